What follows belongs to an exercise in optimizing a design on an open flow for small area, a short achievable clock period and few clock cycles per item; a production flow would make more cautious choices. At most, simulation tests tie the RTL to the original design; equivalence was not proved. Runs are listed by start time; runs that overlapped did not see each other's results, and the first one shown may already differ from the original design. The series may have gaps, and a smaller design here may also do less where the tests do not look. Function not checked in runs 2 to 7, 19, 21 to 25, 31, 35 and 46: the RTL went through the layout flow alone. Power is estimated from default activity; no workload was simulated.

$ cat design/flow/run.sh
#!/bin/bash
# synth_recipe.tcl (not shown) runs the flow's synth.tcl, then flattens the netlist and writes it again
# the make line also repeats each setting of config.mk as NAME=value (left out here)
make -C /OpenROAD-flow-scripts/flow DESIGN_CONFIG=/design/flow/config.mk WORK_HOME=/design/flow/orfs CLKGATE_MAP_FILE= SYNTH_SCRIPT=/design/flow/synth_recipe.tcl finish
$ cat design/flow/design.v
`timescale 1ns / 1ps
module cordic(
    input clk,
    input rst,                 
    input start,               
    input signed [7:0] xin,  
    input signed [7:0] yin,  
    input signed [7:0] angle,  
    output reg signed [7:0] sine,  
    output reg done            
);
    parameter IDLE = 0;
    parameter STAGE_0 = 1;
    parameter STAGE_1 = 2;
    parameter STAGE_2 = 3;
    parameter STAGE_3 = 4;
    parameter STAGE_4 = 5;
    parameter STAGE_5 = 6;
    parameter STAGE_6 = 7;
    parameter STAGE_7 = 8;
    reg [3:0] state;   
    reg signed [7:0] x_stage[0:7];
    reg signed [7:0] y_stage[0:7];
    reg signed [7:0] z_stage[0:7];
    wire [7:0] atan_table [0:7];
    assign atan_table[0] = 8'b00110010;  
    assign atan_table[1] = 8'b00011101;  
    assign atan_table[2] = 8'b00001111; 
    assign atan_table[3] = 8'b00001000; 
    assign atan_table[4] = 8'b00000100; 
    assign atan_table[5] = 8'b00000010; 
    assign atan_table[6] = 8'b00000001; 
    assign atan_table[7] = 8'b00000000;
    always @(posedge clk) begin
    state <= 4'b0000;
    done <= 1'b0;
    if (rst) begin
        state <= IDLE;
    end else begin
        case (state)
            IDLE: begin
                x_stage[0] <= xin;
                y_stage[0] <= yin;
                z_stage[0] <= angle;
                state <= start ? STAGE_0 : IDLE;
            end
            STAGE_0: begin
                x_stage[1] <= (z_stage[0][7] ? x_stage[0] + (y_stage[0] >>> 0) : x_stage[0] - (y_stage[0] >>> 0));
                y_stage[1] <= (z_stage[0][7] ? y_stage[0] - (x_stage[0] >>> 0) : y_stage[0] + (x_stage[0] >>> 0));
                z_stage[1] <= (z_stage[0][7] ? z_stage[0] + atan_table[0] : z_stage[0] - atan_table[0]);
                state <= STAGE_1;
            end
            STAGE_1: begin
                x_stage[2] <= (z_stage[1][7] ? x_stage[1] + (y_stage[1] >>> 1) : x_stage[1] - (y_stage[1] >>> 1));
                y_stage[2] <= (z_stage[1][7] ? y_stage[1] - (x_stage[1] >>> 1) : y_stage[1] + (x_stage[1] >>> 1));
                z_stage[2] <= (z_stage[1][7] ? z_stage[1] + atan_table[1] : z_stage[1] - atan_table[1]);
                state <= STAGE_2;
            end
            STAGE_2: begin
                x_stage[3] <= (z_stage[2][7] ? x_stage[2] + (y_stage[2] >>> 2) : x_stage[2] - (y_stage[2] >>> 2));
                y_stage[3] <= (z_stage[2][7] ? y_stage[2] - (x_stage[2] >>> 2) : y_stage[2] + (x_stage[2] >>> 2));
                z_stage[3] <= (z_stage[2][7] ? z_stage[2] + atan_table[2] : z_stage[2] - atan_table[2]);
                state <= STAGE_3;
            end
             STAGE_3: begin
                x_stage[4] <= z_stage[3][7] ? x_stage[3] + (y_stage[3] >>> 3) : x_stage[3] - (y_stage[3] >>> 3);
                y_stage[4] <= z_stage[3][7] ? y_stage[3] - (x_stage[3] >>> 3) : y_stage[3] + (x_stage[3] >>> 3);
                z_stage[4] <= z_stage[3][7] ? z_stage[3] + atan_table[3] : z_stage[3] - atan_table[3];
                state <= STAGE_4;
            end
            STAGE_4: begin
                x_stage[5] <= z_stage[4][7] ? x_stage[4] + (y_stage[4] >>> 4) : x_stage[4] - (y_stage[4] >>> 4);
                y_stage[5] <= z_stage[4][7] ? y_stage[4] - (x_stage[4] >>> 4) : y_stage[4] + (x_stage[4] >>> 4);
                z_stage[5] <= z_stage[4][7] ? z_stage[4] + atan_table[4] : z_stage[4] - atan_table[4];
                state <= STAGE_5;
            end
            STAGE_5: begin
                x_stage[6] <= z_stage[5][7] ? x_stage[5] + (y_stage[5] >>> 5) : x_stage[5] - (y_stage[5] >>> 5);
                y_stage[6] <= z_stage[5][7] ? y_stage[5] - (x_stage[5] >>> 5) : y_stage[5] + (x_stage[5] >>> 5);
                z_stage[6] <= z_stage[5][7] ? z_stage[5] + atan_table[5] : z_stage[5] - atan_table[5];
                state <= STAGE_6;
            end
            STAGE_6: begin
                x_stage[7] <= z_stage[6][7] ? x_stage[6] + (y_stage[6] >>> 6) : x_stage[6] - (y_stage[6] >>> 6);
                y_stage[7] <= z_stage[6][7] ? y_stage[6] - (x_stage[6] >>> 6) : y_stage[6] + (x_stage[6] >>> 6);
                z_stage[7] <= z_stage[6][7] ? z_stage[6] + atan_table[6] : z_stage[6] - atan_table[6];
                state <= STAGE_7;
            end
            STAGE_7: begin
               sine <= (z_stage[7][7] ? y_stage[7] - (x_stage[7] >>> 7) : y_stage[7] + (x_stage[7] >>> 7));
                done <= 1'b1;
                state <= IDLE;   
            end
        endcase
    end
    end
endmodule
$ cat design/flow/config.mk
export PLATFORM = sky130hd
export DESIGN_NAME = cordic
export DESIGN_NICKNAME = cordic
export VERILOG_FILES = /design/flow/design.v
export SDC_FILE = /design/flow/constraint.sdc
export NUM_CORES = 4
export LEC_CHECK = 0
export CAP_MARGIN = 20
export CORE_MARGIN = 2
export CORE_UTILIZATION = 40
export SLEW_MARGIN = 20
$ cat design/flow/constraint.sdc
create_clock -name core_clock -period 4.0 [get_ports {clk}]
set_input_delay 0.8000 -clock core_clock [delete_from_list [all_inputs] [get_ports {clk}]]
set_output_delay 0.8000 -clock core_clock [all_outputs]
set_load 0.01 [all_outputs]
==> results of run 1 <==
==> cell usage in the layout (no fill, tap or decap), drive strengths merged, types with 4 or more instances in the layout <==
cell           instances
edfxtp               185
ha                   164
inv                  121
xnor2                104
nor2                  98
a21oi                 88
o21ai                 43
nor3                  38
xor2                  36
clkdlybuf4s50         35
nor2b                 29
a21o                  22
o21bai                22
fa                    21
mux2i                 18
nand2                 18
clkbuf                17
o21a                  12
o41ai                 12
mux2                  10
nand2b                 9
buf                    7
clkinv                 6
dfxtp                  5
or3                    4
o41a                   4
a31oi                  4
==> where the power goes <==
| group | switching [mW] | internal [mW] | total [mW] |
|---|---|---|---|
| registers | 0.0601 | 2.29 | 2.35 |
| clock network | 0.825 | 0.840 | 1.67 |
| logic | 0.373 | 0.340 | 0.713 |
| total | 1.26 | 3.47 | 4.72 |
==> cells in the mapped netlist, types with 3 or more instances <==
library cell  number
a31oi_1            4
nor2b_1           28
fa_1              21
nor2_1            97
dfxtp_1            5
nand2b_1           9
clkbuf_1          10
inv_1            113
o21a_1            12
o41ai_1           11
o41a_1             4
nor3_1            38
nand3_1            3
xor2_1            36
xnor2_1          104
edfxtp_1         185
ha_1             164
o21ai_0           40
a211oi_1           3
o21bai_1          21
mux2i_1           18
buf_4              3
a21oi_1           88
mux2_2            10
nand2_1           18
buf_2              4
a21o_1            22
or3_1              4
==> layer usage <==
metal	vias to the layer above	part of all wire
met1	3664	0.43
met3	26	0.018
met5	-	0
met4	0	0.018
li1	4030	-
met2	73	0.53
==> cell families (layout without fill, tap and decap cells) <==
group	after synthesis	after routing	share of synthesized area
AOI/OAI and AO/OA	227	227	0.1154
and+or+nand+nor	207	207	0.07651
DFF	190	190	0.4485
adders and majority gates	185	185	0.1961
xor gates and xnor gates	141	141	0.09904
buffers and inverters	132	188	0.04118
muxes	28	28	0.02322
==> worst max-delay path, stage by stage (launching register included) <==
cell      delay, ps
edfxtp_1        820
mux2_2          440
ha_1            270
a21oi_1         120
nor2b_1          80
o21a_1          190
o21a_1          180
o41a_1          320
xnor2_1         130
==> state kept, by name, indices dropped and copies added, names as in the netlist <==
| name | cells |
|---|---|
| done | 1 |
| sine | 8 |
| state | 4 |
| x_stage | 57 |
| y_stage | 63 |
| z_stage | 57 |
==> through the flow <==
stage | worst slack (ps) | power, mW | instance area (µm²) | hold slack [ps]
2_1_floorplan | 719.3 | 2.945 | 12610 | 400.3
3_3_place_gp | 1230 | 3.095 | 13450 | 403.4
3_5_place_dp | 1218 | 3.113 | 13450 | 404.5
4_1_cts | 1194 | 4.801 | 14040 | 423.5
5_1_grt | 1024 | 4.961 | 14040 | 433.0
6_report | 1198 | 4.724 | 14040 | 421.7
==> layout make-up <==
cell class,instances,area (µm²)
fill,2863,17270
multi-input combinational,788,6456
sequential,190,5655
tap,402,503.0
inverter,114,427.9
clock buffer,17,425.4
timing repair buffer,42,402.9
clock inverter,15,166.4
==> path summary, 6_finish.rpt <==
kind                  from       endpoint  cells past startpoint
max          z_stage[2][7]  x_stage[3][7]                      8
max reg2reg  z_stage[2][7]  x_stage[3][7]                      8
min          z_stage[3][2]  z_stage[4][2]                      0
min reg2reg  z_stage[3][2]  z_stage[4][2]                      0
==> results.sh, run 1 <==
export IMPL_status="no timing/DRC/antenna violations"
export IMPL_synth_area_leaders="edfxtp_1 (44%), ha_1 (16%), xnor2_1 (7.2%), a21oi_1 (3.5%), inv_1 (3.4%)"
export IMPL_cts_sinks=190
export IMPL_rows=65
export IMPL_grt_pass1_vias=7855
export IMPL_dr_pass1_iters=5
export IMPL_start_kind="flip-flop"
export IMPL_hp_class="flip-flop to flip-flop"
export IMPL_synth_main_ff_cell="edfxtp_1"
export IMPL_grt_remaining_overflow=0
export IMPL_finalHoldViolations=0
export IMPL_vdd_drop_max_mv=0.3276
export IMPL_yosysWarnings=4
export IMPL_slew_violations=0
export IMPL_period_share=0.7004
export IMPL_cts_htree_levels=4
export IMPL_async_reset_ff_frac=0
export IMPL_final_nets=1365
export IMPL_yosysUniqueCellTypes=56
export IMPL_setup_viol=0
export IMPL_syn_inst=1110
export IMPL_drt_iter0_markers=285
export IMPL_cts_hold_buf=0
export IMPL_rsz0062_at_grt="false"
export IMPL_netlist_area_mm2=0.01261
export IMPL_power_density_mw_per_mm2=336.5
export IMPL_die_w_um=181.5
export IMPL_wirelength_um=21260
export IMPL_tightest_slew_ps=887.4
export IMPL_layout_min_cycle_time_ps=2802
export IMPL_criticalPathCategory="flip-flop to flip-flop"
export IMPL_fin_setup_tns_ps=0
export IMPL_cap_viol_max_count=0
export IMPL_synth_top_area_share=0.4406
export IMPL_final_cells=1568
export IMPL_clk_path_buf_depth=2
export IMPL_layout_drive_gt1_share=0.05660
export IMPL_antenna_found_initial=0
export IMPL_worst_ep_arrival_time_ps=2990
export IMPL_fp_coreArea_mm2=0.03131
export IMPL_ys_ff_latch=190
export IMPL_worstPathMaxFanout=20
export IMPL_reg2reg_setup_slack_ps=1200
export IMPL_hpwl_um=16950
export IMPL_port_buffers=35
export IMPL_syn_to_final_growth_pct=11.33
export IMPL_syn_area_per_cell_um2=11.36
export IMPL_endpoint_kind="flip-flop"
export IMPL_cts_resized_gates=0
export IMPL_die_y_um=181.5
export IMPL_clk_pin_slew_ps=70
export IMPL_postCtsSetupRepairBufs=0
export IMPL_routedWlPerCell_um=13.56
export IMPL_fmax_ghz=0.3569
export IMPL_grt_util_met2=0.2581
export IMPL_avgViaCountPerCell=4.970
export IMPL_io_pins=36
export IMPL_cts_tree="done"
export IMPL_slew_limit_headroom=0.4084
export IMPL_dp_cells=1536
export IMPL_p_leak_nw=5.586
export IMPL_grt_max_degree=29
export IMPL_track_usage=0.1337
export IMPL_required_ps=4190
export IMPL_grtUsageMet3=0.02306
export IMPL_synth_edf_count=185
export IMPL_cts_made_buffers=17
export IMPL_root_buffer="clkbuf_16"
export IMPL_final_util=0.4483
export IMPL_gp_congestion=0.8062
export IMPL_drc=0
export IMPL_insertion_delay_ps=430
export IMPL_grt_pass1_wl_um=35830
export IMPL_busiest_layer="met2"
export IMPL_antenna_cells=0
export IMPL_dieArea_mm2=0.03296
export IMPL_vias=7793
export IMPL_yosys_area_top_type="edfxtp_1"
export IMPL_met1_usage=0.1472
export IMPL_finClkSkew_ps=10.57
export IMPL_ant_nets=0
export IMPL_synth_net_count=1322
export IMPL_start_util=0.4027
export IMPL_ys_seq_area_frac=0.4485
Testbench counts, summed over its fixed seeds: cycles 36,000, items 4,000.
==> run 2, diff against run 1 <==
==> design/flow/design.v (replaced) <==
`timescale 1ns / 1ps
module cordic(
    input clk,
    input rst,                 
    input start,               
    input signed [7:0] xin,
    input signed [7:0] yin,
    input signed [7:0] angle,
    output reg signed [7:0] sine,
    output reg done
);
    parameter CUT = 4;   
    function [23:0] rot;
        input [7:0] xi, yi, zi;
        input integer i;
        reg signed [7:0] x, y, z, xs, ys;
        reg [7:0] at;
        begin
            x = xi; y = yi; z = zi;
            case (i)
                0: at = 8'd50;
                1: at = 8'd29;
                2: at = 8'd15;
                3: at = 8'd8;
                4: at = 8'd4;
                5: at = 8'd2;
                default: at = 8'd1;
            endcase
            xs = x >>> i;
            ys = y >>> i;
            if (z[7]) rot = {x + ys, y - xs, z + at};
            else      rot = {x - ys, y + xs, z - at};
        end
    endfunction
    reg [23:0] s [0:7];
    integer k;
    always @(*) begin
        s[0] = {xin, yin, angle};
        for (k = 0; k < CUT; k = k + 1) s[k+1] = rot(s[k][23:16], s[k][15:8], s[k][7:0], k);
    end
    reg [23:0] mid;
    reg [23:0] t [0:7];
    reg signed [7:0] xf, yf;
    always @(posedge clk) begin
        mid <= s[CUT];
        done <= start & ~rst;
    end
    always @(*) begin
        t[CUT] = mid;
        for (k = CUT; k < 7; k = k + 1) t[k+1] = rot(t[k][23:16], t[k][15:8], t[k][7:0], k);
        xf = t[7][23:16];
        yf = t[7][15:8];
        sine = t[7][7] ? yf - (xf >>> 7) : yf + (xf >>> 7);
    end
endmodule
==> run 2 against run 1 <==
Synthesized area down 38%. Sequential share of layout area down 36 points. Routed wire length up 8.6%. Global-route usage up 8.2 points. Die area down 38%. Fmax down 68%. The layout now fails its checks (setup timing). Critical path depth up 37. Synthesized cell count down 12%. Worst setup slack worse by 5800 ps. Design area down 4.7%. Via count up 7.0%.
==> results.sh, run 2 <==
export IMPL_seqCellArea_um2=508.0
export IMPL_rsz0062_at_grt="true"
export IMPL_vias=8339
export IMPL_largest_reg_flops=24
export IMPL_synth_area_leaders="ha_1 (27%), xnor2_1 (9.7%), dfxtp_1 (6.5%), inv_1 (6.4%), a21oi_1 (6.2%)"
export IMPL_setup_ws_ps=-4635
export IMPL_dpl_cell_area_mm2=0.01149
export IMPL_layout_drive_gt1_share=0.5119
export IMPL_regMostFlops="mid"
export IMPL_rows=50
export IMPL_syn_area_per_cell_um2=7.908
export IMPL_dieArea_mm2=0.02052
export IMPL_syn_inst=981
export IMPL_drt_iter0_markers=269
export IMPL_avgViaCountPerCell=4.952
export IMPL_final_fill_count=1406
export IMPL_slew_limit_headroom=0.7028
export IMPL_final_common_cell="buf_4"
export IMPL_drc=0
export IMPL_setup_viol=29
export IMPL_fin_setup_tns_ps=-69200
export IMPL_start_kind="flip-flop"
export IMPL_yosysWarnings=3
export IMPL_slew_violations=0
export IMPL_track_usage=0.2153
export IMPL_antenna_found_initial=0
export IMPL_grt_remaining_overflow=0
export IMPL_grt_max_degree=18
export IMPL_start_util=0.4106
export IMPL_dr_pass1_iters=5
export IMPL_async_reset_ff_frac=0
export IMPL_synth_edf_count=0
export IMPL_cts_htree_levels=1
export IMPL_post_place_ws_ps=-5020
export IMPL_cts_hold_buf=0
export IMPL_final_nets=1638
export IMPL_checkFailReasons="setup timing"
export IMPL_tightest_slew_ps=441.7
export IMPL_clk_path_buf_depth=2
export IMPL_reg_largest_list="mid x24, done x1"
export IMPL_grt_pass1_vias=8287
export IMPL_routedWlPerCell_um=13.71
export IMPL_endpoint_kind="output pin"
export IMPL_cts_made_buffers=3
export IMPL_hpwl_um=17510
export IMPL_multi_input_area_mm2=0.008268
export IMPL_synthTopCellsByCount="ha_1 (166), inv_1 (132), a21oi_1 (96)"
export IMPL_min_delay_start="rst"
export IMPL_cpMostUsedCell="xnor2_1"
export IMPL_status="failed layout checks"
export IMPL_port_buffers=35
export IMPL_wirelength_um=23090
export IMPL_cpMaxStageDelayCell="a2111o_1"
export IMPL_grt_pass1_wl_um=36620
export IMPL_period_share=2.159
export IMPL_cts_tree="done"
export IMPL_required_ps=3200
export IMPL_whs_ps=1068
export IMPL_finalHoldViolations=0
export IMPL_hp_class="input pin to flip-flop"
export IMPL_yosys_area_top_type="ha_1"
export IMPL_antenna_cells=0
export IMPL_clk_pin_slew_ps=60
export IMPL_ys_ff_latch=25
export IMPL_crit_start="mid[13]"
export IMPL_finish_instance_area_mm2=0.01338
export IMPL_synth_net_count=1194
export IMPL_die_w_um=143.3
export IMPL_synth_top_area_share=0.2677
export IMPL_gp_congestion=0.8704
export IMPL_die_y_um=143.3
export IMPL_cp_slowest_stage_delay_ps=390
export IMPL_layout_min_cycle_time_ps=8635
export IMPL_final_cell_mix="buf_4 (377), ha_1 (118), inv_1 (99), xnor2_1 (63), a21oi_1 (52)"
export IMPL_worst_ep_arrival_time_ps=7840
export IMPL_netlist_area_mm2=0.007757
export IMPL_cap_viol_max_count=0
export IMPL_yosysUniqueCellTypes=73
export IMPL_fp_coreArea_mm2=0.01889
export IMPL_worstPathMaxFanout=5
export IMPL_ys_seq_area_frac=0.06452
export IMPL_syn_to_final_growth_pct=72.52
export IMPL_fmax_ghz=0.1158
export IMPL_io_pins=36
export IMPL_ant_nets=0
export IMPL_root_buffer="clkbuf_16"
export IMPL_cts_sinks=25
export IMPL_synth_main_ff_cell="dfxtp_1"
export IMPL_synth_most_common_cell="ha_1"
export IMPL_criticalPathCategory="flip-flop to output pin"
[run 2: cell types whose count changed in the layout (fill, tap and decap cells not counted), sizes merged, moves of 12 or more]
cell and delta:
dfxtp +20, buf +418, o21ai +17, inv +14, nor2 -32, edfxtp -185
nand2b +13, a21o +12, nor3 -27, clkdlybuf4s50 -24, xnor2 -13, nand2 +15
[run 2: timing repair]
item                                    4_1_cts  5_1_grt
buffers inserted                             75       35
pin swaps                                   136      157
gates resized for setup                     199      166
cloned                                        1        0
endpoints found under the setup margin       31       30
[run 2: cell type report]
cell class | count | share of cell area
Multi-Input combinational cell | 807 | 0.6178
Timing Repair Buffer | 450 | 0.2712
Inverter | 138 | 0.04254
Sequential cell | 25 | 0.03796
Tap cell | 260 | 0.02431
Clock buffer | 3 | 0.005610
Clock inverter | 1 | 0.0005610
[run 2: worst paths after layout]
kind / to / slack [ps] / depth (start not counted)
setup / recovery: sine[7] / -4640 / 45
hold / removal: done / 1070 / 2
[run 2: routing by layer]
layer / part of all wire / GRT usage
met1: 0.42 / 0.2586
met2: 0.55 / 0.4286
met4: 0.015 / 0.03251
met3: 0.020 / 0.007713
met5: 0 / 0
[run 2: worst max-delay path: cells and delay by family, from the launching register on]
family | cells | cell delay [ps]
simple gates | 5 | 640
buf+inv | 6 | 470
compound gates | 17 | 2570
mux | 2 | 480
fa+ha+maj | 7 | 1640
flops | 1 | 360
xor+xnor | 8 | 1410
[run 2: logic make-up after synthesis]
| logic type | after synthesis | share of synthesized area |
|---|---|---|
| buffers and inverters | 149 | 0.07564 |
| xor gates and xnor gates | 132 | 0.1600 |
| AOI/OAI and AO/OA | 282 | 0.2358 |
| adders and majority gates | 186 | 0.3194 |
| and+or+nand+nor | 192 | 0.1244 |
| muxes | 15 | 0.02032 |
| DFF | 25 | 0.06452 |
[run 2: stage by stage]
step | instances | utilization
after floorplan | 981 | -
after global placement | 1608 | 0.6084
after detailed placement | 1608 | 0.6084
after CTS | 1677 | 0.6725
after global routing | 1684 | 0.7083
final | 1684 | 0.7083
Power of run 2 is left out: the tool's default activity adds up to more than one toggle a clock period on the data nets, which glitch-free logic cannot reach.
==> run 3, diff against run 2 <==
==> design/flow/design.v (replaced) <==
`timescale 1ns / 1ps
module cordic(
    input clk,
    input rst,                 
    input start,               
    input signed [7:0] xin,
    input signed [7:0] yin,
    input signed [7:0] angle,
    output reg signed [7:0] sine,
    output reg done
);
    reg signed [7:0] x, y, z;
    reg [2:0] cnt;
    reg busy;
    reg [7:0] at;
    always @(*) begin
        case (cnt)
            3'd0: at = 8'd50;
            3'd1: at = 8'd29;
            3'd2: at = 8'd15;
            3'd3: at = 8'd8;
            3'd4: at = 8'd4;
            3'd5: at = 8'd2;
            default: at = 8'd1;
        endcase
    end
    wire signed [7:0] xs = x >>> cnt;
    wire signed [7:0] ys = y >>> cnt;
    wire neg = z[7];
    always @(posedge clk) begin
        done <= 1'b0;
        if (rst) begin
            busy <= 1'b0;
        end else if (start) begin
            x <= xin;
            y <= yin;
            z <= angle;
            cnt <= 3'd0;
            busy <= 1'b1;
        end else if (busy) begin
            x <= neg ? x + ys : x - ys;
            y <= neg ? y - xs : y + xs;
            z <= neg ? z + at : z - at;
            cnt <= cnt + 3'd1;
            if (cnt == 3'd6) begin
                busy <= 1'b0;
                done <= 1'b1;
            end
        end
    end
    always @(*) sine = z[7] ? y - (x >>> 7) : y + (x >>> 7);
endmodule
==> run 3 against run 2 <==
Now clean on timing, DRC and antenna. Synthesized cell count down 60%. Sequential share of layout area up 17 points. Fmax rose by 130%. Die area shrank 55%. First-iteration DRC count decreased by 55%. Routed wire length decreased by 66%. Non-clock buffer count is 394 lower. Via count is 65% lower. Critical path depth fell by 35. Critical endpoint unchanged.
==> results.sh, run 3 <==
export IMPL_status="no timing/DRC/antenna violations"
export IMPL_p_leak_nw=1.640
export IMPL_drc=0
export IMPL_synth_area_leaders="edfxtp_1 (24%), ha_1 (14%), o21ai_0 (5.6%), xnor2_1 (5.1%), a21oi_1 (4.3%)"
export IMPL_endpoint_kind="output pin"
export IMPL_setup_viol=0
export IMPL_finClkSkew_ps=7.541
export IMPL_syn_to_final_growth_pct=18.83
export IMPL_cts_tree="done"
export IMPL_ant_nets=0
export IMPL_insertion_delay_ps=280
export IMPL_reg_largest_list="x x8, y x8, z x8"
export IMPL_final_fill_count=810
export IMPL_finalHoldViolations=0
export IMPL_ys_ff_latch=29
export IMPL_whs_ps=478.3
export IMPL_final_common_cell="ha_1"
export IMPL_synth_top_area_share=0.2374
export IMPL_seqCellArea_um2=850.8
export IMPL_cpMostUsedCell="o21ai_0"
export IMPL_hpwl_um=5834
export IMPL_cts_made_buffers=5
export IMPL_synth_edf_count=27
export IMPL_synthTopCellsByCount="o21ai_0 (38), ha_1 (37), nand2_1 (31)"
export IMPL_synth_main_ff_cell="edfxtp_1"
export IMPL_dr_pass1_iters=4
export IMPL_yosysWarnings=1
export IMPL_antenna_found_initial=0
export IMPL_period_share=0.9345
export IMPL_root_buffer="clkbuf_8"
export IMPL_crit_buf_inv=1
export IMPL_worstPathMaxFanout=8
export IMPL_start_util=0.4135
export IMPL_final_cell_mix="ha_1 (37), o21ai_0 (36), clkdlybuf4s50_1 (35), nand2_1 (31)"
export IMPL_power_density_mw_per_mm2=448.6
export IMPL_grt_pass1_vias=2782
export IMPL_final_nets=496
export IMPL_dieArea_mm2=0.009291
export IMPL_grt_remaining_overflow=0
export IMPL_fp_coreArea_mm2=0.008258
export IMPL_synth_net_count=456
export IMPL_syn_inst=388
export IMPL_drt_iter0_markers=121
export IMPL_yosys_area_top_type="edfxtp_1"
export IMPL_synth_most_common_cell="o21ai_0"
export IMPL_final_util=0.4914
export IMPL_io_pins=36
export IMPL_criticalPathCategory="flip-flop to output pin"
export IMPL_yosysUniqueCellTypes=53
export IMPL_layout_min_cycle_time_ps=3738
export IMPL_async_reset_ff_frac=0
export IMPL_cpMaxStageDelayCell="clkdlybuf4s50_1"
export IMPL_layout_drive_gt1_share=0.1166
export IMPL_clk_pin_slew_ps=60
export IMPL_rows=33
export IMPL_slew_limit_headroom=0.6829
export IMPL_syn_area_per_cell_um2=8.800
export IMPL_antenna_cells=0
export IMPL_grt_pass1_wl_um=13040
export IMPL_vdd_drop_max_mv=0.1735
export IMPL_vias=2905
export IMPL_avgViaCountPerCell=5.440
export IMPL_wirelength_um=7866
export IMPL_tightest_slew_ps=475.6
export IMPL_track_usage=0.1794
export IMPL_cts_sinks=29
export IMPL_netlist_area_mm2=0.003415
export IMPL_worstPathCellList="nand2_1 > ha_1 > nor2b_1 > o21ai_0 > nand2b_1 > a21o_1 > a21oi_1 > o21ai_0 > xnor2_1 > clkdlybuf4s50_1"
export IMPL_gp_congestion=0.8386
export IMPL_grt_max_degree=47
export IMPL_routedWlPerCell_um=14.73
export IMPL_multi_input_area_mm2=0.002396
export IMPL_slew_violations=0
export IMPL_required_ps=3200
export IMPL_path_delay_family="compound AO/OA/AOI/OAI gates"
export IMPL_fmax_ghz=0.2675
export IMPL_port_buffers=35
export IMPL_p_total_mw=1.820
export IMPL_die_w_um=96.39
export IMPL_worst_ep_arrival_time_ps=2940
export IMPL_cts_htree_levels=2
export IMPL_start_kind="flip-flop"
export IMPL_hp_class="flip-flop to flip-flop"
export IMPL_clk_path_buf_depth=2
export IMPL_die_y_um=96.39
export IMPL_cp_slowest_stage_delay_ps=550
export IMPL_ys_seq_area_frac=0.2492
export IMPL_cap_viol_max_count=0
-- run 3: cell count changes after synthesis, moves of 16 or more --
cell and delta:
a21o_1 -26, a21oi_1 -67, dfxtp_1 -23, edfxtp_1 +27, fa_1 -16, ha_1 -129, inv_1 -111, nand2b_1 -16
nor2_1 -37, o21ai_0 -16, o21bai_1 -20, xnor2_1 -66, xor2_1 -24
-- run 3: worst paths after layout --
check               from  endpoint  slack [ps]  cells after the start
hold / removal      busy      done         480                      1
hold reg to reg     busy      done         480                      1
setup / recovery    x[7]   sine[7]         260                     10
setup reg to reg  cnt[1]      x[7]         290                     15
-- run 3: metal layers --
metal	wire [µm]	GRT usage	vias up	share of wire
li1	-	-	1473	-
met1	3674	0.2352	1373	0.47
met2	3832	0.3108	47	0.49
met3	202	0.01939	12	0.026
met4	157	0.05516	0	0.020
met5	0	0	-	0
-- run 3: repair_timing --
item,CTS,global route
setup buffers,1,3
endpoints found under the setup margin,1,5
hold buffers,0,0
gates cloned,0,0
endpoints found under the hold margin,0,0
resized for setup,0,4
-- run 3: kinds of logic after synthesis --
logic type	share of synthesized area
xor+xnor	0.09381
simple gates	0.1466
flops	0.2492
buf+inv	0.05240
mux	0.09894
compound gates	0.2001
fa+ha+maj	0.1590
-- run 3: report_power, final --
| part | switching [mW] | total, mW | internal (mW) |
|---|---|---|---|
| clock network | 0.111 | 0.235 | 0.123 |
| logic | 0.544 | 1.13 | 0.582 |
| registers | 0.0551 | 0.459 | 0.404 |
| total | 0.711 | 1.82 | 1.11 |
-- run 3: layout make-up --
type                    instances  share of cell area
repair buffers                 56              0.1283
flip-flops and latches         29              0.2097
multi-input cells             315              0.5905
well taps                     105             0.03238
inverters                      21             0.01943
clock buffers                   8             0.01973
-- run 3: worst reg2reg max path: stages, from the launching register on --
cell and delay (ps):
edfxtp_1 440, buf_4 170, mux4_2 480, o21ai_0 260
ha_1 290, nor2_1 110, a21oi_2 60, ha_1 290
a21o_1 150, a21oi_1 200, nor2b_1 70, o21a_1 200
o41ai_1 260, buf_4 170, xnor3_1 280, o21ai_1 130
-- run 3: per-stage QoR --
stage               worst slack [ps]  setup TNS, ps  cells  cell area, µm²
floorplan                      46.52              0    388            3415
global placement               123.3              0    522            3939
detailed placement             64.11              0    522            3939
CTS                            46.82              0    531            4026
global route                  -34.87         -34.87    534            4058
finish                         262.0              0    534            4058
==> run 4, diff against run 3 <==
==> design/flow/design.v (replaced) <==
`timescale 1ns / 1ps
module cordic(
    input clk,
    input rst,                 
    input start,               
    input signed [7:0] xin,
    input signed [7:0] yin,
    input signed [7:0] angle,
    output reg signed [7:0] sine,
    output reg done
);
    reg signed [7:0] x, y, z;
    reg [1:0] p;
    reg busy;
    reg [7:0] at0, at1;
    always @(*) begin
        case (p)
            2'd0: begin at0 = 8'd50; at1 = 8'd29; end
            2'd1: begin at0 = 8'd15; at1 = 8'd8;  end
            2'd2: begin at0 = 8'd4;  at1 = 8'd2;  end
            default: begin at0 = 8'd1; at1 = 8'd0; end
        endcase
    end
    wire [2:0] sh0 = {p, 1'b0};
    wire [2:0] sh1 = {p, 1'b1};
    wire n0 = z[7];
    wire signed [7:0] x1 = n0 ? x + (y >>> sh0) : x - (y >>> sh0);
    wire signed [7:0] y1 = n0 ? y - (x >>> sh0) : y + (x >>> sh0);
    wire signed [7:0] z1 = n0 ? z + at0 : z - at0;
    wire n1 = z1[7];
    wire signed [7:0] x2 = n1 ? x1 + (y1 >>> sh1) : x1 - (y1 >>> sh1);
    wire signed [7:0] y2 = n1 ? y1 - (x1 >>> sh1) : y1 + (x1 >>> sh1);
    wire signed [7:0] z2 = n1 ? z1 + at1 : z1 - at1;
    always @(posedge clk) begin
        done <= 1'b0;
        if (rst) begin
            busy <= 1'b0;
        end else if (start) begin
            x <= xin;
            y <= yin;
            z <= angle;
            p <= 2'd0;
            busy <= 1'b1;
        end else if (busy) begin
            x <= x2;
            y <= y2;
            z <= z2;
            p <= p + 2'd1;
            if (p == 2'd3) begin
                busy <= 1'b0;
                done <= 1'b1;
            end
        end
    end
    always @(*) sine = y;
endmodule
==> run 4 against run 3 <==
Now fails the layout checks on setup timing. Via count increased by 73%. Sequential share of layout area decreased by 9.8 points. Worst setup slack got worse by 2000 ps. Register-to-register slack got worse by 2000 ps. Non-clock buffer count increased by 200. Flip-flop and latch count decreased by 1.
==> results.sh, run 4 <==
export IMPL_fp_coreArea_mm2=0.01084
export IMPL_finish_instance_area_mm2=0.007348
export IMPL_start_kind="flip-flop"
export IMPL_cts_htree_levels=1
export IMPL_layout_min_cycle_time_ps=5710
export IMPL_final_cell_mix="buf_4 (202), nand2_1 (54), ha_1 (43), nor2_1 (37), clkdlybuf4s50_1 (34)"
export IMPL_criticalPathCategory="flip-flop to flip-flop"
export IMPL_finalHoldViolations=0
export IMPL_syn_area_per_cell_um2=8.062
export IMPL_dpl_cell_area_mm2=0.006334
export IMPL_grt_pass1_vias=5046
export IMPL_grt_remaining_overflow=0
export IMPL_antenna_cells=0
export IMPL_top_layer_used="met4"
export IMPL_layout_drive_gt1_share=0.4369
export IMPL_cts_hold_buf=0
export IMPL_grt_max_degree=51
export IMPL_insertion_delay_ps=300
export IMPL_hpwl_um=11590
export IMPL_fin_setup_tns_ps=-20610
export IMPL_status="failed layout checks"
export IMPL_start_util=0.4112
export IMPL_synthTopCellsByCount="nand2_1 (58), ha_1 (50), nor2_1 (45)"
export IMPL_reg2reg_depth=24
export IMPL_setup_viol=23
export IMPL_period_share=1.427
export IMPL_wl_met2_um=8320
export IMPL_synth_area_leaders="edfxtp_1 (18%), ha_1 (14%), xnor2_1 (8.1%), nand2_1 (4.9%), o21ai_0 (4.8%)"
export IMPL_final_fill_count=844
export IMPL_worstPathMaxFanout=4
export IMPL_root_buffer="clkbuf_8"
export IMPL_cts_sinks=28
export IMPL_hp_class="flip-flop to flip-flop"
export IMPL_grt_pass1_wl_um=24360
export IMPL_clk_pin_slew_ps=120
export IMPL_cts_made_buffers=3
export IMPL_rows=38
export IMPL_wl_met3_um=487
export IMPL_cpMaxStageDelayCell="mux4_2"
export IMPL_synth_main_ff_cell="edfxtp_1"
export IMPL_gp_congestion=0.9713
export IMPL_final_cells=932
export IMPL_setup_ws_ps=-1710
export IMPL_syn_inst=553
export IMPL_wirelength_um=15840
export IMPL_ys_seq_area_frac=0.1841
export IMPL_clk_path_buf_depth=2
export IMPL_ys_ff_latch=28
export IMPL_ant_nets=0
export IMPL_routedWlPerCell_um=17.00
export IMPL_rsz0062_at_grt="true"
export IMPL_antenna_found_initial=0
export IMPL_final_nets=876
export IMPL_async_reset_ff_frac=0
export IMPL_tightest_slew_ps=527.3
export IMPL_drt_met1_wl_um=6581
export IMPL_cp_slowest_stage_delay_ps=540
export IMPL_slew_limit_headroom=0.6429
export IMPL_slew_violations=0
export IMPL_finClkSkew_ps=17.87
export IMPL_die_w_um=109.6
export IMPL_port_buffers=35
export IMPL_avgViaCountPerCell=5.407
export IMPL_yosysUniqueCellTypes=68
export IMPL_checkFailReasons="setup timing"
export IMPL_required_ps=4040
export IMPL_netlist_area_mm2=0.004458
export IMPL_whs_path_depth=1
export IMPL_synth_net_count=636
export IMPL_cts_tree="done"
export IMPL_vias=5039
export IMPL_yosysWarnings=1
export IMPL_dieArea_mm2=0.01201
export IMPL_reg_largest_list="x x8, y x8, z x8"
export IMPL_endpoint_kind="flip-flop"
export IMPL_track_usage=0.2605
export IMPL_fmax_ghz=0.1751
export IMPL_dp_cells=884
export IMPL_synth_most_common_cell="nand2_1"
export IMPL_dr_pass1_iters=4
export IMPL_yosys_area_top_type="edfxtp_1"
export IMPL_synth_top_area_share=0.1751
export IMPL_worst_ep_arrival_time_ps=5750
export IMPL_final_common_cell="buf_4"
export IMPL_cap_viol_max_count=0
export IMPL_synth_edf_count=26
export IMPL_io_pins=36
export IMPL_die_y_um=109.6
export IMPL_worstPathCellList="buf_6 > mux4_2 > inv_2 > ha_4 > mux2_4 > inv_2 > ha_4 > nor2b_4 > o31a_1 > or4_4 > a31oi_4 > xnor3_2 > o22ai_4 > and2_4 > or3_1 > o211ai_1 > ha_1 > and3_4 > o2111ai_4 > a31oi_4 > nor2_2 > maj3_2 > xnor2_2 > o21ai_1"
export IMPL_drt_iter0_markers=311
export IMPL_drc=0
export IMPL_syn_to_final_growth_pct=64.83
-- run 4: changes by cell type after synthesis, sizes merged, moves of 6 or more --
cell    delta
and3       +6
a21oi     +11
nor2      +16
o211ai     +6
ha        +13
xnor2     +21
nand2     +27
o21ai     +10
inv       +16
-- run 4: path summary, 6_finish.rpt --
check | to | start | slack (ps)
hold reg to reg | done | busy | 510
setup reg to reg | x[7] | p[0] | -1710
setup / recovery | x[7] | p[0] | -1710
hold / removal | done | busy | 510
-- run 4: layout make-up --
type	count	area (µm²)	share of cell area
Sequential cell	28	820.8	0.1117
Inverter	37	141.4	0.01924
Clock buffer	3	41.29	0.005619
Multi-Input combinational cell	467	4034	0.5490
Clock inverter	1	30.03	0.004086
Timing Repair Buffer	256	2106	0.2866
Tap cell	140	175.2	0.02384
-- run 4: per-stage QoR --
stage | util | worst slack (ps) | hold WS (ps)
final | 0.6779 | -1710 | 511.2
after global routing | 0.6779 | -1859 | 542.3
after detailed placement | 0.5843 | -1814 | 496.5
after floorplan | - | -1806 | 471.2
after global placement | 0.5843 | -1789 | 488.0
after CTS | 0.6285 | -1735 | 514.7
-- run 4: routing by layer --
layer / GRT usage / vias up
li1: - / 2471
met1: 0.3164 / 2440
met2: 0.4749 / 99
met3: 0.02134 / 29
met4: 0.09946 / 0
met5: 0 / -
-- run 4: cell families (layout without fill, tap and decap cells) --
family,Yosys count,in the layout,synth area share
AO/OA/AOI/OAI,161,161,0.2330
XOR/XNOR,58,58,0.1204
adder cells (fa/ha/maj),57,57,0.1698
buffers and inverters,58,297,0.05024
flip-flops,28,28,0.1841
multiplexers,18,18,0.05192
AND/OR/NAND/NOR,173,173,0.1906
-- run 4: worst max-delay path: cells and delay by family (launching register included) --
family,cells,cell delay (ps)
AND/OR/NAND/NOR,6,1120
buffers and inverters,3,300
XOR/XNOR,2,490
AO/OA/AOI/OAI,7,1140
adder cells (fa/ha/maj),4,1080
multiplexers,2,840
flip-flops,1,490
-- run 4: what timing repair did --
action	in CTS	in global routing
endpoints found under the setup margin	23	23
setup buffers	27	20
cloned	0	1
gates resized for setup	53	84
pin swaps	25	40
endpoints found under the hold margin	0	0
Power of run 4 is left out: the tool's default activity adds up to more than one toggle a clock period on the data nets, which glitch-free logic cannot reach.
==> run 5, diff against run 4 <==
==> design/flow/design.v (replaced) <==
`timescale 1ns / 1ps
module cordic(
    input clk,
    input rst,                 
    input start,               
    input signed [7:0] xin,
    input signed [7:0] yin,
    input signed [7:0] angle,
    output reg signed [7:0] sine,
    output reg done
);
    reg signed [7:0] x, y, z;
    reg [2:0] cnt;             
    reg [7:0] at;
    always @(*) begin
        case (cnt)
            3'd0: at = 8'd50;
            3'd1: at = 8'd29;
            3'd2: at = 8'd15;
            3'd3: at = 8'd8;
            3'd4: at = 8'd4;
            3'd5: at = 8'd2;
            default: at = 8'd1;
        endcase
    end
    wire signed [7:0] xa = start ? xin : x;
    wire signed [7:0] ya = start ? yin : y;
    wire signed [7:0] za = start ? angle : z;
    wire signed [7:0] xs = start ? xin : (x >>> cnt);
    wire signed [7:0] ys = start ? yin : (y >>> cnt);
    wire neg = za[7];
    always @(posedge clk) begin
        x <= neg ? xa + ys : xa - ys;
        y <= neg ? ya - xs : ya + xs;
        z <= neg ? za + at : za - at;
        done <= 1'b0;
        if (rst) begin
            cnt <= 3'd0;
        end else if (start) begin
            cnt <= 3'd1;
        end else if (cnt != 3'd0) begin
            cnt <= (cnt == 3'd6) ? 3'd0 : cnt + 3'd1;
            done <= (cnt == 3'd6);
        end
    end
    always @(*) sine = z[7] ? y - (x >>> 7) : y + (x >>> 7);
endmodule
--- a/design/flow/config.mk
+++ b/design/flow/config.mk
@@ -9,3 +9,4 @@
 export CORE_MARGIN = 2
 export CORE_UTILIZATION = 40
+export SETUP_SLACK_MARGIN = 1.0
 export SLEW_MARGIN = 20
==> run 5 against run 4 <==
The run now finishes clean. Die area is 28% lower. Sequential share of layout area is 2.1 points higher. Utilization is 11 points lower. Clock-buffer cell count stayed put. Global-route usage is 5.5 points lower. Register-to-register slack better by 2500 ps.
==> results.sh, run 5 <==
export IMPL_fin_setup_tns_ps=0
export IMPL_finClkSkew_ps=2.791
export IMPL_grt_max_degree=24
export IMPL_rows=32
export IMPL_clk_pin_slew_ps=120
export IMPL_drc=0
export IMPL_grt_remaining_overflow=0
export IMPL_antenna_cells=0
export IMPL_whs_ps=593.0
export IMPL_synth_most_common_cell="ha_1"
export IMPL_track_usage=0.2052
export IMPL_syn_area_per_cell_um2=8.418
export IMPL_multi_input_area_mm2=0.002596
export IMPL_drt_iter0_markers=187
export IMPL_final_common_cell="buf_4"
export IMPL_final_nets=526
export IMPL_reg2reg_from="cnt[0]"
export IMPL_worst_ep_arrival_time_ps=3420
export IMPL_layout_drive_gt1_share=0.3139
export IMPL_worstPathMaxFanout=7
export IMPL_crit_start="cnt[0]"
export IMPL_p_int_mw=1.988
export IMPL_syn_to_final_growth_pct=37.42
export IMPL_yosys_area_top_type="dfxtp_1"
export IMPL_yosysWarnings=1
export IMPL_clockPowerShare=0.070
export IMPL_yosysUniqueCellTypes=64
export IMPL_cts_htree_levels=1
export IMPL_netlist_area_mm2=0.003157
export IMPL_ys_ff_latch=28
export IMPL_fmax_ghz=0.3133
export IMPL_rsz0062_at_grt="true"
export IMPL_setup_viol=0
export IMPL_finalHoldViolations=0
export IMPL_hp_class="flip-flop to flip-flop"
export IMPL_status="no timing/DRC/antenna violations"
export IMPL_ys_seq_area_frac=0.1776
export IMPL_cpMaxStageDelayCell="mux4_2"
export IMPL_die_y_um=92.84
export IMPL_worstPathCellList="mux2_4 > mux4_2 > mux2i_4 > ha_4 > nand2_1 > o21ai_2 > ha_1 > a21o_1 > a21oi_2 > nor2b_1 > nor2_1 > nor2_2 > o41ai_2 > xnor2_1"
export IMPL_synth_main_ff_cell="dfxtp_1"
export IMPL_async_reset_ff_frac=0
export IMPL_grt_pass1_vias=2931
export IMPL_synthTopCellsByCount="ha_1 (32), xnor2_1 (31), a21oi_1 (29)"
export IMPL_endpoint_kind="flip-flop"
export IMPL_crit_end="x[7]"
export IMPL_ant_nets=0
export IMPL_combPwrFrac=0.760
export IMPL_root_buffer="clkbuf_8"
export IMPL_cp_slowest_stage_delay_ps=520
export IMPL_cts_made_buffers=3
export IMPL_reg2reg_setup_slack_ps=810
export IMPL_dr_pass1_iters=5
export IMPL_insertion_delay_ps=290
export IMPL_antenna_found_initial=0
export IMPL_syn_inst=375
export IMPL_hpwl_um=6244
export IMPL_grt_pass1_wl_um=14080
export IMPL_cap_viol_max_count=0
export IMPL_final_cells=564
export IMPL_dp_cells=510
export IMPL_power_density_mw_per_mm2=801.6
export IMPL_synth_net_count=438
export IMPL_period_share=0.7979
export IMPL_vias=3065
export IMPL_die_w_um=92.84
export IMPL_slew_violations=0
export IMPL_start_util=0.4106
export IMPL_layout_min_cycle_time_ps=3192
export IMPL_fp_coreArea_mm2=0.007687
export IMPL_port_buffers=35
export IMPL_routedWlPerCell_um=16.05
export IMPL_synth_top_area_share=0.1776
export IMPL_power_share_sequential=0.170
export IMPL_final_cell_mix="buf_4 (58), xnor2_1 (30), clkdlybuf4s50_1 (30), ha_1 (29), inv_1 (26)"
export IMPL_p_sw_frac=0.4283
export IMPL_vdd_drop_max_mv=0.5056
export IMPL_start_kind="flip-flop"
export IMPL_avgViaCountPerCell=5.434
export IMPL_criticalPathCategory="flip-flop to flip-flop"
export IMPL_required_ps=4230
export IMPL_final_fill_count=694
export IMPL_synth_area_leaders="dfxtp_1 (18%), ha_1 (13%), xnor2_1 (8.6%), mux2i_1 (5.4%), mux2_2 (5.4%)"
export IMPL_p_leak_nw=1.878
export IMPL_synth_edf_count=0
export IMPL_slew_limit_headroom=0.6670
export IMPL_reg_largest_list="x x8, y x8, z x8"
export IMPL_p_switching_mw=1.489
export IMPL_seqCellArea_um2=576.8
export IMPL_reg2reg_depth=14
export IMPL_cts_hold_buf=0
export IMPL_cts_tree="done"
export IMPL_wirelength_um=9050
export IMPL_r2r_end="x[7]"
export IMPL_clk_path_buf_depth=2
export IMPL_tightest_slew_ps=494.3
export IMPL_gp_congestion=0.8693
export IMPL_dieArea_mm2=0.008618
export IMPL_cts_sinks=28
export IMPL_io_pins=36
run 5: changes by cell type after synthesis, sizes merged, moves of 13 or more:
cell	delta
mux2i	+13
ha	-18
nor2	-17
o21ai	-21
edfxtp	-26
nand2	-34
dfxtp	+26
run 5: worst min path at each step:
stage	from	to	slack (ps)	cells after the start
after global placement	z[0]	z[0]	550	2
after global routing	z[0]	z[0]	630	2
after detailed placement	z[0]	z[0]	570	2
final	z[0]	z[0]	590	2
after floorplan	z[0]	z[0]	540	2
after CTS	z[0]	z[0]	600	2
run 5: power groups by stage:
| stage | logic (mW) | registers (mW) | clock network, mW |
|---|---|---|---|
| after floorplan | 1.64 | 0.505 | 0 |
| final | 2.64 | 0.591 | 0.244 |
| after CTS | 2.35 | 0.577 | 0.245 |
| after global routing | 2.94 | 0.606 | 0.253 |
| after detailed placement | 2.24 | 0.573 | 0 |
| after global placement | 2.21 | 0.574 | 0 |
run 5: logic make-up (layout without fill, tap and decap cells):
logic type,Yosys count,in the layout,synth area share
compound gates,101,101,0.2089
buf+inv,44,131,0.06738
fa+ha+maj,36,36,0.1522
xor+xnor,41,41,0.1161
simple gates,87,87,0.1395
flops,28,28,0.1776
mux,38,38,0.1383
run 5: cell type report:
type                            instances  area share
Clock buffer                            3    0.009518
Clock inverter                          1    0.006922
Inverter                               29     0.02682
Multi-Input combinational cell        303      0.5985
Sequential cell                        28      0.1330
Tap cell                              102     0.02942
Timing Repair Buffer                   98      0.1958
run 5: per-layer routing:
| metal | routed length, µm | GRT usage |
|---|---|---|
| met3 | 534 | 0.03173 |
| met4 | 245 | 0.06985 |
| met2 | 4290 | 0.3351 |
| met1 | 3979 | 0.2750 |
| met5 | 0 | 0 |
run 5: timing repair:
action | 4_1_cts | 5_1_grt
buffers inserted | 27 | 23
pin swaps | 11 | 24
setup endpoints to repair | 22 | 14
gates resized for setup | 35 | 34
run 5: critical path, delay by kind of cell (launching register included):
family | cells | cell delay (ps)
xor+xnor | 1 | 150
flops | 1 | 420
simple gates | 4 | 370
compound gates | 4 | 620
mux | 3 | 1070
fa+ha+maj | 2 | 510
run 5: per-stage QoR:
step | setup WS [ps] | cell area [µm²] | total power [mW] | utilization
after global placement | 427.8 | 3659 | 2.788 | 0.4759
after global routing | 594.1 | 4338 | 3.797 | 0.5643
final | 808.3 | 4338 | 3.477 | 0.5643
after detailed placement | 412.2 | 3659 | 2.817 | 0.4759
after CTS | 827.1 | 4031 | 3.174 | 0.5244
after floorplan | 995.9 | 3217 | 2.147 | -
==> run 6, diff against run 5 <==
--- a/design/flow/config.mk
+++ b/design/flow/config.mk
@@ -9,4 +9,3 @@
 export CORE_MARGIN = 2
 export CORE_UTILIZATION = 40
-export SETUP_SLACK_MARGIN = 1.0
 export SLEW_MARGIN = 20
==> run 6 against run 5 <==
Still clean on timing, DRC and antenna. Synthesized area unchanged. Clock power shrank 2%. Global-route usage down 1.8 points. Fmax fell by 14%. Worst setup slack got worse by 510 ps. Flip-flop and latch count did not move. Register-to-register slack worse by 510 ps. Sequential share of layout area grew 1.7 points. Power shrank 13%. Routed wire length decreased by 15%.
==> results.sh, run 6 <==
export IMPL_status="no timing/DRC/antenna violations"
export IMPL_crit_buf_inv=5
export IMPL_synth_edf_count=0
export IMPL_tightest_slew_ps=510.3
export IMPL_drc=0
export IMPL_r2r_end="y[7]"
export IMPL_syn_inst=375
export IMPL_criticalPathCategory="flip-flop to flip-flop"
export IMPL_yosys_area_top_type="dfxtp_1"
export IMPL_vdd_drop_max_mv=0.4728
export IMPL_dieArea_mm2=0.008618
export IMPL_io_pins=36
export IMPL_die_w_um=92.84
export IMPL_final_common_cell="clkdlybuf4s50_1"
export IMPL_cpMostUsedCell="inv_1"
export IMPL_drt_iter0_markers=166
export IMPL_start_util=0.4106
export IMPL_seqCellArea_um2=560.5
export IMPL_routedWlPerCell_um=14.98
export IMPL_worstPathCellList="buf_4 > inv_1 > a2111oi_0 > buf_4 > o41ai_4 > inv_1 > ha_1 > o21a_1 > inv_1 > ha_1 > nor2b_1 > o21ai_0 > nand2b_1 > a21o_1 > a21oi_1 > o21ai_0 > xnor2_1"
export IMPL_finClkSkew_ps=3.527
export IMPL_fp_coreArea_mm2=0.007687
export IMPL_synthTopCellsByCount="ha_1 (32), xnor2_1 (31), a21oi_1 (29)"
export IMPL_finalHoldViolations=0
export IMPL_yosys_area_share_xor_xnor=0.1161
export IMPL_synth_area_leaders="dfxtp_1 (18%), ha_1 (13%), xnor2_1 (8.6%), mux2i_1 (5.4%), mux2_2 (5.4%)"
export IMPL_path_delay_family="compound AO/OA/AOI/OAI gates"
export IMPL_synth_top_area_share=0.1776
export IMPL_port_buffers=35
export IMPL_layout_min_cycle_time_ps=3703
export IMPL_yosysUniqueCellTypes=64
export IMPL_synth_compound_area_share=0.2089
export IMPL_fmax_ghz=0.2700
export IMPL_yosys_area_share_simple=0.1395
export IMPL_slew_limit_headroom=0.6569
export IMPL_cap_viol_max_count=0
export IMPL_gp_congestion=0.8576
export IMPL_p_leak_nw=1.600
export IMPL_yosysWarnings=1
export IMPL_multi_input_area_mm2=0.002397
export IMPL_fin_setup_tns_ps=0
export IMPL_die_y_um=92.84
export IMPL_grt_pass1_wl_um=12790
export IMPL_synth_most_common_cell="ha_1"
export IMPL_grt_pass1_vias=2549
export IMPL_synth_main_ff_cell="dfxtp_1"
export IMPL_reg_largest_list="x x8, y x8, z x8"
export IMPL_synth_top_family_by_area="compound AO/OA/AOI/OAI gates"
export IMPL_p_total_mw=3.039
export IMPL_rows=32
export IMPL_async_reset_ff_frac=0
export IMPL_avgViaCountPerCell=5.302
export IMPL_worst_path_stages=17
export IMPL_ys_ff_latch=28
export IMPL_postCtsSetupRepairBufs=0
export IMPL_root_buffer="clkbuf_8"
export IMPL_syn_to_final_growth_pct=18.35
export IMPL_synth_fa_ha_area_frac=0.1522
export IMPL_period_share=0.9258
export IMPL_reg2reg_from="cnt[0]"
export IMPL_whs_path_depth=2
export IMPL_grt_max_degree=43
export IMPL_vias=2736
export IMPL_antenna_found_initial=0
export IMPL_clk_pin_slew_ps=110
export IMPL_yosys_mux_area_fraction=0.1383
export IMPL_slew_violations=0
export IMPL_worst_ep_arrival_time_ps=3890
export IMPL_power_density_mw_per_mm2=813.4
export IMPL_reg2reg_setup_slack_ps=300
export IMPL_cpMaxStageDelayCell="dfxtp_1"
export IMPL_cts_htree_levels=1
export IMPL_cts_made_buffers=3
export IMPL_setup_viol=0
export IMPL_final_cell_mix="clkdlybuf4s50_1 (34), ha_1 (32), xnor2_1 (31), a21oi_1 (29)"
export IMPL_required_ps=4190
export IMPL_ys_seq_area_frac=0.1776
export IMPL_layout_drive_gt1_share=0.1304
export IMPL_grt_remaining_overflow=0
export IMPL_synth_net_count=438
export IMPL_cts_sinks=28
export IMPL_syn_area_per_cell_um2=8.418
export IMPL_start_kind="flip-flop"
export IMPL_worstPathMaxFanout=25
export IMPL_reg2reg_depth=17
export IMPL_track_usage=0.1871
export IMPL_cts_tree="done"
export IMPL_hpwl_um=6213
export IMPL_netlist_area_mm2=0.003157
export IMPL_final_nets=478
export IMPL_cts_hold_buf=0
export IMPL_min_delay_start="z[0]"
export IMPL_antenna_cells=0
export IMPL_cp_slowest_stage_delay_ps=480
export IMPL_insertion_delay_ps=290
export IMPL_hp_class="flip-flop to flip-flop"
export IMPL_final_fill_count=758
export IMPL_clk_path_buf_depth=2
export IMPL_dr_pass1_iters=4
export IMPL_wirelength_um=7731
export IMPL_endpoint_kind="flip-flop"
export IMPL_ant_nets=0
export IMPL_rsz0062_at_grt="false"
export IMPL_hold_path_end="z[0]"
-- run 6: changes by cell type in the layout (fill, tap and decap cells not counted), moves of 4 or more --
cell | before | now
a21oi_1 | 19 | 29
o21ai_0 | 20 | 26
dfxtp_1 | 23 | 28
buf_6 | 4 | 0
nor2_1 | 19 | 25
o21ai_1 | 7 | 2
fa_2 | 4 | 0
dfxtp_4 | 4 | 0
buf_4 | 58 | 14
nor2_2 | 7 | 2
fa_1 | 0 | 4
clkdlybuf4s50_1 | 30 | 34
a21oi_2 | 9 | 0
-- run 6: cells by family after synthesis --
| logic type | Yosys count |
|---|---|
| xor+xnor | 41 |
| buf+inv | 44 |
| simple gates | 87 |
| mux | 38 |
| compound gates | 101 |
| fa+ha+maj | 36 |
| flops | 28 |
-- run 6: how the worst max path moves through the flow --
stage | slack, ps | end | from
6_report | 300 | y[7] | cnt[0]
5_1_grt | 30 | y[7] | cnt[0]
4_1_cts | 190 | sine[7] | x[7]
3_5_place_dp | 340 | y[7] | cnt[0]
3_3_place_gp | 360 | y[7] | cnt[0]
2_1_floorplan | 600 | y[7] | start
-- run 6: metrics by stage --
step	cells	setup WS (ps)	instance area, µm²	util	hold slack, ps
6_report	516	296.8	3736	0.4860	582.1
5_1_grt	516	30.54	3736	0.4860	626.0
4_1_cts	516	190.0	3722	0.4842	588.9
3_5_place_dp	512	337.5	3651	0.4749	559.6
3_3_place_gp	512	361.6	3651	0.4749	549.1
2_1_floorplan	375	599.3	3157	-	541.5
-- run 6: cell type report --
type / count / share of cell area
timing repair buffer: 50 / 0.1259
clock buffer: 3 / 0.01105
sequential: 28 / 0.1500
inverter: 29 / 0.02914
tap: 102 / 0.03416
multi-input combinational: 303 / 0.6417
clock inverter: 1 / 0.008038
-- run 6: power by group --
group          total [mW]  switching [mW]  internal, mW
clock network       0.238           0.104         0.134
registers           0.556           0.128         0.428
logic                2.24            1.06          1.18
-- run 6: repair_timing --
action	4_1_cts	5_1_grt
endpoints found under the setup margin	0	2
hold endpoints to repair	0	0
resized for setup	0	2
-- run 6: metal layers --
layer / track usage / routed length [µm] / vias up
li1: - / - / 1397
met1: 0.2661 / 3660 / 1282
met2: 0.2965 / 3584 / 46
met3: 0.01953 / 340 / 11
met4: 0.05882 / 146 / 0
met5: 0 / 0 / -
-- run 6: worst reg2reg max path: stages (launching register included) --
cell and delay, ps:
dfxtp_1 480, buf_4 350, inv_1 220, a2111oi_0 410, buf_4 210, o41ai_4 100, inv_1 80, ha_1 220
o21a_1 210, inv_1 60, ha_1 210, nor2b_1 120, o21ai_0 150, nand2b_1 110, a21o_1 180, a21oi_1 210
o21ai_0 150, xnor2_1 140
==> run 7, diff against run 6 <==
==> design/flow/design.v (replaced) <==
`timescale 1ns / 1ps
module cordic(
    input clk,
    input rst,                 
    input start,               
    input signed [7:0] xin,
    input signed [7:0] yin,
    input signed [7:0] angle,
    output reg signed [7:0] sine,
    output reg done
);
    reg signed [7:0] x, y, z;
    reg [6:0] ph;
    wire idle = ph[0];
    reg [7:0] xs, ys, at;
    integer j, k;
    always @(*) begin
        for (j = 0; j < 8; j = j + 1) begin
            xs[j] = idle & xin[j];
            ys[j] = idle & yin[j];
            for (k = 1; k < 7; k = k + 1) begin
                xs[j] = xs[j] | (ph[k] & x[(j + k > 7) ? 7 : j + k]);
                ys[j] = ys[j] | (ph[k] & y[(j + k > 7) ? 7 : j + k]);
            end
        end
        at = ({8{idle}} & 8'd50) | ({8{ph[1]}} & 8'd29) | ({8{ph[2]}} & 8'd15)
           | ({8{ph[3]}} & 8'd8) | ({8{ph[4]}} & 8'd4) | ({8{ph[5]}} & 8'd2)
           | ({8{ph[6]}} & 8'd1);
    end
    wire signed [7:0] xa = idle ? xin : x;
    wire signed [7:0] ya = idle ? yin : y;
    wire signed [7:0] za = idle ? angle : z;
    wire neg = za[7];
    always @(posedge clk) begin
        x <= neg ? xa + ys : xa - ys;
        y <= neg ? ya - xs : ya + xs;
        z <= neg ? za + at : za - at;
        done <= ph[6] & ~rst;
        if (rst)
            ph <= 7'b0000001;
        else if (idle)
            ph <= start ? 7'b0000010 : 7'b0000001;
        else
            ph <= {ph[5:0], ph[6]};
    end
    always @(*) sine = z[7] ? y - (x >>> 7) : y + (x >>> 7);
endmodule
==> run 7 against run 6 <==
Still clean. Synthesized area down 5.7%. Clock power up 37%. Worst setup slack better by 84 ps. Clock skew up 6.5 ps. Sequential share of layout area up 3.3 points. Sequential power up 8.1%. Critical path type is now flip-flop to output pin. Largest power group unchanged. Highest routed layer unchanged.
==> results.sh, run 7 <==
export IMPL_whs_path_depth=1
export IMPL_busiest_layer="met2"
export IMPL_fin_setup_tns_ps=0
export IMPL_vdd_drop_max_mv=0.2433
export IMPL_async_reset_ff_frac=0
export IMPL_setup_ws_ps=381.0
export IMPL_power_density_mw_per_mm2=736.9
export IMPL_tightest_slew_ps=758.8
export IMPL_vias=2592
export IMPL_hpwl_um=5193
export IMPL_port_buffers=35
export IMPL_ys_ff_latch=32
export IMPL_reg_largest_list="x x8, y x8, z x8"
export IMPL_finClkSkew_ps=10.05
export IMPL_grt_max_degree=23
export IMPL_synth_most_common_cell="dfxtp_1"
export IMPL_slew_violations=0
export IMPL_yosys_area_top_type="dfxtp_1"
export IMPL_antenna_cells=0
export IMPL_die_w_um=90.25
export IMPL_cts_htree_levels=2
export IMPL_drt_iter0_markers=215
export IMPL_slew_limit_headroom=0.4940
export IMPL_whs_ps=498.2
export IMPL_syn_to_final_growth_pct=17.58
export IMPL_postCtsSetupRepairBufs=0
export IMPL_ant_nets=0
export IMPL_final_fill_count=734
export IMPL_synthTopCellsByCount="dfxtp_1 (32), ha_1 (30), xnor2_1 (29)"
export IMPL_fmax_ghz=0.2763
export IMPL_worstPathMaxFanout=8
export IMPL_synth_main_ff_cell="dfxtp_1"
export IMPL_syn_area_per_cell_um2=8.453
export IMPL_die_y_um=90.25
export IMPL_yosysWarnings=1
export IMPL_synth_area_leaders="dfxtp_1 (22%), ha_1 (13%), xnor2_1 (8.5%), mux2_2 (5.3%), nor2_1 (3.5%)"
export IMPL_grt_util_met2=0.3089
export IMPL_start_kind="flip-flop"
export IMPL_clk_pin_slew_ps=80
export IMPL_criticalPathCategory="flip-flop to output pin"
export IMPL_grt_pass1_vias=2553
export IMPL_synth_top_area_share=0.2153
export IMPL_cts_sinks=32
export IMPL_gp_congestion=0.8355
export IMPL_required_ps=3200
export IMPL_cts_hold_buf=0
export IMPL_antenna_found_initial=0
export IMPL_grt_pass1_wl_um=12030
export IMPL_reg2reg_setup_slack_ps=790
export IMPL_layout_drive_gt1_share=0.09711
export IMPL_fp_coreArea_mm2=0.007214
export IMPL_dr_pass1_iters=8
export IMPL_wirelength_um=6850
export IMPL_dieArea_mm2=0.008144
export IMPL_period_share=0.9047
export IMPL_ys_seq_area_frac=0.2153
export IMPL_grt_remaining_overflow=0
export IMPL_cts_resized_gates=0
export IMPL_final_common_cell="clkdlybuf4s50_1"
export IMPL_start_util=0.4124
export IMPL_layout_min_cycle_time_ps=3619
export IMPL_cts_tree="done"
export IMPL_setup_viol=0
export IMPL_routedWlPerCell_um=14.27
export IMPL_rsz0062_at_grt="false"
export IMPL_clk_path_buf_depth=2
export IMPL_drc=0
export IMPL_synth_net_count=413
export IMPL_met1_usage=0.2273
export IMPL_worst_ep_arrival_time_ps=2820
export IMPL_endpoint_kind="output pin"
export IMPL_syn_inst=352
export IMPL_reg2reg_depth=12
export IMPL_finalHoldViolations=0
export IMPL_final_cell_mix="clkdlybuf4s50_1 (35), dfxtp_1 (31), ha_1 (30), xnor2_1 (29), nor2_1 (28)"
export IMPL_p_leak_nw=1.476
export IMPL_insertion_delay_ps=300
export IMPL_rows=31
export IMPL_final_nets=441
export IMPL_netlist_area_mm2=0.002975
export IMPL_yosysUniqueCellTypes=52
export IMPL_cap_viol_max_count=0
export IMPL_hp_class="flip-flop to flip-flop"
export IMPL_status="no timing/DRC/antenna violations"
export IMPL_synth_edf_count=0
export IMPL_cts_made_buffers=5
export IMPL_io_pins=36
export IMPL_grtUsageMet3=0.04610
export IMPL_post_place_ws_ps=293.0
export IMPL_avgViaCountPerCell=5.400
export IMPL_track_usage=0.1805
export IMPL_root_buffer="clkbuf_8"
[run 7: cell count changes in the layout (fill, tap and decap cells not counted), sizes merged, moves of 8 or more]
cell and change:
a222oi +9, a22oi +8, mux2i -15, a21oi -12
o21ai -10, buf -10
[run 7: final timing paths]
kind                            start      end
worst max-delay path             z[7]  sine[5]
worst min-delay path            ph[6]     done
worst max register to register  ph[4]     x[7]
worst min register to register  ph[6]     done
[run 7: cell families after synthesis]
logic type,count (synthesis),share of synthesized area
AO/OA/AOI/OAI,88,0.2111
XOR/XNOR,40,0.1177
adder cells (fa/ha/maj),34,0.1531
buffers and inverters,43,0.06686
flip-flops,32,0.2153
multiplexers,17,0.06308
AND/OR/NAND/NOR,98,0.1728
[run 7: metal layers]
metal,vias to the layer above,wire (µm)
met5,-,0
met4,0,67
met3,7,457
met2,91,3302
met1,1177,3023
li1,1317,-
[run 7: cell type report]
class | count | area [µm²] | share of cell area
clock inverter | 3 | 46.29 | 0.01323
timing repair buffer | 41 | 395.4 | 0.1130
multi-input combinational | 277 | 2136 | 0.6105
tap | 99 | 123.9 | 0.03541
sequential | 32 | 641.9 | 0.1835
inverter | 23 | 86.33 | 0.02468
clock buffer | 5 | 68.82 | 0.01967
[run 7: worst max-delay path, cell delays in order (launching register included)]
cell	delay, ps
dfxtp_1	390
nand2_1	240
ha_1	350
nor2b_1	120
o21ai_0	190
a21boi_0	150
o21ai_0	240
nor2b_1	190
xnor2_1	120
clkdlybuf4s50_1	540
[run 7: report_power, final]
group          internal [mW]  switching [mW]
Combinational          0.899           0.750
Clock                  0.188           0.140
Sequential             0.453           0.149
[run 7: per-stage QoR]
stage	utilization	power, mW	cells	instance area (µm²)
3_5_place_dp	0.4690	2.269	472	3383
6_report	0.4849	2.578	480	3498
2_1_floorplan	-	1.716	352	2975
4_1_cts	0.4849	2.612	480	3498
5_1_grt	0.4849	2.837	480	3498
3_3_place_gp	0.4690	2.249	472	3383
==> run 8, diff against run 7 <==
--- a/design/flow/design.v
+++ b/design/flow/design.v
@@ -32,8 +32,17 @@
     wire signed [7:0] za = idle ? angle : z;
     wire neg = za[7];
+    function [7:0] addsub;
+        input [7:0] a, b;
+        input n;
+        reg [8:0] t;
+        begin
+            t = {a, 1'b1} + {b ^ {8{n}}, n};
+            addsub = t[8:1];
+        end
+    endfunction
     always @(posedge clk) begin
-        x <= neg ? xa + ys : xa - ys;
-        y <= neg ? ya - xs : ya + xs;
-        z <= neg ? za + at : za - at;
+        x <= addsub(xa, ys, ~neg);
+        y <= addsub(ya, xs, neg);
+        z <= addsub(za, at, ~neg);
         done <= ph[6] & ~rst;
         if (rst)
==> run 8 against run 7 <==
Largest power group unchanged. Clock-buffer cell count unchanged. Clock skew about the same. Via count fell by 4.4%. Power rose by 5.2%. Combinational power grew 12%. Register-to-register slack improved by 350 ps. Clock power is 19% lower. Non-clock buffer count decreased by 2. First-iteration DRC count fell by 23%. Global-route usage is 0.87 points higher. Synthesized cell count fell by 2.8%. Utilization rose by 0.59 points.
==> results.sh, run 8 <==
export IMPL_drc=0
export IMPL_fmax_ghz=0.2765
export IMPL_reg2reg_depth=9
export IMPL_synth_most_common_cell="xnor2_1"
export IMPL_cpMaxStageDelayCell="clkdlybuf4s50_1"
export IMPL_clk_pin_slew_ps=80
export IMPL_vdd_drop_max_mv=0.3081
export IMPL_p_total_mw=2.713
export IMPL_synth_area_leaders="dfxtp_1 (23%), xnor2_1 (14%), ha_1 (12%), mux2_2 (6.3%), o21ai_0 (4.6%)"
export IMPL_die_y_um=88.25
export IMPL_gp_congestion=0.8124
export IMPL_reg2reg_setup_slack_ps=1140
export IMPL_track_usage=0.1892
export IMPL_yosys_area_share_xor_xnor=0.1604
export IMPL_status="no timing/DRC/antenna violations"
export IMPL_crit_buf_inv=1
export IMPL_synth_top_area_share=0.2257
export IMPL_grt_util_met2=0.2953
export IMPL_rows=30
export IMPL_clk_path_buf_depth=2
export IMPL_cts_made_buffers=5
export IMPL_layout_min_cycle_time_ps=3617
export IMPL_async_reset_ff_frac=0
export IMPL_insertion_delay_ps=300
export IMPL_fp_coreArea_mm2=0.006832
export IMPL_yosys_mux_area_fraction=0.06875
export IMPL_path_delay_family="compound AO/OA/AOI/OAI gates"
export IMPL_antenna_cells=0
export IMPL_dr_pass1_iters=6
export IMPL_cts_htree_levels=2
export IMPL_worstPathMaxFanout=8
export IMPL_setup_viol=0
export IMPL_grt_remaining_overflow=0
export IMPL_setup_ws_ps=383.0
export IMPL_postCtsSetupRepairBufs=0
export IMPL_synth_fa_ha_area_frac=0.1305
export IMPL_io_pins=36
export IMPL_synth_main_ff_cell="dfxtp_1"
export IMPL_worst_ep_arrival_time_ps=2820
export IMPL_slew_limit_headroom=0.4518
export IMPL_final_cells=467
export IMPL_port_buffers=35
export IMPL_cp_slowest_stage_delay_ps=540
export IMPL_die_w_um=88.25
export IMPL_routedWlPerCell_um=14.80
export IMPL_final_util=0.4908
export IMPL_endpoint_kind="output pin"
export IMPL_start_util=0.4156
export IMPL_tightest_slew_ps=821.2
export IMPL_p_leak_nw=1.398
export IMPL_cts_resized_gates=0
export IMPL_hp_class="flip-flop to flip-flop"
export IMPL_r2r_end="x[7]"
export IMPL_period_share=0.9043
export IMPL_ys_ff_latch=32
export IMPL_post_place_ws_ps=520.1
export IMPL_synth_edf_count=0
export IMPL_power_density_mw_per_mm2=808.9
export IMPL_final_common_cell="xnor2_1"
export IMPL_root_buffer="clkbuf_8"
export IMPL_avgViaCountPerCell=5.308
export IMPL_finClkSkew_ps=10.22
export IMPL_start_kind="flip-flop"
export IMPL_hold_path_end="z[7]"
export IMPL_layout_drive_gt1_share=0.09973
export IMPL_fin_setup_tns_ps=0
export IMPL_rsz0062_at_grt="false"
export IMPL_finish_instance_area_mm2=0.003353
export IMPL_cts_hold_buf=0
export IMPL_met1_usage=0.2708
export IMPL_drt_iter0_markers=166
export IMPL_grt_pass1_wl_um=11620
export IMPL_grt_pass1_vias=2375
export IMPL_cap_viol_max_count=0
export IMPL_required_ps=3200
export IMPL_antenna_found_initial=0
export IMPL_ant_nets=0
export IMPL_final_nets=426
export IMPL_dpl_cell_area_mm2=0.003261
export IMPL_cts_tree="done"
export IMPL_syn_to_final_growth_pct=18.11
export IMPL_wirelength_um=6910
export IMPL_netlist_area_mm2=0.002839
export IMPL_ys_seq_area_frac=0.2257
export IMPL_synth_compound_area_share=0.2177
export IMPL_syn_area_per_cell_um2=8.301
export IMPL_grtUsageMet3=0.03358
export IMPL_grt_max_degree=47
export IMPL_whs_path_depth=3
export IMPL_reg2reg_from="ph[3]"
export IMPL_syn_inst=342
export IMPL_reg_largest_list="x x8, y x8, z x8"
export IMPL_yosysWarnings=1
export IMPL_worstPathCellList="nand2_1 > ha_1 > nor2b_1 > o21ai_0 > a21boi_0 > o21ai_0 > nor2b_1 > xnor2_1 > clkdlybuf4s50_1"
export IMPL_finalHoldViolations=0
export IMPL_cts_sinks=32
export IMPL_yosysUniqueCellTypes=48
export IMPL_final_cell_mix="xnor2_1 (44), clkdlybuf4s50_1 (35), dfxtp_1 (32), nand2_1 (31), ha_1 (28)"
export IMPL_synth_net_count=398
export IMPL_dp_cells=459
export IMPL_whs_ps=661.4
export IMPL_yosys_area_share_simple=0.1428
export IMPL_min_delay_start="z[6]"
export IMPL_synthTopCellsByCount="xnor2_1 (44), dfxtp_1 (32), nand2_1 (31)"
export IMPL_busiest_layer="met2"
export IMPL_yosys_area_top_type="dfxtp_1"
export IMPL_vias=2479
export IMPL_hpwl_um=5096
export IMPL_slew_violations=0
export IMPL_dieArea_mm2=0.007787
export IMPL_criticalPathCategory="flip-flop to output pin"
export IMPL_synth_top_family_by_area="compound AO/OA/AOI/OAI gates"
==> run 8: area by class of cell <==
| type | count | area, µm² |
|---|---|---|
| well taps | 96 | 120.1 |
| clock inverters | 3 | 23.77 |
| repair buffers | 39 | 380.4 |
| flip-flops and latches | 32 | 640.6 |
| multi-input cells | 272 | 2044 |
| inverters | 20 | 75.07 |
| clock buffers | 5 | 68.82 |
| fillers | 678 | 3478 |
==> run 8: layer usage <==
layer  vias to the layer above  share of wire
met2                        67           0.43
li1                       1273              -
met3                         7          0.051
met5                         -              0
met4                         0         0.0088
met1                      1132           0.51
==> run 8: report_power, final <==
part           total, mW  switching, mW  internal [mW]  leakage [nW]
clock network      0.266          0.143          0.123        0.0404
logic               1.84          0.866          0.972          1.09
registers          0.609          0.148          0.462         0.267
==> run 8: worst max path at each step <==
stage,startpoint,endpoint,slack (ps),depth (start not counted)
floorplan,x[7],sine[7],1180,9
global placement,angle[7],y[7],570,11
detailed placement,angle[7],y[7],520,11
CTS,z[7],sine[5],350,9
global route,x[7],sine[7],130,9
finish,z[7],sine[5],380,9
==> run 8: logic make-up after synthesis <==
logic type | Yosys count
AOI/OAI and AO/OA | 91
xor gates and xnor gates | 52
adders and majority gates | 29
buffers and inverters | 38
DFF | 32
muxes | 17
and+or+nand+nor | 83
==> run 8: worst min-delay path, stage by stage (launching register included) <==
cell	delay, ps
dfxtp_1	310
mux2_2	140
ha_1	130
a21oi_1	40
Testbench counts for the RTL of run 8, summed over its fixed seeds: cycles 28,000, items 4,000.
==> run 9, diff against run 8 <==
--- a/design/flow/config.mk
+++ b/design/flow/config.mk
@@ -9,3 +9,4 @@
 export CORE_MARGIN = 2
 export CORE_UTILIZATION = 40
+export SETUP_SLACK_MARGIN = 0.8
 export SLEW_MARGIN = 20
==> run 9 against run 8 <==
Highest routed layer unchanged. Die area unchanged. First-iteration DRC count up 23%. Synthesized cell count is the same. Sequential power increased by 0.8%. Critical path depth unchanged.
==> results.sh, run 9 <==
export IMPL_antenna_found_initial=0
export IMPL_routedWlPerCell_um=14.89
export IMPL_dpl_cell_area_mm2=0.003261
export IMPL_cts_htree_levels=2
export IMPL_slew_violations=0
export IMPL_grt_max_degree=47
export IMPL_grt_pass1_vias=2371
export IMPL_grt_remaining_overflow=0
export IMPL_rsz0062_at_grt="true"
export IMPL_syn_area_per_cell_um2=8.301
export IMPL_synthTopCellsByCount="xnor2_1 (44), dfxtp_1 (32), nand2_1 (31)"
export IMPL_layout_min_cycle_time_ps=3283
export IMPL_final_cells=467
export IMPL_avgViaCountPerCell=5.355
export IMPL_port_buffers=35
export IMPL_p_leak_nw=1.416
export IMPL_seqCellArea_um2=641.9
export IMPL_hp_class="flip-flop to flip-flop"
export IMPL_rows=30
export IMPL_worstPathMaxFanout=8
export IMPL_ys_ff_latch=32
export IMPL_period_share=0.8208
export IMPL_grt_pass1_wl_um=11610
export IMPL_status="no timing/DRC/antenna violations"
export IMPL_slew_limit_headroom=0.4491
export IMPL_ant_nets=0
export IMPL_cts_made_buffers=5
export IMPL_final_fill_count=680
export IMPL_ys_seq_area_frac=0.2257
export IMPL_root_buffer="clkbuf_8"
export IMPL_final_cell_mix="xnor2_1 (44), clkdlybuf4s50_1 (32), dfxtp_1 (31), nand2_1 (30), ha_1 (27)"
export IMPL_hpwl_um=5096
export IMPL_tightest_slew_ps=825.3
export IMPL_start_util=0.4156
export IMPL_cts_resized_gates=9
export IMPL_finish_instance_area_mm2=0.003374
export IMPL_start_kind="flip-flop"
export IMPL_dp_cells=459
export IMPL_required_ps=3200
export IMPL_track_usage=0.1890
export IMPL_setup_viol=0
export IMPL_async_reset_ff_frac=0
export IMPL_clk_pin_slew_ps=80
export IMPL_synth_area_leaders="dfxtp_1 (23%), xnor2_1 (14%), ha_1 (12%), mux2_2 (6.3%), o21ai_0 (4.6%)"
export IMPL_layout_drive_gt1_share=0.1159
export IMPL_dr_pass1_iters=5
export IMPL_antenna_cells=0
export IMPL_worst_ep_arrival_time_ps=2480
export IMPL_fin_setup_tns_ps=0
export IMPL_synth_main_ff_cell="dfxtp_1"
export IMPL_gp_congestion=0.8124
export IMPL_syn_to_final_growth_pct=18.86
export IMPL_dieArea_mm2=0.007787
export IMPL_synth_net_count=398
export IMPL_syn_inst=342
export IMPL_yosysWarnings=1
export IMPL_criticalPathCategory="flip-flop to output pin"
export IMPL_clk_path_buf_depth=2
export IMPL_insertion_delay_ps=300
export IMPL_synth_edf_count=0
export IMPL_wirelength_um=6955
export IMPL_endpoint_kind="output pin"
export IMPL_final_nets=426
export IMPL_vdd_drop_max_mv=0.3080
export IMPL_synth_top_area_share=0.2257
export IMPL_die_y_um=88.25
export IMPL_yosysUniqueCellTypes=48
export IMPL_netlist_area_mm2=0.002839
export IMPL_yosys_area_top_type="dfxtp_1"
export IMPL_finClkSkew_ps=9.608
export IMPL_reg_largest_list="x x8, y x8, z x8"
export IMPL_cts_tree="done"
export IMPL_final_common_cell="xnor2_1"
export IMPL_finalHoldViolations=0
export IMPL_fp_coreArea_mm2=0.006832
export IMPL_io_pins=36
export IMPL_die_w_um=88.25
export IMPL_drc=0
export IMPL_multi_input_area_mm2=0.002062
export IMPL_cts_sinks=32
export IMPL_drt_iter0_markers=205
export IMPL_fmax_ghz=0.3046
export IMPL_postCtsSetupRepairBufs=0
export IMPL_vias=2501
export IMPL_power_density_mw_per_mm2=800.3
export IMPL_cap_viol_max_count=0
export IMPL_cts_hold_buf=0
export IMPL_synth_most_common_cell="xnor2_1"
[run 9: cell count changes in the layout (fill, tap and decap cells not counted), sizes merged]
cell / before / now
clkdlybuf4s50: 35 / 32
dlygate4sd2: 0 / 1
dlymetal6s2s: 0 / 1
clkbuf: 5 / 6
[run 9: path summary, 6_finish.rpt]
check | from | slack, ps | end | depth (start not counted)
max | z[7] | 720 | sine[5] | 9
min | z[6] | 660 | z[7] | 3
max reg2reg | ph[3] | 1150 | x[7] | 9
min reg2reg | z[6] | 660 | z[7] | 3
[run 9: metal layers]
| metal | vias to the layer above | track usage | wire (µm) |
|---|---|---|---|
| met2 | 69 | 0.2946 | 2990 |
| met4 | 0 | 0.04821 | 63 |
| met1 | 1151 | 0.2708 | 3486 |
| met3 | 6 | 0.03358 | 414 |
| met5 | - | 0 | 0 |
| li1 | 1275 | - | - |
[run 9: cell families (layout without fill, tap and decap cells)]
kind of cell | Yosys count | in the layout | share of synthesized area
xor+xnor | 52 | 52 | 0.1604
compound gates | 91 | 91 | 0.2177
simple gates | 83 | 83 | 0.1428
flops | 32 | 32 | 0.2256
mux | 17 | 17 | 0.06875
buf+inv | 38 | 67 | 0.05421
fa+ha+maj | 29 | 29 | 0.1305
[run 9: critical path: stages (launching register included)]
cell and delay [ps]:
dfxtp_1 380, nand2_4 110, ha_1 280, nor2b_1 130, o21ai_1 160, a21boi_1 110
o21ai_1 180, nor2b_2 180, xnor2_1 110, clkdlybuf4s50_1 540
[run 9: per-stage QoR]
step                total power [mW]    util  setup WS, ps  hold WS, ps
finish                         2.701  0.4940         716.8        661.1
global route                   2.964  0.4940         547.3        690.0
CTS                            2.712  0.4923         676.4        662.5
detailed placement             2.448  0.4773         520.1        652.6
global placement               2.424  0.4773         570.4        644.8
floorplan                      1.853       -          1177        593.6
[run 9: final cells by class]
class,count,share of cell area
Inverter,20,0.02299
Multi-Input combinational cell,272,0.6110
Timing Repair Buffer,39,0.1127
Tap cell,96,0.03560
Clock inverter,3,0.007045
Clock buffer,5,0.02039
Sequential cell,32,0.1902
[run 9: where the power goes]
group          total, mW  switching (mW)  internal, mW
Sequential         0.614           0.151         0.463
Combinational       1.82           0.876         0.944
Clock              0.267           0.144         0.123
Total               2.70            1.17          1.53
==> run 10, diff against run 9 <==
--- a/design/flow/config.mk
+++ b/design/flow/config.mk
@@ -9,4 +9,4 @@
 export CORE_MARGIN = 2
 export CORE_UTILIZATION = 40
-export SETUP_SLACK_MARGIN = 0.8
+export SETUP_SLACK_MARGIN = 0.4
 export SLEW_MARGIN = 20
==> run 10 against run 9 <==
Fmax decreased by 3.7%. Sequential power shrank 1%. Power is 0.69% higher. Non-clock buffer count stayed put. Still clean. Hold slack worse by 1.6 ps. Die area did not move. Highest routed layer unchanged. Clock skew barely moved. Cell count unchanged. Clock power hardly changed.
==> results.sh, run 10 <==
export IMPL_synth_top_area_share=0.2257
export IMPL_cts_made_buffers=5
export IMPL_grt_pass1_wl_um=11600
export IMPL_worstPathCellList="buf_4 > ha_1 > fa_1 > nor2b_1 > o21ai_0 > nand2b_1 > a21o_1 > a21oi_1 > xnor2_1 > clkdlybuf4s50_1"
export IMPL_synth_most_common_cell="xnor2_1"
export IMPL_die_w_um=88.25
export IMPL_hpwl_um=5096
export IMPL_reg2reg_from="ph[3]"
export IMPL_netlist_area_mm2=0.002839
export IMPL_cts_hold_buf=0
export IMPL_io_pins=36
export IMPL_worst_ep_arrival_time_ps=2610
export IMPL_final_nets=426
export IMPL_start_util=0.4156
export IMPL_insertion_delay_ps=300
export IMPL_ant_nets=0
export IMPL_antenna_found_initial=0
export IMPL_rows=30
export IMPL_fp_coreArea_mm2=0.006832
export IMPL_grt_pass1_vias=2368
export IMPL_crit_end="sine[6]"
export IMPL_syn_area_per_cell_um2=8.301
export IMPL_postCtsSetupRepairBufs=0
export IMPL_ys_ff_latch=32
export IMPL_cpMaxStageDelayCell="clkdlybuf4s50_1"
export IMPL_wirelength_um=6900
export IMPL_tightest_slew_ps=803.9
export IMPL_finish_instance_area_mm2=0.003356
export IMPL_finClkSkew_ps=9.461
export IMPL_worstPathMaxFanout=8
export IMPL_reg_largest_list="x x8, y x8, z x8"
export IMPL_root_buffer="clkbuf_8"
export IMPL_die_y_um=88.25
export IMPL_period_share=0.8526
export IMPL_slew_violations=0
export IMPL_drc=0
export IMPL_dieArea_mm2=0.007787
export IMPL_multi_input_area_mm2=0.002047
export IMPL_cap_viol_max_count=0
export IMPL_gp_congestion=0.8124
export IMPL_cp_slowest_stage_delay_ps=540
export IMPL_synth_main_ff_cell="dfxtp_1"
export IMPL_layout_min_cycle_time_ps=3411
export IMPL_syn_inst=342
export IMPL_yosysWarnings=1
export IMPL_final_cell_mix="xnor2_1 (44), clkdlybuf4s50_1 (35), dfxtp_1 (32), nand2_1 (30), ha_1 (28)"
export IMPL_rsz0062_at_grt="false"
export IMPL_status="no timing/DRC/antenna violations"
export IMPL_grt_max_degree=47
export IMPL_seqCellArea_um2=640.6
export IMPL_port_buffers=35
export IMPL_avgViaCountPerCell=5.325
export IMPL_synth_edf_count=0
export IMPL_async_reset_ff_frac=0
export IMPL_hp_class="flip-flop to flip-flop"
export IMPL_cts_tree="done"
export IMPL_grt_remaining_overflow=0
export IMPL_required_ps=3200
export IMPL_endpoint_kind="output pin"
export IMPL_dr_pass1_iters=7
export IMPL_reg2reg_depth=9
export IMPL_start_kind="flip-flop"
export IMPL_final_fill_count=681
export IMPL_finalHoldViolations=0
export IMPL_crit_start="x[7]"
export IMPL_clk_pin_slew_ps=80
export IMPL_synth_area_leaders="dfxtp_1 (23%), xnor2_1 (14%), ha_1 (12%), mux2_2 (6.3%), o21ai_0 (4.6%)"
export IMPL_slew_limit_headroom=0.4633
export IMPL_reg2reg_setup_slack_ps=1150
export IMPL_yosys_area_top_type="dfxtp_1"
export IMPL_syn_to_final_growth_pct=18.20
export IMPL_antenna_cells=0
export IMPL_fin_setup_tns_ps=0
export IMPL_final_common_cell="xnor2_1"
export IMPL_ys_seq_area_frac=0.2257
export IMPL_routedWlPerCell_um=14.78
export IMPL_cts_htree_levels=2
export IMPL_setup_viol=0
export IMPL_yosysUniqueCellTypes=48
export IMPL_p_leak_nw=1.398
export IMPL_vias=2487
export IMPL_track_usage=0.1890
export IMPL_cts_sinks=32
export IMPL_dpl_cell_area_mm2=0.003261
export IMPL_vdd_drop_max_mv=0.3072
export IMPL_drt_iter0_markers=179
export IMPL_layout_drive_gt1_share=0.1024
export IMPL_synth_net_count=398
export IMPL_criticalPathCategory="flip-flop to output pin"
export IMPL_r2r_end="x[7]"
export IMPL_clk_path_buf_depth=2
export IMPL_power_density_mw_per_mm2=810.3
export IMPL_fmax_ghz=0.2932
export IMPL_synthTopCellsByCount="xnor2_1 (44), dfxtp_1 (32), nand2_1 (31)"
==> run 10: how the worst min path moves through the flow <==
| stage | startpoint | slack [ps] | endpoint | depth (start not counted) |
|---|---|---|---|---|
| 5_1_grt | ph[5] | 690 | ph[6] | 1 |
| 3_5_place_dp | z[6] | 650 | z[7] | 3 |
| 3_3_place_gp | z[6] | 640 | z[7] | 3 |
| 6_report | z[6] | 660 | z[7] | 3 |
| 2_1_floorplan | ph[3] | 590 | ph[4] | 2 |
| 4_1_cts | z[6] | 660 | z[7] | 3 |
==> run 10: cell families after synthesis <==
family / Yosys count / synth area share
AO/OA/AOI/OAI: 91 / 0.2177
XOR/XNOR: 52 / 0.1604
adder cells (fa/ha/maj): 29 / 0.1305
buffers and inverters: 38 / 0.05421
flip-flops: 32 / 0.2256
multiplexers: 17 / 0.06875
AND/OR/NAND/NOR: 83 / 0.1428
==> run 10: where the power goes <==
part	internal (mW)	switching [mW]	leakage, nW	total, mW
Combinational	0.976	0.870	1.09	1.85
Clock	0.123	0.142	0.0404	0.265
Sequential	0.462	0.146	0.267	0.608
Total	1.56	1.16	1.40	2.72
==> run 10: worst max-delay path: cells and delay by family, from the launching register on <==
kind	cells	cell delay (ps)
AOI/OAI and AO/OA	3	280
buffers and inverters	2	720
xor gates and xnor gates	1	130
and+or+nand+nor	2	230
DFF	1	330
adders and majority gates	2	620
==> run 10: metal layers <==
metal,wire [µm],vias to the layer above,part of all wire,track usage
met2,2916,75,0.42,0.2946
li1,-,1275,-,-
met1,3462,1129,0.50,0.2708
met4,79,0,0.011,0.04821
met3,442,8,0.064,0.03358
met5,0,-,0,0
==> run 10: cell type report <==
type | count | share of cell area
clock buffers | 5 | 0.02051
repair buffers | 39 | 0.1133
clock inverters | 3 | 0.007084
flip-flops and latches | 32 | 0.1909
multi-input cells | 272 | 0.6100
inverters | 20 | 0.02237
well taps | 96 | 0.03579
==> run 10: repair_timing <==
item | in CTS | in global routing
hold endpoints to repair | 0 | 0
gates resized for setup | 1 | 2
endpoints found under the setup margin | 2 | 2
==> run 10: through the flow <==
stage          hold slack (ps)  cells  total power, mW    util  setup slack [ps]
6_report                 659.5    467            2.719  0.4912             589.4
5_1_grt                  690.0    467            2.987  0.4912             403.8
4_1_cts                  662.5    467            2.727  0.4912             468.9
3_5_place_dp             652.6    459            2.448  0.4773             520.1
3_3_place_gp             644.8    459            2.424  0.4773             570.4
2_1_floorplan            593.6    342            1.853       -              1177
==> run 11, diff against run 10 <==
--- a/design/flow/config.mk
+++ b/design/flow/config.mk
@@ -9,4 +9,4 @@
 export CORE_MARGIN = 2
 export CORE_UTILIZATION = 40
-export SETUP_SLACK_MARGIN = 0.4
+export SETUP_SLACK_MARGIN = 1.2
 export SLEW_MARGIN = 20
==> run 11 against run 10 <==
Still clean. First-iteration DRC count increased by 46%. Via count is 8.9% higher. Clock skew is 4.5 ps lower. Non-clock buffer count increased by 30. Cell count increased by 6.4%. Combinational power rose by 17%. Clock power rose by 19%. Utilization increased by 6.2 points. Die area unchanged. Power is 14% higher. Worst setup slack better by 590 ps. Critical path type unchanged. Largest cell class unchanged. Highest routed layer unchanged.
==> results.sh, run 11 <==
export IMPL_status="no timing/DRC/antenna violations"
export IMPL_reg2reg_depth=9
export IMPL_dieArea_mm2=0.007787
export IMPL_cts_htree_levels=2
export IMPL_grt_pass1_wl_um=12100
export IMPL_wirelength_um=7959
export IMPL_reg_largest_list="x x8, y x8, z x8"
export IMPL_period_share=0.7052
export IMPL_power_density_mw_per_mm2=819.8
export IMPL_synthTopCellsByCount="xnor2_1 (44), dfxtp_1 (32), nand2_1 (31)"
export IMPL_worstPathMaxFanout=4
export IMPL_ys_seq_area_frac=0.2257
export IMPL_track_usage=0.2003
export IMPL_yosys_area_top_type="dfxtp_1"
export IMPL_root_buffer="clkbuf_8"
export IMPL_antenna_found_initial=0
export IMPL_cts_hold_buf=0
export IMPL_syn_to_final_growth_pct=33.05
export IMPL_fmax_ghz=0.3545
export IMPL_async_reset_ff_frac=0
export IMPL_required_ps=3200
export IMPL_worst_ep_arrival_time_ps=2020
export IMPL_grt_remaining_overflow=0
export IMPL_drc=0
export IMPL_reg2reg_setup_slack_ps=1340
export IMPL_synth_most_common_cell="xnor2_1"
export IMPL_vias=2708
export IMPL_fp_coreArea_mm2=0.006832
export IMPL_slew_violations=0
export IMPL_vdd_drop_max_mv=0.2564
export IMPL_hpwl_um=5186
export IMPL_die_y_um=88.25
export IMPL_yosysWarnings=1
export IMPL_dr_pass1_iters=8
export IMPL_rows=30
export IMPL_grt_max_degree=47
export IMPL_synth_edf_count=0
export IMPL_port_buffers=35
export IMPL_io_pins=36
export IMPL_synth_main_ff_cell="dfxtp_1"
export IMPL_rsz0062_at_grt="true"
export IMPL_yosysUniqueCellTypes=48
export IMPL_cts_sinks=32
export IMPL_syn_inst=342
export IMPL_cts_made_buffers=5
export IMPL_finish_instance_area_mm2=0.003777
export IMPL_hp_class="flip-flop to flip-flop"
export IMPL_whs_path_depth=1
export IMPL_drt_iter0_markers=261
export IMPL_ys_ff_latch=32
export IMPL_criticalPathCategory="flip-flop to output pin"
export IMPL_syn_area_per_cell_um2=8.301
export IMPL_die_w_um=88.25
export IMPL_final_cells=497
export IMPL_finalHoldViolations=0
export IMPL_tightest_slew_ps=479.4
export IMPL_synth_net_count=398
export IMPL_layout_drive_gt1_share=0.2569
export IMPL_dpl_cell_area_mm2=0.003256
export IMPL_layout_min_cycle_time_ps=2821
export IMPL_cts_tree="done"
export IMPL_start_kind="flip-flop"
export IMPL_synth_area_leaders="dfxtp_1 (23%), xnor2_1 (14%), ha_1 (12%), mux2_2 (6.3%), o21ai_0 (4.6%)"
export IMPL_clk_path_buf_depth=2
export IMPL_start_util=0.4156
export IMPL_final_nets=456
export IMPL_grt_pass1_vias=2478
export IMPL_synth_top_area_share=0.2257
export IMPL_endpoint_kind="output pin"
export IMPL_finClkSkew_ps=4.924
export IMPL_avgViaCountPerCell=5.449
export IMPL_ant_nets=0
export IMPL_netlist_area_mm2=0.002839
export IMPL_final_common_cell="xnor2_1"
export IMPL_p_leak_nw=1.628
export IMPL_setup_viol=0
export IMPL_slew_limit_headroom=0.6804
export IMPL_clk_pin_slew_ps=70
export IMPL_dp_cells=458
export IMPL_insertion_delay_ps=290
export IMPL_cap_viol_max_count=0
export IMPL_gp_congestion=0.8339
export IMPL_final_cell_mix="xnor2_1 (42), buf_4 (32), nand2_1 (30), clkdlybuf4s50_1 (27), dfxtp_1 (24)"
export IMPL_whs_ps=510.2
export IMPL_fin_setup_tns_ps=0
export IMPL_antenna_cells=0
export IMPL_routedWlPerCell_um=16.01
run 11: changes by cell type in the layout (fill, tap and decap cells not counted), sizes merged:
cell,before,now
dlygate4sd2,0,2
bufinv,0,1
buf,4,38
dlymetal6s2s,0,2
clkinvlp,2,0
clkbuf,5,6
clkdlybuf4s50,35,27
run 11: path summary, 6_finish.rpt:
path | start | to
worst min-delay path | ph[4] | ph[5]
worst max-delay path | x[7] | sine[6]
worst max register to register | ph[5] | x[7]
worst min register to register | ph[4] | ph[5]
run 11: worst max-delay path: stages (launching register included):
cell      delay [ps]
dfxtp_2          360
nand2_4           80
buf_6            130
ha_4             240
nor2b_4          120
o21ai_2          100
nand2b_1          90
a21o_1           190
a21oi_2          140
xnor2_1          130
buf_2            150
run 11: cell families after synthesis:
group,Yosys count,synth area share
mux,17,0.06875
buf+inv,38,0.05421
compound gates,91,0.2177
xor+xnor,52,0.1604
fa+ha+maj,29,0.1305
flops,32,0.2256
simple gates,83,0.1428
run 11: through the flow:
| stage | setup slack (ps) | utilization | total power, mW |
|---|---|---|---|
| 6_report | 1179 | 0.5529 | 3.097 |
| 5_1_grt | 1062 | 0.5529 | 3.353 |
| 4_1_cts | 1119 | 0.5216 | 2.900 |
| 3_5_place_dp | 309.2 | 0.4766 | 2.458 |
| 3_3_place_gp | 391.2 | 0.4766 | 2.425 |
| 2_1_floorplan | 1234 | - | 1.856 |
run 11: repair_timing:
item,in CTS,in global routing
pin swaps,15,22
setup endpoints to repair,23,11
hold endpoints to repair,0,0
setup buffers,17,14
gates resized for setup,43,31
run 11: metal layers:
metal  vias to the layer above  share of wire  global-route usage
li1                       1329              -                   -
met2                        85           0.48              0.3281
met4                         0          0.014             0.06474
met5                         -              0                   0
met1                      1285           0.46              0.2677
met3                         9          0.048             0.03638
run 11: where the power goes:
part	internal, mW	switching [mW]	total (mW)
clock network	0.185	0.130	0.315
registers	0.462	0.163	0.625
logic	1.13	1.03	2.16
total	1.78	1.32	3.10
run 11: area by class of cell:
type,count,area (µm²)
Fill cell,648,3054
Multi-Input combinational cell,272,2213
Sequential cell,32,658.1
Timing Repair Buffer,69,595.6
Tap cell,96,120.1
Inverter,20,82.58
Clock buffer,6,72.57
Clock inverter,2,35.03
==> run 12, diff against run 11 <==
--- a/design/flow/config.mk
+++ b/design/flow/config.mk
@@ -8,5 +8,5 @@
 export CAP_MARGIN = 20
 export CORE_MARGIN = 2
-export CORE_UTILIZATION = 40
-export SETUP_SLACK_MARGIN = 1.2
+export CORE_UTILIZATION = 70
+export SETUP_SLACK_MARGIN = 0.8
 export SLEW_MARGIN = 20
==> run 12 against run 11 <==
Power shrank 12%. Critical endpoint is now y[7]. Synthesized cell count is the same. First-iteration DRC count shrank 15%. Flip-flop and latch count is the same. Fmax shrank 8.2%. Global-route usage grew 14 points. Combinational power shrank 15%. Routed wire length shrank 11%. Still clean.
==> results.sh, run 12 <==
export IMPL_final_nets=426
export IMPL_yosys_area_top_type="dfxtp_1"
export IMPL_synth_edf_count=0
export IMPL_synthTopCellsByCount="xnor2_1 (44), dfxtp_1 (32), nand2_1 (31)"
export IMPL_insertion_delay_ps=290
export IMPL_synth_main_ff_cell="dfxtp_1"
export IMPL_netlist_area_mm2=0.002839
export IMPL_grt_pass1_wl_um=11520
export IMPL_antenna_cells=0
export IMPL_final_cell_mix="xnor2_1 (44), clkdlybuf4s50_1 (31), nand2_1 (30), dfxtp_1 (30), ha_1 (28)"
export IMPL_ant_nets=0
export IMPL_synth_top_family_by_area="compound AO/OA/AOI/OAI gates"
export IMPL_setup_viol=0
export IMPL_yosys_mux_area_fraction=0.06875
export IMPL_vias=2610
export IMPL_power_density_mw_per_mm2=824.3
export IMPL_endpoint_kind="flip-flop"
export IMPL_cpMaxStageDelayCell="clkdlybuf4s50_1"
export IMPL_layout_drive_gt1_share=0.1186
export IMPL_vdd_drop_max_mv=0.6155
export IMPL_clk_path_buf_depth=2
export IMPL_async_reset_ff_frac=0
export IMPL_setup_ws_ps=928.3
export IMPL_worstPathCellList="clkdlybuf4s50_1 > mux2_2 > inv_6 > xnor2_1 > ha_1 > a21o_1 > a21oi_1 > nor2b_1 > a311oi_2 > o21ai_1 > xnor2_1"
export IMPL_power_share_sequential=0.233
export IMPL_yosys_area_share_simple=0.1428
export IMPL_slew_violations=0
export IMPL_reg_largest_list="x x8, y x8, z x8"
export IMPL_layout_min_cycle_time_ps=3072
export IMPL_seqCellArea_um2=648.1
export IMPL_path_delay_family="compound AO/OA/AOI/OAI gates"
export IMPL_worst_ep_arrival_time_ps=3250
export IMPL_track_usage=0.3372
export IMPL_start_kind="input pin"
export IMPL_p_sw_frac=0.4398
export IMPL_p_leak_nw=1.428
export IMPL_clockPowerShare=0.096
export IMPL_period_share=0.7679
export IMPL_whs_path_depth=1
export IMPL_worstPathMaxFanout=17
export IMPL_slew_limit_headroom=0.4450
export IMPL_reg2reg_setup_slack_ps=1080
export IMPL_gp_congestion=0.8940
export IMPL_dp_cells=411
export IMPL_routedWlPerCell_um=16.90
export IMPL_synth_area_leaders="dfxtp_1 (23%), xnor2_1 (14%), ha_1 (12%), mux2_2 (6.3%), o21ai_0 (4.6%)"
export IMPL_fmax_ghz=0.3256
export IMPL_synth_fa_ha_area_frac=0.1305
export IMPL_tightest_slew_ps=831.3
export IMPL_ys_seq_area_frac=0.2257
export IMPL_combPwrFrac=0.671
export IMPL_synth_net_count=398
export IMPL_post_place_ws_ps=452.2
export IMPL_synth_compound_area_share=0.2177
export IMPL_final_cells=421
export IMPL_syn_area_per_cell_um2=8.301
export IMPL_cts_htree_levels=2
export IMPL_reg2reg_from="ph[3]"
export IMPL_synth_top_area_share=0.2257
export IMPL_wirelength_um=7117
export IMPL_syn_to_final_growth_pct=17.06
export IMPL_cts_sinks=32
export IMPL_min_delay_start="ph[5]"
export IMPL_multi_input_area_mm2=0.002064
export IMPL_avgViaCountPerCell=6.200
export IMPL_final_fill_count=259
export IMPL_reg2reg_depth=9
export IMPL_drt_iter0_markers=223
export IMPL_io_pins=36
export IMPL_cpMostUsedCell="xnor2_1"
export IMPL_p_int_mw=1.535
export IMPL_synth_most_common_cell="xnor2_1"
export IMPL_finalHoldViolations=0
export IMPL_hpwl_um=5199
export IMPL_dr_pass1_iters=6
export IMPL_grt_pass1_vias=2671
export IMPL_criticalPathCategory="input pin to flip-flop"
export IMPL_cts_tree="done"
export IMPL_start_util=0.7201
export IMPL_drc=0
export IMPL_finClkSkew_ps=7.116
export IMPL_required_ps=4170
export IMPL_rsz0062_at_grt="true"
export IMPL_cap_viol_max_count=0
export IMPL_final_common_cell="xnor2_1"
export IMPL_root_buffer="clkbuf_8"
export IMPL_ys_ff_latch=32
export IMPL_clk_pin_slew_ps=70
export IMPL_grt_remaining_overflow=0
export IMPL_p_switching_mw=1.205
export IMPL_antenna_found_initial=0
export IMPL_port_buffers=35
export IMPL_syn_inst=342
export IMPL_cts_made_buffers=5
export IMPL_r2r_end="x[7]"
export IMPL_status="no timing/DRC/antenna violations"
export IMPL_yosysUniqueCellTypes=48
export IMPL_die_w_um=67.69
export IMPL_die_y_um=67.69
export IMPL_yosys_area_share_xor_xnor=0.1604
export IMPL_fin_setup_tns_ps=0
export IMPL_hold_path_end="ph[6]"
export IMPL_grt_max_degree=47
export IMPL_fp_coreArea_mm2=0.003943
export IMPL_crit_buf_inv=2
export IMPL_cp_slowest_stage_delay_ps=490
export IMPL_rows=23
export IMPL_dieArea_mm2=0.004581
export IMPL_hp_class="flip-flop to flip-flop"
export IMPL_yosysWarnings=1
-- run 12: cell counts after synthesis --
Identical to the previous run, type by type.
-- run 12: area by class of cell --
| class | count | area share |
|---|---|---|
| well taps | 50 | 0.01883 |
| clock buffers | 6 | 0.02485 |
| clock inverters | 2 | 0.003012 |
| repair buffers | 39 | 0.1130 |
| inverters | 20 | 0.02410 |
| multi-input cells | 272 | 0.6212 |
| flip-flops and latches | 32 | 0.1950 |
-- run 12: worst max-delay path by stage --
stage                     slack [ps]     start  depth (start not counted)      end
after detailed placement         450      x[7]                          9  sine[5]
after CTS                        710      z[7]                          9  sine[5]
after global routing             790  angle[7]                         10     x[6]
final                            930  angle[7]                         11     y[7]
after global placement           590  angle[7]                         11     y[7]
after floorplan                 1180      x[7]                          9  sine[7]
-- run 12: repair_timing --
action	CTS	global route
gates resized for setup	13	7
buffers inserted	2	0
hold buffers	0	0
endpoints found under the setup margin	6	6
hold endpoints to repair	0	0
-- run 12: kinds of logic after synthesis --
group,Yosys count
mux,17
simple gates,83
buf+inv,38
xor+xnor,52
compound gates,91
fa+ha+maj,29
flops,32
-- run 12: power by group through the flow --
stage | sequential (mW) | clock, mW | combinational [mW]
after floorplan | 0.540 | 0 | 1.31
after global placement | 0.624 | 0 | 1.76
after detailed placement | 0.630 | 0 | 1.83
after CTS | 0.622 | 0.264 | 1.83
after global routing | 0.647 | 0.278 | 2.05
final | 0.638 | 0.264 | 1.84
-- run 12: metrics by stage --
step / utilization / total power, mW / hold WS (ps) / instance area, µm²
2_1_floorplan: - / 1.853 / 593.6 / 2839
3_3_place_gp: 0.8086 / 2.388 / 621.9 / 3188
3_5_place_dp: 0.8086 / 2.456 / 626.0 / 3188
4_1_cts: 0.8394 / 2.714 / 641.2 / 3309
5_1_grt: 0.8429 / 2.971 / 689.1 / 3323
6_report: 0.8429 / 2.739 / 662.6 / 3323
-- run 12: metal layers --
metal	vias up	wire, µm	global-route usage
li1	1271	-	-
met1	1212	2887	0.3915
met2	104	3590	0.5858
met3	23	450	0.07000
met4	0	188	0.1607
met5	-	0	0
==> run 13, diff against run 12 <==
==> design/flow/flow/run.sh (new file) <==
#!/bin/bash
# The standard layout, with the port buffers made from buf_2 cells instead of the
# slow delay buffers buffer_ports picks by default.
set -euo pipefail
export BUFFER_PORTS_ARGS="-buffer_cell sky130_fd_sc_hd__buf_2"
bash standard.sh > standard.log 2>&1
==> design/flow/standard.sh (new file) <==
#!/bin/bash
# synth_recipe.tcl (not shown) runs the flow's synth.tcl, then flattens the netlist and writes it again
# the make line also repeats each setting of config.mk as NAME=value (left out here)
make -C /OpenROAD-flow-scripts/flow DESIGN_CONFIG=/design/flow/config.mk WORK_HOME=/design/flow/orfs CLKGATE_MAP_FILE= SYNTH_SCRIPT=/design/flow/synth_recipe.tcl "${@:-finish}"
--- a/design/flow/config.mk
+++ b/design/flow/config.mk
@@ -8,5 +8,5 @@
 export CAP_MARGIN = 20
 export CORE_MARGIN = 2
-export CORE_UTILIZATION = 70
+export CORE_UTILIZATION = 40
 export SETUP_SLACK_MARGIN = 0.8
 export SLEW_MARGIN = 20
removed: design/flow/run.sh
==> run 13 against run 12 <==
Via count decreased by 7.3%. Die area increased by 70%. Still clean on timing, DRC and antenna. Worst setup slack improved by 39 ps. Routed wire length decreased by 11%. Utilization decreased by 38 points. Global-route usage decreased by 16 points. Clock-buffer cell count decreased by 1. Highest routed layer unchanged. Design area decreased by 4.6%.
==> results.sh, run 13 <==
export IMPL_status="no timing/DRC/antenna violations"
export IMPL_finalHoldViolations=0
export IMPL_grt_pass1_vias=2195
export IMPL_criticalPathCategory="flip-flop to output pin"
export IMPL_layout_min_cycle_time_ps=3033
export IMPL_cts_htree_levels=2
export IMPL_reg2reg_setup_slack_ps=1180
export IMPL_postCtsSetupRepairBufs=0
export IMPL_rsz0062_at_grt="false"
export IMPL_antenna_found_initial=0
export IMPL_finClkSkew_ps=7.991
export IMPL_final_nets=424
export IMPL_worstPathMaxFanout=9
export IMPL_track_usage=0.1776
export IMPL_netlist_area_mm2=0.002839
export IMPL_hp_class="flip-flop to flip-flop"
export IMPL_p_leak_nw=1.391
export IMPL_tightest_slew_ps=764.9
export IMPL_synth_net_count=398
export IMPL_async_reset_ff_frac=0
export IMPL_avgViaCountPerCell=5.202
export IMPL_slew_violations=0
export IMPL_synth_most_common_cell="xnor2_1"
export IMPL_rows=30
export IMPL_clk_path_buf_depth=2
export IMPL_cap_viol_max_count=0
export IMPL_drt_iter0_markers=155
export IMPL_cts_tree="done"
export IMPL_die_y_um=88.25
export IMPL_ant_nets=0
export IMPL_reg_largest_list="x x8, y x8, z x8"
export IMPL_yosysWarnings=1
export IMPL_syn_inst=342
export IMPL_ys_ff_latch=32
export IMPL_die_w_um=88.25
export IMPL_port_buffers=35
export IMPL_grt_pass1_wl_um=10840
export IMPL_syn_to_final_growth_pct=11.64
export IMPL_antenna_cells=0
export IMPL_whs_path_depth=3
export IMPL_hpwl_um=4857
export IMPL_start_util=0.4156
export IMPL_root_buffer="clkbuf_8"
export IMPL_io_pins=36
export IMPL_synth_area_leaders="dfxtp_1 (23%), xnor2_1 (14%), ha_1 (12%), mux2_2 (6.3%), o21ai_0 (4.6%)"
export IMPL_grt_max_degree=47
export IMPL_min_delay_start="z[6]"
export IMPL_cts_sinks=32
export IMPL_wirelength_um=6343
export IMPL_grt_remaining_overflow=0
export IMPL_final_fill_count=712
export IMPL_cts_made_buffers=5
export IMPL_synthTopCellsByCount="xnor2_1 (44), dfxtp_1 (32), nand2_1 (31)"
export IMPL_p_total_mw=2.502
export IMPL_r2r_end="x[7]"
export IMPL_dr_pass1_iters=5
export IMPL_yosysUniqueCellTypes=48
export IMPL_start_kind="flip-flop"
export IMPL_period_share=0.7582
export IMPL_fp_coreArea_mm2=0.006832
export IMPL_cts_hold_buf=0
export IMPL_syn_area_per_cell_um2=8.301
export IMPL_synth_main_ff_cell="dfxtp_1"
export IMPL_slew_limit_headroom=0.4893
export IMPL_endpoint_kind="output pin"
export IMPL_yosys_area_top_type="dfxtp_1"
export IMPL_layout_drive_gt1_share=0.1951
export IMPL_cts_resized_gates=3
export IMPL_final_cell_mix="xnor2_1 (44), buf_2 (35), dfxtp_1 (31), nand2_1 (30), ha_1 (28)"
export IMPL_dieArea_mm2=0.007787
export IMPL_gp_congestion=0.8334
export IMPL_synth_edf_count=0
export IMPL_hold_path_end="z[7]"
export IMPL_clk_pin_slew_ps=80
export IMPL_reg2reg_from="ph[3]"
export IMPL_insertion_delay_ps=290
export IMPL_setup_viol=0
export IMPL_routedWlPerCell_um=13.64
export IMPL_fmax_ghz=0.3297
export IMPL_ys_seq_area_frac=0.2257
export IMPL_vias=2419
export IMPL_reg2reg_depth=9
export IMPL_required_ps=3200
export IMPL_drc=0
export IMPL_power_density_mw_per_mm2=789.4
export IMPL_final_common_cell="xnor2_1"
export IMPL_worst_ep_arrival_time_ps=2230
export IMPL_vdd_drop_max_mv=0.2856
export IMPL_fin_setup_tns_ps=0
export IMPL_synth_top_area_share=0.2257
==> run 13: report_power, final <==
group | internal (mW) | switching [mW]
combinational | 0.798 | 0.829
sequential | 0.466 | 0.154
clock | 0.123 | 0.133
==> run 13: area by class of cell <==
type,instances,area (µm²),share of cell area
Clock buffer,5,68.82,0.02171
Clock inverter,3,23.77,0.007501
Inverter,20,75.07,0.02369
Multi-Input combinational cell,272,2047,0.6459
Sequential cell,32,644.4,0.2033
Tap cell,96,120.1,0.03790
Timing Repair Buffer,37,190.2,0.06001
==> run 13: critical path, cell delays in order (launching register included) <==
cell      delay, ps
dfxtp_4         440
nand2_2         160
ha_1            340
nor2b_1         140
o21ai_0         150
nand2b_1        100
a21o_1          180
a21oi_1         160
xnor2_1         130
buf_2           140
==> run 13: cell families after synthesis <==
group | after synthesis | share of synthesized area
buffers and inverters | 38 | 0.05421
AO/OA/AOI/OAI | 91 | 0.2177
AND/OR/NAND/NOR | 83 | 0.1428
XOR/XNOR | 52 | 0.1604
multiplexers | 17 | 0.06875
adder cells (fa/ha/maj) | 29 | 0.1305
flip-flops | 32 | 0.2256
==> run 13: metal layers <==
metal / wire length (µm) / vias to the layer above / track usage
li1: - / 1270 / -
met5: 0 / - / 0
met1: 3272 / 1076 / 0.2714
met3: 394 / 6 / 0.02985
met2: 2605 / 67 / 0.2563
met4: 70 / 0 / 0.04821
==> run 13: how the worst max path moves through the flow <==
| stage | start | end | slack [ps] | depth (start not counted) |
|---|---|---|---|---|
| floorplan | x[7] | sine[7] | 1180 | 9 |
| global placement | angle[7] | y[7] | 750 | 11 |
| detailed placement | angle[7] | y[7] | 720 | 11 |
| CTS | x[7] | sine[5] | 850 | 9 |
| global route | z[7] | sine[6] | 810 | 10 |
| finish | x[7] | sine[6] | 970 | 9 |
==> run 13: metrics by stage <==
stage | cells | hold slack (ps) | cell area (µm²) | util | setup slack (ps)
CTS | 465 | 650.4 | 3169 | 0.4639 | 848.0
finish | 465 | 653.5 | 3169 | 0.4639 | 967.2
floorplan | 342 | 593.6 | 2839 | - | 1177
detailed placement | 457 | 638.1 | 3070 | 0.4495 | 719.9
global route | 465 | 696.5 | 3169 | 0.4639 | 814.9
global placement | 457 | 645.5 | 3070 | 0.4495 | 748.2
==> run 14, diff against run 13 <==
--- a/design/flow/config.mk
+++ b/design/flow/config.mk
@@ -8,5 +8,5 @@
 export CAP_MARGIN = 20
 export CORE_MARGIN = 2
-export CORE_UTILIZATION = 40
-export SETUP_SLACK_MARGIN = 0.8
+export CORE_UTILIZATION = 70
+export SETUP_SLACK_MARGIN = 1.2
 export SLEW_MARGIN = 20
==> run 14 against run 13 <==
Global-route usage is 16 points higher. Cell count decreased by 6.7%. First-iteration DRC count rose by 29%.
==> results.sh, run 14 <==
export IMPL_track_usage=0.3352
export IMPL_tightest_slew_ps=458.4
export IMPL_p_int_mw=1.599
export IMPL_syn_to_final_growth_pct=18.86
export IMPL_syn_inst=342
export IMPL_cpMaxStageDelayCell="dfxtp_4"
export IMPL_worstPathMaxFanout=3
export IMPL_dr_pass1_iters=9
export IMPL_worst_ep_arrival_time_ps=2130
export IMPL_synth_edf_count=0
export IMPL_status="no timing/DRC/antenna violations"
export IMPL_synthTopCellsByCount="xnor2_1 (44), dfxtp_1 (32), nand2_1 (31)"
export IMPL_avgViaCountPerCell=6.300
export IMPL_p_sw_frac=0.4556
export IMPL_ant_nets=0
export IMPL_required_ps=3200
export IMPL_cts_made_buffers=5
export IMPL_antenna_found_initial=0
export IMPL_dieArea_mm2=0.004581
export IMPL_insertion_delay_ps=290
export IMPL_vdd_drop_max_mv=0.5759
export IMPL_reg_largest_list="x x8, y x8, z x8"
export IMPL_reg2reg_setup_slack_ps=1270
export IMPL_slew_limit_headroom=0.6944
export IMPL_worstPathCellList="ha_4 > fa_2 > nor2b_1 > o21ai_1 > nand2b_1 > a21o_1 > a21oi_2 > xnor2_1 > buf_2"
export IMPL_yosys_mux_area_fraction=0.06875
export IMPL_netlist_area_mm2=0.002839
export IMPL_port_buffers=35
export IMPL_grt_pass1_vias=2400
export IMPL_die_w_um=67.69
export IMPL_cts_tree="done"
export IMPL_io_pins=36
export IMPL_grt_remaining_overflow=0
export IMPL_power_share_sequential=0.220
export IMPL_root_buffer="clkbuf_8"
export IMPL_p_switching_mw=1.338
export IMPL_worst_path_stages=9
export IMPL_finClkSkew_ps=2.465
export IMPL_grt_max_degree=47
export IMPL_fin_setup_tns_ps=0
export IMPL_rsz0062_at_grt="true"
export IMPL_vias=2734
export IMPL_fp_coreArea_mm2=0.003943
export IMPL_synth_area_leaders="dfxtp_1 (23%), xnor2_1 (14%), ha_1 (12%), mux2_2 (6.3%), o21ai_0 (4.6%)"
export IMPL_yosysUniqueCellTypes=48
export IMPL_clk_pin_slew_ps=70
export IMPL_whs_ps=549.0
export IMPL_wirelength_um=7646
export IMPL_cts_htree_levels=2
export IMPL_r2r_end="y[7]"
export IMPL_fmax_ghz=0.3410
export IMPL_period_share=0.7331
export IMPL_syn_area_per_cell_um2=8.301
export IMPL_yosys_area_share_xor_xnor=0.1604
export IMPL_reg2reg_from="ph[5]"
export IMPL_synth_most_common_cell="xnor2_1"
export IMPL_finalHoldViolations=0
export IMPL_rows=23
export IMPL_p_leak_nw=1.499
export IMPL_layout_drive_gt1_share=0.2917
export IMPL_cts_sinks=32
export IMPL_synth_main_ff_cell="dfxtp_1"
export IMPL_ys_ff_latch=32
export IMPL_layout_min_cycle_time_ps=2932
export IMPL_die_y_um=67.69
export IMPL_criticalPathCategory="flip-flop to output pin"
export IMPL_setup_viol=0
export IMPL_yosys_area_share_simple=0.1428
export IMPL_start_kind="flip-flop"
export IMPL_crit_start="x[7]"
export IMPL_grt_pass1_wl_um=11390
export IMPL_power_density_mw_per_mm2=870.5
export IMPL_synth_fa_ha_area_frac=0.1305
export IMPL_path_delay_family="adder cells"
export IMPL_combPwrFrac=0.689
export IMPL_routedWlPerCell_um=17.62
export IMPL_synth_compound_area_share=0.2177
export IMPL_endpoint_kind="output pin"
export IMPL_final_common_cell="xnor2_1"
export IMPL_cap_viol_max_count=0
export IMPL_hpwl_um=4840
export IMPL_drc=0
export IMPL_synth_top_area_share=0.2257
export IMPL_slew_violations=0
export IMPL_cp_slowest_stage_delay_ps=390
export IMPL_final_nets=439
export IMPL_crit_buf_inv=1
export IMPL_reg2reg_depth=10
export IMPL_gp_congestion=0.9745
export IMPL_synth_net_count=398
export IMPL_antenna_cells=0
export IMPL_yosysWarnings=1
export IMPL_hp_class="flip-flop to flip-flop"
export IMPL_clockPowerShare=0.091
export IMPL_async_reset_ff_frac=0
export IMPL_drt_iter0_markers=200
export IMPL_final_cell_mix="xnor2_1 (44), buf_2 (35), nand2_1 (30)"
export IMPL_synth_top_family_by_area="compound AO/OA/AOI/OAI gates"
export IMPL_clk_path_buf_depth=2
export IMPL_start_util=0.7201
export IMPL_crit_end="sine[6]"
export IMPL_ys_seq_area_frac=0.2257
export IMPL_yosys_area_top_type="dfxtp_1"
run 14: layout make-up:
type                            count  area (µm²)
Multi-Input combinational cell    272        2161
Sequential cell                    32       665.6
Fill cell                         240       568.0
Timing Repair Buffer               52       310.3
Clock buffer                        6       82.58
Inverter                           20       82.58
Tap cell                           50       62.56
Clock inverter                      2       10.01
run 14: worst min path at each step:
stage / from / end / slack, ps / cells past startpoint
6_report: ph[5] / ph[6] / 550 / 1
3_5_place_dp: z[6] / z[7] / 670 / 3
5_1_grt: ph[5] / ph[6] / 550 / 1
3_3_place_gp: z[6] / z[7] / 650 / 3
4_1_cts: ph[4] / ph[5] / 600 / 1
2_1_floorplan: ph[3] / ph[4] / 590 / 2
run 14: stage by stage:
stage	cells	instance area [µm²]	power [mW]	setup WS (ps)	util
finish	434	3374	2.938	1068	0.8559
detailed placement	410	3008	2.248	723.1	0.7629
global route	434	3374	3.145	1011	0.8559
floorplan	342	2841	1.856	1234	-
global placement	410	3008	2.219	754.4	0.7629
CTS	424	3237	2.691	1181	0.8210
run 14: cells by family (layout without fill, tap and decap cells):
family                     after synthesis  count (layout)
and+or+nand+nor                         83              83
AOI/OAI and AO/OA                       91              91
adders and majority gates               29              29
buffers and inverters                   38              80
DFF                                     32              32
xor gates and xnor gates                52              52
muxes                                   17              17
run 14: power by group through the flow:
stage / clock network [mW] / logic [mW] / registers [mW]
floorplan: 0 / 1.32 / 0.540
global placement: 0 / 1.60 / 0.624
detailed placement: 0 / 1.62 / 0.626
CTS: 0.269 / 1.79 / 0.630
global route: 0.279 / 2.21 / 0.657
finish: 0.267 / 2.02 / 0.647
run 14: what timing repair did:
item,4_1_cts,5_1_grt
setup endpoints to repair,10,9
hold buffers,0,0
gates resized for setup,22,23
setup buffers,6,10
pin swaps,5,10
run 14: routing by layer:
metal | wire length (µm) | up-vias | GRT usage
met5 | 0 | - | 0
met4 | 204 | 0 | 0.1352
met3 | 627 | 25 | 0.07167
met2 | 3680 | 168 | 0.5772
met1 | 3133 | 1244 | 0.4025
li1 | - | 1297 | -
==> run 15, diff against run 14 <==
--- a/design/flow/config.mk
+++ b/design/flow/config.mk
@@ -6,7 +6,8 @@
 export NUM_CORES = 4
 export LEC_CHECK = 0
+export ABC_CLOCK_PERIOD_IN_PS = 2000
 export CAP_MARGIN = 20
 export CORE_MARGIN = 2
 export CORE_UTILIZATION = 70
-export SETUP_SLACK_MARGIN = 1.2
+export SETUP_SLACK_MARGIN = 0.8
 export SLEW_MARGIN = 20
==> run 15 against run 14 <==
Clock power decreased by 2%. Largest cell class unchanged. Clock skew is 2.2 ps higher. Design area decreased by 8.0%. Die area unchanged. Critical endpoint unchanged. Synthesized area unchanged. Critical path depth is the same. Routed wire length shrank 13%. Still clean. Worst setup slack lost 130 ps. Cell count shrank 3.7%. Clock-buffer cell count grew 2. Synthesized cell count unchanged.
==> results.sh, run 15 <==
export IMPL_status="no timing/DRC/antenna violations"
export IMPL_synth_area_leaders="dfxtp_1 (23%), xnor2_1 (14%), ha_1 (12%), mux2_2 (6.3%), o21ai_0 (4.6%)"
export IMPL_slew_violations=0
export IMPL_die_w_um=67.69
export IMPL_crit_buf_inv=1
export IMPL_synth_most_common_cell="xnor2_1"
export IMPL_hpwl_um=4954
export IMPL_netlist_area_mm2=0.002839
export IMPL_final_util=0.7877
export IMPL_finalHoldViolations=0
export IMPL_grt_remaining_overflow=0
export IMPL_reg2reg_from="ph[3]"
export IMPL_cts_sinks=32
export IMPL_rows=23
export IMPL_drt_iter0_markers=189
export IMPL_die_y_um=67.69
export IMPL_layout_drive_gt1_share=0.1929
export IMPL_crit_end="sine[6]"
export IMPL_syn_to_final_growth_pct=9.387
export IMPL_cap_viol_max_count=0
export IMPL_power_density_mw_per_mm2=823.7
export IMPL_vias=2570
export IMPL_grt_pass1_wl_um=10590
export IMPL_reg2reg_setup_slack_ps=1130
export IMPL_cp_slowest_stage_delay_ps=410
export IMPL_tightest_slew_ps=782.5
export IMPL_period_share=0.7659
export IMPL_final_cell_mix="xnor2_1 (44), buf_2 (35), nand2_1 (30), dfxtp_1 (30), ha_1 (28)"
export IMPL_drc=0
export IMPL_crit_start="z[7]"
export IMPL_yosys_area_top_type="dfxtp_1"
export IMPL_fp_coreArea_mm2=0.003943
export IMPL_start_kind="flip-flop"
export IMPL_r2r_end="x[7]"
export IMPL_worst_path_stages=9
export IMPL_cpMaxStageDelayCell="dfxtp_2"
export IMPL_antenna_found_initial=0
export IMPL_clk_path_buf_depth=2
export IMPL_fmax_ghz=0.3264
export IMPL_hp_class="flip-flop to flip-flop"
export IMPL_synth_net_count=398
export IMPL_endpoint_kind="output pin"
export IMPL_gp_congestion=0.9167
export IMPL_layout_min_cycle_time_ps=3064
export IMPL_ys_seq_area_frac=0.2257
export IMPL_p_leak_nw=1.394
export IMPL_yosysWarnings=1
export IMPL_routedWlPerCell_um=15.94
export IMPL_worstPathCellList="nand2_2 > ha_1 > nor2b_1 > o21ai_0 > nand2b_1 > a21o_1 > a21oi_1 > xnor2_1 > buf_2"
export IMPL_rsz0062_at_grt="false"
export IMPL_async_reset_ff_frac=0
export IMPL_synth_main_ff_cell="dfxtp_1"
export IMPL_final_cells=418
export IMPL_grt_max_degree=47
export IMPL_port_buffers=35
export IMPL_reg_largest_list="x x8, y x8, z x8"
export IMPL_criticalPathCategory="flip-flop to output pin"
export IMPL_yosysUniqueCellTypes=48
export IMPL_required_ps=3200
export IMPL_dp_cells=410
export IMPL_ys_ff_latch=32
export IMPL_wirelength_um=6662
export IMPL_start_util=0.7201
export IMPL_synth_edf_count=0
export IMPL_finClkSkew_ps=4.622
export IMPL_clk_pin_slew_ps=70
export IMPL_dr_pass1_iters=5
export IMPL_cts_tree="done"
export IMPL_reg2reg_depth=9
export IMPL_avgViaCountPerCell=6.148
export IMPL_synth_top_area_share=0.2257
export IMPL_whs_ps=645.7
export IMPL_track_usage=0.3113
export IMPL_final_nets=423
export IMPL_cts_htree_levels=2
export IMPL_cts_made_buffers=5
export IMPL_vdd_drop_max_mv=0.5508
export IMPL_worst_ep_arrival_time_ps=2260
export IMPL_root_buffer="clkbuf_8"
export IMPL_syn_inst=342
export IMPL_slew_limit_headroom=0.4776
export IMPL_setup_viol=0
export IMPL_syn_area_per_cell_um2=8.301
export IMPL_path_delay_family="compound AO/OA/AOI/OAI gates"
export IMPL_postCtsSetupRepairBufs=0
export IMPL_final_common_cell="xnor2_1"
export IMPL_io_pins=36
export IMPL_fin_setup_tns_ps=0
export IMPL_grt_pass1_vias=2335
export IMPL_dieArea_mm2=0.004581
export IMPL_ant_nets=0
export IMPL_worstPathMaxFanout=8
export IMPL_antenna_cells=0
export IMPL_insertion_delay_ps=290
export IMPL_synthTopCellsByCount="xnor2_1 (44), dfxtp_1 (32), nand2_1 (31)"
## run 15: cell counts after synthesis
No cell type changed its count.
## run 15: report_power, final
part	switching, mW	internal, mW	leakage [nW]
Sequential	0.168	0.467	0.268
Combinational	0.859	0.803	1.08
Clock	0.121	0.140	0.0455
Total	1.15	1.41	1.39
## run 15: what timing repair did
action | in CTS | in global routing
endpoints found under the setup margin | 3 | 3
resized for setup | 4 | 4
hold buffers | 0 | 0
endpoints found under the hold margin | 0 | 0
pin swaps | 0 | 1
## run 15: metrics by stage
stage,worst slack [ps],area (µm²),power [mW]
finish,936.2,3105,2.558
floorplan,1177,2839,1.853
global placement,779.2,3005,2.221
global route,822.4,3105,2.787
CTS,874.8,3100,2.546
detailed placement,716.8,3005,2.268
## run 15: worst min path at each step
| stage | from | end | cells past startpoint |
|---|---|---|---|
| 3_5_place_dp | z[6] | z[7] | 3 |
| 2_1_floorplan | ph[3] | ph[4] | 2 |
| 4_1_cts | ph[5] | ph[6] | 1 |
| 6_report | z[6] | z[7] | 3 |
| 5_1_grt | ph[5] | ph[6] | 1 |
| 3_3_place_gp | ph[5] | ph[6] | 1 |
## run 15: cell type report
type	instances	area, µm²
Fill cell	289	837.1
Timing Repair Buffer	36	182.7
Clock buffer	8	90.09
Sequential cell	32	645.6
Tap cell	50	62.56
Multi-Input combinational cell	272	2049
Inverter	20	75.07
## run 15: kinds of logic after synthesis
group | count (synthesis) | synth area share
AO/OA/AOI/OAI | 91 | 0.2177
AND/OR/NAND/NOR | 83 | 0.1428
XOR/XNOR | 52 | 0.1604
buffers and inverters | 38 | 0.05421
flip-flops | 32 | 0.2256
adder cells (fa/ha/maj) | 29 | 0.1305
multiplexers | 17 | 0.06875
## run 15: worst register-to-register path, delay by kind of cell (launching register included)
kind | cells | cell delay (ps)
xor+xnor | 2 | 330
fa+ha+maj | 1 | 290
flops | 1 | 460
simple gates | 3 | 1050
compound gates | 3 | 640
## run 15: layer usage
layer  vias to the layer above  GRT usage  routed length [µm]
met3                        18    0.06000                 399
met4                         0     0.1327                 138
met1                      1178     0.3707                2812
li1                       1270          -                   -
met2                       104     0.5404                3312
met5                         -          0                   0
==> run 16, diff against run 15 <==
--- a/design/flow/flow/run.sh
+++ b/design/flow/flow/run.sh
@@ -4,3 +4,4 @@
 set -euo pipefail
 export BUFFER_PORTS_ARGS="-buffer_cell sky130_fd_sc_hd__buf_2"
+export ADDER_MAP_FILE=
 bash standard.sh > standard.log 2>&1
--- a/design/flow/config.mk
+++ b/design/flow/config.mk
@@ -6,5 +6,4 @@
 export NUM_CORES = 4
 export LEC_CHECK = 0
-export ABC_CLOCK_PERIOD_IN_PS = 2000
 export CAP_MARGIN = 20
 export CORE_MARGIN = 2
==> run 16 against run 15 <==
Design area shrank 1.6%. Sequential share of layout area grew 0.21 points. Worst setup slack gained 4.6 ps. Critical path depth is the same. Clock power grew 32%. Clock skew grew 4.3 ps. Fmax grew 0.15%. First-iteration DRC count grew 14%. Via count grew 2.2%. Synthesized cell count grew 1.2%. Synthesized area shrank 1.9%. Register-to-register slack lost 190 ps. Largest power group unchanged.
==> results.sh, run 16 <==
export IMPL_status="no timing/DRC/antenna violations"
export IMPL_grt_remaining_overflow=0
export IMPL_rsz0062_at_grt="true"
export IMPL_die_w_um=67.07
export IMPL_ys_seq_area_frac=0.2301
export IMPL_slew_violations=0
export IMPL_routedWlPerCell_um=16.33
export IMPL_whs_ps=547.6
export IMPL_tightest_slew_ps=667.2
export IMPL_antenna_cells=0
export IMPL_r2r_end="y[7]"
export IMPL_period_share=0.7648
export IMPL_rows=22
export IMPL_final_fill_count=263
export IMPL_drc=0
export IMPL_hp_class="flip-flop to flip-flop"
export IMPL_cap_viol_max_count=0
export IMPL_synth_area_leaders="dfxtp_1 (23%), xnor2_1 (17%), xor2_1 (4.7%), mux2i_1 (4.7%), nand2_1 (4.6%)"
export IMPL_yosysWarnings=1
export IMPL_cts_sinks=32
export IMPL_reg2reg_setup_slack_ps=940
export IMPL_whs_path_depth=2
export IMPL_drt_iter0_markers=216
export IMPL_async_reset_ff_frac=0
export IMPL_clockPowerShare=0.164
export IMPL_synth_edf_count=0
export IMPL_final_util=0.8165
export IMPL_ant_nets=0
export IMPL_finClkSkew_ps=8.944
export IMPL_io_pins=36
export IMPL_worst_ep_arrival_time_ps=3230
export IMPL_power_density_mw_per_mm2=689.4
export IMPL_cts_resized_gates=0
export IMPL_postCtsSetupRepairBufs=0
export IMPL_insertion_delay_ps=290
export IMPL_reg_largest_list="x x8, y x8, z x8"
export IMPL_ys_ff_latch=32
export IMPL_final_common_cell="xnor2_1"
export IMPL_setup_viol=0
export IMPL_vdd_drop_max_mv=0.3879
export IMPL_grt_max_degree=35
export IMPL_fmax_ghz=0.3269
export IMPL_dr_pass1_iters=6
export IMPL_p_sw_frac=0.4336
export IMPL_worstPathMaxFanout=23
export IMPL_criticalPathCategory="flip-flop to flip-flop"
export IMPL_dieArea_mm2=0.004498
export IMPL_port_buffers=35
export IMPL_reg2reg_depth=9
export IMPL_finalHoldViolations=0
export IMPL_synthTopCellsByCount="xnor2_1 (55), nand2_1 (34), dfxtp_1 (32)"
export IMPL_synth_most_common_cell="xnor2_1"
export IMPL_start_util=0.7436
export IMPL_layout_min_cycle_time_ps=3059
export IMPL_synth_top_area_share=0.2301
export IMPL_syn_area_per_cell_um2=8.046
export IMPL_final_cells=415
export IMPL_gp_congestion=0.8780
export IMPL_cts_tree="done"
export IMPL_synth_main_ff_cell="dfxtp_1"
export IMPL_combPwrFrac=0.514
export IMPL_p_switching_mw=0.9136
export IMPL_root_buffer="clkbuf_8"
export IMPL_clk_path_buf_depth=2
export IMPL_p_int_mw=1.194
export IMPL_wirelength_um=6779
export IMPL_cts_htree_levels=2
export IMPL_netlist_area_mm2=0.002784
export IMPL_cts_hold_buf=0
export IMPL_track_usage=0.3247
export IMPL_slew_limit_headroom=0.5546
export IMPL_final_nets=393
export IMPL_syn_to_final_growth_pct=9.798
export IMPL_layout_drive_gt1_share=0.1880
export IMPL_start_kind="flip-flop"
export IMPL_fp_coreArea_mm2=0.003744
export IMPL_fin_setup_tns_ps=0
export IMPL_reg2reg_from="ph[0]"
export IMPL_grt_pass1_vias=2475
export IMPL_clk_pin_slew_ps=70
export IMPL_die_y_um=67.07
export IMPL_endpoint_kind="flip-flop"
export IMPL_grt_pass1_wl_um=11230
export IMPL_hpwl_um=4818
export IMPL_dp_cells=407
export IMPL_hold_path_end="ph[1]"
export IMPL_yosys_area_top_type="dfxtp_1"
export IMPL_final_cell_mix="xnor2_1 (55), buf_2 (35), nand2_1 (34), dfxtp_1 (31), nor2_1 (18)"
export IMPL_vias=2627
export IMPL_cts_made_buffers=5
export IMPL_power_share_sequential=0.323
export IMPL_yosysUniqueCellTypes=50
export IMPL_antenna_found_initial=0
export IMPL_p_leak_nw=1.266
export IMPL_min_delay_start="ph[0]"
export IMPL_required_ps=4170
export IMPL_avgViaCountPerCell=6.330
export IMPL_synth_net_count=373
export IMPL_p_total_mw=2.107
export IMPL_syn_inst=346
## run 16: cell count changes in the layout (fill, tap and decap cells not counted), moves of 8 or more
cell	delta
ha_1	-28
mux2i_1	+13
inv_1	-11
xnor2_1	+11
mux2_2	-9
nand3_1	+8
## run 16: worst max path at each step
| stage | start | end | slack, ps | cells after the start |
|---|---|---|---|---|
| 6_report | ph[0] | y[7] | 940 | 9 |
| 3_5_place_dp | angle[7] | y[7] | 680 | 11 |
| 5_1_grt | z[7] | sine[7] | 760 | 9 |
| 2_1_floorplan | angle[7] | y[7] | 1040 | 9 |
| 4_1_cts | angle[7] | y[7] | 960 | 11 |
| 3_3_place_gp | angle[7] | y[7] | 780 | 11 |
## run 16: critical path, cell delays in order, from the launching register on
cell and delay (ps):
dfxtp_2 420, buf_4 300, mux2_4 450, xnor2_1 200
maj3_2 360, a21oi_2 260, o211ai_2 150, maj3_2 350
maj3_2 330, xnor2_1 120
## run 16: kinds of logic after synthesis
group                    count (synthesis)  synth area share
buffers and inverters                   33           0.05618
flip-flops                              32            0.2301
AO/OA/AOI/OAI                           82            0.2045
multiplexers                            24           0.09348
AND/OR/NAND/NOR                         97            0.1640
adder cells (fa/ha/maj)                  8           0.03146
XOR/XNOR                                70            0.2202
## run 16: through the flow
step	setup WS, ps	instance area [µm²]
after floorplan	1041	2784
after global placement	780.7	2917
after detailed placement	678.5	2917
after CTS	962.3	3043
after global routing	757.2	3057
final	940.8	3057
## run 16: layout make-up
class / count / area [µm²] / area share
Timing Repair Buffer: 38 / 197.7 / 0.06467
Inverter: 8 / 30.03 / 0.009824
Clock buffer: 7 / 96.34 / 0.03152
Multi-Input combinational cell: 281 / 2001 / 0.6545
Sequential cell: 32 / 641.9 / 0.2100
Clock inverter: 1 / 30.03 / 0.009824
Tap cell: 48 / 60.06 / 0.01965
## run 16: per-layer routing
metal,GRT usage,up-vias,routed length (µm)
li1,-,1284,-
met1,0.4066,1195,2922
met2,0.5557,125,3162
met3,0.06588,23,548
met4,0.09694,0,145
met5,0,-,0
## run 16: power by group through the flow
| stage | Clock, mW | Sequential [mW] | Combinational [mW] |
|---|---|---|---|
| 6_report | 0.345 | 0.680 | 1.08 |
| 5_1_grt | 0.362 | 0.689 | 1.19 |
| 4_1_cts | 0.348 | 0.658 | 1.08 |
| 3_5_place_dp | 0 | 0.665 | 1.06 |
| 3_3_place_gp | 0 | 0.665 | 1.02 |
| 2_1_floorplan | 0 | 0.526 | 0.946 |
==> run 17, diff against run 16 <==
--- a/design/flow/flow/run.sh
+++ b/design/flow/flow/run.sh
@@ -4,4 +4,4 @@
 set -euo pipefail
 export BUFFER_PORTS_ARGS="-buffer_cell sky130_fd_sc_hd__buf_2"
-export ADDER_MAP_FILE=
+
 bash standard.sh > standard.log 2>&1
--- a/design/flow/config.mk
+++ b/design/flow/config.mk
@@ -9,4 +9,7 @@
 export CORE_MARGIN = 2
 export CORE_UTILIZATION = 70
+export CTS_BUF_LIST = sky130_fd_sc_hd__clkbuf_16
+export CTS_CLUSTER_DIAMETER = 200
+export CTS_CLUSTER_SIZE = 50
 export SETUP_SLACK_MARGIN = 0.8
 export SLEW_MARGIN = 20
==> run 17 against run 16 <==
Power up 26%. Combinational power up 55%. Synthesized cell count down 1.2%. Global-route usage down 1.7 points. Non-clock buffer count down 2. Largest power group unchanged. Via count down 3.0%. Synthesized area up 2.0%. Die area up 1.9%. Routed wire length down 1.9%. Design area up 3.3%.
==> results.sh, run 17 <==
export IMPL_status="no timing/DRC/antenna violations"
export IMPL_power_density_mw_per_mm2=843.5
export IMPL_grt_remaining_overflow=0
export IMPL_busiest_layer="met2"
export IMPL_ys_seq_area_frac=0.2257
export IMPL_cp_slowest_stage_delay_ps=420
export IMPL_tightest_slew_ps=772.1
export IMPL_track_usage=0.3082
export IMPL_path_delay_family="compound AO/OA/AOI/OAI gates"
export IMPL_avgViaCountPerCell=6.093
export IMPL_cts_sinks=32
export IMPL_final_common_cell="xnor2_1"
export IMPL_synth_edf_count=0
export IMPL_async_reset_ff_frac=0
export IMPL_endpoint_kind="flip-flop"
export IMPL_cpMaxStageDelayCell="mux2_2"
export IMPL_yosysWarnings=1
export IMPL_criticalPathCategory="input pin to flip-flop"
export IMPL_cap_viol_max_count=0
export IMPL_period_share=0.7539
export IMPL_grt_util_met2=0.5319
export IMPL_wirelength_um=6650
export IMPL_clk_path_buf_depth=2
export IMPL_synth_top_area_share=0.2257
export IMPL_worstPathMaxFanout=17
export IMPL_syn_inst=342
export IMPL_finClkSkew_ps=3.733
export IMPL_insertion_delay_ps=280
export IMPL_rsz0062_at_grt="false"
export IMPL_grtUsageMet3=0.07667
export IMPL_ys_ff_latch=32
export IMPL_clk_pin_slew_ps=50
export IMPL_routedWlPerCell_um=15.91
export IMPL_drc=0
export IMPL_netlist_area_mm2=0.002839
export IMPL_die_w_um=67.69
export IMPL_grt_pass1_vias=2316
export IMPL_met1_usage=0.3616
export IMPL_gp_congestion=0.9167
export IMPL_yosys_area_top_type="dfxtp_1"
export IMPL_synth_area_leaders="dfxtp_1 (23%), xnor2_1 (14%), ha_1 (12%), mux2_2 (6.3%), o21ai_0 (4.6%)"
export IMPL_syn_to_final_growth_pct=11.19
export IMPL_required_ps=4160
export IMPL_start_kind="input pin"
export IMPL_layout_drive_gt1_share=0.1902
export IMPL_port_buffers=35
export IMPL_antenna_cells=0
export IMPL_slew_limit_headroom=0.4845
export IMPL_drt_iter0_markers=215
export IMPL_root_buffer="clkbuf_16"
export IMPL_final_nets=423
export IMPL_synth_net_count=398
export IMPL_start_util=0.7201
export IMPL_vdd_drop_max_mv=0.5696
export IMPL_antenna_found_initial=0
export IMPL_cts_made_buffers=5
export IMPL_dieArea_mm2=0.004581
export IMPL_die_y_um=67.69
export IMPL_reg_largest_list="x x8, y x8, z x8"
export IMPL_cpMostUsedCell="xnor2_1"
export IMPL_yosysUniqueCellTypes=48
export IMPL_synthTopCellsByCount="xnor2_1 (44), dfxtp_1 (32), nand2_1 (31)"
export IMPL_worstPathCellList="buf_2 > mux2_2 > inv_2 > xnor2_1 > ha_1 > a21o_1 > a21oi_1 > nor2b_1 > a311oi_2 > o21ai_1 > xnor2_1"
export IMPL_p_leak_nw=1.425
export IMPL_rows=23
export IMPL_io_pins=36
export IMPL_hpwl_um=4954
export IMPL_grt_pass1_wl_um=10450
export IMPL_finalHoldViolations=0
export IMPL_hp_class="flip-flop to flip-flop"
export IMPL_synth_most_common_cell="xnor2_1"
export IMPL_grt_max_degree=47
export IMPL_synth_main_ff_cell="dfxtp_1"
export IMPL_dr_pass1_iters=6
export IMPL_ant_nets=0
export IMPL_layout_min_cycle_time_ps=3016
export IMPL_fmax_ghz=0.3316
export IMPL_whs_ps=646.0
export IMPL_cts_tree="done"
export IMPL_setup_viol=0
export IMPL_slew_violations=0
export IMPL_vias=2547
export IMPL_syn_area_per_cell_um2=8.301
export IMPL_crit_buf_inv=2
export IMPL_fp_coreArea_mm2=0.003943
export IMPL_fin_setup_tns_ps=0
export IMPL_cts_htree_levels=2
export IMPL_worst_ep_arrival_time_ps=3180
export IMPL_final_cell_mix="xnor2_1 (44), buf_2 (35), nand2_1 (30), dfxtp_1 (30), ha_1 (28)"
## run 17: worst paths after layout
path	startpoint	end	slack [ps]	cells past startpoint
max	angle[7]	y[7]	980	11
max reg2reg	ph[3]	x[7]	1130	9
min	z[6]	z[7]	650	3
min reg2reg	z[6]	z[7]	650	3
## run 17: where the power goes
group | internal (mW) | switching (mW)
logic | 0.803 | 0.862
registers | 0.468 | 0.171
clock network | 0.223 | 0.135
## run 17: per-layer routing
layer	vias up	part of all wire	routed length [µm]
met2	79	0.49	3253
met3	11	0.051	339
met4	0	0.015	101
met5	-	0	0
li1	1271	-	-
met1	1186	0.44	2955
## run 17: logic make-up (layout without fill, tap and decap cells)
kind of cell	count (synthesis)	count (layout)	share of synthesized area
flip-flops	32	32	0.2256
AND/OR/NAND/NOR	83	83	0.1428
multiplexers	17	17	0.06875
AO/OA/AOI/OAI	91	91	0.2177
buffers and inverters	38	64	0.05421
adder cells (fa/ha/maj)	29	29	0.1305
XOR/XNOR	52	52	0.1604
## run 17: worst reg2reg max path, stage by stage, from the launching register on
cell,delay (ps)
dfxtp_1,450
or4_4,650
or2_2,320
a222oi_1,380
xnor2_1,170
ha_1,290
o21a_1,200
nor2_1,80
a31oi_1,60
xor2_1,160
## run 17: metrics by stage
stage	cell area (µm²)	setup slack, ps	cells	total power [mW]	util
CTS	3146	808.5	418	2.644	0.7978
global placement	3005	779.2	410	2.221	0.7623
global route	3157	804.9	418	2.889	0.8007
detailed placement	3005	716.8	410	2.268	0.7623
finish	3157	984.4	418	2.663	0.8007
floorplan	2839	1177	342	1.853	-
## run 17: final cells by class
| class | instances | area (µm²) |
|---|---|---|
| clock buffers | 5 | 125.1 |
| clock inverters | 3 | 11.26 |
| fillers | 286 | 785.8 |
| inverters | 20 | 75.07 |
| multi-input cells | 272 | 2054 |
| flip-flops and latches | 32 | 645.6 |
| well taps | 50 | 62.56 |
| repair buffers | 36 | 182.7 |
## run 17: repair_timing
action                     4_1_cts  5_1_grt
resized for setup                3        5
hold buffers                     0        0
setup endpoints to repair        3        3
pin swaps                        0        1
setup buffers                    0        0
==> run 18, diff against run 17 <==
--- a/design/flow/flow/run.sh
+++ b/design/flow/flow/run.sh
@@ -4,4 +4,3 @@
 set -euo pipefail
 export BUFFER_PORTS_ARGS="-buffer_cell sky130_fd_sc_hd__buf_2"
-
 bash standard.sh > standard.log 2>&1
--- a/design/flow/config.mk
+++ b/design/flow/config.mk
@@ -9,7 +9,4 @@
 export CORE_MARGIN = 2
 export CORE_UTILIZATION = 70
-export CTS_BUF_LIST = sky130_fd_sc_hd__clkbuf_16
-export CTS_CLUSTER_DIAMETER = 200
-export CTS_CLUSTER_SIZE = 50
 export SETUP_SLACK_MARGIN = 0.8
 export SLEW_MARGIN = 20
==> run 18 against run 17 <==
Critical path depth fell by 2. Sequential power fell by 0.6%. Still clean on timing, DRC and antenna. Sequential share of layout area rose by 0.34 points. Hold slack barely moved. First-iteration DRC count fell by 12%. Synthesized cell count did not move. Largest power group unchanged. Flip-flop and latch count did not move. Synthesized area did not move. Critical path type is now flip-flop to output pin.
==> results.sh, run 18 <==
export IMPL_status="no timing/DRC/antenna violations"
export IMPL_rsz0062_at_grt="false"
export IMPL_reg_largest_list="x x8, y x8, z x8"
export IMPL_final_fill_count=289
export IMPL_synth_main_ff_cell="dfxtp_1"
export IMPL_ys_ff_latch=32
export IMPL_cap_viol_max_count=0
export IMPL_fin_setup_tns_ps=0
export IMPL_required_ps=3200
export IMPL_io_pins=36
export IMPL_syn_area_per_cell_um2=8.301
export IMPL_synth_top_area_share=0.2257
export IMPL_cts_tree="done"
export IMPL_slew_limit_headroom=0.4776
export IMPL_hp_class="flip-flop to flip-flop"
export IMPL_antenna_found_initial=0
export IMPL_yosysUniqueCellTypes=48
export IMPL_finClkSkew_ps=4.622
export IMPL_die_y_um=67.69
export IMPL_finish_instance_area_mm2=0.003105
export IMPL_wirelength_um=6662
export IMPL_p_leak_nw=1.394
export IMPL_layout_drive_gt1_share=0.1929
export IMPL_worst_ep_arrival_time_ps=2260
export IMPL_layout_min_cycle_time_ps=3064
export IMPL_syn_to_final_growth_pct=9.387
export IMPL_rows=23
export IMPL_routedWlPerCell_um=15.94
export IMPL_criticalPathCategory="flip-flop to output pin"
export IMPL_dp_cells=410
export IMPL_ys_seq_area_frac=0.2257
export IMPL_hpwl_um=4954
export IMPL_power_density_mw_per_mm2=823.7
export IMPL_postCtsSetupRepairBufs=0
export IMPL_grt_max_degree=47
export IMPL_start_kind="flip-flop"
export IMPL_dpl_cell_area_mm2=0.003005
export IMPL_fp_coreArea_mm2=0.003943
export IMPL_cts_htree_levels=2
export IMPL_yosys_area_top_type="dfxtp_1"
export IMPL_clk_pin_slew_ps=70
export IMPL_worstPathMaxFanout=8
export IMPL_yosysWarnings=1
export IMPL_fmax_ghz=0.3264
export IMPL_avgViaCountPerCell=6.148
export IMPL_antenna_cells=0
export IMPL_final_common_cell="xnor2_1"
export IMPL_synth_edf_count=0
export IMPL_drc=0
export IMPL_netlist_area_mm2=0.002839
export IMPL_endpoint_kind="output pin"
export IMPL_root_buffer="clkbuf_8"
export IMPL_cts_sinks=32
export IMPL_gp_congestion=0.9167
export IMPL_synthTopCellsByCount="xnor2_1 (44), dfxtp_1 (32), nand2_1 (31)"
export IMPL_seqCellArea_um2=645.6
export IMPL_syn_inst=342
export IMPL_synth_area_leaders="dfxtp_1 (23%), xnor2_1 (14%), ha_1 (12%), mux2_2 (6.3%), o21ai_0 (4.6%)"
export IMPL_start_util=0.7201
export IMPL_drt_iter0_markers=189
export IMPL_dr_pass1_iters=5
export IMPL_port_buffers=35
export IMPL_cts_hold_buf=0
export IMPL_grt_remaining_overflow=0
export IMPL_synth_net_count=398
export IMPL_final_cells=418
export IMPL_multi_input_area_mm2=0.002049
export IMPL_grt_pass1_vias=2335
export IMPL_finalHoldViolations=0
export IMPL_synth_most_common_cell="xnor2_1"
export IMPL_insertion_delay_ps=290
export IMPL_final_nets=423
export IMPL_track_usage=0.3113
export IMPL_period_share=0.7659
export IMPL_final_cell_mix="xnor2_1 (44), buf_2 (35), nand2_1 (30), dfxtp_1 (30), ha_1 (28)"
export IMPL_slew_violations=0
export IMPL_whs_ps=645.7
export IMPL_vias=2570
export IMPL_ant_nets=0
export IMPL_dieArea_mm2=0.004581
export IMPL_async_reset_ff_frac=0
export IMPL_cts_made_buffers=5
export IMPL_die_w_um=67.69
export IMPL_setup_viol=0
export IMPL_clk_path_buf_depth=2
export IMPL_grt_pass1_wl_um=10590
export IMPL_vdd_drop_max_mv=0.5508
export IMPL_tightest_slew_ps=782.5
[run 18: cell counts after synthesis]
Identical to the previous run, type by type.
[run 18: worst paths after layout]
check                            from       to  slack [ps]  cells past startpoint
worst min register to register   z[6]     z[7]         650                      3
worst max-delay path             z[7]  sine[6]         940                      9
worst max register to register  ph[3]     x[7]        1130                      9
worst min-delay path             z[6]     z[7]         650                      3
[run 18: cell type report]
cell class / count / area share
inverters: 20 / 0.02417
repair buffers: 36 / 0.05882
multi-input cells: 272 / 0.6600
well taps: 50 / 0.02015
clock buffers: 8 / 0.02901
flip-flops and latches: 32 / 0.2079
[run 18: what timing repair did]
action	4_1_cts	5_1_grt
endpoints found under the hold margin	0	0
pin swaps	0	1
gates resized for setup	4	4
setup endpoints to repair	3	3
[run 18: kinds of logic after synthesis]
logic type      Yosys count  synth area share
compound gates           91            0.2177
xor+xnor                 52            0.1604
fa+ha+maj                29            0.1305
mux                      17           0.06875
simple gates             83            0.1428
flops                    32            0.2256
buf+inv                  38           0.05421
[run 18: metrics by stage]
stage / util / power, mW / worst slack (ps)
floorplan: - / 1.853 / 1177
global placement: 0.7623 / 2.221 / 779.2
detailed placement: 0.7623 / 2.268 / 716.8
CTS: 0.7864 / 2.546 / 874.8
global route: 0.7877 / 2.787 / 822.4
finish: 0.7877 / 2.558 / 936.2
[run 18: worst max-delay path, cell delays in order, from the launching register on]
cell	delay (ps)
dfxtp_2	410
nand2_2	160
ha_1	350
nor2b_1	140
o21ai_0	160
nand2b_1	110
a21o_1	190
a21oi_1	170
xnor2_1	130
buf_2	140
[run 18: report_power, final]
group	internal [mW]	total, mW	switching [mW]
registers	0.467	0.635	0.168
logic	0.803	1.66	0.859
clock network	0.140	0.261	0.121
total	1.41	2.56	1.15
[run 18: per-layer routing]
layer,global-route usage,share of wire,up-vias,wire [µm]
met5,0,0,-,0
met4,0.1327,0.021,0,138
met3,0.06000,0.060,18,399
met2,0.5404,0.50,104,3312
met1,0.3707,0.42,1178,2812
li1,-,-,1270,-
==> run 19, diff against run 18 <==
==> design/flow/design.v (replaced) <==
`timescale 1ns / 1ps
module cordic(
    input clk,
    input rst,                 
    input start,               
    input signed [7:0] xin,
    input signed [7:0] yin,
    input signed [7:0] angle,
    output reg signed [7:0] sine,
    output reg done
);
    reg signed [7:0] x, y, z;
    reg [6:0] ph;
    wire idle = ph[0];
    wire ni = angle[7];        
    wire nr = z[7];            
    wire [7:0] xi = xin ^ {8{ni}};        
    wire [7:0] yi = yin ^ {8{~ni}};       
    wire [7:0] xr = x ^ {8{nr}};
    wire [7:0] yr = y ^ {8{~nr}};
    reg [7:0] bx, by, bz;
    integer j, k;
    always @(*) begin
        for (j = 0; j < 8; j = j + 1) begin
            by[j] = idle & xi[j];
            bx[j] = idle & yi[j];
            for (k = 1; k < 7; k = k + 1) begin
                by[j] = by[j] | (ph[k] & xr[(j + k > 7) ? 7 : j + k]);
                bx[j] = bx[j] | (ph[k] & yr[(j + k > 7) ? 7 : j + k]);
            end
        end
        bz = ({8{idle}} & (ni ? 8'd50 : ~8'd50)) | ({8{ph[1]}} & (nr ? 8'd29 : ~8'd29))
           | ({8{ph[2]}} & (nr ? 8'd15 : ~8'd15)) | ({8{ph[3]}} & (nr ? 8'd8 : ~8'd8))
           | ({8{ph[4]}} & (nr ? 8'd4 : ~8'd4)) | ({8{ph[5]}} & (nr ? 8'd2 : ~8'd2))
           | ({8{ph[6]}} & (nr ? 8'd1 : ~8'd1));
    end
    wire n = idle ? ni : nr;
    wire [7:0] xa = idle ? xin : x;
    wire [7:0] ya = idle ? yin : y;
    wire [7:0] za = idle ? angle : z;
    function [7:0] add_c;
        input [7:0] a, b;
        input c;
        reg [8:0] t;
        begin
            t = {a, 1'b1} + {b, c};
            add_c = t[8:1];
        end
    endfunction
    always @(posedge clk) begin
        x <= add_c(xa, bx, ~n);
        y <= add_c(ya, by, n);
        z <= add_c(za, bz, ~n);
        done <= ph[6] & ~rst;
        if (rst)
            ph <= 7'b0000001;
        else if (idle)
            ph <= start ? 7'b0000010 : 7'b0000001;
        else
            ph <= {ph[5:0], ph[6]};
    end
    always @(*) sine = z[7] ? y - (x >>> 7) : y + (x >>> 7);
endmodule
==> run 19 against run 18 <==
Synthesized area up 16%. Clock skew up 1.3 ps. Clock power up 18%. Non-clock buffer count up 2. Critical endpoint unchanged. Sequential share of layout area down 2.8 points. Fmax down 2.7%. Sequential power up 9.6%. Cell count up 16%. Combinational power up about 20%. Design area up 15%. Routed wire length up 29%.
==> results.sh, run 19 <==
export IMPL_syn_inst=413
export IMPL_ant_nets=0
export IMPL_finalHoldViolations=0
export IMPL_dr_pass1_iters=9
export IMPL_reg2reg_setup_slack_ps=970
export IMPL_min_delay_start="z[0]"
export IMPL_hold_path_end="z[0]"
export IMPL_routedWlPerCell_um=17.86
export IMPL_synth_top_area_share=0.1944
export IMPL_p_leak_nw=1.575
export IMPL_drt_iter0_markers=507
export IMPL_vdd_drop_max_mv=0.5160
export IMPL_reg2reg_depth=10
export IMPL_dieArea_mm2=0.005273
export IMPL_clk_path_buf_depth=2
export IMPL_fp_coreArea_mm2=0.004444
export IMPL_hp_class="flip-flop to flip-flop"
export IMPL_grt_remaining_overflow=0
export IMPL_fin_setup_tns_ps=0
export IMPL_power_density_mw_per_mm2=838.9
export IMPL_synth_most_common_cell="dfxtp_1"
export IMPL_grt_pass1_vias=3065
export IMPL_postCtsSetupRepairBufs=0
export IMPL_rows=24
export IMPL_setup_viol=0
export IMPL_post_place_ws_ps=843.8
export IMPL_final_nets=490
export IMPL_io_pins=36
export IMPL_reg_largest_list="x x8, y x8, z x8"
export IMPL_slew_violations=0
export IMPL_fmax_ghz=0.3176
export IMPL_die_y_um=72.62
export IMPL_start_util=0.7416
export IMPL_r2r_end="x[7]"
export IMPL_netlist_area_mm2=0.003296
export IMPL_synth_main_ff_cell="dfxtp_1"
export IMPL_track_usage=0.3420
export IMPL_cts_tree="done"
export IMPL_tightest_slew_ps=796.2
export IMPL_syn_to_final_growth_pct=8.694
export IMPL_dpl_cell_area_mm2=0.003447
export IMPL_path_delay_family="simple AND/OR/NAND/NOR gates"
export IMPL_ys_ff_latch=32
export IMPL_synth_net_count=473
export IMPL_whs_path_depth=2
export IMPL_crit_buf_inv=2
export IMPL_grt_pass1_wl_um=14150
export IMPL_vias=3278
export IMPL_hpwl_um=6410
export IMPL_synth_area_leaders="dfxtp_1 (19%), ha_1 (11%), xnor2_1 (6.4%), xor2_1 (5.6%), mux2_2 (5.5%)"
export IMPL_criticalPathCategory="flip-flop to output pin"
export IMPL_worstPathMaxFanout=6
export IMPL_endpoint_kind="output pin"
export IMPL_layout_drive_gt1_share=0.1763
export IMPL_cpMaxStageDelayCell="or4_1"
export IMPL_ys_seq_area_frac=0.1944
export IMPL_reg2reg_from="ph[3]"
export IMPL_final_cell_mix="buf_2 (35), nand2_1 (30), ha_1 (28), dfxtp_1 (28)"
export IMPL_finClkSkew_ps=5.959
export IMPL_avgViaCountPerCell=6.787
export IMPL_finish_instance_area_mm2=0.003582
export IMPL_setup_ws_ps=851.0
export IMPL_yosys_area_top_type="dfxtp_1"
export IMPL_start_kind="flip-flop"
export IMPL_drc=0
export IMPL_layout_min_cycle_time_ps=3149
export IMPL_wirelength_um=8625
export IMPL_antenna_found_initial=0
export IMPL_cts_htree_levels=2
export IMPL_rsz0062_at_grt="true"
export IMPL_root_buffer="clkbuf_8"
export IMPL_clk_pin_slew_ps=70
export IMPL_die_w_um=72.62
export IMPL_port_buffers=35
export IMPL_cp_slowest_stage_delay_ps=430
export IMPL_worst_ep_arrival_time_ps=2350
export IMPL_grt_max_degree=39
export IMPL_cts_made_buffers=5
export IMPL_worst_path_stages=9
export IMPL_synthTopCellsByCount="dfxtp_1 (32), nand2_1 (30), ha_1 (29)"
export IMPL_antenna_cells=0
export IMPL_yosysWarnings=1
export IMPL_synth_edf_count=0
export IMPL_worstPathCellList="ha_4 > inv_1 > ha_1 > nor2b_1 > o21ai_2 > a21boi_1 > or4_1 > nand3_1 > buf_2"
export IMPL_status="no timing/DRC/antenna violations"
export IMPL_final_common_cell="buf_2"
export IMPL_final_cells=483
export IMPL_insertion_delay_ps=290
export IMPL_cts_sinks=32
export IMPL_gp_congestion=1.000
export IMPL_dp_cells=475
export IMPL_period_share=0.7873
export IMPL_yosysUniqueCellTypes=54
export IMPL_syn_area_per_cell_um2=7.980
export IMPL_required_ps=3200
export IMPL_cap_viol_max_count=0
export IMPL_async_reset_ff_frac=0
export IMPL_slew_limit_headroom=0.4540
[run 19: per-stage QoR]
stage          power (mW)    util  hold slack [ps]
2_1_floorplan       2.093       -            599.9
3_3_place_gp        2.522  0.7756            635.7
3_5_place_dp        2.582  0.7756            650.4
4_1_cts             2.931  0.8032            671.8
5_1_grt             3.255  0.8060            710.2
6_report            3.005  0.8060            665.7
[run 19: worst register-to-register path: stages, from the launching register on]
cell,delay [ps]
dfxtp_1,500
inv_1,320
o22ai_1,140
o41ai_1,490
nand2_1,190
fa_1,430
a21o_1,200
a211oi_1,250
nor2_1,100
o22ai_1,200
xor2_1,150
[run 19: metal layers]
metal / vias to the layer above / track usage / wire [µm]
li1: 1563 / - / -
met1: 1459 / 0.4743 / 3508
met2: 214 / 0.5162 / 3736
met3: 42 / 0.07597 / 1003
met4: 0 / 0.1358 / 376
met5: - / 0 / 0
[run 19: where the power goes]
group          switching, mW  total [mW]  internal [mW]
Combinational           1.07        2.00          0.927
Clock                  0.125       0.309          0.185
Sequential             0.227       0.696          0.469
Total                   1.42        3.01           1.58
[run 19: what timing repair did]
action	in CTS	in global routing
setup endpoints to repair	2	5
hold buffers	0	0
gates resized for setup	5	5
[run 19: worst max path at each step]
stage	slack, ps	startpoint	to
floorplan	1010	angle[7]	z[7]
detailed placement	840	angle[7]	z[7]
global placement	900	angle[7]	x[6]
CTS	820	x[7]	sine[6]
global route	760	x[7]	sine[6]
finish	850	x[7]	sine[6]
[run 19: area by class of cell]
type / count / area, µm²
Sequential cell: 32 / 645.6
Clock buffer: 6 / 72.57
Inverter: 23 / 86.33
Tap cell: 52 / 65.06
Clock inverter: 2 / 35.03
Multi-Input combinational cell: 330 / 2480
Timing Repair Buffer: 38 / 197.7
Fill cell: 305 / 862.1
[run 19: cell families (layout without fill, tap and decap cells)]
family,Yosys count,after routing,synth area share
flops,32,32,0.1944
compound gates,133,133,0.2775
mux,19,19,0.06378
simple gates,100,100,0.1500
fa+ha+maj,33,33,0.1344
buf+inv,51,69,0.06036
xor+xnor,45,45,0.1196
==> run 20, diff against run 19 <==
==> design/flow/design.v (replaced) <==
`timescale 1ns / 1ps
module cordic(
    input clk,
    input rst,                 
    input start,               
    input signed [7:0] xin,
    input signed [7:0] yin,
    input signed [7:0] angle,
    output reg signed [7:0] sine,
    output reg done
);
    reg signed [7:0] x, y, z;
    reg [6:0] ph;
    wire idle = ph[0];
    reg [7:0] xs, ys, at;
    integer j, k;
    always @(*) begin
        for (j = 0; j < 8; j = j + 1) begin
            xs[j] = idle & xin[j];
            ys[j] = idle & yin[j];
            for (k = 1; k < 7; k = k + 1) begin
                xs[j] = xs[j] | (ph[k] & x[(j + k > 7) ? 7 : j + k]);
                ys[j] = ys[j] | (ph[k] & y[(j + k > 7) ? 7 : j + k]);
            end
        end
        at = ({8{idle}} & 8'd50) | ({8{ph[1]}} & 8'd29) | ({8{ph[2]}} & 8'd15)
           | ({8{ph[3]}} & 8'd8) | ({8{ph[4]}} & 8'd4) | ({8{ph[5]}} & 8'd2)
           | ({8{ph[6]}} & 8'd1);
    end
    wire signed [7:0] xa = idle ? xin : x;
    wire signed [7:0] ya = idle ? yin : y;
    wire signed [7:0] za = idle ? angle : z;
    wire neg = za[7];
    function [7:0] addsub;
        input [7:0] a, b;
        input n;
        reg [8:0] t;
        begin
            t = {a, 1'b1} + {b ^ {8{n}}, n};
            addsub = t[8:1];
        end
    endfunction
    always @(posedge clk) begin
        x <= addsub(xa, ys, ~neg);
        y <= addsub(ya, xs, neg);
        z <= addsub(za, at, ~neg);
        done <= ph[6] & ~rst;
        if (rst)
            ph <= 7'b0000001;
        else if (idle)
            ph <= start ? 7'b0000010 : 7'b0000001;
        else
            ph <= {ph[5:0], ph[6]};
    end
    always @(*) sine = z[7] ? y - (x >>> 7) : y + (x >>> 7);
endmodule
--- a/design/flow/flow/run.sh
+++ b/design/flow/flow/run.sh
@@ -4,3 +4,4 @@
 set -euo pipefail
 export BUFFER_PORTS_ARGS="-buffer_cell sky130_fd_sc_hd__buf_2"
+
 bash standard.sh > standard.log 2>&1
--- a/design/flow/config.mk
+++ b/design/flow/config.mk
@@ -6,4 +6,5 @@
 export NUM_CORES = 4
 export LEC_CHECK = 0
+export ABC_AREA = 1
 export CAP_MARGIN = 20
 export CORE_MARGIN = 2
==> run 20 against run 19 <==
Largest cell class unchanged. Power is 11% lower. Highest routed layer unchanged. Critical path depth is 1 lower. Synthesized area is 9.8% lower. Synthesized cell count is 6.1% higher.
==> results.sh, run 20 <==
export IMPL_status="no timing/DRC/antenna violations"
export IMPL_fp_coreArea_mm2=0.004029
export IMPL_fin_setup_tns_ps=0
export IMPL_clk_pin_slew_ps=70
export IMPL_worst_ep_arrival_time_ps=2260
export IMPL_finClkSkew_ps=4.440
export IMPL_worstPathCellList="nand2_2 > ha_1 > nand2_1 > o21ai_0 > a21oi_1 > o21ai_0 > xor2_1 > buf_2"
export IMPL_antenna_found_initial=0
export IMPL_synth_most_common_cell="nand2_1"
export IMPL_cts_htree_levels=2
export IMPL_synth_top_area_share=0.2156
export IMPL_ys_seq_area_frac=0.2156
export IMPL_start_kind="flip-flop"
export IMPL_layout_drive_gt1_share=0.1371
export IMPL_dr_pass1_iters=5
export IMPL_p_switching_mw=1.283
export IMPL_synth_area_leaders="dfxtp_1 (22%), nand2_1 (18%), ha_1 (12%), xor2_1 (9.4%), inv_1 (5.9%)"
export IMPL_antenna_cells=0
export IMPL_synthTopCellsByCount="nand2_1 (146), inv_1 (47), dfxtp_1 (32), xor2_1 (32), ha_1 (28)"
export IMPL_power_share_sequential=0.223
export IMPL_syn_to_final_growth_pct=10.19
export IMPL_setup_viol=0
export IMPL_yosys_area_top_type="dfxtp_1"
export IMPL_avgViaCountPerCell=5.733
export IMPL_io_pins=36
export IMPL_syn_area_per_cell_um2=6.784
export IMPL_cpMostUsedCell="o21ai_0"
export IMPL_insertion_delay_ps=290
export IMPL_async_reset_ff_frac=0
export IMPL_cpMaxStageDelayCell="dfxtp_2"
export IMPL_cts_sinks=32
export IMPL_yosys_area_share_xor_xnor=0.1293
export IMPL_yosys_mux_area_fraction=0
export IMPL_cts_made_buffers=5
export IMPL_p_leak_nw=1.810
export IMPL_gp_congestion=0.9203
export IMPL_cap_viol_max_count=0
export IMPL_hpwl_um=5745
export IMPL_power_density_mw_per_mm2=814.0
export IMPL_grt_max_degree=26
export IMPL_worstPathMaxFanout=9
export IMPL_rsz0062_at_grt="true"
export IMPL_wirelength_um=7316
export IMPL_finalHoldViolations=0
export IMPL_clockPowerShare=0.117
export IMPL_dpl_cell_area_mm2=0.003163
export IMPL_grt_pass1_vias=2857
export IMPL_p_total_mw=2.665
export IMPL_reg_largest_list="x x8, y x8, z x8"
export IMPL_ys_ff_latch=32
export IMPL_cts_hold_buf=0
export IMPL_track_usage=0.3206
export IMPL_synth_net_count=494
export IMPL_slew_limit_headroom=0.6459
export IMPL_clk_path_buf_depth=2
export IMPL_period_share=0.7642
export IMPL_layout_min_cycle_time_ps=3057
export IMPL_path_delay_family="compound AO/OA/AOI/OAI gates"
export IMPL_synth_compound_area_share=0.1764
export IMPL_criticalPathCategory="flip-flop to output pin"
export IMPL_yosys_area_share_simple=0.2678
export IMPL_crit_buf_inv=1
export IMPL_rows=23
export IMPL_port_buffers=35
export IMPL_ant_nets=0
export IMPL_synth_top_family_by_area="simple AND/OR/NAND/NOR gates"
export IMPL_endpoint_kind="output pin"
export IMPL_slew_violations=0
export IMPL_root_buffer="clkbuf_8"
export IMPL_yosysWarnings=1
export IMPL_drt_iter0_markers=192
export IMPL_vdd_drop_max_mv=0.4326
export IMPL_synth_edf_count=0
export IMPL_drc=0
export IMPL_final_common_cell="nand2_1"
export IMPL_p_int_mw=1.382
export IMPL_cts_resized_gates=1
export IMPL_final_nets=529
export IMPL_vias=3004
export IMPL_final_cell_mix="nand2_1 (145), inv_1 (47), buf_2 (35), xor2_1 (32), dfxtp_1 (31)"
export IMPL_yosysUniqueCellTypes=37
export IMPL_combPwrFrac=0.660
export IMPL_grt_remaining_overflow=0
export IMPL_required_ps=3200
export IMPL_grt_pass1_wl_um=12700
export IMPL_postCtsSetupRepairBufs=0
export IMPL_routedWlPerCell_um=13.96
export IMPL_tightest_slew_ps=531.1
export IMPL_synth_fa_ha_area_frac=0.1246
export IMPL_start_util=0.7376
export IMPL_hp_class="flip-flop to flip-flop"
export IMPL_whs_ps=615.1
export IMPL_cp_slowest_stage_delay_ps=430
export IMPL_synth_main_ff_cell="dfxtp_1"
export IMPL_fmax_ghz=0.3271
export IMPL_finish_instance_area_mm2=0.003274
export IMPL_die_w_um=69.16
export IMPL_dieArea_mm2=0.004782
export IMPL_cts_tree="done"
export IMPL_die_y_um=69.16
export IMPL_p_sw_frac=0.4815
export IMPL_netlist_area_mm2=0.002972
export IMPL_syn_inst=438
## run 20: stage by stage
step,std cells,setup WS [ps],util
floorplan,438,1356,-
global placement,516,1071,0.7851
detailed placement,516,1011,0.7851
CTS,524,833.2,0.8124
global route,524,765.2,0.8127
finish,524,943.2,0.8127
## run 20: power groups by stage
stage                     Sequential [mW]  Combinational (mW)  Clock, mW
after floorplan                     0.542                1.34          0
after global placement              0.589                1.67          0
after detailed placement            0.590                1.74          0
after CTS                           0.586                1.75      0.311
after global routing                0.604                1.99      0.326
final                               0.595                1.76      0.312
## run 20: worst register-to-register path, stage by stage (launching register included)
cell	delay, ps
dfxtp_1	320
buf_4	210
o21ai_2	460
buf_4	350
xor2_1	210
ha_1	310
a21oi_1	210
nor2_1	60
a211oi_1	180
nand2_1	110
xor2_1	150
## run 20: final timing paths
kind	start	to	slack, ps	cells after the start
worst min register to register	ph[6]	done	620	2
worst max-delay path	x[7]	sine[5]	940	8
worst max register to register	ph[0]	z[5]	1340	10
worst min-delay path	ph[6]	done	620	2
## run 20: routing by layer
| layer | share of wire | track usage | vias up |
|---|---|---|---|
| met2 | 0.47 | 0.5427 | 129 |
| met1 | 0.43 | 0.4134 | 1349 |
| met4 | 0.023 | 0.1133 | 0 |
| met5 | 0 | 0 | - |
| li1 | - | - | 1506 |
| met3 | 0.071 | 0.04825 | 20 |
## run 20: cell type report
class	instances	area (µm²)
clock inverters	2	35.03
multi-input cells	347	2081
flip-flops and latches	32	641.9
repair buffers	38	197.7
fillers	303	754.5
well taps	50	62.56
clock buffers	6	72.57
inverters	49	183.9
## run 20: cells by family after synthesis
family | count (synthesis)
buffers and inverters | 59
AO/OA/AOI/OAI | 84
XOR/XNOR | 43
flip-flops | 32
AND/OR/NAND/NOR | 191
adder cells (fa/ha/maj) | 29
Testbench counts for the RTL of run 20, summed over its fixed seeds: cycles 28,000, items 4,000.
==> run 21, diff against run 20 <==
--- a/design/flow/design.v
+++ b/design/flow/design.v
@@ -11,5 +11,5 @@
 );
     reg signed [7:0] x, y, z;
-    reg [6:0] ph;
+    reg [5:0] ph;
     wire idle = ph[0];
     reg [7:0] xs, ys, at;
@@ -19,5 +19,5 @@
             xs[j] = idle & xin[j];
             ys[j] = idle & yin[j];
-            for (k = 1; k < 7; k = k + 1) begin
+            for (k = 1; k < 6; k = k + 1) begin
                 xs[j] = xs[j] | (ph[k] & x[(j + k > 7) ? 7 : j + k]);
                 ys[j] = ys[j] | (ph[k] & y[(j + k > 7) ? 7 : j + k]);
@@ -25,6 +25,5 @@
         end
         at = ({8{idle}} & 8'd50) | ({8{ph[1]}} & 8'd29) | ({8{ph[2]}} & 8'd15)
-           | ({8{ph[3]}} & 8'd8) | ({8{ph[4]}} & 8'd4) | ({8{ph[5]}} & 8'd2)
-           | ({8{ph[6]}} & 8'd1);
+           | ({8{ph[3]}} & 8'd8) | ({8{ph[4]}} & 8'd4) | ({8{ph[5]}} & 8'd2);
     end
     wire signed [7:0] xa = idle ? xin : x;
@@ -45,12 +44,19 @@
         y <= addsub(ya, xs, neg);
         z <= addsub(za, at, ~neg);
-        done <= ph[6] & ~rst;
+        done <= ph[5] & ~rst;
         if (rst)
-            ph <= 7'b0000001;
+            ph <= 6'b000001;
         else if (idle)
-            ph <= start ? 7'b0000010 : 7'b0000001;
+            ph <= start ? 6'b000010 : 6'b000001;
         else
-            ph <= {ph[5:0], ph[6]};
+            ph <= {ph[4:0], ph[5]};
     end
-    always @(*) sine = z[7] ? y - (x >>> 7) : y + (x >>> 7);
+    wire nr = z[7];
+    wire signed [2:0] xh = {x[7], x[7:6]};              
+    wire signed [2:0] yh = {y[7], y[7:6]};              
+    wire signed [7:0] x7 = nr ? x + yh : x - yh;
+    wire n7 = nr ? (z != 8'hff) : (z == 8'h00);          
+    wire signed [2:0] c7 = x7[7] ? (n7 ? 3'sd1 : -3'sd1) : 3'sd0;    
+    wire signed [2:0] d = (nr ? -xh : xh) + c7;
+    always @(*) sine = y + {{5{d[2]}}, d};
 endmodule
--- a/design/flow/flow/run.sh
+++ b/design/flow/flow/run.sh
@@ -4,4 +4,4 @@
 set -euo pipefail
 export BUFFER_PORTS_ARGS="-buffer_cell sky130_fd_sc_hd__buf_2"
-
+export ADDER_MAP_FILE=
 bash standard.sh > standard.log 2>&1
--- a/design/flow/config.mk
+++ b/design/flow/config.mk
@@ -6,5 +6,4 @@
 export NUM_CORES = 4
 export LEC_CHECK = 0
-export ABC_AREA = 1
 export CAP_MARGIN = 20
 export CORE_MARGIN = 2
==> run 21 against run 20 <==
Non-clock buffer count is 28 higher. First-iteration DRC count rose by 100%. Power is 33% higher. Synthesized cell count decreased by 9.6%. Via count is 14% higher. Sequential power increased by 22%. Critical path depth is 3 higher. Critical endpoint unchanged. Clock-buffer cell count decreased by 1. Register-to-register slack got worse by 330 ps. Combinational power rose by 44%. Cell count decreased by 6.3%.
==> results.sh, run 21 <==
export IMPL_status="no timing/DRC/antenna violations"
export IMPL_grt_pass1_wl_um=14970
export IMPL_required_ps=3200
export IMPL_finClkSkew_ps=7.083
export IMPL_start_util=0.7302
export IMPL_crit_end="sine[5]"
export IMPL_power_density_mw_per_mm2=940.7
export IMPL_cts_tree="done"
export IMPL_fmax_ghz=0.2597
export IMPL_synth_most_common_cell="xnor2_1"
export IMPL_finalHoldViolations=0
export IMPL_io_pins=36
export IMPL_syn_to_final_growth_pct=18.22
export IMPL_criticalPathCategory="flip-flop to output pin"
export IMPL_synth_edf_count=0
export IMPL_yosys_area_share_simple=0.2035
export IMPL_synth_main_ff_cell="dfxtp_1"
export IMPL_yosys_mux_area_fraction=0.07517
export IMPL_ant_nets=0
export IMPL_wirelength_um=9755
export IMPL_dpl_cell_area_mm2=0.003302
export IMPL_setup_viol=0
export IMPL_insertion_delay_ps=300
export IMPL_synth_area_leaders="dfxtp_1 (20%), xnor2_1 (13%), mux2i_1 (5.7%), xor2_1 (5.2%), a22oi_1 (5.0%)"
export IMPL_track_usage=0.3692
export IMPL_hp_class="input pin to flip-flop"
export IMPL_synth_compound_area_share=0.2192
export IMPL_start_kind="flip-flop"
export IMPL_grt_pass1_vias=3207
export IMPL_p_leak_nw=1.562
export IMPL_grt_remaining_overflow=0
export IMPL_tightest_slew_ps=602.9
export IMPL_yosys_area_share_xor_xnor=0.2035
export IMPL_met1_usage=0.4614
export IMPL_netlist_area_mm2=0.003179
export IMPL_synth_top_area_share=0.1952
export IMPL_syn_area_per_cell_um2=8.029
export IMPL_ys_seq_area_frac=0.1952
export IMPL_die_y_um=71.40
export IMPL_reg_largest_list="x x8, y x8, z x8"
export IMPL_vias=3411
export IMPL_final_cell_mix="xnor2_1 (46), nand2_1 (36), buf_2 (34), buf_4 (26), dfxtp_1 (22)"
export IMPL_avgViaCountPerCell=6.947
export IMPL_yosysUniqueCellTypes=70
export IMPL_hpwl_um=5589
export IMPL_yosys_area_top_type="dfxtp_1"
export IMPL_clk_path_buf_depth=2
export IMPL_cts_made_buffers=5
export IMPL_cts_htree_levels=2
export IMPL_async_reset_ff_frac=0
export IMPL_root_buffer="clkbuf_8"
export IMPL_post_place_ws_ps=215.0
export IMPL_reg2reg_depth=8
export IMPL_cts_hold_buf=0
export IMPL_clk_pin_slew_ps=80
export IMPL_rows=24
export IMPL_grt_max_degree=36
export IMPL_final_nets=465
export IMPL_slew_limit_headroom=0.5975
export IMPL_setup_ws_ps=148.8
export IMPL_period_share=0.9628
export IMPL_syn_inst=396
export IMPL_yosysWarnings=1
export IMPL_fp_coreArea_mm2=0.004354
export IMPL_dr_pass1_iters=7
export IMPL_drc=0
export IMPL_synthTopCellsByCount="xnor2_1 (49), nand2_1 (39), dfxtp_1 (31)"
export IMPL_fin_setup_tns_ps=0
export IMPL_reg2reg_setup_slack_ps=1010
export IMPL_p_total_mw=3.536
export IMPL_antenna_found_initial=0
export IMPL_finish_instance_area_mm2=0.003759
export IMPL_gp_congestion=0.8866
export IMPL_synth_net_count=423
export IMPL_rsz0062_at_grt="true"
export IMPL_grtUsageMet3=0.06188
export IMPL_synth_fa_ha_area_frac=0.02952
export IMPL_worstPathMaxFanout=6
export IMPL_ys_ff_latch=31
export IMPL_slew_violations=0
export IMPL_port_buffers=35
export IMPL_layout_drive_gt1_share=0.2916
export IMPL_r2r_end="z[7]"
export IMPL_crit_start="y[6]"
export IMPL_cp_slowest_stage_delay_ps=560
export IMPL_drt_iter0_markers=388
export IMPL_final_util=0.8632
export IMPL_cts_sinks=31
export IMPL_cap_viol_max_count=0
export IMPL_synth_top_family_by_area="compound AO/OA/AOI/OAI gates"
export IMPL_die_w_um=71.40
export IMPL_grt_util_met2=0.5905
export IMPL_dieArea_mm2=0.005097
export IMPL_vdd_drop_max_mv=0.5792
export IMPL_endpoint_kind="output pin"
export IMPL_reg2reg_from="z[7]"
export IMPL_routedWlPerCell_um=19.87
export IMPL_busiest_layer="met2"
export IMPL_worstPathCellList="nor3b_4 > a21oi_4 > xnor2_4 > xor2_4 > buf_6 > o211ai_1 > nand3_2 > or4_4 > o22ai_2 > xor2_1 > buf_2"
export IMPL_layout_min_cycle_time_ps=3851
export IMPL_worst_ep_arrival_time_ps=3050
export IMPL_antenna_cells=0
export IMPL_final_common_cell="xnor2_1"
export IMPL_cpMaxStageDelayCell="or4_4"
-- run 21: cell types whose count changed after synthesis, moves of 18 or more --
| cell | previous run | this run |
|---|---|---|
| a22oi_1 | 0 | 21 |
| ha_1 | 28 | 0 |
| inv_1 | 47 | 8 |
| mux2i_1 | 0 | 18 |
| nand2_1 | 146 | 39 |
| xnor2_1 | 10 | 49 |
-- run 21: report_power, final --
part | internal (mW) | total [mW] | switching, mW
clock | 0.125 | 0.273 | 0.148
combinational | 1.24 | 2.54 | 1.30
sequential | 0.462 | 0.727 | 0.265
-- run 21: worst min path at each step --
stage,to,cells after the start,from
4_1_cts,ph[5],1,ph[4]
6_report,ph[1],2,rst
3_3_place_gp,z[0],2,z[0]
5_1_grt,ph[1],2,rst
3_5_place_dp,ph[5],1,ph[4]
2_1_floorplan,z[0],2,z[0]
-- run 21: per-layer routing --
layer	part of all wire	wire length [µm]
met5	0	0
met4	0.049	479
met3	0.087	845
met2	0.48	4694
met1	0.38	3736
-- run 21: critical path, delay by kind of cell (launching register included) --
family / cells / cell delay, ps
XOR/XNOR: 3 / 560
flip-flops: 1 / 400
AO/OA/AOI/OAI: 3 / 490
AND/OR/NAND/NOR: 3 / 1010
buffers and inverters: 2 / 290
-- run 21: cell type report --
cell class | instances | area (µm²)
multi-input combinational | 326 | 2491
sequential | 31 | 646.9
fill | 250 | 595.6
timing repair buffer | 66 | 432.9
clock buffer | 5 | 68.82
tap | 52 | 65.06
inverter | 8 | 30.03
clock inverter | 3 | 23.77
-- run 21: cell families after synthesis --
logic type	count (synthesis)
multiplexers	23
buffers and inverters	39
XOR/XNOR	70
flip-flops	31
AO/OA/AOI/OAI	99
AND/OR/NAND/NOR	125
adder cells (fa/ha/maj)	9
-- run 21: through the flow --
stage / instances / hold WS [ps]
floorplan: 396 / 603.6
global placement: 462 / 669.7
detailed placement: 462 / 667.3
CTS: 487 / 679.3
global route: 491 / 714.8
finish: 491 / 707.0
-- run 21: timing repair --
item,in CTS,in global routing
cloned,0,0
pin swaps,17,6
endpoints found under the setup margin,7,11
resized for setup,36,18
buffers inserted,17,4
==> run 22, diff against run 21 <==
--- a/design/flow/design.v
+++ b/design/flow/design.v
@@ -53,10 +53,20 @@
     end
     wire nr = z[7];
-    wire signed [2:0] xh = {x[7], x[7:6]};              
-    wire signed [2:0] yh = {y[7], y[7:6]};              
-    wire signed [7:0] x7 = nr ? x + yh : x - yh;
-    wire n7 = nr ? (z != 8'hff) : (z == 8'h00);          
-    wire signed [2:0] c7 = x7[7] ? (n7 ? 3'sd1 : -3'sd1) : 3'sd0;    
-    wire signed [2:0] d = (nr ? -xh : xh) + c7;
-    always @(*) sine = y + {{5{d[2]}}, d};
+    wire e_p1 = nr ? (y[7:6] == 2'b01) : (y[7:6] == 2'b11);    
+    wire e_p2 = ~nr & (y[7:6] == 2'b10);                          
+    wire e_m1 = nr ? (y[7:6] == 2'b11) : (y[7:6] == 2'b01);    
+    wire e_m2 = nr & (y[7:6] == 2'b10);                         
+    wire ones = &x[6:1];
+    wire zeros = ~|x[6:1];
+    wire flip = (e_p1 & ones & x[0]) | (e_p2 & ones) | (e_m1 & zeros & ~x[0]) | (e_m2 & zeros);
+    wire x7n = x[7] ^ flip;                                       
+    wire n7 = nr ? (z != 8'hff) : (z == 8'h00);                   
+    wire signed [2:0] xh = {x[7], x[7:6]};                        
+    wire signed [2:0] a = nr ? -xh : xh;
+    wire signed [1:0] c7 = x7n ? (n7 ? 2'sd1 : -2'sd1) : 2'sd0;
+    wire signed [3:0] t = $signed({2'b00, y[1:0]}) + a + c7;
+    wire [5:0] hi = y[7:2];
+    wire [5:0] hi_p = hi + 6'd1;
+    wire [5:0] hi_m = hi - 6'd1;
+    always @(*) sine = {t[3] ? hi_m : (t[2] ? hi_p : hi), t[1:0]};
 endmodule
--- a/design/flow/flow/run.sh
+++ b/design/flow/flow/run.sh
@@ -4,4 +4,4 @@
 set -euo pipefail
 export BUFFER_PORTS_ARGS="-buffer_cell sky130_fd_sc_hd__buf_2"
-export ADDER_MAP_FILE=
+
 bash standard.sh > standard.log 2>&1
==> run 22 against run 21 <==
Now fails the layout checks on setup timing. Flip-flop and latch count did not move. Cell count decreased by 3.7%. Utilization increased by 4.2 points. Routed wire length down 0.17%. Hold slack got worse by 3.9 ps. Die area fell by 4.3%. Synthesized area decreased by 4.5%. Fmax shrank 18%. Largest cell class unchanged.
==> results.sh, run 22 <==
export IMPL_status="failed layout checks"
export IMPL_checkFailReasons="setup timing"
export IMPL_ys_seq_area_frac=0.2045
export IMPL_antenna_found_initial=0
export IMPL_setup_ws_ps=-692.5
export IMPL_vias=3228
export IMPL_syn_area_per_cell_um2=8.160
export IMPL_dr_pass1_iters=7
export IMPL_start_kind="flip-flop"
export IMPL_synth_top_area_share=0.2045
export IMPL_grt_pass1_vias=3160
export IMPL_seqCellArea_um2=630.6
export IMPL_cts_htree_levels=2
export IMPL_clk_path_buf_depth=2
export IMPL_netlist_area_mm2=0.003035
export IMPL_r2r_end="y[6]"
export IMPL_yosysUniqueCellTypes=57
export IMPL_cts_hold_buf=0
export IMPL_final_cell_mix="xnor2_1 (41), nand2_1 (35), buf_2 (34), ha_1 (25), dfxtp_1 (25)"
export IMPL_final_cells=473
export IMPL_whs_ps=703.1
export IMPL_root_buffer="clkbuf_8"
export IMPL_slew_limit_headroom=0.5991
export IMPL_setup_viol=6
export IMPL_crit_buf_inv=4
export IMPL_fmax_ghz=0.2131
export IMPL_insertion_delay_ps=300
export IMPL_reg2reg_depth=10
export IMPL_final_nets=478
export IMPL_synth_edf_count=0
export IMPL_hold_path_end="done"
export IMPL_dieArea_mm2=0.004879
export IMPL_multi_input_area_mm2=0.002400
export IMPL_cts_tree="done"
export IMPL_hp_class="input pin to flip-flop"
export IMPL_layout_min_cycle_time_ps=4692
export IMPL_cap_viol_max_count=0
export IMPL_syn_inst=372
export IMPL_start_util=0.7428
export IMPL_reg2reg_setup_slack_ps=800
export IMPL_finalHoldViolations=0
export IMPL_rsz0062_at_grt="true"
export IMPL_fin_setup_tns_ps=-3417
export IMPL_grt_pass1_wl_um=14970
export IMPL_worst_ep_arrival_time_ps=3890
export IMPL_synth_area_leaders="dfxtp_1 (20%), xnor2_1 (12%), ha_1 (11%), mux2_2 (5.2%), nand2_1 (4.8%)"
export IMPL_worstPathCellList="nor4_4 > a31oi_1 > o31ai_1 > xnor2_1 > nand2_1 > fa_1 > inv_2 > ha_4 > inv_2 > fa_2 > buf_6 > xnor2_4 > nor4_4 > nor2_1 > xnor2_1 > buf_2"
export IMPL_synth_most_common_cell="xnor2_1"
export IMPL_crit_start="x[1]"
export IMPL_yosys_area_top_type="dfxtp_1"
export IMPL_gp_congestion=0.8984
export IMPL_fp_coreArea_mm2=0.004086
export IMPL_worstPathMaxFanout=3
export IMPL_drc=0
export IMPL_hpwl_um=5944
export IMPL_rows=23
export IMPL_required_ps=3200
export IMPL_synth_main_ff_cell="dfxtp_1"
export IMPL_criticalPathCategory="flip-flop to output pin"
export IMPL_cts_made_buffers=5
export IMPL_final_common_cell="xnor2_1"
export IMPL_clk_pin_slew_ps=70
export IMPL_yosysWarnings=1
export IMPL_port_buffers=35
export IMPL_syn_to_final_growth_pct=21.93
export IMPL_tightest_slew_ps=601.4
export IMPL_reg_largest_list="x x8, y x8, z x8"
export IMPL_synth_net_count=428
export IMPL_antenna_cells=0
export IMPL_path_delay_family="adder cells"
export IMPL_synthTopCellsByCount="xnor2_1 (43), nand2_1 (39), dfxtp_1 (31)"
export IMPL_final_fill_count=188
export IMPL_grt_max_degree=47
export IMPL_endpoint_kind="output pin"
export IMPL_drt_iter0_markers=412
export IMPL_wirelength_um=9738
export IMPL_io_pins=36
export IMPL_reg2reg_from="z[7]"
export IMPL_whs_path_depth=2
export IMPL_dp_cells=459
export IMPL_finClkSkew_ps=8.100
export IMPL_routedWlPerCell_um=20.59
export IMPL_ant_nets=0
export IMPL_period_share=1.173
export IMPL_die_y_um=69.85
export IMPL_layout_drive_gt1_share=0.2931
export IMPL_avgViaCountPerCell=6.825
export IMPL_async_reset_ff_frac=0
export IMPL_cp_slowest_stage_delay_ps=460
export IMPL_cts_sinks=31
export IMPL_track_usage=0.3903
export IMPL_grt_remaining_overflow=0
export IMPL_final_util=0.9057
export IMPL_slew_violations=0
export IMPL_min_delay_start="rst"
export IMPL_die_w_um=69.85
export IMPL_ys_ff_latch=31
export IMPL_cpMaxStageDelayCell="fa_1"
## run 22: final cells by class
type,count,share of cell area
clock buffers,8,0.02705
inverters,19,0.01927
multi-input cells,300,0.6484
flip-flops and latches,31,0.1704
well taps,50,0.01690
repair buffers,65,0.1180
## run 22: worst max-delay path by stage
stage          endpoint  slack, ps  depth (start not counted)
2_1_floorplan   sine[7]       -150                         16
3_3_place_gp    sine[7]       -180                         17
3_5_place_dp    sine[7]       -330                         17
4_1_cts         sine[5]       -440                         16
5_1_grt         sine[5]       -870                         16
6_report        sine[5]       -690                         16
## run 22: what timing repair did
item                                    CTS  global route
endpoints found under the setup margin    7             8
pin swaps                                18             2
resized for setup                        30             3
setup buffers                             6             0
## run 22: kinds of logic (layout without fill, tap and decap cells)
kind of cell / Yosys count / count (layout) / synth area share
AO/OA/AOI/OAI: 96 / 96 / 0.2271
multiplexers: 19 / 19 / 0.06884
buffers and inverters: 41 / 92 / 0.05770
adder cells (fa/ha/maj): 29 / 29 / 0.1245
XOR/XNOR: 53 / 53 / 0.1529
flip-flops: 31 / 31 / 0.2045
AND/OR/NAND/NOR: 103 / 103 / 0.1645
## run 22: per-layer routing
layer / wire (µm) / vias up / part of all wire / global-route usage
li1: - / 1436 / - / -
met3: 1041 / 79 / 0.11 / 0.08947
met2: 4401 / 263 / 0.45 / 0.6381
met1: 3744 / 1450 / 0.38 / 0.4768
met5: 0 / - / 0 / 0
met4: 551 / 0 / 0.057 / 0.2030
## run 22: stage by stage
stage | setup WS [ps] | area (µm²)
after floorplan | -154.1 | 3100
after global routing | -874.9 | 3701
after CTS | -436.4 | 3684
final | -692.5 | 3701
after global placement | -184.8 | 3400
after detailed placement | -334.5 | 3400
Power of run 22 is not shown: the default activity estimate is doubtful for this run.
==> run 23, diff against run 22 <==
--- a/design/flow/flow/run.sh
+++ b/design/flow/flow/run.sh
@@ -4,4 +4,4 @@
 set -euo pipefail
 export BUFFER_PORTS_ARGS="-buffer_cell sky130_fd_sc_hd__buf_2"
-
+export ADDER_MAP_FILE=
 bash standard.sh > standard.log 2>&1
==> run 23 against run 22 <==
Flip-flop and latch count unchanged. The layout still fails its checks (setup timing). Sequential share of layout area increased by 2.0 points. Clock skew increased by 0.53 ps. Global-route usage decreased by 6.2 points. Routed wire length decreased by 20%. Largest cell class unchanged. Via count decreased by 15%. Non-clock buffer count decreased by 9. Critical path depth decreased by 6.
==> results.sh, run 23 <==
export IMPL_status="failed layout checks"
export IMPL_checkFailReasons="setup timing"
export IMPL_cpMaxStageDelayCell="or4_4"
export IMPL_synth_main_ff_cell="dfxtp_1"
export IMPL_netlist_area_mm2=0.002939
export IMPL_track_usage=0.3282
export IMPL_syn_area_per_cell_um2=8.619
export IMPL_slew_violations=0
export IMPL_worstPathCellList="or4_4 > or4_4 > nand2_2 > mux2_4 > o32a_1 > o221a_4 > or3b_4 > a21oi_4 > xnor2_2 > buf_2"
export IMPL_ys_seq_area_frac=0.2112
export IMPL_port_buffers=35
export IMPL_finClkSkew_ps=8.631
export IMPL_grt_max_degree=26
export IMPL_final_common_cell="xnor2_1"
export IMPL_final_nets=404
export IMPL_start_kind="flip-flop"
export IMPL_cp_slowest_stage_delay_ps=540
export IMPL_multi_input_area_mm2=0.002173
export IMPL_synth_area_leaders="dfxtp_1 (21%), xnor2_1 (16%), a22oi_1 (5.4%), xor2_1 (5.4%), mux2i_1 (4.8%)"
export IMPL_fmax_ghz=0.2380
export IMPL_io_pins=36
export IMPL_hp_class="flip-flop to flip-flop"
export IMPL_setup_ws_ps=-202.1
export IMPL_drt_met1_wl_um=3188
export IMPL_final_cell_mix="xnor2_1 (51), buf_2 (35), nand2_1 (25), dfxtp_1 (22), a22oi_1 (21)"
export IMPL_grt_pass1_vias=2406
export IMPL_clk_pin_slew_ps=80
export IMPL_synth_edf_count=0
export IMPL_syn_inst=341
export IMPL_cap_viol_max_count=0
export IMPL_cts_sinks=31
export IMPL_wirelength_um=7748
export IMPL_rows=23
export IMPL_yosys_area_top_type="dfxtp_1"
export IMPL_endpoint_kind="output pin"
export IMPL_seqCellArea_um2=634.4
export IMPL_finalHoldViolations=0
export IMPL_hpwl_um=5513
export IMPL_yosysUniqueCellTypes=63
export IMPL_synth_net_count=368
export IMPL_vias=2749
export IMPL_wl_met2_um=3767
export IMPL_layout_drive_gt1_share=0.3122
export IMPL_cpMostUsedCell="or4_4"
export IMPL_ant_nets=0
export IMPL_final_util=0.8264
export IMPL_cts_tree="done"
export IMPL_routedWlPerCell_um=18.10
export IMPL_drt_iter0_markers=282
export IMPL_gp_congestion=0.9290
export IMPL_rsz0062_at_grt="true"
export IMPL_grt_pass1_wl_um=11320
export IMPL_insertion_delay_ps=290
export IMPL_cts_htree_levels=2
export IMPL_layout_min_cycle_time_ps=4202
export IMPL_dr_pass1_iters=6
export IMPL_die_w_um=68.80
export IMPL_die_y_um=68.80
export IMPL_fp_coreArea_mm2=0.004029
export IMPL_drc=0
export IMPL_grt_remaining_overflow=0
export IMPL_synth_most_common_cell="xnor2_1"
export IMPL_finish_instance_area_mm2=0.003329
export IMPL_worst_ep_arrival_time_ps=3400
export IMPL_avgViaCountPerCell=6.423
export IMPL_synthTopCellsByCount="xnor2_1 (55), dfxtp_1 (31), nand2_1 (25)"
export IMPL_final_fill_count=288
export IMPL_wl_met3_um=596
export IMPL_yosysWarnings=1
export IMPL_clk_path_buf_depth=2
export IMPL_setup_viol=5
export IMPL_syn_to_final_growth_pct=13.28
export IMPL_antenna_cells=0
export IMPL_criticalPathCategory="flip-flop to output pin"
export IMPL_cts_hold_buf=0
export IMPL_worstPathMaxFanout=3
export IMPL_async_reset_ff_frac=0
export IMPL_reg_largest_list="x x8, y x8, z x8"
export IMPL_fin_setup_tns_ps=-691.1
export IMPL_dpl_cell_area_mm2=0.003124
export IMPL_ys_ff_latch=31
export IMPL_synth_top_area_share=0.2112
export IMPL_cts_made_buffers=5
export IMPL_dieArea_mm2=0.004733
export IMPL_slew_limit_headroom=0.6620
export IMPL_post_place_ws_ps=74.23
export IMPL_top_layer_used="met4"
export IMPL_tightest_slew_ps=503.6
export IMPL_antenna_found_initial=0
export IMPL_root_buffer="clkbuf_8"
export IMPL_period_share=1.051
export IMPL_start_util=0.7295
export IMPL_required_ps=3200
## run 23: cell types whose count changed after synthesis, sizes merged, moves of 6 or more
cell	previous run	this run
ha	27	0
nand2	39	26
nor2	23	10
maj3	0	12
xnor2	43	55
inv	19	8
a22oi	11	21
mux2i	4	14
xor2	10	18
a21oi	17	10
mux2	15	8
clkbuf	12	18
nor3	6	12
o21ai	27	21
## run 23: routing by layer
layer	GRT usage	vias to the layer above
li1	-	1299
met1	0.4206	1289
met2	0.5397	143
met3	0.06006	18
met4	0.1397	0
met5	0	-
## run 23: repair_timing
action | 4_1_cts | 5_1_grt
gates resized for setup | 6 | 22
setup buffers | 2 | 1
setup endpoints to repair | 12 | 13
gates cloned | 0 | 0
pin swaps | 7 | 2
## run 23: final cells by class
| class | count | share of cell area |
|---|---|---|
| clock inverter | 2 | 0.003758 |
| multi-input combinational | 275 | 0.6528 |
| sequential | 31 | 0.1905 |
| timing repair buffer | 56 | 0.1011 |
| clock buffer | 6 | 0.02180 |
| inverter | 8 | 0.01127 |
| tap | 50 | 0.01879 |
## run 23: per-stage QoR
stage	cells	hold WS (ps)
floorplan	341	562.5
global placement	417	594.4
detailed placement	417	620.9
CTS	427	635.7
global route	428	596.1
finish	428	591.1
## run 23: critical path, delay by kind of cell, from the launching register on
kind | cells | cell delay (ps)
flops | 1 | 320
simple gates | 4 | 1550
compound gates | 3 | 690
mux | 1 | 300
xor+xnor | 1 | 120
buf+inv | 1 | 140
## run 23: kinds of logic (layout without fill, tap and decap cells)
kind of cell	Yosys count	after routing	synth area share
flops	31	31	0.2112
compound gates	80	80	0.1954
fa+ha+maj	12	12	0.04385
buf+inv	35	72	0.09025
xor+xnor	74	74	0.2252
mux	22	22	0.07833
simple gates	87	87	0.1558
## run 23: path summary, 6_finish.rpt
check | start | end | slack (ps) | depth (start not counted)
setup / recovery | x[6] | sine[7] | -200 | 10
hold / removal | ph[4] | ph[5] | 590 | 1
setup reg to reg | ph[2] | x[7] | 840 | 10
hold reg to reg | ph[4] | ph[5] | 590 | 1
Power of run 23 is not shown: the default activity estimate is doubtful for this run.
==> run 24, diff against run 23 <==
--- a/design/flow/design.v
+++ b/design/flow/design.v
@@ -52,4 +52,14 @@
             ph <= {ph[4:0], ph[5]};
     end
+    wire [7:0] sine_w;
+    cordic_final fin (.x(x), .y(y), .z(z), .sine(sine_w));
+    always @(*) sine = sine_w;
+endmodule
+module cordic_final(
+    input [7:0] x,
+    input [7:0] y,
+    input [7:0] z,
+    output [7:0] sine
+);
     wire nr = z[7];
     wire e_p1 = nr ? (y[7:6] == 2'b01) : (y[7:6] == 2'b11);    
@@ -69,4 +79,4 @@
     wire [5:0] hi_p = hi + 6'd1;
     wire [5:0] hi_m = hi - 6'd1;
-    always @(*) sine = {t[3] ? hi_m : (t[2] ? hi_p : hi), t[1:0]};
+    assign sine = {t[3] ? hi_m : (t[2] ? hi_p : hi), t[1:0]};
 endmodule
--- a/design/flow/flow/run.sh
+++ b/design/flow/flow/run.sh
@@ -4,4 +4,4 @@
 set -euo pipefail
 export BUFFER_PORTS_ARGS="-buffer_cell sky130_fd_sc_hd__buf_2"
-export ADDER_MAP_FILE=
+
 bash standard.sh > standard.log 2>&1
--- a/design/flow/config.mk
+++ b/design/flow/config.mk
@@ -11,2 +11,3 @@
 export SETUP_SLACK_MARGIN = 0.8
 export SLEW_MARGIN = 20
+export SYNTH_HIERARCHICAL = 1
==> run 24 against run 23 <==
The layout still fails its checks (setup timing). Design area grew 8.3%. Hold slack gained 110 ps. Cell count grew 8.4%. Synthesized cell count grew 7.6%. Via count grew 11%. Fmax shrank 6.3%. Worst setup slack lost 280 ps. Global-route usage grew 2.6 points. First-iteration DRC count grew 15%. Sequential share of layout area shrank 1.4 points. Register-to-register slack gained 190 ps. Utilization grew 5.6 points.
==> results.sh, run 24 <==
export IMPL_status="failed layout checks"
export IMPL_checkFailReasons="setup timing"
export IMPL_clk_path_buf_depth=2
export IMPL_reg_largest_list="x x8, y x8, z x8"
export IMPL_antenna_found_initial=0
export IMPL_cpMaxStageDelayCell="or4_4"
export IMPL_final_cell_mix="xnor2_1 (41), buf_2 (35), nand2_1 (32), ha_1 (27)"
export IMPL_multi_input_area_mm2=0.002399
export IMPL_root_buffer="clkbuf_8"
export IMPL_cts_sinks=31
export IMPL_syn_inst=367
export IMPL_netlist_area_mm2=0.003047
export IMPL_clk_pin_slew_ps=70
export IMPL_yosysUniqueCellTypes=57
export IMPL_wirelength_um=9149
export IMPL_syn_area_per_cell_um2=8.302
export IMPL_ys_ff_latch=31
export IMPL_finalHoldViolations=0
export IMPL_tightest_slew_ps=698.6
export IMPL_fp_coreArea_mm2=0.004086
export IMPL_drc=0
export IMPL_cts_tree="done"
export IMPL_synth_area_leaders="dfxtp_1 (20%), xnor2_1 (13%), ha_1 (11%), mux2_2 (4.8%), nand2_1 (4.3%)"
export IMPL_slew_violations=0
export IMPL_hp_class="flip-flop to flip-flop"
export IMPL_dr_pass1_iters=5
export IMPL_insertion_delay_ps=290
export IMPL_port_buffers=35
export IMPL_cts_htree_levels=2
export IMPL_avgViaCountPerCell=6.565
export IMPL_routedWlPerCell_um=19.72
export IMPL_final_nets=469
export IMPL_rsz0062_at_grt="true"
export IMPL_final_fill_count=212
export IMPL_layout_drive_gt1_share=0.2995
export IMPL_synth_main_ff_cell="dfxtp_1"
export IMPL_dieArea_mm2=0.004896
export IMPL_cp_slowest_stage_delay_ps=540
export IMPL_seqCellArea_um2=635.6
export IMPL_setup_ws_ps=-484.6
export IMPL_worstPathCellList="or4_4 > nor4_4 > o22ai_2 > nand2_2 > fa_1 > inv_1 > ha_1 > inv_1 > fa_2 > xor2_4 > nor2_2 > and4_4 > a22oi_2 > xnor2_2 > buf_2"
export IMPL_required_ps=3200
export IMPL_die_w_um=69.97
export IMPL_syn_to_final_growth_pct=18.36
export IMPL_cpMostUsedCell="inv_1"
export IMPL_yosysWarnings=7
export IMPL_synth_net_count=423
export IMPL_criticalPathCategory="flip-flop to output pin"
export IMPL_synth_edf_count=0
export IMPL_endpoint_kind="output pin"
export IMPL_layout_min_cycle_time_ps=4485
export IMPL_fin_setup_tns_ps=-1952
export IMPL_period_share=1.121
export IMPL_synthTopCellsByCount="xnor2_1 (45), nand2_1 (35), dfxtp_1 (31)"
export IMPL_cap_viol_max_count=0
export IMPL_setup_viol=6
export IMPL_synth_top_area_share=0.2037
export IMPL_finClkSkew_ps=5.035
export IMPL_ant_nets=0
export IMPL_io_pins=36
export IMPL_ys_seq_area_frac=0.2037
export IMPL_die_y_um=69.97
export IMPL_final_common_cell="xnor2_1"
export IMPL_vias=3046
export IMPL_worst_ep_arrival_time_ps=3680
export IMPL_synth_most_common_cell="xnor2_1"
export IMPL_grt_pass1_wl_um=14030
export IMPL_cts_made_buffers=5
export IMPL_worstPathMaxFanout=3
export IMPL_slew_limit_headroom=0.5336
export IMPL_start_util=0.7456
export IMPL_track_usage=0.3538
export IMPL_antenna_cells=0
export IMPL_rows=23
export IMPL_gp_congestion=0.9444
export IMPL_cts_hold_buf=0
export IMPL_yosys_area_top_type="dfxtp_1"
export IMPL_async_reset_ff_frac=0
export IMPL_fmax_ghz=0.2230
export IMPL_hpwl_um=5779
export IMPL_grt_remaining_overflow=0
export IMPL_start_kind="flip-flop"
export IMPL_drt_iter0_markers=324
export IMPL_grt_max_degree=35
export IMPL_grt_pass1_vias=3009
[run 24: worst paths after layout]
path	endpoint	start	depth (start not counted)	slack, ps
worst max-delay path	sine[7]	z[2]	15	-480
worst min-delay path	done	ph[5]	1	700
worst max register to register	x[7]	ph[0]	13	1030
worst min register to register	done	ph[5]	1	700
[run 24: critical path, delay by kind of cell (launching register included)]
| kind | cells | cell delay [ps] |
|---|---|---|
| adders and majority gates | 3 | 1020 |
| buffers and inverters | 3 | 320 |
| DFF | 1 | 320 |
| and+or+nand+nor | 5 | 1200 |
| AOI/OAI and AO/OA | 2 | 200 |
| xor gates and xnor gates | 2 | 360 |
[run 24: cells by family (layout without fill, tap and decap cells)]
logic type | after synthesis | after routing | synth area share
AND/OR/NAND/NOR | 101 | 101 | 0.1606
buffers and inverters | 38 | 85 | 0.05832
adder cells (fa/ha/maj) | 29 | 29 | 0.1240
XOR/XNOR | 55 | 55 | 0.1581
multiplexers | 20 | 20 | 0.07762
flip-flops | 31 | 31 | 0.2037
AO/OA/AOI/OAI | 93 | 93 | 0.2177
[run 24: modules after synthesis, one instance, submodules excluded]
module	copies in the design	cells	flip-flops and latches	area, µm²
cordic_final	1	62	0	464.2
cordic	1	305	31	2582
[run 24: area by class of cell]
type,instances,area share
Timing Repair Buffer,57,0.09542
Clock inverter,2,0.003470
Tap cell,50,0.01735
Clock buffer,6,0.02012
Sequential cell,31,0.1763
Multi-Input combinational cell,298,0.6652
Inverter,20,0.02221
[run 24: repair_timing]
item                       4_1_cts  5_1_grt
setup buffers                    5        1
gates resized for setup         19        7
gates cloned                     0        0
setup endpoints to repair        7        7
pin swaps                        3        5
[run 24: metrics by stage]
| step | hold slack [ps] | setup slack, ps | cell area, µm² | instances | utilization |
|---|---|---|---|---|---|
| 2_1_floorplan | 627.7 | 153.7 | 3104 | 367 | - |
| 3_3_place_gp | 658.2 | 14.77 | 3364 | 450 | 0.8233 |
| 3_5_place_dp | 662.5 | -112.8 | 3364 | 450 | 0.8233 |
| 4_1_cts | 671.0 | -313.3 | 3552 | 463 | 0.8693 |
| 5_1_grt | 702.9 | -590.0 | 3606 | 464 | 0.8824 |
| 6_report | 697.3 | -484.6 | 3606 | 464 | 0.8824 |
[run 24: routing by layer]
| layer | track usage | vias up | part of all wire |
|---|---|---|---|
| met2 | 0.6011 | 189 | 0.48 |
| li1 | - | 1413 | - |
| met1 | 0.4307 | 1412 | 0.39 |
| met3 | 0.06349 | 32 | 0.093 |
| met4 | 0.1688 | 0 | 0.040 |
| met5 | 0 | - | 0 |
Power of run 24 is not shown: the default activity estimate is doubtful for this run.
==> run 25, diff against run 24 <==
--- a/design/flow/flow/run.sh
+++ b/design/flow/flow/run.sh
@@ -4,4 +4,4 @@
 set -euo pipefail
 export BUFFER_PORTS_ARGS="-buffer_cell sky130_fd_sc_hd__buf_2"
-
+export ADDER_MAP_FILE=
 bash standard.sh > standard.log 2>&1
==> run 25 against run 24 <==
Now clean on timing, DRC and antenna. Global-route usage grew 4.6 points. Die area increased by 14%. Via count is 35% higher. Sequential share of layout area decreased by 2.2 points. Critical path type unchanged. Hold slack got worse by 52 ps. Fmax up 19%. Synthesized cell count increased by 21%. Register-to-register slack got worse by 280 ps. Design area rose by 17%. Routed wire length is 32% higher.
==> results.sh, run 25 <==
export IMPL_vias=4124
export IMPL_io_pins=36
export IMPL_start_kind="flip-flop"
export IMPL_yosysWarnings=7
export IMPL_synthTopCellsByCount="xnor2_1 (58), nand2_1 (34), nor2_1 (34)"
export IMPL_synth_top_area_share=0.1775
export IMPL_finalHoldViolations=0
export IMPL_yosysUniqueCellTypes=74
export IMPL_final_common_cell="xnor2_1"
export IMPL_dr_pass1_iters=9
export IMPL_dieArea_mm2=0.005576
export IMPL_ys_ff_latch=31
export IMPL_final_nets=528
export IMPL_crit_start="x[5]"
export IMPL_track_usage=0.4003
export IMPL_async_reset_ff_frac=0
export IMPL_ant_nets=0
export IMPL_wirelength_um=12120
export IMPL_worstPathMaxFanout=8
export IMPL_netlist_area_mm2=0.003496
export IMPL_routedWlPerCell_um=21.30
export IMPL_gp_congestion=0.9367
export IMPL_synth_area_leaders="dfxtp_1 (18%), xnor2_1 (15%), mux2i_1 (4.9%), a22oi_1 (4.5%), xor2_1 (3.8%)"
export IMPL_setup_ws_ps=223.0
export IMPL_synth_edf_count=0
export IMPL_yosys_area_top_type="dfxtp_1"
export IMPL_reg_largest_list="x x8, y x8, z x8"
export IMPL_cap_viol_max_count=0
export IMPL_port_buffers=35
export IMPL_hpwl_um=7191
export IMPL_cts_hold_buf=0
export IMPL_cts_made_buffers=5
export IMPL_required_ps=3200
export IMPL_insertion_delay_ps=290
export IMPL_antenna_found_initial=0
export IMPL_vdd_drop_max_mv=0.4483
export IMPL_fin_setup_tns_ps=0
export IMPL_cts_htree_levels=2
export IMPL_syn_to_final_growth_pct=20.54
export IMPL_cts_sinks=31
export IMPL_reg2reg_from="x[4]"
export IMPL_worst_ep_arrival_time_ps=2980
export IMPL_power_density_mw_per_mm2=800.5
export IMPL_r2r_end="y[7]"
export IMPL_endpoint_kind="output pin"
export IMPL_worstPathCellList="nand4_1 > buf_4 > a2111oi_4 > buf_4 > o21ai_2 > o2111a_2 > a2111oi_4 > a32oi_4 > a31oi_1 > xnor2_1 > buf_2"
export IMPL_ys_seq_area_frac=0.1775
export IMPL_drc=0
export IMPL_rsz0062_at_grt="true"
export IMPL_final_cell_mix="xnor2_1 (56), buf_4 (41), buf_2 (35), nand2_1 (33), nor2_1 (32)"
export IMPL_setup_viol=0
export IMPL_synth_most_common_cell="xnor2_1"
export IMPL_slew_violations=0
export IMPL_status="no timing/DRC/antenna violations"
export IMPL_grt_pass1_vias=3654
export IMPL_syn_inst=444
export IMPL_fmax_ghz=0.2648
export IMPL_clk_pin_slew_ps=80
export IMPL_drt_iter0_markers=824
export IMPL_clk_path_buf_depth=2
export IMPL_cpMaxStageDelayCell="dfxtp_2"
export IMPL_period_share=0.9442
export IMPL_layout_min_cycle_time_ps=3777
export IMPL_whs_path_depth=2
export IMPL_hp_class="flip-flop to flip-flop"
export IMPL_synth_net_count=471
export IMPL_reg2reg_setup_slack_ps=750
export IMPL_cts_tree="done"
export IMPL_hold_path_end="z[6]"
export IMPL_min_delay_start="z[6]"
export IMPL_tightest_slew_ps=663.2
export IMPL_grt_remaining_overflow=0
export IMPL_avgViaCountPerCell=7.248
export IMPL_criticalPathCategory="flip-flop to output pin"
export IMPL_die_y_um=74.67
export IMPL_finClkSkew_ps=9.315
export IMPL_cp_slowest_stage_delay_ps=460
export IMPL_start_util=0.7353
export IMPL_reg2reg_depth=10
export IMPL_fp_coreArea_mm2=0.004755
export IMPL_slew_limit_headroom=0.5579
export IMPL_grt_max_degree=27
export IMPL_post_place_ws_ps=315.3
export IMPL_rows=25
export IMPL_layout_drive_gt1_share=0.2988
export IMPL_grt_pass1_wl_um=17270
export IMPL_antenna_cells=0
export IMPL_p_leak_nw=1.709
export IMPL_synth_main_ff_cell="dfxtp_1"
export IMPL_syn_area_per_cell_um2=7.874
export IMPL_die_w_um=74.67
export IMPL_root_buffer="clkbuf_8"
run 25: changes by cell type in the layout (fill, tap and decap cells not counted), sizes merged, moves of 11 or more:
cell   change
buf       +19
ha        -27
mux2      -11
mux2i     +14
nor2      +15
xnor2     +13
run 25: metal layers:
metal  vias to the layer above  global-route usage  routed length (µm)
met1                      1873              0.4835                4191
li1                       1746                   -                   -
met2                       373              0.6676                5542
met5                         -                   0                   0
met3                       132             0.08701                1420
met4                         0              0.2103                 967
run 25: how the worst max path moves through the flow:
stage                     endpoint
after global placement     sine[5]
after detailed placement   sine[5]
final                      sine[6]
after global routing       sine[5]
after floorplan               y[7]
after CTS                  sine[5]
run 25: where the power goes:
group / internal (mW) / total (mW) / switching [mW]
Clock: 0.202 / 0.333 / 0.131
Sequential: 0.458 / 0.712 / 0.254
Combinational: 1.05 / 2.33 / 1.27
run 25: cell type report:
| type | count | area (µm²) |
|---|---|---|
| inverters | 10 | 37.54 |
| flip-flops and latches | 31 | 648.1 |
| clock buffers | 6 | 82.58 |
| well taps | 67 | 83.83 |
| clock inverters | 2 | 35.03 |
| fillers | 234 | 540.5 |
| repair buffers | 77 | 488.0 |
| multi-input cells | 376 | 2839 |
run 25: kinds of logic (layout without fill, tap and decap cells):
| family | Yosys count | count (layout) | synth area share |
|---|---|---|---|
| buf+inv | 37 | 95 | 0.05046 |
| mux | 23 | 23 | 0.06800 |
| fa+ha+maj | 9 | 9 | 0.02756 |
| flops | 31 | 31 | 0.1775 |
| xor+xnor | 73 | 73 | 0.1829 |
| simple gates | 148 | 148 | 0.2169 |
| compound gates | 123 | 123 | 0.2767 |
run 25: what timing repair did:
item,in CTS,in global routing
pin swaps,20,18
cloned,0,0
endpoints found under the setup margin,10,12
resized for setup,29,13
buffers inserted,14,16
run 25: worst max-delay path: cells and delay by family (launching register included):
family / cells / cell delay, ps
AO/OA/AOI/OAI: 6 / 1330
XOR/XNOR: 1 / 130
buffers and inverters: 3 / 570
flip-flops: 1 / 460
AND/OR/NAND/NOR: 1 / 200
run 25: per-module statistics from Yosys, one instance, submodules excluded:
module,flip-flops and latches,cells
cordic,31,317
cordic_final,0,127
run 25: stage by stage:
step | power, mW | util | area [µm²] | hold slack [ps] | cells
final | 3.373 | 0.8863 | 4214 | 644.8 | 569
after global routing | 3.527 | 0.8863 | 4214 | 704.2 | 569
after CTS | 3.100 | 0.8492 | 4038 | 624.8 | 553
after detailed placement | 2.574 | 0.7832 | 3724 | 615.7 | 531
after global placement | 2.512 | 0.7832 | 3724 | 600.7 | 531
after floorplan | 2.117 | - | 3517 | 548.8 | 444
==> run 26, diff against run 25 <==
==> design/flow/design.v (replaced) <==
`timescale 1ns / 1ps
module cordic(
    input clk,
    input rst,                 
    input start,               
    input signed [7:0] xin,
    input signed [7:0] yin,
    input signed [7:0] angle,
    output reg signed [7:0] sine,
    output reg done
);
    reg signed [7:0] x, y, z;
    reg [6:0] ph;
    wire idle = ph[0];
    reg [7:0] xs, ys, at;
    integer j, k;
    always @(*) begin
        for (j = 0; j < 8; j = j + 1) begin
            xs[j] = idle & xin[j];
            ys[j] = idle & yin[j];
            for (k = 1; k < 7; k = k + 1) begin
                xs[j] = xs[j] | (ph[k] & x[(j + k > 7) ? 7 : j + k]);
                ys[j] = ys[j] | (ph[k] & y[(j + k > 7) ? 7 : j + k]);
            end
        end
        at = ({8{idle}} & 8'd50) | ({8{ph[1]}} & 8'd29) | ({8{ph[2]}} & 8'd15)
           | ({8{ph[3]}} & 8'd8) | ({8{ph[4]}} & 8'd4) | ({8{ph[5]}} & 8'd2)
           | ({8{ph[6]}} & 8'd1);
    end
    wire signed [7:0] xa = idle ? xin : x;
    wire signed [7:0] ya = idle ? yin : y;
    wire signed [7:0] za = idle ? angle : z;
    wire neg = za[7];
    function [7:0] addsub;
        input [7:0] a, b;
        input n;
        reg [7:0] bb, g, p, gg, pp, gn, pn;
        integer i, s;
        begin
            bb = b ^ {8{n}};
            g = a & bb;
            p = a ^ bb;
            gg = g;
            pp = p;
            gg[0] = g[0] | (p[0] & n);
            for (s = 1; s < 8; s = s * 2) begin
                gn = gg;
                pn = pp;
                for (i = s; i < 8; i = i + 1) begin
                    gn[i] = gg[i] | (pp[i] & gg[i - s]);
                    pn[i] = pp[i] & pp[i - s];
                end
                gg = gn;
                pp = pn;
            end
            addsub = p ^ {gg[6:0], n};
        end
    endfunction
    always @(posedge clk) begin
        x <= addsub(xa, ys, ~neg);
        y <= addsub(ya, xs, neg);
        z <= addsub(za, at, ~neg);
        done <= ph[6] & ~rst;
        if (rst)
            ph <= 7'b0000001;
        else if (idle)
            ph <= start ? 7'b0000010 : 7'b0000001;
        else
            ph <= {ph[5:0], ph[6]};
    end
    always @(*) sine = z[7] ? y - (x >>> 7) : y + (x >>> 7);
endmodule
--- a/design/flow/config.mk
+++ b/design/flow/config.mk
@@ -11,3 +11,2 @@
 export SETUP_SLACK_MARGIN = 0.8
 export SLEW_MARGIN = 20
-export SYNTH_HIERARCHICAL = 1
==> run 26 against run 25 <==
First-iteration DRC count decreased by 61%. Synthesized cell count shrank 18%. Sequential share of layout area increased by 5.0 points. Hold slack lost 72 ps. Die area fell by 16%. Synthesized area down 17%. Critical path type is now input pin to flip-flop. Largest power group unchanged. Highest routed layer unchanged.
==> results.sh, run 26 <==
export IMPL_antenna_found_initial=0
export IMPL_synth_most_common_cell="xnor2_1"
export IMPL_dieArea_mm2=0.004674
export IMPL_die_y_um=68.37
export IMPL_cts_sinks=32
export IMPL_p_leak_nw=1.282
export IMPL_seqCellArea_um2=644.4
export IMPL_status="no timing/DRC/antenna violations"
export IMPL_cts_made_buffers=5
export IMPL_clk_path_buf_depth=2
export IMPL_ys_ff_latch=32
export IMPL_die_w_um=68.37
export IMPL_grt_pass1_vias=2516
export IMPL_final_nets=411
export IMPL_cts_hold_buf=0
export IMPL_required_ps=4220
export IMPL_dr_pass1_iters=8
export IMPL_grt_max_degree=26
export IMPL_synth_main_ff_cell="dfxtp_1"
export IMPL_ys_seq_area_frac=0.2209
export IMPL_fin_setup_tns_ps=0
export IMPL_port_buffers=35
export IMPL_worstPathCellList="buf_2 > mux2i_2 > or4_1 > a21oi_2 > maj3_1 > o211ai_1 > a21o_1 > a41oi_1 > a31oi_1 > xnor2_1"
export IMPL_start_util=0.7251
export IMPL_layout_min_cycle_time_ps=3023
export IMPL_period_share=0.7558
export IMPL_start_kind="input pin"
export IMPL_cp_slowest_stage_delay_ps=570
export IMPL_final_cells=435
export IMPL_endpoint_kind="flip-flop"
export IMPL_grt_pass1_wl_um=11990
export IMPL_reg2reg_from="ph[0]"
export IMPL_io_pins=36
export IMPL_yosysUniqueCellTypes=54
export IMPL_drt_iter0_markers=319
export IMPL_synth_edf_count=0
export IMPL_drc=0
export IMPL_final_common_cell="xnor2_1"
export IMPL_cpMaxStageDelayCell="mux2i_2"
export IMPL_routedWlPerCell_um=16.96
export IMPL_slew_limit_headroom=0.5204
export IMPL_multi_input_area_mm2=0.002113
export IMPL_criticalPathCategory="input pin to flip-flop"
export IMPL_hpwl_um=5287
export IMPL_reg_largest_list="x x8, y x8, z x8"
export IMPL_worst_ep_arrival_time_ps=3240
export IMPL_synth_net_count=391
export IMPL_gp_congestion=0.9088
export IMPL_yosysWarnings=1
export IMPL_cts_htree_levels=2
export IMPL_synth_top_area_share=0.2209
export IMPL_wirelength_um=7379
export IMPL_netlist_area_mm2=0.002900
export IMPL_layout_drive_gt1_share=0.1922
export IMPL_final_cell_mix="xnor2_1 (54), nand2_1 (36), buf_2 (35), dfxtp_1 (31), nor2_1 (26)"
export IMPL_hp_class="flip-flop to flip-flop"
export IMPL_worstPathMaxFanout=10
export IMPL_path_delay_family="compound AO/OA/AOI/OAI gates"
export IMPL_track_usage=0.3437
export IMPL_setup_viol=0
export IMPL_finalHoldViolations=0
export IMPL_cts_tree="done"
export IMPL_dp_cells=425
export IMPL_grt_remaining_overflow=0
export IMPL_antenna_cells=0
export IMPL_vdd_drop_max_mv=0.4023
export IMPL_syn_area_per_cell_um2=7.968
export IMPL_finClkSkew_ps=7.328
export IMPL_synth_area_leaders="dfxtp_1 (22%), xnor2_1 (16%), mux2i_1 (6.2%), nand2_1 (4.7%), a22oi_1 (3.6%)"
export IMPL_fp_coreArea_mm2=0.004000
export IMPL_min_delay_start="x[0]"
export IMPL_syn_to_final_growth_pct=9.102
export IMPL_cap_viol_max_count=0
export IMPL_slew_violations=0
export IMPL_fmax_ghz=0.3308
export IMPL_clk_pin_slew_ps=70
export IMPL_vias=2803
export IMPL_async_reset_ff_frac=0
export IMPL_tightest_slew_ps=718.4
export IMPL_rows=23
export IMPL_power_density_mw_per_mm2=653.6
export IMPL_syn_inst=364
export IMPL_crit_buf_inv=1
export IMPL_insertion_delay_ps=290
export IMPL_crit_start="angle[7]"
export IMPL_ant_nets=0
export IMPL_final_fill_count=302
export IMPL_root_buffer="clkbuf_8"
export IMPL_rsz0062_at_grt="false"
export IMPL_avgViaCountPerCell=6.444
export IMPL_synthTopCellsByCount="xnor2_1 (54), nand2_1 (36), dfxtp_1 (32)"
export IMPL_yosys_area_top_type="dfxtp_1"
==> run 26: logic make-up after synthesis <==
family	Yosys count	share of synthesized area
AOI/OAI and AO/OA	84	0.2101
xor gates and xnor gates	66	0.1993
adders and majority gates	9	0.03279
buffers and inverters	34	0.05263
DFF	32	0.2209
muxes	28	0.1018
and+or+nand+nor	111	0.1825
==> run 26: path summary, 6_finish.rpt <==
path	to	slack (ps)	cells past startpoint
worst min-delay path	x[0]	570	2
worst max register to register	y[7]	980	10
worst max-delay path	y[7]	980	10
worst min register to register	x[0]	570	2
==> run 26: cell type report <==
type                       count  share of cell area
tap                           50             0.01977
multi-input combinational    298              0.6679
inverter                       5            0.005931
clock inverter                 1            0.002372
sequential                    32              0.2036
timing repair buffer          42             0.07315
clock buffer                   7             0.02728
==> run 26: worst reg2reg max path: cells and delay by family, from the launching register on <==
| kind | cells | cell delay [ps] |
|---|---|---|
| flip-flops | 1 | 430 |
| buffers and inverters | 1 | 220 |
| adder cells (fa/ha/maj) | 1 | 450 |
| AO/OA/AOI/OAI | 6 | 1560 |
| XOR/XNOR | 2 | 290 |
==> run 26: report_power, final <==
part | internal, mW | switching [mW] | total (mW)
registers | 0.449 | 0.231 | 0.680
logic | 0.546 | 0.574 | 1.12
clock network | 0.140 | 0.128 | 0.268
==> run 26: metrics by stage <==
stage                     worst slack [ps]  total power [mW]  utilization  hold slack (ps)  cell area [µm²]
after floorplan                      943.9             1.505            -            507.6             2900
after global placement               843.1             1.735       0.7607            528.1             3043
after detailed placement             760.1             1.769       0.7607            546.9             3043
after CTS                            879.1             2.044       0.7842            576.7             3137
after global routing                 836.1             2.227       0.7911            614.1             3164
final                                976.8             2.068       0.7911            572.7             3164
==> run 26: metal layers <==
metal | global-route usage | part of all wire | vias to the layer above
met1 | 0.4516 | 0.43 | 1280
met2 | 0.5607 | 0.46 | 155
li1 | - | - | 1344
met3 | 0.05757 | 0.081 | 24
met4 | 0.1325 | 0.025 | 0
met5 | 0 | 0 | -
==> run 26: timing repair <==
action | in CTS | in global routing
buffers inserted | 0 | 2
setup endpoints to repair | 0 | 5
gates resized for setup | 0 | 3
Testbench counts for the RTL of run 26, summed over its fixed seeds: cycles 28,000, items 4,000.
==> run 27, diff against run 26 <==
--- a/design/flow/flow/run.sh
+++ b/design/flow/flow/run.sh
@@ -4,4 +4,4 @@
 set -euo pipefail
 export BUFFER_PORTS_ARGS="-buffer_cell sky130_fd_sc_hd__buf_2"
-export ADDER_MAP_FILE=
+
 bash standard.sh > standard.log 2>&1
==> run 27 against run 26 <==
Register-to-register slack improved by 260 ps. Sequential share of layout area is 0.94 points higher. Via count fell by 12%. Critical path depth down 1. Fmax increased by 0.48%. Design area is 4.0% lower. Combinational power grew about 30%. Synthesized area down 4.7%. Largest power group unchanged.
==> results.sh, run 27 <==
export IMPL_synth_edf_count=0
export IMPL_criticalPathCategory="flip-flop to output pin"
export IMPL_required_ps=3200
export IMPL_async_reset_ff_frac=0
export IMPL_wirelength_um=6259
export IMPL_dp_cells=389
export IMPL_clk_pin_slew_ps=70
export IMPL_syn_area_per_cell_um2=8.580
export IMPL_yosys_area_share_xor_xnor=0.1427
export IMPL_drt_iter0_markers=422
export IMPL_reg2reg_from="z[7]"
export IMPL_gp_congestion=0.8895
export IMPL_layout_min_cycle_time_ps=3009
export IMPL_rows=22
export IMPL_min_delay_start="x[0]"
export IMPL_whs_path_depth=2
export IMPL_slew_limit_headroom=0.5390
export IMPL_grt_max_degree=50
export IMPL_insertion_delay_ps=290
export IMPL_yosysUniqueCellTypes=46
export IMPL_synth_most_common_cell="xnor2_1"
export IMPL_synthTopCellsByCount="xnor2_1 (34), nand2_1 (33), dfxtp_1 (32)"
export IMPL_rsz0062_at_grt="false"
export IMPL_final_cells=397
export IMPL_yosys_mux_area_fraction=0.06793
export IMPL_synth_fa_ha_area_frac=0.1603
export IMPL_fin_setup_tns_ps=0
export IMPL_postCtsSetupRepairBufs=0
export IMPL_final_common_cell="buf_2"
export IMPL_slew_violations=0
export IMPL_yosys_area_share_simple=0.1472
export IMPL_finClkSkew_ps=4.883
export IMPL_ant_nets=0
export IMPL_syn_to_final_growth_pct=9.918
export IMPL_die_w_um=66.82
export IMPL_period_share=0.7522
export IMPL_p_leak_nw=1.397
export IMPL_grt_pass1_vias=2255
export IMPL_r2r_end="z[6]"
export IMPL_tightest_slew_ps=690.6
export IMPL_routedWlPerCell_um=15.77
export IMPL_hold_path_end="x[0]"
export IMPL_dieArea_mm2=0.004465
export IMPL_avgViaCountPerCell=6.181
export IMPL_netlist_area_mm2=0.002763
export IMPL_grt_pass1_wl_um=10500
export IMPL_endpoint_kind="output pin"
export IMPL_port_buffers=35
export IMPL_track_usage=0.3106
export IMPL_final_fill_count=271
export IMPL_die_y_um=66.82
export IMPL_synth_top_area_share=0.2319
export IMPL_io_pins=36
export IMPL_vdd_drop_max_mv=0.4971
export IMPL_final_cell_mix="buf_2 (35), xnor2_1 (34), nand2_1 (32), ha_1 (29), dfxtp_1 (29)"
export IMPL_drc=0
export IMPL_status="no timing/DRC/antenna violations"
export IMPL_yosys_area_top_type="dfxtp_1"
export IMPL_worst_ep_arrival_time_ps=2210
export IMPL_cts_sinks=32
export IMPL_multi_input_area_mm2=0.001964
export IMPL_post_place_ws_ps=699.2
export IMPL_clk_path_buf_depth=2
export IMPL_yosysWarnings=1
export IMPL_whs_ps=589.1
export IMPL_setup_viol=0
export IMPL_final_nets=408
export IMPL_synth_net_count=382
export IMPL_cap_viol_max_count=0
export IMPL_layout_drive_gt1_share=0.2034
export IMPL_syn_inst=322
export IMPL_grt_remaining_overflow=0
export IMPL_hpwl_um=4617
export IMPL_power_density_mw_per_mm2=790.5
export IMPL_synth_main_ff_cell="dfxtp_1"
export IMPL_reg2reg_depth=9
export IMPL_start_kind="flip-flop"
export IMPL_synth_top_family_by_area="compound AO/OA/AOI/OAI gates"
export IMPL_antenna_cells=0
export IMPL_worstPathMaxFanout=9
export IMPL_reg2reg_setup_slack_ps=1240
export IMPL_antenna_found_initial=0
export IMPL_fp_coreArea_mm2=0.003716
export IMPL_reg_largest_list="x x8, y x8, z x8"
export IMPL_finalHoldViolations=0
export IMPL_dr_pass1_iters=7
export IMPL_root_buffer="clkbuf_8"
export IMPL_synth_compound_area_share=0.1902
export IMPL_hp_class="flip-flop to flip-flop"
export IMPL_ys_seq_area_frac=0.2319
export IMPL_fmax_ghz=0.3324
export IMPL_seqCellArea_um2=646.9
export IMPL_cts_htree_levels=2
export IMPL_cts_made_buffers=5
export IMPL_ys_ff_latch=32
export IMPL_vias=2454
export IMPL_cts_tree="done"
export IMPL_start_util=0.7434
export IMPL_setup_ws_ps=991.3
export IMPL_synth_area_leaders="dfxtp_1 (23%), ha_1 (13%), xnor2_1 (11%), nand2_1 (4.5%), mux2_2 (4.5%)"
[run 27: cell types whose count changed after synthesis, sizes merged, moves of 9 or more]
cell / previous run / this run
ha: 0 / 29
xnor2: 54 / 34
nor2: 26 / 12
inv: 5 / 18
mux2i: 19 / 6
clkbuf: 17 / 8
maj3: 9 / 0
[run 27: through the flow]
step / total power [mW] / utilization / instance area [µm²]
finish: 2.400 / 0.8172 / 3037
global route: 2.605 / 0.8172 / 3037
CTS: 2.387 / 0.8148 / 3028
detailed placement: 2.058 / 0.7828 / 2909
floorplan: 1.688 / - / 2763
global placement: 2.015 / 0.7828 / 2909
[run 27: what timing repair did]
action | in CTS | in global routing
setup endpoints to repair | 3 | 3
hold buffers | 0 | 0
endpoints found under the hold margin | 0 | 0
gates resized for setup | 4 | 3
[run 27: area by class of cell]
class	count	area share
tap	48	0.01978
timing repair buffer	36	0.06016
inverter	18	0.02349
clock buffer	5	0.02266
multi-input combinational	255	0.6469
sequential	32	0.2130
clock inverter	3	0.01401
[run 27: power breakdown]
part           internal (mW)  total, mW  switching [mW]
Clock                  0.184      0.314           0.130
Sequential             0.460      0.630           0.170
Combinational          0.704       1.46           0.753
[run 27: how the worst max path moves through the flow]
stage / cells after the start / start / end
floorplan: 11 / angle[7] / y[6]
global placement: 10 / angle[7] / z[6]
detailed placement: 10 / angle[7] / z[6]
CTS: 9 / z[7] / sine[5]
global route: 9 / z[7] / sine[5]
finish: 9 / z[7] / sine[5]
[run 27: logic make-up after synthesis]
logic type,Yosys count
and+or+nand+nor,83
adders and majority gates,33
AOI/OAI and AO/OA,77
xor gates and xnor gates,45
DFF,32
muxes,17
buffers and inverters,35
[run 27: metal layers]
layer  vias up  part of all wire  track usage
li1       1188                 -            -
met1      1120              0.44       0.4165
met2       128              0.46       0.5038
met3        18             0.074      0.04899
met4         0             0.030       0.1097
met5         -                 0            0
[run 27: worst max-delay path, stage by stage, from the launching register on]
cell and delay [ps]:
dfxtp_2 430, nand2_4 120, ha_1 280, nor2b_1 130
o21ai_1 170, a21boi_0 130, o21ai_0 200, nor2b_1 180
xnor2_1 120, buf_2 140
==> run 28, diff against run 27 <==
--- a/design/flow/config.mk
+++ b/design/flow/config.mk
@@ -9,4 +9,4 @@
 export CORE_MARGIN = 2
 export CORE_UTILIZATION = 70
-export SETUP_SLACK_MARGIN = 0.8
+export SETUP_SLACK_MARGIN = 1.0
 export SLEW_MARGIN = 20
==> run 28 against run 27 <==
Still clean. Clock-buffer cell count unchanged. Power up 3.5%. Global-route usage grew 0.14 points. Synthesized area did not move. Combinational power is 5% higher. Register-to-register slack is essentially flat. Synthesized cell count is the same. Clock power about the same. Cell count increased by 2.0%. Flip-flop and latch count did not move. Via count grew 2.4%. Largest cell class unchanged.
==> results.sh, run 28 <==
export IMPL_p_switching_mw=1.091
export IMPL_slew_violations=0
export IMPL_clk_path_buf_depth=2
export IMPL_worst_path_stages=9
export IMPL_grt_max_degree=50
export IMPL_antenna_found_initial=0
export IMPL_required_ps=3200
export IMPL_final_common_cell="buf_2"
export IMPL_root_buffer="clkbuf_8"
export IMPL_setup_viol=0
export IMPL_cts_made_buffers=5
export IMPL_reg2reg_setup_slack_ps=1240
export IMPL_syn_inst=322
export IMPL_whs_ps=579.7
export IMPL_clockPowerShare=0.127
export IMPL_synth_top_area_share=0.2319
export IMPL_status="no timing/DRC/antenna violations"
export IMPL_synthTopCellsByCount="xnor2_1 (34), nand2_1 (33), dfxtp_1 (32)"
export IMPL_start_kind="flip-flop"
export IMPL_p_leak_nw=1.431
export IMPL_die_w_um=66.82
export IMPL_wirelength_um=6588
export IMPL_criticalPathCategory="flip-flop to output pin"
export IMPL_hp_class="flip-flop to flip-flop"
export IMPL_yosys_area_top_type="dfxtp_1"
export IMPL_dieArea_mm2=0.004465
export IMPL_cts_tree="done"
export IMPL_dr_pass1_iters=6
export IMPL_combPwrFrac=0.619
export IMPL_finalHoldViolations=0
export IMPL_cts_htree_levels=2
export IMPL_layout_drive_gt1_share=0.2269
export IMPL_setup_ws_ps=1084
export IMPL_cp_slowest_stage_delay_ps=410
export IMPL_avgViaCountPerCell=6.205
export IMPL_crit_end="sine[5]"
export IMPL_rsz0062_at_grt="true"
export IMPL_ys_seq_area_frac=0.2319
export IMPL_insertion_delay_ps=290
export IMPL_period_share=0.7289
export IMPL_fp_coreArea_mm2=0.003716
export IMPL_worstPathCellList="nand2_4 > ha_1 > nor2b_1 > o21ai_1 > a21boi_1 > o21ai_1 > nor2b_1 > xnor2_1 > buf_2"
export IMPL_finish_instance_area_mm2=0.003112
export IMPL_path_delay_family="compound AO/OA/AOI/OAI gates"
export IMPL_tightest_slew_ps=683.2
export IMPL_yosysUniqueCellTypes=46
export IMPL_power_density_mw_per_mm2=798.6
export IMPL_hpwl_um=4617
export IMPL_gp_congestion=0.8895
export IMPL_die_y_um=66.82
export IMPL_fmax_ghz=0.3430
export IMPL_yosysWarnings=1
export IMPL_synth_net_count=382
export IMPL_vdd_drop_max_mv=0.5074
export IMPL_layout_min_cycle_time_ps=2916
export IMPL_final_cell_mix="buf_2 (35), xnor2_1 (34), nand2_1 (32), dfxtp_1 (29), ha_1 (28)"
export IMPL_cpMaxStageDelayCell="dfxtp_4"
export IMPL_endpoint_kind="output pin"
export IMPL_rows=22
export IMPL_drc=0
export IMPL_crit_buf_inv=1
export IMPL_power_share_sequential=0.255
export IMPL_ys_ff_latch=32
export IMPL_cts_hold_buf=0
export IMPL_routedWlPerCell_um=16.27
export IMPL_synth_most_common_cell="xnor2_1"
export IMPL_port_buffers=35
export IMPL_antenna_cells=0
export IMPL_worstPathMaxFanout=9
export IMPL_slew_limit_headroom=0.5439
export IMPL_synth_area_leaders="dfxtp_1 (23%), ha_1 (13%), xnor2_1 (11%), nand2_1 (4.5%), mux2_2 (4.5%)"
export IMPL_clk_pin_slew_ps=70
export IMPL_reg2reg_depth=9
export IMPL_vias=2513
export IMPL_crit_start="x[7]"
export IMPL_grt_remaining_overflow=0
export IMPL_synth_main_ff_cell="dfxtp_1"
export IMPL_syn_to_final_growth_pct=12.64
export IMPL_cap_viol_max_count=0
export IMPL_grt_pass1_vias=2271
export IMPL_async_reset_ff_frac=0
export IMPL_grt_pass1_wl_um=10570
export IMPL_track_usage=0.3120
export IMPL_p_int_mw=1.394
export IMPL_ant_nets=0
export IMPL_synth_edf_count=0
export IMPL_io_pins=36
export IMPL_fin_setup_tns_ps=0
export IMPL_dpl_cell_area_mm2=0.002909
export IMPL_start_util=0.7434
export IMPL_drt_iter0_markers=500
export IMPL_final_nets=416
export IMPL_netlist_area_mm2=0.002763
export IMPL_reg_largest_list="x x8, y x8, z x8"
export IMPL_p_sw_frac=0.4389
export IMPL_syn_area_per_cell_um2=8.580
export IMPL_r2r_end="x[6]"
export IMPL_post_place_ws_ps=699.2
export IMPL_reg2reg_from="ph[0]"
export IMPL_finClkSkew_ps=4.543
export IMPL_cts_sinks=32
export IMPL_worst_ep_arrival_time_ps=2120
run 28: cells by family after synthesis:
family,Yosys count,synth area share
compound gates,77,0.1902
xor+xnor,45,0.1427
fa+ha+maj,33,0.1603
buf+inv,35,0.05978
flops,32,0.2319
mux,17,0.06793
simple gates,83,0.1472
run 28: layer usage:
metal | GRT usage | vias up | share of wire
met5 | 0 | - | 0
met4 | 0.1097 | 0 | 0.028
met3 | 0.04899 | 18 | 0.068
met2 | 0.5138 | 121 | 0.46
met1 | 0.4123 | 1168 | 0.44
li1 | - | 1206 | -
run 28: worst min path at each step:
stage	startpoint	depth (start not counted)	to	slack, ps
after floorplan	x[0]	2	x[0]	510
after global placement	x[0]	2	x[0]	550
after detailed placement	x[0]	2	x[0]	560
after CTS	x[0]	2	x[0]	580
after global routing	x[0]	2	x[0]	620
final	x[0]	2	x[0]	580
run 28: worst min-delay path, delay by kind of cell, from the launching register on:
kind	cells	cell delay, ps
muxes	1	100
DFF	1	310
xor gates and xnor gates	1	140
run 28: area by class of cell:
cell class	count	area (µm²)
clock buffer	5	68.82
clock inverter	3	42.54
fill	256	604.3
inverter	18	71.32
multi-input combinational	255	1979
sequential	32	649.4
tap	48	60.06
timing repair buffer	43	235.2
timing repair inverter	1	5.005
run 28: timing repair:
action,in CTS,in global routing
buffers inserted,0,7
setup endpoints to repair,6,7
cloned,0,1
gates resized for setup,8,4
run 28: per-stage QoR:
step / std cells / util / power [mW]
2_1_floorplan: 322 / - / 1.688
3_3_place_gp: 389 / 0.7828 / 2.015
3_5_place_dp: 389 / 0.7828 / 2.058
4_1_cts: 397 / 0.8178 / 2.399
5_1_grt: 405 / 0.8374 / 2.680
6_report: 405 / 0.8374 / 2.485
run 28: power by group through the flow:
| stage | Clock (mW) | Sequential (mW) | Combinational, mW |
|---|---|---|---|
| after floorplan | 0 | 0.539 | 1.15 |
| after global placement | 0 | 0.610 | 1.40 |
| after detailed placement | 0 | 0.614 | 1.44 |
| after CTS | 0.316 | 0.621 | 1.46 |
| after global routing | 0.329 | 0.640 | 1.71 |
| final | 0.315 | 0.633 | 1.54 |
==> run 29, diff against run 28 <==
--- a/design/flow/config.mk
+++ b/design/flow/config.mk
@@ -9,4 +9,5 @@
 export CORE_MARGIN = 2
 export CORE_UTILIZATION = 70
-export SETUP_SLACK_MARGIN = 1.0
+export PLACE_DENSITY = 0.85
+export SETUP_SLACK_MARGIN = 0.8
 export SLEW_MARGIN = 20
==> run 29 against run 28 <==
Sequential share of layout area grew 0.49 points. Register-to-register slack got worse by 140 ps. Design area shrank 2.5%. Routed wire length shrank 6.3%. Fmax shrank 4.3%. Sequential power hardly changed. Power fell by 3.6%. Clock power hardly changed. Clock-buffer cell count did not move. Via count down 3.5%. Critical endpoint is now y[6]. Worst setup slack got worse by 130 ps. Cell count fell by 2.0%.
==> results.sh, run 29 <==
export IMPL_status="no timing/DRC/antenna violations"
export IMPL_finalHoldViolations=0
export IMPL_yosysUniqueCellTypes=46
export IMPL_antenna_found_initial=0
export IMPL_drc=0
export IMPL_final_common_cell="buf_2"
export IMPL_ys_ff_latch=32
export IMPL_hp_class="flip-flop to flip-flop"
export IMPL_final_cells=397
export IMPL_dpl_cell_area_mm2=0.002908
export IMPL_synth_net_count=382
export IMPL_die_w_um=66.82
export IMPL_synth_edf_count=0
export IMPL_reg2reg_setup_slack_ps=1100
export IMPL_rows=22
export IMPL_final_cell_mix="buf_2 (35), xnor2_1 (34), nand2_1 (32), dfxtp_1 (30), ha_1 (29)"
export IMPL_criticalPathCategory="input pin to flip-flop"
export IMPL_die_y_um=66.82
export IMPL_fin_setup_tns_ps=0
export IMPL_postCtsSetupRepairBufs=0
export IMPL_hpwl_um=4537
export IMPL_worstPathCellList="buf_2 > mux2_2 > inv_1 > xnor2_1 > fa_1 > a21o_1 > a21oi_1 > o21bai_1 > a21oi_1 > xnor2_1"
export IMPL_insertion_delay_ps=290
export IMPL_avgViaCountPerCell=6.111
export IMPL_period_share=0.7616
export IMPL_io_pins=36
export IMPL_synthTopCellsByCount="xnor2_1 (34), nand2_1 (33), dfxtp_1 (32)"
export IMPL_fmax_ghz=0.3282
export IMPL_cts_sinks=32
export IMPL_ant_nets=0
export IMPL_cts_hold_buf=0
export IMPL_layout_min_cycle_time_ps=3047
export IMPL_yosys_area_top_type="dfxtp_1"
export IMPL_synth_most_common_cell="xnor2_1"
export IMPL_grt_pass1_wl_um=10360
export IMPL_cts_tree="done"
export IMPL_async_reset_ff_frac=0
export IMPL_synth_top_area_share=0.2319
export IMPL_fp_coreArea_mm2=0.003716
export IMPL_final_nets=408
export IMPL_gp_congestion=0.8724
export IMPL_drt_iter0_markers=453
export IMPL_reg_largest_list="x x8, y x8, z x8"
export IMPL_grt_pass1_vias=2281
export IMPL_routedWlPerCell_um=15.54
export IMPL_port_buffers=35
export IMPL_wirelength_um=6170
export IMPL_start_kind="input pin"
export IMPL_yosysWarnings=1
export IMPL_cts_htree_levels=2
export IMPL_worstPathMaxFanout=11
export IMPL_syn_to_final_growth_pct=9.828
export IMPL_whs_path_depth=2
export IMPL_track_usage=0.3081
export IMPL_power_density_mw_per_mm2=789.9
export IMPL_clk_pin_slew_ps=70
export IMPL_syn_inst=322
export IMPL_ys_seq_area_frac=0.2319
export IMPL_worst_ep_arrival_time_ps=3270
export IMPL_dr_pass1_iters=7
export IMPL_layout_drive_gt1_share=0.1977
export IMPL_grt_remaining_overflow=0
export IMPL_cap_viol_max_count=0
export IMPL_reg2reg_depth=9
export IMPL_antenna_cells=0
export IMPL_dp_cells=389
export IMPL_reg2reg_from="ph[0]"
export IMPL_min_delay_start="x[0]"
export IMPL_setup_viol=0
export IMPL_root_buffer="clkbuf_8"
export IMPL_netlist_area_mm2=0.002763
export IMPL_syn_area_per_cell_um2=8.580
export IMPL_vias=2426
export IMPL_cts_made_buffers=5
export IMPL_rsz0062_at_grt="false"
export IMPL_cp_slowest_stage_delay_ps=460
export IMPL_dieArea_mm2=0.004465
export IMPL_clk_path_buf_depth=2
export IMPL_endpoint_kind="flip-flop"
export IMPL_finClkSkew_ps=4.185
export IMPL_hold_path_end="x[0]"
export IMPL_setup_ws_ps=953.5
export IMPL_tightest_slew_ps=710.0
export IMPL_finish_instance_area_mm2=0.003034
export IMPL_post_place_ws_ps=680.7
export IMPL_required_ps=4220
export IMPL_vdd_drop_max_mv=0.4352
export IMPL_final_util=0.8165
export IMPL_start_util=0.7434
export IMPL_synth_area_leaders="dfxtp_1 (23%), ha_1 (13%), xnor2_1 (11%), nand2_1 (4.5%), mux2_2 (4.5%)"
export IMPL_p_leak_nw=1.403
export IMPL_slew_violations=0
export IMPL_r2r_end="y[6]"
export IMPL_cts_resized_gates=3
export IMPL_grt_max_degree=50
export IMPL_synth_main_ff_cell="dfxtp_1"
export IMPL_slew_limit_headroom=0.5260
export IMPL_cpMaxStageDelayCell="fa_1"
==> run 29: how the worst max path moves through the flow <==
stage	cells past startpoint	slack (ps)	endpoint	from
floorplan	11	1100	y[6]	angle[7]
global placement	10	790	z[6]	angle[7]
detailed placement	10	680	y[6]	angle[7]
CTS	9	820	sine[5]	x[7]
global route	9	810	sine[5]	x[7]
finish	10	950	y[6]	angle[7]
==> run 29: where the power goes <==
part / switching, mW / internal, mW
clock network: 0.131 / 0.184
registers: 0.169 / 0.461
logic: 0.749 / 0.703
total: 1.05 / 1.35
==> run 29: final cells by class <==
| type | instances | area [µm²] |
|---|---|---|
| Fill cell | 251 | 681.9 |
| Multi-Input combinational cell | 255 | 1964 |
| Tap cell | 48 | 60.06 |
| Timing Repair Buffer | 36 | 182.7 |
| Sequential cell | 32 | 648.1 |
| Clock buffer | 5 | 68.82 |
| Inverter | 18 | 67.56 |
| Clock inverter | 3 | 42.54 |
==> run 29: metal layers <==
metal,track usage,wire length (µm),share of wire
met1,0.3977,2598,0.42
met2,0.5025,2928,0.47
met3,0.07264,541,0.088
met4,0.1046,102,0.017
met5,0,0,0
==> run 29: per-stage QoR <==
stage	hold slack, ps	total power, mW
finish	596.9	2.397
floorplan	512.3	1.688
CTS	594.1	2.389
global route	624.0	2.630
detailed placement	558.2	2.059
global placement	549.0	2.012
==> run 29: worst max-delay path: cells and delay by family <==
family / cells / cell delay [ps]
AOI/OAI and AO/OA: 4 / 690
buffers and inverters: 2 / 580
adders and majority gates: 1 / 460
muxes: 1 / 370
xor gates and xnor gates: 2 / 370
==> run 29: kinds of logic (layout without fill, tap and decap cells) <==
group,count (synthesis),count (layout),share of synthesized area
compound gates,77,77,0.1902
xor+xnor,45,45,0.1427
fa+ha+maj,33,33,0.1603
buf+inv,35,62,0.05978
flops,32,32,0.2319
mux,17,17,0.06793
simple gates,83,83,0.1472
==> run 30, diff against run 29 <==
--- a/design/flow/config.mk
+++ b/design/flow/config.mk
@@ -9,5 +9,4 @@
 export CORE_MARGIN = 2
 export CORE_UTILIZATION = 70
-export PLACE_DENSITY = 0.85
-export SETUP_SLACK_MARGIN = 0.8
+export SETUP_SLACK_MARGIN = 1.2
 export SLEW_MARGIN = 20
==> run 30 against run 29 <==
First-iteration DRC count grew 25%. Design area is 12% higher. Sequential power up 8.2%. Register-to-register slack about the same. Die area unchanged. Fmax up 3.4%. Clock power is 3% higher. Flip-flop and latch count did not move. Cell count is 6.5% higher. Still clean. Routed wire length increased by 54%. Largest power group unchanged. Clock skew rose by 2.8 ps. Sequential share of layout area shrank 2.0 points.
==> results.sh, run 30 <==
export IMPL_grt_util_met2=0.6263
export IMPL_final_nets=434
export IMPL_fp_coreArea_mm2=0.003716
export IMPL_p_switching_mw=1.423
export IMPL_vdd_drop_max_mv=0.5443
export IMPL_grt_pass1_wl_um=12560
export IMPL_syn_inst=322
export IMPL_start_kind="flip-flop"
export IMPL_period_share=0.7368
export IMPL_power_share_sequential=0.220
export IMPL_rows=22
export IMPL_cts_sinks=32
export IMPL_clockPowerShare=0.104
export IMPL_busiest_layer="met2"
export IMPL_layout_drive_gt1_share=0.3253
export IMPL_finClkSkew_ps=6.963
export IMPL_cp_slowest_stage_delay_ps=370
export IMPL_syn_area_per_cell_um2=8.580
export IMPL_ant_nets=0
export IMPL_start_util=0.7434
export IMPL_reg_largest_list="x x8, y x8, z x8"
export IMPL_drc=0
export IMPL_syn_to_final_growth_pct=23.28
export IMPL_tightest_slew_ps=567.7
export IMPL_synth_net_count=382
export IMPL_status="no timing/DRC/antenna violations"
export IMPL_grt_max_degree=31
export IMPL_die_w_um=66.82
export IMPL_grt_pass1_vias=2708
export IMPL_combPwrFrac=0.676
export IMPL_grtUsageMet3=0.06757
export IMPL_p_sw_frac=0.4579
export IMPL_grt_remaining_overflow=0
export IMPL_netlist_area_mm2=0.002763
export IMPL_synth_area_leaders="dfxtp_1 (23%), ha_1 (13%), xnor2_1 (11%), nand2_1 (4.5%), mux2_2 (4.5%)"
export IMPL_p_leak_nw=1.551
export IMPL_whs_ps=599.7
export IMPL_antenna_found_initial=0
export IMPL_rsz0062_at_grt="true"
export IMPL_clk_path_buf_depth=2
export IMPL_cap_viol_max_count=0
export IMPL_endpoint_kind="output pin"
export IMPL_synthTopCellsByCount="xnor2_1 (34), nand2_1 (33), dfxtp_1 (32)"
export IMPL_setup_ws_ps=1053
export IMPL_die_y_um=66.82
export IMPL_p_total_mw=3.108
export IMPL_finish_instance_area_mm2=0.003406
export IMPL_synth_main_ff_cell="dfxtp_1"
export IMPL_yosys_area_top_type="dfxtp_1"
export IMPL_criticalPathCategory="flip-flop to output pin"
export IMPL_hpwl_um=4761
export IMPL_dpl_cell_area_mm2=0.002912
export IMPL_wirelength_um=9532
export IMPL_dr_pass1_iters=11
export IMPL_required_ps=3200
export IMPL_root_buffer="clkbuf_8"
export IMPL_ys_seq_area_frac=0.2319
export IMPL_cts_hold_buf=0
export IMPL_power_density_mw_per_mm2=912.6
export IMPL_slew_violations=0
export IMPL_io_pins=36
export IMPL_finalHoldViolations=0
export IMPL_final_cell_mix="buf_2 (35), xnor2_1 (34), nand2_1 (31), ha_1 (25)"
export IMPL_worst_ep_arrival_time_ps=2150
export IMPL_dieArea_mm2=0.004465
export IMPL_antenna_cells=0
export IMPL_post_place_ws_ps=683.8
export IMPL_final_common_cell="buf_2"
export IMPL_worstPathCellList="inv_1 > ha_4 > fa_2 > nor2b_1 > o21ai_1 > nand2b_1 > a21o_1 > a21oi_2 > xnor2_1 > buf_2"
export IMPL_clk_pin_slew_ps=80
export IMPL_synth_edf_count=0
export IMPL_async_reset_ff_frac=0
export IMPL_yosysUniqueCellTypes=46
export IMPL_worstPathMaxFanout=2
export IMPL_final_fill_count=152
export IMPL_hp_class="flip-flop to flip-flop"
export IMPL_cts_htree_levels=2
export IMPL_synth_top_area_share=0.2319
export IMPL_ys_ff_latch=32
export IMPL_slew_limit_headroom=0.6187
export IMPL_p_int_mw=1.685
export IMPL_port_buffers=35
export IMPL_routedWlPerCell_um=22.53
export IMPL_cts_made_buffers=5
export IMPL_layout_min_cycle_time_ps=2947
export IMPL_drt_iter0_markers=568
export IMPL_avgViaCountPerCell=6.865
export IMPL_yosysWarnings=1
export IMPL_cts_tree="done"
export IMPL_fmax_ghz=0.3393
export IMPL_setup_viol=0
export IMPL_fin_setup_tns_ps=0
export IMPL_vias=2904
export IMPL_track_usage=0.3757
export IMPL_met1_usage=0.4443
export IMPL_crit_buf_inv=2
export IMPL_path_delay_family="adder cells"
export IMPL_cpMaxStageDelayCell="fa_2"
export IMPL_insertion_delay_ps=290
export IMPL_gp_congestion=0.8832
export IMPL_synth_most_common_cell="xnor2_1"
## run 30: cell counts after synthesis
No cell type changed its count.
## run 30: per-stage QoR
stage,util,cells
after floorplan,-,322
after global placement,0.7835,389
after detailed placement,0.7835,389
after global routing,0.9165,423
after CTS,0.8677,415
final,0.9165,423
## run 30: power groups by stage
stage	clock, mW	sequential [mW]	combinational (mW)
6_report	0.323	0.683	2.10
5_1_grt	0.330	0.680	2.28
4_1_cts	0.316	0.628	1.71
3_5_place_dp	0	0.622	1.46
3_3_place_gp	0	0.619	1.40
2_1_floorplan	0	0.539	1.15
## run 30: per-layer routing
layer	routed length (µm)	vias up
li1	-	1241
met1	3419	1316
met2	4253	255
met3	1120	92
met4	739	0
met5	0	-
## run 30: cells by family after synthesis
logic type,Yosys count,synth area share
AO/OA/AOI/OAI,77,0.1902
XOR/XNOR,45,0.1427
adder cells (fa/ha/maj),33,0.1603
buffers and inverters,35,0.05978
flip-flops,32,0.2319
multiplexers,17,0.06793
AND/OR/NAND/NOR,83,0.1472
## run 30: repair_timing
action | in CTS | in global routing
pin swaps | 6 | 10
buffers inserted | 17 | 8
endpoints found under the hold margin | 0 | 0
gates resized for setup | 17 | 32
cloned | 1 | 0
setup endpoints to repair | 14 | 13
## run 30: final timing paths
kind	from	end	slack, ps	depth (start not counted)
max	y[0]	sine[6]	1050	10
min	ph[4]	ph[5]	600	1
min reg2reg	ph[4]	ph[5]	600	1
max reg2reg	ph[5]	y[6]	1100	9
## run 30: cell type report
| cell class | instances | area, µm² | share of cell area |
|---|---|---|---|
| sequential | 32 | 660.6 | 0.1940 |
| clock inverter | 3 | 42.54 | 0.01249 |
| timing repair buffer | 61 | 389.1 | 0.1143 |
| tap | 48 | 60.06 | 0.01763 |
| clock buffer | 5 | 68.82 | 0.02021 |
| inverter | 18 | 71.32 | 0.02094 |
| multi-input combinational | 256 | 2113 | 0.6205 |
==> run 31, diff against run 30 <==
--- a/design/flow/design.v
+++ b/design/flow/design.v
@@ -13,13 +13,16 @@
     reg [6:0] ph;
     wire idle = ph[0];
-    reg [7:0] xs, ys, at;
+    wire ni = angle[7];
+    wire nr = z[7];
+    wire [7:0] xsr, ysr;
+    reg [7:0] xsh, ysh, at;
     integer j, k;
     always @(*) begin
         for (j = 0; j < 8; j = j + 1) begin
-            xs[j] = idle & xin[j];
-            ys[j] = idle & yin[j];
+            xsh[j] = 1'b0;
+            ysh[j] = 1'b0;
             for (k = 1; k < 7; k = k + 1) begin
-                xs[j] = xs[j] | (ph[k] & x[(j + k > 7) ? 7 : j + k]);
-                ys[j] = ys[j] | (ph[k] & y[(j + k > 7) ? 7 : j + k]);
+                xsh[j] = xsh[j] | (ph[k] & x[(j + k > 7) ? 7 : j + k]);
+                ysh[j] = ysh[j] | (ph[k] & y[(j + k > 7) ? 7 : j + k]);
             end
         end
@@ -28,8 +31,10 @@
            | ({8{ph[6]}} & 8'd1);
     end
+    wire [7:0] bx = idle ? (yin ^ {8{~ni}}) : (ysh ^ {8{~nr}});
+    wire [7:0] by = idle ? (xin ^ {8{ni}}) : (xsh ^ {8{nr}});
+    wire n = idle ? ni : nr;
     wire signed [7:0] xa = idle ? xin : x;
     wire signed [7:0] ya = idle ? yin : y;
     wire signed [7:0] za = idle ? angle : z;
-    wire neg = za[7];
     function [7:0] addsub;
         input [7:0] a, b;
@@ -57,8 +62,32 @@
         end
     endfunction
+    function [7:0] addc;
+        input [7:0] a, b;
+        input c;
+        reg [7:0] g, p, gg, pp, gn, pn;
+        integer i, s;
+        begin
+            g = a & b;
+            p = a ^ b;
+            gg = g;
+            pp = p;
+            gg[0] = g[0] | (p[0] & c);
+            for (s = 1; s < 8; s = s * 2) begin
+                gn = gg;
+                pn = pp;
+                for (i = s; i < 8; i = i + 1) begin
+                    gn[i] = gg[i] | (pp[i] & gg[i - s]);
+                    pn[i] = pp[i] & pp[i - s];
+                end
+                gg = gn;
+                pp = pn;
+            end
+            addc = p ^ {gg[6:0], c};
+        end
+    endfunction
     always @(posedge clk) begin
-        x <= addsub(xa, ys, ~neg);
-        y <= addsub(ya, xs, neg);
-        z <= addsub(za, at, ~neg);
+        x <= addc(xa, bx, ~n);
+        y <= addc(ya, by, n);
+        z <= addsub(za, at, ~n);
         done <= ph[6] & ~rst;
         if (rst)
--- a/design/flow/config.mk
+++ b/design/flow/config.mk
@@ -9,4 +9,4 @@
 export CORE_MARGIN = 2
 export CORE_UTILIZATION = 70
-export SETUP_SLACK_MARGIN = 1.2
+export SETUP_SLACK_MARGIN = 1.0
 export SLEW_MARGIN = 20
==> run 31 against run 30 <==
Largest power group unchanged. Critical path depth is 2 lower. Non-clock buffer count decreased by 23. Still clean on timing, DRC and antenna. First-iteration DRC count is 71% lower. Register-to-register slack improved by 130 ps.
==> results.sh, run 31 <==
export IMPL_hpwl_um=4517
export IMPL_combPwrFrac=0.642
export IMPL_grt_pass1_vias=2196
export IMPL_root_buffer="clkbuf_8"
export IMPL_clockPowerShare=0.105
export IMPL_synth_area_leaders="dfxtp_1 (22%), ha_1 (11%), xnor2_1 (10%), mux2_2 (6.5%), xor2_1 (5.9%)"
export IMPL_routedWlPerCell_um=14.94
export IMPL_syn_to_final_growth_pct=10.22
export IMPL_required_ps=3200
export IMPL_worst_ep_arrival_time_ps=2070
export IMPL_cts_hold_buf=0
export IMPL_dieArea_mm2=0.004750
export IMPL_start_kind="flip-flop"
export IMPL_rsz0062_at_grt="false"
export IMPL_die_w_um=68.92
export IMPL_fp_coreArea_mm2=0.004029
export IMPL_die_y_um=68.92
export IMPL_avgViaCountPerCell=5.905
export IMPL_syn_inst=337
export IMPL_yosysWarnings=1
export IMPL_cts_htree_levels=2
export IMPL_fmax_ghz=0.3480
export IMPL_track_usage=0.2756
export IMPL_synth_net_count=397
export IMPL_port_buffers=35
export IMPL_status="no timing/DRC/antenna violations"
export IMPL_start_util=0.7323
export IMPL_syn_area_per_cell_um2=8.755
export IMPL_synth_top_area_share=0.2171
export IMPL_p_total_mw=2.475
export IMPL_yosys_area_top_type="dfxtp_1"
export IMPL_cap_viol_max_count=0
export IMPL_drc=0
export IMPL_finClkSkew_ps=6.110
export IMPL_drt_iter0_markers=165
export IMPL_yosysUniqueCellTypes=47
export IMPL_hp_class="flip-flop to flip-flop"
export IMPL_reg_largest_list="x x8, y x8, z x8"
export IMPL_tightest_slew_ps=466.2
export IMPL_slew_limit_headroom=0.6888
export IMPL_p_int_mw=1.392
export IMPL_final_util=0.8071
export IMPL_rows=23
export IMPL_grt_pass1_wl_um=9735
export IMPL_power_density_mw_per_mm2=761.2
export IMPL_ys_seq_area_frac=0.2171
export IMPL_antenna_cells=0
export IMPL_clk_path_buf_depth=2
export IMPL_insertion_delay_ps=280
export IMPL_io_pins=36
export IMPL_grt_max_degree=39
export IMPL_vias=2433
export IMPL_criticalPathCategory="flip-flop to output pin"
export IMPL_vdd_drop_max_mv=0.3957
export IMPL_synth_main_ff_cell="dfxtp_1"
export IMPL_ant_nets=0
export IMPL_dr_pass1_iters=6
export IMPL_gp_congestion=0.8887
export IMPL_cts_tree="done"
export IMPL_finalHoldViolations=0
export IMPL_final_common_cell="xnor2_1"
export IMPL_synth_edf_count=0
export IMPL_wirelength_um=6155
export IMPL_netlist_area_mm2=0.002950
export IMPL_p_switching_mw=1.084
export IMPL_p_sw_frac=0.4378
export IMPL_final_nets=421
export IMPL_grt_remaining_overflow=0
export IMPL_synth_most_common_cell="xnor2_1"
export IMPL_period_share=0.7184
export IMPL_p_leak_nw=1.467
export IMPL_fin_setup_tns_ps=0
export IMPL_synthTopCellsByCount="xnor2_1 (35), dfxtp_1 (32), ha_1 (27)"
export IMPL_layout_min_cycle_time_ps=2873
export IMPL_power_share_sequential=0.253
export IMPL_ys_ff_latch=32
export IMPL_final_cell_mix="xnor2_1 (35), buf_2 (34), dfxtp_1 (26), ha_1 (25), nor2_1 (22)"
export IMPL_slew_violations=0
export IMPL_cts_sinks=32
export IMPL_antenna_found_initial=0
export IMPL_clk_pin_slew_ps=70
export IMPL_async_reset_ff_frac=0
export IMPL_cts_made_buffers=5
export IMPL_layout_drive_gt1_share=0.2210
export IMPL_setup_viol=0
export IMPL_worstPathMaxFanout=7
export IMPL_endpoint_kind="output pin"
[run 31: cell types whose count changed in the layout (fill, tap and decap cells not counted), sizes merged, moves of 3 or more]
cell and change:
nand2 -14, a222oi -6, mux2i -3, a22oi +10
xor2 +9, a21oi -4, a21boi +4, o21ai +3
buf -24, nor2 +10, inv -4, mux2 +8
or2 -3, nand4 -4
[run 31: worst paths after layout]
path,to,depth (start not counted),slack [ps],start
setup / recovery,sine[6],8,1130,x[7]
setup reg to reg,y[6],11,1230,ph[3]
hold reg to reg,z[0],2,560,z[0]
hold / removal,z[0],2,560,z[0]
[run 31: per-layer routing]
layer	wire length, µm	GRT usage	part of all wire	vias to the layer above
met4	91	0.1029	0.015	0
li1	-	-	-	1232
met3	354	0.04708	0.058	10
met5	0	0	0	-
met2	3051	0.4928	0.50	87
met1	2657	0.3280	0.43	1104
[run 31: worst max-delay path, cell delays in order, from the launching register on]
cell and delay (ps):
dfxtp_4 410, ha_2 210, fa_1 220, nor2b_1 60, o21ai_1 150, a21boi_1 110
or4_1 410, nand3_1 90, buf_2 120
[run 31: area by class of cell]
| type | count | area (µm²) |
|---|---|---|
| clock buffers | 6 | 82.58 |
| clock inverters | 2 | 10.01 |
| well taps | 50 | 62.56 |
| flip-flops and latches | 32 | 653.1 |
| fillers | 280 | 777.0 |
| inverters | 13 | 48.80 |
| repair buffers | 38 | 203.9 |
| multi-input cells | 271 | 2191 |
[run 31: through the flow]
step	worst slack (ps)	hold slack [ps]	instance area, µm²	std cells
4_1_cts	1023	572.9	3214	411
5_1_grt	1012	589.0	3252	412
6_report	1127	564.8	3252	412
3_5_place_dp	809.8	556.8	3108	403
3_3_place_gp	873.6	552.8	3108	403
2_1_floorplan	1102	538.5	2950	337
[run 31: what timing repair did]
action,CTS,global route
buffers inserted,0,1
pin swaps,0,1
cloned,0,0
endpoints found under the setup margin,4,4
resized for setup,5,9
[run 31: cell families after synthesis]
group                      share of synthesized area
AOI/OAI and AO/OA                             0.1925
and+or+nand+nor                               0.1192
buffers and inverters                        0.04919
DFF                                           0.2171
muxes                                        0.08821
adders and majority gates                     0.1552
xor gates and xnor gates                      0.1785
[run 31: power by group through the flow]
stage / Clock (mW) / Combinational (mW) / Sequential, mW
3_5_place_dp: 0 / 1.55 / 0.615
4_1_cts: 0.262 / 1.56 / 0.618
3_3_place_gp: 0 / 1.51 / 0.612
5_1_grt: 0.277 / 1.80 / 0.644
6_report: 0.259 / 1.59 / 0.626
2_1_floorplan: 0 / 1.25 / 0.534
==> run 32, diff against run 31 <==
==> design/flow/design.v (replaced) <==
`timescale 1ns / 1ps
module cordic(
    input clk,
    input rst,                 
    input start,               
    input signed [7:0] xin,
    input signed [7:0] yin,
    input signed [7:0] angle,
    output reg signed [7:0] sine,
    output reg done
);
    reg signed [7:0] x, y, z;
    reg [6:0] ph;
    wire idle = ph[0];
    reg [7:0] xs, ys, at;
    integer j, k;
    always @(*) begin
        for (j = 0; j < 8; j = j + 1) begin
            xs[j] = idle & xin[j];
            ys[j] = idle & yin[j];
            for (k = 1; k < 7; k = k + 1) begin
                xs[j] = xs[j] | (ph[k] & x[(j + k > 7) ? 7 : j + k]);
                ys[j] = ys[j] | (ph[k] & y[(j + k > 7) ? 7 : j + k]);
            end
        end
        at = ({8{idle}} & 8'd50) | ({8{ph[1]}} & 8'd29) | ({8{ph[2]}} & 8'd15)
           | ({8{ph[3]}} & 8'd8) | ({8{ph[4]}} & 8'd4) | ({8{ph[5]}} & 8'd2)
           | ({8{ph[6]}} & 8'd1);
    end
    wire signed [7:0] xa = idle ? xin : x;
    wire signed [7:0] ya = idle ? yin : y;
    wire signed [7:0] za = idle ? angle : z;
    wire neg = za[7];
    function [7:0] addsub;
        input [7:0] a, b;
        input n;
        reg [7:0] bb, g, p, gg, pp, gn, pn;
        integer i, s;
        begin
            bb = b ^ {8{n}};
            g = a & bb;
            p = a ^ bb;
            gg = g;
            pp = p;
            gg[0] = g[0] | (p[0] & n);
            for (s = 1; s < 8; s = s * 2) begin
                gn = gg;
                pn = pp;
                for (i = s; i < 8; i = i + 1) begin
                    gn[i] = gg[i] | (pp[i] & gg[i - s]);
                    pn[i] = pp[i] & pp[i - s];
                end
                gg = gn;
                pp = pn;
            end
            addsub = p ^ {gg[6:0], n};
        end
    endfunction
    always @(posedge clk) begin
        x <= addsub(xa, ys, ~neg);
        y <= addsub(ya, xs, neg);
        z <= addsub(za, at, ~neg);
        done <= ph[6] & ~rst;
        if (rst)
            ph <= 7'b0000001;
        else if (idle)
            ph <= start ? 7'b0000010 : 7'b0000001;
        else
            ph <= {ph[5:0], ph[6]};
    end
    always @(*) sine = z[7] ? y - (x >>> 7) : y + (x >>> 7);
endmodule
--- a/design/flow/config.mk
+++ b/design/flow/config.mk
@@ -6,7 +6,7 @@
 export NUM_CORES = 4
 export LEC_CHECK = 0
-export CAP_MARGIN = 20
+export CAP_MARGIN = 5
 export CORE_MARGIN = 2
 export CORE_UTILIZATION = 70
 export SETUP_SLACK_MARGIN = 1.0
-export SLEW_MARGIN = 20
+export SLEW_MARGIN = 5
==> run 32 against run 31 <==
Via count is 3.3% higher. Global-route usage up 3.6 points. Still clean on timing, DRC and antenna. Die area is 6.0% lower. Routed wire length increased by 7.0%. Largest power group unchanged. Highest routed layer unchanged.
==> results.sh, run 32 <==
export IMPL_status="no timing/DRC/antenna violations"
export IMPL_p_sw_frac=0.4389
export IMPL_yosysUniqueCellTypes=46
export IMPL_antenna_cells=0
export IMPL_synth_most_common_cell="xnor2_1"
export IMPL_finalHoldViolations=0
export IMPL_io_pins=36
export IMPL_final_cells=405
export IMPL_tightest_slew_ps=683.2
export IMPL_yosys_area_share_simple=0.1472
export IMPL_start_kind="flip-flop"
export IMPL_syn_inst=322
export IMPL_synth_top_family_by_area="compound AO/OA/AOI/OAI gates"
export IMPL_cts_tree="done"
export IMPL_hp_class="flip-flop to flip-flop"
export IMPL_routedWlPerCell_um=16.27
export IMPL_r2r_end="x[6]"
export IMPL_period_share=0.7289
export IMPL_slew_violations=0
export IMPL_ant_nets=0
export IMPL_wirelength_um=6588
export IMPL_syn_to_final_growth_pct=12.64
export IMPL_avgViaCountPerCell=6.205
export IMPL_endpoint_kind="output pin"
export IMPL_layout_drive_gt1_share=0.2269
export IMPL_grt_pass1_vias=2271
export IMPL_dr_pass1_iters=6
export IMPL_cts_htree_levels=2
export IMPL_ys_ff_latch=32
export IMPL_synth_main_ff_cell="dfxtp_1"
export IMPL_clk_path_buf_depth=2
export IMPL_synth_top_area_share=0.2319
export IMPL_reg2reg_setup_slack_ps=1240
export IMPL_path_delay_family="compound AO/OA/AOI/OAI gates"
export IMPL_hold_path_end="x[0]"
export IMPL_synth_net_count=382
export IMPL_async_reset_ff_frac=0
export IMPL_setup_viol=0
export IMPL_start_util=0.7434
export IMPL_synth_area_leaders="dfxtp_1 (23%), ha_1 (13%), xnor2_1 (11%), nand2_1 (4.5%), mux2_2 (4.5%)"
export IMPL_yosys_mux_area_fraction=0.06793
export IMPL_antenna_found_initial=0
export IMPL_worst_path_stages=9
export IMPL_required_ps=3200
export IMPL_combPwrFrac=0.619
export IMPL_power_share_sequential=0.255
export IMPL_hpwl_um=4617
export IMPL_cap_viol_max_count=0
export IMPL_clockPowerShare=0.127
export IMPL_reg2reg_from="ph[0]"
export IMPL_synth_compound_area_share=0.1902
export IMPL_whs_path_depth=2
export IMPL_crit_buf_inv=1
export IMPL_die_y_um=66.82
export IMPL_clk_pin_slew_ps=70
export IMPL_cpMaxStageDelayCell="dfxtp_4"
export IMPL_drt_iter0_markers=500
export IMPL_grt_remaining_overflow=0
export IMPL_cp_slowest_stage_delay_ps=410
export IMPL_reg2reg_depth=9
export IMPL_power_density_mw_per_mm2=798.6
export IMPL_slew_limit_headroom=0.5439
export IMPL_reg_largest_list="x x8, y x8, z x8"
export IMPL_ys_seq_area_frac=0.2319
export IMPL_final_common_cell="buf_2"
export IMPL_layout_min_cycle_time_ps=2916
export IMPL_yosys_area_top_type="dfxtp_1"
export IMPL_synth_edf_count=0
export IMPL_final_cell_mix="buf_2 (35), xnor2_1 (34), nand2_1 (32), dfxtp_1 (29), ha_1 (28)"
export IMPL_fin_setup_tns_ps=0
export IMPL_drc=0
export IMPL_yosysWarnings=1
export IMPL_syn_area_per_cell_um2=8.580
export IMPL_gp_congestion=0.8895
export IMPL_p_leak_nw=1.431
export IMPL_root_buffer="clkbuf_8"
export IMPL_grt_pass1_wl_um=10570
export IMPL_port_buffers=35
export IMPL_dieArea_mm2=0.004465
export IMPL_track_usage=0.3120
export IMPL_vias=2513
export IMPL_synthTopCellsByCount="xnor2_1 (34), nand2_1 (33), dfxtp_1 (32)"
export IMPL_vdd_drop_max_mv=0.5074
export IMPL_cts_sinks=32
export IMPL_cts_made_buffers=5
export IMPL_whs_ps=579.7
export IMPL_worstPathCellList="nand2_4 > ha_1 > nor2b_1 > o21ai_1 > a21boi_1 > o21ai_1 > nor2b_1 > xnor2_1 > buf_2"
export IMPL_netlist_area_mm2=0.002763
export IMPL_min_delay_start="x[0]"
export IMPL_grt_max_degree=50
export IMPL_p_switching_mw=1.091
export IMPL_p_int_mw=1.394
export IMPL_worstPathMaxFanout=9
export IMPL_dp_cells=389
export IMPL_insertion_delay_ps=290
export IMPL_final_nets=416
export IMPL_fmax_ghz=0.3430
export IMPL_rows=22
export IMPL_worst_ep_arrival_time_ps=2120
export IMPL_criticalPathCategory="flip-flop to output pin"
export IMPL_die_w_um=66.82
export IMPL_synth_fa_ha_area_frac=0.1603
export IMPL_finClkSkew_ps=4.543
export IMPL_fp_coreArea_mm2=0.003716
export IMPL_yosys_area_share_xor_xnor=0.1427
export IMPL_rsz0062_at_grt="true"
[run 32: cell types whose count changed in the layout (fill, tap and decap cells not counted), moves of 4 or more]
cell,previous run,this run
a21boi_1,5,1
a21oi_1,14,19
a222oi_1,4,10
a22oi_1,18,8
buf_4,2,8
inv_1,12,17
mux2_2,17,11
nand2_1,20,32
nand4_1,0,4
nor2_1,22,12
o21ai_0,5,16
o21ai_1,17,4
xor2_1,20,11
[run 32: cells by family (layout without fill, tap and decap cells)]
group,count (synthesis),in the layout
xor+xnor,45,45
compound gates,77,77
mux,17,17
buf+inv,35,70
simple gates,83,83
fa+ha+maj,33,33
flops,32,32
[run 32: what timing repair did]
item | 4_1_cts | 5_1_grt
setup endpoints to repair | 6 | 7
pin swaps | 0 | 0
gates resized for setup | 8 | 4
hold buffers | 0 | 0
gates cloned | 0 | 1
setup buffers | 0 | 7
[run 32: worst register-to-register path, delay by kind of cell (launching register included)]
kind / cells / cell delay, ps
buffers and inverters: 1 / 460
DFF: 1 / 370
xor gates and xnor gates: 1 / 140
adders and majority gates: 1 / 440
AOI/OAI and AO/OA: 4 / 730
muxes: 2 / 570
[run 32: worst max path at each step]
stage / to / startpoint
3_5_place_dp: z[6] / angle[7]
6_report: sine[5] / x[7]
2_1_floorplan: y[6] / angle[7]
5_1_grt: sine[5] / x[7]
4_1_cts: sine[5] / x[7]
3_3_place_gp: z[6] / angle[7]
[run 32: routing by layer]
layer / wire, µm / vias up / global-route usage / part of all wire
met1: 2904 / 1168 / 0.4123 / 0.44
met5: 0 / - / 0 / 0
met2: 3047 / 121 / 0.5138 / 0.46
met3: 449 / 18 / 0.04899 / 0.068
met4: 187 / 0 / 0.1097 / 0.028
li1: - / 1206 / - / -
[run 32: layout make-up]
cell class,instances,area (µm²)
clock buffer,5,68.82
tap,48,60.06
timing repair inverter,1,5.005
inverter,18,71.32
clock inverter,3,42.54
multi-input combinational,255,1979
sequential,32,649.4
fill,256,604.3
timing repair buffer,43,235.2
[run 32: per-stage QoR]
step,utilization,cell area (µm²),power (mW),setup WS [ps]
3_3_place_gp,0.7828,2909,2.015,763.9
3_5_place_dp,0.7828,2909,2.058,699.2
6_report,0.8374,3112,2.485,1084
4_1_cts,0.8178,3039,2.399,985.1
2_1_floorplan,-,2763,1.688,1097
5_1_grt,0.8374,3112,2.680,967.5
[run 32: power by group through the flow]
stage	registers (mW)	logic, mW	clock network, mW
floorplan	0.539	1.15	0
global placement	0.610	1.40	0
detailed placement	0.614	1.44	0
CTS	0.621	1.46	0.316
global route	0.640	1.71	0.329
finish	0.633	1.54	0.315
Testbench counts for the RTL of run 32, summed over its fixed seeds: cycles 28,000, items 4,000.
==> run 33, diff against run 32 <==
--- a/design/flow/config.mk
+++ b/design/flow/config.mk
@@ -6,7 +6,8 @@
 export NUM_CORES = 4
 export LEC_CHECK = 0
-export CAP_MARGIN = 5
+export CAP_MARGIN = 20
 export CORE_MARGIN = 2
 export CORE_UTILIZATION = 70
 export SETUP_SLACK_MARGIN = 1.0
-export SLEW_MARGIN = 5
+export SLEW_MARGIN = 20
+export TNS_END_PERCENT = 5
==> run 33 against run 32 <==
Still clean. Synthesized area stayed put. Critical path depth did not move. Utilization shrank 0.40 points. First-iteration DRC count grew 3.2%. Sequential share of layout area up 0.10 points. Worst setup slack got worse by 24 ps. Synthesized cell count unchanged. Hold slack worse by 4.5 ps. Clock-buffer cell count unchanged.
==> results.sh, run 33 <==
export IMPL_status="no timing/DRC/antenna violations"
export IMPL_synth_top_area_share=0.2319
export IMPL_reg2reg_depth=9
export IMPL_port_buffers=35
export IMPL_synth_most_common_cell="xnor2_1"
export IMPL_finalHoldViolations=0
export IMPL_yosysWarnings=1
export IMPL_p_leak_nw=1.432
export IMPL_insertion_delay_ps=290
export IMPL_final_common_cell="buf_2"
export IMPL_yosys_area_top_type="dfxtp_1"
export IMPL_synth_edf_count=0
export IMPL_wirelength_um=6504
export IMPL_hp_class="flip-flop to flip-flop"
export IMPL_whs_path_depth=2
export IMPL_io_pins=36
export IMPL_grt_pass1_wl_um=10570
export IMPL_grt_max_degree=50
export IMPL_criticalPathCategory="flip-flop to output pin"
export IMPL_tightest_slew_ps=680.4
export IMPL_die_y_um=66.82
export IMPL_period_share=0.7350
export IMPL_clk_pin_slew_ps=70
export IMPL_reg_largest_list="x x8, y x8, z x8"
export IMPL_async_reset_ff_frac=0
export IMPL_power_density_mw_per_mm2=794.0
export IMPL_drc=0
export IMPL_layout_drive_gt1_share=0.2213
export IMPL_cts_sinks=32
export IMPL_synth_net_count=382
export IMPL_dr_pass1_iters=5
export IMPL_vias=2501
export IMPL_whs_ps=575.2
export IMPL_rows=22
export IMPL_slew_violations=0
export IMPL_avgViaCountPerCell=6.175
export IMPL_yosys_area_share_simple=0.1472
export IMPL_yosys_area_share_xor_xnor=0.1427
export IMPL_synth_main_ff_cell="dfxtp_1"
export IMPL_antenna_cells=0
export IMPL_syn_area_per_cell_um2=8.580
export IMPL_clk_path_buf_depth=2
export IMPL_drt_iter0_markers=516
export IMPL_synth_area_leaders="dfxtp_1 (23%), ha_1 (13%), xnor2_1 (11%), nand2_1 (4.5%), mux2_2 (4.5%)"
export IMPL_endpoint_kind="output pin"
export IMPL_netlist_area_mm2=0.002763
export IMPL_cts_htree_levels=2
export IMPL_syn_to_final_growth_pct=12.09
export IMPL_setup_viol=0
export IMPL_p_total_mw=2.459
export IMPL_root_buffer="clkbuf_8"
export IMPL_yosys_mux_area_fraction=0.06793
export IMPL_cap_viol_max_count=0
export IMPL_antenna_found_initial=0
export IMPL_ant_nets=0
export IMPL_dieArea_mm2=0.004465
export IMPL_ys_seq_area_frac=0.2319
export IMPL_start_kind="flip-flop"
export IMPL_fin_setup_tns_ps=0
export IMPL_synth_fa_ha_area_frac=0.1603
export IMPL_die_w_um=66.82
export IMPL_cts_made_buffers=5
export IMPL_worstPathMaxFanout=9
export IMPL_rsz0062_at_grt="true"
export IMPL_start_util=0.7434
export IMPL_synth_top_family_by_area="compound AO/OA/AOI/OAI gates"
export IMPL_hpwl_um=4617
export IMPL_track_usage=0.3120
export IMPL_final_nets=416
export IMPL_fmax_ghz=0.3401
export IMPL_final_cell_mix="buf_2 (35), xnor2_1 (34), nand2_1 (32), ha_1 (29), dfxtp_1 (29)"
export IMPL_grt_pass1_vias=2271
export IMPL_cts_tree="done"
export IMPL_vdd_drop_max_mv=0.5050
export IMPL_fp_coreArea_mm2=0.003716
export IMPL_routedWlPerCell_um=16.06
export IMPL_worst_ep_arrival_time_ps=2140
export IMPL_grt_remaining_overflow=0
export IMPL_synthTopCellsByCount="xnor2_1 (34), nand2_1 (33), dfxtp_1 (32)"
export IMPL_gp_congestion=0.8895
export IMPL_syn_inst=322
export IMPL_synth_compound_area_share=0.1902
export IMPL_yosysUniqueCellTypes=46
export IMPL_cts_hold_buf=0
export IMPL_setup_ws_ps=1060
export IMPL_slew_limit_headroom=0.5458
export IMPL_layout_min_cycle_time_ps=2940
export IMPL_post_place_ws_ps=699.2
export IMPL_final_util=0.8333
export IMPL_required_ps=3200
export IMPL_finClkSkew_ps=4.443
export IMPL_ys_ff_latch=32
## run 33: changes by cell type in the layout (fill, tap and decap cells not counted)
cell | before | now
ha_4 | 1 | 0
fa_2 | 1 | 0
ha_1 | 28 | 29
fa_1 | 3 | 4
## run 33: where the power goes
part           switching [mW]  total [mW]  internal, mW
clock                   0.130       0.314         0.184
combinational           0.779        1.51         0.735
sequential              0.169       0.631         0.462
## run 33: final cells by class
cell class	instances	area [µm²]
repair inverters	1	5.005
inverters	18	71.32
flip-flops and latches	32	649.4
well taps	48	60.06
repair buffers	43	235.2
fillers	260	619.3
clock inverters	3	42.54
clock buffers	5	68.82
multi-input cells	255	1964
## run 33: final timing paths
path | slack [ps] | endpoint | startpoint
worst max-delay path | 1060 | sine[6] | x[7]
worst min-delay path | 580 | x[0] | x[0]
worst max register to register | 1240 | x[6] | ph[0]
worst min register to register | 580 | x[0] | x[0]
## run 33: what timing repair did
| action | in CTS | in global routing |
|---|---|---|
| cloned | 0 | 1 |
| buffers inserted | 0 | 7 |
| gates resized for setup | 8 | 2 |
| endpoints found under the setup margin | 6 | 7 |
| endpoints found under the hold margin | 0 | 0 |
## run 33: cells by family after synthesis
kind of cell,Yosys count
AOI/OAI and AO/OA,77
xor gates and xnor gates,45
adders and majority gates,33
buffers and inverters,35
DFF,32
muxes,17
and+or+nand+nor,83
## run 33: metal layers
metal,track usage,share of wire
met5,0,0
met1,0.4123,0.42
met4,0.1097,0.031
met3,0.04899,0.091
met2,0.5138,0.46
## run 33: metrics by stage
| stage | std cells | area (µm²) |
|---|---|---|
| final | 405 | 3097 |
| after global routing | 405 | 3097 |
| after CTS | 397 | 3039 |
| after detailed placement | 389 | 2909 |
| after global placement | 389 | 2909 |
| after floorplan | 322 | 2763 |
## run 33: worst max-delay path, cell delays in order (launching register included)
cell and delay, ps:
dfxtp_4 410, nand2_4 110, ha_1 330, nor2b_1 140, o21ai_0 140, nand2b_1 100, a21o_1 180, a21oi_1 170
xnor2_1 130, buf_2 140
==> run 34, diff against run 33 <==
--- a/design/flow/design.v
+++ b/design/flow/design.v
@@ -47,7 +47,9 @@
                 gn = gg;
                 pn = pp;
-                for (i = s; i < 8; i = i + 1) begin
-                    gn[i] = gg[i] | (pp[i] & gg[i - s]);
-                    pn[i] = pp[i] & pp[i - s];
+                for (i = 0; i < 8; i = i + 1) begin
+                    if ((i & s) != 0) begin
+                        gn[i] = gg[i] | (pp[i] & gg[(i & ~(s - 1)) - 1]);
+                        pn[i] = pp[i] & pp[(i & ~(s - 1)) - 1];
+                    end
                 end
                 gg = gn;
--- a/design/flow/config.mk
+++ b/design/flow/config.mk
@@ -9,5 +9,4 @@
 export CORE_MARGIN = 2
 export CORE_UTILIZATION = 70
-export SETUP_SLACK_MARGIN = 1.0
+export SETUP_SLACK_MARGIN = 0.8
 export SLEW_MARGIN = 20
-export TNS_END_PERCENT = 5
==> run 34 against run 33 <==
Still clean. Worst setup slack worse by 110 ps. Sequential share of layout area is 0.95 points higher. Utilization is 2.1 points lower. Cell count is 7.2% lower. Clock-buffer cell count stayed put. Hold slack worse by 5.8 ps. Synthesized cell count is 7.8% lower. Clock power is 2% higher. Design area is 4.7% lower. Clock skew hardly changed. Global-route usage is 1.2 points lower. Synthesized area is 4.8% lower. Critical path type unchanged. Highest routed layer unchanged.
==> results.sh, run 34 <==
export IMPL_synth_top_area_share=0.2437
export IMPL_dieArea_mm2=0.004261
export IMPL_post_place_ws_ps=982.3
export IMPL_worst_path_stages=7
export IMPL_synth_most_common_cell="dfxtp_1"
export IMPL_worst_ep_arrival_time_ps=2250
export IMPL_synth_edf_count=0
export IMPL_root_buffer="clkbuf_8"
export IMPL_die_y_um=65.28
export IMPL_syn_inst=297
export IMPL_cp_slowest_stage_delay_ps=410
export IMPL_rows=22
export IMPL_synth_area_leaders="dfxtp_1 (24%), ha_1 (10%), fa_1 (7.6%), xnor2_1 (7.3%), xor2_1 (5.3%)"
export IMPL_yosysUniqueCellTypes=40
export IMPL_final_cells=376
export IMPL_track_usage=0.3005
export IMPL_cap_viol_max_count=0
export IMPL_syn_area_per_cell_um2=8.851
export IMPL_r2r_end="x[5]"
export IMPL_dp_cells=368
export IMPL_finClkSkew_ps=4.097
export IMPL_async_reset_ff_frac=0
export IMPL_vias=2288
export IMPL_io_pins=36
export IMPL_min_delay_start="x[0]"
export IMPL_grt_remaining_overflow=0
export IMPL_clk_pin_slew_ps=70
export IMPL_period_share=0.7613
export IMPL_synth_net_count=356
export IMPL_grt_pass1_wl_um=9942
export IMPL_dr_pass1_iters=6
export IMPL_p_leak_nw=1.379
export IMPL_dpl_cell_area_mm2=0.002829
export IMPL_yosys_area_top_type="dfxtp_1"
export IMPL_grt_max_degree=20
export IMPL_criticalPathCategory="flip-flop to output pin"
export IMPL_syn_to_final_growth_pct=12.28
export IMPL_hpwl_um=4312
export IMPL_vdd_drop_max_mv=0.4677
export IMPL_ys_ff_latch=32
export IMPL_cts_htree_levels=2
export IMPL_finish_instance_area_mm2=0.002952
export IMPL_insertion_delay_ps=290
export IMPL_fin_setup_tns_ps=0
export IMPL_layout_min_cycle_time_ps=3045
export IMPL_grt_pass1_vias=2226
export IMPL_yosysWarnings=1
export IMPL_start_util=0.7235
export IMPL_cts_resized_gates=2
export IMPL_crit_buf_inv=1
export IMPL_reg2reg_from="ph[0]"
export IMPL_required_ps=3200
export IMPL_finalHoldViolations=0
export IMPL_tightest_slew_ps=592.7
export IMPL_crit_start="z[7]"
export IMPL_status="no timing/DRC/antenna violations"
export IMPL_cpMaxStageDelayCell="dfxtp_2"
export IMPL_synth_main_ff_cell="dfxtp_1"
export IMPL_fmax_ghz=0.3284
export IMPL_final_cell_mix="buf_2 (35), dfxtp_1 (29), inv_1 (25), nand2_1 (24)"
export IMPL_layout_drive_gt1_share=0.1707
export IMPL_setup_ws_ps=954.8
export IMPL_hp_class="flip-flop to flip-flop"
export IMPL_reg2reg_depth=9
export IMPL_slew_violations=0
export IMPL_avgViaCountPerCell=6.085
export IMPL_final_util=0.8123
export IMPL_wirelength_um=5801
export IMPL_synthTopCellsByCount="dfxtp_1 (32), inv_1 (25), nand2_1 (25)"
export IMPL_final_nets=386
export IMPL_netlist_area_mm2=0.002629
export IMPL_p_total_mw=2.356
export IMPL_reg_largest_list="x x8, y x8, z x8"
export IMPL_rsz0062_at_grt="false"
export IMPL_power_density_mw_per_mm2=798.1
export IMPL_port_buffers=35
export IMPL_path_delay_family="compound AO/OA/AOI/OAI gates"
export IMPL_antenna_found_initial=0
export IMPL_postCtsSetupRepairBufs=0
export IMPL_cts_tree="done"
export IMPL_cts_hold_buf=0
export IMPL_drc=0
export IMPL_cts_made_buffers=5
export IMPL_cts_sinks=32
export IMPL_worstPathCellList="nand2_2 > ha_1 > a21o_1 > a41o_1 > o41a_1 > xnor2_1 > buf_2"
export IMPL_die_w_um=65.28
export IMPL_reg2reg_setup_slack_ps=1210
export IMPL_fp_coreArea_mm2=0.003633
export IMPL_drt_iter0_markers=186
export IMPL_routedWlPerCell_um=15.43
export IMPL_crit_end="sine[7]"
export IMPL_endpoint_kind="output pin"
export IMPL_antenna_cells=0
export IMPL_clk_path_buf_depth=2
export IMPL_whs_ps=569.4
export IMPL_worstPathMaxFanout=8
export IMPL_ys_seq_area_frac=0.2437
export IMPL_slew_limit_headroom=0.6043
export IMPL_ant_nets=0
export IMPL_setup_viol=0
export IMPL_final_common_cell="buf_2"
export IMPL_gp_congestion=0.8682
export IMPL_start_kind="flip-flop"
-- run 34: changes by cell type after synthesis, moves of 8 or more --
cell	delta
mux2_2	-11
mux2_1	+11
o21ai_0	-12
o21ai_1	+8
xnor2_1	-12
nand2_1	-8
a21oi_1	-15
-- run 34: layout make-up --
type	count	area, µm²
Multi-Input combinational cell	225	1838
Fill cell	262	681.9
Sequential cell	32	646.9
Timing Repair Buffer	38	197.7
Inverter	25	93.84
Clock buffer	5	68.82
Tap cell	48	60.06
Clock inverter	3	46.29
-- run 34: kinds of logic after synthesis --
| family | synth area share |
|---|---|
| and+or+nand+nor | 0.1366 |
| AOI/OAI and AO/OA | 0.1675 |
| buffers and inverters | 0.05807 |
| xor gates and xnor gates | 0.1266 |
| adders and majority gates | 0.1809 |
| DFF | 0.2437 |
| muxes | 0.08663 |
-- run 34: report_power, final --
| group | internal [mW] | switching, mW | total [mW] |
|---|---|---|---|
| combinational | 0.666 | 0.743 | 1.41 |
| sequential | 0.458 | 0.170 | 0.628 |
| clock | 0.187 | 0.132 | 0.319 |
| total | 1.31 | 1.04 | 2.36 |
-- run 34: layer usage --
metal,routed length (µm),vias to the layer above,track usage,share of wire
li1,-,1107,-,-
met4,116,0,0.1042,0.020
met2,2775,114,0.5000,0.48
met1,2475,1050,0.3791,0.43
met3,432,17,0.07534,0.074
met5,0,-,0,0
-- run 34: worst min-delay path, cell delays in order (launching register included) --
cell     delay (ps)
dfxtp_1         310
mux2_1          150
xor2_1           70
-- run 34: how the worst min path moves through the flow --
stage,end,slack (ps),depth (start not counted)
2_1_floorplan,x[0],530,2
3_3_place_gp,x[0],540,2
3_5_place_dp,x[0],570,2
4_1_cts,x[0],580,2
5_1_grt,x[0],610,2
6_report,x[0],570,2
Testbench counts for the RTL of run 34, summed over its fixed seeds: cycles 28,000, items 4,000.
==> run 35, diff against run 34 <==
--- a/design/flow/design.v
+++ b/design/flow/design.v
@@ -35,6 +35,5 @@
         input [7:0] a, b;
         input n;
-        reg [7:0] bb, g, p, gg, pp, gn, pn;
-        integer i, s;
+        reg [7:0] bb, g, p, gg, pp;
         begin
             bb = b ^ {8{n}};
@@ -44,16 +43,14 @@
             pp = p;
             gg[0] = g[0] | (p[0] & n);
-            for (s = 1; s < 8; s = s * 2) begin
-                gn = gg;
-                pn = pp;
-                for (i = 0; i < 8; i = i + 1) begin
-                    if ((i & s) != 0) begin
-                        gn[i] = gg[i] | (pp[i] & gg[(i & ~(s - 1)) - 1]);
-                        pn[i] = pp[i] & pp[(i & ~(s - 1)) - 1];
-                    end
-                end
-                gg = gn;
-                pp = pn;
-            end
+            {gg[1], pp[1]} = {gg[1] | (pp[1] & gg[0]), pp[1] & pp[0]};
+            {gg[3], pp[3]} = {gg[3] | (pp[3] & gg[2]), pp[3] & pp[2]};
+            {gg[5], pp[5]} = {gg[5] | (pp[5] & gg[4]), pp[5] & pp[4]};
+            {gg[7], pp[7]} = {gg[7] | (pp[7] & gg[6]), pp[7] & pp[6]};
+            {gg[3], pp[3]} = {gg[3] | (pp[3] & gg[1]), pp[3] & pp[1]};
+            {gg[7], pp[7]} = {gg[7] | (pp[7] & gg[5]), pp[7] & pp[5]};
+            {gg[5], pp[5]} = {gg[5] | (pp[5] & gg[3]), pp[5] & pp[3]};
+            {gg[2], pp[2]} = {gg[2] | (pp[2] & gg[1]), pp[2] & pp[1]};
+            {gg[4], pp[4]} = {gg[4] | (pp[4] & gg[3]), pp[4] & pp[3]};
+            {gg[6], pp[6]} = {gg[6] | (pp[6] & gg[5]), pp[6] & pp[5]};
             addsub = p ^ {gg[6:0], n};
         end
--- a/design/flow/config.mk
+++ b/design/flow/config.mk
@@ -9,4 +9,4 @@
 export CORE_MARGIN = 2
 export CORE_UTILIZATION = 70
-export SETUP_SLACK_MARGIN = 0.8
+export SETUP_SLACK_MARGIN = 1.0
 export SLEW_MARGIN = 20
==> run 35 against run 34 <==
Utilization rose by 6.8 points. Register-to-register slack got worse by 160 ps. Flip-flop and latch count did not move. Power rose by 11%. Worst setup slack improved by 51 ps. Clock power barely moved. Combinational power rose by 17%. Design area rose by 7.6%. Synthesized cell count fell by 4.4%.
==> results.sh, run 35 <==
export IMPL_status="no timing/DRC/antenna violations"
export IMPL_io_pins=36
export IMPL_ant_nets=0
export IMPL_track_usage=0.3056
export IMPL_slew_limit_headroom=0.6735
export IMPL_avgViaCountPerCell=6.252
export IMPL_fin_setup_tns_ps=0
export IMPL_cts_sinks=32
export IMPL_grt_pass1_wl_um=9894
export IMPL_criticalPathCategory="input pin to flip-flop"
export IMPL_setup_viol=0
export IMPL_synth_fa_ha_area_frac=0.1925
export IMPL_worstPathMaxFanout=2
export IMPL_synth_most_common_cell="dfxtp_1"
export IMPL_clk_pin_slew_ps=80
export IMPL_ys_ff_latch=32
export IMPL_wirelength_um=6717
export IMPL_synth_top_family_by_area="adder cells"
export IMPL_yosys_area_share_xor_xnor=0.1287
export IMPL_cts_made_buffers=5
export IMPL_antenna_found_initial=0
export IMPL_period_share=0.7485
export IMPL_multi_input_area_mm2=0.001904
export IMPL_tightest_slew_ps=489.0
export IMPL_rsz0062_at_grt="true"
export IMPL_vdd_drop_max_mv=0.4274
export IMPL_whs_ps=593.8
export IMPL_synthTopCellsByCount="dfxtp_1 (32), inv_1 (28), xnor2_1 (27)"
export IMPL_vias=2357
export IMPL_cts_tree="done"
export IMPL_async_reset_ff_frac=0
export IMPL_synth_area_leaders="dfxtp_1 (25%), fa_1 (10%), ha_1 (9.2%), xnor2_1 (9.1%), mux2i_1 (5.0%)"
export IMPL_power_density_mw_per_mm2=821.7
export IMPL_worst_ep_arrival_time_ps=3170
export IMPL_yosys_area_top_type="dfxtp_1"
export IMPL_hp_class="flip-flop to flip-flop"
export IMPL_required_ps=4180
export IMPL_antenna_cells=0
export IMPL_endpoint_kind="flip-flop"
export IMPL_grt_pass1_vias=2200
export IMPL_gp_congestion=0.8219
export IMPL_final_nets=387
export IMPL_dieArea_mm2=0.004197
export IMPL_slew_violations=0
export IMPL_grt_max_degree=24
export IMPL_finClkSkew_ps=8.160
export IMPL_hpwl_um=4119
export IMPL_dr_pass1_iters=8
export IMPL_clk_path_buf_depth=2
export IMPL_fp_coreArea_mm2=0.003606
export IMPL_port_buffers=35
export IMPL_drt_iter0_markers=390
export IMPL_layout_min_cycle_time_ps=2994
export IMPL_synth_top_area_share=0.2477
export IMPL_syn_to_final_growth_pct=22.79
export IMPL_drc=0
export IMPL_yosysUniqueCellTypes=38
export IMPL_cap_viol_max_count=0
export IMPL_reg2reg_from="ph[5]"
export IMPL_final_fill_count=196
export IMPL_start_kind="input pin"
export IMPL_cts_htree_levels=2
export IMPL_syn_area_per_cell_um2=9.106
export IMPL_rows=22
export IMPL_reg_largest_list="x x8, y x8, z x8"
export IMPL_routedWlPerCell_um=17.82
export IMPL_start_util=0.7172
export IMPL_insertion_delay_ps=290
export IMPL_crit_start="xin[1]"
export IMPL_yosys_area_share_simple=0.1103
export IMPL_die_w_um=64.79
export IMPL_finalHoldViolations=0
export IMPL_layout_drive_gt1_share=0.3222
export IMPL_root_buffer="clkbuf_8"
export IMPL_synth_net_count=343
export IMPL_min_delay_start="z[0]"
export IMPL_syn_inst=284
export IMPL_ys_seq_area_frac=0.2477
export IMPL_yosysWarnings=1
export IMPL_synth_compound_area_share=0.1684
export IMPL_seqCellArea_um2=655.6
export IMPL_synth_edf_count=0
export IMPL_netlist_area_mm2=0.002586
export IMPL_synth_main_ff_cell="dfxtp_1"
export IMPL_final_common_cell="buf_2"
export IMPL_die_y_um=64.79
export IMPL_p_leak_nw=1.503
export IMPL_grt_remaining_overflow=0
export IMPL_yosys_mux_area_fraction=0.08079
export IMPL_fmax_ghz=0.3340
export IMPL_final_cell_mix="buf_2 (34), inv_1 (26), dfxtp_1 (26), xnor2_1 (22), nand2_1 (20)"
[run 35: worst max-delay path, stage by stage]
cell      delay [ps]
buf_2            120
a222oi_1         270
nand3_1          210
xnor2_2          200
fa_2             360
inv_2             70
a21o_1           110
a21o_1           140
a21o_1           140
a21oi_1           90
fa_2             380
xnor2_2          140
xnor2_1          130
[run 35: layout make-up]
cell class | count | area share
flip-flops and latches | 32 | 0.2065
clock buffers | 5 | 0.02167
multi-input cells | 206 | 0.5997
well taps | 48 | 0.01891
clock inverters | 3 | 0.01340
inverters | 29 | 0.03428
repair buffers | 54 | 0.1056
[run 35: repair_timing]
item / in CTS / in global routing
gates resized for setup: 9 / 33
hold buffers: 0 / 0
setup endpoints to repair: 9 / 7
buffers inserted: 1 / 15
pin swaps: 1 / 28
[run 35: where the power goes]
part	internal, mW	leakage [nW]	switching, mW
logic	0.835	1.18	0.812
registers	0.457	0.270	0.188
clock network	0.184	0.0541	0.134
total	1.48	1.50	1.13
[run 35: kinds of logic after synthesis]
kind of cell | count (synthesis)
flip-flops | 32
multiplexers | 20
adder cells (fa/ha/maj) | 32
AO/OA/AOI/OAI | 59
AND/OR/NAND/NOR | 57
XOR/XNOR | 38
buffers and inverters | 46
[run 35: worst paths after layout]
kind | end | slack (ps) | cells past startpoint
setup / recovery | y[7] | 1010 | 13
hold / removal | z[0] | 590 | 2
setup reg to reg | y[6] | 1050 | 12
hold reg to reg | z[0] | 590 | 2
[run 35: metrics by stage]
stage | power [mW] | utilization | area, µm² | worst slack [ps] | instances
final | 2.609 | 0.8806 | 3176 | 1006 | 377
after detailed placement | 1.926 | 0.7679 | 2769 | 715.4 | 353
after global placement | 1.877 | 0.7679 | 2769 | 818.9 | 353
after global routing | 2.808 | 0.8806 | 3176 | 924.0 | 377
after CTS | 2.281 | 0.8081 | 2914 | 993.9 | 362
after floorplan | 1.567 | - | 2589 | 1063 | 284
[run 35: layer usage]
layer	GRT usage	part of all wire	vias to the layer above	wire, µm
met5	0	0	-	0
met4	0.1197	0.033	0	225
met3	0.07118	0.084	28	565
met2	0.5284	0.50	162	3387
met1	0.3654	0.38	1097	2538
li1	-	-	1070	-
==> run 36, diff against run 35 <==
--- a/design/flow/design.v
+++ b/design/flow/design.v
@@ -35,5 +35,6 @@
         input [7:0] a, b;
         input n;
-        reg [7:0] bb, g, p, gg, pp;
+        reg [7:0] bb, g, p, gg, pp, gn, pn;
+        integer i, s;
         begin
             bb = b ^ {8{n}};
@@ -43,14 +44,16 @@
             pp = p;
             gg[0] = g[0] | (p[0] & n);
-            {gg[1], pp[1]} = {gg[1] | (pp[1] & gg[0]), pp[1] & pp[0]};
-            {gg[3], pp[3]} = {gg[3] | (pp[3] & gg[2]), pp[3] & pp[2]};
-            {gg[5], pp[5]} = {gg[5] | (pp[5] & gg[4]), pp[5] & pp[4]};
-            {gg[7], pp[7]} = {gg[7] | (pp[7] & gg[6]), pp[7] & pp[6]};
-            {gg[3], pp[3]} = {gg[3] | (pp[3] & gg[1]), pp[3] & pp[1]};
-            {gg[7], pp[7]} = {gg[7] | (pp[7] & gg[5]), pp[7] & pp[5]};
-            {gg[5], pp[5]} = {gg[5] | (pp[5] & gg[3]), pp[5] & pp[3]};
-            {gg[2], pp[2]} = {gg[2] | (pp[2] & gg[1]), pp[2] & pp[1]};
-            {gg[4], pp[4]} = {gg[4] | (pp[4] & gg[3]), pp[4] & pp[3]};
-            {gg[6], pp[6]} = {gg[6] | (pp[6] & gg[5]), pp[6] & pp[5]};
+            for (s = 1; s < 8; s = s * 2) begin
+                gn = gg;
+                pn = pp;
+                for (i = 0; i < 8; i = i + 1) begin
+                    if ((i & s) != 0) begin
+                        gn[i] = gg[i] | (pp[i] & gg[(i & ~(s - 1)) - 1]);
+                        pn[i] = pp[i] & pp[(i & ~(s - 1)) - 1];
+                    end
+                end
+                gg = gn;
+                pp = pn;
+            end
             addsub = p ^ {gg[6:0], n};
         end
==> run 36 against run 35 <==
Die area grew 1.5%. Still clean on timing, DRC and antenna. Clock power shrank 2%. Routed wire length shrank 12%. Sequential share of layout area grew 0.99 points. Critical path type is now flip-flop to output pin. Utilization shrank 5.5 points. Design area shrank 5.5%. Combinational power shrank 12%. Hold slack lost 5.0 ps. Largest power group unchanged. Synthesized area grew 1.6%. Via count shrank 5.1%.
==> results.sh, run 36 <==
export IMPL_fin_setup_tns_ps=0
export IMPL_final_cells=380
export IMPL_port_buffers=35
export IMPL_dieArea_mm2=0.004261
export IMPL_synth_net_count=356
export IMPL_ant_nets=0
export IMPL_cts_htree_levels=2
export IMPL_track_usage=0.3013
export IMPL_whs_ps=588.8
export IMPL_grt_remaining_overflow=0
export IMPL_r2r_end="x[7]"
export IMPL_multi_input_area_mm2=0.001858
export IMPL_start_kind="flip-flop"
export IMPL_finalHoldViolations=0
export IMPL_reg2reg_from="ph[6]"
export IMPL_ys_seq_area_frac=0.2437
export IMPL_synth_top_area_share=0.2437
export IMPL_insertion_delay_ps=290
export IMPL_rows=22
export IMPL_worstPathMaxFanout=8
export IMPL_yosys_area_top_type="dfxtp_1"
export IMPL_hpwl_um=4246
export IMPL_vias=2237
export IMPL_reg2reg_setup_slack_ps=1250
export IMPL_hold_path_end="z[0]"
export IMPL_syn_area_per_cell_um2=8.851
export IMPL_root_buffer="clkbuf_8"
export IMPL_final_common_cell="buf_2"
export IMPL_grt_pass1_wl_um=9818
export IMPL_drt_iter0_markers=146
export IMPL_reg_largest_list="x x8, y x8, z x8"
export IMPL_final_cell_mix="buf_2 (36), dfxtp_1 (29), inv_1 (25), nand2_1 (24)"
export IMPL_crit_start="z[7]"
export IMPL_finClkSkew_ps=2.226
export IMPL_reg2reg_depth=9
export IMPL_required_ps=3200
export IMPL_routedWlPerCell_um=15.59
export IMPL_start_util=0.7235
export IMPL_min_delay_start="z[0]"
export IMPL_synth_most_common_cell="dfxtp_1"
export IMPL_synth_main_ff_cell="dfxtp_1"
export IMPL_synth_area_leaders="dfxtp_1 (24%), ha_1 (10%), fa_1 (7.6%), xnor2_1 (7.3%), xor2_1 (5.3%)"
export IMPL_cap_viol_max_count=0
export IMPL_power_density_mw_per_mm2=796.3
export IMPL_netlist_area_mm2=0.002629
export IMPL_grt_pass1_vias=2125
export IMPL_synth_edf_count=0
export IMPL_seqCellArea_um2=649.4
export IMPL_fp_coreArea_mm2=0.003633
export IMPL_period_share=0.7261
export IMPL_status="no timing/DRC/antenna violations"
export IMPL_yosysUniqueCellTypes=40
export IMPL_final_nets=390
export IMPL_cts_sinks=32
export IMPL_cts_tree="done"
export IMPL_vdd_drop_max_mv=0.3499
export IMPL_setup_viol=0
export IMPL_antenna_cells=0
export IMPL_clk_path_buf_depth=2
export IMPL_p_leak_nw=1.403
export IMPL_wirelength_um=5925
export IMPL_syn_inst=297
export IMPL_fmax_ghz=0.3443
export IMPL_layout_drive_gt1_share=0.1867
export IMPL_ys_ff_latch=32
export IMPL_rsz0062_at_grt="true"
export IMPL_grt_max_degree=49
export IMPL_dp_cells=367
export IMPL_cts_hold_buf=0
export IMPL_io_pins=36
export IMPL_tightest_slew_ps=676.9
export IMPL_slew_limit_headroom=0.5391
export IMPL_endpoint_kind="output pin"
export IMPL_worst_ep_arrival_time_ps=2100
export IMPL_avgViaCountPerCell=5.887
export IMPL_cts_made_buffers=5
export IMPL_final_fill_count=269
export IMPL_die_w_um=65.28
export IMPL_drc=0
export IMPL_hp_class="flip-flop to flip-flop"
export IMPL_dr_pass1_iters=7
export IMPL_syn_to_final_growth_pct=14.18
export IMPL_antenna_found_initial=0
export IMPL_clk_pin_slew_ps=70
export IMPL_layout_min_cycle_time_ps=2904
export IMPL_gp_congestion=0.9334
export IMPL_slew_violations=0
export IMPL_synthTopCellsByCount="dfxtp_1 (32), inv_1 (25), nand2_1 (25)"
export IMPL_async_reset_ff_frac=0
export IMPL_die_y_um=65.28
export IMPL_whs_path_depth=3
export IMPL_criticalPathCategory="flip-flop to output pin"
export IMPL_yosysWarnings=1
## run 36: cell types whose count changed after synthesis, sizes merged, moves of 4 or more
cell,change
inv,-4
xnor2,-5
clkbuf,+4
mux2,+4
a21o,-5
a21oi,-4
nor2,+9
xor2,+5
nand2,+4
buf,-6
## run 36: final cells by class
class	count	share of cell area
multi-input combinational	225	0.6190
clock buffer	5	0.02293
inverter	25	0.03126
clock inverter	3	0.01417
sequential	32	0.2163
timing repair buffer	42	0.07628
tap	48	0.02001
## run 36: timing repair
item | CTS | global route
setup endpoints to repair | 4 | 5
hold endpoints to repair | 0 | 0
buffers inserted | 0 | 5
gates resized for setup | 6 | 3
pin swaps | 0 | 2
## run 36: kinds of logic after synthesis
family / after synthesis / synth area share
multiplexers: 21 / 0.08663
AND/OR/NAND/NOR: 74 / 0.1366
flip-flops: 32 / 0.2437
buffers and inverters: 40 / 0.05807
AO/OA/AOI/OAI: 60 / 0.1675
adder cells (fa/ha/maj): 32 / 0.1809
XOR/XNOR: 38 / 0.1266
## run 36: through the flow
step / setup slack (ps) / power, mW / util / area (µm²)
global route: 986.3 / 2.619 / 0.8261 / 3002
floorplan: 1079 / 1.638 / - / 2638
detailed placement: 932.9 / 2.006 / 0.7789 / 2830
finish: 1096 / 2.390 / 0.8261 / 3002
global placement: 979.6 / 1.972 / 0.7789 / 2830
CTS: 1007 / 2.344 / 0.8137 / 2957
## run 36: how the worst max path moves through the flow
stage	cells past startpoint	to
floorplan	7	sine[7]
global placement	7	sine[7]
detailed placement	9	x[5]
CTS	7	sine[7]
global route	7	sine[7]
finish	7	sine[7]
## run 36: worst max-delay path, cell delays in order, from the launching register on
cell	delay (ps)
dfxtp_4	380
nand2_4	90
ha_1	280
a21o_1	190
a41o_1	250
o41a_1	320
xnor2_1	140
buf_2	150
## run 36: report_power, final
part | switching (mW) | internal (mW) | total [mW]
sequential | 0.155 | 0.460 | 0.615
clock | 0.128 | 0.184 | 0.312
combinational | 0.763 | 0.699 | 1.46
total | 1.05 | 1.34 | 2.39
## run 36: metal layers
layer  wire (µm)  track usage  vias to the layer above  part of all wire
met5           0            0                        -                 0
met4          89       0.1224                        0             0.015
met3         443      0.05822                        8             0.075
met2        2819       0.4809                      104              0.48
met1        2573       0.4007                     1006              0.43
li1            -            -                     1119                 -
Testbench counts for the RTL of run 36, summed over its fixed seeds: cycles 28,000, items 4,000.
==> run 37, diff against run 36 <==
--- a/design/flow/config.mk
+++ b/design/flow/config.mk
@@ -9,4 +9,4 @@
 export CORE_MARGIN = 2
 export CORE_UTILIZATION = 70
-export SETUP_SLACK_MARGIN = 1.0
+export SETUP_SLACK_MARGIN = 1.1
 export SLEW_MARGIN = 20
==> run 37 against run 36 <==
Still clean. Worst setup slack better by 24 ps. First-iteration DRC count up 60%. Via count up 4.2%. Cell count up 0.79%. Register-to-register slack worse by 80 ps. Die area unchanged. Fmax up 0.83%. Power up 4.6%. Largest cell class unchanged.
==> results.sh, run 37 <==
export IMPL_status="no timing/DRC/antenna violations"
export IMPL_final_common_cell="buf_2"
export IMPL_finClkSkew_ps=5.320
export IMPL_dieArea_mm2=0.004261
export IMPL_async_reset_ff_frac=0
export IMPL_yosysWarnings=1
export IMPL_ys_ff_latch=32
export IMPL_synth_most_common_cell="dfxtp_1"
export IMPL_fin_setup_tns_ps=0
export IMPL_gp_congestion=0.9295
export IMPL_die_w_um=65.28
export IMPL_fp_coreArea_mm2=0.003633
export IMPL_antenna_found_initial=0
export IMPL_cp_slowest_stage_delay_ps=370
export IMPL_start_util=0.7235
export IMPL_insertion_delay_ps=290
export IMPL_dr_pass1_iters=5
export IMPL_grt_pass1_vias=2205
export IMPL_cts_hold_buf=0
export IMPL_slew_violations=0
export IMPL_whs_path_depth=2
export IMPL_port_buffers=35
export IMPL_start_kind="flip-flop"
export IMPL_clk_path_buf_depth=2
export IMPL_rsz0062_at_grt="true"
export IMPL_worstPathMaxFanout=2
export IMPL_worst_ep_arrival_time_ps=2080
export IMPL_ant_nets=0
export IMPL_layout_min_cycle_time_ps=2880
export IMPL_syn_to_final_growth_pct=17.23
export IMPL_synth_top_area_share=0.2437
export IMPL_drt_iter0_markers=233
export IMPL_syn_inst=297
export IMPL_setup_viol=0
export IMPL_vdd_drop_max_mv=0.3634
export IMPL_netlist_area_mm2=0.002629
export IMPL_die_y_um=65.28
export IMPL_layout_drive_gt1_share=0.2239
export IMPL_endpoint_kind="output pin"
export IMPL_syn_area_per_cell_um2=8.851
export IMPL_hp_class="flip-flop to flip-flop"
export IMPL_grt_pass1_wl_um=10180
export IMPL_ys_seq_area_frac=0.2437
export IMPL_io_pins=36
export IMPL_synth_edf_count=0
export IMPL_criticalPathCategory="flip-flop to output pin"
export IMPL_power_density_mw_per_mm2=811.1
export IMPL_cts_tree="done"
export IMPL_drc=0
export IMPL_final_cell_mix="buf_2 (35), inv_1 (25), nand2_1 (24), dfxtp_1 (23), xnor2_1 (22)"
export IMPL_antenna_cells=0
export IMPL_required_ps=3200
export IMPL_track_usage=0.3097
export IMPL_routedWlPerCell_um=16.86
export IMPL_reg2reg_depth=9
export IMPL_cpMaxStageDelayCell="fa_2"
export IMPL_final_util=0.8481
export IMPL_reg2reg_setup_slack_ps=1170
export IMPL_p_leak_nw=1.410
export IMPL_cap_viol_max_count=0
export IMPL_hold_path_end="x[0]"
export IMPL_synthTopCellsByCount="dfxtp_1 (32), inv_1 (25), nand2_1 (25)"
export IMPL_avgViaCountPerCell=6.084
export IMPL_grt_remaining_overflow=0
export IMPL_path_delay_family="adder cells"
export IMPL_cts_htree_levels=2
export IMPL_p_total_mw=2.500
export IMPL_yosysUniqueCellTypes=40
export IMPL_wirelength_um=6456
export IMPL_slew_limit_headroom=0.5915
export IMPL_reg2reg_from="ph[6]"
export IMPL_synth_main_ff_cell="dfxtp_1"
export IMPL_yosys_area_top_type="dfxtp_1"
export IMPL_finalHoldViolations=0
export IMPL_grt_max_degree=29
export IMPL_vias=2330
export IMPL_root_buffer="clkbuf_8"
export IMPL_r2r_end="y[7]"
export IMPL_final_nets=393
export IMPL_tightest_slew_ps=611.9
export IMPL_min_delay_start="x[0]"
export IMPL_synth_area_leaders="dfxtp_1 (24%), ha_1 (10%), fa_1 (7.6%), xnor2_1 (7.3%), xor2_1 (5.3%)"
export IMPL_hpwl_um=4381
export IMPL_worstPathCellList="inv_1 > ha_2 > fa_2 > nor2b_1 > o21ai_1 > a21boi_2 > mux2i_1 > nand2_1 > buf_2"
export IMPL_clk_pin_slew_ps=70
export IMPL_synth_net_count=356
export IMPL_cts_sinks=32
export IMPL_cts_made_buffers=5
export IMPL_period_share=0.7201
export IMPL_fmax_ghz=0.3472
export IMPL_reg_largest_list="x x8, y x8, z x8"
export IMPL_crit_buf_inv=2
export IMPL_rows=22
==> run 37: worst max-delay path by stage <==
stage | from | endpoint | depth (start not counted)
finish | y[0] | sine[6] | 9
global route | y[0] | sine[6] | 9
CTS | x[7] | sine[7] | 7
detailed placement | angle[7] | x[5] | 9
global placement | angle[7] | x[5] | 9
floorplan | z[7] | sine[7] | 7
==> run 37: cell families after synthesis <==
family,Yosys count,share of synthesized area
buf+inv,40,0.05807
compound gates,60,0.1675
xor+xnor,38,0.1266
flops,32,0.2437
mux,21,0.08663
fa+ha+maj,32,0.1809
simple gates,74,0.1366
==> run 37: per-stage QoR <==
step,cells,hold slack [ps],setup slack (ps),area [µm²]
after global placement,367,548.6,1048,2833
after floorplan,297,528.8,1157,2641
final,383,560.0,1120,3082
after global routing,383,598.3,1037,3082
after CTS,378,564.1,1085,2963
after detailed placement,367,550.3,994.3,2833
==> run 37: layout make-up <==
| cell class | instances | area [µm²] |
|---|---|---|
| Inverter | 25 | 93.84 |
| Clock inverter | 3 | 23.77 |
| Clock buffer | 5 | 68.82 |
| Tap cell | 48 | 60.06 |
| Timing Repair Buffer | 45 | 266.5 |
| Fill cell | 228 | 551.8 |
| Multi-Input combinational cell | 225 | 1907 |
| Sequential cell | 32 | 661.9 |
==> run 37: report_power, final <==
part | total, mW | internal (mW) | switching, mW | leakage (nW)
clock network | 0.256 | 0.123 | 0.133 | 0.0404
registers | 0.640 | 0.462 | 0.177 | 0.270
logic | 1.60 | 0.781 | 0.823 | 1.10
total | 2.50 | 1.37 | 1.13 | 1.41
==> run 37: per-layer routing <==
metal | up-vias | part of all wire | global-route usage
li1 | 1120 | - | -
met1 | 1079 | 0.42 | 0.3963
met2 | 116 | 0.48 | 0.5140
met3 | 15 | 0.078 | 0.06164
met4 | 0 | 0.018 | 0.1198
met5 | - | 0 | 0
==> run 37: what timing repair did <==
item,4_1_cts,5_1_grt
pin swaps,1,7
gates resized for setup,6,15
buffers inserted,3,5
endpoints found under the setup margin,4,14
==> run 37: worst register-to-register path, cell delays in order (launching register included) <==
cell,delay (ps)
dfxtp_4,400
or4_4,560
or2_0,280
a222oi_1,440
xor2_1,130
ha_1,350
o21ai_0,90
a31oi_1,220
nor2_1,100
xnor2_1,140
==> run 38, diff against run 37 <==
--- a/design/flow/design.v
+++ b/design/flow/design.v
@@ -71,4 +71,11 @@
             ph <= {ph[5:0], ph[6]};
     end
-    always @(*) sine = z[7] ? y - (x >>> 7) : y + (x >>> 7);
+    wire [7:0] t = y ~^ {8{z[7]}};
+    reg [7:0] run;             
+    integer m;
+    always @(*) begin
+        run[0] = 1'b1;
+        for (m = 1; m < 8; m = m + 1) run[m] = run[m - 1] & t[m - 1];
+        sine = y ^ ({8{x[7]}} & run);
+    end
 endmodule
--- a/design/flow/config.mk
+++ b/design/flow/config.mk
@@ -9,4 +9,4 @@
 export CORE_MARGIN = 2
 export CORE_UTILIZATION = 70
-export SETUP_SLACK_MARGIN = 1.1
+export SETUP_SLACK_MARGIN = 1.0
 export SLEW_MARGIN = 20
==> run 38 against run 37 <==
Routed wire length is 12% lower. Utilization is 3.0 points lower. Clock skew is 5.8 ps higher.
==> results.sh, run 38 <==
export IMPL_status="no timing/DRC/antenna violations"
export IMPL_reg2reg_setup_slack_ps=1200
export IMPL_dieArea_mm2=0.004084
export IMPL_start_util=0.7412
export IMPL_vdd_drop_max_mv=0.3924
export IMPL_gp_congestion=0.8605
export IMPL_routedWlPerCell_um=15.58
export IMPL_syn_inst=293
export IMPL_dp_cells=355
export IMPL_final_cells=364
export IMPL_yosysUniqueCellTypes=41
export IMPL_criticalPathCategory="flip-flop to output pin"
export IMPL_p_sw_frac=0.4359
export IMPL_root_buffer="clkbuf_4"
export IMPL_synth_top_area_share=0.2550
export IMPL_reg2reg_from="ph[1]"
export IMPL_combPwrFrac=0.484
export IMPL_cts_tree="done"
export IMPL_final_util=0.8184
export IMPL_r2r_end="z[5]"
export IMPL_ys_ff_latch=32
export IMPL_ant_nets=0
export IMPL_final_cell_mix="buf_2 (35), nand2_1 (30), dfxtp_1 (30), xnor2_1 (25), o21ai_0 (22)"
export IMPL_die_y_um=63.91
export IMPL_fp_coreArea_mm2=0.003390
export IMPL_cts_sinks=32
export IMPL_synth_net_count=344
export IMPL_p_int_mw=1.011
export IMPL_hp_class="flip-flop to flip-flop"
export IMPL_yosys_area_top_type="dfxtp_1"
export IMPL_rsz0062_at_grt="false"
export IMPL_synth_most_common_cell="dfxtp_1"
export IMPL_syn_to_final_growth_pct=10.41
export IMPL_clk_path_buf_depth=2
export IMPL_final_common_cell="buf_2"
export IMPL_final_nets=368
export IMPL_setup_viol=0
export IMPL_endpoint_kind="output pin"
export IMPL_cap_viol_max_count=0
export IMPL_antenna_cells=0
export IMPL_fmax_ghz=0.3514
export IMPL_period_share=0.7115
export IMPL_rows=21
export IMPL_fin_setup_tns_ps=0
export IMPL_finalHoldViolations=0
export IMPL_synth_main_ff_cell="dfxtp_1"
export IMPL_cts_htree_levels=2
export IMPL_start_kind="flip-flop"
export IMPL_tightest_slew_ps=592.2
export IMPL_layout_min_cycle_time_ps=2846
export IMPL_wirelength_um=5672
export IMPL_synth_edf_count=0
export IMPL_reg_largest_list="x x8, y x8, z x8"
export IMPL_clockPowerShare=0.145
export IMPL_p_leak_nw=1.278
export IMPL_drt_iter0_markers=201
export IMPL_grt_pass1_wl_um=9446
export IMPL_layout_drive_gt1_share=0.1887
export IMPL_finClkSkew_ps=11.09
export IMPL_dr_pass1_iters=9
export IMPL_grt_remaining_overflow=0
export IMPL_cts_made_buffers=5
export IMPL_hpwl_um=4075
export IMPL_synthTopCellsByCount="dfxtp_1 (32), nand2_1 (30), xnor2_1 (25)"
export IMPL_slew_violations=0
export IMPL_grt_max_degree=27
export IMPL_p_total_mw=1.792
export IMPL_p_switching_mw=0.7811
export IMPL_die_w_um=63.91
export IMPL_required_ps=3200
export IMPL_antenna_found_initial=0
export IMPL_clk_pin_slew_ps=120
export IMPL_drc=0
export IMPL_grt_pass1_vias=2194
export IMPL_avgViaCountPerCell=6.124
export IMPL_crit_end="sine[7]"
export IMPL_power_share_sequential=0.370
export IMPL_power_density_mw_per_mm2=646.0
export IMPL_slew_limit_headroom=0.6046
export IMPL_finish_instance_area_mm2=0.002774
export IMPL_final_fill_count=229
export IMPL_port_buffers=35
export IMPL_dpl_cell_area_mm2=0.002680
export IMPL_netlist_area_mm2=0.002512
export IMPL_reg2reg_depth=9
export IMPL_vias=2229
export IMPL_async_reset_ff_frac=0
export IMPL_crit_start="z[7]"
export IMPL_io_pins=36
export IMPL_synth_area_leaders="dfxtp_1 (25%), xnor2_1 (8.7%), ha_1 (7.5%), fa_1 (7.2%), xor2_1 (6.3%)"
export IMPL_insertion_delay_ps=350
export IMPL_worstPathMaxFanout=15
export IMPL_yosysWarnings=1
export IMPL_syn_area_per_cell_um2=8.575
export IMPL_worst_ep_arrival_time_ps=2050
export IMPL_track_usage=0.2957
export IMPL_ys_seq_area_frac=0.2550
==> run 38: worst min-delay path by stage <==
stage / slack (ps) / startpoint / cells past startpoint / to
6_report: 590 / x[0] / 2 / x[0]
4_1_cts: 600 / x[0] / 2 / x[0]
3_5_place_dp: 580 / x[0] / 2 / x[0]
2_1_floorplan: 530 / z[0] / 3 / z[0]
5_1_grt: 620 / rst / 2 / done
3_3_place_gp: 550 / x[0] / 2 / x[0]
==> run 38: kinds of logic (layout without fill, tap and decap cells) <==
kind of cell	Yosys count	after routing	share of synthesized area
AOI/OAI and AO/OA	58	58	0.1554
xor gates and xnor gates	43	43	0.1499
adders and majority gates	24	24	0.1464
buffers and inverters	40	65	0.06424
DFF	32	32	0.2550
muxes	18	18	0.07769
and+or+nand+nor	78	78	0.1514
==> run 38: power groups by stage <==
stage	Clock (mW)	Combinational [mW]	Sequential (mW)
global route	0.275	0.990	0.680
floorplan	0	0.763	0.522
CTS	0.263	0.871	0.653
detailed placement	0	0.857	0.660
finish	0.261	0.868	0.663
global placement	0	0.825	0.654
==> run 38: critical path, cell delays in order (launching register included) <==
cell and delay (ps):
dfxtp_4 430, or4_1 550, nor2_1 120, o21a_1 190
o21ai_0 130, xnor2_1 140, buf_2 140
==> run 38: what timing repair did <==
item,CTS,global route
resized for setup,0,3
hold buffers,0,0
setup buffers,0,1
setup endpoints to repair,0,13
==> run 38: per-layer routing <==
layer / wire length, µm / GRT usage / part of all wire / vias to the layer above
met5: 0 / 0 / 0 / -
met4: 59 / 0.1196 / 0.010 / 0
met3: 394 / 0.05458 / 0.069 / 8
met2: 2857 / 0.5208 / 0.50 / 103
met1: 2361 / 0.3515 / 0.42 / 1057
li1: - / - / - / 1061
==> run 38: cell type report <==
cell class / count / area (µm²) / area share
clock buffers: 5 / 37.54 / 0.01353
clock inverters: 3 / 42.54 / 0.01534
inverters: 19 / 71.32 / 0.02571
multi-input cells: 221 / 1719 / 0.6198
flip-flops and latches: 32 / 648.1 / 0.2336
well taps: 46 / 57.56 / 0.02075
repair buffers: 38 / 197.7 / 0.07127
==> run 38: through the flow <==
step / setup WS, ps / hold WS, ps
6_report: 1154 / 591.6
5_1_grt: 1002 / 619.1
4_1_cts: 1011 / 596.0
3_5_place_dp: 922.0 / 576.5
3_3_place_gp: 973.6 / 551.7
2_1_floorplan: 1105 / 526.9
Testbench counts for the RTL of run 38, summed over its fixed seeds: cycles 28,000, items 4,000.
==> run 39, diff against run 38 <==
--- a/design/flow/config.mk
+++ b/design/flow/config.mk
@@ -9,4 +9,5 @@
 export CORE_MARGIN = 2
 export CORE_UTILIZATION = 70
+export CTS_BUF_LIST = sky130_fd_sc_hd__clkbuf_4
 export SETUP_SLACK_MARGIN = 1.0
 export SLEW_MARGIN = 20
==> run 39 against run 38 <==
Flip-flop and latch count unchanged. Register-to-register slack about the same. First-iteration DRC count unchanged. Via count unchanged. Largest power group unchanged. Largest cell class unchanged. Critical path type unchanged. Worst setup slack unchanged. Hold slack unchanged.
==> results.sh, run 39 <==
export IMPL_status="no timing/DRC/antenna violations"
export IMPL_rsz0062_at_grt="false"
export IMPL_hp_class="flip-flop to flip-flop"
export IMPL_wirelength_um=5672
export IMPL_period_share=0.7115
export IMPL_cts_htree_levels=2
export IMPL_final_common_cell="buf_2"
export IMPL_cts_hold_buf=0
export IMPL_rows=21
export IMPL_async_reset_ff_frac=0
export IMPL_die_y_um=63.91
export IMPL_worstPathCellList="or4_1 > nor2_1 > o21a_1 > o21ai_0 > xnor2_1 > buf_2"
export IMPL_criticalPathCategory="flip-flop to output pin"
export IMPL_reg_largest_list="x x8, y x8, z x8"
export IMPL_synth_most_common_cell="dfxtp_1"
export IMPL_fmax_ghz=0.3514
export IMPL_slew_limit_headroom=0.6046
export IMPL_routedWlPerCell_um=15.58
export IMPL_hpwl_um=4075
export IMPL_multi_input_area_mm2=0.001719
export IMPL_crit_buf_inv=1
export IMPL_synth_main_ff_cell="dfxtp_1"
export IMPL_grtUsageMet3=0.05458
export IMPL_combPwrFrac=0.484
export IMPL_io_pins=36
export IMPL_start_util=0.7412
export IMPL_p_int_mw=1.011
export IMPL_grt_remaining_overflow=0
export IMPL_yosys_area_top_type="dfxtp_1"
export IMPL_grt_util_met2=0.5208
export IMPL_ys_ff_latch=32
export IMPL_cp_slowest_stage_delay_ps=550
export IMPL_synth_top_area_share=0.2550
export IMPL_vias=2229
export IMPL_endpoint_kind="output pin"
export IMPL_avgViaCountPerCell=6.124
export IMPL_final_cell_mix="buf_2 (35), nand2_1 (30), dfxtp_1 (30), xnor2_1 (25), o21ai_0 (22)"
export IMPL_drt_iter0_markers=201
export IMPL_gp_congestion=0.8605
export IMPL_clk_path_buf_depth=2
export IMPL_fp_coreArea_mm2=0.003390
export IMPL_p_switching_mw=0.7811
export IMPL_busiest_layer="met2"
export IMPL_seqCellArea_um2=648.1
export IMPL_vdd_drop_max_mv=0.3924
export IMPL_synth_edf_count=0
export IMPL_power_density_mw_per_mm2=646.0
export IMPL_final_util=0.8184
export IMPL_layout_min_cycle_time_ps=2846
export IMPL_yosysWarnings=1
export IMPL_reg2reg_setup_slack_ps=1200
export IMPL_clk_pin_slew_ps=120
export IMPL_path_delay_family="simple AND/OR/NAND/NOR gates"
export IMPL_ys_seq_area_frac=0.2550
export IMPL_antenna_found_initial=0
export IMPL_worstPathMaxFanout=15
export IMPL_syn_area_per_cell_um2=8.575
export IMPL_worst_ep_arrival_time_ps=2050
export IMPL_p_sw_frac=0.4359
export IMPL_cts_sinks=32
export IMPL_cts_made_buffers=5
export IMPL_cap_viol_max_count=0
export IMPL_start_kind="flip-flop"
export IMPL_dieArea_mm2=0.004084
export IMPL_met1_usage=0.3515
export IMPL_finalHoldViolations=0
export IMPL_port_buffers=35
export IMPL_synth_area_leaders="dfxtp_1 (25%), xnor2_1 (8.7%), ha_1 (7.5%), fa_1 (7.2%), xor2_1 (6.3%)"
export IMPL_track_usage=0.2957
export IMPL_p_leak_nw=1.278
export IMPL_slew_violations=0
export IMPL_power_share_sequential=0.370
export IMPL_cts_tree="done"
export IMPL_dr_pass1_iters=9
export IMPL_fin_setup_tns_ps=0
export IMPL_cpMaxStageDelayCell="or4_1"
export IMPL_final_nets=368
export IMPL_grt_max_degree=27
export IMPL_setup_viol=0
export IMPL_final_fill_count=229
export IMPL_ant_nets=0
export IMPL_drc=0
export IMPL_root_buffer="clkbuf_4"
export IMPL_post_place_ws_ps=922.0
export IMPL_tightest_slew_ps=592.2
export IMPL_insertion_delay_ps=350
export IMPL_synthTopCellsByCount="dfxtp_1 (32), nand2_1 (30), xnor2_1 (25)"
export IMPL_die_w_um=63.91
export IMPL_grt_pass1_vias=2194
export IMPL_grt_pass1_wl_um=9446
export IMPL_netlist_area_mm2=0.002512
export IMPL_finClkSkew_ps=11.09
export IMPL_layout_drive_gt1_share=0.1887
export IMPL_syn_inst=293
export IMPL_antenna_cells=0
export IMPL_yosysUniqueCellTypes=41
export IMPL_synth_net_count=344
export IMPL_required_ps=3200
export IMPL_setup_ws_ps=1154
export IMPL_clockPowerShare=0.145
export IMPL_syn_to_final_growth_pct=10.41
-- run 39: power by group through the flow --
stage | combinational, mW | sequential, mW | clock (mW)
after floorplan | 0.763 | 0.522 | 0
after global placement | 0.825 | 0.654 | 0
after detailed placement | 0.857 | 0.660 | 0
after CTS | 0.871 | 0.653 | 0.263
after global routing | 0.990 | 0.680 | 0.275
final | 0.868 | 0.663 | 0.261
-- run 39: worst paths after layout --
path	from	to	depth (start not counted)
worst min register to register	x[0]	x[0]	2
worst max-delay path	z[7]	sine[7]	6
worst min-delay path	x[0]	x[0]	2
worst max register to register	ph[1]	z[5]	9
-- run 39: repair_timing --
action	CTS	global route
buffers inserted	0	1
endpoints found under the setup margin	0	13
gates resized for setup	0	3
-- run 39: layer usage --
| metal | vias up | part of all wire |
|---|---|---|
| met5 | - | 0 |
| met1 | 1057 | 0.42 |
| met3 | 8 | 0.069 |
| li1 | 1061 | - |
| met2 | 103 | 0.50 |
| met4 | 0 | 0.010 |
-- run 39: cell families (layout without fill, tap and decap cells) --
logic type,after synthesis,count (layout),share of synthesized area
AND/OR/NAND/NOR,78,78,0.1514
buffers and inverters,40,65,0.06424
AO/OA/AOI/OAI,58,58,0.1554
multiplexers,18,18,0.07769
adder cells (fa/ha/maj),24,24,0.1464
flip-flops,32,32,0.2550
XOR/XNOR,43,43,0.1499
-- run 39: final cells by class --
| cell class | instances | area share |
|---|---|---|
| clock buffer | 5 | 0.01353 |
| clock inverter | 3 | 0.01534 |
| inverter | 19 | 0.02571 |
| multi-input combinational | 221 | 0.6198 |
| sequential | 32 | 0.2336 |
| tap | 46 | 0.02075 |
| timing repair buffer | 38 | 0.07127 |
-- run 39: worst reg2reg max path: cells and delay by family (launching register included) --
kind            cells  cell delay (ps)
xor+xnor            1              130
compound gates      4              620
fa+ha+maj           2              930
buf+inv             1               70
simple gates        1              450
flops               1              510
-- run 39: metrics by stage --
step | hold slack [ps] | instance area, µm² | total power, mW | std cells
2_1_floorplan | 526.9 | 2521 | 1.284 | 293
3_3_place_gp | 551.7 | 2680 | 1.480 | 355
3_5_place_dp | 576.5 | 2680 | 1.518 | 355
4_1_cts | 596.0 | 2760 | 1.788 | 363
5_1_grt | 619.1 | 2774 | 1.944 | 364
6_report | 591.6 | 2774 | 1.792 | 364
==> run 40, diff against run 39 <==
--- a/design/flow/flow/run.sh
+++ b/design/flow/flow/run.sh
@@ -4,4 +4,4 @@
 set -euo pipefail
 export BUFFER_PORTS_ARGS="-buffer_cell sky130_fd_sc_hd__buf_2"
-
+export ADDER_MAP_FILE=
 bash standard.sh > standard.log 2>&1
--- a/design/flow/config.mk
+++ b/design/flow/config.mk
@@ -9,5 +9,4 @@
 export CORE_MARGIN = 2
 export CORE_UTILIZATION = 70
-export CTS_BUF_LIST = sky130_fd_sc_hd__clkbuf_4
 export SETUP_SLACK_MARGIN = 1.0
 export SLEW_MARGIN = 20
==> run 40 against run 39 <==
Still clean on timing, DRC and antenna. Routed wire length up 26%. Synthesized area increased by 15%. Design area up 14%. Via count up 21%. Clock skew fell by 6.3 ps. Critical path depth up 1. Non-clock buffer count rose by 2. Synthesized cell count up 19%. Cell count rose by 16%. Critical path type unchanged.
==> results.sh, run 40 <==
export IMPL_synth_main_ff_cell="dfxtp_1"
export IMPL_reg_largest_list="x x8, y x8, z x8"
export IMPL_netlist_area_mm2=0.002884
export IMPL_cap_viol_max_count=0
export IMPL_wirelength_um=7175
export IMPL_track_usage=0.3289
export IMPL_vdd_drop_max_mv=0.4135
export IMPL_grt_max_degree=25
export IMPL_worstPathMaxFanout=18
export IMPL_cts_hold_buf=0
export IMPL_grtUsageMet3=0.07730
export IMPL_synth_net_count=377
export IMPL_busiest_layer="met2"
export IMPL_cts_made_buffers=5
export IMPL_routedWlPerCell_um=17.04
export IMPL_endpoint_kind="output pin"
export IMPL_gp_congestion=0.8218
export IMPL_syn_area_per_cell_um2=8.240
export IMPL_yosysWarnings=1
export IMPL_dpl_cell_area_mm2=0.003018
export IMPL_rows=23
export IMPL_ys_seq_area_frac=0.2221
export IMPL_tightest_slew_ps=825.1
export IMPL_io_pins=36
export IMPL_hold_path_end="z[0]"
export IMPL_async_reset_ff_frac=0
export IMPL_hpwl_um=4974
export IMPL_die_w_um=68.19
export IMPL_r2r_end="y[7]"
export IMPL_synth_most_common_cell="xnor2_1"
export IMPL_reg2reg_from="ph[2]"
export IMPL_final_cell_mix="xnor2_1 (56), buf_2 (35), dfxtp_1 (29), nand2_1 (24), mux2i_1 (21)"
export IMPL_crit_start="z[7]"
export IMPL_status="no timing/DRC/antenna violations"
export IMPL_synth_top_area_share=0.2221
export IMPL_synth_edf_count=0
export IMPL_final_fill_count=299
export IMPL_dr_pass1_iters=6
export IMPL_min_delay_start="z[0]"
export IMPL_port_buffers=35
export IMPL_layout_min_cycle_time_ps=2941
export IMPL_cts_htree_levels=2
export IMPL_grt_pass1_vias=2419
export IMPL_hp_class="flip-flop to flip-flop"
export IMPL_fmax_ghz=0.3400
export IMPL_fin_setup_tns_ps=0
export IMPL_finalHoldViolations=0
export IMPL_final_nets=397
export IMPL_multi_input_area_mm2=0.002115
export IMPL_finClkSkew_ps=4.764
export IMPL_whs_path_depth=2
export IMPL_ant_nets=0
export IMPL_dieArea_mm2=0.004649
export IMPL_setup_viol=0
export IMPL_power_density_mw_per_mm2=646.8
export IMPL_yosysUniqueCellTypes=52
export IMPL_grt_util_met2=0.5413
export IMPL_finish_instance_area_mm2=0.003172
export IMPL_drc=0
export IMPL_synthTopCellsByCount="xnor2_1 (57), dfxtp_1 (32), nand2_1 (24)"
export IMPL_yosys_area_top_type="dfxtp_1"
export IMPL_start_kind="flip-flop"
export IMPL_drt_iter0_markers=252
export IMPL_die_y_um=68.19
export IMPL_reg2reg_setup_slack_ps=1120
export IMPL_synth_area_leaders="dfxtp_1 (22%), xnor2_1 (17%), mux2i_1 (7.3%), a22oi_1 (4.4%), xor2_1 (3.9%)"
export IMPL_criticalPathCategory="flip-flop to output pin"
export IMPL_insertion_delay_ps=300
export IMPL_antenna_cells=0
export IMPL_cts_sinks=32
export IMPL_grt_pass1_wl_um=11330
export IMPL_vias=2697
export IMPL_fp_coreArea_mm2=0.003971
export IMPL_worst_ep_arrival_time_ps=2140
export IMPL_reg2reg_depth=8
export IMPL_met1_usage=0.4168
export IMPL_syn_inst=350
export IMPL_avgViaCountPerCell=6.406
export IMPL_root_buffer="clkbuf_8"
export IMPL_final_common_cell="xnor2_1"
export IMPL_clk_path_buf_depth=2
export IMPL_slew_violations=0
export IMPL_period_share=0.7352
export IMPL_slew_limit_headroom=0.4499
export IMPL_syn_to_final_growth_pct=9.978
export IMPL_ys_ff_latch=32
export IMPL_antenna_found_initial=0
export IMPL_cts_tree="done"
export IMPL_clk_pin_slew_ps=70
export IMPL_grt_remaining_overflow=0
export IMPL_p_leak_nw=1.318
export IMPL_start_util=0.7262
export IMPL_rsz0062_at_grt="true"
export IMPL_layout_drive_gt1_share=0.1698
export IMPL_required_ps=3200
export IMPL_seqCellArea_um2=646.9
==> run 40: report_power, final <==
| group | switching, mW | internal [mW] |
|---|---|---|
| clock network | 0.137 | 0.184 |
| logic | 0.515 | 0.536 |
| registers | 0.229 | 0.450 |
==> run 40: routing by layer <==
layer | up-vias | part of all wire
met5 | - | 0
met4 | 0 | 0.013
met3 | 11 | 0.077
met2 | 108 | 0.48
met1 | 1262 | 0.43
li1 | 1316 | -
==> run 40: worst max-delay path: stages, from the launching register on <==
cell	delay, ps
dfxtp_2	340
buf_12	150
or4_4	530
mux2i_1	170
and2_4	190
o21ai_0	100
xnor2_1	190
buf_2	160
==> run 40: area by class of cell <==
class,count,share of cell area
multi-input combinational,288,0.6667
sequential,32,0.2039
timing repair buffer,40,0.07101
clock buffer,5,0.02170
tap,50,0.01972
clock inverter,3,0.01341
inverter,3,0.003550
==> run 40: repair_timing <==
item / in CTS / in global routing
buffers inserted: 0 / 1
resized for setup: 2 / 8
setup endpoints to repair: 3 / 10
endpoints found under the hold margin: 0 / 0
pin swaps: 1 / 2
==> run 40: kinds of logic after synthesis <==
kind of cell / Yosys count / synth area share
AOI/OAI and AO/OA: 85 / 0.2035
DFF: 32 / 0.2221
xor gates and xnor gates: 70 / 0.2126
adders and majority gates: 11 / 0.03861
muxes: 27 / 0.09718
buffers and inverters: 30 / 0.05076
and+or+nand+nor: 95 / 0.1753
==> run 40: metrics by stage <==
stage	worst slack, ps	instances	hold slack [ps]	utilization	total power, mW
floorplan	1097	350	515.8	-	1.448
global placement	842.9	412	552.6	0.7599	1.657
detailed placement	742.6	412	577.3	0.7599	1.687
CTS	1016	420	594.4	0.7895	2.015
global route	994.2	421	640.6	0.7987	2.191
finish	1059	421	582.6	0.7987	2.052
==> run 40: how the worst max path moves through the flow <==
stage | to | slack (ps) | depth (start not counted)
final | sine[6] | 1060 | 7
after global routing | y[7] | 990 | 8
after CTS | sine[7] | 1020 | 7
after detailed placement | z[7] | 740 | 9
after global placement | z[7] | 840 | 9
after floorplan | z[7] | 1100 | 10
==> run 41, diff against run 40 <==
--- a/design/flow/flow/run.sh
+++ b/design/flow/flow/run.sh
@@ -4,4 +4,4 @@
 set -euo pipefail
 export BUFFER_PORTS_ARGS="-buffer_cell sky130_fd_sc_hd__buf_2"
-export ADDER_MAP_FILE=
+
 bash standard.sh > standard.log 2>&1
--- a/design/flow/config.mk
+++ b/design/flow/config.mk
@@ -9,4 +9,5 @@
 export CORE_MARGIN = 2
 export CORE_UTILIZATION = 70
+export CTS_BUF_LIST = sky130_fd_sc_hd__clkbuf_8
 export SETUP_SLACK_MARGIN = 1.0
 export SLEW_MARGIN = 20
==> run 41 against run 40 <==
Clock-buffer cell count is the same. Design area shrank 12%. Flip-flop and latch count is the same. Worst setup slack gained 140 ps. Fmax grew 4.9%. Cell count shrank 14%. Still clean. Utilization grew 2.7 points. Synthesized cell count shrank 16%. Synthesized area shrank 13%. Power shrank 9.7%. Largest power group unchanged.
==> results.sh, run 41 <==
export IMPL_worstPathMaxFanout=15
export IMPL_final_cell_mix="buf_2 (35), nand2_1 (30), dfxtp_1 (30), xnor2_1 (25), o21ai_0 (22)"
export IMPL_layout_min_cycle_time_ps=2804
export IMPL_cts_sinks=32
export IMPL_port_buffers=35
export IMPL_cts_made_buffers=5
export IMPL_synth_net_count=344
export IMPL_synth_main_ff_cell="dfxtp_1"
export IMPL_required_ps=3200
export IMPL_antenna_cells=0
export IMPL_synth_top_area_share=0.2550
export IMPL_ant_nets=0
export IMPL_clk_path_buf_depth=2
export IMPL_period_share=0.7010
export IMPL_cap_viol_max_count=0
export IMPL_start_util=0.7412
export IMPL_grt_pass1_wl_um=9660
export IMPL_track_usage=0.3003
export IMPL_post_place_ws_ps=922.0
export IMPL_met1_usage=0.3630
export IMPL_power_density_mw_per_mm2=661.9
export IMPL_gp_congestion=0.8605
export IMPL_fp_coreArea_mm2=0.003390
export IMPL_min_delay_start="x[0]"
export IMPL_die_w_um=63.91
export IMPL_grt_util_met2=0.5221
export IMPL_netlist_area_mm2=0.002512
export IMPL_fmax_ghz=0.3566
export IMPL_seqCellArea_um2=645.6
export IMPL_antenna_found_initial=0
export IMPL_grt_remaining_overflow=0
export IMPL_ys_seq_area_frac=0.2550
export IMPL_synth_most_common_cell="dfxtp_1"
export IMPL_vias=2227
export IMPL_p_leak_nw=1.287
export IMPL_drt_iter0_markers=153
export IMPL_hp_class="flip-flop to flip-flop"
export IMPL_grt_pass1_vias=2235
export IMPL_insertion_delay_ps=290
export IMPL_wirelength_um=5774
export IMPL_crit_start="z[7]"
export IMPL_layout_drive_gt1_share=0.1861
export IMPL_reg2reg_from="ph[1]"
export IMPL_reg_largest_list="x x8, y x8, z x8"
export IMPL_syn_to_final_growth_pct=11.40
export IMPL_hpwl_um=4075
export IMPL_cts_htree_levels=2
export IMPL_yosysWarnings=1
export IMPL_routedWlPerCell_um=15.91
export IMPL_fin_setup_tns_ps=0
export IMPL_status="no timing/DRC/antenna violations"
export IMPL_async_reset_ff_frac=0
export IMPL_yosysUniqueCellTypes=41
export IMPL_die_y_um=63.91
export IMPL_multi_input_area_mm2=0.001719
export IMPL_cts_hold_buf=0
export IMPL_root_buffer="clkbuf_8"
export IMPL_synth_edf_count=0
export IMPL_setup_ws_ps=1196
export IMPL_final_common_cell="buf_2"
export IMPL_avgViaCountPerCell=6.135
export IMPL_finalHoldViolations=0
export IMPL_slew_limit_headroom=0.6038
export IMPL_grt_max_degree=27
export IMPL_postCtsSetupRepairBufs=0
export IMPL_yosys_area_top_type="dfxtp_1"
export IMPL_tightest_slew_ps=593.5
export IMPL_final_nets=367
export IMPL_vdd_drop_max_mv=0.4144
export IMPL_cts_resized_gates=0
export IMPL_rows=21
export IMPL_busiest_layer="met2"
export IMPL_grtUsageMet3=0.04401
export IMPL_io_pins=36
export IMPL_criticalPathCategory="flip-flop to output pin"
export IMPL_start_kind="flip-flop"
export IMPL_drc=0
export IMPL_slew_violations=0
export IMPL_dr_pass1_iters=6
export IMPL_rsz0062_at_grt="false"
export IMPL_clk_pin_slew_ps=80
export IMPL_dieArea_mm2=0.004084
export IMPL_finClkSkew_ps=7.667
export IMPL_endpoint_kind="output pin"
export IMPL_ys_ff_latch=32
export IMPL_cts_tree="done"
export IMPL_synth_area_leaders="dfxtp_1 (25%), xnor2_1 (8.7%), ha_1 (7.5%), fa_1 (7.2%), xor2_1 (6.3%)"
export IMPL_syn_inst=293
export IMPL_synthTopCellsByCount="dfxtp_1 (32), nand2_1 (30), xnor2_1 (25)"
export IMPL_syn_area_per_cell_um2=8.575
export IMPL_worst_ep_arrival_time_ps=2000
export IMPL_final_fill_count=222
export IMPL_setup_viol=0
run 41: final timing paths:
check | endpoint | slack [ps] | cells after the start
setup reg to reg | z[5] | 1200 | 9
setup / recovery | sine[6] | 1200 | 6
hold / removal | x[0] | 590 | 2
hold reg to reg | x[0] | 590 | 2
run 41: cell families after synthesis:
kind of cell / Yosys count / share of synthesized area
simple gates: 78 / 0.1514
flops: 32 / 0.2550
fa+ha+maj: 24 / 0.1464
buf+inv: 40 / 0.06424
compound gates: 58 / 0.1554
mux: 18 / 0.07769
xor+xnor: 43 / 0.1499
run 41: worst max-delay path: stages, from the launching register on:
cell and delay, ps:
dfxtp_2 420, or4_1 570, nor2_1 120, o21a_1 190
o21ai_0 130, xnor2_1 130, buf_2 150
run 41: area by class of cell:
cell class | count | area share
well taps | 46 | 0.02056
inverters | 19 | 0.02548
flip-flops and latches | 32 | 0.2307
clock inverters | 3 | 0.01520
multi-input cells | 221 | 0.6142
repair buffers | 37 | 0.06929
clock buffers | 5 | 0.02459
run 41: metrics by stage:
step / instances / power (mW) / hold WS [ps] / utilization / cell area [µm²]
after global routing: 363 / 2.004 / 610.3 / 0.8258 / 2799
final: 363 / 1.853 / 594.7 / 0.8258 / 2799
after detailed placement: 355 / 1.518 / 576.5 / 0.7907 / 2680
after CTS: 363 / 1.850 / 594.5 / 0.8236 / 2791
after floorplan: 293 / 1.284 / 526.9 / - / 2521
after global placement: 355 / 1.480 / 551.7 / 0.7907 / 2680
run 41: where the power goes:
group	internal, mW	switching (mW)	leakage, nW
clock network	0.184	0.134	0.0541
registers	0.454	0.211	0.267
logic	0.425	0.443	0.966
run 41: routing by layer:
metal	routed length, µm	part of all wire	vias up
li1	-	-	1062
met1	2418	0.42	1049
met2	2833	0.49	96
met3	367	0.064	20
met4	155	0.027	0
met5	0	0	-
==> run 42, diff against run 41 <==
--- a/design/flow/config.mk
+++ b/design/flow/config.mk
@@ -8,6 +8,6 @@
 export CAP_MARGIN = 20
 export CORE_MARGIN = 2
-export CORE_UTILIZATION = 70
+export CORE_UTILIZATION = 60
 export CTS_BUF_LIST = sky130_fd_sc_hd__clkbuf_8
-export SETUP_SLACK_MARGIN = 1.0
+export SETUP_SLACK_MARGIN = 1.1
 export SLEW_MARGIN = 20
==> run 42 against run 41 <==
Non-clock buffer count is 3 higher. Worst setup slack improved by 26 ps. Synthesized cell count did not move. Highest routed layer unchanged.
==> results.sh, run 42 <==
export IMPL_status="no timing/DRC/antenna violations"
export IMPL_routedWlPerCell_um=15.46
export IMPL_slew_limit_headroom=0.6420
export IMPL_grt_max_degree=49
export IMPL_setup_viol=0
export IMPL_finClkSkew_ps=9.473
export IMPL_clockPowerShare=0.169
export IMPL_final_fill_count=348
export IMPL_crit_start="angle[7]"
export IMPL_worstPathMaxFanout=12
export IMPL_avgViaCountPerCell=5.754
export IMPL_fmax_ghz=0.3599
export IMPL_dpl_cell_area_mm2=0.002685
export IMPL_synth_area_leaders="dfxtp_1 (25%), xnor2_1 (8.7%), ha_1 (7.5%), fa_1 (7.2%), xor2_1 (6.3%)"
export IMPL_synthTopCellsByCount="dfxtp_1 (32), nand2_1 (30), xnor2_1 (25)"
export IMPL_cts_tree="done"
export IMPL_syn_to_final_growth_pct=12.70
export IMPL_die_w_um=68.71
export IMPL_start_util=0.6236
export IMPL_synth_top_area_share=0.2550
export IMPL_clk_pin_slew_ps=70
export IMPL_cts_htree_levels=2
export IMPL_fin_setup_tns_ps=0
export IMPL_endpoint_kind="flip-flop"
export IMPL_power_share_sequential=0.351
export IMPL_synth_net_count=344
export IMPL_grt_pass1_wl_um=8887
export IMPL_grt_pass1_vias=1898
export IMPL_dr_pass1_iters=6
export IMPL_p_int_mw=1.083
export IMPL_yosys_area_top_type="dfxtp_1"
export IMPL_antenna_cells=0
export IMPL_synth_main_ff_cell="dfxtp_1"
export IMPL_min_delay_start="x[0]"
export IMPL_rsz0062_at_grt="false"
export IMPL_cts_sinks=32
export IMPL_final_cell_mix="buf_2 (35), nand2_1 (30), dfxtp_1 (26), xnor2_1 (25), o21ai_0 (21)"
export IMPL_start_kind="input pin"
export IMPL_syn_area_per_cell_um2=8.575
export IMPL_cts_made_buffers=5
export IMPL_p_leak_nw=1.303
export IMPL_netlist_area_mm2=0.002512
export IMPL_criticalPathCategory="input pin to flip-flop"
export IMPL_worst_ep_arrival_time_ps=2960
export IMPL_dieArea_mm2=0.004721
export IMPL_synth_edf_count=0
export IMPL_clk_path_buf_depth=2
export IMPL_power_density_mw_per_mm2=654.0
export IMPL_yosysWarnings=1
export IMPL_layout_min_cycle_time_ps=2778
export IMPL_ys_ff_latch=32
export IMPL_track_usage=0.2569
export IMPL_vias=2129
export IMPL_hp_class="flip-flop to flip-flop"
export IMPL_vdd_drop_max_mv=0.3654
export IMPL_combPwrFrac=0.480
export IMPL_fp_coreArea_mm2=0.004029
export IMPL_ys_seq_area_frac=0.2550
export IMPL_reg2reg_setup_slack_ps=1280
export IMPL_slew_violations=0
export IMPL_period_share=0.6946
export IMPL_p_sw_frac=0.4154
export IMPL_cts_hold_buf=0
export IMPL_yosysUniqueCellTypes=41
export IMPL_tightest_slew_ps=536.3
export IMPL_finalHoldViolations=0
export IMPL_wirelength_um=5720
export IMPL_final_common_cell="buf_2"
export IMPL_antenna_found_initial=0
export IMPL_rows=23
export IMPL_final_nets=370
export IMPL_async_reset_ff_frac=0
export IMPL_drc=0
export IMPL_layout_drive_gt1_share=0.2063
export IMPL_hpwl_um=4151
export IMPL_cap_viol_max_count=0
export IMPL_synth_most_common_cell="dfxtp_1"
export IMPL_root_buffer="clkbuf_8"
export IMPL_drt_iter0_markers=209
export IMPL_gp_congestion=0.8601
export IMPL_die_y_um=68.71
export IMPL_reg_largest_list="x x8, y x8, z x8"
export IMPL_p_switching_mw=0.7692
export IMPL_syn_inst=293
export IMPL_grt_remaining_overflow=0
export IMPL_reg2reg_from="ph[2]"
export IMPL_required_ps=4180
export IMPL_ant_nets=0
export IMPL_port_buffers=35
export IMPL_io_pins=36
export IMPL_insertion_delay_ps=290
export IMPL_finish_instance_area_mm2=0.002831
[run 42: changes by cell type in the layout (fill, tap and decap cells not counted), sizes merged]
cell / before / now
buf: 37 / 40
[run 42: logic make-up (layout without fill, tap and decap cells)]
family | after synthesis | in the layout | share of synthesized area
compound gates | 58 | 58 | 0.1554
simple gates | 78 | 78 | 0.1514
mux | 18 | 18 | 0.07769
buf+inv | 40 | 67 | 0.06424
xor+xnor | 43 | 43 | 0.1499
fa+ha+maj | 24 | 24 | 0.1464
flops | 32 | 32 | 0.2550
[run 42: power groups by stage]
| stage | registers [mW] | logic, mW | clock network (mW) |
|---|---|---|---|
| after floorplan | 0.522 | 0.763 | 0 |
| after global placement | 0.656 | 0.840 | 0 |
| after detailed placement | 0.657 | 0.856 | 0 |
| after CTS | 0.651 | 0.864 | 0.318 |
| after global routing | 0.662 | 1.01 | 0.332 |
| final | 0.650 | 0.889 | 0.313 |
[run 42: final cells by class]
class / count / area (µm²) / area share
clock buffer: 5 / 68.82 / 0.02430
timing repair buffer: 40 / 216.5 / 0.07645
multi-input combinational: 221 / 1719 / 0.6072
clock inverter: 3 / 42.54 / 0.01502
tap: 50 / 62.56 / 0.02209
sequential: 32 / 650.6 / 0.2298
inverter: 19 / 71.32 / 0.02519
[run 42: path summary, 6_finish.rpt]
check / endpoint / depth (start not counted)
hold / removal: x[0] / 2
setup / recovery: y[5] / 10
hold reg to reg: x[0] / 2
setup reg to reg: z[4] / 9
[run 42: stage by stage]
step,worst slack [ps],util,hold slack [ps],total power [mW],cells
6_report,1222,0.7028,573.0,1.852,370
5_1_grt,1102,0.7028,594.7,2.004,370
4_1_cts,1197,0.6944,577.6,1.834,367
3_5_place_dp,911.3,0.6665,563.7,1.513,359
3_3_place_gp,936.2,0.6665,557.7,1.496,359
2_1_floorplan,1105,-,526.9,1.284,293
[run 42: metal layers]
layer  up-vias  part of all wire  global-route usage
li1       1067                 -                   -
met1       973              0.46              0.3428
met2        76              0.46              0.4195
met3        13             0.062             0.05519
met4         0             0.016             0.07353
met5         -                 0                   0
[run 42: what timing repair did]
| item | 4_1_cts | 5_1_grt |
|---|---|---|
| setup endpoints to repair | 2 | 7 |
| pin swaps | 0 | 2 |
| hold endpoints to repair | 0 | 0 |
| buffers inserted | 0 | 3 |
| gates resized for setup | 1 | 7 |
[run 42: worst max-delay path, stage by stage]
cell and delay (ps):
buf_2 140, mux2i_4 300, buf_4 280, xnor2_1 190, ha_1 270, nor2b_1 140
o21ai_0 150, nand2b_1 100, fa_1 430, xor2_1 150
==> run 43, diff against run 42 <==
--- a/design/flow/config.mk
+++ b/design/flow/config.mk
@@ -8,5 +8,5 @@
 export CAP_MARGIN = 20
 export CORE_MARGIN = 2
-export CORE_UTILIZATION = 60
+export CORE_UTILIZATION = 65
 export CTS_BUF_LIST = sky130_fd_sc_hd__clkbuf_8
 export SETUP_SLACK_MARGIN = 1.1
==> run 43 against run 42 <==
Power rose by 1.6%. Synthesized cell count unchanged. Die area decreased by 7.3%. Clock-buffer cell count stayed put. Via count is 3.1% higher. Register-to-register slack got worse by 20 ps. Worst setup slack worse by 40 ps. Combinational power rose by 2.8%. Critical path type unchanged. Critical endpoint unchanged.
==> results.sh, run 43 <==
export IMPL_status="no timing/DRC/antenna violations"
export IMPL_required_ps=4180
export IMPL_worstPathMaxFanout=12
export IMPL_hpwl_um=4109
export IMPL_clk_path_buf_depth=2
export IMPL_ys_seq_area_frac=0.2550
export IMPL_insertion_delay_ps=290
export IMPL_routedWlPerCell_um=15.95
export IMPL_ant_nets=0
export IMPL_p_sw_frac=0.4186
export IMPL_wirelength_um=5884
export IMPL_power_density_mw_per_mm2=660.9
export IMPL_die_y_um=66.17
export IMPL_cap_viol_max_count=0
export IMPL_crit_end="y[5]"
export IMPL_cts_tree="done"
export IMPL_period_share=0.7046
export IMPL_power_share_sequential=0.346
export IMPL_vdd_drop_max_mv=0.3714
export IMPL_clockPowerShare=0.168
export IMPL_drt_iter0_markers=267
export IMPL_grt_max_degree=49
export IMPL_start_util=0.6811
export IMPL_combPwrFrac=0.486
export IMPL_layout_min_cycle_time_ps=2818
export IMPL_r2r_end="y[5]"
export IMPL_final_cell_mix="buf_2 (35), nand2_1 (30), dfxtp_1 (27), xnor2_1 (24), o21ai_0 (22)"
export IMPL_start_kind="input pin"
export IMPL_fin_setup_tns_ps=0
export IMPL_antenna_found_initial=0
export IMPL_port_buffers=35
export IMPL_final_nets=371
export IMPL_crit_start="angle[7]"
export IMPL_reg2reg_depth=9
export IMPL_track_usage=0.2893
export IMPL_ys_ff_latch=32
export IMPL_layout_drive_gt1_share=0.2087
export IMPL_rsz0062_at_grt="true"
export IMPL_synth_net_count=344
export IMPL_synth_area_leaders="dfxtp_1 (25%), xnor2_1 (8.7%), ha_1 (7.5%), fa_1 (7.2%), xor2_1 (6.3%)"
export IMPL_root_buffer="clkbuf_8"
export IMPL_syn_to_final_growth_pct=13.30
export IMPL_slew_limit_headroom=0.6578
export IMPL_async_reset_ff_frac=0
export IMPL_die_w_um=66.17
export IMPL_endpoint_kind="flip-flop"
export IMPL_reg_largest_list="x x8, y x8, z x8"
export IMPL_io_pins=36
export IMPL_setup_ws_ps=1182
export IMPL_synth_top_area_share=0.2550
export IMPL_cts_sinks=32
export IMPL_fmax_ghz=0.3548
export IMPL_syn_area_per_cell_um2=8.575
export IMPL_hp_class="flip-flop to flip-flop"
export IMPL_p_total_mw=1.881
export IMPL_finClkSkew_ps=3.959
export IMPL_clk_pin_slew_ps=70
export IMPL_cts_hold_buf=0
export IMPL_final_common_cell="buf_2"
export IMPL_rows=22
export IMPL_syn_inst=293
export IMPL_tightest_slew_ps=512.6
export IMPL_yosysUniqueCellTypes=41
export IMPL_synth_main_ff_cell="dfxtp_1"
export IMPL_setup_viol=0
export IMPL_criticalPathCategory="input pin to flip-flop"
export IMPL_grt_pass1_vias=1952
export IMPL_reg2reg_from="ph[4]"
export IMPL_final_fill_count=275
export IMPL_cts_htree_levels=2
export IMPL_grt_pass1_wl_um=9377
export IMPL_dr_pass1_iters=8
export IMPL_p_switching_mw=0.7874
export IMPL_final_cells=369
export IMPL_synth_edf_count=0
export IMPL_vias=2196
export IMPL_synthTopCellsByCount="dfxtp_1 (32), nand2_1 (30), xnor2_1 (25)"
export IMPL_finalHoldViolations=0
export IMPL_drc=0
export IMPL_netlist_area_mm2=0.002512
export IMPL_fp_coreArea_mm2=0.003689
export IMPL_dp_cells=357
export IMPL_p_leak_nw=1.313
export IMPL_avgViaCountPerCell=5.951
export IMPL_post_place_ws_ps=898.3
export IMPL_yosys_area_top_type="dfxtp_1"
export IMPL_reg2reg_setup_slack_ps=1260
export IMPL_dieArea_mm2=0.004378
export IMPL_gp_congestion=0.8416
export IMPL_slew_violations=0
export IMPL_antenna_cells=0
export IMPL_grt_remaining_overflow=0
export IMPL_yosysWarnings=1
export IMPL_p_int_mw=1.094
export IMPL_worst_ep_arrival_time_ps=3000
export IMPL_synth_most_common_cell="dfxtp_1"
export IMPL_cts_made_buffers=5
==> run 43: changes by cell type in the layout (fill, tap and decap cells not counted), sizes merged <==
cell  change
buf       +1
==> run 43: power groups by stage <==
| stage | logic [mW] | clock network, mW | registers (mW) |
|---|---|---|---|
| after global placement | 0.835 | 0 | 0.653 |
| after global routing | 1.04 | 0.333 | 0.669 |
| final | 0.914 | 0.316 | 0.651 |
| after floorplan | 0.763 | 0 | 0.522 |
| after detailed placement | 0.863 | 0 | 0.658 |
| after CTS | 0.874 | 0.325 | 0.651 |
==> run 43: through the flow <==
| stage | hold WS (ps) | instance area [µm²] | utilization |
|---|---|---|---|
| finish | 571.3 | 2846 | 0.7717 |
| global route | 582.1 | 2846 | 0.7717 |
| CTS | 571.6 | 2795 | 0.7578 |
| detailed placement | 561.7 | 2683 | 0.7273 |
| global placement | 557.0 | 2683 | 0.7273 |
| floorplan | 526.9 | 2521 | - |
==> run 43: worst max-delay path: stages <==
cell and delay (ps):
buf_2 150, mux2i_4 320, buf_6 240, xnor2_2 160
ha_1 260, nor2b_1 150, o21ai_0 210, nand2b_1 120
fa_1 430, xor2_1 150
==> run 43: final cells by class <==
| cell class | instances | area [µm²] | share of cell area |
|---|---|---|---|
| tap | 48 | 60.06 | 0.02110 |
| inverter | 19 | 71.32 | 0.02505 |
| multi-input combinational | 221 | 1727 | 0.6066 |
| timing repair buffer | 41 | 227.7 | 0.08000 |
| sequential | 32 | 649.4 | 0.2281 |
| clock inverter | 3 | 42.54 | 0.01495 |
| clock buffer | 5 | 68.82 | 0.02418 |
==> run 43: kinds of logic after synthesis <==
family	share of synthesized area
AOI/OAI and AO/OA	0.1554
xor gates and xnor gates	0.1499
adders and majority gates	0.1464
buffers and inverters	0.06424
DFF	0.2550
muxes	0.07769
and+or+nand+nor	0.1514
==> run 43: worst min-delay path by stage <==
stage                     startpoint    to  depth (start not counted)
after CTS                       x[0]  x[0]                          2
after detailed placement        x[0]  x[0]                          2
after global routing            x[0]  x[0]                          2
after floorplan                 z[0]  z[0]                          3
after global placement          x[0]  x[0]                          2
final                           x[0]  x[0]                          2
==> run 43: what timing repair did <==
action | in CTS | in global routing
gates resized for setup | 1 | 7
pin swaps | 0 | 2
setup endpoints to repair | 3 | 8
buffers inserted | 0 | 4
==> run 43: per-layer routing <==
metal | track usage | share of wire | wire length, µm
met5 | 0 | 0 | 0
met4 | 0.1199 | 0.022 | 129
met3 | 0.06133 | 0.075 | 439
met2 | 0.4763 | 0.48 | 2802
met1 | 0.3659 | 0.43 | 2512
==> run 44, diff against run 43 <==
==> design/flow/run.sh (new file) <==
#!/bin/bash
# synth_recipe.tcl (not shown) runs the flow's synth.tcl, then flattens the netlist and writes it again
# the make line also repeats each setting of config.mk as NAME=value (left out here)
make -C /OpenROAD-flow-scripts/flow DESIGN_CONFIG=/design/flow/config.mk WORK_HOME=/design/flow/orfs CLKGATE_MAP_FILE= SYNTH_SCRIPT=/design/flow/synth_recipe.tcl finish
--- a/design/flow/config.mk
+++ b/design/flow/config.mk
@@ -8,6 +8,6 @@
 export CAP_MARGIN = 20
 export CORE_MARGIN = 2
-export CORE_UTILIZATION = 65
+export CORE_UTILIZATION = 70
 export CTS_BUF_LIST = sky130_fd_sc_hd__clkbuf_8
-export SETUP_SLACK_MARGIN = 1.1
+export SETUP_SLACK_MARGIN = 1.0
 export SLEW_MARGIN = 20
removed: design/flow/flow/run.sh
removed: design/flow/standard.sh
==> run 44 against run 43 <==
Via count increased by 5.6%. Utilization increased by 13 points. Synthesized area unchanged. Register-to-register slack got worse by 110 ps. Sequential power increased by 3.1%. Highest routed layer unchanged. Die area decreased by 6.7%.
==> results.sh, run 44 <==
export IMPL_layout_min_cycle_time_ps=2936
export IMPL_syn_area_per_cell_um2=8.575
export IMPL_hp_class="flip-flop to flip-flop"
export IMPL_worst_ep_arrival_time_ps=3120
export IMPL_reg2reg_setup_slack_ps=1150
export IMPL_grt_remaining_overflow=0
export IMPL_netlist_area_mm2=0.002512
export IMPL_hold_path_end="x[0]"
export IMPL_r2r_end="z[4]"
export IMPL_start_kind="input pin"
export IMPL_whs_path_depth=2
export IMPL_criticalPathCategory="input pin to flip-flop"
export IMPL_rows=21
export IMPL_gp_congestion=0.9313
export IMPL_hpwl_um=4432
export IMPL_path_delay_family="adder cells"
export IMPL_finalHoldViolations=0
export IMPL_period_share=0.7340
export IMPL_setup_viol=0
export IMPL_grt_pass1_wl_um=10420
export IMPL_crit_buf_inv=1
export IMPL_grt_pass1_vias=2266
export IMPL_routedWlPerCell_um=17.96
export IMPL_die_w_um=63.91
export IMPL_slew_violations=0
export IMPL_io_pins=36
export IMPL_layout_drive_gt1_share=0.1211
export IMPL_start_util=0.7412
export IMPL_synth_most_common_cell="dfxtp_1"
export IMPL_seqCellArea_um2=645.6
export IMPL_min_delay_start="x[0]"
export IMPL_final_nets=372
export IMPL_dieArea_mm2=0.004084
export IMPL_vdd_drop_max_mv=0.4579
export IMPL_cts_sinks=32
export IMPL_grt_max_degree=25
export IMPL_clk_pin_slew_ps=70
export IMPL_final_fill_count=154
export IMPL_async_reset_ff_frac=0
export IMPL_endpoint_kind="flip-flop"
export IMPL_dp_cells=356
export IMPL_cp_slowest_stage_delay_ps=460
export IMPL_synthTopCellsByCount="dfxtp_1 (32), nand2_1 (30), xnor2_1 (25)"
export IMPL_ant_nets=0
export IMPL_cts_hold_buf=0
export IMPL_cpMaxStageDelayCell="clkdlybuf4s50_1"
export IMPL_track_usage=0.3313
export IMPL_antenna_found_initial=0
export IMPL_fmax_ghz=0.3406
export IMPL_insertion_delay_ps=300
export IMPL_synth_main_ff_cell="dfxtp_1"
export IMPL_yosys_area_top_type="dfxtp_1"
export IMPL_wirelength_um=6609
export IMPL_required_ps=4190
export IMPL_multi_input_area_mm2=0.001769
export IMPL_antenna_cells=0
export IMPL_avgViaCountPerCell=6.299
export IMPL_drc=0
export IMPL_synth_edf_count=0
export IMPL_die_y_um=63.91
export IMPL_final_cells=368
export IMPL_root_buffer="clkbuf_8"
export IMPL_finClkSkew_ps=2.363
export IMPL_ys_ff_latch=32
export IMPL_worstPathCellList="clkdlybuf4s50_1 > a222oi_1 > nand3_1 > mux2i_1 > fa_2 > nor2b_1 > o21ai_1 > nand2b_1 > fa_1 > xor2_1"
export IMPL_status="no timing/DRC/antenna violations"
export IMPL_p_leak_nw=1.372
export IMPL_fin_setup_tns_ps=0
export IMPL_ys_seq_area_frac=0.2550
export IMPL_cts_made_buffers=5
export IMPL_rsz0062_at_grt="false"
export IMPL_syn_inst=293
export IMPL_slew_limit_headroom=0.5894
export IMPL_reg2reg_from="ph[0]"
export IMPL_dr_pass1_iters=7
export IMPL_reg2reg_depth=9
export IMPL_vias=2318
export IMPL_port_buffers=35
export IMPL_tightest_slew_ps=615.1
export IMPL_syn_to_final_growth_pct=22.26
export IMPL_synth_net_count=344
export IMPL_clk_path_buf_depth=2
export IMPL_yosysUniqueCellTypes=41
export IMPL_yosysWarnings=1
export IMPL_drt_iter0_markers=286
export IMPL_cts_tree="done"
export IMPL_worstPathMaxFanout=2
export IMPL_cts_htree_levels=2
export IMPL_synth_area_leaders="dfxtp_1 (25%), xnor2_1 (8.7%), ha_1 (7.5%), fa_1 (7.2%), xor2_1 (6.3%)"
export IMPL_power_density_mw_per_mm2=647.6
export IMPL_final_cell_mix="nand2_1 (30), dfxtp_1 (30), clkdlybuf4s50_1 (27), xnor2_1 (23), inv_1 (19)"
export IMPL_fp_coreArea_mm2=0.003390
export IMPL_reg_largest_list="x x8, y x8, z x8"
export IMPL_cap_viol_max_count=0
export IMPL_synth_top_area_share=0.2550
## run 44: changes by cell type in the layout (fill, tap and decap cells not counted), sizes merged
cell and delta:
buf -34, clkdlybuf4s50 +27, dlymetal6s2s +4, dlygate4sd2 +3
clkbuf +1
## run 44: layout make-up
type                    count  area share
multi-input cells         221      0.5760
flip-flops and latches     32      0.2102
repair buffers             42      0.1356
inverters                  19     0.02322
clock buffers               5     0.02240
well taps                  46     0.01874
clock inverters             3     0.01385
## run 44: worst reg2reg max path, cell delays in order (launching register included)
cell and delay, ps:
dfxtp_2 650, buf_4 350, buf_4 240, mux2i_1 330
inv_1 90, ha_1 290, a21o_1 190, a21oi_2 200
fa_1 410, inv_1 60
## run 44: repair_timing
action	CTS	global route
endpoints found under the setup margin	13	15
setup buffers	2	2
resized for setup	8	19
gates cloned	0	0
pin swaps	0	12
hold endpoints to repair	0	0
## run 44: kinds of logic after synthesis
| family | count (synthesis) | synth area share |
|---|---|---|
| buf+inv | 40 | 0.06424 |
| xor+xnor | 43 | 0.1499 |
| fa+ha+maj | 24 | 0.1464 |
| flops | 32 | 0.2550 |
| mux | 18 | 0.07769 |
| compound gates | 58 | 0.1554 |
| simple gates | 78 | 0.1514 |
## run 44: how the worst max path moves through the flow
stage	start	to	slack [ps]	cells past startpoint
detailed placement	angle[7]	x[5]	530	9
global route	yin[0]	x[7]	950	10
global placement	angle[7]	z[5]	610	9
finish	yin[0]	x[5]	1060	10
floorplan	angle[7]	y[5]	1100	9
CTS	angle[7]	x[5]	970	10
## run 44: metal layers
metal | track usage | wire length (µm) | vias up | share of wire
met4 | 0.1766 | 256 | 0 | 0.039
met1 | 0.3821 | 2448 | 1066 | 0.37
li1 | - | - | 1073 | -
met5 | 0 | 0 | - | 0
met2 | 0.5677 | 3355 | 144 | 0.51
met3 | 0.07394 | 548 | 35 | 0.083
## run 44: where the power goes
part / leakage, nW / switching (mW) / total, mW / internal (mW)
Combinational: 1.05 / 0.484 / 0.997 / 0.513
Clock: 0.0541 / 0.136 / 0.321 / 0.184
Sequential: 0.267 / 0.215 / 0.671 / 0.457
Total: 1.37 / 0.835 / 1.99 / 1.15
## run 44: metrics by stage
stage | power (mW) | hold WS (ps) | instance area [µm²] | util | setup slack (ps)
after floorplan | 1.284 | 526.9 | 2521 | - | 1105
after global placement | 1.548 | 550.3 | 2863 | 0.8446 | 608.6
after detailed placement | 1.607 | 559.8 | 2863 | 0.8446 | 526.8
after CTS | 1.933 | 569.6 | 3004 | 0.8863 | 969.5
after global routing | 2.128 | 622.6 | 3072 | 0.9062 | 947.2
final | 1.989 | 576.5 | 3072 | 0.9062 | 1064
==> run 45, diff against run 44 <==
==> design/flow/flow/run.sh (new file) <==
#!/bin/bash
# The standard layout, with the port buffers made from buf_2 cells instead of the
# slow delay buffers buffer_ports picks by default.
set -euo pipefail
export BUFFER_PORTS_ARGS="-buffer_cell sky130_fd_sc_hd__buf_2"

bash standard.sh > standard.log 2>&1
==> design/flow/standard.sh (new file) <==
#!/bin/bash
# synth_recipe.tcl (not shown) runs the flow's synth.tcl, then flattens the netlist and writes it again
# the make line also repeats each setting of config.mk as NAME=value (left out here)
make -C /OpenROAD-flow-scripts/flow DESIGN_CONFIG=/design/flow/config.mk WORK_HOME=/design/flow/orfs CLKGATE_MAP_FILE= SYNTH_SCRIPT=/design/flow/synth_recipe.tcl "${@:-finish}"
--- a/design/flow/config.mk
+++ b/design/flow/config.mk
@@ -10,4 +10,4 @@
 export CORE_UTILIZATION = 70
 export CTS_BUF_LIST = sky130_fd_sc_hd__clkbuf_8
-export SETUP_SLACK_MARGIN = 1.0
+export SETUP_SLACK_MARGIN = 1.1
 export SLEW_MARGIN = 20
removed: design/flow/run.sh
==> run 45 against run 44 <==
Clock power about the same. Die area unchanged. Power down 6.3%. Largest cell class unchanged. Combinational power down 12%. Via count down 4.6%.
==> results.sh, run 45 <==
export IMPL_status="no timing/DRC/antenna violations"
export IMPL_drt_iter0_markers=198
export IMPL_cts_sinks=32
export IMPL_track_usage=0.3003
export IMPL_routedWlPerCell_um=15.79
export IMPL_start_kind="flip-flop"
export IMPL_criticalPathCategory="flip-flop to output pin"
export IMPL_antenna_found_initial=0
export IMPL_finalHoldViolations=0
export IMPL_fmax_ghz=0.3613
export IMPL_avgViaCountPerCell=6.060
export IMPL_synthTopCellsByCount="dfxtp_1 (32), nand2_1 (30), xnor2_1 (25)"
export IMPL_ys_seq_area_frac=0.2550
export IMPL_vias=2212
export IMPL_p_leak_nw=1.305
export IMPL_dieArea_mm2=0.004084
export IMPL_die_y_um=63.91
export IMPL_slew_limit_headroom=0.6678
export IMPL_ant_nets=0
export IMPL_wirelength_um=5764
export IMPL_drc=0
export IMPL_cts_made_buffers=5
export IMPL_grt_max_degree=27
export IMPL_reg_largest_list="x x8, y x8, z x8"
export IMPL_ys_ff_latch=32
export IMPL_reg2reg_from="ph[3]"
export IMPL_syn_area_per_cell_um2=8.575
export IMPL_tightest_slew_ps=497.5
export IMPL_fin_setup_tns_ps=0
export IMPL_start_util=0.7412
export IMPL_port_buffers=35
export IMPL_setup_viol=0
export IMPL_syn_to_final_growth_pct=12.60
export IMPL_synth_top_area_share=0.2550
export IMPL_min_delay_start="x[0]"
export IMPL_synth_net_count=344
export IMPL_endpoint_kind="output pin"
export IMPL_slew_violations=0
export IMPL_whs_ps=602.5
export IMPL_vdd_drop_max_mv=0.4194
export IMPL_yosysUniqueCellTypes=41
export IMPL_crit_start="z[7]"
export IMPL_worstPathMaxFanout=15
export IMPL_netlist_area_mm2=0.002512
export IMPL_clk_pin_slew_ps=80
export IMPL_layout_drive_gt1_share=0.1975
export IMPL_worst_ep_arrival_time_ps=1970
export IMPL_synth_main_ff_cell="dfxtp_1"
export IMPL_period_share=0.6920
export IMPL_syn_inst=293
export IMPL_rsz0062_at_grt="true"
export IMPL_insertion_delay_ps=300
export IMPL_root_buffer="clkbuf_8"
export IMPL_final_nets=369
export IMPL_async_reset_ff_frac=0
export IMPL_final_common_cell="buf_2"
export IMPL_io_pins=36
export IMPL_yosysWarnings=1
export IMPL_antenna_cells=0
export IMPL_clk_path_buf_depth=2
export IMPL_die_w_um=63.91
export IMPL_finClkSkew_ps=8.205
export IMPL_cap_viol_max_count=0
export IMPL_required_ps=3200
export IMPL_fp_coreArea_mm2=0.003390
export IMPL_dr_pass1_iters=9
export IMPL_grt_pass1_wl_um=9660
export IMPL_rows=21
export IMPL_grt_remaining_overflow=0
export IMPL_layout_min_cycle_time_ps=2768
export IMPL_cts_tree="done"
export IMPL_cts_htree_levels=2
export IMPL_final_cell_mix="buf_2 (35), nand2_1 (30), dfxtp_1 (29), xnor2_1 (24), o21ai_0 (22)"
export IMPL_hp_class="flip-flop to flip-flop"
export IMPL_hpwl_um=4075
export IMPL_synth_edf_count=0
export IMPL_power_density_mw_per_mm2=658.8
export IMPL_grt_pass1_vias=2235
export IMPL_synth_most_common_cell="dfxtp_1"
export IMPL_gp_congestion=0.8605
export IMPL_synth_area_leaders="dfxtp_1 (25%), xnor2_1 (8.7%), ha_1 (7.5%), fa_1 (7.2%), xor2_1 (6.3%)"
export IMPL_yosys_area_top_type="dfxtp_1"
## run 45: cell counts after synthesis
No cell type changed its count.
## run 45: path summary, 6_finish.rpt
kind	endpoint	slack, ps	cells past startpoint
worst max-delay path	sine[6]	1230	6
worst min-delay path	x[0]	600	2
worst max register to register	x[7]	1250	9
worst min register to register	x[0]	600	2
## run 45: metrics by stage
step                      power [mW]  instance area (µm²)  setup slack, ps    util  instances
final                          1.864                 2829             1232  0.8346        365
after global routing           2.014                 2829             1059  0.8346        365
after CTS                      1.851                 2795             1179  0.8247        363
after detailed placement       1.518                 2680            922.0  0.7907        355
after global placement         1.480                 2680            973.6  0.7907        355
after floorplan                1.284                 2521             1105       -        293
## run 45: repair_timing
item	in CTS	in global routing
setup endpoints to repair	6	10
hold buffers	0	0
gates cloned	0	0
gates resized for setup	2	5
pin swaps	0	1
setup buffers	0	2
## run 45: cells by family (layout without fill, tap and decap cells)
logic type,after synthesis,in the layout,share of synthesized area
compound gates,58,58,0.1554
xor+xnor,43,43,0.1499
fa+ha+maj,24,24,0.1464
buf+inv,40,66,0.06424
flops,32,32,0.2550
mux,18,18,0.07769
simple gates,78,78,0.1514
## run 45: area by class of cell
class / instances / area, µm²
clock buffer: 5 / 68.82
clock inverter: 3 / 42.54
fill: 215 / 560.5
inverter: 19 / 71.32
multi-input combinational: 221 / 1727
sequential: 32 / 649.4
tap: 46 / 57.56
timing repair buffer: 39 / 212.7
## run 45: power breakdown
group / switching, mW / internal [mW] / total [mW]
logic: 0.445 / 0.431 / 0.877
registers: 0.210 / 0.456 / 0.666
clock network: 0.137 / 0.184 / 0.321
## run 45: critical path, cell delays in order (launching register included)
cell     delay (ps)
dfxtp_4         410
or4_1           560
nor2_1          110
o21a_1          190
o21ai_0         120
xnor2_1         130
buf_2           150
## run 45: metal layers
layer,vias to the layer above,routed length [µm],track usage,part of all wire
met5,-,0,0,0
met2,90,2874,0.5221,0.50
met4,0,127,0.1386,0.022
li1,1067,-,-,-
met3,16,362,0.04401,0.063
met1,1039,2400,0.3630,0.42
==> run 46, diff against run 45 <==
--- a/design/flow/design.v
+++ b/design/flow/design.v
@@ -59,8 +59,33 @@
         end
     endfunction
+    function [7:0] addsub_ks;
+        input [7:0] a, b;
+        input n;
+        reg [7:0] bb, g, p, gg, pp, gn, pn;
+        integer i, s;
+        begin
+            bb = b ^ {8{n}};
+            g = a & bb;
+            p = a ^ bb;
+            gg = g;
+            pp = p;
+            gg[0] = g[0] | (p[0] & n);
+            for (s = 1; s < 8; s = s * 2) begin
+                gn = gg;
+                pn = pp;
+                for (i = s; i < 8; i = i + 1) begin
+                    gn[i] = gg[i] | (pp[i] & gg[i - s]);
+                    pn[i] = pp[i] & pp[i - s];
+                end
+                gg = gn;
+                pp = pn;
+            end
+            addsub_ks = p ^ {gg[6:0], n};
+        end
+    endfunction
     always @(posedge clk) begin
         x <= addsub(xa, ys, ~neg);
         y <= addsub(ya, xs, neg);
-        z <= addsub(za, at, ~neg);
+        z <= addsub_ks(za, at, ~neg);
         done <= ph[6] & ~rst;
         if (rst)
==> run 46 against run 45 <==
First-iteration DRC count rose by 71%. Routed wire length up 31%. Highest routed layer unchanged. Still clean on timing, DRC and antenna. Critical path depth grew 3. Die area increased by 5.4%. Largest power group unchanged. Clock-buffer cell count is the same. Design area rose by 12%. Non-clock buffer count up 18. Via count increased by 14%. Worst setup slack worse by 210 ps.
==> results.sh, run 46 <==
export IMPL_tightest_slew_ps=520.5
export IMPL_antenna_cells=0
export IMPL_avgViaCountPerCell=6.312
export IMPL_slew_violations=0
export IMPL_synth_edf_count=0
export IMPL_synth_area_leaders="dfxtp_1 (24%), xnor2_1 (8.9%), ha_1 (7.5%), mux2_2 (5.9%), xor2_1 (5.9%)"
export IMPL_synth_most_common_cell="dfxtp_1"
export IMPL_wirelength_um=7567
export IMPL_gp_congestion=0.8883
export IMPL_insertion_delay_ps=280
export IMPL_start_util=0.7256
export IMPL_fp_coreArea_mm2=0.003661
export IMPL_clk_pin_slew_ps=70
export IMPL_hp_class="flip-flop to flip-flop"
export IMPL_cpMaxStageDelayCell="fa_2"
export IMPL_die_w_um=65.60
export IMPL_layout_min_cycle_time_ps=2976
export IMPL_drc=0
export IMPL_io_pins=36
export IMPL_cp_slowest_stage_delay_ps=410
export IMPL_crit_buf_inv=0
export IMPL_fin_setup_tns_ps=0
export IMPL_fmax_ghz=0.3361
export IMPL_grt_max_degree=46
export IMPL_cts_htree_levels=2
export IMPL_p_total_mw=2.141
export IMPL_ys_ff_latch=32
export IMPL_hpwl_um=4409
export IMPL_ant_nets=0
export IMPL_slew_limit_headroom=0.6493
export IMPL_required_ps=4170
export IMPL_rsz0062_at_grt="true"
export IMPL_vdd_drop_max_mv=0.5947
export IMPL_start_kind="flip-flop"
export IMPL_criticalPathCategory="flip-flop to flip-flop"
export IMPL_period_share=0.7439
export IMPL_grt_pass1_vias=2237
export IMPL_track_usage=0.3179
export IMPL_finClkSkew_ps=5.947
export IMPL_p_leak_nw=1.435
export IMPL_layout_drive_gt1_share=0.2833
export IMPL_worstPathMaxFanout=7
export IMPL_rows=22
export IMPL_grt_remaining_overflow=0
export IMPL_antenna_found_initial=0
export IMPL_syn_inst=312
export IMPL_power_density_mw_per_mm2=675.9
export IMPL_cts_sinks=32
export IMPL_min_delay_start="ph[4]"
export IMPL_cts_made_buffers=5
export IMPL_reg2reg_from="x[6]"
export IMPL_yosysUniqueCellTypes=45
export IMPL_vias=2531
export IMPL_port_buffers=35
export IMPL_routedWlPerCell_um=18.87
export IMPL_synth_net_count=362
export IMPL_final_cell_mix="buf_2 (35), xnor2_1 (26), dfxtp_1 (25), nand2_1 (23)"
export IMPL_crit_start="x[6]"
export IMPL_root_buffer="clkbuf_8"
export IMPL_worstPathCellList="a222oi_1 > nand4_1 > xnor2_4 > ha_1 > nor2b_1 > o21a_1 > or2_2 > fa_2 > xor2_1"
export IMPL_cap_viol_max_count=0
export IMPL_dieArea_mm2=0.004303
export IMPL_finish_instance_area_mm2=0.003168
export IMPL_setup_viol=0
export IMPL_drt_iter0_markers=338
export IMPL_die_y_um=65.60
export IMPL_dpl_cell_area_mm2=0.002836
export IMPL_clk_path_buf_depth=2
export IMPL_finalHoldViolations=0
export IMPL_path_delay_family="simple AND/OR/NAND/NOR gates"
export IMPL_final_common_cell="buf_2"
export IMPL_final_nets=402
export IMPL_worst_ep_arrival_time_ps=3140
export IMPL_synthTopCellsByCount="dfxtp_1 (32), xnor2_1 (27), nand2_1 (23)"
export IMPL_yosysWarnings=1
export IMPL_syn_area_per_cell_um2=8.514
export IMPL_dr_pass1_iters=5
export IMPL_grt_pass1_wl_um=10450
export IMPL_synth_main_ff_cell="dfxtp_1"
export IMPL_synth_top_area_share=0.2412
export IMPL_yosys_area_top_type="dfxtp_1"
export IMPL_netlist_area_mm2=0.002656
export IMPL_reg_largest_list="x x8, y x8, z x8"
export IMPL_endpoint_kind="flip-flop"
export IMPL_status="no timing/DRC/antenna violations"
export IMPL_syn_to_final_growth_pct=19.27
export IMPL_cts_tree="done"
export IMPL_async_reset_ff_frac=0
export IMPL_ys_seq_area_frac=0.2412
-- run 46: worst register-to-register path, cell delays in order (launching register included) --
cell	delay, ps
dfxtp_1	390
a222oi_1	380
nand4_1	350
xnor2_4	240
ha_1	290
nor2b_1	150
o21a_1	190
or2_2	300
fa_2	410
xor2_1	160
-- run 46: power breakdown --
part / total (mW) / internal [mW] / switching [mW]
Sequential: 0.659 / 0.455 / 0.205
Combinational: 1.17 / 0.572 / 0.598
Clock: 0.312 / 0.184 / 0.128
-- run 46: path summary, 6_finish.rpt --
kind / end / slack (ps) / cells after the start
min reg2reg: ph[5] / 570 / 1
max: y[5] / 1020 / 9
max reg2reg: y[5] / 1020 / 9
min: ph[5] / 570 / 1
-- run 46: metal layers --
| layer | routed length, µm | up-vias | track usage |
|---|---|---|---|
| li1 | - | 1190 | - |
| met1 | 3051 | 1171 | 0.4214 |
| met2 | 3677 | 149 | 0.5485 |
| met3 | 644 | 21 | 0.04452 |
| met4 | 193 | 0 | 0.07031 |
| met5 | 0 | - | 0 |
-- run 46: cell type report --
class | count | area (µm²)
well taps | 48 | 60.06
fillers | 214 | 493.0
flip-flops and latches | 32 | 656.9
clock inverters | 3 | 42.54
clock buffers | 5 | 68.82
multi-input cells | 237 | 1891
repair buffers | 57 | 377.9
inverters | 19 | 71.32
-- run 46: kinds of logic (layout without fill, tap and decap cells) --
group,Yosys count,after routing,share of synthesized area
AOI/OAI and AO/OA,71,71,0.1842
xor gates and xnor gates,45,45,0.1484
adders and majority gates,23,23,0.1281
buffers and inverters,43,84,0.06500
DFF,32,32,0.2412
muxes,20,20,0.08337
and+or+nand+nor,78,78,0.1498
-- run 46: metrics by stage --
stage                     utilization  setup WS [ps]  hold WS, ps  cells
after CTS                      0.8206           1105        566.0    387
after detailed placement       0.7748          597.6        555.4    373
after global routing           0.8653          914.9        571.4    401
after global placement         0.7748          627.1        545.8    373
after floorplan                     -           1101        529.0    312
final                          0.8653           1024        566.0    401
-- run 46: timing repair --
action | in CTS | in global routing
gates cloned | 0 | 1
pin swaps | 6 | 11
gates resized for setup | 7 | 16
buffers inserted | 6 | 13
setup endpoints to repair | 10 | 13
hold buffers | 0 | 0
==> run 47, diff against run 46 <==
--- a/design/flow/design.v
+++ b/design/flow/design.v
@@ -59,33 +59,8 @@
         end
     endfunction
-    function [7:0] addsub_ks;
-        input [7:0] a, b;
-        input n;
-        reg [7:0] bb, g, p, gg, pp, gn, pn;
-        integer i, s;
-        begin
-            bb = b ^ {8{n}};
-            g = a & bb;
-            p = a ^ bb;
-            gg = g;
-            pp = p;
-            gg[0] = g[0] | (p[0] & n);
-            for (s = 1; s < 8; s = s * 2) begin
-                gn = gg;
-                pn = pp;
-                for (i = s; i < 8; i = i + 1) begin
-                    gn[i] = gg[i] | (pp[i] & gg[i - s]);
-                    pn[i] = pp[i] & pp[i - s];
-                end
-                gg = gn;
-                pp = pn;
-            end
-            addsub_ks = p ^ {gg[6:0], n};
-        end
-    endfunction
     always @(posedge clk) begin
         x <= addsub(xa, ys, ~neg);
         y <= addsub(ya, xs, neg);
-        z <= addsub_ks(za, at, ~neg);
+        z <= addsub(za, at, ~neg);
         done <= ph[6] & ~rst;
         if (rst)
--- a/design/flow/config.mk
+++ b/design/flow/config.mk
@@ -10,4 +10,4 @@
 export CORE_UTILIZATION = 70
 export CTS_BUF_LIST = sky130_fd_sc_hd__clkbuf_8
-export SETUP_SLACK_MARGIN = 1.1
+export SETUP_SLACK_MARGIN = 1.2
 export SLEW_MARGIN = 20
==> run 47 against run 46 <==
Hold slack improved by 9.4 ps. Synthesized area decreased by 5.4%. Synthesized cell count decreased by 6.1%. Routed wire length decreased by 20%. Via count decreased by 11%. Sequential power about the same. Utilization decreased by 1.6 points. First-iteration DRC count decreased by 13%. Flip-flop and latch count unchanged. Largest power group unchanged. Highest routed layer unchanged.
==> results.sh, run 47 <==
export IMPL_status="no timing/DRC/antenna violations"
export IMPL_slew_violations=0
export IMPL_ys_ff_latch=32
export IMPL_p_total_mw=1.907
export IMPL_final_cell_mix="buf_2 (35), nand2_1 (30), dfxtp_1 (26), xnor2_1 (24), o21ai_0 (21)"
export IMPL_dr_pass1_iters=6
export IMPL_final_common_cell="buf_2"
export IMPL_antenna_cells=0
export IMPL_synth_main_ff_cell="dfxtp_1"
export IMPL_insertion_delay_ps=290
export IMPL_rsz0062_at_grt="true"
export IMPL_clk_pin_slew_ps=80
export IMPL_finalHoldViolations=0
export IMPL_cts_htree_levels=2
export IMPL_dp_cells=356
export IMPL_setup_viol=0
export IMPL_worst_ep_arrival_time_ps=1930
export IMPL_routedWlPerCell_um=16.35
export IMPL_vdd_drop_max_mv=0.4480
export IMPL_period_share=0.6816
export IMPL_slew_limit_headroom=0.6783
export IMPL_reg2reg_depth=9
export IMPL_ant_nets=0
export IMPL_whs_ps=575.4
export IMPL_min_delay_start="ph[4]"
export IMPL_hold_path_end="ph[5]"
export IMPL_syn_area_per_cell_um2=8.575
export IMPL_rows=21
export IMPL_worstPathCellList="or4_4 > nor2_1 > o21a_2 > o21ai_0 > xnor2_1 > buf_2"
export IMPL_track_usage=0.3191
export IMPL_cts_sinks=32
export IMPL_start_kind="flip-flop"
export IMPL_fmax_ghz=0.3668
export IMPL_hp_class="flip-flop to flip-flop"
export IMPL_yosys_area_top_type="dfxtp_1"
export IMPL_endpoint_kind="output pin"
export IMPL_path_delay_family="simple AND/OR/NAND/NOR gates"
export IMPL_yosysWarnings=1
export IMPL_cap_viol_max_count=0
export IMPL_power_density_mw_per_mm2=662.2
export IMPL_criticalPathCategory="flip-flop to output pin"
export IMPL_finish_instance_area_mm2=0.002880
export IMPL_wirelength_um=6067
export IMPL_syn_inst=293
export IMPL_fp_coreArea_mm2=0.003390
export IMPL_synth_net_count=344
export IMPL_reg2reg_from="ph[1]"
export IMPL_fin_setup_tns_ps=0
export IMPL_dieArea_mm2=0.004084
export IMPL_tightest_slew_ps=481.9
export IMPL_root_buffer="clkbuf_8"
export IMPL_p_leak_nw=1.337
export IMPL_layout_drive_gt1_share=0.2277
export IMPL_avgViaCountPerCell=6.043
export IMPL_dpl_cell_area_mm2=0.002688
export IMPL_reg2reg_setup_slack_ps=1320
export IMPL_cts_tree="done"
export IMPL_port_buffers=35
export IMPL_cts_made_buffers=5
export IMPL_antenna_found_initial=0
export IMPL_drt_iter0_markers=295
export IMPL_setup_ws_ps=1274
export IMPL_syn_to_final_growth_pct=14.64
export IMPL_async_reset_ff_frac=0
export IMPL_synth_most_common_cell="dfxtp_1"
export IMPL_reg_largest_list="x x8, y x8, z x8"
export IMPL_synth_area_leaders="dfxtp_1 (25%), xnor2_1 (8.7%), ha_1 (7.5%), fa_1 (7.2%), xor2_1 (6.3%)"
export IMPL_final_nets=375
export IMPL_post_place_ws_ps=835.8
export IMPL_hpwl_um=4167
export IMPL_r2r_end="z[5]"
export IMPL_finClkSkew_ps=8.775
export IMPL_die_w_um=63.91
export IMPL_gp_congestion=0.8335
export IMPL_die_y_um=63.91
export IMPL_synth_top_area_share=0.2550
export IMPL_cp_slowest_stage_delay_ps=550
export IMPL_synth_edf_count=0
export IMPL_worstPathMaxFanout=7
export IMPL_required_ps=3200
export IMPL_drc=0
export IMPL_start_util=0.7412
export IMPL_whs_path_depth=1
export IMPL_synthTopCellsByCount="dfxtp_1 (32), nand2_1 (30), xnor2_1 (25)"
export IMPL_cpMaxStageDelayCell="or4_4"
export IMPL_vias=2242
export IMPL_grt_max_degree=27
export IMPL_io_pins=36
export IMPL_crit_start="y[0]"
export IMPL_final_util=0.8498
export IMPL_final_cells=371
export IMPL_layout_min_cycle_time_ps=2726
export IMPL_netlist_area_mm2=0.002512
export IMPL_yosysUniqueCellTypes=41
export IMPL_crit_buf_inv=1
export IMPL_clk_path_buf_depth=2
export IMPL_grt_remaining_overflow=0
export IMPL_ys_seq_area_frac=0.2550
export IMPL_grt_pass1_vias=2249
export IMPL_grt_pass1_wl_um=10110
export IMPL_cts_hold_buf=0
==> run 47: cell count changes after synthesis, moves of 3 or more <==
cell      before  now
o211ai_1       0    3
nor3_1        12    3
o21ai_0       18   22
nand2_1       23   30
mux2_2        14    9
nor2_1         7   13
or2_2          4    1
buf_1          4    1
mux2i_1        5    8
a21oi_1       14    5
==> run 47: per-layer routing <==
metal  wire, µm  track usage  vias to the layer above
met3        422      0.06690                       18
met4        189       0.1522                        0
li1           -            -                     1072
met1       2454       0.3757                     1040
met2       3001       0.5495                      112
met5          0            0                        -
==> run 47: cell type report <==
type	count	area [µm²]
multi-input combinational	221	1732
sequential	32	650.6
fill	210	509.2
timing repair buffer	45	257.7
inverter	19	71.32
clock buffer	5	68.82
tap	46	57.56
clock inverter	3	42.54
==> run 47: repair_timing <==
item | CTS | global route
buffers inserted | 3 | 4
resized for setup | 4 | 8
endpoints found under the setup margin | 8 | 10
pin swaps | 0 | 3
==> run 47: cells by family after synthesis <==
family / Yosys count / share of synthesized area
buf+inv: 40 / 0.06424
flops: 32 / 0.2550
compound gates: 58 / 0.1554
xor+xnor: 43 / 0.1499
mux: 18 / 0.07769
fa+ha+maj: 24 / 0.1464
simple gates: 78 / 0.1514
==> run 47: how the worst max path moves through the flow <==
stage | endpoint | slack, ps | cells after the start
2_1_floorplan | y[5] | 1210 | 9
4_1_cts | sine[6] | 1190 | 6
3_5_place_dp | x[5] | 840 | 10
3_3_place_gp | x[5] | 890 | 10
5_1_grt | y[7] | 1170 | 10
6_report | sine[7] | 1270 | 6
==> run 47: report_power, final <==
| group | internal (mW) | switching, mW |
|---|---|---|
| Combinational | 0.462 | 0.473 |
| Sequential | 0.457 | 0.199 |
| Clock | 0.184 | 0.132 |
Testbench counts for the RTL of run 47, summed over its fixed seeds: cycles 28,000, items 4,000.
==> run 48, diff against run 47 <==
--- a/design/flow/config.mk
+++ b/design/flow/config.mk
@@ -10,4 +10,5 @@
 export CORE_UTILIZATION = 70
 export CTS_BUF_LIST = sky130_fd_sc_hd__clkbuf_8
-export SETUP_SLACK_MARGIN = 1.2
+export PLACE_DENSITY = 0.7
+export SETUP_SLACK_MARGIN = 1.1
 export SLEW_MARGIN = 20
==> run 48 against run 47 <==
Utilization decreased by 1.5 points. Design area decreased by 1.8%. Non-clock buffer count decreased by 6. Critical path type unchanged. Combinational power decreased by 6.2%. Global-route usage decreased by 1.9 points. Fmax decreased by 1.5%. Synthesized cell count unchanged. Clock power increased by 2%. Die area unchanged. Still clean on timing, DRC and antenna. Clock skew decreased by 0.57 ps. Worst setup slack got worse by 42 ps. Sequential power increased by 2%.
==> results.sh, run 48 <==
export IMPL_status="no timing/DRC/antenna violations"
export IMPL_fin_setup_tns_ps=0
export IMPL_cts_tree="done"
export IMPL_ys_seq_area_frac=0.2550
export IMPL_netlist_area_mm2=0.002512
export IMPL_io_pins=36
export IMPL_clk_pin_slew_ps=80
export IMPL_track_usage=0.3003
export IMPL_cts_hold_buf=0
export IMPL_criticalPathCategory="flip-flop to output pin"
export IMPL_yosysUniqueCellTypes=41
export IMPL_slew_limit_headroom=0.6678
export IMPL_grt_max_degree=27
export IMPL_routedWlPerCell_um=15.79
export IMPL_required_ps=3200
export IMPL_synth_net_count=344
export IMPL_vdd_drop_max_mv=0.4194
export IMPL_cap_viol_max_count=0
export IMPL_layout_drive_gt1_share=0.1975
export IMPL_final_cell_mix="buf_2 (35), nand2_1 (30), dfxtp_1 (29), xnor2_1 (24), o21ai_0 (22)"
export IMPL_dr_pass1_iters=9
export IMPL_tightest_slew_ps=497.5
export IMPL_final_common_cell="buf_2"
export IMPL_grt_pass1_vias=2235
export IMPL_drt_iter0_markers=198
export IMPL_top_layer_used="met4"
export IMPL_wl_met3_um=362
export IMPL_finClkSkew_ps=8.205
export IMPL_worstPathMaxFanout=15
export IMPL_grt_pass1_wl_um=9660
export IMPL_wl_met2_um=2874
export IMPL_worst_ep_arrival_time_ps=1970
export IMPL_vias=2212
export IMPL_dieArea_mm2=0.004084
export IMPL_syn_to_final_growth_pct=12.60
export IMPL_fmax_ghz=0.3613
export IMPL_fp_coreArea_mm2=0.003390
export IMPL_cts_sinks=32
export IMPL_grt_remaining_overflow=0
export IMPL_post_place_ws_ps=922.0
export IMPL_ant_nets=0
export IMPL_gp_congestion=0.8605
export IMPL_insertion_delay_ps=300
export IMPL_avgViaCountPerCell=6.060
export IMPL_antenna_cells=0
export IMPL_reg2reg_setup_slack_ps=1250
export IMPL_cts_htree_levels=2
export IMPL_synthTopCellsByCount="dfxtp_1 (32), nand2_1 (30), xnor2_1 (25)"
export IMPL_rows=21
export IMPL_final_nets=369
export IMPL_wirelength_um=5764
export IMPL_synth_top_area_share=0.2550
export IMPL_drt_met1_wl_um=2400
export IMPL_layout_min_cycle_time_ps=2768
export IMPL_syn_inst=293
export IMPL_synth_main_ff_cell="dfxtp_1"
export IMPL_yosys_area_top_type="dfxtp_1"
export IMPL_start_util=0.7412
export IMPL_cts_made_buffers=5
export IMPL_yosysWarnings=1
export IMPL_reg_largest_list="x x8, y x8, z x8"
export IMPL_p_leak_nw=1.305
export IMPL_final_fill_count=215
export IMPL_finalHoldViolations=0
export IMPL_ys_ff_latch=32
export IMPL_syn_area_per_cell_um2=8.575
export IMPL_slew_violations=0
export IMPL_rsz0062_at_grt="true"
export IMPL_antenna_found_initial=0
export IMPL_drc=0
export IMPL_start_kind="flip-flop"
export IMPL_clk_path_buf_depth=2
export IMPL_synth_area_leaders="dfxtp_1 (25%), xnor2_1 (8.7%), ha_1 (7.5%), fa_1 (7.2%), xor2_1 (6.3%)"
export IMPL_async_reset_ff_frac=0
export IMPL_setup_viol=0
export IMPL_hpwl_um=4075
export IMPL_die_w_um=63.91
export IMPL_root_buffer="clkbuf_8"
export IMPL_port_buffers=35
export IMPL_synth_edf_count=0
export IMPL_power_density_mw_per_mm2=658.8
export IMPL_setup_ws_ps=1232
export IMPL_synth_most_common_cell="dfxtp_1"
export IMPL_period_share=0.6920
export IMPL_die_y_um=63.91
export IMPL_hp_class="flip-flop to flip-flop"
export IMPL_endpoint_kind="output pin"
## run 48: cell count changes in the layout (fill, tap and decap cells not counted)
cell,change
o21ai_1,-1
o21a_2,-1
or4_4,-1
dfxtp_4,+1
o21ai_0,+1
buf_4,-6
dfxtp_2,-4
o21a_1,+1
or4_1,+1
dfxtp_1,+3
## run 48: final timing paths
kind | from | endpoint | depth (start not counted)
hold / removal | x[0] | x[0] | 2
hold reg to reg | x[0] | x[0] | 2
setup reg to reg | ph[3] | x[7] | 9
setup / recovery | z[7] | sine[6] | 6
## run 48: cell type report
type,count,area [µm²],share of cell area
sequential,32,649.4,0.2295
inverter,19,71.32,0.02521
multi-input combinational,221,1727,0.6104
clock inverter,3,42.54,0.01504
timing repair buffer,39,212.7,0.07519
tap,46,57.56,0.02035
clock buffer,5,68.82,0.02433
## run 48: stage by stage
| step | total power, mW | util | cells | hold WS (ps) | cell area [µm²] |
|---|---|---|---|---|---|
| after global routing | 2.014 | 0.8346 | 365 | 610.3 | 2829 |
| after detailed placement | 1.518 | 0.7907 | 355 | 576.5 | 2680 |
| after global placement | 1.480 | 0.7907 | 355 | 551.7 | 2680 |
| final | 1.864 | 0.8346 | 365 | 602.5 | 2829 |
| after floorplan | 1.284 | - | 293 | 526.9 | 2521 |
| after CTS | 1.851 | 0.8247 | 363 | 594.5 | 2795 |
## run 48: what timing repair did
item | CTS | global route
setup buffers | 0 | 2
pin swaps | 0 | 1
hold endpoints to repair | 0 | 0
resized for setup | 2 | 5
setup endpoints to repair | 6 | 10
## run 48: critical path: stages (launching register included)
cell     delay, ps
dfxtp_4        410
or4_1          560
nor2_1         110
o21a_1         190
o21ai_0        120
xnor2_1        130
buf_2          150
## run 48: kinds of logic (layout without fill, tap and decap cells)
family                     after synthesis  in the layout  synth area share
adders and majority gates               24             24            0.1464
buffers and inverters                   40             66           0.06424
muxes                                   18             18           0.07769
xor gates and xnor gates                43             43            0.1499
AOI/OAI and AO/OA                       58             58            0.1554
DFF                                     32             32            0.2550
and+or+nand+nor                         78             78            0.1514
## run 48: per-layer routing
layer  track usage  vias up
met4        0.1386        0
met1        0.3630     1039
met2        0.5221       90
met5             0        -
met3       0.04401       16
li1              -     1067
## run 48: power by group
group	internal (mW)	switching, mW
Sequential	0.456	0.210
Clock	0.184	0.137
Combinational	0.431	0.445
==> run 49, diff against run 48 <==
--- a/design/flow/config.mk
+++ b/design/flow/config.mk
@@ -10,5 +10,5 @@
 export CORE_UTILIZATION = 70
 export CTS_BUF_LIST = sky130_fd_sc_hd__clkbuf_8
-export PLACE_DENSITY = 0.7
-export SETUP_SLACK_MARGIN = 1.1
+export SETUP_SLACK_MARGIN = 1.2
 export SLEW_MARGIN = 20
+export TNS_END_PERCENT = 5
==> run 49 against run 48 <==
First-iteration DRC count is 27% higher. Critical path depth stayed put. Via count is 0.14% lower. Clock power is 2% lower. Largest power group unchanged.
==> results.sh, run 49 <==
export IMPL_setup_viol=0
export IMPL_synth_fa_ha_area_frac=0.1464
export IMPL_fp_coreArea_mm2=0.003390
export IMPL_status="no timing/DRC/antenna violations"
export IMPL_whs_path_depth=1
export IMPL_crit_buf_inv=1
export IMPL_period_share=0.6814
export IMPL_finClkSkew_ps=9.539
export IMPL_dieArea_mm2=0.004084
export IMPL_yosys_area_share_xor_xnor=0.1499
export IMPL_wirelength_um=5875
export IMPL_synth_edf_count=0
export IMPL_root_buffer="clkbuf_8"
export IMPL_p_total_mw=1.888
export IMPL_track_usage=0.3169
export IMPL_start_kind="flip-flop"
export IMPL_clk_path_buf_depth=2
export IMPL_cts_hold_buf=0
export IMPL_yosysWarnings=1
export IMPL_synth_compound_area_share=0.1554
export IMPL_cp_slowest_stage_delay_ps=550
export IMPL_avgViaCountPerCell=5.970
export IMPL_final_cell_mix="buf_2 (35), nand2_1 (30), dfxtp_1 (27), xnor2_1 (24), o21ai_0 (21)"
export IMPL_grt_pass1_vias=2239
export IMPL_grt_remaining_overflow=0
export IMPL_fmax_ghz=0.3669
export IMPL_die_w_um=63.91
export IMPL_layout_min_cycle_time_ps=2726
export IMPL_syn_area_per_cell_um2=8.575
export IMPL_cts_htree_levels=2
export IMPL_slew_limit_headroom=0.6748
export IMPL_syn_inst=293
export IMPL_gp_congestion=0.8335
export IMPL_start_util=0.7412
export IMPL_layout_drive_gt1_share=0.2222
export IMPL_yosys_area_share_simple=0.1514
export IMPL_yosys_mux_area_fraction=0.07769
export IMPL_worstPathCellList="or4_4 > nor2_1 > o21a_2 > o21ai_0 > xnor2_1 > buf_2"
export IMPL_worst_ep_arrival_time_ps=1930
export IMPL_power_share_sequential=0.346
export IMPL_combPwrFrac=0.487
export IMPL_routedWlPerCell_um=15.88
export IMPL_synth_main_ff_cell="dfxtp_1"
export IMPL_hpwl_um=4167
export IMPL_path_delay_family="simple AND/OR/NAND/NOR gates"
export IMPL_port_buffers=35
export IMPL_criticalPathCategory="flip-flop to output pin"
export IMPL_syn_to_final_growth_pct=13.99
export IMPL_drt_iter0_markers=251
export IMPL_ys_seq_area_frac=0.2550
export IMPL_fin_setup_tns_ps=0
export IMPL_clockPowerShare=0.167
export IMPL_reg2reg_depth=9
export IMPL_p_leak_nw=1.328
export IMPL_finalHoldViolations=0
export IMPL_final_common_cell="buf_2"
export IMPL_yosysUniqueCellTypes=41
export IMPL_netlist_area_mm2=0.002512
export IMPL_cpMaxStageDelayCell="or4_4"
export IMPL_ys_ff_latch=32
export IMPL_antenna_found_initial=0
export IMPL_cap_viol_max_count=0
export IMPL_reg_largest_list="x x8, y x8, z x8"
export IMPL_endpoint_kind="output pin"
export IMPL_vias=2209
export IMPL_synth_net_count=344
export IMPL_synth_top_family_by_area="compound AO/OA/AOI/OAI gates"
export IMPL_required_ps=3200
export IMPL_grt_pass1_wl_um=10050
export IMPL_cts_tree="done"
export IMPL_rsz0062_at_grt="true"
export IMPL_p_int_mw=1.094
export IMPL_ant_nets=0
export IMPL_die_y_um=63.91
export IMPL_slew_violations=0
export IMPL_cts_sinks=32
export IMPL_rows=21
export IMPL_drc=0
export IMPL_io_pins=36
export IMPL_yosys_area_top_type="dfxtp_1"
export IMPL_final_nets=374
export IMPL_p_switching_mw=0.7934
export IMPL_antenna_cells=0
export IMPL_hp_class="flip-flop to flip-flop"
export IMPL_async_reset_ff_frac=0
export IMPL_tightest_slew_ps=487.2
export IMPL_worstPathMaxFanout=7
export IMPL_synth_top_area_share=0.2550
export IMPL_synthTopCellsByCount="dfxtp_1 (32), nand2_1 (30), xnor2_1 (25)"
export IMPL_power_density_mw_per_mm2=659.1
export IMPL_worst_path_stages=6
export IMPL_vdd_drop_max_mv=0.4232
export IMPL_synth_area_leaders="dfxtp_1 (25%), xnor2_1 (8.7%), ha_1 (7.5%), fa_1 (7.2%), xor2_1 (6.3%)"
export IMPL_insertion_delay_ps=290
export IMPL_clk_pin_slew_ps=80
export IMPL_dr_pass1_iters=6
export IMPL_cts_made_buffers=5
export IMPL_synth_most_common_cell="dfxtp_1"
export IMPL_grt_max_degree=27
export IMPL_whs_ps=585.2
export IMPL_p_sw_frac=0.4203
==> run 49: final timing paths <==
kind	start	end	slack (ps)
worst max-delay path	y[0]	sine[7]	1270
worst min-delay path	ph[3]	ph[4]	590
worst max register to register	ph[4]	x[7]	1360
worst min register to register	ph[3]	ph[4]	590
==> run 49: layer usage <==
layer  wire, µm  global-route usage  vias to the layer above
li1           -                   -                     1074
met1       2453              0.3757                     1026
met2       2907              0.5417                       93
met3        336             0.06690                       16
met4        178              0.1522                        0
met5          0                   0                        -
==> run 49: power groups by stage <==
| stage | clock network [mW] | logic, mW | registers (mW) |
|---|---|---|---|
| after floorplan | 0 | 0.766 | 0.522 |
| after global placement | 0 | 0.829 | 0.649 |
| after detailed placement | 0 | 0.862 | 0.657 |
| after CTS | 0.316 | 0.877 | 0.654 |
| after global routing | 0.332 | 1.06 | 0.670 |
| final | 0.315 | 0.920 | 0.654 |
==> run 49: kinds of logic after synthesis <==
family	Yosys count
flip-flops	32
multiplexers	18
AND/OR/NAND/NOR	78
adder cells (fa/ha/maj)	24
AO/OA/AOI/OAI	58
buffers and inverters	40
XOR/XNOR	43
==> run 49: worst reg2reg max path, delay by kind of cell, from the launching register on <==
| kind | cells | cell delay (ps) |
|---|---|---|
| and+or+nand+nor | 3 | 930 |
| adders and majority gates | 1 | 330 |
| xor gates and xnor gates | 2 | 240 |
| DFF | 1 | 410 |
| AOI/OAI and AO/OA | 3 | 620 |
==> run 49: per-stage QoR <==
step / cells / area (µm²) / worst slack, ps / utilization
final: 370 / 2864 / 1274 / 0.8450
after global routing: 370 / 2864 / 1181 / 0.8450
after CTS: 367 / 2824 / 1163 / 0.8331
after detailed placement: 356 / 2688 / 835.8 / 0.7929
after global placement: 356 / 2688 / 893.2 / 0.7929
after floorplan: 293 / 2527 / 1215 / -
==> run 49: area by class of cell <==
type	count	area [µm²]
flip-flops and latches	32	649.4
multi-input cells	221	1732
clock inverters	3	42.54
clock buffers	5	68.82
inverters	19	71.32
repair buffers	44	242.7
fillers	211	525.5
well taps	46	57.56
==> run 49: what timing repair did <==
action | CTS | global route
endpoints found under the setup margin | 8 | 11
pin swaps | 0 | 0
resized for setup | 2 | 7
buffers inserted | 3 | 3

## port drivers added, routing unchanged
The flow's constraints put no driver on any port. The routed layouts listed below were extracted and timed again, unchanged, in two steps.
Step 1: set_driving_cell puts a clkbuf_16 on clk and a buf_2 on each other input, an assumption about the parent block.
Step 2 times the ports against the registers' clock, not the clock port: input delays grow and output delays shrink by t, the midpoint of the rising clock arrivals with the driver on.
Three values: ideal, step 1, step 2; two values: the first two.
run | t (ns) | slack for setup (ns) | hold WS [ns] | worst data-port slew with drivers (ns)
run 1 | 0.474 | 1.198 / 1.198 / 1.198 | 0.422 / 0.422 / 0.422 | 0.03
run 2 | 0.300 | -4.635 / -4.674 / -4.373 | 1.068 / 1.052 / 1.352 | 0.06
run 3 | 0.304 | 0.262 / 0.234 / 0.289 | 0.478 / 0.478 / 0.478 | 0.03
run 4 | 0.327 | -1.710 / -1.710 / -1.710 | 0.511 / 0.511 / 0.511 | 0.03
run 5 | 0.322 | 0.808 / 0.808 / 0.535 | 0.593 / 0.593 / 0.593 | 0.03
run 6 | 0.316 | 0.297 / 0.268 / 0.297 | 0.582 / 0.582 / 0.582 | 0.03
run 7 | 0.321 | 0.381 / 0.351 / 0.249 | 0.498 / 0.498 / 0.498 | 0.03
run 8 | 0.324 | 0.383 / 0.353 / 0.514 | 0.661 / 0.661 / 0.661 | 0.04
run 9 | 0.323 | 0.717 / 0.688 / 0.643 | 0.661 / 0.661 / 0.661 | 0.04
run 10 | 0.322 | 0.589 / 0.561 / 0.508 | 0.660 / 0.660 / 0.660 | 0.04
run 11 | 0.319 | 1.179 / 1.149 / 0.964 | 0.510 / 0.510 / 0.510 | 0.04
run 12 | 0.320 | 0.928 / 0.900 / 0.601 | 0.663 / 0.663 / 0.663 | 0.05
run 13 | 0.318 | 0.967 / 0.935 / 0.709 | 0.653 / 0.653 / 0.653 | 0.04
run 14 | 0.320 | 1.068 / 1.040 / 0.934 | 0.549 / 0.549 / 0.549 | 0.03
run 15 | 0.319 | 0.936 / 0.907 / 0.686 | 0.646 / 0.646 / 0.646 | 0.03
run 16 | 0.308 | 0.941 / 0.941 / 0.752 | 0.548 / 0.548 / 0.548 | 0.03
run 17 | 0.309 | 0.984 / 0.966 / 0.689 | 0.646 / 0.646 / 0.646 | 0.03
run 18 | 0.319 | 0.936 / 0.907 / 0.686 | 0.646 / 0.646 / 0.646 | 0.03
run 19 | 0.308 | 0.851 / 0.826 / 0.824 | 0.666 / 0.666 / 0.666 | 0.04
run 20 | 0.315 | 0.943 / 0.914 / 0.987 | 0.615 / 0.615 / 0.615 | 0.04
run 21 | 0.324 | 0.149 / 0.120 / 0.444 | 0.707 / 0.698 / 0.712 | 0.04
run 22 | 0.322 | -0.692 / -0.721 / -0.399 | 0.703 / 0.697 / 0.721 | 0.04
run 23 | 0.320 | -0.202 / -0.232 / 0.088 | 0.591 / 0.591 / 0.591 | 0.05
run 24 | 0.312 | -0.485 / -0.512 / -0.200 | 0.697 / 0.693 / 0.697 | 0.05
run 25 | 0.313 | 0.223 / 0.196 / 0.420 | 0.645 / 0.645 / 0.645 | 0.06
run 26 | 0.314 | 0.977 / 0.981 / 0.674 | 0.573 / 0.573 / 0.573 | 0.03
run 27 | 0.314 | 0.991 / 0.962 / 0.750 | 0.589 / 0.589 / 0.589 | 0.03
run 28 | 0.315 | 1.084 / 1.055 / 0.859 | 0.580 / 0.580 / 0.580 | 0.03
run 29 | 0.316 | 0.953 / 0.949 / 0.648 | 0.597 / 0.597 / 0.597 | 0.03
run 30 | 0.321 | 1.053 / 1.023 / 0.995 | 0.600 / 0.600 / 0.600 | 0.07
run 31 | 0.310 | 1.127 / 1.096 / 0.883 | 0.565 / 0.565 / 0.565 | 0.03
run 32 | 0.315 | 1.084 / 1.055 / 0.859 | 0.580 / 0.580 / 0.580 | 0.03
run 33 | 0.316 | 1.060 / 1.030 / 0.861 | 0.575 / 0.575 / 0.575 | 0.03
run 34 | 0.314 | 0.955 / 0.927 / 0.943 | 0.569 / 0.569 / 0.569 | 0.04
run 35 | 0.314 | 1.006 / 1.008 / 0.699 | 0.594 / 0.594 / 0.594 | 0.04
run 36 | 0.317 | 1.096 / 1.067 / 0.904 | 0.589 / 0.589 / 0.589 | 0.03
run 37 | 0.311 | 1.120 / 1.093 / 1.045 | 0.560 / 0.560 / 0.560 | 0.03
run 38 | 0.373 | 1.154 / 1.128 / 0.925 | 0.592 / 0.592 / 0.592 | 0.03
run 39 | 0.373 | 1.154 / 1.128 / 0.925 | 0.592 / 0.592 / 0.592 | 0.03
run 40 | 0.326 | 1.059 / 1.029 / 0.879 | 0.583 / 0.583 / 0.583 | 0.04
run 41 | 0.317 | 1.196 / 1.168 / 0.956 | 0.595 / 0.595 / 0.595 | 0.03
run 42 | 0.313 | 1.222 / 1.226 / 0.913 | 0.573 / 0.573 / 0.573 | 0.03
run 43 | 0.319 | 1.182 / 1.190 / 0.871 | 0.571 / 0.571 / 0.571 | 0.04
run 44 | 0.324 | 1.064 / 1.060 / 0.748 | 0.577 / 0.577 / 0.577 | 0.04
run 45 | 0.320 | 1.232 / 1.204 / 0.958 | 0.603 / 0.603 / 0.603 | 0.03
run 46 | 0.306 | 1.024 / 1.024 / 0.823 | 0.566 / 0.566 / 0.566 | 0.03
run 47 | 0.322 | 1.274 / 1.243 / 1.028 | 0.575 / 0.575 / 0.575 | 0.03
run 48 | 0.320 | 1.232 / 1.204 / 0.958 | 0.603 / 0.603 / 0.603 | 0.03
run 49 | 0.320 | 1.274 / 1.243 / 1.027 | 0.585 / 0.585 / 0.585 | 0.03
For run 12, which loses most, drivers alone change the setup slack by -0.028 ns; drivers and shift together by -0.327 ns.
